From an optimization exercise on the open Yosys and OpenROAD flow, aimed at a short achievable clock period and few clock cycles; shortcuts taken in it are not production practice.
At most, simulation tests tie the RTL to the original design; equivalence was not proved.
The runs stand in the order in which they began. Some may have run side by side, so a run need not build on the results above it, and the first need not be the original design.
Not every run is shown, and edits may drop behaviour that the tests do not exercise.
For runs 2 and 4, only the layout was checked, not whether the RTL still works.
Power is estimated from default activity; no workload was simulated.

[constraint.sdc]
create_clock -name core_clock -period 12.5 [get_ports {clk}]
set_input_delay 2.5000 -clock core_clock [delete_from_list [all_inputs] [get_ports {clk}]]
set_output_delay 2.5000 -clock core_clock [all_outputs]
set_load 0.01 [all_outputs]
[run.sh]
#!/bin/bash
# synth_recipe.tcl (not shown) runs the flow's synth.tcl, then flattens the netlist and writes it again
# the make line also repeats each setting of config.mk as NAME=value (left out here)
make -C /OpenROAD-flow-scripts/flow DESIGN_CONFIG=/design/flow/config.mk WORK_HOME=/design/flow/orfs CLKGATE_MAP_FILE= SYNTH_SCRIPT=/design/flow/synth_recipe.tcl finish
[design.v]
module alu (
    input [3:0]         i_opcode,
    input [3:0]         i_nzcv,
    input [31:0]        i_op1,
    input [31:0]        i_op2,
    input               i_shift_carry,   
    output reg [3:0]    o_nzcv,
    output reg [31:0]   o_result
);
    reg [31:0] adc_unit_op1, adc_unit_op2;
    reg adc_unit_carryin;
    wire [31:0] adc_unit_result;
    wire adc_unit_carryout, adc_unit_overflowout;
    assign {adc_unit_carryout, adc_unit_result} = adc_unit_op1 + adc_unit_op2 + adc_unit_carryin;
    assign adc_unit_overflowout = ({adc_unit_op1[31], adc_unit_op2[31], adc_unit_result[31]}==3'b110)|({adc_unit_op1[31], adc_unit_op2[31], adc_unit_result[31]}==3'b001);
    always @(*) begin
        case (i_opcode)
            4'b0010, 4'b1010: begin
                adc_unit_op1 = i_op1;
                adc_unit_op2 = ~i_op2;
                adc_unit_carryin = 'b1;
            end
            4'b0011: begin
                adc_unit_op1 = ~i_op1;
                adc_unit_op2 = i_op2;
                adc_unit_carryin = 'b1;
            end
            4'b0100, 4'b1011: begin
                adc_unit_op1 = i_op1;
                adc_unit_op2 = i_op2;
                adc_unit_carryin = 'b0;
            end
            4'b0101: begin
                adc_unit_op1 = i_op1;
                adc_unit_op2 = i_op2;
                adc_unit_carryin = i_nzcv[1];
            end
            4'b0110: begin
                adc_unit_op1 = i_op1;
                adc_unit_op2 = ~i_op2;
                adc_unit_carryin = i_nzcv[1];
            end
            4'b0111: begin
                adc_unit_op1 = ~i_op1;
                adc_unit_op2 = i_op2;
                adc_unit_carryin = i_nzcv[1];
            end
            default: begin
                adc_unit_op1 = 'b0;
                adc_unit_op2 = 'b0;
                adc_unit_carryin = 'b0;
            end
        endcase
    end
    always @(*) begin
        case (i_opcode)
            4'b0000, 4'b1000: begin
                o_result = i_op1 & i_op2;
            end
            4'b0001, 4'b1001: begin
                o_result = i_op1 ^ i_op2;
            end
            4'b0010, 4'b0011, 4'b0100, 4'b0101, 4'b0110, 4'b0111, 4'b1010, 4'b1011: begin
                o_result = adc_unit_result;
            end
            4'b1100: begin
                o_result = i_op1 | i_op2;
            end
            4'b1101: begin
                o_result = i_op2;
            end
            4'b1110: begin
                o_result = i_op1 & (~i_op2);
            end
            4'b1111: begin
                o_result = ~i_op2;
            end
        endcase
    end
    always @(*) begin
        case (i_opcode)
            4'b0000, 4'b1000, 4'b0001, 4'b1001, 4'b1100, 4'b1101, 4'b1110, 4'b1111: begin
                o_nzcv = {o_result[31], (o_result == 'd0), i_shift_carry, i_nzcv[0]};
            end
            4'b0010, 4'b0011, 4'b0100, 4'b0101, 4'b0110, 4'b0111, 4'b1010, 4'b1011: begin
                o_nzcv = {o_result[31], (o_result == 'd0), adc_unit_carryout, adc_unit_overflowout};
            end
        endcase
    end
endmodule
module shift (
    input [1:0]     i_type,  
    input [31:0]    i_op,
    input [4:0]     i_amount,
    input           i_carry,
    output [31:0]   o_result,
    output          o_carry
);
    localparam LSL = 2'b00;
    localparam LSR = 2'b01;
    localparam ASR = 2'b10;
    localparam ROR = 2'b11;
    reg [31:0] shift1;
    reg carry1;
    always @(*) begin
        if (i_amount[0]) begin
            case (i_type)
                LSL: begin
                    shift1 = {i_op[30:0], 1'b0};
                    carry1 = i_op[31];
                end
                LSR: begin
                    shift1 = {1'b0, i_op[31:1]};
                    carry1 = i_op[0];
                end
                ASR: begin
                    shift1 = {i_op[31], i_op[31:1]};
                    carry1 = i_op[0];
                end
                ROR: begin
                    shift1 = {i_op[0], i_op[31:1]};
                    carry1 = i_op[0];
                end
            endcase
        end
        else begin
            shift1 = i_op;
            carry1 = i_carry;
        end
    end
    reg [31:0] shift2;
    reg carry2;
    always @(*) begin
        if (i_amount[1]) begin
            case (i_type)
                LSL: begin
                    shift2 = {shift1[29:0], 2'b0};
                    carry2 = shift1[30];
                end
                LSR: begin
                    shift2 = {2'b0, shift1[31:2]};
                    carry2 = shift1[1];
                end
                ASR: begin
                    shift2 = {{2{shift1[31]}}, shift1[31:2]};
                    carry2 = shift1[1];
                end
                ROR: begin
                    shift2 = {shift1[1:0], shift1[31:2]};
                    carry2 = shift1[1];
                end
            endcase
        end
        else begin
            shift2 = shift1;
            carry2 = carry1;
        end
    end
    reg [31:0] shift4;
    reg carry4;
    always @(*) begin
        if (i_amount[2]) begin
            case (i_type)
                LSL: begin
                    shift4 = {shift2[27:0], 4'b0};
                    carry4 = shift2[28];
                end
                LSR: begin
                    shift4 = {4'b0, shift2[31:4]};
                    carry4 = shift2[3];
                end
                ASR: begin
                    shift4 = {{4{shift2[31]}}, shift2[31:4]};
                    carry4 = shift2[3];
                end
                ROR: begin
                    shift4 = {shift2[3:0], shift2[31:4]};
                    carry4 = shift2[3];
                end
            endcase
        end
        else begin
            shift4 = shift2;
            carry4 = carry2;
        end
    end
    reg [31:0] shift8;
    reg carry8;
    always @(*) begin
        if (i_amount[3]) begin
            case (i_type)
                LSL: begin
                    shift8 = {shift4[23:0], 8'b0};
                    carry8 = shift4[24];
                end
                LSR: begin
                    shift8 = {8'b0, shift4[31:8]};
                    carry8 = shift4[7];
                end
                ASR: begin
                    shift8 = {{8{shift4[31]}}, shift4[31:8]};
                    carry8 = shift4[7];
                end
                ROR: begin
                    shift8 = {shift4[7:0], shift4[31:8]};
                    carry8 = shift4[7];
                end
            endcase
        end
        else begin
            shift8 = shift4;
            carry8 = carry4;
        end
    end
    reg [31:0] shift16;
    reg carry16;
    always @(*) begin
        if (i_amount[4]) begin
            case (i_type)
                LSL: begin
                    shift16 = {shift8[15:0], 16'b0};
                    carry16 = shift8[16];
                end
                LSR: begin
                    shift16 = {16'b0, shift8[31:16]};
                    carry16 = shift8[15];
                end
                ASR: begin
                    shift16 = {{16{shift8[31]}}, shift8[31:16]};
                    carry16 = shift8[15];
                end
                ROR: begin
                    shift16 = {shift8[15:0], shift8[31:16]};
                    carry16 = shift8[15];
                end
            endcase
        end
        else begin
            shift16 = shift8;
            carry16 = carry8;
        end
    end
    assign o_result = shift16;
    assign o_carry = carry16;
endmodule
module shift_unit (
    input [31:0]        i_op,
    input [2:0]         i_type,      
    input [7:0]         i_amount,    
    input               i_carry,
    output reg [31:0]   o_result,
    output reg          o_carry
);
    wire [31:0] shift_result;
    wire shift_carry;
    shift shift_0 (
        .i_type     (i_type[1:0]),
        .i_op       (i_op),
        .i_amount   (i_amount[4:0]),
        .i_carry    (i_carry),
        .o_result   (shift_result),
        .o_carry    (shift_carry)
    );
    always @(*) begin
        case (i_type)
            3'b000: begin
                if (i_amount == 8'd32) begin
                    o_result = 'b0;
                    o_carry = i_op[0];
                end
                else if ((|i_amount[7:5]) != 'b1) begin
                    o_result = shift_result;
                    o_carry = shift_carry;
                end
                else begin
                    o_result = 'b0;
                    o_carry = 'b0;
                end
            end
            3'b001: begin
                if (i_amount == 8'd32) begin
                    o_result = 'b0;
                    o_carry = i_op[31];
                end
                else if ((|i_amount[7:5]) != 'b1) begin
                    o_result = shift_result;
                    o_carry = shift_carry;
                end
                else begin
                    o_result = 'b0;
                    o_carry = 'b0;
                end
            end
            3'b010: begin
                if ((|i_amount[7:5]) != 'b1) begin
                    o_result = shift_result;
                    o_carry = shift_carry;
                end
                else begin
                    o_result = {32{i_op[31]}};
                    o_carry = i_op[31];
                end
            end
            3'b011: begin
                o_result = shift_result;
                if ((i_amount[4:0] == 5'd0) && (|i_amount[7:5])) begin
                    o_carry = i_op[31];
                end
                else begin
                    o_carry = shift_carry;
                end
            end
            3'b100: begin
                o_result = {i_carry, i_op[31:1]};
                o_carry = i_op[0];
            end
            default: begin
                o_result = i_op;
                o_carry = i_carry;
            end
        endcase
    end
endmodule
module one_detector (
    input [15:0]    i_code,
    input           i_order,     
    output [3:0]    o_index
);
    wire [15:0] code_reversal;
    genvar i;
    generate
        for (i = 0; i<16; i=i+1) begin
            assign code_reversal[i] = i_code[15-i];
        end
    endgenerate
    wire [15:0] code;
    assign code = i_order?i_code:code_reversal;
    wire [3:0] index;
    wire [7:0] cmp_result0;
    wire [3:0] cmp_result1;
    wire [1:0] cmp_result2;
    assign index[3] = ~(|code[7:0]);
    assign cmp_result0 = index[3]?code[15:8]:code[7:0];
    assign index[2] = ~(|cmp_result0[3:0]);
    assign cmp_result1 = index[2]?cmp_result0[7:4]:cmp_result0[3:0];
    assign index[1] = ~(|cmp_result1[1:0]);
    assign cmp_result2 = index[1]?cmp_result1[3:2]:cmp_result1[1:0];
    assign index[0] = ~cmp_result2[0];
    assign o_index = i_order?index:(~index);
endmodule
module cpsr (
    input clk,
    input rst_n,
    input en,
    input               i_spsr_bak,
    input               i_spsr_res,
    output              o_int_mode,
    output              o_irq_mask,
    input               i_nzcv_flag,
    input [3:0]         i_nzcv_alu,
    output [3:0]        o_nzcv,
    output [3:0]        o_nzcv_next,
    input               i_xpsr_en_ex,
    input               i_xpsr_sel,  
    input [31:0]        i_xpsr_reg,
    output [31:0]       o_xpsr_reg
);
    wire write_cpsr;
    assign write_cpsr = ({i_xpsr_en_ex, i_xpsr_sel} == 2'b10);
    wire write_spsr;
    assign write_spsr = ({i_xpsr_en_ex, i_xpsr_sel} == 2'b11);
    reg int_mode;
    always @(posedge clk or negedge rst_n) begin
        if (!rst_n) begin
            int_mode <= 'b0;
        end
        else if (en) begin
            case ({i_spsr_bak, i_spsr_res})
                2'b00: int_mode <= int_mode;
                2'b01: int_mode <= 'b0;
                2'b10: int_mode <= 'b1;
                2'b11: int_mode <= 'b1;
            endcase
        end
    end
    assign o_int_mode = int_mode;
    reg irq_mask;
    reg irq_mask_spsr;
    always @(posedge clk or negedge rst_n) begin
        if (!rst_n) begin
            irq_mask <= 'b1;
            irq_mask_spsr <= 'b1;
        end
        else if (en) begin
            if (i_spsr_res) begin
                irq_mask <= irq_mask_spsr;
            end
            else if (i_spsr_bak) begin
                irq_mask <= 'b1;
            end
            else if (write_cpsr) begin
                irq_mask <= i_xpsr_reg[7];
            end
            if (i_spsr_bak) begin
                irq_mask_spsr <= write_cpsr?i_xpsr_reg[7]:irq_mask;
            end
            else if (write_spsr) begin
                irq_mask_spsr <= i_xpsr_reg[7];
            end
        end
    end
    assign o_irq_mask = irq_mask;
    reg [3:0] nzcv;
    reg [3:0] nzcv_next;
    always @(*) begin
        case ({i_nzcv_flag, write_cpsr})
            2'b00: nzcv_next = nzcv;
            2'b01: nzcv_next = i_xpsr_reg[31:28];
            2'b10: nzcv_next = i_nzcv_alu;
            2'b11: nzcv_next = i_xpsr_reg[31:28];
        endcase
    end
    reg [3:0] nzcv_spsr;
    always @(posedge clk or negedge rst_n) begin
        if (!rst_n) begin
            nzcv <= 4'b0000;
            nzcv_spsr <= 4'b0000; 
        end
        else if (en) begin
            if (i_spsr_res) begin
                nzcv <= nzcv_spsr;
            end
            else begin
                nzcv <= nzcv_next;
            end
            if (i_spsr_bak) begin
                nzcv_spsr <= nzcv_next;
            end
            else if (write_spsr) begin
                nzcv_spsr <= i_xpsr_reg[31:28];
            end
        end
    end
    assign o_nzcv = nzcv;
    assign o_nzcv_next = nzcv_next;
    wire [31:0] cpsr_reg;
    wire [31:0] spsr_reg;
    assign cpsr_reg = {nzcv, 20'b0, irq_mask, 5'b10100, int_mode, 1'b0};
    assign spsr_reg = {nzcv_spsr, 20'b0, irq_mask_spsr, 5'b10100, int_mode, 1'b0};
    assign o_xpsr_reg = i_xpsr_sel?spsr_reg:cpsr_reg;
endmodule
module registers (
    input clk,
    input rst_n,
    input en,
    input               i_int_mode,
    input [1:0]         i_irq_bak,
    input [31:0]        i_irq_r0,
    input [3:0] i_rm_code,
    input [3:0] i_rn_code,
    input [3:0] i_rs_code,
    input [3:0] i_re_code,
    output [31:0] o_rm_reg,
    output [31:0] o_rn_reg,
    output [31:0] o_rs_reg,
    output [31:0] o_re_reg,
    output              o_pc_en,
    output [31:0]       o_pc_reg,
    input [31:0]        i_pc_next,
    input               i_rd_en_ex,
    input [3:0]         i_rd_code_ex,
    input [31:0]        i_rd_reg_ex,
    input               i_rd_en_wb,
    input [3:0]         i_rd_code_wb,
    input [31:0]        i_rd_reg_wb
);
    reg [31:0] reg_stack [14:0];
    reg [31:0] reg_stack_int [14:0];
    wire [31:0] reg_output [15:0];
    genvar i;
    generate
        for (i = 0; i<15; i=i+1) begin
            assign reg_output[i] = (!i_int_mode)?reg_stack[i]:reg_stack_int[i];
        end
        assign reg_output[15] = i_pc_next;
    endgenerate
    assign o_rm_reg = reg_output[i_rm_code];
    assign o_rn_reg = reg_output[i_rn_code];
    assign o_rs_reg = reg_output[i_rs_code];
    assign o_re_reg = reg_output[i_re_code];
    wire pc_en_ex, pc_en_wb;
    assign pc_en_ex = (i_rd_code_ex == 4'b1111)&i_rd_en_ex;
    assign pc_en_wb = (i_rd_code_wb == 4'b1111)&i_rd_en_wb;
    assign o_pc_en = pc_en_ex|pc_en_wb;
    assign o_pc_reg = pc_en_wb?(i_rd_reg_wb):(i_rd_reg_ex);
    reg [31:0] reg_next [14:0];
    generate
        for (i = 0; i<15; i=i+1) begin
            always @(*) begin
                case ({(i_rd_code_ex == i)&i_rd_en_ex, (i_rd_code_wb == i)&i_rd_en_wb})
                    2'b00: if (!i_int_mode) begin
                        reg_next[i] = reg_stack[i];
                    end
                    else begin
                        reg_next[i] = reg_stack_int[i];
                    end
                    2'b01: reg_next[i] = i_rd_reg_wb;
                    2'b10: reg_next[i] = i_rd_reg_ex;
                    2'b11: reg_next[i] = i_rd_reg_ex;
                endcase
            end
            if (0 == i) begin
                always @(posedge clk or negedge rst_n) begin
                    if (!rst_n) begin
                        reg_stack[i] <= 'b0;
                        reg_stack_int[i] <= 'b0;
                    end
                    else begin
                        if (en) begin
                            if (!i_int_mode) begin
                                reg_stack[i] <= reg_next[i];
                                case (i_irq_bak)
                                    2'b00, 2'b01: reg_stack_int[i] <= i_irq_r0;
                                    default: reg_stack_int[i] <= reg_stack_int[i];
                                endcase
                            end
                            else begin
                                reg_stack_int[i] <= reg_next[i];
                            end
                        end
                    end
                end
            end
            else if (13 == i) begin
                always @(posedge clk or negedge rst_n) begin
                    if (!rst_n) begin
                        reg_stack[i] <= 'b0;
                        reg_stack_int[i] <= 'b0;
                    end
                    else begin
                        if (en) begin
                            if (!i_int_mode) begin
                                reg_stack[i] <= reg_next[i];
                                case (i_irq_bak)
                                    2'b10, 2'b11: reg_stack_int[13] <= reg_next[13];
                                    default: reg_stack_int[13] <= reg_stack_int[13];
                                endcase
                            end
                            else begin
                                reg_stack_int[i] <= reg_next[i];
                            end
                        end
                    end
                end
            end
            else if (14 == i) begin
                always @(posedge clk or negedge rst_n) begin
                    if (!rst_n) begin
                        reg_stack[i] <= 'b0;
                        reg_stack_int[i] <= 'b0;
                    end
                    else begin
                        if (en) begin
                            if (!i_int_mode) begin
                                reg_stack[i] <= reg_next[i];
                                case (i_irq_bak)
                                    2'b10: begin
                                        reg_stack_int[14] <= i_pc_next;
                                    end
                                    2'b11: begin
                                        if (o_pc_en) begin
                                            reg_stack_int[14] <= o_pc_reg;
                                        end
                                    end
                                    default: reg_stack_int[14] <= reg_stack_int[14];
                                endcase
                            end
                            else begin
                                reg_stack_int[i] <= reg_next[i];
                            end
                        end
                    end
                end
            end
            else begin
                always @(posedge clk or negedge rst_n) begin
                    if (!rst_n) begin
                        reg_stack[i] <= 'b0;
                        reg_stack_int[i] <= 'b0;
                    end
                    else begin
                        if (en) begin
                            if (!i_int_mode) begin
                                reg_stack[i] <= reg_next[i];
                            end
                            else begin
                                reg_stack_int[i] <= reg_next[i];
                            end
                        end
                    end
                end
            end
        end
    endgenerate
endmodule
module pc (
    input clk,
    input rst_n,
    input en,
    input               i_irq_flag,
    output reg          o_irq_flag,
    input               i_pc_en,
    input [31:0]        i_pc_reg,
    input               i_pc_irq,
    output [31:0]       o_pc,
    output [31:0]       o_pc_next
);
    always @(posedge clk or negedge rst_n) begin
        if (!rst_n) begin
            o_irq_flag <= 'b0;
        end
        else if(en)begin
            o_irq_flag <= i_irq_flag;
        end
    end
    reg [31:0] pc;
    reg [31:0] pc_next;
    always @(*) begin
        if (i_pc_en) begin
            pc_next = i_pc_reg;
        end
        else begin
            pc_next = pc + 'd4;
        end
    end
    always @(posedge clk or negedge rst_n) begin
        if (!rst_n) begin
            pc <= 32'h0000_0000;
        end
        else if(en)begin
            if (i_pc_irq) begin
                pc <= 32'h0000_0004;
            end
            else begin
                pc <= pc_next;
            end
        end
    end
    assign o_pc = pc;
    assign o_pc_next = pc_next;
endmodule
module irq_ctrl (
    input clk,
    input rst_n,
    input en,
    input   i_irq,
    input   i_irq_mask,
    input   i_irq_res,
    output  o_irq_flag
);
    reg irq_flag;
    always @(posedge clk or negedge rst_n) begin
        if (!rst_n) begin
            irq_flag <= 'b0;
        end
        else if (en) begin
            if (!irq_flag) begin
                if ((!i_irq_mask) && i_irq) begin
                    irq_flag <= 'b1;
                end
                else begin
                    irq_flag <= 'b0;
                end
            end
            else begin
                if (i_irq_res) begin
                    irq_flag <= 'b0;
                end
                else begin
                    irq_flag <= 'b1;
                end
            end
        end
    end
    assign o_irq_flag = irq_flag;
endmodule
module if_id (
    input clk,
    input rst_n,
    input en,
    input       i_irq_flag,
    input       i_inst_vld,
    output reg  o_irq_flag,
    output reg  o_inst_vld
);
    always @(posedge clk or negedge rst_n) begin
        if (!rst_n) begin
            o_irq_flag <= 1'b0;
            o_inst_vld <= 1'b0;
        end
        else if (en) begin
            o_irq_flag <= i_irq_flag;
            o_inst_vld <= i_inst_vld;
        end
    end
endmodule
module id_stage (
    input               i_inst_vld,
    input [31:0]        i_inst,
    input [3:0]         i_nzcv_next,
    input [31:0]        i_pc,
    output reg [3:0]    o_rm_code,
    output reg [3:0]    o_rn_code,
    output reg [3:0]    o_rs_code,
    output reg          o_rm_code_vld,
    output reg          o_rn_code_vld,
    output reg          o_rs_code_vld,
    input [31:0]        i_rm_reg,
    input [31:0]        i_rn_reg,
    input [31:0]        i_rs_reg,
    output reg [31:0]   o_op1,
    output reg [31:0]   o_op2,
    output reg [7:0]    o_shift,
    output reg [2:0]    o_shift_type,
    output reg [31:0]   o_op3,
    output reg [3:0]    o_opcode,
    output reg          o_mem_vld,
    output reg [1:0]    o_mem_size,
    output reg          o_mem_sign,
    output reg          o_mem_addr_src,
    output reg          o_rd_vld,
    output reg [3:0]    o_rd_code,
    output reg          o_wb_rd_vld,
    output reg [3:0]    o_wb_rd_code,
    output reg          o_nzcv_flag,
    output reg          o_swp_vld,       
    output reg          o_ldm_vld,       
    output reg          o_mrs_vld,       
    output reg          o_msr_vld,       
    output              o_ldm_p,
    output              o_ldm_u,
    output              o_ldm_s,
    output              o_ldm_l,
    output [15:0]       o_ldm_reglist
);
    wire cpsr_n, cpsr_z, cpsr_c, cpsr_v;
    assign {cpsr_n, cpsr_z, cpsr_c, cpsr_v} = i_nzcv_next;
    reg cond_vld;
    always @(*) begin
        case (i_inst[31:28])
            4'h0: cond_vld = i_inst_vld & (cpsr_z==1'b1);
            4'h1: cond_vld = i_inst_vld & (cpsr_z==1'b0);
            4'h2: cond_vld = i_inst_vld & (cpsr_c==1'b1);
            4'h3: cond_vld = i_inst_vld & (cpsr_c==1'b0);
            4'h4: cond_vld = i_inst_vld & (cpsr_n==1'b1);
            4'h5: cond_vld = i_inst_vld & (cpsr_n==1'b0);
            4'h6: cond_vld = i_inst_vld & (cpsr_v==1'b1);
            4'h7: cond_vld = i_inst_vld & (cpsr_v==1'b0);
            4'h8: cond_vld = i_inst_vld & ((cpsr_c==1'b1)&(cpsr_z==1'b0));
            4'h9: cond_vld = i_inst_vld & ((cpsr_c==1'b0)|(cpsr_z==1'b1));
            4'ha: cond_vld = i_inst_vld & (cpsr_n==cpsr_v);
            4'hb: cond_vld = i_inst_vld & (cpsr_n!=cpsr_v);
            4'hc: cond_vld = i_inst_vld & ((cpsr_z==1'b0)&(cpsr_n==cpsr_v));
            4'hd: cond_vld = i_inst_vld & ((cpsr_z==1'b1)|(cpsr_n!=cpsr_v));
            4'he: cond_vld = i_inst_vld & 1'b1;
            4'hf: cond_vld = i_inst_vld & 1'b0;
        endcase
    end
    wire is_dp0,
        is_dp1,
        is_dp2,
        is_b,
        is_ldr0,
        is_ldr1,
        is_ldrh0,
        is_ldrh1,
        is_ldrsb0,
        is_ldrsb1,
        is_ldrsh0,
        is_ldrsh1,
        is_swp,
        is_ldm,
        is_mrs,
        is_msr;
    assign is_dp0 = ({i_inst[27:25],i_inst[4]}==4'b0000)&((i_inst[24:23]!=2'b10)|i_inst[20]);
    assign is_dp1 = ({i_inst[27:25],i_inst[7],i_inst[4]}==5'b00001) & ((i_inst[24:23]!=2'b10)|i_inst[20]);
    assign is_dp2 = (i_inst[27:25]==3'b001)&((i_inst[24:23]!=2'b10)|i_inst[20]);
    assign is_b = (i_inst[27:25]==3'b101);
    assign is_ldr0 = (i_inst[27:25]==3'b010);
    assign is_ldr1 = ({i_inst[27:25],i_inst[4]}==4'b0110);
    assign is_ldrh0 = ({i_inst[27:25],i_inst[22],i_inst[11:4]}==12'b000_0_00001011);
    assign is_ldrh1 = ({i_inst[27:25],i_inst[22],i_inst[7:4]}==8'b000_1_1011);
    assign is_ldrsb0 = ({i_inst[27:25],i_inst[22],i_inst[20],i_inst[11:4]}==13'b000_0_1_00001101);
    assign is_ldrsb1 = ({i_inst[27:25],i_inst[22],i_inst[20],i_inst[7:4]}==9'b000_1_1_1101);
    assign is_ldrsh0 = ({i_inst[27:25],i_inst[22],i_inst[20],i_inst[11:4]}==13'b000_0_1_00001111);
    assign is_ldrsh1 = ({i_inst[27:25],i_inst[22],i_inst[20],i_inst[7:4]}==9'b000_1_1_1111);
    assign is_swp = ({i_inst[27:23],i_inst[21:20],i_inst[11:4]}==15'b00010_00_00001001);
    assign is_ldm = (i_inst[27:25]==3'b100);
    assign is_mrs = ({i_inst[27:23],i_inst[21:20],i_inst[7],i_inst[4]}==9'b000100000);
    assign is_msr = ({i_inst[27:23],i_inst[21:20],i_inst[7],i_inst[4]}==9'b000101000);
    wire [3:0] rm_code, rn_code, rs_code, rd_code;
    assign rm_code = i_inst[3:0];
    assign rn_code = (is_b)?4'b1111:i_inst[19:16];
    assign rs_code = i_inst[11:8];
    assign rd_code = i_inst[15:12];
    reg [7:0] imm5_shift;
    reg [2:0] imm5_shift_type;
    always @(*) begin
        case (i_inst[6:5])
            2'b00: begin
                imm5_shift = {3'b000, i_inst[11:7]};
                imm5_shift_type = 3'b000;  
            end
            2'b01: begin
                if (i_inst[11:7] == 5'b00000) imm5_shift = 8'd32;
                else imm5_shift = {3'b000, i_inst[11:7]};
                imm5_shift_type = 3'b001;  
            end
            2'b10: begin
                if (i_inst[11:7] == 5'b00000) imm5_shift = 8'd32;
                else imm5_shift = {3'b000, i_inst[11:7]};
                imm5_shift_type = 3'b010;  
            end
            2'b11: begin
                imm5_shift = {3'b000, i_inst[11:7]};
                if (i_inst[11:7] == 5'b00000) imm5_shift_type = 3'b100;  
                else imm5_shift_type = 3'b011;  
            end
        endcase
    end
    wire mem_p, mem_u, mem_b, mem_w, mem_l;
    assign {mem_p, mem_u, mem_b, mem_w, mem_l} = i_inst[24:20];
    wire ldm_p, ldm_u, ldm_s, ldm_w, ldm_l;
    wire [15:0] ldm_reglist;
    assign {ldm_p, ldm_u, ldm_s, ldm_w, ldm_l} = i_inst[24:20];
    assign ldm_reglist = i_inst[15:0];
    assign {o_ldm_p, o_ldm_u, o_ldm_s, o_ldm_l, o_ldm_reglist} = {ldm_p, ldm_u, ldm_s, ldm_l, ldm_reglist};
    always @(*) begin
        if (is_ldr0||is_ldr1||is_ldrh0||is_ldrh1) begin
            o_rm_code = rm_code;
            o_rn_code = rn_code;
            o_rs_code = rd_code;
        end
        else begin
            o_rm_code = rm_code;
            o_rn_code = rn_code;
            o_rs_code = rs_code;
        end
        if (is_b) begin
            o_rd_code = 4'd15;
            o_wb_rd_code = 4'd14;  
        end
        else if (is_ldr0||is_ldr1||is_ldrh0||is_ldrh1||is_ldrsb0||is_ldrsb1||is_ldrsh0||is_ldrsh1||is_ldm) begin
            o_rd_code = rn_code;  
            o_wb_rd_code = rd_code;
        end
        else begin
            o_rd_code = rd_code;
            o_wb_rd_code = rd_code;
        end
    end
    always @(*) begin
        if (is_dp0) begin
            o_op1 = i_rn_reg;
            o_op2 = i_rm_reg;
            o_shift = imm5_shift;
            o_shift_type = imm5_shift_type;
            o_op3 = 'b0;
            o_opcode = i_inst[24:21];
            o_rm_code_vld = 'b1;
            o_rn_code_vld = ({i_inst[24:23], i_inst[21]}!=3'b111);  
            o_rs_code_vld = 'b0;
        end
        else if (is_dp1) begin
            o_op1 = i_rn_reg;
            o_op2 = i_rm_reg;
            o_shift = i_rs_reg[7:0];
            o_shift_type = {1'b0, i_inst[6:5]};
            o_op3 = 'b0;
            o_opcode = i_inst[24:21];
            o_rm_code_vld = 'b1;
            o_rn_code_vld = ({i_inst[24:23], i_inst[21]}!=3'b111);  
            o_rs_code_vld = 'b1;
        end
        else if (is_dp2) begin
            o_op1 = i_rn_reg;
            o_op2 = {24'b0, i_inst[7:0]};
            o_shift = {3'b0, i_inst[11:8], 1'b0};
            o_shift_type = 3'b011;  
            o_op3 = 'b0;
            o_opcode = i_inst[24:21];
            o_rm_code_vld = 'b0;
            o_rn_code_vld = ({i_inst[24:23], i_inst[21]}!=3'b111);  
            o_rs_code_vld = 'b0;
        end
        else if (is_b) begin
            o_op1 = i_rn_reg;
            o_op2 = {{6{i_inst[23]}}, i_inst[23:0], 2'b0};
            o_shift = 8'd0;
            o_shift_type = 3'b111;  
            o_op3 = i_pc;                
            o_opcode = 4'b0100;
            o_rm_code_vld = 'b0;
            o_rn_code_vld = 'b1;
            o_rs_code_vld = 'b0;
        end
        else if (is_ldr0) begin
            o_op1 = i_rn_reg;
            o_op2 = {20'b0, i_inst[11:0]};
            o_shift = 8'd0;
            o_shift_type = 3'b111;  
            o_op3 = i_rs_reg;  
            if (mem_u) o_opcode = 4'b0100;
            else o_opcode = 4'b0010;
            o_rm_code_vld = 'b0;
            o_rn_code_vld = 'b1;
            o_rs_code_vld = ~mem_l;  
        end
        else if (is_ldr1) begin
            o_op1 = i_rn_reg;
            o_op2 = i_rm_reg;
            o_shift = imm5_shift;
            o_shift_type = imm5_shift_type;
            o_op3 = i_rs_reg;  
            if (mem_u) o_opcode = 4'b0100;
            else o_opcode = 4'b0010;
            o_rm_code_vld = 'b1;
            o_rn_code_vld = 'b1;
            o_rs_code_vld = ~mem_l;  
        end
        else if (is_ldrh0||is_ldrsb0||is_ldrsh0) begin
            o_op1 = i_rn_reg;
            o_op2 = i_rm_reg;
            o_shift = 8'd0;
            o_shift_type = 3'b111;  
            o_op3 = i_rs_reg;  
            if (mem_u) o_opcode = 4'b0100;
            else o_opcode = 4'b0010;
            o_rm_code_vld = 'b1;
            o_rn_code_vld = 'b1;
            o_rs_code_vld = ~mem_l;  
        end
        else if (is_ldrh1||is_ldrsb1||is_ldrsh1) begin
            o_op1 = i_rn_reg;
            o_op2 = {24'b0, i_inst[11:8], i_inst[3:0]};
            o_shift = 8'd0;
            o_shift_type = 3'b111;  
            o_op3 = i_rs_reg;  
            if (mem_u) o_opcode = 4'b0100;
            else o_opcode = 4'b0010;
            o_rm_code_vld = 'b0;
            o_rn_code_vld = 'b1;
            o_rs_code_vld = ~mem_l;  
        end
        else if (is_swp) begin
            o_op1 = i_rn_reg;
            o_op2 = 32'b0;
            o_shift = 8'd0;
            o_shift_type = 3'b111;  
            o_op3 = i_rm_reg;
            o_opcode = 4'b0100;
            o_rm_code_vld = 'b1;
            o_rn_code_vld = 'b1;
            o_rs_code_vld = 'b0;
        end
        else if(is_ldm) begin
            o_op1 = i_rn_reg;
            o_op2 = 32'b0;
            o_shift = 8'd0;
            o_shift_type = 3'b111;  
            o_op3 = 'b0;
            if (ldm_u) o_opcode = 4'b0100;
            else o_opcode = 4'b0010;
            o_rm_code_vld = 'b0;
            o_rn_code_vld = 'b1;
            o_rs_code_vld = 'b0;
        end
        else if (is_msr) begin
            o_op1 = 32'b0;
            o_op2 = i_rm_reg;
            o_shift = 'b0;
            o_shift_type = 3'b111;  
            o_op3 = 'b0;
            o_opcode = 4'b1100;
            o_rm_code_vld = 'b1;
            o_rn_code_vld = 'b0;
            o_rs_code_vld = 'b0;
        end
        else begin
            o_op1 = i_rn_reg;
            o_op2 = i_rm_reg;
            o_shift = 'b0;
            o_shift_type = 3'b111;  
            o_op3 = 'b0;
            o_opcode = 4'b0000;
            o_rm_code_vld = 'b0;
            o_rn_code_vld = 'b0;
            o_rs_code_vld = 'b0;
        end
    end
    always @(*) begin
        if (cond_vld && (is_dp0||is_dp1||is_dp2)) begin
            o_mem_vld = 'b0;
            o_mem_size = 2'b10;
            o_mem_sign = 'b0;
            o_mem_addr_src = 'b1;
            o_rd_vld = (i_inst[24:23]!=2'b10);   
            o_wb_rd_vld = 'b0;
            o_nzcv_flag = i_inst[20];
        end
        else if (cond_vld && is_b) begin
            o_mem_vld = 'b0;
            o_mem_size = 2'b10;
            o_mem_sign = 'b0;
            o_mem_addr_src = 'b1;
            o_rd_vld = 'b1;
            o_wb_rd_vld = i_inst[24];  
            o_nzcv_flag = 'b0;
        end
        else if (cond_vld && (is_ldr0||is_ldr1)) begin
            o_mem_vld = 'b1;
            case (mem_b)
                1'b0: o_mem_size = 2'b10;
                1'b1: o_mem_size = 2'b00;
            endcase
            o_mem_sign = 'b0;
            o_mem_addr_src = (mem_p==1'b1);  
            o_rd_vld = ((mem_w==1'b1)||(mem_p==1'b0));  
            o_wb_rd_vld = mem_l;  
            o_nzcv_flag = 'b0;
        end
        else if (cond_vld && (is_ldrh0||is_ldrh1)) begin
            o_mem_vld = 'b1;
            o_mem_size = 2'b01;
            o_mem_sign = 'b0;
            o_mem_addr_src = (mem_p==1'b1);
            o_rd_vld = ((mem_w==1'b1)||(mem_p==1'b0));  
            o_wb_rd_vld = mem_l;  
            o_nzcv_flag = 'b0;
        end
        else if (cond_vld && (is_ldrsb0||is_ldrsb1)) begin
            o_mem_vld = 'b1;
            o_mem_size = 2'b00;
            o_mem_sign = 'b1;
            o_mem_addr_src = (mem_p==1'b1);
            o_rd_vld = ((mem_w==1'b1)||(mem_p==1'b0));  
            o_wb_rd_vld = 'b1;  
            o_nzcv_flag = 'b0;
        end
        else if (cond_vld && (is_ldrsh0||is_ldrsh1)) begin
            o_mem_vld = 'b1;
            o_mem_size = 2'b01;
            o_mem_sign = 'b1;
            o_mem_addr_src = (mem_p==1'b1);
            o_rd_vld = ((mem_w==1'b1)||(mem_p==1'b0));  
            o_wb_rd_vld = 'b1;  
            o_nzcv_flag = 'b0;
        end
        else if (cond_vld && is_swp) begin
            o_mem_vld = 'b1;
            case (mem_b)
                1'b0: o_mem_size = 2'b10;
                1'b1: o_mem_size = 2'b00;
            endcase
            o_mem_sign = 'b0;
            o_mem_addr_src = 'b1;
            o_rd_vld = 'b0;
            o_wb_rd_vld = 'b1;
            o_nzcv_flag = 'b0;
        end
        else if (cond_vld && is_ldm) begin
            o_mem_vld = 'b1;
            o_mem_size = 2'b10;
            o_mem_sign = 'b0;
            o_mem_addr_src = 'b1;
            o_rd_vld = ldm_w;
            o_wb_rd_vld = ldm_l;
            o_nzcv_flag = 'b0;
        end
        else if (cond_vld && is_mrs) begin
            o_mem_vld = 'b0;
            o_mem_size = 2'b10;
            o_mem_sign = 'b0;
            o_mem_addr_src = i_inst[22];  
            o_rd_vld = 'b1;
            o_wb_rd_vld = 'b0;
            o_nzcv_flag = 'b0;
        end
        else if (cond_vld && is_msr) begin
            o_mem_vld = 'b0;
            o_mem_size = 2'b10;
            o_mem_sign = 'b0;
            o_mem_addr_src = i_inst[22];  
            o_rd_vld = 'b0;
            o_wb_rd_vld = 'b0;
            o_nzcv_flag = 'b0;
        end
        else begin
            o_mem_vld = 'b0;
            o_mem_size = 2'b10;
            o_mem_sign = 'b0;
            o_mem_addr_src = 'b1;
            o_rd_vld = 'b0;
            o_wb_rd_vld = 'b0;
            o_nzcv_flag = 'b0;
        end
    end
    always @(*) begin
        if (cond_vld && is_swp) begin
            o_swp_vld = 'b1;
            o_ldm_vld = 'b0;
            o_mrs_vld = 'b0;
            o_msr_vld = 'b0;
        end
        else if (cond_vld && is_ldm) begin
            o_swp_vld = 'b0;
            o_ldm_vld = 'b1;
            o_mrs_vld = 'b0;
            o_msr_vld = 'b0;
        end
        else if (cond_vld && is_mrs) begin
            o_swp_vld = 'b0;
            o_ldm_vld = 'b0;
            o_mrs_vld = 'b1;
            o_msr_vld = 'b0;
        end
        else if (cond_vld && is_msr) begin
            o_swp_vld = 'b0;
            o_ldm_vld = 'b0;
            o_mrs_vld = 'b0;
            o_msr_vld = 'b1;
        end
        else begin
            o_swp_vld = 'b0;
            o_ldm_vld = 'b0;
            o_mrs_vld = 'b0;
            o_msr_vld = 'b0;
        end
    end
endmodule
module id_ex (
    input clk,
    input rst_n,
    input en,
    input               i_irq_flag,
    input [31:0]        i_op1,
    input [31:0]        i_op2,
    input [7:0]         i_shift,
    input [2:0]         i_shift_type,
    input [31:0]        i_op3,
    input [3:0]         i_opcode,
    input               i_mem_vld,
    input [1:0]         i_mem_size,
    input               i_mem_sign,
    input               i_mem_addr_src,
    input               i_rd_vld,
    input [3:0]         i_rd_code,
    input               i_wb_rd_vld,
    input [3:0]         i_wb_rd_code,
    input               i_nzcv_flag,
    input               i_swp_vld,
    input               i_ldm_vld,
    input               i_mrs_vld,
    input               i_msr_vld,
    output reg          o_irq_flag,
    output reg [31:0]   o_op1,
    output reg [31:0]   o_op2,
    output reg [7:0]    o_shift,
    output reg [2:0]    o_shift_type,
    output reg [31:0]   o_op3,
    output reg [3:0]    o_opcode,
    output reg          o_mem_vld,
    output reg [1:0]    o_mem_size,
    output reg          o_mem_sign,
    output reg          o_mem_addr_src,
    output reg          o_rd_vld,
    output reg [3:0]    o_rd_code,
    output reg          o_wb_rd_vld,
    output reg [3:0]    o_wb_rd_code,
    output reg          o_nzcv_flag,
    output reg          o_swp_vld,
    output reg          o_ldm_vld,
    output reg          o_mrs_vld,
    output reg          o_msr_vld
);
    always @(posedge clk or negedge rst_n) begin
        if (!rst_n) begin
            o_irq_flag      <= 'b0;
            o_op1           <= 'b0;
            o_op2           <= 'b0;
            o_shift         <= 'b0;
            o_shift_type    <= 'b0;
            o_op3           <= 'b0;
            o_opcode        <= 'b0;
            o_mem_vld       <= 'b0;
            o_mem_size      <= 'b0;
            o_mem_sign      <= 'b0;
            o_mem_addr_src  <= 'b0;
            o_rd_vld        <= 'b0;
            o_rd_code       <= 'b0;
            o_wb_rd_vld     <= 'b0;
            o_wb_rd_code    <= 'b0;
            o_nzcv_flag     <= 'b0;
            o_swp_vld       <= 'b0;
            o_ldm_vld       <= 'b0;
            o_mrs_vld       <= 'b0;
            o_msr_vld       <= 'b0;
        end
        else if (en) begin
            o_irq_flag      <= i_irq_flag      ;
            o_op1           <= i_op1           ;
            o_op2           <= i_op2           ;
            o_shift         <= i_shift         ;
            o_shift_type    <= i_shift_type    ;
            o_op3           <= i_op3           ;
            o_opcode        <= i_opcode        ;
            o_mem_vld       <= i_mem_vld       ;
            o_mem_size      <= i_mem_size      ;
            o_mem_sign      <= i_mem_sign      ;
            o_mem_addr_src  <= i_mem_addr_src  ;
            o_rd_vld        <= i_rd_vld        ;
            o_rd_code       <= i_rd_code       ;
            o_wb_rd_vld     <= i_wb_rd_vld     ;
            o_wb_rd_code    <= i_wb_rd_code    ;
            o_nzcv_flag     <= i_nzcv_flag     ;
            o_swp_vld       <= i_swp_vld       ;
            o_ldm_vld       <= i_ldm_vld       ;
            o_mrs_vld       <= i_mrs_vld       ;
            o_msr_vld       <= i_msr_vld       ;
        end
    end
endmodule
module ex_stage (
    input [3:0]         i_nzcv,
    output [3:0]        o_nzcv_alu,
    output              o_xpsr_en_ex,
    output              o_xpsr_sel,  
    output [31:0]       o_xpsr_reg,
    input [31:0]        i_xpsr_reg,
    output              o_rd_en_ex,
    output [3:0]        o_rd_code_ex,
    output [31:0]       o_rd_reg_ex,
    output              o_memctrl_vld,
    output              o_memctrl_wr,
    output              o_memctrl_sign,
    output [1:0]        o_memctrl_size,
    output [31:0]       o_memctrl_addr,
    output [31:0]       o_memctrl_wdata,
    input [31:0]        i_op1,
    input [31:0]        i_op2,
    input [7:0]         i_shift,
    input [2:0]         i_shift_type,
    input [31:0]        i_op3,
    input [3:0]         i_opcode,
    input               i_mem_vld,
    input [1:0]         i_mem_size,
    input               i_mem_sign,
    input               i_mem_addr_src,
    input               i_rd_vld,
    input [3:0]         i_rd_code,
    input               i_wb_rd_vld,
    input [3:0]         i_wb_rd_code,
    input               i_swp_hold,
    input [31:0]        i_ldm_offset,
    input               i_ldm_mem_vld,
    input [3:0]         i_ldm_reg_code,
    input [31:0]        i_ldm_reg,
    input               i_swp_vld,        
    input               i_ldm_vld,        
    input               i_mrs_vld,
    input               i_msr_vld,
    output [31:0]       o_wb_op,
    output              o_wb_rd_src,
    output              o_wb_rd_vld,
    output [3:0]        o_wb_rd_code
);
    reg [31:0] muxed_op2;
    always @(*) begin
        if (i_ldm_vld) begin
            muxed_op2 = i_ldm_offset;
        end
        else begin
            muxed_op2 = i_op2;
        end
    end
    reg [31:0] muxed_op3;
    always @(*) begin
        if (i_ldm_vld) begin
            muxed_op3 = i_ldm_reg;
        end
        else begin
            muxed_op3 = i_op3;
        end
    end
    reg muxed_mem_vld;
    always @(*) begin
        if (i_ldm_vld) begin
            muxed_mem_vld = i_ldm_mem_vld;
        end
        else begin
            muxed_mem_vld = i_mem_vld;
        end
    end
    reg muxed_wb_rd_vld;
    always @(*) begin
        case ({i_swp_vld, i_ldm_vld})
            'b10: muxed_wb_rd_vld = i_swp_hold;
            'b01: muxed_wb_rd_vld = i_ldm_mem_vld&i_wb_rd_vld;
            default: muxed_wb_rd_vld = i_wb_rd_vld;
        endcase
    end
    reg [3:0] muxed_wb_rd_code;
    always @(*) begin
        if (i_ldm_vld) begin
            muxed_wb_rd_code = i_ldm_reg_code;
        end
        else begin
            muxed_wb_rd_code = i_wb_rd_code;
        end
    end
    wire [31:0] shift_result;
    wire shift_carry;
    wire [31:0] alu_result;
    shift_unit shift_unit_0(
        .i_op       (muxed_op2),
        .i_type     (i_shift_type),
        .i_amount   (i_shift),
        .i_carry    (i_nzcv[1]),
        .o_result   (shift_result),
        .o_carry    (shift_carry)
    );
    alu alu_0(
        .i_opcode       (i_opcode),
        .i_nzcv         (i_nzcv),
        .i_op1          (i_op1),
        .i_op2          (shift_result),
        .i_shift_carry  (shift_carry),
        .o_nzcv         (o_nzcv_alu),
        .o_result       (alu_result)
    );
    assign o_xpsr_en_ex = i_msr_vld;
    assign o_xpsr_sel = i_mem_addr_src;  
    assign o_xpsr_reg = alu_result;
    assign o_rd_en_ex = i_rd_vld;
    assign o_rd_code_ex = i_rd_code;
    assign o_rd_reg_ex = i_mrs_vld?i_xpsr_reg:alu_result;
    assign o_memctrl_vld = muxed_mem_vld;
    assign o_memctrl_wr = (~muxed_wb_rd_vld);    
    assign o_memctrl_sign = i_mem_sign;
    assign o_memctrl_size = i_mem_size;
    assign o_memctrl_addr = i_mem_addr_src?alu_result:i_op1;     
    assign o_memctrl_wdata = muxed_op3;
    assign o_wb_op = muxed_op3;              
    assign o_wb_rd_src = muxed_mem_vld;      
    assign o_wb_rd_vld = muxed_wb_rd_vld;
    assign o_wb_rd_code = muxed_wb_rd_code;
endmodule
module ex_wb (
    input clk,
    input rst_n,
    input en,
    input [31:0]        i_wb_op,
    input               i_wb_rd_src,
    input               i_wb_rd_vld,
    input [3:0]         i_wb_rd_code,
    output reg[31:0]    o_wb_op,
    output reg          o_wb_rd_src,
    output reg          o_wb_rd_vld,
    output reg [3:0]    o_wb_rd_code
);
    always @(posedge clk or negedge rst_n) begin
        if (!rst_n) begin
            o_wb_op         <=  'b0;
            o_wb_rd_src     <=  'b0;
            o_wb_rd_vld     <=  'b0;
            o_wb_rd_code    <=  'b0;
        end
        else if (en) begin
            o_wb_op         <=  i_wb_op      ;
            o_wb_rd_src     <=  i_wb_rd_src  ;
            o_wb_rd_vld     <=  i_wb_rd_vld  ;
            o_wb_rd_code    <=  i_wb_rd_code ;
        end
    end
endmodule
module wb_stage (
    input [31:0]        i_wb_op,
    input               i_wb_rd_src,
    input               i_wb_rd_vld,
    input [3:0]         i_wb_rd_code,
    input [31:0]        i_memctrl_rdata,
    output              o_rd_en_wb,
    output [3:0]        o_rd_code_wb,
    output [31:0]       o_rd_reg_wb
);
    assign o_rd_en_wb = i_wb_rd_vld;
    assign o_rd_code_wb = i_wb_rd_code;
    assign o_rd_reg_wb = i_wb_rd_src?(i_memctrl_rdata):(i_wb_op);
endmodule
module memctrl (
    input clk,
    input rst_n,
    input en,
    input               i_memctrl_vld,
    input               i_memctrl_wr,
    input               i_memctrl_sign,
    input [1:0]         i_memctrl_size,
    input [31:0]        i_memctrl_addr,
    output reg [31:0]   o_memctrl_rdata,
    input [31:0]        i_memctrl_wdata,
    output              o_ram_en,
    output              o_ram_wr,
    output [1:0]        o_ram_size,
    output [31:0]       o_ram_addr,
    input [31:0]        i_ram_rdata,
    output [31:0]       o_ram_wdata
);
    reg memctrl_sign;
    reg [1:0] memctrl_size;
    always @(posedge clk or negedge rst_n) begin
        if (!rst_n) begin
            memctrl_sign <= 'b0;
            memctrl_size <= 'b0;
        end
        else if (en) begin
            memctrl_sign <= i_memctrl_sign;
            memctrl_size <= i_memctrl_size;
        end
    end
    assign o_ram_en = i_memctrl_vld;
    assign o_ram_wr = i_memctrl_wr;
    assign o_ram_size = i_memctrl_size;
    assign o_ram_addr = i_memctrl_addr;
    always @(*) begin
        if (memctrl_sign) begin
            case (memctrl_size)
                2'b00: o_memctrl_rdata = {{24{i_ram_rdata[7]}} ,i_ram_rdata[7:0]};
                2'b01: o_memctrl_rdata = {{16{i_ram_rdata[15]}} ,i_ram_rdata[15:0]};
                default: o_memctrl_rdata = i_ram_rdata;
            endcase
        end
        else begin
            o_memctrl_rdata = i_ram_rdata;
        end
    end
    assign o_ram_wdata = i_memctrl_wdata;
endmodule
module forward_ctrl (
    input               i_rd_en_ex,
    input [3:0]         i_rd_code_ex,
    input [31:0]        i_rd_reg_ex,
    input               i_rd_en_wb,
    input [3:0]         i_rd_code_wb,
    input [31:0]        i_rd_reg_wb,
    input [3:0]         i_rm_code,
    input [3:0]         i_rn_code,
    input [3:0]         i_rs_code,
    input [31:0]        i_rm_reg,
    input [31:0]        i_rn_reg,
    input [31:0]        i_rs_reg,
    output reg [31:0]   o_rm_reg,
    output reg [31:0]   o_rn_reg,
    output reg [31:0]   o_rs_reg,
    input [3:0]         i_re_code,
    input [31:0]        i_re_reg,
    output reg [31:0]   o_re_reg
);
    always @(*) begin
        case ({i_rd_en_ex & (i_rd_code_ex == i_rm_code), i_rd_en_wb & (i_rd_code_wb == i_rm_code)})
            2'b00: o_rm_reg = i_rm_reg;
            2'b01: o_rm_reg = i_rd_reg_wb;
            2'b10: o_rm_reg = i_rd_reg_ex;
            2'b11: o_rm_reg = i_rd_reg_ex;
        endcase
        case ({i_rd_en_ex & (i_rd_code_ex == i_rn_code), i_rd_en_wb & (i_rd_code_wb == i_rn_code)})
            2'b00: o_rn_reg = i_rn_reg;
            2'b01: o_rn_reg = i_rd_reg_wb;
            2'b10: o_rn_reg = i_rd_reg_ex;
            2'b11: o_rn_reg = i_rd_reg_ex;
        endcase
        case ({i_rd_en_ex & (i_rd_code_ex == i_rs_code), i_rd_en_wb & (i_rd_code_wb == i_rs_code)})
            2'b00: o_rs_reg = i_rs_reg;
            2'b01: o_rs_reg = i_rd_reg_wb;
            2'b10: o_rs_reg = i_rd_reg_ex;
            2'b11: o_rs_reg = i_rd_reg_ex;
        endcase
    end
    always @(*) begin
        if (i_rd_en_wb & (i_rd_code_wb == i_re_code)) begin
            o_re_reg = i_rd_reg_wb;
        end
        else begin
            o_re_reg = i_re_reg;
        end
    end
endmodule
module hazard_ctrl (
    input i_irq_flag,
    input i_pc_en,
    input       i_wb_rd_vld,
    input [3:0] i_wb_rd_code,
    input [3:0]         i_rm_code,
    input [3:0]         i_rn_code,
    input [3:0]         i_rs_code,
    input               i_rm_code_vld,
    input               i_rn_code_vld,
    input               i_rs_code_vld,
    input               i_swp_hold,
    input               i_ldm_hold,
    output o_id_flush,
    output o_ex_flush,
    output o_bubble,
    output o_pipelinehold
);
    wire hazard_data;
    assign hazard_data = i_wb_rd_vld&&(
        (i_rm_code_vld&&(i_rm_code==i_wb_rd_code))||
        (i_rn_code_vld&&(i_rn_code==i_wb_rd_code))||
        (i_rs_code_vld&&(i_rs_code==i_wb_rd_code))
    );
    wire hazard_wb_b;
    assign hazard_wb_b = i_wb_rd_vld&&(i_wb_rd_code==4'b1111);
    wire hazard_b;
    assign hazard_b = i_pc_en;
    assign o_id_flush = hazard_b;
    assign o_ex_flush = hazard_b||hazard_wb_b||hazard_data||i_irq_flag||o_pipelinehold;
    assign o_bubble = hazard_data;
    assign o_pipelinehold = i_swp_hold||i_ldm_hold;
endmodule
module swp_ctrl (
    input clk,
    input rst_n,
    input en,
    input       i_swp_vld,
    output reg  o_swp_hold
);
    always @(posedge clk or negedge rst_n) begin
        if (!rst_n) begin
            o_swp_hold <= 'b0;
        end
        else if (en) begin
            if (o_swp_hold) begin
                o_swp_hold <= 'b0;
            end
            else begin
                o_swp_hold <= i_swp_vld;
            end
        end
    end
endmodule
module ldm_ctrl (
    input clk,
    input rst_n,
    input en,
    input               i_ldm_vld,
    input               i_ldm_p,     
    input               i_ldm_u,     
    input               i_ldm_s,     
    input               i_ldm_l,     
    input [15:0]        i_reglist,
    output              o_spsr_res,
    output              o_ldm_hold,
    output              o_ldm_flushreq,
    output [31:0]       o_ldm_offset,
    output              o_ldm_mem_vld,
    output [3:0]        o_ldm_reg_code
);
    reg ldm_p;
    reg ldm_u;
    reg ldm_s;
    reg lpc_flag;
    reg [15:0] reglist_reg;
    wire [3:0] reg_code;
    reg [3:0] reg_code_past;
    one_detector one_detector_0(
        .i_code     (reglist_reg),
        .i_order    (ldm_u),
        .o_index    (reg_code)
    );
    always @(posedge clk or negedge rst_n) begin
        if (!rst_n) begin
            reg_code_past <= 'b0;
        end
        else if (en) begin
            reg_code_past <= reg_code;
        end
    end
    reg [4:0] cnt;
    assign o_spsr_res = lpc_flag & (reglist_reg=='b0) & ldm_s;
    assign o_ldm_hold = ~(reglist_reg=='b0);
    assign o_ldm_flushreq = lpc_flag & (reglist_reg=='b0);
    assign o_ldm_offset = {25'd0, cnt, 2'd0};
    assign o_ldm_mem_vld = ldm_p ? (cnt!='b0) : (reglist_reg!='b0);
    assign o_ldm_reg_code = ldm_p ? reg_code_past : reg_code;
    always @(posedge clk or negedge rst_n) begin
        if (!rst_n) begin
            cnt <= 'd0;
            ldm_p <= 'b0;
            ldm_u <= 'b0;
            ldm_s <= 'b0;
            reglist_reg <= 'b0;
            lpc_flag <= 'b0;
        end
        else if (en) begin
            if (reglist_reg=='b0) begin
                cnt <= 'd0;
                ldm_p <= i_ldm_p;
                ldm_u <= i_ldm_u;
                ldm_s <= i_ldm_s;
                if (i_ldm_vld) begin
                    reglist_reg <= i_reglist;
                    lpc_flag <= i_ldm_l & i_reglist[15];  
                end
                else begin
                    reglist_reg <= 'b0;
                    lpc_flag <= 'b0;
                end
            end
            else begin
                cnt <= cnt[3:0] + 1'd1;
                reglist_reg[reg_code] <= 'b0;
            end
        end
    end
endmodule
module armv4core (
    input clk,
    input rst_n,
    input en,
    input           i_irq,
    input [31:0]    i_irq_r0,
    output          o_rom_en,
    output [31:0]   o_rom_addr,
    input [31:0]    i_rom_data,
    output          o_ram_en,
    output          o_ram_wr,
    output [1:0]    o_ram_size,
    output [31:0]   o_ram_addr,
    input [31:0]    i_ram_rdata,
    output [31:0]   o_ram_wdata
);
    wire            irq_flag                ;
    wire            pc_en                   ;
    wire [31:0]     pc_reg                  ;
    wire [31:0]     pc                      ;
    wire [31:0]     pc_next                 ;
    wire            int_mode                ;
    wire            irq_mask                ;
    wire [3:0]      nzcv                    ;
    wire [3:0]      nzcv_alu                ;
    wire [3:0]      nzcv_next               ;
    wire            xpsr_en_ex              ;
    wire            xpsr_sel                ;
    wire [31:0]     xpsr_reg_msr            ;
    wire [31:0]     xpsr_reg_mrs            ;
    wire [3:0]      rm_code                 ;
    wire [3:0]      rn_code                 ;
    wire [3:0]      rs_code                 ;
    wire [3:0]      re_code                 ;
    wire            rm_code_vld             ;
    wire            rn_code_vld             ;
    wire            rs_code_vld             ;
    wire [31:0]     rm_reg                  ;
    wire [31:0]     rn_reg                  ;
    wire [31:0]     rs_reg                  ;
    wire [31:0]     re_reg                  ;
    wire [31:0]     rm_reg_forwarded        ;
    wire [31:0]     rn_reg_forwarded        ;
    wire [31:0]     rs_reg_forwarded        ;
    wire [31:0]     re_reg_forwarded        ;
    wire            hazard_id_flush         ;
    wire            hazard_ex_flush         ;
    wire            hazard_bubble           ;
    wire            hazard_pipelinehold     ;
    wire            if_irq_flag             ;
    wire [31:0]     inst                    ;
    wire            inst_vld                ;
    wire            id_irq_flag             ;
    wire [31:0]     id_op1                  ;
    wire [31:0]     id_op2                  ;
    wire [7:0]      id_shift                ;
    wire [2:0]      id_shift_type           ;
    wire [31:0]     id_op3                  ;
    wire [3:0]      id_opcode               ;
    wire            id_mem_vld              ;
    wire [1:0]      id_mem_size             ;
    wire            id_mem_sign             ;
    wire            id_mem_addr_src         ;
    wire            id_rd_vld               ;
    wire [3:0]      id_rd_code              ;
    wire            id_wb_rd_vld            ;
    wire [3:0]      id_wb_rd_code           ;
    wire            id_nzcv_flag            ;
    wire            id_swp_vld              ;
    wire            id_ldm_vld              ;
    wire            id_mrs_vld              ;
    wire            id_msr_vld              ;
    wire            id_ldm_p                ;
    wire            id_ldm_u                ;
    wire            id_ldm_s                ;
    wire            id_ldm_l                ;
    wire [15:0]     id_ldm_reglist          ;
    wire            ex_irq_flag             ;
    wire [31:0]     ex_op1                  ;
    wire [31:0]     ex_op2                  ;
    wire [7:0]      ex_shift                ;
    wire [2:0]      ex_shift_type           ;
    wire [31:0]     ex_op3                  ;
    wire [3:0]      ex_opcode               ;
    wire            ex_mem_vld              ;
    wire [1:0]      ex_mem_size             ;
    wire            ex_mem_sign             ;
    wire            ex_mem_addr_src         ;
    wire            ex_rd_vld               ;
    wire [3:0]      ex_rd_code              ;
    wire            ex_wb_rd_vld            ;
    wire [3:0]      ex_wb_rd_code           ;
    wire            ex_nzcv_flag            ;
    wire            ex_swp_vld              ;
    wire            ex_ldm_vld              ;
    wire            ex_mrs_vld              ;
    wire            ex_msr_vld              ;
    wire            memctrl_vld             ;
    wire            memctrl_wr              ;
    wire            memctrl_sign            ;
    wire [1:0]      memctrl_size            ;
    wire [31:0]     memctrl_addr            ;
    wire [31:0]     memctrl_wdata           ;
    wire [31:0]     memctrl_rdata           ;
    wire [31:0]     ex_next_wb_op       ;
    wire            ex_next_wb_rd_src   ;
    wire            ex_next_wb_rd_vld   ;
    wire [3:0]      ex_next_wb_rd_code  ;
    wire [31:0]     wb_op               ;
    wire            wb_rd_src           ;
    wire            wb_rd_vld           ;
    wire [3:0]      wb_rd_code          ;
    wire            rd_en_ex            ;
    wire [3:0]      rd_code_ex          ;
    wire [31:0]     rd_reg_ex           ;
    wire            rd_en_wb            ;
    wire [3:0]      rd_code_wb          ;
    wire [31:0]     rd_reg_wb           ;
    wire            swp_hold            ;
    wire            spsr_res            ;
    wire            ldm_hold            ;
    wire            ldm_flushreq        ;
    wire [31:0]     ldm_offset          ;
    wire            ldm_mem_vld         ;
    irq_ctrl irq_ctrl_0(
        .clk                (clk                                        ),
        .rst_n              (rst_n                                      ),
        .en                 (en                                         ),
        .i_irq              (i_irq                                      ),
        .i_irq_mask         (irq_mask                                   ),
        .i_irq_res          (ex_irq_flag                                ),
        .o_irq_flag         (irq_flag                                   )
    );
    pc pc_0(
        .clk                (clk                                        ),
        .rst_n              (rst_n                                      ),
        .en                 (en&(~hazard_bubble)&(~hazard_pipelinehold) ),
        .i_irq_flag         (irq_flag                                   ),
        .o_irq_flag         (if_irq_flag                                ),
        .i_pc_en            (pc_en                                      ),
        .i_pc_reg           (pc_reg                                     ),
        .i_pc_irq           (irq_flag&ex_irq_flag                       ),
        .o_pc               (pc                                         ),
        .o_pc_next          (pc_next                                    )
    );
    registers registers_0(
        .clk                (clk                                        ),
        .rst_n              (rst_n                                      ),
        .en                 (en                                         ),
        .i_int_mode         (int_mode                                   ),
        .i_irq_bak          ({irq_flag, if_irq_flag}                    ),
        .i_irq_r0           (i_irq_r0                                   ),
        .i_rm_code          (rm_code                                    ),
        .i_rn_code          (rn_code                                    ),
        .i_rs_code          (rs_code                                    ),
        .i_re_code          (re_code                                    ),
        .o_rm_reg           (rm_reg                                     ),
        .o_rn_reg           (rn_reg                                     ),
        .o_rs_reg           (rs_reg                                     ),
        .o_re_reg           (re_reg                                     ),
        .o_pc_en            (pc_en                                      ),
        .o_pc_reg           (pc_reg                                     ),
        .i_pc_next          (pc_next                                    ),
        .i_rd_en_ex         (rd_en_ex                                   ),
        .i_rd_code_ex       (rd_code_ex                                 ),
        .i_rd_reg_ex        (rd_reg_ex                                  ),
        .i_rd_en_wb         (rd_en_wb                                   ),
        .i_rd_code_wb       (rd_code_wb                                 ),
        .i_rd_reg_wb        (rd_reg_wb                                  )
    );
    cpsr cpsr_0(
        .clk                (clk                                        ),
        .rst_n              (rst_n                                      ),
        .en                 (en&(~hazard_pipelinehold)                  ),
        .i_spsr_bak         (irq_flag&ex_irq_flag                       ),
        .i_spsr_res         (spsr_res                                   ),
        .o_int_mode         (int_mode                                   ),
        .o_irq_mask         (irq_mask                                   ),
        .i_nzcv_flag        (ex_nzcv_flag                               ),
        .i_nzcv_alu         (nzcv_alu                                   ),
        .o_nzcv             (nzcv                                       ),
        .o_nzcv_next        (nzcv_next                                  ),
        .i_xpsr_en_ex       (xpsr_en_ex                                 ),
        .i_xpsr_sel         (xpsr_sel                                   ),
        .i_xpsr_reg         (xpsr_reg_msr                               ),
        .o_xpsr_reg         (xpsr_reg_mrs                               )
    );
    forward_ctrl forward_ctrl_0(
        .i_rd_en_ex         (rd_en_ex                                   ),
        .i_rd_code_ex       (rd_code_ex                                 ),
        .i_rd_reg_ex        (rd_reg_ex                                  ),
        .i_rd_en_wb         (rd_en_wb                                   ),
        .i_rd_code_wb       (rd_code_wb                                 ),
        .i_rd_reg_wb        (rd_reg_wb                                  ),
        .i_rm_code          (rm_code                                    ),
        .i_rn_code          (rn_code                                    ),
        .i_rs_code          (rs_code                                    ),
        .i_rm_reg           (rm_reg                                     ),
        .i_rn_reg           (rn_reg                                     ),
        .i_rs_reg           (rs_reg                                     ),
        .o_rm_reg           (rm_reg_forwarded                           ),
        .o_rn_reg           (rn_reg_forwarded                           ),
        .o_rs_reg           (rs_reg_forwarded                           ),
        .i_re_code          (re_code                                    ),
        .i_re_reg           (re_reg                                     ),
        .o_re_reg           (re_reg_forwarded                           )
    );
    hazard_ctrl hazard_ctrl_0(
        .i_irq_flag         (id_irq_flag                                ),
        .i_pc_en            (pc_en                                      ),
        .i_wb_rd_vld        (ex_next_wb_rd_vld                          ),
        .i_wb_rd_code       (ex_next_wb_rd_code                         ),
        .i_rm_code          (rm_code                                    ),
        .i_rn_code          (rn_code                                    ),
        .i_rs_code          (rs_code                                    ),
        .i_rm_code_vld      (rm_code_vld                                ),
        .i_rn_code_vld      (rn_code_vld                                ),
        .i_rs_code_vld      (rs_code_vld                                ),
        .i_swp_hold         (swp_hold                                   ),
        .i_ldm_hold         (ldm_hold                                   ),
        .o_id_flush         (hazard_id_flush                            ),
        .o_ex_flush         (hazard_ex_flush                            ),
        .o_bubble           (hazard_bubble                              ),
        .o_pipelinehold     (hazard_pipelinehold                        )
    );
    if_id if_id_0(
        .clk                (clk                                        ),
        .rst_n              (rst_n                                      ),
        .en                 (en&(~hazard_bubble)&(~hazard_pipelinehold) ),
        .i_irq_flag         (irq_flag&if_irq_flag                       ),
        .i_inst_vld         (~(hazard_id_flush)                         ),
        .o_irq_flag         (id_irq_flag                                ),
        .o_inst_vld         (inst_vld                                   )
    );
    assign o_rom_en = en&(~hazard_bubble)&(~hazard_pipelinehold);
    assign o_rom_addr = pc;
    assign inst = i_rom_data;
    id_stage id_stage_0(
        .i_inst_vld         (inst_vld&(~hazard_ex_flush)&(~ldm_flushreq)),
        .i_inst             (inst                                       ),
        .i_nzcv_next        (nzcv_next                                  ),
        .i_pc               (pc                                         ),
        .o_rm_code          (rm_code                                    ),
        .o_rn_code          (rn_code                                    ),
        .o_rs_code          (rs_code                                    ),
        .o_rm_code_vld      (rm_code_vld                                ),
        .o_rn_code_vld      (rn_code_vld                                ),
        .o_rs_code_vld      (rs_code_vld                                ),
        .i_rm_reg           (rm_reg_forwarded                           ),
        .i_rn_reg           (rn_reg_forwarded                           ),
        .i_rs_reg           (rs_reg_forwarded                           ),
        .o_op1              (id_op1                                     ),
        .o_op2              (id_op2                                     ),
        .o_shift            (id_shift                                   ),
        .o_shift_type       (id_shift_type                              ),
        .o_op3              (id_op3                                     ),
        .o_opcode           (id_opcode                                  ),
        .o_mem_vld          (id_mem_vld                                 ),
        .o_mem_size         (id_mem_size                                ),
        .o_mem_sign         (id_mem_sign                                ),
        .o_mem_addr_src     (id_mem_addr_src                            ),
        .o_rd_vld           (id_rd_vld                                  ),
        .o_rd_code          (id_rd_code                                 ),
        .o_wb_rd_vld        (id_wb_rd_vld                               ),
        .o_wb_rd_code       (id_wb_rd_code                              ),
        .o_nzcv_flag        (id_nzcv_flag                               ),
        .o_swp_vld          (id_swp_vld                                 ),
        .o_ldm_vld          (id_ldm_vld                                 ),
        .o_mrs_vld          (id_mrs_vld                                 ),
        .o_msr_vld          (id_msr_vld                                 ),
        .o_ldm_p            (id_ldm_p                                   ),
        .o_ldm_u            (id_ldm_u                                   ),
        .o_ldm_s            (id_ldm_s                                   ),
        .o_ldm_l            (id_ldm_l                                   ),
        .o_ldm_reglist      (id_ldm_reglist                             )
    );
    id_ex id_ex_0(
        .clk                (clk                                        ),
        .rst_n              (rst_n                                      ),
        .en                 (en&(~hazard_pipelinehold)                  ),
        .i_irq_flag         (irq_flag&id_irq_flag                       ),
        .i_op1              (id_op1                                     ),
        .i_op2              (id_op2                                     ),
        .i_shift            (id_shift                                   ),
        .i_shift_type       (id_shift_type                              ),
        .i_op3              (id_op3                                     ),
        .i_opcode           (id_opcode                                  ),
        .i_mem_vld          (id_mem_vld                                 ),
        .i_mem_size         (id_mem_size                                ),
        .i_mem_sign         (id_mem_sign                                ),
        .i_mem_addr_src     (id_mem_addr_src                            ),
        .i_rd_vld           (id_rd_vld                                  ),
        .i_rd_code          (id_rd_code                                 ),
        .i_wb_rd_vld        (id_wb_rd_vld                               ),
        .i_wb_rd_code       (id_wb_rd_code                              ),
        .i_nzcv_flag        (id_nzcv_flag                               ),
        .i_swp_vld          (id_swp_vld                                 ),
        .i_ldm_vld          (id_ldm_vld                                 ),
        .i_mrs_vld          (id_mrs_vld                                 ),
        .i_msr_vld          (id_msr_vld                                 ),
        .o_irq_flag         (ex_irq_flag                                ),
        .o_op1              (ex_op1                                     ),
        .o_op2              (ex_op2                                     ),
        .o_shift            (ex_shift                                   ),
        .o_shift_type       (ex_shift_type                              ),
        .o_op3              (ex_op3                                     ),
        .o_opcode           (ex_opcode                                  ),
        .o_mem_vld          (ex_mem_vld                                 ),
        .o_mem_size         (ex_mem_size                                ),
        .o_mem_sign         (ex_mem_sign                                ),
        .o_mem_addr_src     (ex_mem_addr_src                            ),
        .o_rd_vld           (ex_rd_vld                                  ),
        .o_rd_code          (ex_rd_code                                 ),
        .o_wb_rd_vld        (ex_wb_rd_vld                               ),
        .o_wb_rd_code       (ex_wb_rd_code                              ),
        .o_nzcv_flag        (ex_nzcv_flag                               ),
        .o_swp_vld          (ex_swp_vld                                 ),
        .o_ldm_vld          (ex_ldm_vld                                 ),
        .o_mrs_vld          (ex_mrs_vld                                 ),
        .o_msr_vld          (ex_msr_vld                                 )
    );
    swp_ctrl swp_ctrl_0(
        .clk                (clk                                        ),
        .rst_n              (rst_n                                      ),
        .en                 (en                                         ),
        .i_swp_vld          (id_swp_vld                                 ),
        .o_swp_hold         (swp_hold                                   )
    );
    ldm_ctrl ldm_ctrl_0(
        .clk                (clk                                        ),
        .rst_n              (rst_n                                      ),
        .en                 (en                                         ),
        .i_ldm_vld          (id_ldm_vld                                 ),
        .i_ldm_p            (id_ldm_p                                   ),
        .i_ldm_u            (id_ldm_u                                   ),
        .i_ldm_s            (id_ldm_s                                   ),
        .i_ldm_l            (id_ldm_l                                   ),
        .i_reglist          (id_ldm_reglist                             ),
        .o_spsr_res         (spsr_res                                    ),
        .o_ldm_hold         (ldm_hold                                   ),
        .o_ldm_flushreq     (ldm_flushreq                               ),
        .o_ldm_offset       (ldm_offset                                 ),
        .o_ldm_mem_vld      (ldm_mem_vld                                ),
        .o_ldm_reg_code     (re_code                                    )
    );
    ex_stage ex_stage_0(
        .i_nzcv             (nzcv                                       ),
        .o_nzcv_alu         (nzcv_alu                                   ),
        .o_xpsr_en_ex       (xpsr_en_ex                                 ),
        .o_xpsr_sel         (xpsr_sel                                   ),
        .o_xpsr_reg         (xpsr_reg_msr                               ),
        .i_xpsr_reg         (xpsr_reg_mrs                               ),
        .o_rd_en_ex         (rd_en_ex                                   ),
        .o_rd_code_ex       (rd_code_ex                                 ),
        .o_rd_reg_ex        (rd_reg_ex                                  ),
        .o_memctrl_vld      (memctrl_vld                                ),
        .o_memctrl_wr       (memctrl_wr                                 ),
        .o_memctrl_sign     (memctrl_sign                               ),
        .o_memctrl_size     (memctrl_size                               ),
        .o_memctrl_addr     (memctrl_addr                               ),
        .o_memctrl_wdata    (memctrl_wdata                              ),
        .i_op1              (ex_op1                                     ),
        .i_op2              (ex_op2                                     ),
        .i_shift            (ex_shift                                   ),
        .i_shift_type       (ex_shift_type                              ),
        .i_op3              (ex_op3                                     ),
        .i_opcode           (ex_opcode                                  ),
        .i_mem_vld          (ex_mem_vld                                 ),
        .i_mem_size         (ex_mem_size                                ),
        .i_mem_sign         (ex_mem_sign                                ),
        .i_mem_addr_src     (ex_mem_addr_src                            ),
        .i_rd_vld           (ex_rd_vld                                  ),
        .i_rd_code          (ex_rd_code                                 ),
        .i_wb_rd_vld        (ex_wb_rd_vld                               ),
        .i_wb_rd_code       (ex_wb_rd_code                              ),
        .i_swp_hold         (swp_hold                                   ),
        .i_ldm_offset       (ldm_offset                                 ),
        .i_ldm_mem_vld      (ldm_mem_vld                                ),
        .i_ldm_reg_code     (re_code                                    ),
        .i_ldm_reg          (re_reg_forwarded                           ),
        .i_swp_vld          (ex_swp_vld                                 ),
        .i_ldm_vld          (ex_ldm_vld                                 ),
        .i_mrs_vld          (ex_mrs_vld                                 ),
        .i_msr_vld          (ex_msr_vld                                 ),
        .o_wb_op            (ex_next_wb_op                              ),
        .o_wb_rd_src        (ex_next_wb_rd_src                          ),
        .o_wb_rd_vld        (ex_next_wb_rd_vld                          ),
        .o_wb_rd_code       (ex_next_wb_rd_code                         )
    );
    memctrl memctrl_0(
        .clk                (clk                                        ),
        .rst_n              (rst_n                                      ),
        .en                 (en                                         ),
        .i_memctrl_vld      (memctrl_vld                                ),
        .i_memctrl_wr       (memctrl_wr                                 ),
        .i_memctrl_sign     (memctrl_sign                               ),
        .i_memctrl_size     (memctrl_size                               ),
        .i_memctrl_addr     (memctrl_addr                               ),
        .o_memctrl_rdata    (memctrl_rdata                              ),
        .i_memctrl_wdata    (memctrl_wdata                              ),
        .o_ram_en           (o_ram_en                                   ),
        .o_ram_wr           (o_ram_wr                                   ),
        .o_ram_size         (o_ram_size                                 ),
        .o_ram_addr         (o_ram_addr                                 ),
        .i_ram_rdata        (i_ram_rdata                                ),
        .o_ram_wdata        (o_ram_wdata                                )
    );
    ex_wb ex_wb_0(
        .clk                (clk                                        ),
        .rst_n              (rst_n                                      ),
        .en                 (en                                         ),
        .i_wb_op            (ex_next_wb_op                              ),
        .i_wb_rd_src        (ex_next_wb_rd_src                          ),
        .i_wb_rd_vld        (ex_next_wb_rd_vld                          ),
        .i_wb_rd_code       (ex_next_wb_rd_code                         ),
        .o_wb_op            (wb_op                                      ),
        .o_wb_rd_src        (wb_rd_src                                  ),
        .o_wb_rd_vld        (wb_rd_vld                                  ),
        .o_wb_rd_code       (wb_rd_code                                 )
    );
    wb_stage wb_stage_0(
        .i_wb_op            (wb_op                                      ),
        .i_wb_rd_src        (wb_rd_src                                  ),
        .i_wb_rd_vld        (wb_rd_vld                                  ),
        .i_wb_rd_code       (wb_rd_code                                 ),
        .i_memctrl_rdata    (memctrl_rdata                              ),
        .o_rd_en_wb         (rd_en_wb                                   ),
        .o_rd_code_wb       (rd_code_wb                                 ),
        .o_rd_reg_wb        (rd_reg_wb                                  )
    );
endmodule
[config.mk]
export PLATFORM = sky130hd
export DESIGN_NAME = armv4core
export DESIGN_NICKNAME = armv4core
export VERILOG_FILES = /design/flow/design.v
export SDC_FILE = /design/flow/constraint.sdc
export NUM_CORES = 8
export LEC_CHECK = 0
export CAP_MARGIN = 50
export CORE_MARGIN = 2
export CORE_UTILIZATION = 25
export GPL_TIMING_DRIVEN = 1
export SLEW_MARGIN = 50
==> results.sh, run 1 <==
export IMPL_worstSetupPathType="reg2out"
export IMPL_max_stage_delay_ns=0.64
export IMPL_switching_power_mw=25.8
export IMPL_cts_hold_buf=0
export IMPL_power_density_nw_per_um2=385
export IMPL_switching_share_pct=61.2
export IMPL_setup_worst_path_start_class="flop"
export IMPL_drv_slew=0
export IMPL_ant_nets=0
export IMPL_fin_nets=12400
export IMPL_total_power_mw=42.2
export IMPL_clkTransAtPathRegs_ns=0.06
export IMPL_power_frac_clock_pct=11.6
export IMPL_p_seq_share_pct=15.9
export IMPL_drtIter0Drc=20200
export IMPL_ys_warnings_count=19
export IMPL_p_comb_share_pct=72.5
export IMPL_drt_wl_total_um=683000
export IMPL_die_area_um2=369000
export IMPL_synth_distinct_cells=110
export IMPL_grt_ovfl_total=0
export IMPL_clockBufferDepth=4
export IMPL_crit_path_top_delay_cell="dfrtp_2"
export IMPL_place_congestion=1.13
export IMPL_max_slew_margin_pct=30.8
export IMPL_path_common_cell="o21ai_0"
export IMPL_period_needed_ns=12.20
export IMPL_first_pass_iters=13
export IMPL_syn_area_um2=91100
export IMPL_outcome="complete, no violations"
export IMPL_cts_made_buffers=159
export IMPL_rsz0062_at_grt="no"
export IMPL_p_leak_nw=44.8
export IMPL_cts_tree="yes"
export IMPL_cts_sinks=1210
export IMPL_track_usage_pct=35.4
export IMPL_arrival_ns=9.70
export IMPL_synth_edf_count=0
export IMPL_min_path_type="reg2reg"
export IMPL_crit_path_start="id_ex_0.o_shift_type[0]"
export IMPL_internal_power_mw=16.4
export IMPL_tns_ns=0
export IMPL_largest_registers="registers_0.reg_stack: 480 flops, registers_0.reg_stack_int: 480 flops"
export IMPL_via_count=112000
export IMPL_grt_pass1_vias=101000
export IMPL_holdCritStartpoint="registers_0.reg_stack[0][25]"
export IMPL_clockRootBuffer="clkbuf_16"
export IMPL_nFillCells=39000
export IMPL_final_setup_viol_count=0
export IMPL_worst_path_buf_inv=3
export IMPL_rows=221
export IMPL_clkLatencyLatePin_ns=0.91
export IMPL_crit_path_end_kind="primary output"
export IMPL_ir_worst_vdd_uv=334
export IMPL_hold_viol=0
export IMPL_grt_pass1_wl_um=911000
export IMPL_worst_pin_slew_ns=1.04
export IMPL_drcViolationCount=0
export IMPL_regArea_um2=30300
export IMPL_required_ns=10.00
export IMPL_finClkSkew_ns=0.0626
export IMPL_area_growth_pct=20.3
export IMPL_grt_max_degree=195
export IMPL_cp_top_family="compound AO/OA/AOI/OAI gates"
export IMPL_post_route_period_util_pct=97.6
export IMPL_synth_cells=12100
export IMPL_dpl_hpwl_um=492000
export IMPL_seq_area_frac_synth_pct=33.2
export IMPL_post_cts_buffers=0
export IMPL_numPortBuffers=200
export IMPL_ys_ff_latch=1210
export IMPL_multi_input_area_um2=58000
export IMPL_critPathMaxFanout=27
export IMPL_async_flop_share_pct=100
export IMPL_dieHeight_um=608
export IMPL_synth_flop_cell="dfrtp_1"
export IMPL_routed_via_density=6.54
export IMPL_max_freq_mhz=82.0
export IMPL_synth_nets=12300
export IMPL_initial_core_util_pct=25.1
export IMPL_avgSynthCellArea_um2=7.53
export IMPL_h_tree_depth=4
export IMPL_wl_per_cell_um=39.7
export IMPL_pin_count=201
export IMPL_maxCapViolations=0
export IMPL_core_um2=363000
export IMPL_reg2reg_from="id_ex_0.o_shift_type[0]"
export IMPL_fp_dieW_um=608
export IMPL_drive_gt1_share_pct=14.4
export IMPL_antenna_found_initial=91
synthesized netlist by cell type, types with 37 or more instances:
cell type,count,share of area [%]
a2111oi_0,39,0.37
a211oi_1,373,3.1
a21o_1,73,0.60
a21oi_1,861,4.7
a221oi_1,100,0.96
a22oi_1,77,0.63
a31oi_1,89,0.61
and2_1,37,0.25
and3_1,42,0.29
buf_1,92,0.38
buf_2,65,0.36
clkbuf_1,955,3.9
dfrtp_1,1208,33
ha_1,73,1.0
inv_1,120,0.49
mux2_2,222,2.7
mux2i_1,508,5.6
nand2_1,1939,8.0
nand2b_1,45,0.31
nand3_1,186,1.0
nand4_1,72,0.49
nor2_1,1036,4.3
nor2b_1,64,0.44
nor3_1,169,0.93
nor3b_1,47,0.39
nor4_1,134,0.92
o2111ai_1,64,0.62
o211ai_1,151,1.2
o21a_1,63,0.52
o21ai_0,1783,9.8
o21ai_1,56,0.31
o221ai_1,83,0.80
o22ai_1,551,3.8
o31ai_1,66,0.54
or3_1,50,0.34
xnor2_1,48,0.46
xor2_1,37,0.36
path summary, 6_finish.rpt:
kind | endpoint | slack [ns] | cells after the start
max | o_ram_wdata[29] | 0.30 | 26
min | registers_0.reg_stack[0][25] | 0.47 | 2
max reg2reg | id_ex_0.o_swp_vld | 3.26 | 27
min reg2reg | registers_0.reg_stack[0][25] | 0.47 | 2
max in group asynchronous | registers_0.reg_stack_int[7][12] | 8.90 | 6
min in group asynchronous | registers_0.reg_stack_int[6][7] | 1.49 | 1
layout by cell type, fill, tap and decap left out, types with 220 or more instances in the layout:
cell type	instances
o22ai_1	548
a21oi_1	847
mux2i_1	482
nand2_1	1903
nor2_1	968
mux2_2	220
a211oi_1	366
dfrtp_1	1195
o21ai_0	1745
buf_4	766
power by group through the flow:
stage | clock, mW | sequential, mW | combinational, mW
2_1_floorplan | 0 | 6.05 | 13.6
3_3_place_gp | 0 | 6.66 | 27.8
3_5_place_dp | 0 | 6.71 | 28.1
4_1_cts | 4.92 | 6.64 | 28.2
5_1_grt | 5.08 | 6.82 | 30.4
6_report | 4.89 | 6.70 | 30.6
worst register-to-register path: stages, from the launching register on:
cell and delay, ns:
dfrtp_2 0.79, buf_4 0.41, or3b_1 0.57, a21oi_1 0.11, a22oi_1 0.42, a21o_1 0.30, o221ai_1 0.26, or2_2 0.39
a31o_2 0.27, mux2i_1 0.16, fa_1 0.54, inv_1 0.14, fa_1 0.19, nor2b_1 0.08, o31ai_1 0.50, a21oi_1 0.17
o211a_1 0.24, or3_1 0.36, and3_1 0.19, a311o_1 0.37, nand2_1 0.22, nand4_1 0.24, nor4_1 0.45, nand4_1 0.45
o211ai_1 0.33, nor4b_4 0.23, buf_4 0.44, o22ai_1 0.27
kinds of logic after synthesis:
group / count (synthesis) / synth area share, %
compound gates: 4827 / 32.7
xor+xnor: 86 / 0.835
fa+ha+maj: 75 / 1.05
buf+inv: 1258 / 5.36
flops: 1210 / 33.2
mux: 733 / 8.38
simple gates: 3910 / 18.5
cell type report:
| type | instances | area share (%) |
|---|---|---|
| inverters | 126 | 0.435 |
| flip-flops and latches | 1210 | 27.6 |
| repair buffers | 1070 | 8.52 |
| multi-input cells | 9631 | 52.9 |
| clock inverters | 53 | 0.652 |
| diodes | 79 | 0.180 |
| clock buffers | 226 | 4.24 |
| well taps | 4794 | 5.47 |
metrics by stage:
stage	cells	worst slack, ns	hold slack, ns	util (%)	instance area [um^2]
after floorplan	12100	3.80	0.438	-	91100
after global placement	16800	1.14	0.455	28.1	102000
after detailed placement	16800	1.21	0.464	28.5	103000
after CTS	17100	0.237	0.476	30.0	109000
after global routing	17100	0.0162	0.493	30.2	109000
final	17200	0.303	0.474	30.2	110000
per-layer routing:
metal / vias to the layer above / global-route usage, % / wire, um / share of wire, %
li1: 45000 / - / - / -
met2: 9640 / 48.5 / 266000 / 39
met4: 42 / 28.8 / 70100 / 10
met5: - / 0.522 / 661 / 0.097
met1: 54600 / 42.8 / 254000 / 37
met3: 2995 / 14.7 / 92600 / 14
repair_timing:
action / 4_1_cts / 5_1_grt
endpoints found under the setup margin: 0 / 2
resized for setup: 0 / 2
hold endpoints to repair: 0 / 0
Testbench counts, summed over its fixed seeds: cycles 243,306.
==> inputs of run 2 (changes only) <==
==> design.v (replaced) <==
module armv4core (
    input clk,
    input rst_n,
    input en,
    input           i_irq,
    input [31:0]    i_irq_r0,
    output          o_rom_en,
    output [31:0]   o_rom_addr,
    input [31:0]    i_rom_data,
    output          o_ram_en,
    output          o_ram_wr,
    output [1:0]    o_ram_size,
    output [31:0]   o_ram_addr,
    input [31:0]    i_ram_rdata,
    output [31:0]   o_ram_wdata
);
    integer k;
    reg [3:0]  nzcv;
    reg        ibit;
    reg        mode;         
    reg [3:0]  spsr_nzcv;
    reg        spsr_i;
    reg        irq_q;
    function cpass;
        input [3:0] c;
        input [3:0] f;
        reg n, z, cc, v;
        begin
            {n, z, cc, v} = f;
            case (c)
                4'h0: cpass = z;
                4'h1: cpass = ~z;
                4'h2: cpass = cc;
                4'h3: cpass = ~cc;
                4'h4: cpass = n;
                4'h5: cpass = ~n;
                4'h6: cpass = v;
                4'h7: cpass = ~v;
                4'h8: cpass = cc & ~z;
                4'h9: cpass = ~cc | z;
                4'ha: cpass = (n == v);
                4'hb: cpass = (n != v);
                4'hc: cpass = ~z & (n == v);
                4'hd: cpass = z | (n != v);
                4'he: cpass = 1'b1;
                default: cpass = 1'b0;
            endcase
        end
    endfunction
    reg [31:0] ru [0:14];
    reg [31:0] ri [0:14];
    reg [31:0] pc_f;
    reg        v_d;
    reg [31:0] pc_d;
    reg        pd_taken;
    reg [31:0] pd_tgt;
    reg        v_r;
    reg [31:0] ins_r;
    reg [31:0] pc_r, pc4_r, pc8_r;
    reg        pr_taken;
    reg [31:0] pr_tgt;
    reg        r_irq;
    reg        r_dp_i, r_dp_rs, r_dp_rr, r_mrs, r_msr, r_b, r_bl, r_ldr, r_hw, r_swp, r_blk;
    reg        r_ret, r_dppc, r_memreg, r_fastoff, r_needpre, r_load, r_store;
    reg [3:0]  ra_idx, rb_idx, rc_idx;
    reg        ra_use, ra_early, rb_use, rb_early, rc_use, rc_early;
    reg        r_lsl0;           
    reg [4:0]  sh_k;             
    reg [4:0]  sh_amt;           
    reg [1:0]  sh_type;
    reg        sh_zero, sh_big, sh_eq32, sh_rrx;
    reg [31:0] r_imm;            
    reg        r_immc_flag;      
    reg [4:0]  r_blk_n;
    reg [3:0]  r_first_k;
    reg [15:0] r_rest;
    reg        r_blk_pc;
    reg        r_pre;            
    reg [7:0]  rs_amt_q;
    reg [31:0] off_q;
    reg        v_e;
    reg        e_new;
    reg [4:0]  e_left;
    reg [4:0]  acc_left;
    reg        k_dp, k_b, k_ret, k_dppc, k_mem, k_blk, k_swp, k_mrs, k_msr, k_irq;
    reg [3:0]  cond_e;
    reg [31:0] op1_e, op2_e;
    reg        shc_e, shcf_e, rrx_e, inv_a_e, inv_b_e;
    reg [1:0]  cin_e;            
    reg [1:0]  lsel_e;           
    reg        setf_e, arith_e;
    reg [3:0]  rd_e;
    reg        rdwe_e, early_e;
    reg [31:0] early_val_e;
    reg        spsr_sel_e;
    reg        path_e;
    reg [31:0] alt_e, tgt_e, ptgt_e, pc_e;
    reg [31:0] sum_e, rn_e, seq_e;
    reg        p_e, first_e, st_e, ld_e, sign_e, u_e, blk_l_e, blk_pc_e, blk_s_e;
    reg [1:0]  size_e;
    reg [3:0]  ldrd_e;
    reg [3:0]  cur_k_e;
    reg [15:0] rest_e;
    reg [31:0] wdata_e;
    reg        bl_e;
    reg        w_v;
    reg [3:0]  w_rd;
    reg        w_sign;
    reg [1:0]  w_size;
    reg [31:0] pcld_q;
    reg [31:0] w_data;
    always @(*) begin
        w_data = i_ram_rdata;
        if (w_sign) begin
            if (w_size == 2'b00) w_data = {{24{i_ram_rdata[7]}}, i_ram_rdata[7:0]};
            else if (w_size == 2'b01) w_data = {{16{i_ram_rdata[15]}}, i_ram_rdata[15:0]};
        end
    end
    wire w_we = w_v & (w_rd != 4'd15);
    wire cp = cpass(cond_e, nzcv);
    wire cflag = nzcv[1];
    wire [31:0] b_in = {rrx_e ? cflag : op2_e[31], op2_e[30:0]};
    wire [31:0] ax = op1_e ^ {32{inv_a_e}};
    wire [31:0] bx = b_in ^ {32{inv_b_e}};
    wire        cin = (cin_e == 2'd2) ? cflag : cin_e[0];
    wire [32:0] sum33 = {1'b0, ax} + {1'b0, bx} + {32'd0, cin};
    reg  [31:0] alu_res;
    always @(*) begin
        case (lsel_e)
            2'd0: alu_res = sum33[31:0];
            2'd1: alu_res = op1_e & bx;
            2'd2: alu_res = op1_e ^ bx;
            default: alu_res = op1_e | bx;
        endcase
    end
    wire alu_v = (ax[31] == bx[31]) & (sum33[31] != ax[31]);
    wire shc_fin = shcf_e ? cflag : shc_e;
    wire [3:0] alu_nzcv = {alu_res[31], (alu_res == 32'd0),
                           arith_e ? sum33[32] : shc_fin,
                           arith_e ? alu_v : nzcv[0]};
    wire irq_ok = irq_q & ~ibit;
    wire [31:0] cpsr_val = {nzcv, 20'd0, ibit, 5'b10100, mode, 1'b0};
    wire [31:0] spsr_val = {spsr_nzcv, 20'd0, spsr_i, 5'b10100, mode, 1'b0};
    wire [31:0] e_data = k_mrs ? (spsr_sel_e ? spsr_val : cpsr_val) :
                         early_e ? early_val_e : alu_res;
    wire e_we = v_e & e_new & cp & rdwe_e & (rd_e != 4'd15) & (~k_irq | irq_ok);
    wire e_wbank = mode | k_irq;
    wire swp_rd_cyc = k_swp & (e_left == 5'd2);
    wire swp_wr_cyc = k_swp & (e_left == 5'd1);
    wire blk_acc = k_blk & (acc_left != 5'd0);
    wire e_acc = k_mem | k_swp | blk_acc;
    wire e_wr = (k_mem & st_e) | swp_wr_cyc | (k_blk & ~blk_l_e);
    wire e_ld = (k_mem & ld_e) | swp_rd_cyc | (k_blk & blk_l_e);
    wire [31:0] addr_cur = first_e ? (p_e ? sum_e : rn_e) : seq_e;
    assign o_ram_en    = v_e & cp & e_acc;
    assign o_ram_wr    = e_wr;
    assign o_ram_size  = size_e;
    assign o_ram_addr  = addr_cur;
    assign o_ram_wdata = wdata_e;
    wire       eld_any = v_e & e_ld & (k_mem | swp_rd_cyc | blk_acc);
    wire [3:0] eld_rd = k_blk ? cur_k_e : ldrd_e;
    reg [3:0]  nk;
    wire [15:0] nk_oh = 16'd1 << nk;
    always @(*) begin
        nk = 4'd0;
        if (u_e) begin
            for (k = 15; k >= 0; k = k - 1)
                if (rest_e[k]) begin nk = k; end
        end else begin
            for (k = 0; k < 16; k = k + 1)
                if (rest_e[k]) begin nk = k; end
        end
    end
    wire irq_take = v_e & k_irq & irq_ok;
    wire blk_final = k_blk & blk_pc_e & (e_left == 5'd1);
    wire ret_hit = path_e & (op2_e == ptgt_e);
    reg        redir_e;
    reg [31:0] tgt_re;
    always @(*) begin
        redir_e = 1'b0;
        tgt_re = alt_e;
        if (v_e) begin
            if (k_irq) begin
                redir_e = 1'b1;
                tgt_re = irq_ok ? 32'h0000_0004 : pc_e;
            end else if (k_b) begin
                redir_e = (cp != path_e);
                tgt_re = alt_e;
            end else if (k_ret) begin
                if (cp) begin
                    redir_e = ~ret_hit;
                    tgt_re = op2_e;
                end else begin
                    redir_e = path_e;
                    tgt_re = alt_e;
                end
            end else if (k_dppc) begin
                redir_e = cp | path_e;
                tgt_re = cp ? alu_res : alt_e;
            end else if (blk_final) begin
                redir_e = cp;
                tgt_re = pcld_q;
            end
        end
    end
    wire e_busy = v_e & (e_left > 5'd1);
    wire [31:0] cur [0:15];
    genvar gi;
    generate
        for (gi = 0; gi < 15; gi = gi + 1) begin : g_cur
            assign cur[gi] = mode ? ri[gi] : ru[gi];
        end
    endgenerate
    assign cur[15] = pc8_r;
    wire [3:0] rc_sel = e_busy ? nk : rc_idx;
    wire [31:0] rfa = cur[ra_idx];
    wire [31:0] rfb = cur[rb_idx];
    wire [31:0] rfc = cur[rc_sel];
    wire efa = e_we & (rd_e == ra_idx) & (ra_idx != 4'd15);
    wire efb = e_we & (rd_e == rb_idx) & (rb_idx != 4'd15);
    wire efc = e_we & (rd_e == rc_sel) & (rc_sel != 4'd15);
    wire wfa = w_we & (w_rd == ra_idx) & (ra_idx != 4'd15);
    wire wfb = w_we & (w_rd == rb_idx) & (rb_idx != 4'd15);
    wire wfc = w_we & (w_rd == rc_sel) & (rc_sel != 4'd15);
    wire [31:0] ra_p = efa ? e_data : wfa ? w_data : rfa;
    wire [31:0] rb_p = efb ? e_data : wfb ? w_data : rfb;
    wire [31:0] rc_p = efc ? e_data : wfc ? w_data : rfc;
    wire [31:0] ra_x = efa ? early_val_e : rfa;
    wire [31:0] rb_x = efb ? early_val_e : rfb;
    wire e_late_wr = v_e & e_new & rdwe_e & ~early_e;
    wire hz_a = ra_use & (ra_idx != 4'd15) & ((eld_any & (eld_rd == ra_idx)) |
                (ra_early & e_late_wr & (rd_e == ra_idx)) | (ra_early & w_v & (w_rd == ra_idx)));
    wire hz_b = rb_use & (rb_idx != 4'd15) & ((eld_any & (eld_rd == rb_idx)) |
                (rb_early & e_late_wr & (rd_e == rb_idx)) | (rb_early & w_v & (w_rd == rb_idx)));
    wire hz_c = rc_use & (rc_idx != 4'd15) & ((eld_any & (eld_rd == rc_idx)) |
                (rc_early & e_late_wr & (rd_e == rc_idx)) | (rc_early & w_v & (w_rd == rc_idx)));
    wire stm_hz = r_blk & ~r_load & eld_any & (|(ins_r[15:0] & (16'd1 << eld_rd)));
    wire rrx_hz = r_memreg & sh_rrx & v_e & (setf_e | k_msr);
    wire hazard = hz_a | hz_b | hz_c | stm_hz | rrx_hz;
    wire stall_r = e_busy | hazard | (r_needpre & ~r_pre);
    wire adv = ~(v_r & stall_r);
    wire [4:0]  shk = sh_k;
    wire [31:0] sh_in = rb_x;
    wire [63:0] sh_dbl = {sh_in, sh_in} >> shk;
    wire [31:0] sh_rot = sh_dbl[31:0];
    reg  [31:0] sh_mask;
    always @(*) begin
        for (k = 0; k < 32; k = k + 1) begin
            if (sh_zero) sh_mask[k] = 1'b1;
            else if (sh_big) sh_mask[k] = (sh_type == 2'd3);
            else case (sh_type)
                2'd0: sh_mask[k] = (k >= sh_amt);
                2'd1, 2'd2: sh_mask[k] = (k < (32 - sh_amt));
                default: sh_mask[k] = 1'b1;
            endcase
        end
    end
    wire sh_fill = (sh_type == 2'd2) & sh_in[31];
    wire [31:0] sh_res0 = (sh_rot & sh_mask) | (~sh_mask & {32{sh_fill}});
    wire [31:0] sh_res = sh_rrx ? {1'b0, sh_in[31:1]} : sh_res0;
    reg sh_c;
    always @(*) begin
        if (sh_rrx) sh_c = sh_in[0];
        else case (sh_type)
            2'd0: sh_c = (sh_big & ~sh_eq32) ? 1'b0 : sh_rot[0];    
            2'd1: sh_c = (sh_big & ~sh_eq32) ? 1'b0 : sh_rot[31];
            2'd2: sh_c = sh_big ? sh_in[31] : sh_rot[31];
            default: sh_c = sh_rot[31];
        endcase
    end
    reg [31:0] offv;
    always @(*) begin
        if (r_memreg) begin
            if (r_fastoff) begin
                case (sh_amt[1:0])
                    2'd0: offv = rb_x;
                    2'd1: offv = {rb_x[30:0], 1'b0};
                    2'd2: offv = {rb_x[29:0], 2'b0};
                    default: offv = {rb_x[28:0], 3'b0};
                endcase
            end else offv = off_q;
        end else offv = r_imm;
    end
    wire r_u = ins_r[23];
    wire [31:0] addr_sum = r_u ? (ra_x + offv) : (ra_x - offv);
    wire [31:0] b_tgt = pc8_r + {{6{ins_r[23]}}, ins_r[23:0], 2'b00};
    reg [13:0] ras [0:7];
    reg [3:0]  ras_n;
    wire       ras_ne = (ras_n != 4'd0);
    wire [31:0] ras_top = {16'd0, ras[0], 2'b00};
    reg        redir_r;
    reg [31:0] tgt_rr;
    reg        path_r;
    reg [31:0] alt_r;
    reg [31:0] ptgt_r;
    always @(*) begin
        redir_r = 1'b0;
        tgt_rr = b_tgt;
        path_r = 1'b0;
        alt_r = pc4_r;
        ptgt_r = pr_tgt;
        if (r_irq) begin
            redir_r = 1'b0;
        end else if (r_b) begin
            if (pr_taken & (pr_tgt == b_tgt)) begin
                path_r = 1'b1;
            end else if ((ins_r[31:28] == 4'he) | ins_r[23]) begin
                path_r = 1'b1;
                redir_r = 1'b1;
                tgt_rr = b_tgt;
            end else if (pr_taken) begin
                redir_r = 1'b1;
                tgt_rr = pc4_r;
            end
            alt_r = path_r ? pc4_r : b_tgt;
        end else if (r_ret) begin
            if (pr_taken) begin
                path_r = 1'b1;
                ptgt_r = pr_tgt;
            end else if ((ins_r[31:28] == 4'he) & ras_ne) begin
                path_r = 1'b1;
                redir_r = 1'b1;
                tgt_rr = ras_top;
                ptgt_r = ras_top;
            end
            alt_r = pc4_r;
        end else if (pr_taken) begin
            redir_r = 1'b1;
            tgt_rr = pc4_r;
        end
    end
    wire r_go = v_r & adv & ~redir_e;            
    wire redir_rg = r_go & redir_r;
    localparam NB = 8;
    reg        btb_v   [0:NB-1];
    reg [13:0] btb_tag [0:NB-1];
    reg [13:0] btb_tgt [0:NB-1];
    reg [1:0]  btb_ctr [0:NB-1];
    reg        btb_ret [0:NB-1];
    reg [2:0]  btb_rr;
    reg        bp_taken;
    reg [31:0] bp_tgt;
    always @(*) begin
        bp_taken = 1'b0;
        bp_tgt = 32'd0;
        for (k = 0; k < NB; k = k + 1) begin
            if (btb_v[k] & (btb_tag[k] == pc_f[15:2]) & btb_ctr[k][1]) begin
                bp_taken = 1'b1;
                bp_tgt = bp_tgt | (btb_ret[k] ? ras_top : {16'd0, btb_tgt[k], 2'b00});
            end
        end
    end
    wire [31:0] pc_f4 = pc_f + 32'd4;
    reg       bu_hit;
    reg [2:0] bu_idx;
    always @(*) begin
        bu_hit = 1'b0;
        bu_idx = 3'd0;
        for (k = 0; k < NB; k = k + 1)
            if (btb_v[k] & (btb_tag[k] == pc_e[15:2])) begin
                bu_hit = 1'b1;
                bu_idx = k;
            end
    end
    wire bu_en = v_e & e_new & (k_b | k_ret);
    assign o_rom_en = adv;
    assign o_rom_addr = pc_f;
    wire [31:0] ins = i_rom_data;
    wire irq_inj = irq_q & ~ibit & ~(v_r & r_irq) & ~(v_e & k_irq);
    wire d_misc   = (ins[24:23] == 2'b10) & ~ins[20];
    wire d_dp_i   = (ins[27:25] == 3'b001) & ~d_misc;
    wire d_dp_rs  = (ins[27:25] == 3'b000) & ~ins[4] & ~d_misc;
    wire d_dp_rr  = (ins[27:25] == 3'b000) & ~ins[7] & ins[4] & ~d_misc;
    wire d_dp     = d_dp_i | d_dp_rs | d_dp_rr;
    wire d_mrs    = (ins[27:23] == 5'b00010) & (ins[21:20] == 2'b00) & ~ins[7] & ~ins[4];
    wire d_msr    = (ins[27:23] == 5'b00010) & (ins[21:20] == 2'b10) & ~ins[7] & ~ins[4];
    wire d_b      = (ins[27:25] == 3'b101);
    wire d_ldr_i  = (ins[27:25] == 3'b010);
    wire d_ldr_r  = (ins[27:25] == 3'b011) & ~ins[4];
    wire d_ldr    = d_ldr_i | d_ldr_r;
    wire d_hw     = (ins[27:25] == 3'b000) & ins[7] & ins[4] & (ins[6:5] != 2'b00) &
                    ((ins[6:5] == 2'b01) | ins[20]) & (ins[22] | (ins[11:8] == 4'd0));
    wire d_hw_r   = d_hw & ~ins[22];
    wire d_swp    = (ins[27:23] == 5'b00010) & (ins[21:20] == 2'b00) & (ins[11:4] == 8'b0000_1001);
    wire d_blk    = (ins[27:25] == 3'b100);
    wire d_mem    = d_ldr | d_hw;
    wire d_load   = ins[20];
    wire [3:0] d_opc = ins[24:21];
    wire d_mov    = (d_opc == 4'b1101) | (d_opc == 4'b1111);
    wire d_test   = (d_opc[3:2] == 2'b10);
    wire d_lsl0   = (ins[11:4] == 8'd0);
    wire d_ret    = d_dp_rs & (d_opc == 4'b1101) & ~ins[20] & d_lsl0 & (ins[3:0] == 4'd14) & (ins[15:12] == 4'd15);
    wire d_dppc   = d_dp & ~d_test & (ins[15:12] == 4'd15) & ~d_ret;
    wire d_fast   = d_ldr_r & (ins[6:5] == 2'b00) & (ins[11:9] == 3'd0);    
    wire d_memreg = d_ldr_r | d_hw_r;
    wire [4:0] d_si = ins[11:7];
    wire [1:0] d_st = ins[6:5];
    wire d_izero  = (d_st == 2'd0) & (d_si == 5'd0);
    wire d_ibig   = (d_st == 2'd1 || d_st == 2'd2) & (d_si == 5'd0);    
    wire d_irrx   = (d_st == 2'd3) & (d_si == 5'd0);
    wire [4:0] d_ik = (d_st == 2'd0) ? (5'd0 - d_si) : d_si;
    wire [63:0] d_imm_dbl = {24'd0, ins[7:0], 24'd0, ins[7:0]} >> {ins[11:8], 1'b0};
    wire [31:0] d_imm_rot = d_imm_dbl[31:0];
    wire [31:0] d_imm = d_dp_i ? d_imm_rot :
                        d_ldr_i ? {20'd0, ins[11:0]} :
                        d_hw ? {24'd0, ins[11:8], ins[3:0]} :
                        d_blk ? 32'd4 : 32'd0;
    wire [15:0] d_list = ins[15:0];
    reg [4:0]  d_cnt;
    reg [3:0]  d_fk;
    always @(*) begin
        d_cnt = 5'd0;
        for (k = 0; k < 16; k = k + 1) d_cnt = d_cnt + {4'd0, d_list[k]};
        d_fk = 4'd0;
        if (ins[23]) begin
            for (k = 15; k >= 0; k = k - 1) if (d_list[k]) d_fk = k;
        end else begin
            for (k = 0; k < 16; k = k + 1) if (d_list[k]) d_fk = k;
        end
    end
    wire [15:0] d_rest = d_list & ~(16'd1 << d_fk);
    reg        x_inv_a, x_inv_b, x_arith, x_rdwe, x_op1z;
    reg [1:0]  x_cin, x_lsel;
    always @(*) begin
        x_inv_a = 1'b0; x_inv_b = 1'b0; x_arith = 1'b0; x_rdwe = 1'b1; x_op1z = 1'b0;
        x_cin = 2'd0; x_lsel = 2'd0;
        case (ins_r[24:21])
            4'b0000: x_lsel = 2'd1;
            4'b0001: x_lsel = 2'd2;
            4'b0010: begin x_arith = 1'b1; x_inv_b = 1'b1; x_cin = 2'd1; end
            4'b0011: begin x_arith = 1'b1; x_inv_a = 1'b1; x_cin = 2'd1; end
            4'b0100: begin x_arith = 1'b1; end
            4'b0101: begin x_arith = 1'b1; x_cin = 2'd2; end
            4'b0110: begin x_arith = 1'b1; x_inv_b = 1'b1; x_cin = 2'd2; end
            4'b0111: begin x_arith = 1'b1; x_inv_a = 1'b1; x_cin = 2'd2; end
            4'b1000: begin x_lsel = 2'd1; x_rdwe = 1'b0; end
            4'b1001: begin x_lsel = 2'd2; x_rdwe = 1'b0; end
            4'b1010: begin x_arith = 1'b1; x_inv_b = 1'b1; x_cin = 2'd1; x_rdwe = 1'b0; end
            4'b1011: begin x_arith = 1'b1; x_rdwe = 1'b0; end
            4'b1100: x_lsel = 2'd3;
            4'b1101: begin x_lsel = 2'd3; x_op1z = 1'b1; end
            4'b1110: begin x_lsel = 2'd1; x_inv_b = 1'b1; end
            default:  begin x_lsel = 2'd3; x_op1z = 1'b1; x_inv_b = 1'b1; end   
        endcase
    end
    wire [31:0] dp_op2 = r_dp_i ? r_imm : (r_dp_rs & r_lsl0) ? rb_p : sh_res;
    always @(posedge clk or negedge rst_n) begin
        if (!rst_n) begin
            nzcv <= 4'd0; ibit <= 1'b1; mode <= 1'b0; spsr_nzcv <= 4'd0; spsr_i <= 1'b1; irq_q <= 1'b0;
            pc_f <= 32'd0; v_d <= 1'b0; pc_d <= 32'd0; pd_taken <= 1'b0; pd_tgt <= 32'd0;
            v_r <= 1'b0; ins_r <= 32'd0; pc_r <= 32'd0; pc4_r <= 32'd0; pc8_r <= 32'd0;
            pr_taken <= 1'b0; pr_tgt <= 32'd0; r_irq <= 1'b0;
            r_dp_i <= 1'b0; r_dp_rs <= 1'b0; r_dp_rr <= 1'b0; r_mrs <= 1'b0; r_msr <= 1'b0;
            r_b <= 1'b0; r_bl <= 1'b0; r_ldr <= 1'b0; r_hw <= 1'b0; r_swp <= 1'b0; r_blk <= 1'b0;
            r_ret <= 1'b0; r_dppc <= 1'b0; r_memreg <= 1'b0; r_fastoff <= 1'b0; r_needpre <= 1'b0;
            r_load <= 1'b0; r_store <= 1'b0;
            ra_idx <= 4'd0; rb_idx <= 4'd0; rc_idx <= 4'd0;
            ra_use <= 1'b0; ra_early <= 1'b0; rb_use <= 1'b0; rb_early <= 1'b0; rc_use <= 1'b0; rc_early <= 1'b0;
            r_lsl0 <= 1'b0; sh_k <= 5'd0; sh_amt <= 5'd0; sh_type <= 2'd0; sh_zero <= 1'b0; sh_big <= 1'b0; sh_eq32 <= 1'b0; sh_rrx <= 1'b0;
            r_imm <= 32'd0; r_immc_flag <= 1'b0; r_blk_n <= 5'd0; r_first_k <= 4'd0; r_rest <= 16'd0; r_blk_pc <= 1'b0;
            r_pre <= 1'b0; rs_amt_q <= 8'd0; off_q <= 32'd0;
            v_e <= 1'b0; e_new <= 1'b0; e_left <= 5'd0; acc_left <= 5'd0;
            k_dp <= 1'b0; k_b <= 1'b0; k_ret <= 1'b0; k_dppc <= 1'b0; k_mem <= 1'b0; k_blk <= 1'b0;
            k_swp <= 1'b0; k_mrs <= 1'b0; k_msr <= 1'b0; k_irq <= 1'b0;
            cond_e <= 4'd0; op1_e <= 32'd0; op2_e <= 32'd0; shc_e <= 1'b0; shcf_e <= 1'b0; rrx_e <= 1'b0;
            inv_a_e <= 1'b0; inv_b_e <= 1'b0; cin_e <= 2'd0; lsel_e <= 2'd0; setf_e <= 1'b0; arith_e <= 1'b0;
            rd_e <= 4'd0; rdwe_e <= 1'b0; early_e <= 1'b0; early_val_e <= 32'd0; spsr_sel_e <= 1'b0;
            path_e <= 1'b0; alt_e <= 32'd0; tgt_e <= 32'd0; ptgt_e <= 32'd0; pc_e <= 32'd0;
            sum_e <= 32'd0; rn_e <= 32'd0; seq_e <= 32'd0; p_e <= 1'b0; first_e <= 1'b0; st_e <= 1'b0; ld_e <= 1'b0;
            sign_e <= 1'b0; u_e <= 1'b0; blk_l_e <= 1'b0; blk_pc_e <= 1'b0; blk_s_e <= 1'b0; size_e <= 2'd0;
            ldrd_e <= 4'd0; cur_k_e <= 4'd0; rest_e <= 16'd0; wdata_e <= 32'd0; bl_e <= 1'b0;
            w_v <= 1'b0; w_rd <= 4'd0; w_sign <= 1'b0; w_size <= 2'd0; pcld_q <= 32'd0;
            ras_n <= 4'd0;
            btb_rr <= 3'd0;
            for (k = 0; k < 8; k = k + 1) ras[k] <= 14'd0;
            for (k = 0; k < NB; k = k + 1) begin
                btb_v[k] <= 1'b0; btb_tag[k] <= 14'd0; btb_tgt[k] <= 14'd0; btb_ctr[k] <= 2'd0; btb_ret[k] <= 1'b0;
            end
        end else if (en) begin
            irq_q <= i_irq;
            w_v <= eld_any & cp;
            w_rd <= eld_rd;
            w_sign <= sign_e & ~k_blk;
            w_size <= size_e;
            if (w_v & (w_rd == 4'd15)) pcld_q <= w_data;
            if (v_e & e_new & cp & setf_e) nzcv <= alu_nzcv;
            if (v_e & cp & k_msr) begin
                if (spsr_sel_e) begin
                    spsr_nzcv <= op2_e[31:28];
                    spsr_i <= op2_e[7];
                end else begin
                    nzcv <= op2_e[31:28];
                    ibit <= op2_e[7];
                end
            end
            if (irq_take) begin
                spsr_nzcv <= nzcv;
                spsr_i <= ibit;
                ibit <= 1'b1;
                mode <= 1'b1;
            end
            if (v_e & blk_final & cp & blk_s_e) begin
                nzcv <= spsr_nzcv;
                ibit <= spsr_i;
                mode <= 1'b0;
            end
            if (bu_en) begin
                if (bu_hit) begin
                    if (cp) btb_ctr[bu_idx] <= (btb_ctr[bu_idx] == 2'd3) ? 2'd3 : btb_ctr[bu_idx] + 2'd1;
                    else    btb_ctr[bu_idx] <= (btb_ctr[bu_idx] == 2'd0) ? 2'd0 : btb_ctr[bu_idx] - 2'd1;
                    if (cp & k_b) btb_tgt[bu_idx] <= tgt_e[15:2];
                end else if (cp) begin
                    btb_v[btb_rr] <= 1'b1;
                    btb_tag[btb_rr] <= pc_e[15:2];
                    btb_tgt[btb_rr] <= tgt_e[15:2];
                    btb_ctr[btb_rr] <= 2'd2;
                    btb_ret[btb_rr] <= k_ret;
                    btb_rr <= btb_rr + 3'd1;
                end
            end
            if (e_busy) begin
                e_left <= e_left - 5'd1;
                e_new <= 1'b0;
                if (blk_acc) begin
                    acc_left <= acc_left - 5'd1;
                    cur_k_e <= nk;
                    rest_e <= rest_e & ~nk_oh;
                    seq_e <= u_e ? (addr_cur + 32'd4) : (addr_cur - 32'd4);
                    first_e <= 1'b0;
                    wdata_e <= rc_p;
                end
            end else if (r_go) begin
                v_e <= 1'b1;
                e_new <= 1'b1;
                pc_e <= pc_r;
                cond_e <= r_irq ? 4'he : ins_r[31:28];
                k_dp <= ~r_irq & (r_dp_i | r_dp_rs | r_dp_rr);
                k_b <= ~r_irq & r_b;
                bl_e <= ~r_irq & r_bl;
                k_ret <= ~r_irq & r_ret;
                k_dppc <= ~r_irq & r_dppc;
                k_mem <= ~r_irq & (r_ldr | r_hw);
                k_blk <= ~r_irq & r_blk;
                k_swp <= ~r_irq & r_swp;
                k_mrs <= ~r_irq & r_mrs;
                k_msr <= ~r_irq & r_msr;
                k_irq <= r_irq;
                path_e <= path_r;
                alt_e <= alt_r;
                tgt_e <= b_tgt;
                ptgt_e <= ptgt_r;
                op1_e <= (x_op1z & ~r_blk) | r_irq | r_msr ? 32'd0 : ra_p;
                if (r_irq | r_msr) op2_e <= rb_p;
                else if (r_blk) op2_e <= {25'd0, r_blk_n, 2'b00};
                else op2_e <= dp_op2;
                shc_e <= r_dp_i ? r_imm[31] : sh_c;
                shcf_e <= r_dp_i ? r_immc_flag : (sh_zero | (r_dp_rs & r_lsl0));
                rrx_e <= r_dp_rs & sh_rrx;
                if (r_irq | r_msr) begin
                    inv_a_e <= 1'b0; inv_b_e <= 1'b0; cin_e <= 2'd0; lsel_e <= 2'd3; arith_e <= 1'b0;
                end else if (r_blk) begin
                    inv_a_e <= 1'b0; inv_b_e <= ~ins_r[23]; cin_e <= {1'b0, ~ins_r[23]}; lsel_e <= 2'd0; arith_e <= 1'b1;
                end else begin
                    inv_a_e <= x_inv_a; inv_b_e <= x_inv_b; cin_e <= x_cin; lsel_e <= x_lsel; arith_e <= x_arith;
                end
                setf_e <= ~r_irq & (r_dp_i | r_dp_rs | r_dp_rr) & ins_r[20];
                if (r_irq) begin
                    rd_e <= 4'd13; rdwe_e <= 1'b1; early_e <= 1'b0;
                end else if (r_dp_i | r_dp_rs | r_dp_rr) begin
                    rd_e <= ins_r[15:12]; rdwe_e <= x_rdwe; early_e <= 1'b0;
                end else if (r_mrs) begin
                    rd_e <= ins_r[15:12]; rdwe_e <= 1'b1; early_e <= 1'b0;
                end else if (r_b) begin
                    rd_e <= 4'd14; rdwe_e <= r_bl; early_e <= 1'b1;
                end else if (r_ldr | r_hw) begin
                    rd_e <= ins_r[19:16]; rdwe_e <= ins_r[21] | ~ins_r[24]; early_e <= 1'b1;
                end else if (r_blk) begin
                    rd_e <= ins_r[19:16]; rdwe_e <= ins_r[21]; early_e <= 1'b0;
                end else begin
                    rd_e <= 4'd0; rdwe_e <= 1'b0; early_e <= 1'b0;
                end
                early_val_e <= r_b ? pc4_r : addr_sum;
                spsr_sel_e <= ins_r[22];
                sum_e <= addr_sum;
                rn_e <= ra_x;
                p_e <= ins_r[24] & ~r_swp;
                first_e <= 1'b1;
                st_e <= r_store;
                ld_e <= r_load;
                u_e <= ins_r[23];
                sign_e <= r_hw & ins_r[6];
                size_e <= r_blk ? 2'b10 :
                          r_hw ? (ins_r[5] ? 2'b01 : 2'b00) :
                          ins_r[22] ? 2'b00 : 2'b10;
                ldrd_e <= ins_r[15:12];
                blk_l_e <= ins_r[20];
                blk_pc_e <= r_blk_pc;
                blk_s_e <= ins_r[22];
                cur_k_e <= r_first_k;
                rest_e <= r_rest;
                acc_left <= r_blk ? r_blk_n : 5'd0;
                e_left <= r_irq ? 5'd1 : r_blk ? (r_blk_n + (r_blk_pc ? 5'd2 : 5'd0)) : r_swp ? 5'd2 : 5'd1;
                wdata_e <= r_swp ? rb_p : rc_p;
            end else begin
                v_e <= 1'b0;
                e_new <= 1'b0;
                e_left <= 5'd1;
                acc_left <= 5'd0;
            end
            if (v_r & ~adv & ~e_busy & ~hazard & r_needpre & ~r_pre) begin
                r_pre <= 1'b1;
                off_q <= {sh_rrx ? nzcv[1] : sh_res[31], sh_res[30:0]};
            end
            if (v_r & r_dp_rr & ~r_pre & ~e_busy & ~hazard) begin
                rs_amt_q <= rc_p[7:0];
                sh_amt <= rc_p[4:0];
                sh_zero <= (rc_p[7:0] == 8'd0);
                sh_big <= (rc_p[7:5] != 3'd0);
                sh_eq32 <= (rc_p[7:0] == 8'd32);
                sh_k <= (ins_r[6:5] == 2'd0) ? (5'd0 - rc_p[4:0]) : rc_p[4:0];
            end
            if (redir_e) begin
                pc_f <= tgt_re;
                v_d <= 1'b0;
                v_r <= 1'b0;
                r_pre <= 1'b0;
            end else if (adv) begin
                v_r <= v_d & ~redir_rg;
                r_pre <= 1'b0;
                ins_r <= ins;
                pc_r <= pc_d;
                pc4_r <= pc_d + 32'd4;
                pc8_r <= pc_d + 32'd8;
                pr_taken <= pd_taken & ~irq_inj;
                pr_tgt <= pd_tgt;
                r_irq <= irq_inj;
                r_dp_i <= d_dp_i & ~irq_inj; r_dp_rs <= d_dp_rs & ~irq_inj; r_dp_rr <= d_dp_rr & ~irq_inj;
                r_mrs <= d_mrs & ~irq_inj; r_msr <= d_msr & ~irq_inj; r_b <= d_b & ~irq_inj; r_bl <= d_b & ins[24] & ~irq_inj;
                r_ldr <= d_ldr & ~irq_inj; r_hw <= d_hw & ~irq_inj; r_swp <= d_swp & ~irq_inj; r_blk <= d_blk & ~irq_inj;
                r_ret <= d_ret & ~irq_inj; r_dppc <= d_dppc & ~irq_inj;
                r_memreg <= d_memreg & ~irq_inj; r_fastoff <= d_fast | d_hw_r; r_needpre <= ~irq_inj & (d_dp_rr | (d_ldr_r & ~d_fast));
                r_load <= d_load; r_store <= ~d_load;
                ra_idx <= irq_inj ? 4'd0 : ins[19:16];
                rb_idx <= irq_inj ? 4'd13 : ins[3:0];
                rc_idx <= d_blk ? d_fk : d_dp_rr ? ins[11:8] : ins[15:12];
                ra_use <= ~irq_inj & ((d_dp & ~d_mov) | d_mem | d_swp | d_blk);
                ra_early <= ~irq_inj & (d_mem | d_swp | d_blk);
                rb_use <= irq_inj | d_dp_rs | d_dp_rr | d_memreg | d_swp | d_msr;
                rb_early <= ~irq_inj & ((d_dp_rs & ~d_lsl0) | d_dp_rr | d_memreg);
                rc_use <= ~irq_inj & (d_dp_rr | ((d_mem | d_blk) & ~d_load));
                rc_early <= ~irq_inj & d_dp_rr;
                r_lsl0 <= d_lsl0;
                sh_k <= d_ik;
                sh_amt <= d_hw ? 5'd0 : d_si;
                sh_type <= d_st;
                sh_zero <= d_izero | d_hw_r;
                sh_big <= d_ibig;
                sh_eq32 <= d_ibig;
                sh_rrx <= d_irrx & (d_dp_rs | d_ldr_r);
                r_imm <= d_imm;
                r_immc_flag <= (ins[11:8] == 4'd0);
                r_blk_n <= d_cnt;
                r_first_k <= d_fk;
                r_rest <= d_rest;
                r_blk_pc <= d_blk & ins[20] & ins[15];
                if (redir_rg) begin
                    pc_f <= tgt_rr;
                    v_d <= 1'b0;
                end else begin
                    v_d <= 1'b1;
                    pc_d <= pc_f;
                    pd_taken <= bp_taken;
                    pd_tgt <= bp_tgt;
                    pc_f <= bp_taken ? bp_tgt : pc_f4;
                end
            end
            if (r_go & ~r_irq & path_r & r_bl) begin
                for (k = 7; k > 0; k = k - 1) ras[k] <= ras[k-1];
                ras[0] <= pc4_r[15:2];
                ras_n <= (ras_n == 4'd8) ? 4'd8 : ras_n + 4'd1;
            end else if (r_go & ~r_irq & path_r & r_ret) begin
                for (k = 0; k < 7; k = k + 1) ras[k] <= ras[k+1];
                ras_n <= (ras_n == 4'd0) ? 4'd0 : ras_n - 4'd1;
            end
        end
    end
    generate
        for (gi = 0; gi < 15; gi = gi + 1) begin : g_rf
            always @(posedge clk or negedge rst_n) begin
                if (!rst_n) begin
                    ru[gi] <= 32'd0;
                    ri[gi] <= 32'd0;
                end else if (en) begin
                    if (e_we & ~e_wbank & (rd_e == gi)) ru[gi] <= e_data;
                    else if (w_we & ~mode & (w_rd == gi)) ru[gi] <= w_data;
                    if (e_we & e_wbank & (rd_e == gi)) ri[gi] <= e_data;
                    else if (w_we & mode & (w_rd == gi)) ri[gi] <= w_data;
                    else if (irq_take & (gi == 0)) ri[gi] <= i_irq_r0;
                    else if (irq_take & (gi == 14)) ri[gi] <= pc_e;
                end
            end
        end
    endgenerate
endmodule
--- a/config.mk
+++ b/config.mk
@@ -5,8 +5,10 @@
 export SDC_FILE = /design/flow/constraint.sdc
 export NUM_CORES = 8
 export LEC_CHECK = 0
+export ABC_CLOCK_PERIOD_IN_PS = 4000
 export CAP_MARGIN = 50
 export CORE_MARGIN = 2
 export CORE_UTILIZATION = 25
 export GPL_TIMING_DRIVEN = 1
+export SETUP_SLACK_MARGIN = 5
 export SLEW_MARGIN = 50
==> run 2 against run 1 <==
Compared with the run above:
- synthesized cell count grew 43%
- critical endpoint is now early_val_e[30]
- sequential cell count grew 928
- highest routed layer unchanged
- sequential power grew 61%
- setup slack gained 4.7 ns
- routed wire length grew 27%
- clock power grew 72%
- non-clock buffer count shrank 31
- clock skew grew 0.050 ns
- core utilization shrank 0.41 points
==> results.sh, run 2 <==
export IMPL_hold_viol=0
export IMPL_cts_sinks=2138
export IMPL_final_cells=24900
export IMPL_grt_pass1_wl_um=1160000
export IMPL_grt_pass1_vias=133000
export IMPL_holdPathStages=2
export IMPL_dpl_cell_area_um2=153000
export IMPL_crit_path_end_kind="flop"
export IMPL_core_um2=556000
export IMPL_p_seq_share_pct=22.7
export IMPL_wl_per_cell_um=35.0
export IMPL_min_path_type="reg2reg"
export IMPL_routed_top_layer="met5"
export IMPL_period_needed_ns=7.46
export IMPL_finClkSkew_ns=0.113
export IMPL_drv_slew=0
export IMPL_via_count=150000
export IMPL_clockBufferDepth=4
export IMPL_max_stage_delay_ns=0.56
export IMPL_first_pass_iters=9
export IMPL_dpl_hpwl_um=597000
export IMPL_setup_worst_path_start_class="flop"
export IMPL_placed_cells=24100
export IMPL_setup_ws_ns=5.04
export IMPL_worst_path_buf_inv=4
export IMPL_fp_dieW_um=751
export IMPL_route_met2_wl_um=332000
export IMPL_yosysMostFrequentCell="nand2_1"
export IMPL_max_slew_margin_pct=41.8
export IMPL_clkTransAtPathRegs_ns=0.06
export IMPL_switching_power_mw=26.3
export IMPL_async_flop_share_pct=100
export IMPL_drive_gt1_share_pct=13.8
export IMPL_synth_common_cells="3043 x nand2_1, 2136 x dfrtp_1, 2022 x o21ai_0"
export IMPL_ir_worst_vdd_uv=298
export IMPL_p_comb_share_pct=59.6
export IMPL_outcome="complete, no violations"
export IMPL_die_area_um2=564000
export IMPL_synth_top_cell_area_share_pct=38.3
export IMPL_ant_nets=0
export IMPL_place_congestion=1.06
export IMPL_synth_edf_count=0
export IMPL_h_tree_depth=5
export IMPL_wl_met3_um=127000
export IMPL_switching_share_pct=55.2
export IMPL_power_frac_clock_pct=17.7
export IMPL_synth_cells=17300
export IMPL_total_power_mw=47.6
export IMPL_drt_met1_wl_um=327000
export IMPL_cts_made_buffers=275
export IMPL_rsz0062_at_grt="yes"
export IMPL_drtIter0Drc=25000
export IMPL_clkLatencyLatePin_ns=1.04
export IMPL_numPortBuffers=200
export IMPL_cts_tree="yes"
export IMPL_final_setup_viol_count=0
export IMPL_routed_via_density=6.01
export IMPL_avgSynthCellArea_um2=8.04
export IMPL_area_growth_pct=19.0
export IMPL_clockRootBuffer="clkbuf_16"
export IMPL_ys_warnings_count=9
export IMPL_largest_registers="ri: 480 flops, ru: 480 flops"
export IMPL_ys_ff_latch=2138
export IMPL_fin_nets=17500
export IMPL_rows=274
export IMPL_fin_util_pct=29.8
export IMPL_fin_area_um2=166000
export IMPL_drt_wl_total_um=871000
export IMPL_tns_ns=0
export IMPL_seq_area_frac_synth_pct=38.4
export IMPL_synth_flop_cell="dfrtp_1"
export IMPL_internal_power_mw=21.3
export IMPL_initial_core_util_pct=25.1
export IMPL_whs_ns=0.449
export IMPL_final_cell_mix="2980 x nand2_1, 2087 x dfrtp_1, 1961 x o21ai_0"
export IMPL_synth_distinct_cells=115
export IMPL_worst_pin_slew_ns=0.848
export IMPL_post_route_period_util_pct=59.6
export IMPL_dieHeight_um=751
export IMPL_synth_nets=17700
export IMPL_crit_path_top_delay_cell="dfrtp_4"
export IMPL_grt_max_degree=130
export IMPL_p_leak_nw=69.6
export IMPL_synth_area_top_cells="dfrtp_1 38%, nand2_1 8.2%, o21ai_0 7.3%"
export IMPL_worstSetupPathType="reg2reg"
export IMPL_cp_top_family="compound AO/OA/AOI/OAI gates"
export IMPL_grt_ovfl_total=0
export IMPL_reg2reg_depth=29
export IMPL_critPathMaxFanout=19
export IMPL_maxCapViolations=0
export IMPL_antenna_found_initial=127
export IMPL_power_density_nw_per_um2=287
export IMPL_pin_count=201
export IMPL_preCtsSetupSlack_ns=3.55
export IMPL_final_common_cell="nand2_1"
export IMPL_syn_area_um2=139000
export IMPL_arrival_ns=8.30
export IMPL_track_usage_pct=29.5
export IMPL_required_ns=13.35
export IMPL_cp_num_cells=29
export IMPL_drcViolationCount=0
export IMPL_synth_largest_area_cell="dfrtp_1"
export IMPL_max_freq_mhz=134
-- run 2: changes by cell type after synthesis, sizes merged, moves of 103 or more --
cell    before   now
a211oi     374   139
inv        122   225
a31oi       89   214
ha          73   226
mux2       224   400
dfrtp     1208  2136
a21oi      863  1507
o21ai     1841  2064
nor2      1037  1827
xnor2       49   309
nand2     1939  3043
mux2i      508   760
clkbuf     956  1275
xor2        37   263
-- run 2: kinds of logic (layout without fill, tap and decap cells) --
logic type / after synthesis / count (layout) / synth area share [%]
muxes: 1251 / 1251 / 10.2
buffers and inverters: 1777 / 1748 / 5.08
adders and majority gates: 242 / 242 / 2.25
other: 0 / 128 / 0
AOI/OAI and AO/OA: 5379 / 5379 / 22.5
xor gates and xnor gates: 575 / 575 / 3.64
and+or+nand+nor: 5980 / 5982 / 18.0
DFF: 2138 / 2138 / 38.4
-- run 2: power by group through the flow --
| stage | logic, mW | clock network, mW | registers (mW) |
|---|---|---|---|
| floorplan | 14.0 | 0 | 9.14 |
| global placement | 25.0 | 0 | 10.7 |
| detailed placement | 25.4 | 0 | 10.7 |
| CTS | 25.9 | 8.44 | 10.6 |
| global route | 28.7 | 8.73 | 10.8 |
| finish | 28.3 | 8.43 | 10.8 |
-- run 2: timing repair --
item,CTS,global route
cloned,10,10
pin swaps,16,41
buffers inserted,27,104
gates resized for setup,81,174
endpoints found under the setup margin,32,16
hold buffers,0,0
-- run 2: cell type report --
class                           instances  area [um^2]
Antenna cell                          128          320
Clock buffer                          383         7770
Clock inverter                         96         1350
Fill cell                           59000       390000
Inverter                              230          866
Multi-Input combinational cell      13400        82300
Sequential cell                      2138        53600
Tap cell                             7452         9320
Timing Repair Buffer                 1039        10400
-- run 2: metal layers --
layer / GRT usage [%] / vias up
li1: - / 61000
met1: 36.6 / 72900
met2: 39.3 / 12200
met3: 13.5 / 3383
met4: 22.7 / 72
met5: 0.581 / -
-- run 2: path summary, 6_finish.rpt --
check | start | end | slack [ns]
worst max-delay path | rb_idx[3] | early_val_e[30] | 5.04
worst min-delay path | pd_tgt[2] | pr_tgt[2] | 0.45
worst max register to register | rb_idx[3] | early_val_e[30] | 5.04
worst min register to register | pd_tgt[2] | pr_tgt[2] | 0.45
max in group asynchronous | rst_n | ri[1][26] | 8.65
min in group asynchronous | rst_n | ras[1][8] | 1.38
-- run 2: tightest hold or removal path, delay by kind of cell (launching register included) --
| kind | cells | cell delay (ns) |
|---|---|---|
| flops | 1 | 0.34 |
| simple gates | 2 | 0.10 |
==> inputs of run 3 (changes only) <==
--- a/design.v
+++ b/design.v
@@ -47,22 +47,34 @@
             endcase
         end
     endfunction
-    reg [31:0] ru [0:14];
-    reg [31:0] ri [0:14];
+    reg [31:0] rcur [0:14];
+    reg [31:0] rsh  [0:14];
     reg [31:0] pc_f;
     reg        v_d;
     reg [31:0] pc_d;
     reg        pd_taken;
     reg [31:0] pd_tgt;
+    reg        pd_hit;           
+    reg [7:0]  pd_idx;           
+    reg        rom_en_q;
+    reg        hold_v;
+    reg [31:0] hold_ins, hold_pc, hold_tgt;
+    reg [31:0] pd_pc4, pd_pc8, hold_pc4, hold_pc8;
+    reg        hold_taken, hold_hit;
+    reg [7:0]  hold_idx;
     reg        v_r;
     reg [31:0] ins_r;
     reg [31:0] pc_r, pc4_r, pc8_r;
     reg        pr_taken;
+    reg        pr_hit;
+    reg [7:0]  pr_idx;
     reg [31:0] pr_tgt;
     reg        r_irq;
     reg        r_dp_i, r_dp_rs, r_dp_rr, r_mrs, r_msr, r_b, r_bl, r_ldr, r_hw, r_swp, r_blk;
     reg        r_ret, r_dppc, r_memreg, r_fastoff, r_needpre, r_load, r_store;
     reg [3:0]  ra_idx, rb_idx, rc_idx;
+    reg [14:0] ra_sel, rb_sel, rc_sel1h;    
+    reg        ra_pc, rb_pc, rc_pc;
     reg        ra_use, ra_early, rb_use, rb_early, rc_use, rc_early;
     reg        r_lsl0;           
     reg [4:0]  sh_k;             
@@ -70,10 +82,12 @@
     reg [1:0]  sh_type;
     reg        sh_zero, sh_big, sh_eq32, sh_rrx;
     reg [31:0] r_imm;            
+    reg [31:0] r_immx;           
+    reg [5:0]  r_osel;           
     reg        r_immc_flag;      
-    reg [4:0]  r_blk_n;
-    reg [3:0]  r_first_k;
-    reg [15:0] r_rest;
+    reg [4:0]  r_blk_n_unused;
+    reg [3:0]  r_first_k_unused;
+    reg [15:0] r_rest_unused;
     reg        r_blk_pc;
     reg        r_pre;            
     reg [7:0]  rs_amt_q;
@@ -95,14 +109,25 @@
     reg        spsr_sel_e;
     reg        path_e;
     reg [31:0] alt_e, tgt_e, ptgt_e, pc_e;
-    reg [31:0] sum_e, rn_e, seq_e;
-    reg        p_e, first_e, st_e, ld_e, sign_e, u_e, blk_l_e, blk_pc_e, blk_s_e;
+    reg [31:0] addr_e;           
+    reg        ram_en_q, ram_wr_q;
+    reg        tmis_e;           
+    reg        st_e, ld_e, sign_e, u_e, blk_l_e, blk_pc_e, blk_s_e;
     reg [1:0]  size_e;
     reg [3:0]  ldrd_e;
     reg [3:0]  cur_k_e;
     reg [15:0] rest_e;
     reg [31:0] wdata_e;
-    reg        bl_e;
+    reg        bl_e, bwd_e;
+    reg        cpm_e;
+    reg [7:0]  idx_e;            
+    reg        busy_q;           
+    reg        eld_q;            
+    reg [3:0]  eld_rd_q;
+    reg [15:0] eld_oh_q;
+    reg        e_late_q;         
+    reg        e_early_q;        
+    reg        e_earlyc_q;       
     reg        w_v;
     reg [3:0]  w_rd;
     reg        w_sign;
@@ -119,11 +144,11 @@
     wire w_we = w_v & (w_rd != 4'd15);
     wire cp = cpass(cond_e, nzcv);
     wire cflag = nzcv[1];
-    wire [31:0] b_in = {rrx_e ? cflag : op2_e[31], op2_e[30:0]};
-    wire [31:0] ax = op1_e ^ {32{inv_a_e}};
-    wire [31:0] bx = b_in ^ {32{inv_b_e}};
+    wire [31:0] ax = op1_e;
+    wire [31:0] bx = {rrx_e ? (cflag ^ inv_b_e) : op2_e[31], op2_e[30:0]};
     wire        cin = (cin_e == 2'd2) ? cflag : cin_e[0];
-    wire [32:0] sum33 = {1'b0, ax} + {1'b0, bx} + {32'd0, cin};
+    wire [32:0] sum33;
+    ks_add32 u_alu_add (.a(ax), .b(bx), .cin(cin), .sum(sum33[31:0]), .cout(sum33[32]));
     reg  [31:0] alu_res;
     always @(*) begin
         case (lsel_e)
@@ -135,7 +160,12 @@
     end
     wire alu_v = (ax[31] == bx[31]) & (sum33[31] != ax[31]);
     wire shc_fin = shcf_e ? cflag : shc_e;
-    wire [3:0] alu_nzcv = {alu_res[31], (alu_res == 32'd0),
+    wire [31:0] zt = {ax[30:0] | bx[30:0], cin};
+    wire        z_add = &(~(ax ^ bx ^ zt));
+    wire        z_log = (lsel_e == 2'd1) ? ((op1_e & bx) == 32'd0) :
+                        (lsel_e == 2'd2) ? ((op1_e ^ bx) == 32'd0) : ((op1_e | bx) == 32'd0);
+    wire        z_res = arith_e ? z_add : z_log;
+    wire [3:0] alu_nzcv = {alu_res[31], z_res,
                            arith_e ? sum33[32] : shc_fin,
                            arith_e ? alu_v : nzcv[0]};
     wire irq_ok = irq_q & ~ibit;
@@ -143,22 +173,20 @@
     wire [31:0] spsr_val = {spsr_nzcv, 20'd0, spsr_i, 5'b10100, mode, 1'b0};
     wire [31:0] e_data = k_mrs ? (spsr_sel_e ? spsr_val : cpsr_val) :
                          early_e ? early_val_e : alu_res;
-    wire e_we = v_e & e_new & cp & rdwe_e & (rd_e != 4'd15) & (~k_irq | irq_ok);
-    wire e_wbank = mode | k_irq;
+    wire e_we = v_e & e_new & cp & rdwe_e & (rd_e != 4'd15) & ~k_irq;
     wire swp_rd_cyc = k_swp & (e_left == 5'd2);
     wire swp_wr_cyc = k_swp & (e_left == 5'd1);
     wire blk_acc = k_blk & (acc_left != 5'd0);
     wire e_acc = k_mem | k_swp | blk_acc;
     wire e_wr = (k_mem & st_e) | swp_wr_cyc | (k_blk & ~blk_l_e);
     wire e_ld = (k_mem & ld_e) | swp_rd_cyc | (k_blk & blk_l_e);
-    wire [31:0] addr_cur = first_e ? (p_e ? sum_e : rn_e) : seq_e;
-    assign o_ram_en    = v_e & cp & e_acc;
-    assign o_ram_wr    = e_wr;
+    assign o_ram_en    = ram_en_q;
+    assign o_ram_wr    = ram_wr_q;
     assign o_ram_size  = size_e;
-    assign o_ram_addr  = addr_cur;
+    assign o_ram_addr  = addr_e;
     assign o_ram_wdata = wdata_e;
-    wire       eld_any = v_e & e_ld & (k_mem | swp_rd_cyc | blk_acc);
-    wire [3:0] eld_rd = k_blk ? cur_k_e : ldrd_e;
+    wire       eld_any = eld_q;
+    wire [3:0] eld_rd = eld_rd_q;
     reg [3:0]  nk;
     wire [15:0] nk_oh = 16'd1 << nk;
     always @(*) begin
@@ -173,6 +201,7 @@
     end
     wire irq_take = v_e & k_irq & irq_ok;
     wire blk_final = k_blk & blk_pc_e & (e_left == 5'd1);
+    wire swap_ret = v_e & blk_final & cp & blk_s_e;
     wire ret_hit = path_e & (op2_e == ptgt_e);
     reg        redir_e;
     reg [31:0] tgt_re;
@@ -184,8 +213,8 @@
                 redir_e = 1'b1;
                 tgt_re = irq_ok ? 32'h0000_0004 : pc_e;
             end else if (k_b) begin
-                redir_e = (cp != path_e);
-                tgt_re = alt_e;
+                redir_e = (cp != path_e) | (cp & tmis_e);
+                tgt_re = (cp & tmis_e) ? tgt_e : alt_e;
             end else if (k_ret) begin
                 if (cp) begin
                     redir_e = ~ret_hit;
@@ -203,19 +232,28 @@
             end
         end
     end
-    wire e_busy = v_e & (e_left > 5'd1);
+    wire e_busy = busy_q;
     wire [31:0] cur [0:15];
     genvar gi;
     generate
         for (gi = 0; gi < 15; gi = gi + 1) begin : g_cur
-            assign cur[gi] = mode ? ri[gi] : ru[gi];
+            assign cur[gi] = rcur[gi];
         end
     endgenerate
     assign cur[15] = pc8_r;
-    wire [3:0] rc_sel = e_busy ? nk : rc_idx;
-    wire [31:0] rfa = cur[ra_idx];
-    wire [31:0] rfb = cur[rb_idx];
-    wire [31:0] rfc = cur[rc_sel];
+    wire [3:0] rc_sel = r_blk ? r_first_k : rc_idx;
+    reg [31:0] rfa, rfb, rfc;
+    wire [14:0] rc_sel1h_x = r_blk ? sel1h(r_first_k) : rc_sel1h;
+    always @(*) begin
+        rfa = ra_pc ? pc8_r : 32'd0;
+        rfb = rb_pc ? pc8_r : 32'd0;
+        rfc = rc_pc ? pc8_r : 32'd0;
+        for (k = 0; k < 15; k = k + 1) begin
+            rfa = rfa | ({32{ra_sel[k]}} & rcur[k]);
+            rfb = rfb | ({32{rb_sel[k]}} & rcur[k]);
+            rfc = rfc | ({32{rc_sel1h_x[k]}} & rcur[k]);
+        end
+    end
     wire efa = e_we & (rd_e == ra_idx) & (ra_idx != 4'd15);
     wire efb = e_we & (rd_e == rb_idx) & (rb_idx != 4'd15);
     wire efc = e_we & (rd_e == rc_sel) & (rc_sel != 4'd15);
@@ -225,18 +263,25 @@
     wire [31:0] ra_p = efa ? e_data : wfa ? w_data : rfa;
     wire [31:0] rb_p = efb ? e_data : wfb ? w_data : rfb;
     wire [31:0] rc_p = efc ? e_data : wfc ? w_data : rfc;
-    wire [31:0] ra_x = efa ? early_val_e : rfa;
-    wire [31:0] rb_x = efb ? early_val_e : rfb;
-    wire e_late_wr = v_e & e_new & rdwe_e & ~early_e;
+    wire [31:0] rfd = cur[nk];
+    wire        wfd = w_we & (w_rd == nk) & (nk != 4'd15);
+    wire [31:0] rd_p = wfd ? w_data : rfd;
+    wire exa = e_early_q & (rd_e == ra_idx) & (ra_idx != 4'd15);
+    wire exb = e_early_q & (rd_e == rb_idx) & (rb_idx != 4'd15);
+    wire [31:0] ra_x = exa ? early_val_e : rfa;
+    wire [31:0] rb_x = exb ? early_val_e : rfb;
+    wire e_late_wr = e_late_q | e_earlyc_q;
     wire hz_a = ra_use & (ra_idx != 4'd15) & ((eld_any & (eld_rd == ra_idx)) |
                 (ra_early & e_late_wr & (rd_e == ra_idx)) | (ra_early & w_v & (w_rd == ra_idx)));
     wire hz_b = rb_use & (rb_idx != 4'd15) & ((eld_any & (eld_rd == rb_idx)) |
                 (rb_early & e_late_wr & (rd_e == rb_idx)) | (rb_early & w_v & (w_rd == rb_idx)));
     wire hz_c = rc_use & (rc_idx != 4'd15) & ((eld_any & (eld_rd == rc_idx)) |
                 (rc_early & e_late_wr & (rd_e == rc_idx)) | (rc_early & w_v & (w_rd == rc_idx)));
-    wire stm_hz = r_blk & ~r_load & eld_any & (|(ins_r[15:0] & (16'd1 << eld_rd)));
+    wire stm_hz = r_blk & ~r_load & eld_any & (|(ins_r[15:0] & eld_oh_q));
     wire rrx_hz = r_memreg & sh_rrx & v_e & (setf_e | k_msr);
-    wire hazard = hz_a | hz_b | hz_c | stm_hz | rrx_hz;
+    wire r_memop = r_ldr | r_hw | r_swp | r_blk;
+    wire cond_hz = r_memop & (ins_r[31:28] != 4'he) & v_e & (setf_e | k_msr);
+    wire hazard = hz_a | hz_b | hz_c | stm_hz | rrx_hz | cond_hz;
     wire stall_r = e_busy | hazard | (r_needpre & ~r_pre);
     wire adv = ~(v_r & stall_r);
     wire [4:0]  shk = sh_k;
@@ -268,22 +313,32 @@
             default: sh_c = sh_rot[31];
         endcase
     end
-    reg [31:0] offv;
+    reg [3:0] r_first_k;
+    always @(*) begin
+        r_first_k = 4'd0;
+        if (ins_r[23]) begin
+            for (k = 15; k >= 0; k = k - 1) if (ins_r[k]) r_first_k = k;
+        end else begin
+            for (k = 0; k < 16; k = k + 1) if (ins_r[k]) r_first_k = k;
+        end
+    end
+    wire [15:0] r_rest = ins_r[15:0] & ~(16'd1 << r_first_k);
+    reg [4:0] r_blk_n;
     always @(*) begin
-        if (r_memreg) begin
-            if (r_fastoff) begin
-                case (sh_amt[1:0])
-                    2'd0: offv = rb_x;
-                    2'd1: offv = {rb_x[30:0], 1'b0};
-                    2'd2: offv = {rb_x[29:0], 2'b0};
-                    default: offv = {rb_x[28:0], 3'b0};
-                endcase
-            end else offv = off_q;
-        end else offv = r_imm;
+        r_blk_n = 5'd0;
+        for (k = 0; k < 16; k = k + 1) r_blk_n = r_blk_n + {4'd0, ins_r[k]};
     end
-    wire r_u = ins_r[23];
-    wire [31:0] addr_sum = r_u ? (ra_x + offv) : (ra_x - offv);
     wire [31:0] b_tgt = pc8_r + {{6{ins_r[23]}}, ins_r[23:0], 2'b00};
+    wire r_u = ins_r[23];
+    wire [31:0] offx = ({32{r_osel[0]}} & r_immx) |
+                       ({32{r_osel[1]}} & rb_x) |
+                       ({32{r_osel[2]}} & {rb_x[30:0], 1'b0}) |
+                       ({32{r_osel[3]}} & {rb_x[29:0], 2'b0}) |
+                       ({32{r_osel[4]}} & {rb_x[28:0], 3'b0}) |
+                       ({32{r_osel[5]}} & off_q);
+    wire [31:0] addr_sum;
+    wire        addr_co_unused;
+    ks_add32 u_addr_add (.a(ra_x), .b(offx), .cin(~r_u), .sum(addr_sum), .cout(addr_co_unused));
     reg [13:0] ras [0:7];
     reg [3:0]  ras_n;
     wire       ras_ne = (ras_n != 4'd0);
@@ -302,21 +357,22 @@
         if (r_irq) begin
             redir_r = 1'b0;
         end else if (r_b) begin
-            if (pr_taken & (pr_tgt == b_tgt)) begin
+            if (pr_taken) begin
                 path_r = 1'b1;
+            end else if (pr_hit & (ins_r[31:28] != 4'he)) begin
+                path_r = 1'b0;
             end else if ((ins_r[31:28] == 4'he) | ins_r[23]) begin
                 path_r = 1'b1;
                 redir_r = 1'b1;
                 tgt_rr = b_tgt;
-            end else if (pr_taken) begin
-                redir_r = 1'b1;
-                tgt_rr = pc4_r;
             end
             alt_r = path_r ? pc4_r : b_tgt;
         end else if (r_ret) begin
             if (pr_taken) begin
                 path_r = 1'b1;
                 ptgt_r = pr_tgt;
+            end else if (pr_hit) begin
+                path_r = 1'b0;
             end else if ((ins_r[31:28] == 4'he) & ras_ne) begin
                 path_r = 1'b1;
                 redir_r = 1'b1;
@@ -335,21 +391,28 @@
     reg        btb_v   [0:NB-1];
     reg [13:0] btb_tag [0:NB-1];
     reg [13:0] btb_tgt [0:NB-1];
-    reg [1:0]  btb_ctr [0:NB-1];
+    reg        btb_cnd [0:NB-1];    
     reg        btb_ret [0:NB-1];
     reg [2:0]  btb_rr;
-    reg        bp_taken;
+    reg [7:0]  ghr;
+    reg [1:0]  pht [0:255];
+    wire [7:0] pidx_f = pc_f[9:2] ^ ghr;
+    wire       pht_t = pht[pidx_f][1];
+    reg        bp_hit, bp_cnd;
     reg [31:0] bp_tgt;
     always @(*) begin
-        bp_taken = 1'b0;
+        bp_hit = 1'b0;
+        bp_cnd = 1'b0;
         bp_tgt = 32'd0;
         for (k = 0; k < NB; k = k + 1) begin
-            if (btb_v[k] & (btb_tag[k] == pc_f[15:2]) & btb_ctr[k][1]) begin
-                bp_taken = 1'b1;
+            if (btb_v[k] & (btb_tag[k] == pc_f[15:2])) begin
+                bp_hit = 1'b1;
+                bp_cnd = bp_cnd | btb_cnd[k];
                 bp_tgt = bp_tgt | (btb_ret[k] ? ras_top : {16'd0, btb_tgt[k], 2'b00});
             end
         end
     end
+    wire bp_taken = bp_hit & (~bp_cnd | pht_t);
     wire [31:0] pc_f4 = pc_f + 32'd4;
     reg       bu_hit;
     reg [2:0] bu_idx;
@@ -363,9 +426,17 @@
             end
     end
     wire bu_en = v_e & e_new & (k_b | k_ret);
-    assign o_rom_en = adv;
+    assign o_rom_en = rom_en_q;
     assign o_rom_addr = pc_f;
-    wire [31:0] ins = i_rom_data;
+    wire        dv = hold_v | v_d;
+    wire [31:0] ins = hold_v ? hold_ins : i_rom_data;
+    wire [31:0] dpc = hold_v ? hold_pc : pc_d;
+    wire [31:0] dpc4 = hold_v ? hold_pc4 : pd_pc4;
+    wire [31:0] dpc8 = hold_v ? hold_pc8 : pd_pc8;
+    wire        dtaken = hold_v ? hold_taken : pd_taken;
+    wire        dhit = hold_v ? hold_hit : pd_hit;
+    wire [7:0]  didx = hold_v ? hold_idx : pd_idx;
+    wire [31:0] dtgt = hold_v ? hold_tgt : pd_tgt;
     wire irq_inj = irq_q & ~ibit & ~(v_r & r_irq) & ~(v_e & k_irq);
     wire d_misc   = (ins[24:23] == 2'b10) & ~ins[20];
     wire d_dp_i   = (ins[27:25] == 3'b001) & ~d_misc;
@@ -404,21 +475,32 @@
     wire [31:0] d_imm = d_dp_i ? d_imm_rot :
                         d_ldr_i ? {20'd0, ins[11:0]} :
                         d_hw ? {24'd0, ins[11:8], ins[3:0]} :
-                        d_blk ? 32'd4 : 32'd0;
+                        d_blk ? {29'd0, ins[24], 2'b00} : 32'd0;
+    wire d_P = ins[24];
+    wire d_U = ins[23];
+    wire [31:0] d_offv = (d_ldr_i & d_P) ? {20'd0, ins[11:0]} :
+                         (d_hw & ins[22] & d_P) ? {24'd0, ins[11:8], ins[3:0]} :
+                         d_blk ? {29'd0, d_P, 2'b00} : 32'd0;
+    wire d_oreg = (d_memreg & d_P);
+    wire d_ofast = d_U & (d_fast | d_hw_r);
+    wire [5:0] d_osel = {d_oreg & ~d_ofast,
+                         d_oreg & d_ofast & d_fast & (ins[8:7] == 2'd3),
+                         d_oreg & d_ofast & d_fast & (ins[8:7] == 2'd2),
+                         d_oreg & d_ofast & d_fast & (ins[8:7] == 2'd1),
+                         d_oreg & d_ofast & ((d_fast & (ins[8:7] == 2'd0)) | d_hw_r),
+                         ~d_oreg};
     wire [15:0] d_list = ins[15:0];
-    reg [4:0]  d_cnt;
-    reg [3:0]  d_fk;
-    always @(*) begin
-        d_cnt = 5'd0;
-        for (k = 0; k < 16; k = k + 1) d_cnt = d_cnt + {4'd0, d_list[k]};
-        d_fk = 4'd0;
-        if (ins[23]) begin
-            for (k = 15; k >= 0; k = k - 1) if (d_list[k]) d_fk = k;
-        end else begin
-            for (k = 0; k < 16; k = k + 1) if (d_list[k]) d_fk = k;
+    wire [3:0] d_ra = irq_inj ? 4'd0 : ins[19:16];
+    wire [3:0] d_rb = irq_inj ? 4'd13 : ins[3:0];
+    wire [3:0] d_rc = d_dp_rr ? ins[11:8] : ins[15:12];
+    function [14:0] sel1h;
+        input [3:0] idx;
+        reg [15:0] oh;
+        begin
+            oh = 16'd1 << idx;
+            sel1h = oh[14:0];
         end
-    end
-    wire [15:0] d_rest = d_list & ~(16'd1 << d_fk);
+    endfunction
     reg        x_inv_a, x_inv_b, x_arith, x_rdwe, x_op1z;
     reg [1:0]  x_cin, x_lsel;
     always @(*) begin
@@ -447,17 +529,21 @@
     always @(posedge clk or negedge rst_n) begin
         if (!rst_n) begin
             nzcv <= 4'd0; ibit <= 1'b1; mode <= 1'b0; spsr_nzcv <= 4'd0; spsr_i <= 1'b1; irq_q <= 1'b0;
-            pc_f <= 32'd0; v_d <= 1'b0; pc_d <= 32'd0; pd_taken <= 1'b0; pd_tgt <= 32'd0;
+            pc_f <= 32'd0; v_d <= 1'b0; pc_d <= 32'd0; pd_taken <= 1'b0; pd_tgt <= 32'd0; pd_hit <= 1'b0; pd_idx <= 8'd0;
+            rom_en_q <= 1'b1; hold_v <= 1'b0; hold_ins <= 32'd0; hold_pc <= 32'd0; hold_tgt <= 32'd0;
+            pd_pc4 <= 32'd0; pd_pc8 <= 32'd0; hold_pc4 <= 32'd0; hold_pc8 <= 32'd0;
+            hold_taken <= 1'b0; hold_hit <= 1'b0; hold_idx <= 8'd0;
             v_r <= 1'b0; ins_r <= 32'd0; pc_r <= 32'd0; pc4_r <= 32'd0; pc8_r <= 32'd0;
-            pr_taken <= 1'b0; pr_tgt <= 32'd0; r_irq <= 1'b0;
+            pr_taken <= 1'b0; pr_tgt <= 32'd0; pr_hit <= 1'b0; pr_idx <= 8'd0; r_irq <= 1'b0;
             r_dp_i <= 1'b0; r_dp_rs <= 1'b0; r_dp_rr <= 1'b0; r_mrs <= 1'b0; r_msr <= 1'b0;
             r_b <= 1'b0; r_bl <= 1'b0; r_ldr <= 1'b0; r_hw <= 1'b0; r_swp <= 1'b0; r_blk <= 1'b0;
             r_ret <= 1'b0; r_dppc <= 1'b0; r_memreg <= 1'b0; r_fastoff <= 1'b0; r_needpre <= 1'b0;
             r_load <= 1'b0; r_store <= 1'b0;
             ra_idx <= 4'd0; rb_idx <= 4'd0; rc_idx <= 4'd0;
+            ra_sel <= 15'd0; rb_sel <= 15'd0; rc_sel1h <= 15'd0; ra_pc <= 1'b0; rb_pc <= 1'b0; rc_pc <= 1'b0;
             ra_use <= 1'b0; ra_early <= 1'b0; rb_use <= 1'b0; rb_early <= 1'b0; rc_use <= 1'b0; rc_early <= 1'b0;
             r_lsl0 <= 1'b0; sh_k <= 5'd0; sh_amt <= 5'd0; sh_type <= 2'd0; sh_zero <= 1'b0; sh_big <= 1'b0; sh_eq32 <= 1'b0; sh_rrx <= 1'b0;
-            r_imm <= 32'd0; r_immc_flag <= 1'b0; r_blk_n <= 5'd0; r_first_k <= 4'd0; r_rest <= 16'd0; r_blk_pc <= 1'b0;
+            r_imm <= 32'd0; r_immc_flag <= 1'b0; r_blk_n_unused <= 5'd0; r_first_k_unused <= 4'd0; r_rest_unused <= 16'd0; r_blk_pc <= 1'b0;
             r_pre <= 1'b0; rs_amt_q <= 8'd0; off_q <= 32'd0;
             v_e <= 1'b0; e_new <= 1'b0; e_left <= 5'd0; acc_left <= 5'd0;
             k_dp <= 1'b0; k_b <= 1'b0; k_ret <= 1'b0; k_dppc <= 1'b0; k_mem <= 1'b0; k_blk <= 1'b0;
@@ -466,19 +552,23 @@
             inv_a_e <= 1'b0; inv_b_e <= 1'b0; cin_e <= 2'd0; lsel_e <= 2'd0; setf_e <= 1'b0; arith_e <= 1'b0;
             rd_e <= 4'd0; rdwe_e <= 1'b0; early_e <= 1'b0; early_val_e <= 32'd0; spsr_sel_e <= 1'b0;
             path_e <= 1'b0; alt_e <= 32'd0; tgt_e <= 32'd0; ptgt_e <= 32'd0; pc_e <= 32'd0;
-            sum_e <= 32'd0; rn_e <= 32'd0; seq_e <= 32'd0; p_e <= 1'b0; first_e <= 1'b0; st_e <= 1'b0; ld_e <= 1'b0;
+            addr_e <= 32'd0; ram_en_q <= 1'b0; ram_wr_q <= 1'b0; tmis_e <= 1'b0; st_e <= 1'b0; ld_e <= 1'b0;
+            r_immx <= 32'd0; r_osel <= 6'd0;
             sign_e <= 1'b0; u_e <= 1'b0; blk_l_e <= 1'b0; blk_pc_e <= 1'b0; blk_s_e <= 1'b0; size_e <= 2'd0;
-            ldrd_e <= 4'd0; cur_k_e <= 4'd0; rest_e <= 16'd0; wdata_e <= 32'd0; bl_e <= 1'b0;
+            ldrd_e <= 4'd0; bwd_e <= 1'b0; cpm_e <= 1'b0; idx_e <= 8'd0; cur_k_e <= 4'd0; rest_e <= 16'd0; wdata_e <= 32'd0; bl_e <= 1'b0;
+            busy_q <= 1'b0; eld_q <= 1'b0; eld_rd_q <= 4'd0; eld_oh_q <= 16'd0; e_late_q <= 1'b0; e_early_q <= 1'b0; e_earlyc_q <= 1'b0;
             w_v <= 1'b0; w_rd <= 4'd0; w_sign <= 1'b0; w_size <= 2'd0; pcld_q <= 32'd0;
             ras_n <= 4'd0;
             btb_rr <= 3'd0;
+            ghr <= 8'd0;
+            for (k = 0; k < 256; k = k + 1) pht[k] <= 2'd2;
             for (k = 0; k < 8; k = k + 1) ras[k] <= 14'd0;
             for (k = 0; k < NB; k = k + 1) begin
-                btb_v[k] <= 1'b0; btb_tag[k] <= 14'd0; btb_tgt[k] <= 14'd0; btb_ctr[k] <= 2'd0; btb_ret[k] <= 1'b0;
+                btb_v[k] <= 1'b0; btb_tag[k] <= 14'd0; btb_tgt[k] <= 14'd0; btb_cnd[k] <= 1'b0; btb_ret[k] <= 1'b0;
             end
         end else if (en) begin
             irq_q <= i_irq;
-            w_v <= eld_any & cp;
+            w_v <= eld_q & cpm_e;
             w_rd <= eld_rd;
             w_sign <= sign_e & ~k_blk;
             w_size <= size_e;
@@ -506,37 +596,51 @@
             end
             if (bu_en) begin
                 if (bu_hit) begin
-                    if (cp) btb_ctr[bu_idx] <= (btb_ctr[bu_idx] == 2'd3) ? 2'd3 : btb_ctr[bu_idx] + 2'd1;
-                    else    btb_ctr[bu_idx] <= (btb_ctr[bu_idx] == 2'd0) ? 2'd0 : btb_ctr[bu_idx] - 2'd1;
                     if (cp & k_b) btb_tgt[bu_idx] <= tgt_e[15:2];
                 end else if (cp) begin
                     btb_v[btb_rr] <= 1'b1;
                     btb_tag[btb_rr] <= pc_e[15:2];
                     btb_tgt[btb_rr] <= tgt_e[15:2];
-                    btb_ctr[btb_rr] <= 2'd2;
+                    btb_cnd[btb_rr] <= (cond_e != 4'he);
                     btb_ret[btb_rr] <= k_ret;
                     btb_rr <= btb_rr + 3'd1;
                 end
+                if (cond_e != 4'he) begin
+                    ghr <= {ghr[6:0], cp};
+                    if (cp) pht[idx_e] <= (pht[idx_e] == 2'd3) ? 2'd3 : pht[idx_e] + 2'd1;
+                    else    pht[idx_e] <= (pht[idx_e] == 2'd0) ? 2'd0 : pht[idx_e] - 2'd1;
+                end
             end
             if (e_busy) begin
                 e_left <= e_left - 5'd1;
                 e_new <= 1'b0;
+                busy_q <= (e_left > 5'd2);
+                eld_q <= k_blk & blk_l_e & (acc_left > 5'd1);
+                eld_rd_q <= nk;
+                eld_oh_q <= nk_oh;
+                e_late_q <= 1'b0;
+                e_early_q <= 1'b0;
+                e_earlyc_q <= 1'b0;
+                ram_en_q <= cpm_e & ((k_blk & (acc_left > 5'd1)) | k_swp);
+                if (k_swp) ram_wr_q <= 1'b1;
                 if (blk_acc) begin
                     acc_left <= acc_left - 5'd1;
                     cur_k_e <= nk;
                     rest_e <= rest_e & ~nk_oh;
-                    seq_e <= u_e ? (addr_cur + 32'd4) : (addr_cur - 32'd4);
-                    first_e <= 1'b0;
-                    wdata_e <= rc_p;
+                    addr_e <= u_e ? addr_e + 32'd4 : addr_e - 32'd4;
+                    wdata_e <= rd_p;
                 end
-            end else if (r_go) begin
-                v_e <= 1'b1;
-                e_new <= 1'b1;
+            end else begin
+                v_e <= r_go;
+                e_new <= r_go;
                 pc_e <= pc_r;
                 cond_e <= r_irq ? 4'he : ins_r[31:28];
+                cpm_e <= cpass(ins_r[31:28], nzcv);
+                idx_e <= pr_idx;
                 k_dp <= ~r_irq & (r_dp_i | r_dp_rs | r_dp_rr);
                 k_b <= ~r_irq & r_b;
                 bl_e <= ~r_irq & r_bl;
+                bwd_e <= r_b & ins_r[23];
                 k_ret <= ~r_irq & r_ret;
                 k_dppc <= ~r_irq & r_dppc;
                 k_mem <= ~r_irq & (r_ldr | r_hw);
@@ -546,19 +650,22 @@
                 k_msr <= ~r_irq & r_msr;
                 k_irq <= r_irq;
                 path_e <= path_r;
+                tmis_e <= pr_taken & r_b & (pr_tgt != b_tgt);
                 alt_e <= alt_r;
                 tgt_e <= b_tgt;
                 ptgt_e <= ptgt_r;
-                op1_e <= (x_op1z & ~r_blk) | r_irq | r_msr ? 32'd0 : ra_p;
+                op1_e <= ((x_op1z & ~r_memop) | r_irq | r_msr) ? 32'd0 :
+                         (x_inv_a & ~r_memop) ? ~ra_p : ra_p;
                 if (r_irq | r_msr) op2_e <= rb_p;
-                else if (r_blk) op2_e <= {25'd0, r_blk_n, 2'b00};
-                else op2_e <= dp_op2;
+                else if (r_blk) op2_e <= ins_r[23] ? {25'd0, r_blk_n, 2'b00} : ~{25'd0, r_blk_n, 2'b00};
+                else if (r_ldr | r_hw) op2_e <= (r_memreg ? sh_res : r_imm) ^ {32{~ins_r[23]}};
+                else op2_e <= x_inv_b ? ~dp_op2 : dp_op2;
                 shc_e <= r_dp_i ? r_imm[31] : sh_c;
                 shcf_e <= r_dp_i ? r_immc_flag : (sh_zero | (r_dp_rs & r_lsl0));
                 rrx_e <= r_dp_rs & sh_rrx;
                 if (r_irq | r_msr) begin
                     inv_a_e <= 1'b0; inv_b_e <= 1'b0; cin_e <= 2'd0; lsel_e <= 2'd3; arith_e <= 1'b0;
-                end else if (r_blk) begin
+                end else if (r_memop) begin
                     inv_a_e <= 1'b0; inv_b_e <= ~ins_r[23]; cin_e <= {1'b0, ~ins_r[23]}; lsel_e <= 2'd0; arith_e <= 1'b1;
                 end else begin
                     inv_a_e <= x_inv_a; inv_b_e <= x_inv_b; cin_e <= x_cin; lsel_e <= x_lsel; arith_e <= x_arith;
@@ -573,7 +680,7 @@
                 end else if (r_b) begin
                     rd_e <= 4'd14; rdwe_e <= r_bl; early_e <= 1'b1;
                 end else if (r_ldr | r_hw) begin
-                    rd_e <= ins_r[19:16]; rdwe_e <= ins_r[21] | ~ins_r[24]; early_e <= 1'b1;
+                    rd_e <= ins_r[19:16]; rdwe_e <= ins_r[21] | ~ins_r[24]; early_e <= ins_r[24];
                 end else if (r_blk) begin
                     rd_e <= ins_r[19:16]; rdwe_e <= ins_r[21]; early_e <= 1'b0;
                 end else begin
@@ -581,10 +688,9 @@
                 end
                 early_val_e <= r_b ? pc4_r : addr_sum;
                 spsr_sel_e <= ins_r[22];
-                sum_e <= addr_sum;
-                rn_e <= ra_x;
-                p_e <= ins_r[24] & ~r_swp;
-                first_e <= 1'b1;
+                addr_e <= addr_sum;
+                ram_en_q <= r_go & ~r_irq & r_memop & cpass(ins_r[31:28], nzcv);
+                ram_wr_q <= ~r_swp & r_store;
                 st_e <= r_store;
                 ld_e <= r_load;
                 u_e <= ins_r[23];
@@ -600,16 +706,19 @@
                 rest_e <= r_rest;
                 acc_left <= r_blk ? r_blk_n : 5'd0;
                 e_left <= r_irq ? 5'd1 : r_blk ? (r_blk_n + (r_blk_pc ? 5'd2 : 5'd0)) : r_swp ? 5'd2 : 5'd1;
+                busy_q <= r_go & ~r_irq & ((r_blk & ((r_blk_n > 5'd1) | r_blk_pc)) | r_swp);
+                eld_q <= r_go & ~r_irq & (((r_ldr | r_hw) & r_load) | r_swp | (r_blk & r_load));
+                eld_rd_q <= r_blk ? r_first_k : ins_r[15:12];
+                eld_oh_q <= 16'd1 << (r_blk ? r_first_k : ins_r[15:12]);
+                e_late_q <= r_go & (r_irq | ((r_dp_i | r_dp_rs | r_dp_rr) & x_rdwe) | r_mrs | (r_blk & ins_r[21]) |
+                            ((r_ldr | r_hw) & ~ins_r[24]));
+                e_early_q <= r_go & ~r_irq & (ins_r[31:28] == 4'he) & ((r_b & r_bl) | ((r_ldr | r_hw) & ins_r[21] & ins_r[24]));
+                e_earlyc_q <= r_go & ~r_irq & (ins_r[31:28] != 4'he) & ((r_b & r_bl) | ((r_ldr | r_hw) & ins_r[21] & ins_r[24]));
                 wdata_e <= r_swp ? rb_p : rc_p;
-            end else begin
-                v_e <= 1'b0;
-                e_new <= 1'b0;
-                e_left <= 5'd1;
-                acc_left <= 5'd0;
             end
             if (v_r & ~adv & ~e_busy & ~hazard & r_needpre & ~r_pre) begin
                 r_pre <= 1'b1;
-                off_q <= {sh_rrx ? nzcv[1] : sh_res[31], sh_res[30:0]};
+                off_q <= {sh_rrx ? nzcv[1] : sh_res[31], sh_res[30:0]} ^ {32{~ins_r[23]}};
             end
             if (v_r & r_dp_rr & ~r_pre & ~e_busy & ~hazard) begin
                 rs_amt_q <= rc_p[7:0];
@@ -619,38 +728,77 @@
                 sh_eq32 <= (rc_p[7:0] == 8'd32);
                 sh_k <= (ins_r[6:5] == 2'd0) ? (5'd0 - rc_p[4:0]) : rc_p[4:0];
             end
-            if (redir_e) begin
-                pc_f <= tgt_re;
+            if (redir_e | (adv & v_r & redir_r)) begin
+                pc_f <= redir_e ? tgt_re : tgt_rr;
                 v_d <= 1'b0;
+                hold_v <= 1'b0;
+                rom_en_q <= 1'b1;
+            end else begin
+                if (rom_en_q) pc_f <= bp_taken ? bp_tgt : pc_f4;
+                hold_v <= hold_v ? ~adv : (v_d & ~adv & rom_en_q);
+                v_d <= rom_en_q | (v_d & ~(adv & ~hold_v));
+                rom_en_q <= ~((hold_v ? ~adv : (v_d & ~adv & rom_en_q)) &
+                              (rom_en_q | (v_d & ~(adv & ~hold_v))));
+            end
+            if (rom_en_q) begin
+                pc_d <= pc_f;
+                pd_pc4 <= pc_f4;
+                pd_pc8 <= pc_f + 32'd8;
+                pd_taken <= bp_taken;
+                pd_hit <= bp_hit;
+                pd_idx <= pidx_f;
+                pd_tgt <= bp_tgt;
+            end
+            if (~hold_v & ~adv & rom_en_q) begin
+                hold_ins <= i_rom_data;
+                hold_pc <= pc_d;
+                hold_pc4 <= pd_pc4;
+                hold_pc8 <= pd_pc8;
+                hold_taken <= pd_taken;
+                hold_hit <= pd_hit;
+                hold_idx <= pd_idx;
+                hold_tgt <= pd_tgt;
+            end
+            if (redir_e) begin
                 v_r <= 1'b0;
                 r_pre <= 1'b0;
             end else if (adv) begin
-                v_r <= v_d & ~redir_rg;
+                v_r <= dv & ~(v_r & redir_r);
                 r_pre <= 1'b0;
+            end
+            if (adv) begin
                 ins_r <= ins;
-                pc_r <= pc_d;
-                pc4_r <= pc_d + 32'd4;
-                pc8_r <= pc_d + 32'd8;
-                pr_taken <= pd_taken & ~irq_inj;
-                pr_tgt <= pd_tgt;
+                pc_r <= dpc;
+                pc4_r <= dpc4;
+                pc8_r <= dpc8;
+                pr_taken <= dtaken & ~irq_inj;
+                pr_hit <= dhit & ~irq_inj;
+                pr_idx <= didx;
+                pr_tgt <= dtgt;
                 r_irq <= irq_inj;
                 r_dp_i <= d_dp_i & ~irq_inj; r_dp_rs <= d_dp_rs & ~irq_inj; r_dp_rr <= d_dp_rr & ~irq_inj;
                 r_mrs <= d_mrs & ~irq_inj; r_msr <= d_msr & ~irq_inj; r_b <= d_b & ~irq_inj; r_bl <= d_b & ins[24] & ~irq_inj;
                 r_ldr <= d_ldr & ~irq_inj; r_hw <= d_hw & ~irq_inj; r_swp <= d_swp & ~irq_inj; r_blk <= d_blk & ~irq_inj;
                 r_ret <= d_ret & ~irq_inj; r_dppc <= d_dppc & ~irq_inj;
-                r_memreg <= d_memreg & ~irq_inj; r_fastoff <= d_fast | d_hw_r; r_needpre <= ~irq_inj & (d_dp_rr | (d_ldr_r & ~d_fast));
+                r_memreg <= d_memreg & ~irq_inj; r_fastoff <= d_fast | d_hw_r; r_needpre <= ~irq_inj & (d_dp_rr | (d_oreg & ~d_ofast));
                 r_load <= d_load; r_store <= ~d_load;
-                ra_idx <= irq_inj ? 4'd0 : ins[19:16];
-                rb_idx <= irq_inj ? 4'd13 : ins[3:0];
-                rc_idx <= d_blk ? d_fk : d_dp_rr ? ins[11:8] : ins[15:12];
+                ra_idx <= d_ra;
+                rb_idx <= d_rb;
+                rc_idx <= d_rc;
+                ra_sel <= sel1h(d_ra);
+                rb_sel <= sel1h(d_rb);
+                rc_sel1h <= d_dp_rr ? sel1h(ins[11:8]) : sel1h(ins[15:12]);
+                ra_pc <= (d_ra == 4'd15);
+                rb_pc <= (d_rb == 4'd15);
+                rc_pc <= (d_dp_rr ? (ins[11:8] == 4'd15) : (ins[15:12] == 4'd15)) & ~d_blk;
                 ra_use <= ~irq_inj & ((d_dp & ~d_mov) | d_mem | d_swp | d_blk);
                 ra_early <= ~irq_inj & (d_mem | d_swp | d_blk);
                 rb_use <= irq_inj | d_dp_rs | d_dp_rr | d_memreg | d_swp | d_msr;
                 rb_early <= ~irq_inj & ((d_dp_rs & ~d_lsl0) | d_dp_rr | d_memreg);
-                rc_use <= ~irq_inj & (d_dp_rr | ((d_mem | d_blk) & ~d_load));
+                rc_use <= ~irq_inj & (d_dp_rr | (d_mem & ~d_load));
                 rc_early <= ~irq_inj & d_dp_rr;
                 r_lsl0 <= d_lsl0;
-                sh_k <= d_ik;
+                sh_k <= d_hw_r ? 5'd0 : d_ik;
                 sh_amt <= d_hw ? 5'd0 : d_si;
                 sh_type <= d_st;
                 sh_zero <= d_izero | d_hw_r;
@@ -658,27 +806,16 @@
                 sh_eq32 <= d_ibig;
                 sh_rrx <= d_irrx & (d_dp_rs | d_ldr_r);
                 r_imm <= d_imm;
+                r_immx <= d_U ? d_offv : ~d_offv;
+                r_osel <= d_osel;
                 r_immc_flag <= (ins[11:8] == 4'd0);
-                r_blk_n <= d_cnt;
-                r_first_k <= d_fk;
-                r_rest <= d_rest;
                 r_blk_pc <= d_blk & ins[20] & ins[15];
-                if (redir_rg) begin
-                    pc_f <= tgt_rr;
-                    v_d <= 1'b0;
-                end else begin
-                    v_d <= 1'b1;
-                    pc_d <= pc_f;
-                    pd_taken <= bp_taken;
-                    pd_tgt <= bp_tgt;
-                    pc_f <= bp_taken ? bp_tgt : pc_f4;
-                end
             end
-            if (r_go & ~r_irq & path_r & r_bl) begin
+            if (v_r & adv & path_r & r_bl) begin
                 for (k = 7; k > 0; k = k - 1) ras[k] <= ras[k-1];
                 ras[0] <= pc4_r[15:2];
                 ras_n <= (ras_n == 4'd8) ? 4'd8 : ras_n + 4'd1;
-            end else if (r_go & ~r_irq & path_r & r_ret) begin
+            end else if (v_r & adv & path_r & r_ret) begin
                 for (k = 0; k < 7; k = k + 1) ras[k] <= ras[k+1];
                 ras_n <= (ras_n == 4'd0) ? 4'd0 : ras_n - 4'd1;
             end
@@ -688,17 +825,56 @@
         for (gi = 0; gi < 15; gi = gi + 1) begin : g_rf
             always @(posedge clk or negedge rst_n) begin
                 if (!rst_n) begin
-                    ru[gi] <= 32'd0;
-                    ri[gi] <= 32'd0;
+                    rcur[gi] <= 32'd0;
+                    rsh[gi] <= 32'd0;
                 end else if (en) begin
-                    if (e_we & ~e_wbank & (rd_e == gi)) ru[gi] <= e_data;
-                    else if (w_we & ~mode & (w_rd == gi)) ru[gi] <= w_data;
-                    if (e_we & e_wbank & (rd_e == gi)) ri[gi] <= e_data;
-                    else if (w_we & mode & (w_rd == gi)) ri[gi] <= w_data;
-                    else if (irq_take & (gi == 0)) ri[gi] <= i_irq_r0;
-                    else if (irq_take & (gi == 14)) ri[gi] <= pc_e;
+                    if (irq_take) begin
+                        if (gi == 0) rcur[gi] <= i_irq_r0;
+                        else if (gi == 13) rcur[gi] <= mode ? rsh[gi] : op2_e;
+                        else if (gi == 14) rcur[gi] <= pc_e;
+                        else if (~mode) rcur[gi] <= rsh[gi];
+                    end else if (swap_ret) begin
+                        rcur[gi] <= rsh[gi];
+                    end else if (e_we & (rd_e == gi)) begin
+                        rcur[gi] <= e_data;
+                    end else if (w_we & (w_rd == gi)) begin
+                        rcur[gi] <= w_data;
+                    end
+                    if ((irq_take & ~mode) | swap_ret) begin
+                        rsh[gi] <= (w_we & (w_rd == gi)) ? w_data : rcur[gi];
+                    end
+                end
+            end
+        end
+    endgenerate
+endmodule
+module ks_add32 (
+    input  [31:0] a,
+    input  [31:0] b,
+    input         cin,
+    output [31:0] sum,
+    output        cout
+);
+    wire [31:0] p0 = a ^ b;
+    wire [31:0] g0 = a & b;
+    wire [32:0] g [0:6];
+    wire [32:0] p [0:6];
+    assign g[0] = {g0, cin};
+    assign p[0] = {p0, 1'b0};
+    genvar l, i;
+    generate
+        for (l = 0; l < 6; l = l + 1) begin : g_lvl
+            for (i = 0; i < 33; i = i + 1) begin : g_bit
+                if (i >= (1 << l)) begin : g_op
+                    assign g[l+1][i] = g[l][i] | (p[l][i] & g[l][i - (1 << l)]);
+                    assign p[l+1][i] = p[l][i] & p[l][i - (1 << l)];
+                end else begin : g_pass
+                    assign g[l+1][i] = g[l][i];
+                    assign p[l+1][i] = p[l][i];
                 end
             end
         end
     endgenerate
+    assign sum = p0 ^ g[6][31:0];
+    assign cout = g[6][32];
 endmodule
==> flow/run.sh (new file) <==
#!/bin/bash
set -uo pipefail
MARGIN=$(cat flow/margin.txt 2>/dev/null || echo 8)
bash standard.sh SETUP_SLACK_MARGIN=$MARGIN "BUFFER_PORTS_ARGS=-buffer_cell sky130_fd_sc_hd__buf_4" finish > standard.log 2>&1
st=$?
cp -f orfs/logs/*/armv4core/base/*.log . 2>/dev/null || true
exit $st
==> flow/margin.txt (new file) <==
8
==> standard.sh (new file) <==
#!/bin/bash
# synth_recipe.tcl (not shown) runs the flow's synth.tcl, then flattens the netlist and writes it again
# the make line also repeats each setting of config.mk as NAME=value (left out here)
make -C /OpenROAD-flow-scripts/flow DESIGN_CONFIG=/design/flow/config.mk WORK_HOME=/design/flow/orfs CLKGATE_MAP_FILE= SYNTH_SCRIPT=/design/flow/synth_recipe.tcl "${@:-finish}"
==> config.mk (replaced) <==
export PLATFORM = sky130hd
export DESIGN_NAME = armv4core
export DESIGN_NICKNAME = armv4core
export VERILOG_FILES = /design/flow/design.v
export SDC_FILE = /design/flow/constraint.sdc
export NUM_CORES = 8
export LEC_CHECK = 0
export CAP_MARGIN = 50
export CORE_MARGIN = 2
export CORE_UTILIZATION = 30
export GPL_TIMING_DRIVEN = 1
export SLEW_MARGIN = 50
export SYNTH_HIERARCHICAL = 1
export TNS_END_PERCENT = 10
removed: run.sh
==> run 3 against run 2 <==
Compared with the run above:
- still clean on timing, DRC and antenna
- synthesized area rose by 30%
- via count rose by 28%
- synthesized cell count rose by 20%
- clock-buffer cell count rose by 103
- cell count rose by 17%
- first-iteration DRC count rose by 32%
- clock skew rose by 0.0094 ns
- die area rose by 8.2%
- highest routed layer unchanged
==> results.sh, run 3 <==
export IMPL_rsz0062_at_grt="yes"
export IMPL_pin_count=201
export IMPL_wl_per_cell_um=37.9
export IMPL_drive_gt1_share_pct=21.1
export IMPL_drtIter0Drc=32900
export IMPL_clkLatencyLatePin_ns=1.08
export IMPL_final_cell_mix="2898 x nand2_1, 2562 x dfrtp_1, 1899 x o21ai_0"
export IMPL_cts_made_buffers=342
export IMPL_max_freq_mhz=195
export IMPL_power_density_nw_per_um2=321
export IMPL_antenna_found_initial=153
export IMPL_grt_ovfl_total=0
export IMPL_drt_wl_total_um=1100000
export IMPL_required_ns=13.46
export IMPL_holdCritStartpoint="pc_r[8]"
export IMPL_largest_reg_flops=512
export IMPL_critPathMaxFanout=94
export IMPL_arrival_ns=6.09
export IMPL_post_route_period_util_pct=41.0
export IMPL_core_um2=602000
export IMPL_synth_cells=20900
export IMPL_final_common_cell="nand2_1"
export IMPL_routed_via_density=6.54
export IMPL_die_area_um2=610000
export IMPL_grt_pass1_wl_um=1480000
export IMPL_regArea_um2=72800
export IMPL_ant_nets=0
export IMPL_finClkSkew_ns=0.122
export IMPL_dieHeight_um=781
export IMPL_ir_worst_vdd_uv=646
export IMPL_outcome="complete, no violations"
export IMPL_whs_ns=0.463
export IMPL_clkTransAtPathRegs_ns=0.06
export IMPL_setup_worst_path_start_class="flop"
export IMPL_final_setup_viol_count=0
export IMPL_cts_sinks=2893
export IMPL_clockRootBuffer="clkbuf_16"
export IMPL_place_congestion=1.08
export IMPL_largest_register="pht"
export IMPL_maxCapViolations=0
export IMPL_nFillCells=61300
export IMPL_h_tree_depth=5
export IMPL_numPortBuffers=200
export IMPL_initial_core_util_pct=30.1
export IMPL_final_cells=29200
export IMPL_clockBufferDepth=4
export IMPL_worst_pin_slew_ns=0.939
export IMPL_drcViolationCount=0
export IMPL_crit_path_start="idx_e[4]"
export IMPL_period_needed_ns=5.13
export IMPL_synth_nets=21200
export IMPL_preCtsSetupSlack_ns=6.06
export IMPL_syn_area_um2=181000
export IMPL_max_slew_margin_pct=37.4
export IMPL_cts_tree="yes"
export IMPL_total_power_mw=69.7
export IMPL_fp_dieW_um=781
export IMPL_track_usage_pct=34.2
export IMPL_setup_ws_ns=7.37
export IMPL_min_path_type="reg2reg"
export IMPL_multi_input_area_um2=105000
export IMPL_largest_registers="pht: 512 flops, rcur: 480 flops, rsh: 480 flops"
export IMPL_tns_ns=0
export IMPL_avgSynthCellArea_um2=8.68
export IMPL_dpl_hpwl_um=751000
export IMPL_p_leak_nw=88.4
export IMPL_via_count=191000
export IMPL_drv_slew=0
export IMPL_reg2reg_from="idx_e[4]"
export IMPL_hold_viol=0
export IMPL_ys_warnings_count=17
export IMPL_area_growth_pct=20.0
export IMPL_fin_nets=21100
export IMPL_worstSetupPathType="reg2reg"
export IMPL_grt_max_degree=131
export IMPL_placed_cells=28000
export IMPL_first_pass_iters=20
export IMPL_rows=285
export IMPL_crit_path_end_kind="flop"
export IMPL_grt_pass1_vias=172000
-- run 3: routing by layer --
layer | part of all wire (%) | track usage (%)
met4 | 10 | 26.6
met5 | 0.10 | 0.689
met1 | 37 | 42.5
met3 | 14 | 14.1
met2 | 39 | 46.7
-- run 3: what timing repair did --
action                     4_1_cts  5_1_grt
buffers inserted               224      150
hold buffers                     0        0
setup endpoints to repair     1779     1737
pin swaps                      124      189
resized for setup              737      462
gates cloned                    55       18
-- run 3: power breakdown --
| group | switching, mW | internal [mW] |
|---|---|---|
| combinational | 28.4 | 14.0 |
| sequential | 4.78 | 11.7 |
| clock | 4.63 | 6.23 |
-- run 3: worst paths after layout --
| check | slack (ns) | depth (start not counted) | endpoint |
|---|---|---|---|
| worst max-delay path | 7.37 | 14 | pht[1][1] |
| worst min-delay path | 0.46 | 2 | pc_e[8] |
| max in group asynchronous | 8.88 | 6 | pc8_r[28] |
| worst max register to register | 7.37 | 14 | pht[1][1] |
| worst min register to register | 0.46 | 2 | pc_e[8] |
| min in group asynchronous | 1.34 | 1 | rsh[1][21] |
-- run 3: worst max-delay path, cell delays in order (launching register included) --
cell and delay, ns:
dfrtp_4 0.54, clkinvlp_4 0.15, nand2_1 0.19, nor2_1 0.12, buf_4 0.28, nand3_1 0.15, nand4_1 0.47, or4_1 0.67
nor4_2 0.20, nand4_1 0.15, or4_4 0.47, mux2_2 0.35, maj3_4 0.42, clkbuf_8 0.34, mux2_2 0.44
-- run 3: cell type report --
type / count / area share [%]
Clock buffer: 486 / 4.51
Clock inverter: 143 / 0.949
Inverter: 304 / 0.538
Timing Repair Buffer: 1463 / 7.33
Sequential cell: 2893 / 33.5
Antenna cell: 100 / 0.115
Tap cell: 8036 / 4.63
Multi-Input combinational cell: 15700 / 48.4
-- run 3: metrics by stage --
stage / area, um^2 / utilization (%)
after global routing: 217000 / 36.1
after floorplan: 181000 / -
final: 217000 / 36.1
after global placement: 192000 / 31.9
after detailed placement: 194000 / 32.3
after CTS: 213000 / 35.4
Testbench counts for the RTL of run 3, summed over its fixed seeds: cycles 198,351.
==> inputs of run 4 (changes only) <==
--- a/design.v
+++ b/design.v
@@ -112,6 +112,7 @@
     reg [31:0] addr_e;           
     reg        ram_en_q, ram_wr_q;
     reg        tmis_e;           
+    reg        ret_late_e;       
     reg        st_e, ld_e, sign_e, u_e, blk_l_e, blk_pc_e, blk_s_e;
     reg [1:0]  size_e;
     reg [3:0]  ldrd_e;
@@ -202,7 +203,8 @@
     wire irq_take = v_e & k_irq & irq_ok;
     wire blk_final = k_blk & blk_pc_e & (e_left == 5'd1);
     wire swap_ret = v_e & blk_final & cp & blk_s_e;
-    wire ret_hit = path_e & (op2_e == ptgt_e);
+    wire [31:0] ret_val = (ret_late_e & w_v) ? w_data : op2_e;
+    wire ret_hit = path_e & (ret_val == ptgt_e);
     reg        redir_e;
     reg [31:0] tgt_re;
     always @(*) begin
@@ -218,7 +220,7 @@
             end else if (k_ret) begin
                 if (cp) begin
                     redir_e = ~ret_hit;
-                    tgt_re = op2_e;
+                    tgt_re = ret_val;
                 end else begin
                     redir_e = path_e;
                     tgt_re = alt_e;
@@ -273,7 +275,8 @@
     wire e_late_wr = e_late_q | e_earlyc_q;
     wire hz_a = ra_use & (ra_idx != 4'd15) & ((eld_any & (eld_rd == ra_idx)) |
                 (ra_early & e_late_wr & (rd_e == ra_idx)) | (ra_early & w_v & (w_rd == ra_idx)));
-    wire hz_b = rb_use & (rb_idx != 4'd15) & ((eld_any & (eld_rd == rb_idx)) |
+    wire ret_skip = r_ret & pr_taken;    
+    wire hz_b = rb_use & (rb_idx != 4'd15) & ((eld_any & (eld_rd == rb_idx) & ~ret_skip) |
                 (rb_early & e_late_wr & (rd_e == rb_idx)) | (rb_early & w_v & (w_rd == rb_idx)));
     wire hz_c = rc_use & (rc_idx != 4'd15) & ((eld_any & (eld_rd == rc_idx)) |
                 (rc_early & e_late_wr & (rd_e == rc_idx)) | (rc_early & w_v & (w_rd == rc_idx)));
@@ -552,7 +555,7 @@
             inv_a_e <= 1'b0; inv_b_e <= 1'b0; cin_e <= 2'd0; lsel_e <= 2'd0; setf_e <= 1'b0; arith_e <= 1'b0;
             rd_e <= 4'd0; rdwe_e <= 1'b0; early_e <= 1'b0; early_val_e <= 32'd0; spsr_sel_e <= 1'b0;
             path_e <= 1'b0; alt_e <= 32'd0; tgt_e <= 32'd0; ptgt_e <= 32'd0; pc_e <= 32'd0;
-            addr_e <= 32'd0; ram_en_q <= 1'b0; ram_wr_q <= 1'b0; tmis_e <= 1'b0; st_e <= 1'b0; ld_e <= 1'b0;
+            addr_e <= 32'd0; ram_en_q <= 1'b0; ram_wr_q <= 1'b0; tmis_e <= 1'b0; ret_late_e <= 1'b0; st_e <= 1'b0; ld_e <= 1'b0;
             r_immx <= 32'd0; r_osel <= 6'd0;
             sign_e <= 1'b0; u_e <= 1'b0; blk_l_e <= 1'b0; blk_pc_e <= 1'b0; blk_s_e <= 1'b0; size_e <= 2'd0;
             ldrd_e <= 4'd0; bwd_e <= 1'b0; cpm_e <= 1'b0; idx_e <= 8'd0; cur_k_e <= 4'd0; rest_e <= 16'd0; wdata_e <= 32'd0; bl_e <= 1'b0;
@@ -651,6 +654,7 @@
                 k_irq <= r_irq;
                 path_e <= path_r;
                 tmis_e <= pr_taken & r_b & (pr_tgt != b_tgt);
+                ret_late_e <= ret_skip & eld_q & (eld_rd_q == 4'd14);
                 alt_e <= alt_r;
                 tgt_e <= b_tgt;
                 ptgt_e <= ptgt_r;
--- a/config.mk
+++ b/config.mk
@@ -9,6 +9,7 @@
 export CORE_MARGIN = 2
 export CORE_UTILIZATION = 30
 export GPL_TIMING_DRIVEN = 1
+export MIN_ROUTING_LAYER = met2
 export SLEW_MARGIN = 50
 export SYNTH_HIERARCHICAL = 1
 export TNS_END_PERCENT = 10
==> run 4 against run 3 <==
Compared with the run above:
- the flow now stops in 5_1_grt
- synthesized cell count grew 1.8%
- synthesized area grew 0.37%
==> results.sh, run 4 <==
export IMPL_rows=285
export IMPL_outcome="stopped before the end"
export IMPL_pin_count=201
export IMPL_fp_dieW_um=782
export IMPL_ys_warnings_count=17
export IMPL_preCtsSetupSlack_ns=4.57
export IMPL_place_congestion=1.23
export IMPL_toolErrorMsg="[ERROR GRT-0116] Global routing finished with congestion. Check the congestion regions in the DRC Viewer."
export IMPL_dpl_hpwl_um=1130000
export IMPL_cts_sinks=2894
export IMPL_clockBufferDepth=4
export IMPL_synth_cells=21200
export IMPL_clockRootBuffer="clkbuf_16"
export IMPL_grt_pass1_wl_um=2460000
export IMPL_flow_stopped_at="5_1_grt"
export IMPL_grt_max_degree=177
export IMPL_syn_area_um2=182000
export IMPL_avgSynthCellArea_um2=8.56
export IMPL_cts_made_buffers=372
export IMPL_initial_core_util_pct=30.1
export IMPL_dpl_cell_area_um2=201000
export IMPL_grt_pass1_vias=315000
export IMPL_numPortBuffers=200
export IMPL_synth_nets=21600
export IMPL_track_usage_pct=86.9
export IMPL_grt_ovfl_total=2288
export IMPL_h_tree_depth=5
export IMPL_dieHeight_um=782
-- run 4: timing repair --
item / 4_1_cts
hold endpoints to repair: 0
buffers inserted: 282
hold buffers: 0
resized for setup: 956
setup endpoints to repair: 2326
pin swaps: 170
cloned: 52
-- run 4: how the worst max path moves through the flow --
stage	from	end	slack [ns]	depth (start not counted)
after floorplan	i_ram_rdata[7]	pc_f[11]	7.41	13
after CTS	nzcv[1]	op2_e[29]	6.73	23
after global placement	i_ram_rdata[7]	pc_f[24]	3.98	16
after detailed placement	i_ram_rdata[7]	pc_f[23]	4.57	18
-- run 4: stage by stage --
| step | hold slack, ns | instances |
|---|---|---|
| detailed placement | 0.451 | 28700 |
| floorplan | 0.438 | 21200 |
| global placement | 0.455 | 28600 |
| CTS | 0.465 | 29800 |
-- run 4: metal layers --
layer | global-route usage, % | GRT overflow
met3 | 92.8 | 1428
met1 | - | -
met2 | 89.2 | 374
met5 | 79.2 | 266
met4 | 74.0 | 220
-- run 4: power by group through the flow --
stage / clock network, mW / logic, mW / registers, mW
floorplan: 0 / 18.9 / 13.6
global placement: 0 / 43.2 / 16.4
detailed placement: 0 / 44.0 / 16.4
CTS: 12.2 / 47.7 / 16.2
==> inputs of run 5 (changes only) <==
--- a/design.v
+++ b/design.v
@@ -53,28 +53,36 @@
     reg        v_d;
     reg [31:0] pc_d;
     reg        pd_taken;
+    reg        pd_fold;          
+    reg [3:0]  pd_fcond;
     reg [31:0] pd_tgt;
     reg        pd_hit;           
-    reg [7:0]  pd_idx;           
+    reg [9:0]  pd_idx;           
+    reg [7:0]  pd_g;             
     reg        rom_en_q;
     reg        hold_v;
     reg [31:0] hold_ins, hold_pc, hold_tgt;
-    reg [31:0] pd_pc4, pd_pc8, hold_pc4, hold_pc8;
-    reg        hold_taken, hold_hit;
-    reg [7:0]  hold_idx;
+    reg        hold_taken, hold_hit, hold_fold;
+    reg [3:0]  hold_fcond;
+    reg [9:0]  hold_idx;
+    reg [7:0]  hold_g;
     reg        v_r;
     reg [31:0] ins_r;
     reg [31:0] pc_r, pc4_r, pc8_r;
     reg        pr_taken;
+    reg        pr_fold;
+    reg [3:0]  pr_fcond;
     reg        pr_hit;
-    reg [7:0]  pr_idx;
+    reg [9:0]  pr_idx;
+    reg [7:0]  pr_g;
     reg [31:0] pr_tgt;
     reg        r_irq;
     reg        r_dp_i, r_dp_rs, r_dp_rr, r_mrs, r_msr, r_b, r_bl, r_ldr, r_hw, r_swp, r_blk;
     reg        r_ret, r_dppc, r_memreg, r_fastoff, r_needpre, r_load, r_store;
     reg [3:0]  ra_idx, rb_idx, rc_idx;
-    reg [14:0] ra_sel, rb_sel, rc_sel1h;    
-    reg        ra_pc, rb_pc, rc_pc;
+    reg [14:0] rc_sel1h;         
+    reg        rc_pc;
+    reg [31:0] ra_val, rb_val;   
     reg        ra_use, ra_early, rb_use, rb_early, rc_use, rc_early;
     reg        r_lsl0;           
     reg [4:0]  sh_k;             
@@ -113,6 +121,16 @@
     reg        ram_en_q, ram_wr_q;
     reg        tmis_e;           
     reg        ret_late_e;       
+    reg        fold_e;           
+    reg        dfr_e;            
+    reg        kill_q;           
+    reg [31:0] kalt_q;           
+    reg [7:0]  kill_g_q;
+    reg [31:0] dfr_pc;
+    reg [3:0]  fcond_e;
+    reg        host_e;           
+    reg        prev_v, prev_host, prev_setf;    
+    reg [31:0] prev_pc;
     reg        st_e, ld_e, sign_e, u_e, blk_l_e, blk_pc_e, blk_s_e;
     reg [1:0]  size_e;
     reg [3:0]  ldrd_e;
@@ -121,7 +139,8 @@
     reg [31:0] wdata_e;
     reg        bl_e, bwd_e;
     reg        cpm_e;
-    reg [7:0]  idx_e;            
+    reg [9:0]  idx_e;
+    reg [7:0]  g_e;            
     reg        busy_q;           
     reg        eld_q;            
     reg [3:0]  eld_rd_q;
@@ -150,15 +169,15 @@
     wire        cin = (cin_e == 2'd2) ? cflag : cin_e[0];
     wire [32:0] sum33;
     ks_add32 u_alu_add (.a(ax), .b(bx), .cin(cin), .sum(sum33[31:0]), .cout(sum33[32]));
-    reg  [31:0] alu_res;
+    reg  [31:0] log_res;
     always @(*) begin
         case (lsel_e)
-            2'd0: alu_res = sum33[31:0];
-            2'd1: alu_res = op1_e & bx;
-            2'd2: alu_res = op1_e ^ bx;
-            default: alu_res = op1_e | bx;
+            2'd1: log_res = op1_e & bx;
+            2'd2: log_res = op1_e ^ bx;
+            default: log_res = op1_e | bx;
         endcase
     end
+    wire [31:0] alu_res = (lsel_e == 2'd0) ? sum33[31:0] : log_res;
     wire alu_v = (ax[31] == bx[31]) & (sum33[31] != ax[31]);
     wire shc_fin = shcf_e ? cflag : shc_e;
     wire [31:0] zt = {ax[30:0] | bx[30:0], cin};
@@ -172,9 +191,10 @@
     wire irq_ok = irq_q & ~ibit;
     wire [31:0] cpsr_val = {nzcv, 20'd0, ibit, 5'b10100, mode, 1'b0};
     wire [31:0] spsr_val = {spsr_nzcv, 20'd0, spsr_i, 5'b10100, mode, 1'b0};
-    wire [31:0] e_data = k_mrs ? (spsr_sel_e ? spsr_val : cpsr_val) :
-                         early_e ? early_val_e : alu_res;
-    wire e_we = v_e & e_new & cp & rdwe_e & (rd_e != 4'd15) & ~k_irq;
+    wire [31:0] e_alt = k_mrs ? (spsr_sel_e ? spsr_val : cpsr_val) : early_val_e;
+    wire [31:0] e_data = (k_mrs | early_e) ? e_alt : alu_res;
+    wire ev = v_e & ~kill_q;     
+    wire e_we = ev & e_new & cp & rdwe_e & (rd_e != 4'd15) & ~k_irq;
     wire swp_rd_cyc = k_swp & (e_left == 5'd2);
     wire swp_wr_cyc = k_swp & (e_left == 5'd1);
     wire blk_acc = k_blk & (acc_left != 5'd0);
@@ -188,29 +208,34 @@
     assign o_ram_wdata = wdata_e;
     wire       eld_any = eld_q;
     wire [3:0] eld_rd = eld_rd_q;
-    reg [3:0]  nk;
-    wire [15:0] nk_oh = 16'd1 << nk;
+    reg [3:0]  nk_e;             
+    reg [15:0] rest2_e;          
+    wire [3:0] nk = nk_e;
+    wire [15:0] nk_oh = 16'd1 << nk_e;
+    reg [3:0]  nk2;
     always @(*) begin
-        nk = 4'd0;
+        nk2 = 4'd0;
         if (u_e) begin
             for (k = 15; k >= 0; k = k - 1)
-                if (rest_e[k]) begin nk = k; end
+                if (rest2_e[k]) begin nk2 = k; end
         end else begin
             for (k = 0; k < 16; k = k + 1)
-                if (rest_e[k]) begin nk = k; end
+                if (rest2_e[k]) begin nk2 = k; end
         end
     end
-    wire irq_take = v_e & k_irq & irq_ok;
+    wire irq_take = ev & k_irq & irq_ok;
     wire blk_final = k_blk & blk_pc_e & (e_left == 5'd1);
-    wire swap_ret = v_e & blk_final & cp & blk_s_e;
+    wire swap_ret = ev & blk_final & cp & blk_s_e;
     wire [31:0] ret_val = (ret_late_e & w_v) ? w_data : op2_e;
-    wire ret_hit = path_e & (ret_val == ptgt_e);
+    wire ret_hit = path_e & (ret_val == ptgt_e);         
+    wire ret_hit_e = path_e & (op2_e == ptgt_e);         
+    wire kill_n = ev & e_new & k_ret & ret_late_e & cp & ~ret_hit;
     reg        redir_e;
     reg [31:0] tgt_re;
     always @(*) begin
         redir_e = 1'b0;
         tgt_re = alt_e;
-        if (v_e) begin
+        if (ev) begin
             if (k_irq) begin
                 redir_e = 1'b1;
                 tgt_re = irq_ok ? 32'h0000_0004 : pc_e;
@@ -219,8 +244,8 @@
                 tgt_re = (cp & tmis_e) ? tgt_e : alt_e;
             end else if (k_ret) begin
                 if (cp) begin
-                    redir_e = ~ret_hit;
-                    tgt_re = ret_val;
+                    redir_e = ~ret_late_e & ~ret_hit_e;
+                    tgt_re = op2_e;
                 end else begin
                     redir_e = path_e;
                     tgt_re = alt_e;
@@ -231,10 +256,25 @@
             end else if (blk_final) begin
                 redir_e = cp;
                 tgt_re = pcld_q;
+            end else if (fold_e & ~cpass(fcond_e, nzcv)) begin
+                redir_e = 1'b1;
+                tgt_re = alt_e;
             end
         end
+        if (st_inval) begin
+            redir_e = 1'b1;
+            tgt_re = v_e ? pc_e + 32'd4 : dfr_pc + 32'd4;
+        end
+        if (kill_q) begin
+            redir_e = 1'b1;
+            tgt_re = kalt_q;
+        end
     end
     wire e_busy = busy_q;
+    wire e_cbr = (k_b | k_ret) & (cond_e != 4'he);
+    wire e_cfold = fold_e & (fcond_e != 4'he);
+    wire [7:0] ghr_re = e_cbr ? {g_e[6:0], cp} :
+                        e_cfold ? {g_e[6:0], cpass(fcond_e, nzcv)} : g_e;
     wire [31:0] cur [0:15];
     genvar gi;
     generate
@@ -243,16 +283,14 @@
         end
     endgenerate
     assign cur[15] = pc8_r;
-    wire [3:0] rc_sel = r_blk ? r_first_k : rc_idx;
+    wire [3:0] rc_sel = e_busy ? nk : r_blk ? r_first_k : rc_idx;
     reg [31:0] rfa, rfb, rfc;
-    wire [14:0] rc_sel1h_x = r_blk ? sel1h(r_first_k) : rc_sel1h;
+    wire [14:0] rc_sel1h_x = e_busy ? nk_oh[14:0] : r_blk ? sel1h(r_first_k) : rc_sel1h;
     always @(*) begin
-        rfa = ra_pc ? pc8_r : 32'd0;
-        rfb = rb_pc ? pc8_r : 32'd0;
-        rfc = rc_pc ? pc8_r : 32'd0;
+        rfa = ra_val;
+        rfb = rb_val;
+        rfc = (rc_pc & ~e_busy) ? pc8_r : 32'd0;
         for (k = 0; k < 15; k = k + 1) begin
-            rfa = rfa | ({32{ra_sel[k]}} & rcur[k]);
-            rfb = rfb | ({32{rb_sel[k]}} & rcur[k]);
             rfc = rfc | ({32{rc_sel1h_x[k]}} & rcur[k]);
         end
     end
@@ -265,16 +303,17 @@
     wire [31:0] ra_p = efa ? e_data : wfa ? w_data : rfa;
     wire [31:0] rb_p = efb ? e_data : wfb ? w_data : rfb;
     wire [31:0] rc_p = efc ? e_data : wfc ? w_data : rfc;
-    wire [31:0] rfd = cur[nk];
-    wire        wfd = w_we & (w_rd == nk) & (nk != 4'd15);
-    wire [31:0] rd_p = wfd ? w_data : rfd;
-    wire exa = e_early_q & (rd_e == ra_idx) & (ra_idx != 4'd15);
-    wire exb = e_early_q & (rd_e == rb_idx) & (rb_idx != 4'd15);
+    wire [31:0] rd_p = rc_p;
+    reg  exa_q, exb_q;
+    wire exa = exa_q;
+    wire exb = exb_q;
     wire [31:0] ra_x = exa ? early_val_e : rfa;
     wire [31:0] rb_x = exb ? early_val_e : rfb;
     wire e_late_wr = e_late_q | e_earlyc_q;
+    wire ra_early_x = ra_early & ~((r_ldr | r_hw) & r_store & ins_r[24]);
     wire hz_a = ra_use & (ra_idx != 4'd15) & ((eld_any & (eld_rd == ra_idx)) |
-                (ra_early & e_late_wr & (rd_e == ra_idx)) | (ra_early & w_v & (w_rd == ra_idx)));
+                (ra_early_x & e_late_wr & (rd_e == ra_idx)) | (ra_early_x & w_v & (w_rd == ra_idx))) |
+                (r_memop & v_e & dfr_e);
     wire ret_skip = r_ret & pr_taken;    
     wire hz_b = rb_use & (rb_idx != 4'd15) & ((eld_any & (eld_rd == rb_idx) & ~ret_skip) |
                 (rb_early & e_late_wr & (rd_e == rb_idx)) | (rb_early & w_v & (w_rd == rb_idx)));
@@ -284,7 +323,13 @@
     wire rrx_hz = r_memreg & sh_rrx & v_e & (setf_e | k_msr);
     wire r_memop = r_ldr | r_hw | r_swp | r_blk;
     wire cond_hz = r_memop & (ins_r[31:28] != 4'he) & v_e & (setf_e | k_msr);
-    wire hazard = hz_a | hz_b | hz_c | stm_hz | rrx_hz | cond_hz;
+    wire lr_hz = (r_blk | r_swp) & v_e & e_new & k_ret & ret_late_e;
+    wire hazard_c = hz_a | hz_b | hz_c | stm_hz | rrx_hz | cond_hz | lr_hz;    
+    wire r_dstore = (r_ldr | r_hw) & r_store & ins_r[24];
+    wire defer_r = r_dstore & (ra_idx != 4'd15) &
+                   ((e_late_wr & (rd_e == ra_idx)) | (w_v & (w_rd == ra_idx)));
+    reg  hazard_q;
+    wire hazard = hazard_q;
     wire stall_r = e_busy | hazard | (r_needpre & ~r_pre);
     wire adv = ~(v_r & stall_r);
     wire [4:0]  shk = sh_k;
@@ -326,6 +371,15 @@
         end
     end
     wire [15:0] r_rest = ins_r[15:0] & ~(16'd1 << r_first_k);
+    reg [3:0] r_second_k;
+    always @(*) begin
+        r_second_k = 4'd0;
+        if (ins_r[23]) begin
+            for (k = 15; k >= 0; k = k - 1) if (r_rest[k]) r_second_k = k;
+        end else begin
+            for (k = 0; k < 16; k = k + 1) if (r_rest[k]) r_second_k = k;
+        end
+    end
     reg [4:0] r_blk_n;
     always @(*) begin
         r_blk_n = 5'd0;
@@ -346,6 +400,9 @@
     reg [3:0]  ras_n;
     wire       ras_ne = (ras_n != 4'd0);
     wire [31:0] ras_top = {16'd0, ras[0], 2'b00};
+    wire r_hostable = ~(r_b | r_ret | r_dppc | r_blk | r_swp | r_msr | r_irq);
+    wire r_setf = (r_dp_i | r_dp_rs | r_dp_rr) & ins_r[20];
+    wire r_hostok = r_hostable & (~r_setf | (pr_fcond == 4'he));
     reg        redir_r;
     reg [31:0] tgt_rr;
     reg        path_r;
@@ -359,6 +416,10 @@
         ptgt_r = pr_tgt;
         if (r_irq) begin
             redir_r = 1'b0;
+        end else if (pr_fold & ~r_hostok) begin
+            redir_r = 1'b1;
+            tgt_rr = pc4_r;
+            alt_r = b_tgt;
         end else if (r_b) begin
             if (pr_taken) begin
                 path_r = 1'b1;
@@ -396,26 +457,37 @@
     reg [13:0] btb_tgt [0:NB-1];
     reg        btb_cnd [0:NB-1];    
     reg        btb_ret [0:NB-1];
+    reg        btb_fold [0:NB-1];   
+    reg [3:0]  btb_fcond [0:NB-1];
     reg [2:0]  btb_rr;
-    reg [7:0]  ghr;
-    reg [1:0]  pht [0:255];
-    wire [7:0] pidx_f = pc_f[9:2] ^ ghr;
-    wire       pht_t = pht[pidx_f][1];
-    reg        bp_hit, bp_cnd;
+    reg [7:0]  ghr;              
+    reg [1:0]  pht [0:63];
+    wire [7:0] pidx_f = {2'd0, pc_f[7:2] ^ ghr[5:0] ^ {ghr[7:6], 4'd0}};
+    wire [1:0] pht_c = pht[pidx_f[5:0]];
+    wire       pht_t = pht_c[1];
+    reg        bp_hit, bp_cnd, bp_fold;
+    reg [3:0]  bp_fcond;
     reg [31:0] bp_tgt;
+    wire       pc_f_low = (pc_f[31:16] == 16'd0);
     always @(*) begin
         bp_hit = 1'b0;
         bp_cnd = 1'b0;
+        bp_fold = 1'b0;
+        bp_fcond = 4'd0;
         bp_tgt = 32'd0;
         for (k = 0; k < NB; k = k + 1) begin
-            if (btb_v[k] & (btb_tag[k] == pc_f[15:2])) begin
+            if (btb_v[k] & (btb_tag[k] == pc_f[15:2]) & pc_f_low) begin
                 bp_hit = 1'b1;
                 bp_cnd = bp_cnd | btb_cnd[k];
+                bp_fold = bp_fold | btb_fold[k];
+                bp_fcond = bp_fcond | btb_fcond[k];
                 bp_tgt = bp_tgt | (btb_ret[k] ? ras_top : {16'd0, btb_tgt[k], 2'b00});
             end
         end
     end
-    wire bp_taken = bp_hit & (~bp_cnd | pht_t);
+    wire bp_next = bp_hit & (~bp_cnd | pht_t);    
+    wire bp_taken = bp_next & ~bp_fold;           
+    wire bp_folds = bp_next & bp_fold;            
     wire [31:0] pc_f4 = pc_f + 32'd4;
     reg       bu_hit;
     reg [2:0] bu_idx;
@@ -428,17 +500,36 @@
                 bu_idx = k;
             end
     end
-    wire bu_en = v_e & e_new & (k_b | k_ret);
+    wire bu_en = ev & e_new & (k_b | k_ret);
+    reg  hu_hit;
+    always @(*) begin
+        hu_hit = 1'b0;
+        for (k = 0; k < NB; k = k + 1)
+            if (btb_v[k] & (btb_tag[k] == prev_pc[15:2])) hu_hit = 1'b1;
+    end
+    wire fold_alloc = k_b & prev_v & prev_host & (prev_pc + 32'd4 == pc_e) & (~prev_setf | (cond_e == 4'he)) &
+                      ~bl_e & ~hu_hit & (prev_pc[31:16] == 16'd0);
+    reg  st_fold_hit;
+    wire [13:0] st_bm1 = addr_e[15:2] - 14'd1;
+    always @(*) begin
+        st_fold_hit = 1'b0;
+        for (k = 0; k < NB; k = k + 1)
+            if (btb_v[k] & btb_fold[k] & (btb_tag[k] == st_bm1)) st_fold_hit = 1'b1;
+    end
+    wire st_inval = ram_en_q & ram_wr_q & (addr_e[31:16] == 16'd0) & st_fold_hit;
     assign o_rom_en = rom_en_q;
     assign o_rom_addr = pc_f;
     wire        dv = hold_v | v_d;
     wire [31:0] ins = hold_v ? hold_ins : i_rom_data;
     wire [31:0] dpc = hold_v ? hold_pc : pc_d;
-    wire [31:0] dpc4 = hold_v ? hold_pc4 : pd_pc4;
-    wire [31:0] dpc8 = hold_v ? hold_pc8 : pd_pc8;
+    wire [31:0] dpc4 = dpc + 32'd4;
+    wire [31:0] dpc8 = dpc + 32'd8;
     wire        dtaken = hold_v ? hold_taken : pd_taken;
+    wire        dfold = hold_v ? hold_fold : pd_fold;
+    wire [3:0]  dfcond = hold_v ? hold_fcond : pd_fcond;
     wire        dhit = hold_v ? hold_hit : pd_hit;
-    wire [7:0]  didx = hold_v ? hold_idx : pd_idx;
+    wire [9:0]  didx = hold_v ? hold_idx : pd_idx;
+    wire [7:0]  dg = hold_v ? hold_g : pd_g;
     wire [31:0] dtgt = hold_v ? hold_tgt : pd_tgt;
     wire irq_inj = irq_q & ~ibit & ~(v_r & r_irq) & ~(v_e & k_irq);
     wire d_misc   = (ins[24:23] == 2'b10) & ~ins[20];
@@ -504,6 +595,82 @@
             sel1h = oh[14:0];
         end
     endfunction
+    reg [31:0] d_rfa, d_rfb;
+    always @(*) begin
+        d_rfa = (d_ra == 4'd15) ? dpc8 : 32'd0;
+        d_rfb = (d_rb == 4'd15) ? dpc8 : 32'd0;
+        for (k = 0; k < 15; k = k + 1) begin
+            d_rfa = d_rfa | ({32{d_ra == k}} & rcur[k]);
+            d_rfb = d_rfb | ({32{d_rb == k}} & rcur[k]);
+        end
+    end
+    wire [3:0]  pa_idx = adv ? d_ra : ra_idx;
+    wire [3:0]  pb_idx = adv ? d_rb : rb_idx;
+    wire [31:0] pa_base = adv ? d_rfa : ra_val;
+    wire [31:0] pb_base = adv ? d_rfb : rb_val;
+    wire pa_e = e_we & (rd_e == pa_idx) & (pa_idx != 4'd15);
+    wire pa_w = w_we & (w_rd == pa_idx) & (pa_idx != 4'd15);
+    wire pb_e = e_we & (rd_e == pb_idx) & (pb_idx != 4'd15);
+    wire pb_w = w_we & (w_rd == pb_idx) & (pb_idx != 4'd15);
+    wire go_n = v_r & adv;
+    wire r_movx = ~r_irq & (r_dp_i | (r_dp_rs & r_lsl0)) & (ins_r[24:21] == 4'b1101 || ins_r[24:21] == 4'b1111);
+    wire [31:0] mov_val = (r_dp_i ? r_imm : rb_p) ^ {32{ins_r[22]}};
+    wire r_wbP = (r_ldr | r_hw) & ins_r[21] & ins_r[24];
+    wire [3:0] n_eld_rd = e_busy ? nk : (r_blk ? r_first_k : ins_r[15:12]);
+    wire [15:0] n_eld_oh = 16'd1 << n_eld_rd;
+    wire n_eld = e_busy ? (k_blk & blk_l_e & (acc_left > 5'd1)) :
+                 (go_n & ~r_irq & (((r_ldr | r_hw) & r_load) | r_swp | (r_blk & r_load)));
+    wire n_late = ~e_busy & go_n & ((r_irq | ((r_dp_i | r_dp_rs | r_dp_rr) & x_rdwe & ~r_movx) | r_mrs |
+                  (r_blk & ins_r[21]) | ((r_ldr | r_hw) & ~ins_r[24]) | (defer_r & ins_r[21])) |
+                  (~r_irq & (ins_r[31:28] != 4'he) & ((r_b & r_bl) | (r_wbP & ~defer_r) | r_movx)));
+    wire [3:0] n_rd = e_busy ? rd_e :
+                      r_irq ? 4'd13 :
+                      (r_dp_i | r_dp_rs | r_dp_rr | r_mrs) ? ins_r[15:12] :
+                      r_b ? 4'd14 : ins_r[19:16];
+    wire n_wv = eld_q & cpm_e;
+    wire n_early = ~e_busy & go_n & ~r_irq & (ins_r[31:28] == 4'he) & ((r_b & r_bl) | (r_wbP & ~defer_r) | r_movx);
+    wire [3:0] n_wrd = eld_rd_q;
+    wire n_flagw = ~e_busy & go_n & ~r_irq & (((r_dp_i | r_dp_rs | r_dp_rr) & ins_r[20]) | r_msr);
+    wire n_dfr = ~e_busy & go_n & ~r_irq & defer_r;
+    wire n_lr = ~e_busy & go_n & ret_skip & eld_q & (eld_rd_q == 4'd14);
+    function hzf;
+        input [3:0] idx;
+        input       use_, early, skip;
+        input       eld;
+        input [3:0] eldrd;
+        input       late;
+        input [3:0] rd;
+        input       wv;
+        input [3:0] wrd;
+        begin
+            hzf = use_ & (idx != 4'd15) & ((eld & (eldrd == idx) & ~skip) |
+                  (early & late & (rd == idx)) | (early & wv & (wrd == idx)));
+        end
+    endfunction
+    wire dq_ra_use = ~irq_inj & ((d_dp & ~d_mov) | d_mem | d_swp | d_blk);
+    wire dq_ra_early = ~irq_inj & ((d_mem & ~(~d_load & d_P)) | d_swp | d_blk);
+    wire dq_rb_use = irq_inj | d_dp_rs | d_dp_rr | d_memreg | d_swp | d_msr;
+    wire dq_rb_early = ~irq_inj & ((d_dp_rs & ~d_lsl0) | d_dp_rr | d_memreg);
+    wire dq_rc_use = ~irq_inj & (d_dp_rr | (d_mem & ~d_load));
+    wire dq_rc_early = ~irq_inj & d_dp_rr;
+    wire dq_skip = ~irq_inj & d_ret & dtaken;
+    wire dq_stm = ~irq_inj & d_blk & ~d_load;
+    wire dq_rrx = ~irq_inj & d_memreg & d_irrx & d_ldr_r;
+    wire dq_cnd = ~irq_inj & (d_mem | d_swp | d_blk) & (ins[31:28] != 4'he);
+    wire hz_d = hzf(d_ra, dq_ra_use, dq_ra_early, 1'b0, n_eld, n_eld_rd, n_late, n_rd, n_wv, n_wrd) |
+                hzf(d_rb, dq_rb_use, dq_rb_early, dq_skip, n_eld, n_eld_rd, n_late, n_rd, n_wv, n_wrd) |
+                hzf(d_rc, dq_rc_use, dq_rc_early, 1'b0, n_eld, n_eld_rd, n_late, n_rd, n_wv, n_wrd) |
+                (dq_stm & n_eld & (|(ins[15:0] & n_eld_oh))) |
+                ((dq_rrx | dq_cnd) & n_flagw) |
+                (~irq_inj & (d_mem | d_swp | d_blk) & n_dfr) |
+                (~irq_inj & (d_swp | d_blk) & n_lr);
+    wire hz_r = hzf(ra_idx, ra_use, ra_early_x, 1'b0, n_eld, n_eld_rd, n_late, n_rd, n_wv, n_wrd) |
+                hzf(rb_idx, rb_use, rb_early, ret_skip, n_eld, n_eld_rd, n_late, n_rd, n_wv, n_wrd) |
+                hzf(rc_idx, rc_use, rc_early, 1'b0, n_eld, n_eld_rd, n_late, n_rd, n_wv, n_wrd) |
+                (r_blk & ~r_load & n_eld & (|(ins_r[15:0] & n_eld_oh))) |
+                (((r_memreg & sh_rrx) | (r_memop & (ins_r[31:28] != 4'he))) & n_flagw) |
+                (r_memop & n_dfr) |
+                ((r_blk | r_swp) & n_lr);
     reg        x_inv_a, x_inv_b, x_arith, x_rdwe, x_op1z;
     reg [1:0]  x_cin, x_lsel;
     always @(*) begin
@@ -529,21 +696,34 @@
         endcase
     end
     wire [31:0] dp_op2 = r_dp_i ? r_imm : (r_dp_rs & r_lsl0) ? rb_p : sh_res;
+    wire [31:0] ra_n = wfa ? w_data : rfa;
+    wire [31:0] rb_n = wfb ? w_data : rfb;
+    wire        op1_zero = (x_op1z & ~r_memop) | r_irq | r_msr;
+    wire        op1_inv = x_inv_a & ~r_memop;
+    wire        op1_late = efa & ~op1_zero;
+    wire [31:0] op1_n = op1_zero ? 32'd0 : (ra_n ^ {32{op1_inv}});
+    wire        op2_rb = r_irq | r_msr | (~r_blk & ~r_ldr & ~r_hw & ~r_dp_i & r_dp_rs & r_lsl0);
+    wire        op2_inv = ~(r_irq | r_msr) & x_inv_b;
+    wire        op2_late = efb & op2_rb;
+    wire [31:0] dp_op2_n = r_dp_i ? r_imm : (r_dp_rs & r_lsl0) ? rb_n : sh_res;
+    wire [31:0] op2_n = (r_irq | r_msr) ? rb_n :
+                        r_blk ? (ins_r[23] ? {25'd0, r_blk_n, 2'b00} : ~{25'd0, r_blk_n, 2'b00}) :
+                        (r_ldr | r_hw) ? ((r_memreg ? sh_res : r_imm) ^ {32{~ins_r[23]}}) :
+                        (x_inv_b ? ~dp_op2_n : dp_op2_n);
     always @(posedge clk or negedge rst_n) begin
         if (!rst_n) begin
             nzcv <= 4'd0; ibit <= 1'b1; mode <= 1'b0; spsr_nzcv <= 4'd0; spsr_i <= 1'b1; irq_q <= 1'b0;
-            pc_f <= 32'd0; v_d <= 1'b0; pc_d <= 32'd0; pd_taken <= 1'b0; pd_tgt <= 32'd0; pd_hit <= 1'b0; pd_idx <= 8'd0;
+            pc_f <= 32'd0; v_d <= 1'b0; pc_d <= 32'd0; pd_taken <= 1'b0; pd_tgt <= 32'd0; pd_hit <= 1'b0; pd_idx <= 10'd0; pd_g <= 8'd0; pd_fold <= 1'b0; pd_fcond <= 4'd0;
             rom_en_q <= 1'b1; hold_v <= 1'b0; hold_ins <= 32'd0; hold_pc <= 32'd0; hold_tgt <= 32'd0;
-            pd_pc4 <= 32'd0; pd_pc8 <= 32'd0; hold_pc4 <= 32'd0; hold_pc8 <= 32'd0;
-            hold_taken <= 1'b0; hold_hit <= 1'b0; hold_idx <= 8'd0;
+            hold_taken <= 1'b0; hold_hit <= 1'b0; hold_idx <= 10'd0; hold_g <= 8'd0; hold_fold <= 1'b0; hold_fcond <= 4'd0;
             v_r <= 1'b0; ins_r <= 32'd0; pc_r <= 32'd0; pc4_r <= 32'd0; pc8_r <= 32'd0;
-            pr_taken <= 1'b0; pr_tgt <= 32'd0; pr_hit <= 1'b0; pr_idx <= 8'd0; r_irq <= 1'b0;
+            pr_taken <= 1'b0; pr_tgt <= 32'd0; pr_hit <= 1'b0; pr_idx <= 10'd0; pr_g <= 8'd0; pr_fold <= 1'b0; pr_fcond <= 4'd0; r_irq <= 1'b0;
             r_dp_i <= 1'b0; r_dp_rs <= 1'b0; r_dp_rr <= 1'b0; r_mrs <= 1'b0; r_msr <= 1'b0;
             r_b <= 1'b0; r_bl <= 1'b0; r_ldr <= 1'b0; r_hw <= 1'b0; r_swp <= 1'b0; r_blk <= 1'b0;
             r_ret <= 1'b0; r_dppc <= 1'b0; r_memreg <= 1'b0; r_fastoff <= 1'b0; r_needpre <= 1'b0;
             r_load <= 1'b0; r_store <= 1'b0;
             ra_idx <= 4'd0; rb_idx <= 4'd0; rc_idx <= 4'd0;
-            ra_sel <= 15'd0; rb_sel <= 15'd0; rc_sel1h <= 15'd0; ra_pc <= 1'b0; rb_pc <= 1'b0; rc_pc <= 1'b0;
+            rc_sel1h <= 15'd0; rc_pc <= 1'b0; ra_val <= 32'd0; rb_val <= 32'd0; exa_q <= 1'b0; exb_q <= 1'b0;
             ra_use <= 1'b0; ra_early <= 1'b0; rb_use <= 1'b0; rb_early <= 1'b0; rc_use <= 1'b0; rc_early <= 1'b0;
             r_lsl0 <= 1'b0; sh_k <= 5'd0; sh_amt <= 5'd0; sh_type <= 2'd0; sh_zero <= 1'b0; sh_big <= 1'b0; sh_eq32 <= 1'b0; sh_rrx <= 1'b0;
             r_imm <= 32'd0; r_immc_flag <= 1'b0; r_blk_n_unused <= 5'd0; r_first_k_unused <= 4'd0; r_rest_unused <= 16'd0; r_blk_pc <= 1'b0;
@@ -555,29 +735,35 @@
             inv_a_e <= 1'b0; inv_b_e <= 1'b0; cin_e <= 2'd0; lsel_e <= 2'd0; setf_e <= 1'b0; arith_e <= 1'b0;
             rd_e <= 4'd0; rdwe_e <= 1'b0; early_e <= 1'b0; early_val_e <= 32'd0; spsr_sel_e <= 1'b0;
             path_e <= 1'b0; alt_e <= 32'd0; tgt_e <= 32'd0; ptgt_e <= 32'd0; pc_e <= 32'd0;
-            addr_e <= 32'd0; ram_en_q <= 1'b0; ram_wr_q <= 1'b0; tmis_e <= 1'b0; ret_late_e <= 1'b0; st_e <= 1'b0; ld_e <= 1'b0;
+            addr_e <= 32'd0; ram_en_q <= 1'b0; ram_wr_q <= 1'b0; tmis_e <= 1'b0; ret_late_e <= 1'b0; fold_e <= 1'b0; fcond_e <= 4'd0; dfr_e <= 1'b0; dfr_pc <= 32'd0; kill_q <= 1'b0; kalt_q <= 32'd0; kill_g_q <= 8'd0; host_e <= 1'b0;
+            prev_v <= 1'b0; prev_host <= 1'b0; prev_setf <= 1'b0; prev_pc <= 32'd0; st_e <= 1'b0; ld_e <= 1'b0;
             r_immx <= 32'd0; r_osel <= 6'd0;
             sign_e <= 1'b0; u_e <= 1'b0; blk_l_e <= 1'b0; blk_pc_e <= 1'b0; blk_s_e <= 1'b0; size_e <= 2'd0;
-            ldrd_e <= 4'd0; bwd_e <= 1'b0; cpm_e <= 1'b0; idx_e <= 8'd0; cur_k_e <= 4'd0; rest_e <= 16'd0; wdata_e <= 32'd0; bl_e <= 1'b0;
-            busy_q <= 1'b0; eld_q <= 1'b0; eld_rd_q <= 4'd0; eld_oh_q <= 16'd0; e_late_q <= 1'b0; e_early_q <= 1'b0; e_earlyc_q <= 1'b0;
+            ldrd_e <= 4'd0; bwd_e <= 1'b0; cpm_e <= 1'b0; idx_e <= 10'd0; g_e <= 8'd0; cur_k_e <= 4'd0; nk_e <= 4'd0; rest2_e <= 16'd0; wdata_e <= 32'd0; bl_e <= 1'b0;
+            hazard_q <= 1'b0; busy_q <= 1'b0; eld_q <= 1'b0; eld_rd_q <= 4'd0; eld_oh_q <= 16'd0; e_late_q <= 1'b0; e_early_q <= 1'b0; e_earlyc_q <= 1'b0;
             w_v <= 1'b0; w_rd <= 4'd0; w_sign <= 1'b0; w_size <= 2'd0; pcld_q <= 32'd0;
             ras_n <= 4'd0;
             btb_rr <= 3'd0;
             ghr <= 8'd0;
-            for (k = 0; k < 256; k = k + 1) pht[k] <= 2'd2;
+            for (k = 0; k < 64; k = k + 1) pht[k] <= 2'd2;
             for (k = 0; k < 8; k = k + 1) ras[k] <= 14'd0;
             for (k = 0; k < NB; k = k + 1) begin
-                btb_v[k] <= 1'b0; btb_tag[k] <= 14'd0; btb_tgt[k] <= 14'd0; btb_cnd[k] <= 1'b0; btb_ret[k] <= 1'b0;
+                btb_v[k] <= 1'b0; btb_tag[k] <= 14'd0; btb_tgt[k] <= 14'd0; btb_cnd[k] <= 1'b0; btb_ret[k] <= 1'b0; btb_fold[k] <= 1'b0; btb_fcond[k] <= 4'd0;
             end
         end else if (en) begin
             irq_q <= i_irq;
-            w_v <= eld_q & cpm_e;
+            ra_val <= pa_e ? e_data : pa_w ? w_data : pa_base;
+            exa_q <= n_early & (pa_idx == n_rd) & (pa_idx != 4'd15);
+            exb_q <= n_early & (pb_idx == n_rd) & (pb_idx != 4'd15);
+            rb_val <= pb_e ? e_data : pb_w ? w_data : pb_base;
+            hazard_q <= adv ? hz_d : hz_r;
+            w_v <= eld_q & cpm_e & ~kill_q;
             w_rd <= eld_rd;
             w_sign <= sign_e & ~k_blk;
             w_size <= size_e;
             if (w_v & (w_rd == 4'd15)) pcld_q <= w_data;
-            if (v_e & e_new & cp & setf_e) nzcv <= alu_nzcv;
-            if (v_e & cp & k_msr) begin
+            if (ev & e_new & cp & setf_e) nzcv <= alu_nzcv;
+            if (ev & cp & k_msr) begin
                 if (spsr_sel_e) begin
                     spsr_nzcv <= op2_e[31:28];
                     spsr_i <= op2_e[7];
@@ -592,28 +778,50 @@
                 ibit <= 1'b1;
                 mode <= 1'b1;
             end
-            if (v_e & blk_final & cp & blk_s_e) begin
+            if (swap_ret) begin
                 nzcv <= spsr_nzcv;
                 ibit <= spsr_i;
                 mode <= 1'b0;
             end
+            if (ev & e_new) begin
+                prev_v <= 1'b1;
+                prev_pc <= pc_e;
+                prev_host <= host_e & ~k_irq;
+                prev_setf <= setf_e;
+            end
+            if (redir_e & k_irq) prev_v <= 1'b0;
             if (bu_en) begin
                 if (bu_hit) begin
                     if (cp & k_b) btb_tgt[bu_idx] <= tgt_e[15:2];
                 end else if (cp) begin
                     btb_v[btb_rr] <= 1'b1;
-                    btb_tag[btb_rr] <= pc_e[15:2];
+                    btb_tag[btb_rr] <= fold_alloc ? prev_pc[15:2] : pc_e[15:2];
                     btb_tgt[btb_rr] <= tgt_e[15:2];
                     btb_cnd[btb_rr] <= (cond_e != 4'he);
                     btb_ret[btb_rr] <= k_ret;
+                    btb_fold[btb_rr] <= fold_alloc;
+                    btb_fcond[btb_rr] <= cond_e;
                     btb_rr <= btb_rr + 3'd1;
                 end
                 if (cond_e != 4'he) begin
-                    ghr <= {ghr[6:0], cp};
-                    if (cp) pht[idx_e] <= (pht[idx_e] == 2'd3) ? 2'd3 : pht[idx_e] + 2'd1;
-                    else    pht[idx_e] <= (pht[idx_e] == 2'd0) ? 2'd0 : pht[idx_e] - 2'd1;
+                    if (cp) pht[idx_e[5:0]] <= (idx_e[9:8] == 2'd3) ? 2'd3 : idx_e[9:8] + 2'd1;
+                    else    pht[idx_e[5:0]] <= (idx_e[9:8] == 2'd0) ? 2'd0 : idx_e[9:8] - 2'd1;
                 end
             end
+            if (ev & e_new & fold_e & (fcond_e != 4'he)) begin
+                if (cpass(fcond_e, nzcv)) pht[idx_e[5:0]] <= (idx_e[9:8] == 2'd3) ? 2'd3 : idx_e[9:8] + 2'd1;
+                else                      pht[idx_e[5:0]] <= (idx_e[9:8] == 2'd0) ? 2'd0 : idx_e[9:8] - 2'd1;
+            end
+            if (st_inval) begin
+                for (k = 0; k < NB; k = k + 1) if (btb_fold[k]) btb_v[k] <= 1'b0;
+            end
+            kill_q <= kill_n;
+            kalt_q <= ret_val;
+            kill_g_q <= (cond_e != 4'he) ? {g_e[6:0], 1'b1} : g_e;
+            if (kill_q) ghr <= kill_g_q;
+            else if (redir_e) ghr <= ghr_re;
+            else if (adv & v_r & redir_r) ghr <= pr_g;
+            else if (rom_en_q & bp_hit & bp_cnd) ghr <= {ghr[6:0], bp_next};
             if (e_busy) begin
                 e_left <= e_left - 5'd1;
                 e_new <= 1'b0;
@@ -628,9 +836,9 @@
                 if (k_swp) ram_wr_q <= 1'b1;
                 if (blk_acc) begin
                     acc_left <= acc_left - 5'd1;
-                    cur_k_e <= nk;
-                    rest_e <= rest_e & ~nk_oh;
-                    addr_e <= u_e ? addr_e + 32'd4 : addr_e - 32'd4;
+                    cur_k_e <= nk_e;
+                    nk_e <= nk2;
+                    rest2_e <= rest2_e & ~(16'd1 << nk2);
                     wdata_e <= rd_p;
                 end
             end else begin
@@ -640,6 +848,7 @@
                 cond_e <= r_irq ? 4'he : ins_r[31:28];
                 cpm_e <= cpass(ins_r[31:28], nzcv);
                 idx_e <= pr_idx;
+                g_e <= pr_g;
                 k_dp <= ~r_irq & (r_dp_i | r_dp_rs | r_dp_rr);
                 k_b <= ~r_irq & r_b;
                 bl_e <= ~r_irq & r_bl;
@@ -654,16 +863,15 @@
                 k_irq <= r_irq;
                 path_e <= path_r;
                 tmis_e <= pr_taken & r_b & (pr_tgt != b_tgt);
+                fold_e <= pr_fold & r_hostok;
+                fcond_e <= pr_fcond;
+                host_e <= r_hostable;
                 ret_late_e <= ret_skip & eld_q & (eld_rd_q == 4'd14);
-                alt_e <= alt_r;
+                alt_e <= (pr_fold & r_hostok) ? pc8_r : alt_r;
                 tgt_e <= b_tgt;
                 ptgt_e <= ptgt_r;
-                op1_e <= ((x_op1z & ~r_memop) | r_irq | r_msr) ? 32'd0 :
-                         (x_inv_a & ~r_memop) ? ~ra_p : ra_p;
-                if (r_irq | r_msr) op2_e <= rb_p;
-                else if (r_blk) op2_e <= ins_r[23] ? {25'd0, r_blk_n, 2'b00} : ~{25'd0, r_blk_n, 2'b00};
-                else if (r_ldr | r_hw) op2_e <= (r_memreg ? sh_res : r_imm) ^ {32{~ins_r[23]}};
-                else op2_e <= x_inv_b ? ~dp_op2 : dp_op2;
+                op1_e <= op1_late ? (e_data ^ {32{op1_inv}}) : op1_n;
+                op2_e <= op2_late ? (e_data ^ {32{op2_inv}}) : op2_n;
                 shc_e <= r_dp_i ? r_imm[31] : sh_c;
                 shcf_e <= r_dp_i ? r_immc_flag : (sh_zero | (r_dp_rs & r_lsl0));
                 rrx_e <= r_dp_rs & sh_rrx;
@@ -678,28 +886,33 @@
                 if (r_irq) begin
                     rd_e <= 4'd13; rdwe_e <= 1'b1; early_e <= 1'b0;
                 end else if (r_dp_i | r_dp_rs | r_dp_rr) begin
-                    rd_e <= ins_r[15:12]; rdwe_e <= x_rdwe; early_e <= 1'b0;
+                    rd_e <= ins_r[15:12]; rdwe_e <= x_rdwe; early_e <= r_movx;
                 end else if (r_mrs) begin
                     rd_e <= ins_r[15:12]; rdwe_e <= 1'b1; early_e <= 1'b0;
                 end else if (r_b) begin
                     rd_e <= 4'd14; rdwe_e <= r_bl; early_e <= 1'b1;
                 end else if (r_ldr | r_hw) begin
-                    rd_e <= ins_r[19:16]; rdwe_e <= ins_r[21] | ~ins_r[24]; early_e <= ins_r[24];
+                    rd_e <= ins_r[19:16]; rdwe_e <= ins_r[21] | ~ins_r[24]; early_e <= ins_r[24] & ~defer_r;
                 end else if (r_blk) begin
                     rd_e <= ins_r[19:16]; rdwe_e <= ins_r[21]; early_e <= 1'b0;
                 end else begin
                     rd_e <= 4'd0; rdwe_e <= 1'b0; early_e <= 1'b0;
                 end
-                early_val_e <= r_b ? pc4_r : addr_sum;
+                early_val_e <= r_b ? pc4_r : r_movx ? mov_val : addr_sum;
                 spsr_sel_e <= ins_r[22];
-                addr_e <= addr_sum;
-                ram_en_q <= r_go & ~r_irq & r_memop & cpass(ins_r[31:28], nzcv);
+                ram_en_q <= r_go & ~r_irq & r_memop & ~defer_r & cpass(ins_r[31:28], nzcv) & ~kill_n;
                 ram_wr_q <= ~r_swp & r_store;
+                dfr_e <= r_go & ~r_irq & defer_r;
+                if (defer_r) dfr_pc <= pc_r;
+                if (dfr_e) begin
+                    ram_en_q <= cpm_e & ~kill_q;
+                    ram_wr_q <= 1'b1;
+                end
                 st_e <= r_store;
                 ld_e <= r_load;
                 u_e <= ins_r[23];
                 sign_e <= r_hw & ins_r[6];
-                size_e <= r_blk ? 2'b10 :
+                if (~dfr_e) size_e <= r_blk ? 2'b10 :
                           r_hw ? (ins_r[5] ? 2'b01 : 2'b00) :
                           ins_r[22] ? 2'b00 : 2'b10;
                 ldrd_e <= ins_r[15:12];
@@ -707,19 +920,23 @@
                 blk_pc_e <= r_blk_pc;
                 blk_s_e <= ins_r[22];
                 cur_k_e <= r_first_k;
-                rest_e <= r_rest;
+                nk_e <= r_second_k;
+                rest2_e <= r_rest & ~(16'd1 << r_second_k);
                 acc_left <= r_blk ? r_blk_n : 5'd0;
                 e_left <= r_irq ? 5'd1 : r_blk ? (r_blk_n + (r_blk_pc ? 5'd2 : 5'd0)) : r_swp ? 5'd2 : 5'd1;
                 busy_q <= r_go & ~r_irq & ((r_blk & ((r_blk_n > 5'd1) | r_blk_pc)) | r_swp);
                 eld_q <= r_go & ~r_irq & (((r_ldr | r_hw) & r_load) | r_swp | (r_blk & r_load));
                 eld_rd_q <= r_blk ? r_first_k : ins_r[15:12];
                 eld_oh_q <= 16'd1 << (r_blk ? r_first_k : ins_r[15:12]);
-                e_late_q <= r_go & (r_irq | ((r_dp_i | r_dp_rs | r_dp_rr) & x_rdwe) | r_mrs | (r_blk & ins_r[21]) |
-                            ((r_ldr | r_hw) & ~ins_r[24]));
-                e_early_q <= r_go & ~r_irq & (ins_r[31:28] == 4'he) & ((r_b & r_bl) | ((r_ldr | r_hw) & ins_r[21] & ins_r[24]));
-                e_earlyc_q <= r_go & ~r_irq & (ins_r[31:28] != 4'he) & ((r_b & r_bl) | ((r_ldr | r_hw) & ins_r[21] & ins_r[24]));
-                wdata_e <= r_swp ? rb_p : rc_p;
-            end
+                e_late_q <= r_go & (r_irq | ((r_dp_i | r_dp_rs | r_dp_rr) & x_rdwe & ~r_movx) | r_mrs | (r_blk & ins_r[21]) |
+                            ((r_ldr | r_hw) & ~ins_r[24]) | (defer_r & ins_r[21]));
+                e_early_q <= r_go & ~r_irq & (ins_r[31:28] == 4'he) & ((r_b & r_bl) | (r_wbP & ~defer_r) | r_movx);
+                e_earlyc_q <= r_go & ~r_irq & (ins_r[31:28] != 4'he) & ((r_b & r_bl) | (r_wbP & ~defer_r) | r_movx);
+                if (~dfr_e) wdata_e <= r_swp ? rb_p : rc_p;
+            end
+            addr_e <= (~e_busy & ~dfr_e) ? addr_sum :
+                      dfr_e ? alu_res :
+                      blk_acc ? (u_e ? addr_e + 32'd4 : addr_e - 32'd4) : addr_e;
             if (v_r & ~adv & ~e_busy & ~hazard & r_needpre & ~r_pre) begin
                 r_pre <= 1'b1;
                 off_q <= {sh_rrx ? nzcv[1] : sh_res[31], sh_res[30:0]} ^ {32{~ins_r[23]}};
@@ -738,7 +955,7 @@
                 hold_v <= 1'b0;
                 rom_en_q <= 1'b1;
             end else begin
-                if (rom_en_q) pc_f <= bp_taken ? bp_tgt : pc_f4;
+                if (rom_en_q) pc_f <= bp_next ? bp_tgt : pc_f4;
                 hold_v <= hold_v ? ~adv : (v_d & ~adv & rom_en_q);
                 v_d <= rom_en_q | (v_d & ~(adv & ~hold_v));
                 rom_en_q <= ~((hold_v ? ~adv : (v_d & ~adv & rom_en_q)) &
@@ -746,21 +963,23 @@
             end
             if (rom_en_q) begin
                 pc_d <= pc_f;
-                pd_pc4 <= pc_f4;
-                pd_pc8 <= pc_f + 32'd8;
                 pd_taken <= bp_taken;
+                pd_fold <= bp_folds;
+                pd_fcond <= bp_fcond;
                 pd_hit <= bp_hit;
-                pd_idx <= pidx_f;
+                pd_idx <= {pht_c, pidx_f};
+                pd_g <= ghr;
                 pd_tgt <= bp_tgt;
             end
             if (~hold_v & ~adv & rom_en_q) begin
                 hold_ins <= i_rom_data;
                 hold_pc <= pc_d;
-                hold_pc4 <= pd_pc4;
-                hold_pc8 <= pd_pc8;
                 hold_taken <= pd_taken;
+                hold_fold <= pd_fold;
+                hold_fcond <= pd_fcond;
                 hold_hit <= pd_hit;
                 hold_idx <= pd_idx;
+                hold_g <= pd_g;
                 hold_tgt <= pd_tgt;
             end
             if (redir_e) begin
@@ -776,8 +995,11 @@
                 pc4_r <= dpc4;
                 pc8_r <= dpc8;
                 pr_taken <= dtaken & ~irq_inj;
+                pr_fold <= dfold & ~irq_inj;
+                pr_fcond <= dfcond;
                 pr_hit <= dhit & ~irq_inj;
                 pr_idx <= didx;
+                pr_g <= dg;
                 pr_tgt <= dtgt;
                 r_irq <= irq_inj;
                 r_dp_i <= d_dp_i & ~irq_inj; r_dp_rs <= d_dp_rs & ~irq_inj; r_dp_rr <= d_dp_rr & ~irq_inj;
@@ -789,11 +1011,7 @@
                 ra_idx <= d_ra;
                 rb_idx <= d_rb;
                 rc_idx <= d_rc;
-                ra_sel <= sel1h(d_ra);
-                rb_sel <= sel1h(d_rb);
                 rc_sel1h <= d_dp_rr ? sel1h(ins[11:8]) : sel1h(ins[15:12]);
-                ra_pc <= (d_ra == 4'd15);
-                rb_pc <= (d_rb == 4'd15);
                 rc_pc <= (d_dp_rr ? (ins[11:8] == 4'd15) : (ins[15:12] == 4'd15)) & ~d_blk;
                 ra_use <= ~irq_inj & ((d_dp & ~d_mov) | d_mem | d_swp | d_blk);
                 ra_early <= ~irq_inj & (d_mem | d_swp | d_blk);
--- a/config.mk
+++ b/config.mk
@@ -9,7 +9,6 @@
 export CORE_MARGIN = 2
 export CORE_UTILIZATION = 30
 export GPL_TIMING_DRIVEN = 1
-export MIN_ROUTING_LAYER = met2
 export SLEW_MARGIN = 50
 export SYNTH_HIERARCHICAL = 1
 export TNS_END_PERCENT = 10
==> run 5 against run 4 <==
Compared with the run above:
- the run now finishes clean
- synthesized cell count fell by 3.1%
- synthesized area decreased by 5.2%
==> results.sh, run 5 <==
export IMPL_worstSetupPathType="reg2reg"
export IMPL_synth_cells=20600
export IMPL_final_common_cell="nand2_1"
export IMPL_place_congestion=1.14
export IMPL_reg2reg_depth=18
export IMPL_hold_viol=0
export IMPL_syn_area_um2=172000
export IMPL_antenna_found_initial=161
export IMPL_synth_nets=20900
export IMPL_avgSynthCellArea_um2=8.38
export IMPL_cts_tree="yes"
export IMPL_clkTransAtPathRegs_ns=0.06
export IMPL_max_slew_margin_pct=39.3
export IMPL_crit_path_top_delay_cell="nor4_1"
export IMPL_drcViolationCount=0
export IMPL_first_pass_iters=22
export IMPL_crit_path_end_kind="flop"
export IMPL_rsz0062_at_grt="yes"
export IMPL_ir_worst_vdd_uv=619
export IMPL_cp_cell_sequence="xor2_1, nor4_1, nand4_1, nor4_1, nor3_1, a21oi_1, nor3_1, o41ai_4, buf_4, o211ai_4, buf_12, buf_6, nand2b_4, buf_6, buf_6, nor2b_1, a21oi_1, a31oi_1"
export IMPL_drv_slew=0
export IMPL_core_um2=573000
export IMPL_pin_count=201
export IMPL_dieHeight_um=762
export IMPL_largest_registers="rcur: 480 flops, rsh: 480 flops, pht: 128 flops"
export IMPL_max_stage_delay_ns=0.83
export IMPL_cts_hold_buf=0
export IMPL_clockBufferDepth=4
export IMPL_post_route_period_util_pct=41.1
export IMPL_numPortBuffers=200
export IMPL_maxCapViolations=0
export IMPL_cts_made_buffers=314
export IMPL_ant_nets=0
export IMPL_clockRootBuffer="clkbuf_16"
export IMPL_die_area_um2=581000
export IMPL_arrival_ns=6.11
export IMPL_grt_pass1_vias=167000
export IMPL_drtIter0Drc=32100
export IMPL_grt_ovfl_total=0
export IMPL_cp_num_cells=18
export IMPL_fin_util_pct=36.4
export IMPL_rows=278
export IMPL_tns_ns=0
export IMPL_drive_gt1_share_pct=18.7
export IMPL_track_usage_pct=35.9
export IMPL_grt_pass1_wl_um=1460000
export IMPL_dpl_hpwl_um=778000
export IMPL_holdPathStages=2
export IMPL_fp_dieW_um=762
export IMPL_area_growth_pct=20.8
export IMPL_min_path_type="reg2reg"
export IMPL_period_needed_ns=5.13
export IMPL_final_setup_viol_count=0
export IMPL_critPathMaxFanout=7
export IMPL_worst_pin_slew_ns=0.902
export IMPL_final_cell_mix="3013 x nand2_1, 2434 x dfrtp_1, 2110 x o21ai_0"
export IMPL_via_count=185000
export IMPL_cts_sinks=2617
export IMPL_path_common_cell="buf_6"
export IMPL_drt_wl_total_um=1090000
export IMPL_grt_max_degree=144
export IMPL_worst_path_buf_inv=5
export IMPL_clkLatencyLatePin_ns=1.09
export IMPL_routed_via_density=6.50
export IMPL_finClkSkew_ns=0.112
export IMPL_max_freq_mhz=195
export IMPL_required_ns=13.47
export IMPL_power_density_nw_per_um2=337
export IMPL_wl_per_cell_um=38.4
export IMPL_cp_top_family="simple AND/OR/NAND/NOR gates"
export IMPL_h_tree_depth=5
export IMPL_initial_core_util_pct=30.1
export IMPL_fin_nets=20800
export IMPL_p_leak_nw=85.0
export IMPL_setup_worst_path_start_class="flop"
export IMPL_outcome="complete, no violations"
export IMPL_ys_warnings_count=19
run 5: metrics by stage:
stage               total power, mW  hold slack, ns  worst slack [ns]  instances  cell area (um^2)
floorplan                      32.4           0.438              7.81      20600            173000
global placement               51.4           0.448              5.42      27100            183000
detailed placement             52.2           0.452              5.77      27200            186000
CTS                            64.4           0.393              7.62      28000            203000
global route                   70.7           0.473              7.44      28300            208000
finish                         70.2           0.406              7.37      28400            208000
run 5: report_power, final:
| group | internal, mW | switching, mW |
|---|---|---|
| registers | 10.8 | 4.99 |
| clock network | 5.78 | 4.29 |
| logic | 14.4 | 30.0 |
run 5: cell type report:
type,instances,area [um^2]
clock inverters,131,1880
clock buffers,438,9050
repair buffers,1511,15100
multi-input cells,15800,106000
fillers,58200,364000
flip-flops and latches,2617,65700
diodes,129,323
well taps,7560,9460
inverters,273,1110
run 5: per-layer routing:
metal	GRT usage [%]	vias to the layer above	part of all wire, %
li1	-	74200	-
met3	16.6	4714	15
met5	1.03	-	0.15
met4	30.3	60	11
met1	43.0	90600	36
met2	48.0	15100	38
run 5: path summary, 6_finish.rpt:
check	from	end	slack, ns
worst min-delay path	pc_r[31]	pc_e[31]	0.41
min in group asynchronous	rst_n	btb_tag[3][6]	1.26
max in group asynchronous	rst_n	rcur[9][5]	8.60
worst min register to register	pc_r[31]	pc_e[31]	0.41
worst max register to register	ptgt_e[10]	pc_f[7]	7.37
worst max-delay path	ptgt_e[10]	pc_f[7]	7.37
run 5: tightest hold or removal path, stage by stage (launching register included):
cell and delay [ns]:
dfrtp_1 0.36, nand2_1 0.05, nand2_1 0.05
run 5: timing repair:
action                                  in CTS  in global routing
setup buffers                              207                255
cloned                                      22                 15
endpoints found under the setup margin    1415                950
pin swaps                                  149                193
resized for setup                          693                539
Testbench counts for the RTL of run 5, summed over its fixed seeds: cycles 181,439.
==> inputs of run 6 (changes only) <==
--- a/design.v
+++ b/design.v
@@ -123,6 +123,7 @@
     reg        ret_late_e;       
     reg        fold_e;           
     reg        dfr_e;            
+    reg        lc_a_e, lc_b_e;   
     reg        kill_q;           
     reg [31:0] kalt_q;           
     reg [7:0]  kill_g_q;
@@ -185,6 +186,16 @@
     wire        z_log = (lsel_e == 2'd1) ? ((op1_e & bx) == 32'd0) :
                         (lsel_e == 2'd2) ? ((op1_e ^ bx) == 32'd0) : ((op1_e | bx) == 32'd0);
     wire        z_res = arith_e ? z_add : z_log;
+    wire [31:0] lca = lc_a_e ? i_ram_rdata : op1_e;
+    wire [31:0] lcb = lc_b_e ? (i_ram_rdata ^ {32{inv_b_e}}) : op2_e;
+    wire [31:0] lc_sum;
+    wire        lc_co;
+    ks_add32 u_lc_add (.a(lca), .b(lcb), .cin(cin_e[0]), .sum(lc_sum), .cout(lc_co));
+    wire [31:0] lc_zt = {lca[30:0] | lcb[30:0], cin_e[0]};
+    wire        lc_z = &(~(lca ^ lcb ^ lc_zt));
+    wire        lc_v = (lca[31] == lcb[31]) & (lc_sum[31] != lca[31]);
+    wire [3:0]  lc_nzcv = {lc_sum[31], lc_z, lc_co, lc_v};
+    wire lc_upd = ev & e_new & cp & setf_e & (lc_a_e | lc_b_e);
     wire [3:0] alu_nzcv = {alu_res[31], z_res,
                            arith_e ? sum33[32] : shc_fin,
                            arith_e ? alu_v : nzcv[0]};
@@ -226,6 +237,9 @@
     wire irq_take = ev & k_irq & irq_ok;
     wire blk_final = k_blk & blk_pc_e & (e_left == 5'd1);
     wire swap_ret = ev & blk_final & cp & blk_s_e;
+    wire [3:0] nzcv_oth = swap_ret ? spsr_nzcv :
+                          (ev & cp & k_msr & ~spsr_sel_e) ? op2_e[31:28] :
+                          (ev & e_new & cp & setf_e) ? alu_nzcv : nzcv;
     wire [31:0] ret_val = (ret_late_e & w_v) ? w_data : op2_e;
     wire ret_hit = path_e & (ret_val == ptgt_e);         
     wire ret_hit_e = path_e & (op2_e == ptgt_e);         
@@ -311,11 +325,14 @@
     wire [31:0] rb_x = exb ? early_val_e : rfb;
     wire e_late_wr = e_late_q | e_earlyc_q;
     wire ra_early_x = ra_early & ~((r_ldr | r_hw) & r_store & ins_r[24]);
-    wire hz_a = ra_use & (ra_idx != 4'd15) & ((eld_any & (eld_rd == ra_idx)) |
+    wire r_lcmp = ~r_irq & (r_dp_i | (r_dp_rs & r_lsl0)) & ((ins_r[24:21] == 4'b1010) | (ins_r[24:21] == 4'b1011));
+    wire e_ld_sx = sign_e & ~k_blk;      
+    wire r_lcmp_ok = r_lcmp & ~e_ld_sx;
+    wire hz_a = ra_use & (ra_idx != 4'd15) & ((eld_any & (eld_rd == ra_idx) & ~r_lcmp_ok) |
                 (ra_early_x & e_late_wr & (rd_e == ra_idx)) | (ra_early_x & w_v & (w_rd == ra_idx))) |
                 (r_memop & v_e & dfr_e);
     wire ret_skip = r_ret & pr_taken;    
-    wire hz_b = rb_use & (rb_idx != 4'd15) & ((eld_any & (eld_rd == rb_idx) & ~ret_skip) |
+    wire hz_b = rb_use & (rb_idx != 4'd15) & ((eld_any & (eld_rd == rb_idx) & ~ret_skip & ~r_lcmp_ok) |
                 (rb_early & e_late_wr & (rd_e == rb_idx)) | (rb_early & w_v & (w_rd == rb_idx)));
     wire hz_c = rc_use & (rc_idx != 4'd15) & ((eld_any & (eld_rd == rc_idx)) |
                 (rc_early & e_late_wr & (rd_e == rc_idx)) | (rc_early & w_v & (w_rd == rc_idx)));
@@ -654,18 +671,20 @@
     wire dq_rc_use = ~irq_inj & (d_dp_rr | (d_mem & ~d_load));
     wire dq_rc_early = ~irq_inj & d_dp_rr;
     wire dq_skip = ~irq_inj & d_ret & dtaken;
+    wire dq_lcmp = ~irq_inj & (d_dp_i | (d_dp_rs & d_lsl0)) & ((d_opc == 4'b1010) | (d_opc == 4'b1011));
     wire dq_stm = ~irq_inj & d_blk & ~d_load;
     wire dq_rrx = ~irq_inj & d_memreg & d_irrx & d_ldr_r;
     wire dq_cnd = ~irq_inj & (d_mem | d_swp | d_blk) & (ins[31:28] != 4'he);
-    wire hz_d = hzf(d_ra, dq_ra_use, dq_ra_early, 1'b0, n_eld, n_eld_rd, n_late, n_rd, n_wv, n_wrd) |
-                hzf(d_rb, dq_rb_use, dq_rb_early, dq_skip, n_eld, n_eld_rd, n_late, n_rd, n_wv, n_wrd) |
+    wire n_eld_sx = ~e_busy & go_n & ~r_irq & r_hw & ins_r[6] & r_load;
+    wire hz_d = hzf(d_ra, dq_ra_use, dq_ra_early, dq_lcmp & ~n_eld_sx, n_eld, n_eld_rd, n_late, n_rd, n_wv, n_wrd) |
+                hzf(d_rb, dq_rb_use, dq_rb_early, dq_skip | (dq_lcmp & ~n_eld_sx), n_eld, n_eld_rd, n_late, n_rd, n_wv, n_wrd) |
                 hzf(d_rc, dq_rc_use, dq_rc_early, 1'b0, n_eld, n_eld_rd, n_late, n_rd, n_wv, n_wrd) |
                 (dq_stm & n_eld & (|(ins[15:0] & n_eld_oh))) |
                 ((dq_rrx | dq_cnd) & n_flagw) |
                 (~irq_inj & (d_mem | d_swp | d_blk) & n_dfr) |
                 (~irq_inj & (d_swp | d_blk) & n_lr);
-    wire hz_r = hzf(ra_idx, ra_use, ra_early_x, 1'b0, n_eld, n_eld_rd, n_late, n_rd, n_wv, n_wrd) |
-                hzf(rb_idx, rb_use, rb_early, ret_skip, n_eld, n_eld_rd, n_late, n_rd, n_wv, n_wrd) |
+    wire hz_r = hzf(ra_idx, ra_use, ra_early_x, r_lcmp & ~n_eld_sx, n_eld, n_eld_rd, n_late, n_rd, n_wv, n_wrd) |
+                hzf(rb_idx, rb_use, rb_early, ret_skip | (r_lcmp & ~n_eld_sx), n_eld, n_eld_rd, n_late, n_rd, n_wv, n_wrd) |
                 hzf(rc_idx, rc_use, rc_early, 1'b0, n_eld, n_eld_rd, n_late, n_rd, n_wv, n_wrd) |
                 (r_blk & ~r_load & n_eld & (|(ins_r[15:0] & n_eld_oh))) |
                 (((r_memreg & sh_rrx) | (r_memop & (ins_r[31:28] != 4'he))) & n_flagw) |
@@ -735,7 +754,7 @@
             inv_a_e <= 1'b0; inv_b_e <= 1'b0; cin_e <= 2'd0; lsel_e <= 2'd0; setf_e <= 1'b0; arith_e <= 1'b0;
             rd_e <= 4'd0; rdwe_e <= 1'b0; early_e <= 1'b0; early_val_e <= 32'd0; spsr_sel_e <= 1'b0;
             path_e <= 1'b0; alt_e <= 32'd0; tgt_e <= 32'd0; ptgt_e <= 32'd0; pc_e <= 32'd0;
-            addr_e <= 32'd0; ram_en_q <= 1'b0; ram_wr_q <= 1'b0; tmis_e <= 1'b0; ret_late_e <= 1'b0; fold_e <= 1'b0; fcond_e <= 4'd0; dfr_e <= 1'b0; dfr_pc <= 32'd0; kill_q <= 1'b0; kalt_q <= 32'd0; kill_g_q <= 8'd0; host_e <= 1'b0;
+            addr_e <= 32'd0; ram_en_q <= 1'b0; ram_wr_q <= 1'b0; tmis_e <= 1'b0; ret_late_e <= 1'b0; fold_e <= 1'b0; fcond_e <= 4'd0; dfr_e <= 1'b0; dfr_pc <= 32'd0; lc_a_e <= 1'b0; lc_b_e <= 1'b0; kill_q <= 1'b0; kalt_q <= 32'd0; kill_g_q <= 8'd0; host_e <= 1'b0;
             prev_v <= 1'b0; prev_host <= 1'b0; prev_setf <= 1'b0; prev_pc <= 32'd0; st_e <= 1'b0; ld_e <= 1'b0;
             r_immx <= 32'd0; r_osel <= 6'd0;
             sign_e <= 1'b0; u_e <= 1'b0; blk_l_e <= 1'b0; blk_pc_e <= 1'b0; blk_s_e <= 1'b0; size_e <= 2'd0;
@@ -762,13 +781,12 @@
             w_sign <= sign_e & ~k_blk;
             w_size <= size_e;
             if (w_v & (w_rd == 4'd15)) pcld_q <= w_data;
-            if (ev & e_new & cp & setf_e) nzcv <= alu_nzcv;
+            nzcv <= lc_upd ? lc_nzcv : nzcv_oth;
             if (ev & cp & k_msr) begin
                 if (spsr_sel_e) begin
                     spsr_nzcv <= op2_e[31:28];
                     spsr_i <= op2_e[7];
                 end else begin
-                    nzcv <= op2_e[31:28];
                     ibit <= op2_e[7];
                 end
             end
@@ -779,7 +797,6 @@
                 mode <= 1'b1;
             end
             if (swap_ret) begin
-                nzcv <= spsr_nzcv;
                 ibit <= spsr_i;
                 mode <= 1'b0;
             end
@@ -863,6 +880,8 @@
                 k_irq <= r_irq;
                 path_e <= path_r;
                 tmis_e <= pr_taken & r_b & (pr_tgt != b_tgt);
+                lc_a_e <= r_lcmp_ok & ra_use & eld_q & cpm_e & ~kill_q & (eld_rd_q == ra_idx) & (ra_idx != 4'd15);
+                lc_b_e <= r_lcmp_ok & rb_use & eld_q & cpm_e & ~kill_q & (eld_rd_q == rb_idx) & (rb_idx != 4'd15);
                 fold_e <= pr_fold & r_hostok;
                 fcond_e <= pr_fcond;
                 host_e <= r_hostable;
==> run 6 against run 5 <==
Compared with the run above:
- maximum frequency increased by 1.8%
- largest cell class unchanged
- global-route usage decreased by 1.3 points
- first-iteration DRC count decreased by 9.9%
- combinational power decreased by 3%
- die area increased by 3.1%
- synthesized area increased by 3.1%
- largest power group unchanged
- still clean
==> results.sh, run 6 <==
export IMPL_clkTransAtPathRegs_ns=0.08
export IMPL_drive_gt1_share_pct=17.7
export IMPL_drv_slew=0
export IMPL_required_ns=13.38
export IMPL_outcome="complete, no violations"
export IMPL_clockBufferDepth=4
export IMPL_clkLatencyLatePin_ns=1.08
export IMPL_avgSynthCellArea_um2=8.27
export IMPL_track_usage_pct=34.5
export IMPL_syn_area_um2=178000
export IMPL_grt_pass1_wl_um=1460000
export IMPL_area_growth_pct=18.9
export IMPL_max_stage_delay_ns=0.70
export IMPL_synth_cells=21500
export IMPL_hold_viol=0
export IMPL_maxCapViolations=0
export IMPL_final_common_cell="nand2_1"
export IMPL_worstSetupPathType="reg2reg"
export IMPL_grt_max_degree=166
export IMPL_arrival_ns=5.93
export IMPL_whs_ns=0.469
export IMPL_ant_nets=0
export IMPL_finClkSkew_ns=0.0965
export IMPL_max_freq_mhz=198
export IMPL_grt_pass1_vias=171000
export IMPL_post_route_period_util_pct=40.4
export IMPL_fin_area_um2=211000
export IMPL_dieHeight_um=774
export IMPL_crit_path_top_delay_cell="nor2_2"
export IMPL_drtIter0Drc=28900
export IMPL_antenna_found_initial=136
export IMPL_first_pass_iters=15
export IMPL_grt_ovfl_total=0
export IMPL_drcViolationCount=0
export IMPL_dpl_cell_area_um2=192000
export IMPL_crit_path_end_kind="flop"
export IMPL_rsz0062_at_grt="yes"
export IMPL_max_slew_margin_pct=39.3
export IMPL_critPathMaxFanout=7
export IMPL_worst_pin_slew_ns=0.910
export IMPL_routed_via_density=6.38
export IMPL_rows=282
export IMPL_power_density_nw_per_um2=326
export IMPL_min_path_type="reg2reg"
export IMPL_place_congestion=1.09
export IMPL_core_um2=590000
export IMPL_initial_core_util_pct=30.1
export IMPL_period_needed_ns=5.04
export IMPL_cts_sinks=2619
export IMPL_placed_cells=28300
export IMPL_h_tree_depth=5
export IMPL_ys_warnings_count=19
export IMPL_setup_worst_path_start_class="flop"
export IMPL_largest_registers="rcur: 480 flops, rsh: 480 flops, pht: 128 flops"
export IMPL_ir_worst_vdd_uv=464
export IMPL_synth_nets=21900
export IMPL_wl_per_cell_um=37.1
export IMPL_fin_nets=21600
export IMPL_drt_wl_total_um=1090000
export IMPL_via_count=187000
export IMPL_numPortBuffers=200
export IMPL_fp_dieW_um=774
export IMPL_tns_ns=0
export IMPL_final_setup_viol_count=0
export IMPL_dpl_hpwl_um=779000
export IMPL_total_power_mw=68.9
export IMPL_path_common_cell="mux2_2"
export IMPL_p_leak_nw=85.7
export IMPL_final_cells=29300
export IMPL_cts_made_buffers=316
export IMPL_cp_cell_sequence="bufbuf_16, buf_4, mux2_2, mux2_2, mux2_2, o21ai_0, mux4_2, mux2i_1, mux2i_2, a221oi_1, xnor2_1, a221oi_1, nor2_2"
export IMPL_final_cell_mix="3225 x nand2_1, 2436 x dfrtp_1, 2058 x o21ai_0"
export IMPL_cts_tree="yes"
export IMPL_clockRootBuffer="clkbuf_16"
export IMPL_die_area_um2=599000
export IMPL_pin_count=201
run 6: cell types whose count changed in the layout (fill, tap and decap cells not counted), moves of 80 or more:
cell | before | now
a211oi_1 | 263 | 405
a21oi_1 | 1529 | 1800
inv_1 | 233 | 313
nand2_1 | 3013 | 3225
mux2_2 | 523 | 605
xnor2_1 | 699 | 810
mux2i_1 | 917 | 563
o211ai_1 | 203 | 344
run 6: cell type report:
type                            instances  area, um^2
Fill cell                           60300      379000
Multi-Input combinational cell      16500      110000
Sequential cell                      2619       65800
Timing Repair Buffer                 1405       13800
Tap cell                             7810        9770
Clock buffer                          444        9060
Clock inverter                        130        1860
Inverter                              340        1330
Antenna cell                           88         220
run 6: what timing repair did:
| item | in CTS | in global routing |
|---|---|---|
| setup buffers | 172 | 127 |
| gates cloned | 20 | 12 |
| pin swaps | 143 | 92 |
| setup endpoints to repair | 1796 | 1355 |
| resized for setup | 637 | 366 |
| hold buffers | 0 | 0 |
run 6: power breakdown:
group / switching (mW) / internal, mW
Combinational: 29.2 / 14.0
Sequential: 4.80 / 10.8
Clock: 4.35 / 5.74
Total: 38.3 / 30.5
run 6: critical path, delay by kind of cell (launching register included):
kind,cells,cell delay (ns)
mux,6,2.17
compound gates,3,0.76
simple gates,1,0.70
flops,1,0.53
buf+inv,2,0.50
xor+xnor,1,0.19
run 6: path summary, 6_finish.rpt:
| path | start | cells past startpoint | slack [ns] | end |
|---|---|---|---|---|
| setup / recovery | exb_q | 13 | 7.46 | op2_e[9] |
| hold / removal | k_swp | 2 | 0.47 | k_swp |
| setup reg to reg | exb_q | 13 | 7.46 | op2_e[9] |
| hold reg to reg | k_swp | 2 | 0.47 | k_swp |
| max in group asynchronous | rst_n | 6 | 8.37 | rsh[7][25] |
| min in group asynchronous | rst_n | 1 | 1.30 | btb_tag[7][7] |
run 6: per-stage QoR:
step | util (%) | setup slack (ns)
2_1_floorplan | - | 7.38
3_3_place_gp | 32.1 | 5.82
3_5_place_dp | 32.5 | 6.06
4_1_cts | 35.2 | 7.64
5_1_grt | 35.8 | 7.50
6_report | 35.8 | 7.46
run 6: per-layer routing:
metal,part of all wire (%),global-route usage (%)
met1,37,41.9
met2,40,48.8
met3,13,13.1
met4,10,27.3
met5,0.054,0.215
Testbench counts for the RTL of run 6, summed over its fixed seeds: cycles 179,045.
==> inputs of run 7 (changes only) <==
--- a/design.v
+++ b/design.v
@@ -123,6 +123,9 @@
     reg        ret_late_e;       
     reg        fold_e;           
     reg        dfr_e;            
+    reg        eq_v;             
+    reg [3:0]  eq_idx;
+    reg [31:0] eq_data;
     reg        lc_a_e, lc_b_e;   
     reg        kill_q;           
     reg [31:0] kalt_q;           
@@ -243,7 +246,7 @@
     wire [31:0] ret_val = (ret_late_e & w_v) ? w_data : op2_e;
     wire ret_hit = path_e & (ret_val == ptgt_e);         
     wire ret_hit_e = path_e & (op2_e == ptgt_e);         
-    wire kill_n = ev & e_new & k_ret & ret_late_e & cp & ~ret_hit;
+    wire kill_n = (ev & e_new & k_ret & ret_late_e & cp & ~ret_hit) | st_inval;
     reg        redir_e;
     reg [31:0] tgt_re;
     always @(*) begin
@@ -275,10 +278,6 @@
                 tgt_re = alt_e;
             end
         end
-        if (st_inval) begin
-            redir_e = 1'b1;
-            tgt_re = v_e ? pc_e + 32'd4 : dfr_pc + 32'd4;
-        end
         if (kill_q) begin
             redir_e = 1'b1;
             tgt_re = kalt_q;
@@ -316,13 +315,11 @@
     wire wfc = w_we & (w_rd == rc_sel) & (rc_sel != 4'd15);
     wire [31:0] ra_p = efa ? e_data : wfa ? w_data : rfa;
     wire [31:0] rb_p = efb ? e_data : wfb ? w_data : rfb;
-    wire [31:0] rc_p = efc ? e_data : wfc ? w_data : rfc;
+    wire qfc = eq_v & (eq_idx == rc_sel) & (rc_sel != 4'd15);
+    wire [31:0] rc_p = efc ? e_data : wfc ? w_data : qfc ? eq_data : rfc;
     wire [31:0] rd_p = rc_p;
-    reg  exa_q, exb_q;
-    wire exa = exa_q;
-    wire exb = exb_q;
-    wire [31:0] ra_x = exa ? early_val_e : rfa;
-    wire [31:0] rb_x = exb ? early_val_e : rfb;
+    wire [31:0] ra_x = rfa;
+    wire [31:0] rb_x = rfb;
     wire e_late_wr = e_late_q | e_earlyc_q;
     wire ra_early_x = ra_early & ~((r_ldr | r_hw) & r_store & ins_r[24]);
     wire r_lcmp = ~r_irq & (r_dp_i | (r_dp_rs & r_lsl0)) & ((ins_r[24:21] == 4'b1010) | (ins_r[24:21] == 4'b1011));
@@ -414,9 +411,11 @@
     wire        addr_co_unused;
     ks_add32 u_addr_add (.a(ra_x), .b(offx), .cin(~r_u), .sum(addr_sum), .cout(addr_co_unused));
     reg [13:0] ras [0:7];
+    reg [2:0]  ras_sp;           
     reg [3:0]  ras_n;
+    reg [13:0] ras_tq;
     wire       ras_ne = (ras_n != 4'd0);
-    wire [31:0] ras_top = {16'd0, ras[0], 2'b00};
+    wire [31:0] ras_top = {16'd0, ras_tq, 2'b00};
     wire r_hostable = ~(r_b | r_ret | r_dppc | r_blk | r_swp | r_msr | r_irq);
     wire r_setf = (r_dp_i | r_dp_rs | r_dp_rr) & ins_r[20];
     wire r_hostok = r_hostable & (~r_setf | (pr_fcond == 4'he));
@@ -476,6 +475,7 @@
     reg        btb_ret [0:NB-1];
     reg        btb_fold [0:NB-1];   
     reg [3:0]  btb_fcond [0:NB-1];
+    reg [13:0] btb_baddr [0:NB-1];  
     reg [2:0]  btb_rr;
     reg [7:0]  ghr;              
     reg [1:0]  pht [0:63];
@@ -527,11 +527,10 @@
     wire fold_alloc = k_b & prev_v & prev_host & (prev_pc + 32'd4 == pc_e) & (~prev_setf | (cond_e == 4'he)) &
                       ~bl_e & ~hu_hit & (prev_pc[31:16] == 16'd0);
     reg  st_fold_hit;
-    wire [13:0] st_bm1 = addr_e[15:2] - 14'd1;
     always @(*) begin
         st_fold_hit = 1'b0;
         for (k = 0; k < NB; k = k + 1)
-            if (btb_v[k] & btb_fold[k] & (btb_tag[k] == st_bm1)) st_fold_hit = 1'b1;
+            if (btb_v[k] & btb_fold[k] & (btb_baddr[k] == addr_e[15:2])) st_fold_hit = 1'b1;
     end
     wire st_inval = ram_en_q & ram_wr_q & (addr_e[31:16] == 16'd0) & st_fold_hit;
     assign o_rom_en = rom_en_q;
@@ -629,6 +628,8 @@
     wire pa_w = w_we & (w_rd == pa_idx) & (pa_idx != 4'd15);
     wire pb_e = e_we & (rd_e == pb_idx) & (pb_idx != 4'd15);
     wire pb_w = w_we & (w_rd == pb_idx) & (pb_idx != 4'd15);
+    wire pa_q = eq_v & (eq_idx == pa_idx) & (pa_idx != 4'd15);
+    wire pb_q = eq_v & (eq_idx == pb_idx) & (pb_idx != 4'd15);
     wire go_n = v_r & adv;
     wire r_movx = ~r_irq & (r_dp_i | (r_dp_rs & r_lsl0)) & (ins_r[24:21] == 4'b1101 || ins_r[24:21] == 4'b1111);
     wire [31:0] mov_val = (r_dp_i ? r_imm : rb_p) ^ {32{ins_r[22]}};
@@ -645,6 +646,7 @@
                       (r_dp_i | r_dp_rs | r_dp_rr | r_mrs) ? ins_r[15:12] :
                       r_b ? 4'd14 : ins_r[19:16];
     wire n_wv = eld_q & cpm_e;
+    wire [31:0] ev_next = r_b ? pc4_r : r_movx ? mov_val : addr_sum;
     wire n_early = ~e_busy & go_n & ~r_irq & (ins_r[31:28] == 4'he) & ((r_b & r_bl) | (r_wbP & ~defer_r) | r_movx);
     wire [3:0] n_wrd = eld_rd_q;
     wire n_flagw = ~e_busy & go_n & ~r_irq & (((r_dp_i | r_dp_rs | r_dp_rr) & ins_r[20]) | r_msr);
@@ -742,7 +744,7 @@
             r_ret <= 1'b0; r_dppc <= 1'b0; r_memreg <= 1'b0; r_fastoff <= 1'b0; r_needpre <= 1'b0;
             r_load <= 1'b0; r_store <= 1'b0;
             ra_idx <= 4'd0; rb_idx <= 4'd0; rc_idx <= 4'd0;
-            rc_sel1h <= 15'd0; rc_pc <= 1'b0; ra_val <= 32'd0; rb_val <= 32'd0; exa_q <= 1'b0; exb_q <= 1'b0;
+            rc_sel1h <= 15'd0; rc_pc <= 1'b0; ra_val <= 32'd0; rb_val <= 32'd0;
             ra_use <= 1'b0; ra_early <= 1'b0; rb_use <= 1'b0; rb_early <= 1'b0; rc_use <= 1'b0; rc_early <= 1'b0;
             r_lsl0 <= 1'b0; sh_k <= 5'd0; sh_amt <= 5'd0; sh_type <= 2'd0; sh_zero <= 1'b0; sh_big <= 1'b0; sh_eq32 <= 1'b0; sh_rrx <= 1'b0;
             r_imm <= 32'd0; r_immc_flag <= 1'b0; r_blk_n_unused <= 5'd0; r_first_k_unused <= 4'd0; r_rest_unused <= 16'd0; r_blk_pc <= 1'b0;
@@ -754,27 +756,30 @@
             inv_a_e <= 1'b0; inv_b_e <= 1'b0; cin_e <= 2'd0; lsel_e <= 2'd0; setf_e <= 1'b0; arith_e <= 1'b0;
             rd_e <= 4'd0; rdwe_e <= 1'b0; early_e <= 1'b0; early_val_e <= 32'd0; spsr_sel_e <= 1'b0;
             path_e <= 1'b0; alt_e <= 32'd0; tgt_e <= 32'd0; ptgt_e <= 32'd0; pc_e <= 32'd0;
-            addr_e <= 32'd0; ram_en_q <= 1'b0; ram_wr_q <= 1'b0; tmis_e <= 1'b0; ret_late_e <= 1'b0; fold_e <= 1'b0; fcond_e <= 4'd0; dfr_e <= 1'b0; dfr_pc <= 32'd0; lc_a_e <= 1'b0; lc_b_e <= 1'b0; kill_q <= 1'b0; kalt_q <= 32'd0; kill_g_q <= 8'd0; host_e <= 1'b0;
+            addr_e <= 32'd0; ram_en_q <= 1'b0; ram_wr_q <= 1'b0; tmis_e <= 1'b0; ret_late_e <= 1'b0; fold_e <= 1'b0; fcond_e <= 4'd0; dfr_e <= 1'b0; dfr_pc <= 32'd0; eq_v <= 1'b0; eq_idx <= 4'd0; eq_data <= 32'd0; lc_a_e <= 1'b0; lc_b_e <= 1'b0; kill_q <= 1'b0; kalt_q <= 32'd0; kill_g_q <= 8'd0; host_e <= 1'b0;
             prev_v <= 1'b0; prev_host <= 1'b0; prev_setf <= 1'b0; prev_pc <= 32'd0; st_e <= 1'b0; ld_e <= 1'b0;
             r_immx <= 32'd0; r_osel <= 6'd0;
             sign_e <= 1'b0; u_e <= 1'b0; blk_l_e <= 1'b0; blk_pc_e <= 1'b0; blk_s_e <= 1'b0; size_e <= 2'd0;
             ldrd_e <= 4'd0; bwd_e <= 1'b0; cpm_e <= 1'b0; idx_e <= 10'd0; g_e <= 8'd0; cur_k_e <= 4'd0; nk_e <= 4'd0; rest2_e <= 16'd0; wdata_e <= 32'd0; bl_e <= 1'b0;
             hazard_q <= 1'b0; busy_q <= 1'b0; eld_q <= 1'b0; eld_rd_q <= 4'd0; eld_oh_q <= 16'd0; e_late_q <= 1'b0; e_early_q <= 1'b0; e_earlyc_q <= 1'b0;
             w_v <= 1'b0; w_rd <= 4'd0; w_sign <= 1'b0; w_size <= 2'd0; pcld_q <= 32'd0;
-            ras_n <= 4'd0;
+            ras_n <= 4'd0; ras_sp <= 3'd0; ras_tq <= 14'd0;
             btb_rr <= 3'd0;
             ghr <= 8'd0;
             for (k = 0; k < 64; k = k + 1) pht[k] <= 2'd2;
             for (k = 0; k < 8; k = k + 1) ras[k] <= 14'd0;
             for (k = 0; k < NB; k = k + 1) begin
-                btb_v[k] <= 1'b0; btb_tag[k] <= 14'd0; btb_tgt[k] <= 14'd0; btb_cnd[k] <= 1'b0; btb_ret[k] <= 1'b0; btb_fold[k] <= 1'b0; btb_fcond[k] <= 4'd0;
+                btb_v[k] <= 1'b0; btb_tag[k] <= 14'd0; btb_tgt[k] <= 14'd0; btb_cnd[k] <= 1'b0; btb_ret[k] <= 1'b0; btb_fold[k] <= 1'b0; btb_fcond[k] <= 4'd0; btb_baddr[k] <= 14'd0;
             end
         end else if (en) begin
             irq_q <= i_irq;
-            ra_val <= pa_e ? e_data : pa_w ? w_data : pa_base;
-            exa_q <= n_early & (pa_idx == n_rd) & (pa_idx != 4'd15);
-            exb_q <= n_early & (pb_idx == n_rd) & (pb_idx != 4'd15);
-            rb_val <= pb_e ? e_data : pb_w ? w_data : pb_base;
+            eq_v <= e_we;
+            eq_idx <= rd_e;
+            eq_data <= e_data;
+            ra_val <= (n_early & (pa_idx == n_rd) & (pa_idx != 4'd15)) ? ev_next :
+                      pa_e ? e_data : pa_w ? w_data : pa_q ? eq_data : pa_base;
+            rb_val <= (n_early & (pb_idx == n_rd) & (pb_idx != 4'd15)) ? ev_next :
+                      pb_e ? e_data : pb_w ? w_data : pb_q ? eq_data : pb_base;
             hazard_q <= adv ? hz_d : hz_r;
             w_v <= eld_q & cpm_e & ~kill_q;
             w_rd <= eld_rd;
@@ -818,6 +823,7 @@
                     btb_ret[btb_rr] <= k_ret;
                     btb_fold[btb_rr] <= fold_alloc;
                     btb_fcond[btb_rr] <= cond_e;
+                    btb_baddr[btb_rr] <= pc_e[15:2];
                     btb_rr <= btb_rr + 3'd1;
                 end
                 if (cond_e != 4'he) begin
@@ -833,7 +839,7 @@
                 for (k = 0; k < NB; k = k + 1) if (btb_fold[k]) btb_v[k] <= 1'b0;
             end
             kill_q <= kill_n;
-            kalt_q <= ret_val;
+            kalt_q <= st_inval ? (v_e ? pc_e + 32'd4 : dfr_pc + 32'd4) : ret_val;
             kill_g_q <= (cond_e != 4'he) ? {g_e[6:0], 1'b1} : g_e;
             if (kill_q) ghr <= kill_g_q;
             else if (redir_e) ghr <= ghr_re;
@@ -917,7 +923,7 @@
                 end else begin
                     rd_e <= 4'd0; rdwe_e <= 1'b0; early_e <= 1'b0;
                 end
-                early_val_e <= r_b ? pc4_r : r_movx ? mov_val : addr_sum;
+                early_val_e <= ev_next;
                 spsr_sel_e <= ins_r[22];
                 ram_en_q <= r_go & ~r_irq & r_memop & ~defer_r & cpass(ins_r[31:28], nzcv) & ~kill_n;
                 ram_wr_q <= ~r_swp & r_store;
@@ -953,6 +959,13 @@
                 e_earlyc_q <= r_go & ~r_irq & (ins_r[31:28] != 4'he) & ((r_b & r_bl) | (r_wbP & ~defer_r) | r_movx);
                 if (~dfr_e) wdata_e <= r_swp ? rb_p : rc_p;
             end
+            if (kill_q) begin
+                v_e <= 1'b0;
+                e_new <= 1'b0;
+                busy_q <= 1'b0;
+                eld_q <= 1'b0;
+                ram_en_q <= 1'b0;
+            end
             addr_e <= (~e_busy & ~dfr_e) ? addr_sum :
                       dfr_e ? alu_res :
                       blk_acc ? (u_e ? addr_e + 32'd4 : addr_e - 32'd4) : addr_e;
@@ -1053,11 +1066,15 @@
                 r_blk_pc <= d_blk & ins[20] & ins[15];
             end
             if (v_r & adv & path_r & r_bl) begin
-                for (k = 7; k > 0; k = k - 1) ras[k] <= ras[k-1];
-                ras[0] <= pc4_r[15:2];
+                ras[ras_sp] <= pc4_r[15:2];
+                ras_sp <= ras_sp + 3'd1;
+                ras_tq <= pc4_r[15:2];
                 ras_n <= (ras_n == 4'd8) ? 4'd8 : ras_n + 4'd1;
             end else if (v_r & adv & path_r & r_ret) begin
-                for (k = 0; k < 7; k = k + 1) ras[k] <= ras[k+1];
+                if (ras_ne) begin
+                    ras_sp <= ras_sp - 3'd1;
+                    ras_tq <= ras[ras_sp - 3'd2];
+                end
                 ras_n <= (ras_n == 4'd0) ? 4'd0 : ras_n - 4'd1;
             end
         end
@@ -1076,13 +1093,13 @@
                         else if (~mode) rcur[gi] <= rsh[gi];
                     end else if (swap_ret) begin
                         rcur[gi] <= rsh[gi];
-                    end else if (e_we & (rd_e == gi)) begin
-                        rcur[gi] <= e_data;
                     end else if (w_we & (w_rd == gi)) begin
                         rcur[gi] <= w_data;
+                    end else if (eq_v & (eq_idx == gi)) begin
+                        rcur[gi] <= eq_data;
                     end
                     if ((irq_take & ~mode) | swap_ret) begin
-                        rsh[gi] <= (w_we & (w_rd == gi)) ? w_data : rcur[gi];
+                        rsh[gi] <= (w_we & (w_rd == gi)) ? w_data : (eq_v & (eq_idx == gi)) ? eq_data : rcur[gi];
                     end
                 end
             end
==> run 7 against run 6 <==
Compared with the run above:
- maximum frequency shrank 4.7%
- sequential cell count is 164 higher
- largest cell class unchanged
- still clean on timing, DRC and antenna
- die area is 4.5% higher
- worst hold slack lost 0.046 ns
- cell count grew 2.4%
- largest power group unchanged
- design area is 5.6% higher
==> results.sh, run 7 <==
export IMPL_clockRootBuffer="clkbuf_16"
export IMPL_h_tree_depth=5
export IMPL_ys_warnings_count=20
export IMPL_area_growth_pct=20.2
export IMPL_multi_input_area_um2=114000
export IMPL_outcome="complete, no violations"
export IMPL_ant_nets=0
export IMPL_critPathMaxFanout=20
export IMPL_min_path_type="reg2reg"
export IMPL_cts_made_buffers=338
export IMPL_largest_registers="rcur: 480 flops, rsh: 480 flops, pht: 128 flops"
export IMPL_hold_viol=0
export IMPL_dpl_hpwl_um=860000
export IMPL_worst_pin_slew_ns=0.953
export IMPL_period_needed_ns=5.29
export IMPL_drv_slew=0
export IMPL_synth_nets=21900
export IMPL_p_leak_nw=93.0
export IMPL_cp_cell_sequence="nand2_1, buf_4, nand4_1, ha_4, nand2_2, nor4_2, o2111ai_1, nand3_1, a21o_1, a211o_1, xor2_2, nand2_1, a31oi_2, mux2i_1, o21ai_0"
export IMPL_syn_area_um2=186000
export IMPL_grt_pass1_wl_um=1590000
export IMPL_antenna_found_initial=177
export IMPL_final_setup_viol_count=0
export IMPL_arrival_ns=6.19
export IMPL_tns_ns=0
export IMPL_setup_worst_path_start_class="flop"
export IMPL_required_ns=13.40
export IMPL_avgSynthCellArea_um2=8.63
export IMPL_cts_sinks=2783
export IMPL_max_stage_delay_ns=0.64
export IMPL_fin_nets=21900
export IMPL_total_power_mw=76.0
export IMPL_drive_gt1_share_pct=21.5
export IMPL_synth_cells=21500
export IMPL_max_freq_mhz=189
export IMPL_grt_max_degree=108
export IMPL_holdPathStages=2
export IMPL_drcViolationCount=0
export IMPL_cts_tree="yes"
export IMPL_power_density_nw_per_um2=341
export IMPL_max_slew_margin_pct=36.3
export IMPL_crit_path_end_kind="flop"
export IMPL_via_count=192000
export IMPL_reg2reg_depth=15
export IMPL_place_congestion=1.09
export IMPL_regArea_um2=69900
export IMPL_maxCapViolations=0
export IMPL_ir_worst_vdd_uv=408
export IMPL_wl_per_cell_um=40.0
export IMPL_drt_wl_total_um=1200000
export IMPL_die_area_um2=626000
export IMPL_final_cell_mix="3278 x nand2_1, 2596 x dfrtp_1, 1764 x nor2_1"
export IMPL_grt_pass1_vias=176000
export IMPL_post_route_period_util_pct=42.3
export IMPL_crit_path_top_delay_cell="nand4_1"
export IMPL_clockBufferDepth=4
export IMPL_track_usage_pct=36.5
export IMPL_rsz0062_at_grt="yes"
export IMPL_routed_via_density=6.40
export IMPL_worstSetupPathType="reg2reg"
export IMPL_path_common_cell="nand2_1"
export IMPL_clkTransAtPathRegs_ns=0.06
export IMPL_pin_count=201
export IMPL_numPortBuffers=200
export IMPL_initial_core_util_pct=30.0
export IMPL_first_pass_iters=11
export IMPL_nFillCells=62900
export IMPL_final_common_cell="nand2_1"
export IMPL_fp_dieW_um=791
export IMPL_clkLatencyLatePin_ns=1.08
export IMPL_dieHeight_um=791
export IMPL_drtIter0Drc=30000
export IMPL_finClkSkew_ns=0.108
export IMPL_rows=289
export IMPL_grt_ovfl_total=0
export IMPL_core_um2=618000
-- run 7: final timing paths --
kind / from / end / slack, ns
max in group asynchronous: rst_n / rcur[12][28] / 8.32
max reg2reg: r_osel[0] / rb_val[24] / 7.21
max: r_osel[0] / rb_val[24] / 7.21
min in group asynchronous: rst_n / kalt_q[30] / 1.30
min: pr_idx[0] / idx_e[0] / 0.42
min reg2reg: pr_idx[0] / idx_e[0] / 0.42
-- run 7: worst max-delay path: cells and delay by family, from the launching register on --
kind / cells / cell delay, ns
simple gates: 6 / 1.84
compound gates: 5 / 1.38
fa+ha+maj: 1 / 0.61
flops: 1 / 0.57
xor+xnor: 1 / 0.35
buf+inv: 1 / 0.28
mux: 1 / 0.13
-- run 7: report_power, final --
group / switching, mW / total (mW) / internal (mW)
clock network: 4.62 / 10.8 / 6.22
registers: 5.81 / 17.6 / 11.8
logic: 31.4 / 47.6 / 16.2
-- run 7: what timing repair did --
action / 4_1_cts / 5_1_grt
gates resized for setup: 602 / 349
hold buffers: 0 / 0
buffers inserted: 195 / 144
gates cloned: 24 / 15
endpoints found under the setup margin: 1848 / 1050
pin swaps: 100 / 99
endpoints found under the hold margin: 0 / 0
-- run 7: area by class of cell --
class | count | area share (%)
antenna | 91 | 0.102
clock buffer | 476 | 4.37
clock inverter | 148 | 0.971
inverter | 314 | 0.557
multi-input combinational | 16500 | 50.9
sequential | 2783 | 31.3
tap | 8148 | 4.57
timing repair buffer | 1584 | 7.27
-- run 7: layer usage --
layer	wire, um	global-route usage [%]	vias up
met3	142000	11.8	4028
met2	485000	51.9	13900
li1	-	-	77500
met1	449000	45.1	96700
met5	674	0.603	-
met4	124000	29.7	76
-- run 7: stage by stage --
stage / hold slack [ns] / cells / util, % / worst slack [ns] / instance area, um^2
global route: 0.491 / 30000 / 36.1 / 7.30 / 223000
finish: 0.423 / 30000 / 36.1 / 7.21 / 223000
global placement: 0.454 / 28800 / 32.1 / 4.68 / 199000
CTS: 0.447 / 29700 / 35.5 / 7.45 / 219000
floorplan: 0.438 / 21500 / - / 7.47 / 186000
detailed placement: 0.454 / 28900 / 32.7 / 5.42 / 202000
Testbench counts for the RTL of run 7, summed over its fixed seeds: cycles 179,045.
==> inputs of run 8 (changes only) <==
--- a/design.v
+++ b/design.v
@@ -123,6 +123,7 @@
     reg        ret_late_e;       
     reg        fold_e;           
     reg        dfr_e;            
+    reg        ret_hit_q;        
     reg        eq_v;             
     reg [3:0]  eq_idx;
     reg [31:0] eq_data;
@@ -245,7 +246,7 @@
                           (ev & e_new & cp & setf_e) ? alu_nzcv : nzcv;
     wire [31:0] ret_val = (ret_late_e & w_v) ? w_data : op2_e;
     wire ret_hit = path_e & (ret_val == ptgt_e);         
-    wire ret_hit_e = path_e & (op2_e == ptgt_e);         
+    wire ret_hit_e = path_e & ret_hit_q;                 
     wire kill_n = (ev & e_new & k_ret & ret_late_e & cp & ~ret_hit) | st_inval;
     reg        redir_e;
     reg [31:0] tgt_re;
@@ -338,7 +339,8 @@
     wire r_memop = r_ldr | r_hw | r_swp | r_blk;
     wire cond_hz = r_memop & (ins_r[31:28] != 4'he) & v_e & (setf_e | k_msr);
     wire lr_hz = (r_blk | r_swp) & v_e & e_new & k_ret & ret_late_e;
-    wire hazard_c = hz_a | hz_b | hz_c | stm_hz | rrx_hz | cond_hz | lr_hz;    
+    wire rt_hz = r_ret & e_late_wr & (rd_e == 4'd14);
+    wire hazard_c = hz_a | hz_b | hz_c | stm_hz | rrx_hz | cond_hz | lr_hz | rt_hz;    
     wire r_dstore = (r_ldr | r_hw) & r_store & ins_r[24];
     wire defer_r = r_dstore & (ra_idx != 4'd15) &
                    ((e_late_wr & (rd_e == ra_idx)) | (w_v & (w_rd == ra_idx)));
@@ -684,14 +686,16 @@
                 (dq_stm & n_eld & (|(ins[15:0] & n_eld_oh))) |
                 ((dq_rrx | dq_cnd) & n_flagw) |
                 (~irq_inj & (d_mem | d_swp | d_blk) & n_dfr) |
-                (~irq_inj & (d_swp | d_blk) & n_lr);
+                (~irq_inj & (d_swp | d_blk) & n_lr) |
+                (~irq_inj & d_ret & n_late & (n_rd == 4'd14));
     wire hz_r = hzf(ra_idx, ra_use, ra_early_x, r_lcmp & ~n_eld_sx, n_eld, n_eld_rd, n_late, n_rd, n_wv, n_wrd) |
                 hzf(rb_idx, rb_use, rb_early, ret_skip | (r_lcmp & ~n_eld_sx), n_eld, n_eld_rd, n_late, n_rd, n_wv, n_wrd) |
                 hzf(rc_idx, rc_use, rc_early, 1'b0, n_eld, n_eld_rd, n_late, n_rd, n_wv, n_wrd) |
                 (r_blk & ~r_load & n_eld & (|(ins_r[15:0] & n_eld_oh))) |
                 (((r_memreg & sh_rrx) | (r_memop & (ins_r[31:28] != 4'he))) & n_flagw) |
                 (r_memop & n_dfr) |
-                ((r_blk | r_swp) & n_lr);
+                ((r_blk | r_swp) & n_lr) |
+                (r_ret & n_late & (n_rd == 4'd14));
     reg        x_inv_a, x_inv_b, x_arith, x_rdwe, x_op1z;
     reg [1:0]  x_cin, x_lsel;
     always @(*) begin
@@ -756,7 +760,7 @@
             inv_a_e <= 1'b0; inv_b_e <= 1'b0; cin_e <= 2'd0; lsel_e <= 2'd0; setf_e <= 1'b0; arith_e <= 1'b0;
             rd_e <= 4'd0; rdwe_e <= 1'b0; early_e <= 1'b0; early_val_e <= 32'd0; spsr_sel_e <= 1'b0;
             path_e <= 1'b0; alt_e <= 32'd0; tgt_e <= 32'd0; ptgt_e <= 32'd0; pc_e <= 32'd0;
-            addr_e <= 32'd0; ram_en_q <= 1'b0; ram_wr_q <= 1'b0; tmis_e <= 1'b0; ret_late_e <= 1'b0; fold_e <= 1'b0; fcond_e <= 4'd0; dfr_e <= 1'b0; dfr_pc <= 32'd0; eq_v <= 1'b0; eq_idx <= 4'd0; eq_data <= 32'd0; lc_a_e <= 1'b0; lc_b_e <= 1'b0; kill_q <= 1'b0; kalt_q <= 32'd0; kill_g_q <= 8'd0; host_e <= 1'b0;
+            addr_e <= 32'd0; ram_en_q <= 1'b0; ram_wr_q <= 1'b0; tmis_e <= 1'b0; ret_late_e <= 1'b0; fold_e <= 1'b0; fcond_e <= 4'd0; dfr_e <= 1'b0; dfr_pc <= 32'd0; ret_hit_q <= 1'b0; eq_v <= 1'b0; eq_idx <= 4'd0; eq_data <= 32'd0; lc_a_e <= 1'b0; lc_b_e <= 1'b0; kill_q <= 1'b0; kalt_q <= 32'd0; kill_g_q <= 8'd0; host_e <= 1'b0;
             prev_v <= 1'b0; prev_host <= 1'b0; prev_setf <= 1'b0; prev_pc <= 32'd0; st_e <= 1'b0; ld_e <= 1'b0;
             r_immx <= 32'd0; r_osel <= 6'd0;
             sign_e <= 1'b0; u_e <= 1'b0; blk_l_e <= 1'b0; blk_pc_e <= 1'b0; blk_s_e <= 1'b0; size_e <= 2'd0;
@@ -886,6 +890,7 @@
                 k_irq <= r_irq;
                 path_e <= path_r;
                 tmis_e <= pr_taken & r_b & (pr_tgt != b_tgt);
+                ret_hit_q <= ((wfb ? w_data : rb_val) == ptgt_r);
                 lc_a_e <= r_lcmp_ok & ra_use & eld_q & cpm_e & ~kill_q & (eld_rd_q == ra_idx) & (ra_idx != 4'd15);
                 lc_b_e <= r_lcmp_ok & rb_use & eld_q & cpm_e & ~kill_q & (eld_rd_q == rb_idx) & (rb_idx != 4'd15);
                 fold_e <= pr_fold & r_hostok;
--- a/config.mk
+++ b/config.mk
@@ -11,4 +11,4 @@
 export GPL_TIMING_DRIVEN = 1
 export SLEW_MARGIN = 50
 export SYNTH_HIERARCHICAL = 1
-export TNS_END_PERCENT = 10
+export TNS_END_PERCENT = 100
==> run 8 against run 7 <==
Compared with the run above:
- still clean on timing, DRC and antenna
- non-clock buffer count rose by 95
- largest cell class unchanged
- sequential power fell by 6%
- core utilization rose by 0.46 points
- critical path depth fell by 1
- sequential share of layout area fell by 0.15 points
- synthesized area fell by 0.53%
- clock skew rose by 0.021 ns
- critical path type is now in2reg
- largest power group unchanged
==> results.sh, run 8 <==
export IMPL_outcome="complete, no violations"
export IMPL_finClkSkew_ns=0.129
export IMPL_fp_dieW_um=789
export IMPL_cts_hold_buf=0
export IMPL_area_growth_pct=21.6
export IMPL_min_path_type="reg2reg"
export IMPL_pin_count=201
export IMPL_track_usage_pct=34.9
export IMPL_grt_ovfl_total=0
export IMPL_reg2reg_from="nzcv[1]"
export IMPL_clockRootBuffer="clkbuf_16"
export IMPL_clkLatencyLatePin_ns=1.09
export IMPL_final_cell_mix="2994 x nand2_1, 2588 x dfrtp_1, 1767 x nor2_1"
export IMPL_grt_pass1_wl_um=1530000
export IMPL_dpl_hpwl_um=803000
export IMPL_hold_viol=0
export IMPL_clockBufferDepth=4
export IMPL_p_leak_nw=93.1
export IMPL_cts_sinks=2784
export IMPL_first_pass_iters=19
export IMPL_crit_path_start="i_rom_data[19]"
export IMPL_synth_nets=22100
export IMPL_crit_path_end_kind="flop"
export IMPL_grt_max_degree=126
export IMPL_initial_core_util_pct=30.1
export IMPL_required_ns=13.44
export IMPL_dieHeight_um=789
export IMPL_wl_per_cell_um=38.1
export IMPL_maxCapViolations=0
export IMPL_avgSynthCellArea_um2=8.54
export IMPL_h_tree_depth=5
export IMPL_die_area_um2=622000
export IMPL_crit_path_top_delay_cell="a222oi_1"
export IMPL_grt_pass1_vias=177000
export IMPL_numPortBuffers=200
export IMPL_worstSetupPathType="in2reg"
export IMPL_drcViolationCount=0
export IMPL_cts_tree="yes"
export IMPL_drive_gt1_share_pct=21.1
export IMPL_largest_registers="rcur: 480 flops, rsh: 480 flops, pht: 128 flops"
export IMPL_dpl_cell_area_um2=200000
export IMPL_cts_made_buffers=342
export IMPL_setup_worst_path_start_class="input port"
export IMPL_place_congestion=1.14
export IMPL_cp_cell_sequence="buf_8, mux2i_4, buf_12, buf_4, a211oi_4, and2_2, clkbuf_8, a222oi_1, o2111ai_4, o211ai_1, o211ai_1, o211ai_1, o21ai_1, mux2_2"
export IMPL_critPathMaxFanout=32
export IMPL_final_setup_viol_count=0
export IMPL_path_common_cell="o211ai_1"
export IMPL_worst_pin_slew_ns=0.914
export IMPL_cp_top_family="compound AO/OA/AOI/OAI gates"
export IMPL_rsz0062_at_grt="yes"
export IMPL_fin_area_um2=225000
export IMPL_rows=288
export IMPL_final_cells=30300
export IMPL_clkTransAtPathRegs_ns=0.07
export IMPL_tns_ns=0
export IMPL_placed_cells=28900
export IMPL_drtIter0Drc=33100
export IMPL_arrival_ns=5.74
export IMPL_drv_slew=0
export IMPL_core_um2=614000
export IMPL_period_needed_ns=4.80
export IMPL_syn_area_um2=185000
export IMPL_max_freq_mhz=208
export IMPL_fin_nets=22100
export IMPL_routed_via_density=6.47
export IMPL_final_common_cell="nand2_1"
export IMPL_max_stage_delay_ns=0.64
export IMPL_post_route_period_util_pct=38.4
export IMPL_synth_cells=21600
export IMPL_drt_wl_total_um=1150000
export IMPL_holdCritStartpoint="pr_idx[4]"
export IMPL_via_count=196000
export IMPL_power_density_nw_per_um2=309
export IMPL_worst_path_buf_inv=4
export IMPL_ant_nets=0
export IMPL_antenna_found_initial=182
export IMPL_ys_warnings_count=20
export IMPL_max_slew_margin_pct=37.3
export IMPL_ir_worst_vdd_uv=604
run 8: cell types whose count changed in the layout (fill, tap and decap cells not counted), sizes merged, moves of 74 or more:
cell	delta
nand3	+80
mux2i	-74
mux2	-327
a21oi	+468
buf	+89
a31oi	-240
o211ai	+150
o21ai	+230
nand2	-282
a22oi	+89
inv	+90
run 8: path summary, 6_finish.rpt:
path | to | slack (ns) | cells after the start
setup / recovery | ra_val[28] | 7.70 | 14
max in group asynchronous | rcur[0][1] | 8.36 | 7
min in group asynchronous | pc_d[13] | 1.36 | 1
hold / removal | idx_e[4] | 0.47 | 2
setup reg to reg | pc_f[25] | 7.77 | 21
hold reg to reg | idx_e[4] | 0.47 | 2
run 8: what timing repair did:
action	in CTS	in global routing
setup endpoints to repair	1342	669
cloned	27	31
buffers inserted	208	264
pin swaps	125	259
resized for setup	653	621
hold endpoints to repair	0	0
run 8: metal layers:
layer	global-route usage, %	vias up	wire length [um]
li1	-	78200	-
met1	42.1	96600	415000
met2	47.0	16200	447000
met3	15.2	4814	165000
met4	29.8	66	125000
met5	0.320	-	789
run 8: where the power goes:
group	switching, mW	total, mW	internal, mW
sequential	5.07	16.6	11.5
clock	4.68	11.1	6.39
combinational	27.9	41.8	13.9
total	37.6	69.4	31.8
run 8: area by class of cell:
type,count,area [um^2]
fillers,61700,390000
multi-input cells,16500,113000
flip-flops and latches,2784,70000
repair buffers,1679,17300
well taps,8120,10200
clock buffers,487,9790
clock inverters,151,2390
inverters,397,1560
diodes,152,380
run 8: worst reg2reg max path, cell delays in order, from the launching register on:
cell,delay (ns)
dfrtp_1,0.39
a21o_1,0.24
fa_2,0.39
a21oi_2,0.18
o211ai_1,0.10
buf_4,0.17
o2111a_2,0.29
o21a_1,0.20
a221o_2,0.41
buf_4,0.15
a21oi_2,0.13
xnor2_1,0.10
a21oi_2,0.18
buf_6,0.18
buf_4,0.14
buf_12,0.12
o211ai_1,0.08
o21a_1,0.14
o21ai_1,0.40
a31oi_1,0.18
a22oi_2,0.28
o211ai_1,0.12
run 8: stage by stage:
step | utilization, % | setup WS (ns) | power [mW] | hold WS, ns
floorplan | - | 7.47 | 31.9 | 0.438
global placement | 32.1 | 5.52 | 50.2 | 0.450
detailed placement | 32.6 | 5.92 | 51.0 | 0.455
CTS | 35.5 | 7.85 | 64.1 | 0.471
global route | 36.5 | 7.70 | 69.8 | 0.491
finish | 36.6 | 7.70 | 69.4 | 0.475
Testbench counts for the RTL of run 8, summed over its fixed seeds: cycles 179,045.
==> inputs of run 9 (changes only) <==
--- a/design.v
+++ b/design.v
@@ -318,6 +318,7 @@
     wire [31:0] rb_p = efb ? e_data : wfb ? w_data : rfb;
     wire qfc = eq_v & (eq_idx == rc_sel) & (rc_sel != 4'd15);
     wire [31:0] rc_p = efc ? e_data : wfc ? w_data : qfc ? eq_data : rfc;
+    wire [31:0] rs_src = (efc & e_early_q) ? early_val_e : wfc ? w_data : qfc ? eq_data : rfc;
     wire [31:0] rd_p = rc_p;
     wire [31:0] ra_x = rfa;
     wire [31:0] rb_x = rfb;
@@ -979,12 +980,12 @@
                 off_q <= {sh_rrx ? nzcv[1] : sh_res[31], sh_res[30:0]} ^ {32{~ins_r[23]}};
             end
             if (v_r & r_dp_rr & ~r_pre & ~e_busy & ~hazard) begin
-                rs_amt_q <= rc_p[7:0];
-                sh_amt <= rc_p[4:0];
-                sh_zero <= (rc_p[7:0] == 8'd0);
-                sh_big <= (rc_p[7:5] != 3'd0);
-                sh_eq32 <= (rc_p[7:0] == 8'd32);
-                sh_k <= (ins_r[6:5] == 2'd0) ? (5'd0 - rc_p[4:0]) : rc_p[4:0];
+                rs_amt_q <= rs_src[7:0];
+                sh_amt <= rs_src[4:0];
+                sh_zero <= (rs_src[7:0] == 8'd0);
+                sh_big <= (rs_src[7:5] != 3'd0);
+                sh_eq32 <= (rs_src[7:0] == 8'd32);
+                sh_k <= (ins_r[6:5] == 2'd0) ? (5'd0 - rs_src[4:0]) : rs_src[4:0];
             end
             if (redir_e | (adv & v_r & redir_r)) begin
                 pc_f <= redir_e ? tgt_re : tgt_rr;
==> run 9 against run 8 <==
Compared with the run above:
- clock skew fell by 0.029 ns
- worst hold slack got worse by 0.010 ns
- maximum frequency is 6.0% lower
- sequential cell count up 1
- non-clock buffer count up 222
- critical path depth up 9
- routed wire length up 2.1%
- critical endpoint is now early_val_e[29]
- largest power group unchanged
- highest routed layer unchanged
==> results.sh, run 9 <==
export IMPL_finClkSkew_ns=0.0999
export IMPL_final_common_cell="nand2_1"
export IMPL_outcome="complete, no violations"
export IMPL_synth_cells=21700
export IMPL_setup_worst_path_start_class="flop"
export IMPL_tns_ns=0
export IMPL_place_congestion=1.13
export IMPL_routed_via_density=6.45
export IMPL_dpl_hpwl_um=808000
export IMPL_period_needed_ns=5.11
export IMPL_hold_viol=0
export IMPL_clockBufferDepth=4
export IMPL_clockRootBuffer="clkbuf_16"
export IMPL_nFillCells=61300
export IMPL_drcViolationCount=0
export IMPL_syn_area_um2=184000
export IMPL_cts_tree="yes"
export IMPL_critPathMaxFanout=3
export IMPL_dpl_cell_area_um2=201000
export IMPL_ant_nets=0
export IMPL_synth_nets=22100
export IMPL_rsz0062_at_grt="yes"
export IMPL_switching_share_pct=53.5
export IMPL_p_seq_share_pct=23.0
export IMPL_required_ns=13.47
export IMPL_fin_util_pct=37.5
export IMPL_grt_pass1_wl_um=1560000
export IMPL_post_route_period_util_pct=40.9
export IMPL_grt_pass1_vias=177000
export IMPL_track_usage_pct=36.0
export IMPL_max_freq_mhz=196
export IMPL_grt_max_degree=118
export IMPL_clkTransAtPathRegs_ns=0.07
export IMPL_h_tree_depth=5
export IMPL_p_leak_nw=94.9
export IMPL_first_pass_iters=17
export IMPL_fin_area_um2=229000
export IMPL_drv_slew=0
export IMPL_cp_cell_sequence="a21o_4, fa_2, a21oi_2, o211ai_1, o2111a_2, o21a_1, a221o_2, mux2i_4, a2111oi_4, nand2_2, o31ai_4, buf_6, mux2i_1, o21ai_1, buf_6, nor3_4, o31ai_4, xnor2_1, mux2i_1, o21ai_2, buf_4, nand2_1, nand2_1"
export IMPL_initial_core_util_pct=30.1
export IMPL_drt_wl_total_um=1180000
export IMPL_largest_registers="rcur: 480 flops, rsh: 480 flops, pht: 128 flops"
export IMPL_worst_pin_slew_ns=0.907
export IMPL_reg2reg_from="nzcv[1]"
export IMPL_switching_power_mw=38.5
export IMPL_whs_ns=0.465
export IMPL_rows=287
export IMPL_pin_count=201
export IMPL_cts_sinks=2785
export IMPL_power_frac_clock_pct=15.2
export IMPL_internal_power_mw=33.5
export IMPL_cts_made_buffers=340
export IMPL_antenna_found_initial=155
export IMPL_worstSetupPathType="reg2reg"
export IMPL_reg2reg_slack_ns=7.39
export IMPL_core_um2=611000
export IMPL_max_stage_delay_ns=0.50
export IMPL_crit_path_top_delay_cell="dfrtp_2"
export IMPL_fin_nets=22400
export IMPL_crit_path_end_kind="flop"
export IMPL_final_setup_viol_count=0
export IMPL_ys_warnings_count=20
export IMPL_wl_per_cell_um=38.6
export IMPL_drive_gt1_share_pct=22.6
export IMPL_multi_input_area_um2=115000
export IMPL_final_cells=30500
export IMPL_cp_top_family="compound AO/OA/AOI/OAI gates"
export IMPL_placed_cells=29000
export IMPL_max_slew_margin_pct=39.3
export IMPL_dieHeight_um=787
export IMPL_regArea_um2=70000
export IMPL_power_density_nw_per_um2=314
export IMPL_clkLatencyLatePin_ns=1.08
export IMPL_die_area_um2=620000
export IMPL_ir_worst_vdd_uv=515
export IMPL_numPortBuffers=200
export IMPL_p_comb_share_pct=61.8
export IMPL_drtIter0Drc=33100
export IMPL_min_path_type="reg2reg"
export IMPL_holdCritStartpoint="pr_idx[1]"
export IMPL_fp_dieW_um=787
export IMPL_worst_path_buf_inv=3
export IMPL_maxCapViolations=0
export IMPL_final_cell_mix="3144 x nand2_1, 2594 x dfrtp_1, 1777 x nor2_1"
export IMPL_avgSynthCellArea_um2=8.48
export IMPL_arrival_ns=6.07
export IMPL_via_count=196000
export IMPL_grt_ovfl_total=0
export IMPL_crit_path_start="nzcv[1]"
export IMPL_area_growth_pct=24.6
## run 9: cell type report
| cell class | count | area share [%] |
|---|---|---|
| Clock inverter | 139 | 0.879 |
| Antenna cell | 95 | 0.104 |
| Timing Repair Buffer | 1901 | 8.88 |
| Sequential cell | 2785 | 30.5 |
| Clock buffer | 481 | 4.31 |
| Multi-Input combinational cell | 16600 | 50.3 |
| Inverter | 344 | 0.582 |
| Tap cell | 8092 | 4.42 |
## run 9: worst register-to-register path: cells and delay by family (launching register included)
family / cells / cell delay, ns
xor+xnor: 1 / 0.15
flops: 1 / 0.50
fa+ha+maj: 1 / 0.39
buf+inv: 3 / 0.48
mux: 3 / 0.44
simple gates: 4 / 0.33
compound gates: 11 / 2.74
## run 9: layer usage
metal  up-vias  share of wire, %  GRT usage (%)
li1      78700                 -              -
met1     97700                37           44.4
met2     15400                39           48.4
met3      4485                14           15.3
met4        74                10           29.0
met5         -             0.086          0.562
## run 9: final timing paths
path,cells past startpoint,end
worst min register to register,2,idx_e[1]
worst max-delay path,23,early_val_e[29]
worst min-delay path,2,idx_e[1]
worst max register to register,23,early_val_e[29]
max in group asynchronous,7,rsh[12][11]
min in group asynchronous,1,ptgt_e[5]
## run 9: power groups by stage
stage,logic [mW],registers (mW),clock network (mW)
CTS,39.6,16.1,10.9
global placement,34.5,16.2,0
global route,44.7,16.5,11.3
finish,44.5,16.6,10.9
floorplan,18.6,13.5,0
detailed placement,35.4,16.3,0
## run 9: timing repair
| item | CTS | global route |
|---|---|---|
| hold buffers | 0 | 0 |
| pin swaps | 300 | 390 |
| endpoints found under the setup margin | 1895 | 825 |
| gates cloned | 58 | 20 |
| gates resized for setup | 1082 | 643 |
| buffers inserted | 459 | 221 |
| endpoints found under the hold margin | 0 | 0 |
## run 9: metrics by stage
step	power, mW	setup slack [ns]
floorplan	32.1	7.33
global placement	50.7	4.89
detailed placement	51.8	5.80
CTS	66.6	7.31
global route	72.5	7.30
finish	72.0	7.39
Testbench counts for the RTL of run 9, summed over its fixed seeds: cycles 179,045.
==> inputs of run 10 (changes only) <==
--- a/config.mk
+++ b/config.mk
@@ -7,7 +7,7 @@
 export LEC_CHECK = 0
 export CAP_MARGIN = 50
 export CORE_MARGIN = 2
-export CORE_UTILIZATION = 30
+export CORE_UTILIZATION = 36
 export GPL_TIMING_DRIVEN = 1
 export SLEW_MARGIN = 50
 export SYNTH_HIERARCHICAL = 1
==> run 10 against run 9 <==
Compared with the run above:
- still clean
- critical path depth shrank 7
- total power shrank 4.0%
- design area shrank 3.5%
- clock skew grew 0.034 ns
- combinational power shrank 5.8%
- setup slack gained 0.0065 ns
- critical endpoint is now rb_val[6]
- largest cell class unchanged
==> results.sh, run 10 <==
export IMPL_outcome="complete, no violations"
export IMPL_grt_max_degree=151
export IMPL_power_density_nw_per_um2=312
export IMPL_drt_wl_total_um=1130000
export IMPL_r2r_end="rb_val[6]"
export IMPL_finClkSkew_ns=0.134
export IMPL_drv_slew=0
export IMPL_drive_gt1_share_pct=20.6
export IMPL_nFillCells=49700
export IMPL_switching_power_mw=37.3
export IMPL_maxCapViolations=0
export IMPL_largest_registers="rcur: 480 flops, rsh: 480 flops, pht: 128 flops"
export IMPL_worst_pin_slew_ns=0.916
export IMPL_cts_made_buffers=334
export IMPL_clockBufferDepth=4
export IMPL_holdPathStages=2
export IMPL_wl_per_cell_um=39.0
export IMPL_worstSetupPathType="reg2reg"
export IMPL_reg2reg_slack_ns=7.40
export IMPL_ant_nets=0
export IMPL_dpl_hpwl_um=793000
export IMPL_rsz0062_at_grt="yes"
export IMPL_final_common_cell="nand2_1"
export IMPL_grt_pass1_wl_um=1500000
export IMPL_pin_count=201
export IMPL_arrival_ns=6.07
export IMPL_reg2reg_from="op2_e[6]"
export IMPL_required_ns=13.47
export IMPL_h_tree_depth=5
export IMPL_cp_cell_sequence="buf_4, inv_1, ha_1, a221oi_1, o31ai_4, buf_12, mux2i_1, nand2_1, buf_4, nor3_1, o31ai_1, xnor2_1, mux2i_1, o21ai_2, mux2i_1, o21ai_1"
export IMPL_avgSynthCellArea_um2=8.48
export IMPL_via_count=194000
export IMPL_crit_path_end_kind="flop"
export IMPL_rows=262
export IMPL_p_leak_nw=91.9
export IMPL_internal_power_mw=31.8
export IMPL_max_slew_margin_pct=38.9
export IMPL_numPortBuffers=200
export IMPL_routed_via_density=6.70
export IMPL_worstHoldEndpoint="idx_e[1]"
export IMPL_p_comb_share_pct=60.6
export IMPL_synth_nets=22100
export IMPL_final_setup_viol_count=0
export IMPL_critPathMaxFanout=8
export IMPL_cts_hold_buf=0
export IMPL_total_power_mw=69.1
export IMPL_drcViolationCount=0
export IMPL_power_frac_clock_pct=15.0
export IMPL_reg2reg_depth=16
export IMPL_post_route_period_util_pct=40.8
export IMPL_die_area_um2=517000
export IMPL_fp_dieW_um=719
export IMPL_clkLatencyLatePin_ns=1.12
export IMPL_cts_tree="yes"
export IMPL_worst_path_buf_inv=4
export IMPL_hold_viol=0
export IMPL_p_seq_share_pct=24.4
export IMPL_path_common_cell="mux2i_1"
export IMPL_regArea_um2=70000
export IMPL_holdCritStartpoint="pr_idx[1]"
export IMPL_tns_ns=0
export IMPL_cp_num_cells=16
export IMPL_grt_pass1_vias=175000
export IMPL_final_cell_mix="3166 x nand2_1, 2581 x dfrtp_1, 1787 x nor2_1"
export IMPL_place_congestion=1.14
export IMPL_cts_sinks=2785
export IMPL_crit_path_top_delay_cell="o21ai_2"
export IMPL_cp_top_family="compound AO/OA/AOI/OAI gates"
export IMPL_period_needed_ns=5.10
export IMPL_antenna_found_initial=185
export IMPL_first_pass_iters=12
export IMPL_setup_worst_path_start_class="flop"
export IMPL_synth_cells=21700
export IMPL_clkTransAtPathRegs_ns=0.07
export IMPL_ys_warnings_count=20
export IMPL_clockRootBuffer="clkbuf_16"
export IMPL_syn_area_um2=184000
export IMPL_switching_share_pct=53.9
export IMPL_preCtsSetupSlack_ns=5.76
export IMPL_max_stage_delay_ns=0.67
export IMPL_core_um2=509000
export IMPL_multi_input_area_um2=113000
export IMPL_max_freq_mhz=196
export IMPL_track_usage_pct=41.4
export IMPL_grt_ovfl_total=0
export IMPL_ir_worst_vdd_uv=645
export IMPL_fin_nets=22200
export IMPL_initial_core_util_pct=36.1
export IMPL_drtIter0Drc=33200
export IMPL_dieHeight_um=719
export IMPL_min_path_type="reg2reg"
export IMPL_area_growth_pct=20.2
export IMPL_setup_ws_ns=7.40
[run 10: how the worst max path moves through the flow]
| stage | slack, ns | to | from |
|---|---|---|---|
| floorplan | 7.33 | nzcv[0] | i_ram_rdata[0] |
| global placement | 5.10 | hazard_q | i_rom_data[5] |
| detailed placement | 5.76 | hazard_q | i_rom_data[5] |
| CTS | 7.61 | ra_val[25] | hold_v |
| global route | 7.46 | ra_val[29] | nzcv[1] |
| finish | 7.40 | rb_val[6] | op2_e[6] |
[run 10: layer usage]
layer / vias up / wire, um / track usage, %
met3: 4307 / 168000 / 19.0
met1: 95600 / 413000 / 51.4
met4: 90 / 115000 / 33.6
li1: 78200 / - / -
met5: - / 1790 / 0.703
met2: 15400 / 427000 / 54.3
[run 10: layout make-up]
type                       count  area share [%]
antenna                      125           0.141
timing repair buffer        1639            7.37
clock inverter               125           0.758
sequential                  2785            31.7
multi-input combinational  16600            51.3
tap                         6732            3.81
inverter                     344           0.612
clock buffer                 485            4.35
[run 10: stage by stage]
stage	cell area, um^2	hold WS (ns)	cells	util [%]
after global routing	221000	0.493	28800	43.4
final	221000	0.469	28900	43.4
after floorplan	185000	0.439	21700	-
after detailed placement	198000	0.452	27600	39.0
after global placement	196000	0.456	27500	38.4
after CTS	216000	0.471	28500	42.4
[run 10: what timing repair did]
action,CTS,global route
pin swaps,200,235
setup buffers,276,186
cloned,16,24
resized for setup,770,457
setup endpoints to repair,1781,959
[run 10: power by group through the flow]
stage          Sequential [mW]  Combinational, mW  Clock, mW
6_report                  16.8               41.9       10.4
4_1_cts                   16.3               37.4       10.4
3_5_place_dp              16.5               34.2          0
5_1_grt                   16.8               42.2       10.7
2_1_floorplan             13.5               18.6          0
3_3_place_gp              16.4               33.4          0
[run 10: worst register-to-register path, delay by kind of cell, from the launching register on]
kind | cells | cell delay (ns)
flip-flops | 1 | 0.41
AND/OR/NAND/NOR | 2 | 0.43
buffers and inverters | 4 | 1.36
XOR/XNOR | 1 | 0.15
AO/OA/AOI/OAI | 5 | 1.49
multiplexers | 3 | 0.70
adder cells (fa/ha/maj) | 1 | 0.48
==> inputs of run 11 (changes only) <==
==> flow/margin.txt (replaced) <==
10
--- a/config.mk
+++ b/config.mk
@@ -7,7 +7,7 @@
 export LEC_CHECK = 0
 export CAP_MARGIN = 50
 export CORE_MARGIN = 2
-export CORE_UTILIZATION = 36
+export CORE_UTILIZATION = 30
 export GPL_TIMING_DRIVEN = 1
 export SLEW_MARGIN = 50
 export SYNTH_HIERARCHICAL = 1
==> run 11 against run 10 <==
Compared with the run above:
- the run now fails in 5_1_grt
- synthesized cell count stayed put
- synthesized area unchanged
==> results.sh, run 11 <==
export IMPL_grt_max_degree=72
export IMPL_ys_warnings_count=20
export IMPL_placed_cells=28900
export IMPL_dpl_hpwl_um=768000
export IMPL_h_tree_depth=5
export IMPL_clockRootBuffer="clkbuf_16"
export IMPL_numPortBuffers=200
export IMPL_place_congestion=1.10
export IMPL_track_usage_pct=43.8
export IMPL_fp_dieW_um=787
export IMPL_cts_sinks=2785
export IMPL_clockBufferDepth=4
export IMPL_outcome="stopped before the end"
export IMPL_toolErrorMsg="[ERROR GRT-0232] Routing congestion too high. Check the congestion heatmap in the GUI."
export IMPL_grt_ovfl_total=1
export IMPL_synth_cells=21700
export IMPL_cts_made_buffers=331
export IMPL_flow_stopped_at="5_1_grt"
export IMPL_dieHeight_um=787
export IMPL_synth_nets=22100
export IMPL_rows=287
export IMPL_avgSynthCellArea_um2=8.48
export IMPL_syn_area_um2=184000
export IMPL_cts_hold_buf=0
export IMPL_pin_count=201
export IMPL_initial_core_util_pct=30.1
## run 11: repair_timing
item | 4_1_cts
gates resized for setup | 5151
endpoints found under the setup margin | 4833
buffers inserted | 1878
cloned | 717
pin swaps | 1547
## run 11: per-layer routing
layer  global-route usage [%]  GRT overflow
met1                     45.4             0
met4                     42.9             0
met2                     57.4             1
met3                     28.0             0
met5                     12.8             0
## run 11: worst max path at each step
stage,to,depth (start not counted)
2_1_floorplan,nzcv[0],17
3_5_place_dp,rsh[3][25],14
3_3_place_gp,pc_f[30],17
4_1_cts,rb_val[29],21
## run 11: power groups by stage
stage | Clock, mW | Sequential [mW] | Combinational (mW)
after CTS | 10.8 | 16.5 | 44.7
after detailed placement | 0 | 16.8 | 33.4
after global placement | 0 | 16.7 | 32.6
after floorplan | 0 | 13.5 | 20.2
## run 11: per-stage QoR
stage	setup WS [ns]	utilization, %	hold WS (ns)	cell area [um^2]
after CTS	7.58	44.8	0.473	274000
after global placement	5.33	33.1	0.455	202000
after detailed placement	6.01	33.6	0.459	205000
after floorplan	7.33	-	0.436	196000
==> inputs of run 12 (changes only) <==
--- a/design.v
+++ b/design.v
@@ -318,7 +318,15 @@
     wire [31:0] rb_p = efb ? e_data : wfb ? w_data : rfb;
     wire qfc = eq_v & (eq_idx == rc_sel) & (rc_sel != 4'd15);
     wire [31:0] rc_p = efc ? e_data : wfc ? w_data : qfc ? eq_data : rfc;
-    wire [31:0] rs_src = (efc & e_early_q) ? early_val_e : wfc ? w_data : qfc ? eq_data : rfc;
+    reg  [7:0] rs_rf;
+    always @(*) begin
+        rs_rf = rc_pc ? pc8_r[7:0] : 8'd0;
+        for (k = 0; k < 15; k = k + 1) rs_rf = rs_rf | ({8{rc_sel1h[k]}} & rcur[k][7:0]);
+    end
+    wire rs_ok = rc_idx != 4'd15;
+    wire [7:0] rs_src = (e_early_q & e_we & (rd_e == rc_idx) & rs_ok) ? early_val_e[7:0] :
+                        (w_we & (w_rd == rc_idx) & rs_ok) ? w_data[7:0] :
+                        (eq_v & (eq_idx == rc_idx) & rs_ok) ? eq_data[7:0] : rs_rf;
     wire [31:0] rd_p = rc_p;
     wire [31:0] ra_x = rfa;
     wire [31:0] rb_x = rfb;
@@ -634,8 +642,9 @@
     wire pa_q = eq_v & (eq_idx == pa_idx) & (pa_idx != 4'd15);
     wire pb_q = eq_v & (eq_idx == pb_idx) & (pb_idx != 4'd15);
     wire go_n = v_r & adv;
-    wire r_movx = ~r_irq & (r_dp_i | (r_dp_rs & r_lsl0)) & (ins_r[24:21] == 4'b1101 || ins_r[24:21] == 4'b1111);
-    wire [31:0] mov_val = (r_dp_i ? r_imm : rb_p) ^ {32{ins_r[22]}};
+    wire r_movx = ~r_irq & (r_dp_i | (r_dp_rs & r_lsl0)) & (ins_r[24:21] == 4'b1101 || ins_r[24:21] == 4'b1111) &
+                  ~(~r_dp_i & e_late_wr & (rd_e == rb_idx));
+    wire [31:0] mov_val = (r_dp_i ? r_imm : efb ? early_val_e : wfb ? w_data : rb_val) ^ {32{ins_r[22]}};
     wire r_wbP = (r_ldr | r_hw) & ins_r[21] & ins_r[24];
     wire [3:0] n_eld_rd = e_busy ? nk : (r_blk ? r_first_k : ins_r[15:12]);
     wire [15:0] n_eld_oh = 16'd1 << n_eld_rd;
==> flow/margin.txt (replaced) <==
8
==> run 12 against run 11 <==
Compared with the run above:
- the run now finishes clean
- synthesized area is 1.7% higher
- synthesized cell count is 2.1% higher
==> results.sh, run 12 <==
export IMPL_total_power_mw=70.0
export IMPL_place_congestion=1.08
export IMPL_power_density_nw_per_um2=311
export IMPL_via_count=201000
export IMPL_max_stage_delay_ns=0.70
export IMPL_met3_usage_pct=15.6
export IMPL_clkTransAtPathRegs_ns=0.06
export IMPL_setup_worst_path_start_class="flop"
export IMPL_clockRootBuffer="clkbuf_16"
export IMPL_top_usage_layer="met2"
export IMPL_avgSynthCellArea_um2=8.44
export IMPL_worst_pin_slew_ns=0.933
export IMPL_track_usage_pct=36.2
export IMPL_drtIter0Drc=34200
export IMPL_dpl_hpwl_um=853000
export IMPL_antenna_found_initial=188
export IMPL_cp_cell_sequence="buf_12, a21o_4, fa_2, a21oi_2, o211ai_1, buf_4, buf_6, o2111ai_4, buf_4, nand2_1, xor2_1, a21oi_2, o21ai_0, nand2b_2, xor2_1, o21ai_0, nand2_1, o21ai_0"
export IMPL_outcome="complete, no violations"
export IMPL_finClkSkew_ns=0.110
export IMPL_period_needed_ns=4.89
export IMPL_final_common_cell="nand2_1"
export IMPL_fin_util_pct=36.1
export IMPL_fin_area_um2=225000
export IMPL_die_area_um2=630000
export IMPL_min_path_type="reg2reg"
export IMPL_grt_met1_usage_pct=44.1
export IMPL_maxCapViolations=0
export IMPL_met2_usage_pct=50.2
export IMPL_cp_top_family="compound AO/OA/AOI/OAI gates"
export IMPL_tns_ns=0
export IMPL_drt_wl_total_um=1210000
export IMPL_final_cell_mix="3224 x nand2_1, 2555 x dfrtp_1, 1875 x nor2_1"
export IMPL_cts_hold_buf=0
export IMPL_worst_path_buf_inv=4
export IMPL_worstSetupPathType="reg2reg"
export IMPL_ys_warnings_count=20
export IMPL_critPathMaxFanout=6
export IMPL_clkLatencyLatePin_ns=1.12
export IMPL_arrival_ns=5.82
export IMPL_drv_slew=0
export IMPL_synth_nets=22600
export IMPL_ant_nets=0
export IMPL_pin_count=201
export IMPL_cts_tree="yes"
export IMPL_wl_per_cell_um=39.2
export IMPL_ir_worst_vdd_uv=610
export IMPL_grt_pass1_wl_um=1600000
export IMPL_rows=290
export IMPL_crit_path_end_kind="flop"
export IMPL_max_slew_margin_pct=37.8
export IMPL_h_tree_depth=5
export IMPL_grt_ovfl_total=0
export IMPL_rsz0062_at_grt="yes"
export IMPL_post_route_period_util_pct=39.2
export IMPL_largest_registers="rcur: 480 flops, rsh: 480 flops, pht: 128 flops"
export IMPL_fin_nets=22500
export IMPL_path_common_cell="o21ai_0"
export IMPL_max_freq_mhz=204
export IMPL_crit_path_top_delay_cell="o21ai_0"
export IMPL_area_growth_pct=20.2
export IMPL_drive_gt1_share_pct=19.9
export IMPL_first_pass_iters=14
export IMPL_synth_cells=22200
export IMPL_routed_via_density=6.51
export IMPL_fp_dieW_um=794
export IMPL_grt_max_degree=109
export IMPL_core_um2=623000
export IMPL_cts_made_buffers=339
export IMPL_clockBufferDepth=4
export IMPL_syn_area_um2=187000
export IMPL_drcViolationCount=0
export IMPL_dieHeight_um=794
export IMPL_cts_sinks=2785
export IMPL_hold_viol=0
export IMPL_dpl_cell_area_um2=202000
export IMPL_grt_pass1_vias=180000
export IMPL_initial_core_util_pct=30.0
export IMPL_numPortBuffers=200
export IMPL_p_leak_nw=92.1
export IMPL_final_setup_viol_count=0
export IMPL_required_ns=13.43
export IMPL_nFillCells=63700
## run 12: worst paths after layout
kind,startpoint,to,slack [ns],cells after the start
min reg2reg,pr_idx[1],idx_e[1],0.47,2
max reg2reg,nzcv[1],op1_e[9],7.61,18
min in group asynchronous,rst_n,rsh[1][6],1.34,1
max,nzcv[1],op1_e[9],7.61,18
min,pr_idx[1],idx_e[1],0.47,2
max in group asynchronous,rst_n,btb_tag[4][6],8.38,8
## run 12: through the flow
step                      hold WS [ns]  instances  setup WS (ns)
after global routing             0.497      30700           7.69
after CTS                        0.478      30500           7.71
after floorplan                  0.438      22200           7.44
final                            0.467      30900           7.61
after detailed placement         0.464      29600           5.95
after global placement           0.450      29500           5.66
## run 12: metal layers
layer | wire [um] | vias up
li1 | - | 79800
met1 | 444000 | 99400
met2 | 476000 | 16600
met3 | 168000 | 4938
met4 | 121000 | 77
met5 | 1160 | -
## run 12: worst min-delay path, cell delays in order (launching register included)
cell and delay, ns:
dfrtp_1 0.35, nand2_1 0.06, nand2_1 0.05
## run 12: report_power, final
part	leakage [nW]	internal [mW]	total, mW	switching (mW)
Clock	5.64	6.06	10.7	4.64
Sequential	35.0	11.7	17.5	5.84
Combinational	51.5	14.0	41.8	27.8
## run 12: repair_timing
| action | 4_1_cts | 5_1_grt |
|---|---|---|
| setup endpoints to repair | 1736 | 1261 |
| gates cloned | 23 | 22 |
| resized for setup | 665 | 481 |
| buffers inserted | 226 | 198 |
| pin swaps | 157 | 240 |
## run 12: final cells by class
class | instances | area (um^2) | share of cell area [%]
multi-input combinational | 17000 | 115000 | 51.0
sequential | 2785 | 70000 | 31.2
timing repair buffer | 1575 | 16200 | 7.20
tap | 8322 | 10400 | 4.63
clock buffer | 474 | 9610 | 4.27
clock inverter | 150 | 1970 | 0.878
inverter | 406 | 1550 | 0.690
antenna | 172 | 430 | 0.191
Testbench counts for the RTL of run 12, summed over its fixed seeds: cycles 179,045.
==> inputs of run 13 (changes only) <==
--- a/config.mk
+++ b/config.mk
@@ -7,7 +7,7 @@
 export LEC_CHECK = 0
 export CAP_MARGIN = 50
 export CORE_MARGIN = 2
-export CORE_UTILIZATION = 30
+export CORE_UTILIZATION = 26
 export GPL_TIMING_DRIVEN = 1
 export SLEW_MARGIN = 50
 export SYNTH_HIERARCHICAL = 1
==> run 13 against run 12 <==
Compared with the run above:
- synthesized cell count unchanged
- sequential cell count unchanged
- design area up 1.9%
- cell count up 4.1%
- sequential share of layout area down 0.60 points
- synthesized area unchanged
- non-clock buffer count up 107
- routed wire length up 2.7%
- worst hold slack worse by 0.0074 ns
- setup slack better by 0.039 ns
- die area up 15%
- highest routed layer unchanged
==> results.sh, run 13 <==
export IMPL_outcome="complete, no violations"
export IMPL_grt_max_degree=160
export IMPL_clockRootBuffer="clkbuf_16"
export IMPL_die_area_um2=726000
export IMPL_placed_cells=30900
export IMPL_routed_top_layer="met5"
export IMPL_p_leak_nw=93.3
export IMPL_drive_gt1_share_pct=20.9
export IMPL_period_needed_ns=4.86
export IMPL_rows=311
export IMPL_cts_hold_buf=0
export IMPL_power_frac_clock_pct=15.2
export IMPL_via_count=200000
export IMPL_avgSynthCellArea_um2=8.44
export IMPL_max_stage_delay_ns=0.48
export IMPL_first_pass_iters=22
export IMPL_setup_worst_path_start_class="flop"
export IMPL_p_comb_share_pct=60.8
export IMPL_initial_core_util_pct=26.1
export IMPL_drt_wl_total_um=1240000
export IMPL_cp_cell_sequence="buf_12, a21o_4, fa_2, a21oi_4, o211ai_1, o2111a_2, o21a_1, a221o_2, mux2i_1, a2111oi_2, nand2_1, o31ai_2, buf_6, nand2_2, a311oi_2, a211oi_2, a31oi_1, a222oi_1, buf_2, nand2b_4, o211ai_1"
export IMPL_numPortBuffers=200
export IMPL_grt_ovfl_total=0
export IMPL_hold_viol=0
export IMPL_worst_pin_slew_ns=0.878
export IMPL_crit_path_end_kind="flop"
export IMPL_place_congestion=1.11
export IMPL_clockBufferDepth=4
export IMPL_drv_slew=0
export IMPL_maxCapViolations=0
export IMPL_synth_cells=22200
export IMPL_max_freq_mhz=206
export IMPL_largest_registers="rcur: 480 flops, rsh: 480 flops, pht: 128 flops"
export IMPL_dpl_hpwl_um=890000
export IMPL_routed_via_density=6.22
export IMPL_drcViolationCount=0
export IMPL_max_slew_margin_pct=41.5
export IMPL_power_density_nw_per_um2=318
export IMPL_path_common_cell="o211ai_1"
export IMPL_cts_made_buffers=340
export IMPL_fin_area_um2=229000
export IMPL_track_usage_pct=32.1
export IMPL_worstSetupPathType="reg2reg"
export IMPL_ant_nets=0
export IMPL_route_met2_wl_um=496000
export IMPL_critPathMaxFanout=4
export IMPL_multi_input_area_um2=116000
export IMPL_post_route_period_util_pct=38.8
export IMPL_ir_worst_vdd_uv=911
export IMPL_nFillCells=74200
export IMPL_cts_tree="yes"
export IMPL_dieHeight_um=852
export IMPL_arrival_ns=5.77
export IMPL_ys_warnings_count=20
export IMPL_wl_per_cell_um=38.7
export IMPL_core_um2=717000
export IMPL_total_power_mw=72.9
export IMPL_dpl_cell_area_um2=205000
export IMPL_holdCritStartpoint="pr_idx[0]"
export IMPL_switching_power_mw=39.8
export IMPL_antenna_found_initial=171
export IMPL_clkLatencyLatePin_ns=1.14
export IMPL_final_cell_mix="3222 x nand2_1, 2572 x dfrtp_1, 1847 x nor2_1"
export IMPL_pin_count=201
export IMPL_reg2reg_from="nzcv[1]"
export IMPL_final_common_cell="nand2_1"
export IMPL_finClkSkew_ns=0.123
export IMPL_h_tree_depth=5
export IMPL_drt_met1_wl_um=455000
export IMPL_wl_met3_um=156000
export IMPL_cts_sinks=2785
export IMPL_setup_ws_ns=7.64
export IMPL_rsz0062_at_grt="yes"
export IMPL_preCtsSetupSlack_ns=5.83
export IMPL_regArea_um2=70000
export IMPL_switching_share_pct=54.6
export IMPL_fin_nets=22600
export IMPL_fp_dieW_um=852
export IMPL_fin_util_pct=32.0
export IMPL_tns_ns=0
export IMPL_required_ns=13.42
export IMPL_crit_path_start="nzcv[1]"
export IMPL_syn_area_um2=187000
export IMPL_drtIter0Drc=33000
export IMPL_grt_pass1_vias=180000
export IMPL_min_path_type="reg2reg"
export IMPL_grt_pass1_wl_um=1630000
export IMPL_crit_path_top_delay_cell="a222oi_1"
export IMPL_final_setup_viol_count=0
export IMPL_area_growth_pct=22.5
export IMPL_clkTransAtPathRegs_ns=0.07
export IMPL_internal_power_mw=33.1
export IMPL_whs_ns=0.460
export IMPL_final_cells=32100
export IMPL_synth_nets=22600
export IMPL_p_seq_share_pct=24.0
-- run 13: changes by cell type in the layout (fill, tap and decap cells not counted), sizes merged --
cell / delta
diode: -55
or4: +3
buf: +109
bufbuf: -7
bufinv: +10
clkinv: +3
clkinvlp: -1
o21bai: -1
clkbuf: +6
clkdlybuf4s15: +1
inv: -8
nand2: -2
and2: -2
-- run 13: worst paths after layout --
path / to / slack (ns) / cells past startpoint
min in group asynchronous: btb_tgt[7][5] / 1.35 / 1
worst max-delay path: pc_f[29] / 7.64 / 21
max in group asynchronous: rsh[0][25] / 8.33 / 8
worst min-delay path: idx_e[0] / 0.46 / 2
worst min register to register: idx_e[0] / 0.46 / 2
worst max register to register: pc_f[29] / 7.64 / 21
-- run 13: final cells by class --
| class | instances | area share [%] |
|---|---|---|
| diodes | 117 | 0.128 |
| clock buffers | 476 | 4.29 |
| clock inverters | 154 | 1.01 |
| inverters | 406 | 0.685 |
| multi-input cells | 17000 | 50.4 |
| flip-flops and latches | 2785 | 30.6 |
| well taps | 9546 | 5.21 |
| repair buffers | 1682 | 7.70 |
-- run 13: worst max-delay path: cells and delay by family, from the launching register on --
family,cells,cell delay [ns]
buf+inv,3,0.60
mux,1,0.21
compound gates,13,2.78
flops,1,0.40
fa+ha+maj,1,0.38
simple gates,3,0.32
-- run 13: power groups by stage --
| stage | sequential (mW) | combinational, mW | clock (mW) |
|---|---|---|---|
| floorplan | 13.7 | 20.0 | 0 |
| global placement | 17.0 | 36.2 | 0 |
| detailed placement | 17.1 | 37.0 | 0 |
| CTS | 16.9 | 39.7 | 11.1 |
| global route | 17.3 | 44.8 | 11.5 |
| finish | 17.5 | 44.3 | 11.1 |
-- run 13: timing repair --
action / 4_1_cts / 5_1_grt
buffers inserted: 230 / 211
resized for setup: 773 / 588
pin swaps: 183 / 297
gates cloned: 26 / 32
endpoints found under the setup margin: 1351 / 636
-- run 13: layer usage --
metal	global-route usage, %	vias up
met3	11.3	4953
met5	0.538	-
met4	27.6	70
li1	-	80000
met2	45.1	15800
met1	38.9	99200

## port drivers added, routing unchanged
Ports are ideal in the flow. The routed layouts listed here were re-timed in OpenROAD. Step 1: set_driving_cell puts a clkbuf_16 on clk and a buf_2 on each other input, an assumption about the parent block. Step 2, shift: input delay + t, output delay - t, t = (earliest + latest rising clock arrival at the registers) / 2. This alone moves slack from input paths to output paths. Three values: ideal ports, drivers, drivers and shift; two values: the first two.
run	t (ns)	setup slack, ns	worst setup path at the end	slew at the worst register clock pin (ns)	cell pins on the clock port's net
run 1	0.976	0.303 / 0.200 / 1.176	register to output	0.07 / 0.07	1
run 2	1.109	5.045 / 5.045 / 5.045	register to register	0.07 / 0.07	1
run 3	1.150	7.372 / 7.372 / 6.322	input to register	0.08 / 0.08	1
run 5	1.169	7.366 / 7.366 / 6.387	input to register	0.08 / 0.08	1
run 6	1.163	7.456 / 7.456 / 6.413	input to register	0.08 / 0.08	1
run 7	1.178	7.207 / 7.207 / 6.203	input to register	0.07 / 0.07	1
run 8	1.145	7.699 / 7.567 / 6.423	input to register	0.07 / 0.07	1
run 9	1.183	7.392 / 7.392 / 6.261	input to register	0.07 / 0.07	1
run 10	1.161	7.399 / 7.399 / 6.327	input to register	0.07 / 0.07	1
run 12	1.206	7.605 / 7.605 / 6.516	input to register	0.08 / 0.08	1
run 13	1.218	7.644 / 7.350 / 6.132	input to register	0.08 / 0.08	1
After both steps every run listed still meets setup and hold. The setup slack of run 13, which loses most, moves by -0.294 ns with the drivers and by -1.512 ns with both steps.
